From an optimization exercise on the open Yosys and OpenROAD flow, aimed at small area; shortcuts taken in it are not production practice. Function was checked by simulation only, so behaviour that the tests miss may differ from the original. Order is by start time. A run may have started before the one above it ended, and the first run may already hold edits. Some runs may be left out. An edit can pass the tests and still lose a function that they never use. Power is estimated from default activity; no workload was simulated.

==> run.sh <==
#!/bin/bash
# synth_recipe.tcl (not shown) runs the flow's synth.tcl, then flattens the netlist and writes it again
# the make line also repeats each setting of config.mk as NAME=value (left out here)
make -C /OpenROAD-flow-scripts/flow DESIGN_CONFIG=/design/flow/config.mk WORK_HOME=/design/flow/orfs CLKGATE_MAP_FILE= SYNTH_SCRIPT=/design/flow/synth_recipe.tcl finish
==> config.mk <==
export PLATFORM = sky130hd
export DESIGN_NAME = HART_DISPLAY
export DESIGN_NICKNAME = HART_DISPLAY
export VERILOG_FILES = /design/flow/design.v
export SDC_FILE = /design/flow/constraint.sdc
export NUM_CORES = 4
export LEC_CHECK = 0
export CAP_MARGIN = 20
export CORE_MARGIN = 2
export CORE_UTILIZATION = 40
export SLEW_MARGIN = 20
==> constraint.sdc <==
create_clock -name core_clock -period 10.0 [get_ports {clk}]
set_input_delay 2.0000 -clock core_clock [delete_from_list [all_inputs] [get_ports {clk}]]
set_output_delay 2.0000 -clock core_clock [all_outputs]
set_load 0.01 [all_outputs]
==> design.v <==
module	square_object	(	
					input		logic	clk,
					input		logic	resetN,
					input 	logic signed	[10:0] pixelX, 
					input 	logic signed	[10:0] pixelY,
					input 	logic signed	[10:0] topLeftX,  
					input 	logic	signed [10:0] topLeftY,    
					output 	logic	[10:0] offsetX, 
					output 	logic	[10:0] offsetY,
					output	logic	drawingRequest,  
					output	logic	[7:0]	 RGBout  
);
parameter  int OBJECT_WIDTH_X = 100;
parameter  int OBJECT_HEIGHT_Y = 100;
parameter  logic [7:0] OBJECT_COLOR = 8'h5b ; 
localparam logic [7:0] TRANSPARENT_ENCODING = 8'hFF ; 
int rightX ;  
int bottomY ;
logic insideBracket ; 
assign rightX	= (topLeftX + OBJECT_WIDTH_X);
assign bottomY	= (topLeftY + OBJECT_HEIGHT_Y);
assign	insideBracket  = 	 ( (pixelX  >= topLeftX) &&  (pixelX < rightX)  
						   && (pixelY  >= topLeftY) &&  (pixelY < bottomY) )  ;  
always_ff@(posedge clk or negedge resetN)
begin
	if(!resetN) begin
		RGBout			<=	8'b0;
		drawingRequest	<=	1'b0;
	end
	else begin 
	      RGBout <= TRANSPARENT_ENCODING ;  
			drawingRequest <= 1'b0 ; 
			offsetX	<= 0;  
			offsetY	<= 0;  
		if (insideBracket)  
		begin 
			RGBout  <= OBJECT_COLOR ;	 
			drawingRequest <= 1'b1 ;
			offsetX	<= (pixelX - topLeftX);  
			offsetY	<= (pixelY - topLeftY);
		end 
	end
end 
endmodule 
module random 	
 ( 
	input	logic  clk,
	input	logic  resetN, 
	input	logic	 rise,
	output logic unsigned [SIZE_BITS-1:0] dout	
  ) ;
parameter SIZE_BITS = 8;
parameter unsigned MIN_VAL = 0;   
parameter unsigned MAX_VAL = 255;
	logic unsigned  [SIZE_BITS-1:0] counter ;
	logic rise_d  ;
always_ff @(posedge clk or negedge resetN) begin
		if (!resetN) begin
			dout <= (MAX_VAL+MIN_VAL)/2;
			counter <= MIN_VAL;
			rise_d <= 1'b0;
		end
		else begin
			counter <= counter+1;
			if ( counter >= MAX_VAL )  
				counter <=  MIN_VAL ;  
			rise_d <= rise;
			if (rise && !rise_d)  
				dout <= counter;
		end
	end
endmodule
module	GridMatrixBitMap	(	
					input	logic	clk,
					input	logic	resetN,
					input logic	[10:0] offsetX, 
					input logic	[10:0] offsetY,
					input	logic	InsideRectangle,  
					input logic random,
					input logic coin_collision,
					output	logic	drawingRequest,  
					output	logic	[7:0] RGBout,   
					output   logic coin_collect
 ) ;
localparam logic [7:0] TRANSPARENT_ENCODING = 8'hFF ; 
wire logic [1:0][0:15] [0:15] [2:0]  MazeBiMapMask= {
{{3'b01, 3'b01, 3'b01, 3'b01, 3'b01, 3'b01, 3'b01, 3'b01, 3'b01, 3'b01, 3'b01, 3'b01, 3'b01, 3'b01, 3'b01, 3'b01},
 {3'b01, 3'b10, 3'b10, 3'b10, 3'b10, 3'b10, 3'b10, 3'b01, 3'b01, 3'b01, 3'b01, 3'b01, 3'b01, 3'b01, 3'b01, 3'b01},
 {3'b10, 3'b01, 3'b01, 3'b01, 3'b01, 3'b01, 3'b10, 3'b01, 3'b01, 3'b01, 3'b01, 3'b01, 3'b01, 3'b01, 3'b01, 3'b01},
 {3'b10, 3'b01, 3'b01, 3'b01, 3'b01, 3'b01, 3'b10, 3'b01, 3'b01, 3'b01, 3'b01, 3'b01, 3'b01, 3'b01, 3'b01, 3'b01},
 {3'b10, 3'b01, 3'b01, 3'b01, 3'b01, 3'b01, 3'b10, 3'b01, 3'b01, 3'b01, 3'b01, 3'b01, 3'b01, 3'b01, 3'b01, 3'b01},
 {3'b10, 3'b01, 3'b01, 3'b01, 3'b01, 3'b01, 3'b10, 3'b01, 3'b01, 3'b01, 3'b01, 3'b01, 3'b01, 3'b01, 3'b01, 3'b01},
 {3'b10, 3'b01, 3'b01, 3'b01, 3'b01, 3'b01, 3'b10, 3'b10, 3'b10, 3'b10, 3'b10, 3'b10, 3'b10, 3'b10, 3'b01, 3'b01},
 {3'b10, 3'b01, 3'b01, 3'b01, 3'b01, 3'b01, 3'b10, 3'b10, 3'b01, 3'b01, 3'b01, 3'b10, 3'b10, 3'b10, 3'b01, 3'b01},
 {3'b10, 3'b01, 3'b01, 3'b01, 3'b01, 3'b01, 3'b10, 3'b10, 3'b10, 3'b01, 3'b01, 3'b10, 3'b01, 3'b01, 3'b01, 3'b01},
 {3'b01, 3'b01, 3'b01, 3'b10, 3'b01, 3'b01, 3'b01, 3'b01, 3'b01, 3'b01, 3'b01, 3'b10, 3'b01, 3'b01, 3'b01, 3'b01},
 {3'b01, 3'b01, 3'b01, 3'b10, 3'b01, 3'b01, 3'b01, 3'b01, 3'b10, 3'b10, 3'b10, 3'b10, 3'b01, 3'b01, 3'b01, 3'b01},
 {3'b01, 3'b01, 3'b01, 3'b10, 3'b01, 3'b01, 3'b01, 3'b01, 3'b10, 3'b01, 3'b01, 3'b10, 3'b01, 3'b01, 3'b01, 3'b01},
 {3'b01, 3'b01, 3'b01, 3'b10, 3'b01, 3'b01, 3'b01, 3'b01, 3'b10, 3'b01, 3'b01, 3'b10, 3'b01, 3'b01, 3'b01, 3'b01},
 {3'b01, 3'b01, 3'b01, 3'b10, 3'b01, 3'b01, 3'b01, 3'b01, 3'b01, 3'b01, 3'b01, 3'b01, 3'b01, 3'b01, 3'b01, 3'b01},
 {3'b01, 3'b01, 3'b01, 3'b01, 3'b01, 3'b01, 3'b01, 3'b01, 3'b01, 3'b01, 3'b01, 3'b01, 3'b10, 3'b10, 3'b10, 3'b01},
 {3'b01, 3'b01, 3'b01, 3'b01, 3'b01, 3'b01, 3'b01, 3'b01, 3'b01, 3'b01, 3'b01, 3'b01, 3'b01, 3'b01, 3'b01, 3'b01}},
 {{3'b01, 3'b01, 3'b01, 3'b01, 3'b10, 3'b10, 3'b10, 3'b10, 3'b10, 3'b01, 3'b01, 3'b01, 3'b01, 3'b01, 3'b01, 3'b01},
 {3'b01, 3'b01, 3'b10, 3'b10, 3'b10, 3'b10, 3'b10, 3'b01, 3'b10, 3'b01, 3'b01, 3'b01, 3'b01, 3'b01, 3'b01, 3'b01},
 {3'b10, 3'b01, 3'b01, 3'b01, 3'b01, 3'b01, 3'b10, 3'b01, 3'b10, 3'b01, 3'b01, 3'b01, 3'b01, 3'b01, 3'b01, 3'b01},
 {3'b10, 3'b01, 3'b01, 3'b01, 3'b01, 3'b01, 3'b10, 3'b01, 3'b10, 3'b01, 3'b01, 3'b01, 3'b01, 3'b01, 3'b01, 3'b01},
 {3'b10, 3'b10, 3'b10, 3'b10, 3'b10, 3'b01, 3'b01, 3'b01, 3'b10, 3'b01, 3'b01, 3'b01, 3'b01, 3'b01, 3'b01, 3'b01},
 {3'b10, 3'b01, 3'b01, 3'b01, 3'b01, 3'b01, 3'b10, 3'b01, 3'b01, 3'b01, 3'b01, 3'b01, 3'b01, 3'b01, 3'b01, 3'b01},
 {3'b10, 3'b10, 3'b10, 3'b10, 3'b10, 3'b10, 3'b10, 3'b10, 3'b10, 3'b10, 3'b10, 3'b10, 3'b10, 3'b10, 3'b01, 3'b01},
 {3'b10, 3'b01, 3'b01, 3'b01, 3'b01, 3'b01, 3'b10, 3'b10, 3'b10, 3'b01, 3'b01, 3'b10, 3'b10, 3'b10, 3'b01, 3'b01},
 {3'b10, 3'b01, 3'b01, 3'b01, 3'b01, 3'b01, 3'b10, 3'b10, 3'b10, 3'b01, 3'b01, 3'b10, 3'b01, 3'b01, 3'b01, 3'b01},
 {3'b01, 3'b01, 3'b01, 3'b10, 3'b01, 3'b01, 3'b01, 3'b01, 3'b01, 3'b01, 3'b01, 3'b10, 3'b01, 3'b01, 3'b01, 3'b01},
 {3'b01, 3'b10, 3'b01, 3'b10, 3'b01, 3'b01, 3'b01, 3'b01, 3'b01, 3'b10, 3'b10, 3'b10, 3'b01, 3'b01, 3'b01, 3'b01},
 {3'b01, 3'b10, 3'b01, 3'b10, 3'b01, 3'b01, 3'b01, 3'b01, 3'b10, 3'b01, 3'b01, 3'b10, 3'b01, 3'b01, 3'b01, 3'b01},
 {3'b01, 3'b10, 3'b01, 3'b10, 3'b01, 3'b01, 3'b01, 3'b01, 3'b01, 3'b01, 3'b01, 3'b10, 3'b01, 3'b01, 3'b01, 3'b01},
 {3'b01, 3'b10, 3'b10, 3'b10, 3'b01, 3'b01, 3'b01, 3'b01, 3'b01, 3'b01, 3'b01, 3'b01, 3'b01, 3'b01, 3'b01, 3'b01},
 {3'b01, 3'b01, 3'b01, 3'b01, 3'b01, 3'b01, 3'b01, 3'b01, 3'b01, 3'b01, 3'b01, 3'b01, 3'b10, 3'b10, 3'b10, 3'b01},
 {3'b10, 3'b10, 3'b10, 3'b10, 3'b10, 3'b10, 3'b10, 3'b10, 3'b10, 3'b10, 3'b10, 3'b10, 3'b10, 3'b10, 3'b10, 3'b10}}
 };
 logic [0:15] [0:15] [2:0] histo_cs;
 logic random_cs;
wire logic[0:31][0:31][7:0] object_colors = {
	{8'hff,8'hff,8'hff,8'hff,8'hff,8'hff,8'hff,8'hff,8'hff,8'hff,8'hff,8'hff,8'hff,8'hff,8'hff,8'hff,8'hff,8'hff,8'hff,8'hff,8'hff,8'hff,8'hff,8'hff,8'hff,8'hff,8'hff,8'hff,8'hff,8'hff,8'hff,8'hff},
	{8'hff,8'hff,8'hff,8'hff,8'hff,8'hff,8'hff,8'hff,8'hff,8'hff,8'hff,8'hff,8'hff,8'hff,8'hff,8'hff,8'hff,8'hff,8'hff,8'hff,8'hff,8'hff,8'hff,8'hff,8'hff,8'hff,8'hff,8'hff,8'hff,8'hff,8'hff,8'hff},
	{8'hff,8'hff,8'hff,8'hff,8'hff,8'hff,8'hff,8'hff,8'hff,8'hff,8'hff,8'hff,8'hff,8'hff,8'hff,8'hff,8'hff,8'hff,8'hff,8'hff,8'hff,8'hff,8'hff,8'hff,8'hff,8'hff,8'hff,8'hff,8'hff,8'hff,8'hff,8'hff},
	{8'hff,8'hff,8'hff,8'hff,8'hff,8'hff,8'hff,8'hff,8'hff,8'hff,8'hff,8'hff,8'hff,8'hff,8'hff,8'hff,8'hff,8'hff,8'hff,8'hff,8'hff,8'hff,8'hff,8'hff,8'hff,8'hff,8'hff,8'hff,8'hff,8'hff,8'hff,8'hff},
	{8'hff,8'hff,8'hff,8'hff,8'hff,8'hff,8'hff,8'hff,8'hff,8'hff,8'hff,8'hff,8'hff,8'hff,8'hff,8'hff,8'hff,8'hff,8'hff,8'hff,8'hff,8'hff,8'hff,8'hff,8'hff,8'hff,8'hff,8'hff,8'hff,8'hff,8'hff,8'hff},
	{8'hff,8'hff,8'hff,8'hff,8'hff,8'hff,8'hff,8'hff,8'hff,8'hff,8'hff,8'hff,8'hff,8'hff,8'h20,8'hf5,8'hf5,8'hf1,8'hf5,8'h64,8'hdf,8'hff,8'hff,8'hff,8'hff,8'hff,8'hff,8'hff,8'hff,8'hff,8'hff,8'hff},
	{8'hff,8'hff,8'hff,8'hff,8'hff,8'hff,8'hff,8'hff,8'hff,8'hff,8'hff,8'hff,8'hd1,8'hf0,8'hf0,8'hf0,8'hf0,8'hf0,8'hf0,8'hf0,8'hf0,8'hf5,8'hb6,8'hff,8'hff,8'hff,8'hff,8'hff,8'hff,8'hff,8'hff,8'hff},
	{8'hff,8'hff,8'hff,8'hff,8'hff,8'hff,8'hff,8'hff,8'hff,8'hff,8'h64,8'hf0,8'hf0,8'hf0,8'hf0,8'hf0,8'hf0,8'hf0,8'hf0,8'hf0,8'hf0,8'hf0,8'hf0,8'hd1,8'hff,8'hff,8'hff,8'hff,8'hff,8'hff,8'hff,8'hff},
	{8'hff,8'hff,8'hff,8'hff,8'hff,8'hff,8'hff,8'hff,8'hff,8'h84,8'hf0,8'hf0,8'hf0,8'hf0,8'hf0,8'hf0,8'hf0,8'hf0,8'hf0,8'hf0,8'hf0,8'hf0,8'hf0,8'hf0,8'hb1,8'hff,8'hff,8'hff,8'hff,8'hff,8'hff,8'hff},
	{8'hff,8'hff,8'hff,8'hff,8'hff,8'hff,8'hff,8'hff,8'h6d,8'hf0,8'hf0,8'hf0,8'hf0,8'hf0,8'hf0,8'hf0,8'hf0,8'hf0,8'hf0,8'hf0,8'hf0,8'hf0,8'hf0,8'hf0,8'hf0,8'had,8'hff,8'hff,8'hff,8'hff,8'hff,8'hff},
	{8'hff,8'hff,8'hff,8'hff,8'hff,8'hff,8'hff,8'hff,8'hf0,8'hf0,8'hf0,8'hf0,8'hf0,8'hf0,8'hf0,8'hf0,8'hf0,8'hf0,8'hf0,8'hf0,8'hf0,8'hf0,8'hf0,8'hf0,8'hf0,8'hf0,8'h6d,8'hff,8'hff,8'hff,8'hff,8'hff},
	{8'hff,8'hff,8'hff,8'hff,8'hff,8'hff,8'hff,8'h64,8'hf0,8'hf0,8'hf0,8'hf0,8'hf0,8'hf0,8'hf0,8'hf0,8'hf0,8'hf4,8'hf0,8'hf0,8'hf0,8'hf0,8'hf0,8'hf0,8'hf0,8'hf0,8'hf5,8'hff,8'hff,8'hff,8'hff,8'hff},
	{8'hff,8'hff,8'hff,8'hff,8'hff,8'hff,8'hff,8'hf0,8'hf0,8'hf0,8'hf0,8'hf0,8'hf0,8'hf0,8'hf0,8'hf0,8'hf0,8'h00,8'hf0,8'hf0,8'hf0,8'hf0,8'hf0,8'hf0,8'hf0,8'hf0,8'hf0,8'hda,8'hff,8'hff,8'hff,8'hff},
	{8'hff,8'hff,8'hff,8'hff,8'hff,8'hff,8'h20,8'hf0,8'hf0,8'hf0,8'hf0,8'hf0,8'hf0,8'hf0,8'hf0,8'hf0,8'hac,8'h00,8'hf5,8'hf0,8'hf0,8'hf0,8'hf0,8'hf0,8'hf0,8'hf0,8'hf0,8'h64,8'hff,8'hff,8'hff,8'hff},
	{8'hff,8'hff,8'hff,8'hff,8'hff,8'hff,8'had,8'hf0,8'hf0,8'hf0,8'hf0,8'hf0,8'hf0,8'hf0,8'hf0,8'h00,8'hf1,8'hf5,8'h20,8'hf0,8'hf0,8'hf0,8'hf0,8'hf0,8'hf0,8'hf0,8'hf0,8'hf5,8'hff,8'hff,8'hff,8'hff},
	{8'hff,8'hff,8'hff,8'hff,8'hff,8'hff,8'hf5,8'hf0,8'hf0,8'hf0,8'hf0,8'hf0,8'hf0,8'hf0,8'hf0,8'h00,8'hf5,8'hf0,8'hf0,8'hf0,8'hf0,8'hf0,8'hf0,8'hf0,8'hf0,8'hf0,8'hf0,8'hf0,8'hff,8'hff,8'hff,8'hff},
	{8'hff,8'hff,8'hff,8'hff,8'hff,8'hff,8'hf5,8'hf0,8'hf0,8'hf0,8'hf0,8'hf0,8'hf0,8'hf0,8'hf0,8'hf1,8'h00,8'h20,8'hf0,8'hf4,8'hf0,8'hf0,8'hf0,8'hf0,8'hf0,8'hf0,8'hf0,8'hf0,8'hff,8'hff,8'hff,8'hff},
	{8'hff,8'hff,8'hff,8'hff,8'hff,8'hff,8'hf5,8'hf0,8'hf0,8'hf0,8'hf0,8'hf0,8'hf0,8'hf0,8'hf0,8'hf0,8'hf0,8'hf5,8'h00,8'hf4,8'hf0,8'hf0,8'hf0,8'hf0,8'hf0,8'hf0,8'hf0,8'hf0,8'hff,8'hff,8'hff,8'hff},
	{8'hff,8'hff,8'hff,8'hff,8'hff,8'hff,8'hd1,8'hf0,8'hf0,8'hf0,8'hf0,8'hf0,8'hf0,8'hf0,8'hf0,8'hf0,8'hf0,8'hf4,8'h00,8'hf4,8'hf0,8'hf0,8'hf0,8'hf0,8'hf0,8'hf0,8'hf0,8'hf5,8'hff,8'hff,8'hff,8'hff},
	{8'hff,8'hff,8'hff,8'hff,8'hff,8'hff,8'h24,8'hf0,8'hf0,8'hf0,8'hf0,8'hf0,8'hf0,8'hf0,8'hf0,8'h00,8'h20,8'h00,8'h00,8'hf0,8'hf0,8'hf0,8'hf0,8'hf0,8'hf0,8'hf0,8'hf0,8'h8d,8'hff,8'hff,8'hff,8'hff},
	{8'hff,8'hff,8'hff,8'hff,8'hff,8'hff,8'hff,8'hf0,8'hf0,8'hf0,8'hf0,8'hf0,8'hf0,8'hf0,8'hf0,8'hf0,8'h00,8'hf0,8'hf0,8'hf0,8'hf0,8'hf0,8'hf0,8'hf0,8'hf0,8'hf0,8'hf0,8'hdb,8'hff,8'hff,8'hff,8'hff},
	{8'hff,8'hff,8'hff,8'hff,8'hff,8'hff,8'hff,8'hac,8'hf0,8'hf0,8'hf0,8'hf0,8'hf0,8'hf0,8'hf0,8'hf0,8'hf5,8'hf0,8'hf0,8'hf0,8'hf0,8'hf0,8'hf0,8'hf0,8'hf0,8'hf0,8'hf0,8'hff,8'hff,8'hff,8'hff,8'hff},
	{8'hff,8'hff,8'hff,8'hff,8'hff,8'hff,8'hff,8'hff,8'hf0,8'hf0,8'hf0,8'hf0,8'hf0,8'hf0,8'hf0,8'hf0,8'hf0,8'hf0,8'hf0,8'hf0,8'hf0,8'hf0,8'hf0,8'hf0,8'hf0,8'hf0,8'h6d,8'hff,8'hff,8'hff,8'hff,8'hff},
	{8'hff,8'hff,8'hff,8'hff,8'hff,8'hff,8'hff,8'hff,8'h24,8'hf0,8'hf0,8'hf0,8'hf0,8'hf0,8'hf0,8'hf0,8'hf0,8'hf0,8'hf0,8'hf0,8'hf0,8'hf0,8'hf0,8'hf0,8'hf0,8'hf1,8'hff,8'hff,8'hff,8'hff,8'hff,8'hff},
	{8'hff,8'hff,8'hff,8'hff,8'hff,8'hff,8'hff,8'hff,8'hff,8'hd1,8'hf0,8'hf0,8'hf0,8'hf0,8'hf0,8'hf0,8'hf0,8'hf0,8'hf0,8'hf0,8'hf0,8'hf0,8'hf0,8'hf0,8'hf5,8'hff,8'hff,8'hff,8'hff,8'hff,8'hff,8'hff},
	{8'hff,8'hff,8'hff,8'hff,8'hff,8'hff,8'hff,8'hff,8'hff,8'hff,8'h64,8'hf0,8'hf0,8'hf0,8'hf0,8'hf0,8'hf0,8'hf0,8'hf0,8'hf0,8'hf0,8'hf0,8'hf0,8'hd1,8'hff,8'hff,8'hff,8'hff,8'hff,8'hff,8'hff,8'hff},
	{8'hff,8'hff,8'hff,8'hff,8'hff,8'hff,8'hff,8'hff,8'hff,8'hff,8'hff,8'hda,8'hf5,8'hf0,8'hf0,8'hf0,8'hf0,8'hf0,8'hf0,8'hf4,8'hf0,8'hf0,8'h20,8'hff,8'hff,8'hff,8'hff,8'hff,8'hff,8'hff,8'hff,8'hff},
	{8'hff,8'hff,8'hff,8'hff,8'hff,8'hff,8'hff,8'hff,8'hff,8'hff,8'hff,8'hff,8'hff,8'hff,8'h24,8'hf5,8'hf5,8'hf5,8'hf5,8'h64,8'hff,8'hff,8'hff,8'hff,8'hff,8'hff,8'hff,8'hff,8'hff,8'hff,8'hff,8'hff},
	{8'hff,8'hff,8'hff,8'hff,8'hff,8'hff,8'hff,8'hff,8'hff,8'hff,8'hff,8'hff,8'hff,8'hff,8'hff,8'hff,8'hff,8'hff,8'hff,8'hff,8'hff,8'hff,8'hff,8'hff,8'hff,8'hff,8'hff,8'hff,8'hff,8'hff,8'hff,8'hff},
	{8'hff,8'hff,8'hff,8'hff,8'hff,8'hff,8'hff,8'hff,8'hff,8'hff,8'hff,8'hff,8'hff,8'hff,8'hff,8'hff,8'hff,8'hff,8'hff,8'hff,8'hff,8'hff,8'hff,8'hff,8'hff,8'hff,8'hff,8'hff,8'hff,8'hff,8'hff,8'hff},
	{8'hff,8'hff,8'hff,8'hff,8'hff,8'hff,8'hff,8'hff,8'hff,8'hff,8'hff,8'hff,8'hff,8'hff,8'hff,8'hff,8'hff,8'hff,8'hff,8'hff,8'hff,8'hff,8'hff,8'hff,8'hff,8'hff,8'hff,8'hff,8'hff,8'hff,8'hff,8'hff},
	{8'hff,8'hff,8'hff,8'hff,8'hff,8'hff,8'hff,8'hff,8'hff,8'hff,8'hff,8'hff,8'hff,8'hff,8'hff,8'hff,8'hff,8'hff,8'hff,8'hff,8'hff,8'hff,8'hff,8'hff,8'hff,8'hff,8'hff,8'hff,8'hff,8'hff,8'hff,8'hff}};
always_ff@(posedge clk or negedge resetN)
begin
	if(!resetN) begin
		RGBout <=	8'h00;
		histo_cs <= MazeBiMapMask[0];
		random_cs <= 0;
	end
	else begin
		RGBout <= TRANSPARENT_ENCODING ;
		coin_collect = 0;
		if(random != random_cs) begin
			random_cs <= random;
			histo_cs <= MazeBiMapMask[random];
		end
		if ((InsideRectangle == 1'b1 ) & (histo_cs[offsetY[8:5]][offsetX[8:5]] == 3'b01 ) && coin_collision) begin
				coin_collect = 1;
				histo_cs[offsetY[8:5]][offsetX[8:5]] <= 0;
		end
		if((InsideRectangle == 1'b1 ) & (histo_cs[offsetY[8:5]][offsetX[8:5]] == 3'b00 )) begin
				RGBout <= TRANSPARENT_ENCODING;
		end else if((InsideRectangle == 1'b1 ) & (histo_cs[offsetY[8:5] ][offsetX[8:5]] == 3'b10 ))
				RGBout <= 8'b00000011;
      else if((InsideRectangle == 1'b1 ) & (histo_cs[offsetY[8:5]][offsetX[8:5]] == 3'b01 ))
				RGBout <= object_colors[offsetY[4:0]][offsetX[4:0]];
end
end
assign drawingRequest = (RGBout != TRANSPARENT_ENCODING ) ? 1'b1 : 1'b0 ;  
endmodule
module	HART_DISPLAY	(
					input	logic	clk,
					input	logic	resetN,
					input	logic	[10:0] pixelX,
					input	logic	[10:0] pixelY,
					input	logic	[10:0] topLeftX,
					input	logic	[10:0] topLeftY,
					input	logic	coin_collision,
					input	logic	star,
					output	logic	[7:0] hartRGB,
					output	logic	HartDrawingRequest,
					output	logic	coin_collect
);
logic	[10:0] offsetX;
logic	[10:0] offsetY;
logic	boxHartDrawingRequest;
logic	[7:0] boxRGB;
logic	rand_bit;
square_object #(
	.OBJECT_WIDTH_X(512),
	.OBJECT_HEIGHT_Y(416),
	.OBJECT_COLOR(8'b01011011)
) inst11 (
	.clk(clk),
	.resetN(resetN),
	.pixelX(pixelX),
	.pixelY(pixelY),
	.topLeftX(topLeftX),
	.topLeftY(topLeftY),
	.offsetX(offsetX),
	.offsetY(offsetY),
	.drawingRequest(boxHartDrawingRequest),
	.RGBout(boxRGB)
);
random #(
	.SIZE_BITS(1),
	.MIN_VAL(0),
	.MAX_VAL(1)
) inst1 (
	.clk(clk),
	.resetN(resetN),
	.rise(star),
	.dout(rand_bit)
);
GridMatrixBitMap inst (
	.clk(clk),
	.resetN(resetN),
	.offsetX(offsetX),
	.offsetY(offsetY),
	.InsideRectangle(boxHartDrawingRequest),
	.random(rand_bit),
	.coin_collision(coin_collision),
	.drawingRequest(HartDrawingRequest),
	.RGBout(hartRGB),
	.coin_collect(coin_collect)
);
endmodule
==> results.toml, run 1 <==
[outcome]
outcome = "complete, no violations"

[sta]
hold_viol = 0
setup_ws_ns = 1.860
skew_ns = 0.03914
fin_crit_sh_pct = 81.40
setup_viol = 0
maxSlewViolCount = 0
tightest_slew_ns = 1.424
max-slew-margin-rel_pct = 5.066
layout_min_cycle_time_ns = 8.140
rsz0062_at_grt = "no"
max_freq_ghz = 0.1228
setup_tns_ns = 0

[finish]
nFillCells = 11950
final_core_util_pct = 44.52
drive_gt1_share_pct = 24.35
area_growth_pct = 10.25
finish.net_count = 4913

[route]
drc = 0
vias = 46630
wl_per_cell_um = 37.37
viasPerCell = 7.118
first_pass_iters = 6
ant_nets = 0
wirelength_mm = 244.8
drtIter0Drc = 7275

[synth]
netlist_top_cells_area = "dfrtp_1 (25%), mux4_2 (21%), dfstp_2 (13%)"
ys_seq_area_share_pct = 39.63
synth_xor_area_share_pct = 0.6406
synth-seq-cells = 800
syn_inst = 4978
synth_top_family_by_area = "multiplexers"
yosys.area.top_type = "dfrtp_1"
synth_common_cells = "a21oi_1 (814), nand2_1 (708), dfrtp_1 (525), mux4_2 (482), nor2_1 (408)"
synth_edf_count = 19
synth-main-ff-cell = "dfrtp_1"
synthMuxAreaShare_pct = 24.49
syn_nets = 5085
async_flop_share_pct = 97.63
synth_compound_area_share_pct = 16.63
synth-simple-area-share_pct = 11.86
synth.distinct_cells = 91
synth.top_cell.area_share_pct = 25.48
synthesis.area_um2 = 51560
synthAdderAreaFrac_pct = 1.490
yosysMostFrequentCell = "a21oi_1"
yosys_warnings = 3
syn_avg_cell_area_um2 = 10.36

[setup_path]
worstPathRequired_ns = 10.55
critPathArrivalTime_ns = 8.69
cp_slowest_cell = "fa_4"
path_cells = "inv_1, ha_1, ha_4, inv_1, fa_4, inv_2, nand2_1, o31ai_1, o41ai_1, o21ai_0, a211o_1, a211oi_2, o32ai_4, buf_4, nor4_4, buf_4, a21oi_1"
cp-start-kind = "flip-flop"
cp_max_fo = 41
critPathMaxStageDelay_ns = 1.40
r2r-start = "inst11.offsetX[7]"
crit_type = "flip-flop to flip-flop"
crit_path_end_kind = "flip-flop"
critPathBufInv = 5
worstRegToRegCells = 17
reg2reg_slack_ns = 1.86
worst_path_dominant_cell_family = "compound AO/OA/AOI/OAI gates"
timing.rr.end = "inst.histo_cs[677]"

[clock_network]
clockBufferDepth = 3
holdBufCountCts = 0
clock-sinks = 800
cts_tree = "done"
postCtsResizedCells = 0
cts_root_buffer = "clkbuf_16"
clk_pin_slew_ns = 0.06
numCtsBuffers = 94
post-cts-setup-buffer-count = 0
htree_levels = 3
insertion_delay_ns = 0.74

[run]
max_cap_viol_count = 0

[die]
row_count = 131
core_area_um2 = 127700
start_util_pct = 40.38
die_area_um2 = 131800
io-pin-count = 58
chipHeight_um = 363.0
die_w_um = 363.0

[global_routing]
antenna_found_initial = 20
grt_start_max_net_pins = 202
grtUsageTotal_pct = 36.89
overflow = 0
met2_usage_pct = 51.50
grt_pass1_wl_mm = 346.1
grt-busiest-layer = "met2"
first_global_vias = 44410
globalRouteMet1Util_pct = 48.34
met3_usage_pct = 13.15

[power]
irDropWorstVdd_uv = 221.9
sw_frac_of_total_pct = 42.67
p_sw_mw = 5.162
p_seq_share_pct = 29.0
leakagePower_nw = 22.34
internal_power_mw = 6.937
power_density_nw_per_um2 = 212.8
comb_power_share_pct = 41.3
power_mw = 12.10
pwr-share-clk_pct = 29.7

[placement]
gp_congestion = 1.065
dp_hpwl_mm = 166.6
dp_slack_ns = 2.132
io_buffers = 57

[min_path]
hold_end = "inst1.counter"
hp-class = "flip-flop to flip-flop"
worstHoldStart = "inst1.counter"
holdPathStages = 1
==> through the flow <==
step	area [um2]	cells	hold WS, ns
after floorplan	51560	4978	0.3829
after global placement	53510	6365	0.3930
after detailed placement	53610	6371	0.3940
after CTS	56800	6548	0.4013
after global routing	56840	6549	0.4232
final	56840	6551	0.4054
==> worst max path at each step <==
| stage | cells after the start | slack (ns) | to | from |
|---|---|---|---|---|
| 2_1_floorplan | 25 | 4.41 | inst.histo_cs[200] | inst11.offsetX[5] |
| 3_3_place_gp | 17 | 2.00 | inst.histo_cs[680] | inst11.offsetX[7] |
| 3_5_place_dp | 17 | 2.13 | inst.histo_cs[680] | inst11.offsetX[7] |
| 4_1_cts | 17 | 2.08 | inst.histo_cs[685] | inst11.offsetX[7] |
| 5_1_grt | 17 | 1.71 | inst.histo_cs[677] | inst11.offsetX[7] |
| 6_report | 17 | 1.86 | inst.histo_cs[677] | inst11.offsetX[7] |
==> logic make-up (layout without fill, tap and decap cells) <==
family	count (synthesis)	count (layout)
other	0	2
xor gates and xnor gates	36	36
AOI/OAI and AO/OA	1443	1443
muxes	656	656
adders and majority gates	59	59
DFF	800	800
and+or+nand+nor	1423	1423
buffers and inverters	561	470
==> power groups by stage <==
stage	logic [mW]	registers (mW)	clock network (mW)
3_5_place_dp	4.74	3.56	0
4_1_cts	4.75	3.50	3.62
2_1_floorplan	2.71	3.50	0
3_3_place_gp	4.72	3.55	0
5_1_grt	5.02	3.52	3.75
6_report	5.00	3.51	3.59
==> worst reg2reg max path, cell delays in order, from the launching register on <==
cell	delay [ns]
edfxtp_1	0.59
inv_1	0.24
ha_1	0.37
ha_4	0.14
inv_1	0.06
fa_4	1.40
inv_2	0.53
nand2_1	0.83
o31ai_1	0.17
o41ai_1	0.89
o21ai_0	0.20
a211o_1	0.36
a211oi_2	0.30
o32ai_4	0.27
buf_4	0.26
nor4_4	0.66
buf_4	0.49
a21oi_1	0.18
==> per-layer routing <==
metal	part of all wire, %	wire length [um]
met5	0.054	131
met3	13	32970
met2	42	101800
met1	37	90600
met4	7.9	19270
==> cells in the final DEF, fill, tap and decap left out, drive strengths merged, types with 28 or more instances in the layout <==
master / netlist / final
a21oi: 815 / 815
a22oi: 84 / 84
a31oi: 168 / 168
buf: 232 / 167
clkbuf: 259 / 133
clkdlybuf4s50: 0 / 56
dfrtp: 525 / 525
dfstp: 256 / 256
ha: 55 / 55
inv: 67 / 74
mux2i: 149 / 149
mux4: 482 / 482
nand2: 708 / 708
nand3: 80 / 80
nor2: 409 / 409
nor2b: 28 / 28
nor3: 46 / 46
nor4: 37 / 37
o21ai: 90 / 90
o22ai: 55 / 55
==> registers in the layout (all words and copies together), names as in the netlist <==
| register | count |
|---|---|
| inst.RGBout | 8 |
| inst11.offsetX | 9 |
| inst1.counter | 1 |
| inst.histo_cs | 768 |
| inst.random_cs | 1 |
| inst1.rise_d | 1 |
| inst.coin_collect | 1 |
| inst1.dout | 1 |
| inst11.offsetY | 9 |
| inst11.drawingRequest | 1 |
==> cell type report <==
cell class / instances / area [um2] / share of cell area, %
clock buffers: 133 / 2761 / 4.858
inverters: 70 / 264.0 / 0.4644
clock inverters: 44 / 422.9 / 0.7440
well taps: 1662 / 2079 / 3.658
multi-input cells: 3617 / 28810 / 50.69
diodes: 2 / 5.005 / 0.008804
repair buffers: 223 / 2063 / 3.630
flip-flops and latches: 800 / 20430 / 35.95
==> run 2, diff against run 1 <==
==> design.v (replaced) <==
module	square_object	(
					input		logic	clk,
					input		logic	resetN,
					input 	logic signed	[10:0] pixelX,
					input 	logic signed	[10:0] pixelY,
					input 	logic signed	[10:0] topLeftX,
					input 	logic	signed [10:0] topLeftY,
					output 	logic	[8:0] offsetX,
					output 	logic	[8:0] offsetY,
					output	logic	drawingRequest  
);
parameter  int OBJECT_WIDTH_X = 512;
parameter  int OBJECT_HEIGHT_Y = 416;
wire signed [11:0] dX = pixelX - topLeftX;
wire signed [11:0] dY = pixelY - topLeftY;
wire insideBracket = (dX >= 0) && (dX < OBJECT_WIDTH_X) && (dY >= 0) && (dY < OBJECT_HEIGHT_Y);
always_ff@(posedge clk or negedge resetN)
begin
	if(!resetN)
		drawingRequest	<=	1'b0;
	else
		drawingRequest	<=	insideBracket;
end
always_ff@(posedge clk)
begin
	offsetX	<= dX[8:0];
	offsetY	<= dY[8:0];
end
endmodule
module random 	
 ( 
	input	logic  clk,
	input	logic  resetN, 
	input	logic	 rise,
	output logic unsigned [SIZE_BITS-1:0] dout	
  ) ;
parameter SIZE_BITS = 8;
parameter unsigned MIN_VAL = 0;   
parameter unsigned MAX_VAL = 255;
	logic unsigned  [SIZE_BITS-1:0] counter ;
	logic rise_d  ;
always_ff @(posedge clk or negedge resetN) begin
		if (!resetN) begin
			dout <= (MAX_VAL+MIN_VAL)/2;
			counter <= MIN_VAL;
			rise_d <= 1'b0;
		end
		else begin
			counter <= counter+1;
			if ( counter >= MAX_VAL )  
				counter <=  MIN_VAL ;  
			rise_d <= rise;
			if (rise && !rise_d)  
				dout <= counter;
		end
	end
endmodule
module GridMatrixBitMap (
	input  logic       clk,
	input  logic       resetN,
	input  logic [3:0] row,       
	input  logic [3:0] col,       
	input  logic [4:0] px,        
	input  logic [4:0] py,        
	input  logic       in_box,
	input  logic       random,
	input  logic       coin_collision,
	output logic       drawingRequest,
	output logic [7:0] RGBout,
	output logic       coin_collect
);
localparam logic [7:0] TRANSPARENT_ENCODING = 8'hFF;
localparam logic [255:0] M0COIN = 256'b0000000000000000000000000000000000000000000000001111011111110101111101101111010111110001111101011111011111110111111101100011111011000110001111101100000000000000111111111011111011111110111000001111111010111110111111101011111011111110100000111111111000001111;
localparam logic [255:0] M1COIN = 256'b0000000000000000000000000000000000000000000000001111011011110111111101101111011111110000111101111111011111110111111101100011111011000111001111101100000000111110111111111011111011111111101111101111111110111110111111111011111011111111100000011111111111111111;
localparam logic [255:0] M0WALL = 256'b0000000000000000000000000000000000000000000000000000100000001010000010010000101000001110000010100000100000001000000010011100000100111001110000010011111111111111000000000100000100000001000111110000000101000001000000010100000100000001011111000000000111110000;
localparam logic [255:0] M1WALL = 256'b0000000000000000000000000000000000000000000000000000100100001000000010010000100000001111000010000000100000001000000010011100000100111000110000010011111111000001000000000100000100000000010000010000000001000001000000000100000100000000011111100000000000000000;
logic random_cs;    
logic valid;        
logic [164:0] eaten;
wire  [255:0] eaten_grid;
wire  [7:0] cidx = {row, col};
assign eaten_grid[0] = eaten[0];
assign eaten_grid[1] = eaten[1];
assign eaten_grid[2] = eaten[2];
assign eaten_grid[3] = eaten[3];
assign eaten_grid[4] = eaten[4];
assign eaten_grid[5] = eaten[5];
assign eaten_grid[6] = eaten[6];
assign eaten_grid[7] = eaten[7];
assign eaten_grid[8] = eaten[8];
assign eaten_grid[9] = eaten[9];
assign eaten_grid[10] = eaten[10];
assign eaten_grid[11] = eaten[11];
assign eaten_grid[12] = eaten[12];
assign eaten_grid[13] = eaten[13];
assign eaten_grid[14] = eaten[14];
assign eaten_grid[15] = eaten[15];
assign eaten_grid[16] = eaten[16];
assign eaten_grid[17] = eaten[17];
assign eaten_grid[23] = eaten[18];
assign eaten_grid[24] = eaten[19];
assign eaten_grid[25] = eaten[20];
assign eaten_grid[26] = eaten[21];
assign eaten_grid[27] = eaten[22];
assign eaten_grid[28] = eaten[23];
assign eaten_grid[29] = eaten[24];
assign eaten_grid[30] = eaten[25];
assign eaten_grid[31] = eaten[26];
assign eaten_grid[33] = eaten[27];
assign eaten_grid[34] = eaten[28];
assign eaten_grid[35] = eaten[29];
assign eaten_grid[36] = eaten[30];
assign eaten_grid[37] = eaten[31];
assign eaten_grid[39] = eaten[32];
assign eaten_grid[40] = eaten[33];
assign eaten_grid[41] = eaten[34];
assign eaten_grid[42] = eaten[35];
assign eaten_grid[43] = eaten[36];
assign eaten_grid[44] = eaten[37];
assign eaten_grid[45] = eaten[38];
assign eaten_grid[46] = eaten[39];
assign eaten_grid[47] = eaten[40];
assign eaten_grid[49] = eaten[41];
assign eaten_grid[50] = eaten[42];
assign eaten_grid[51] = eaten[43];
assign eaten_grid[52] = eaten[44];
assign eaten_grid[53] = eaten[45];
assign eaten_grid[55] = eaten[46];
assign eaten_grid[56] = eaten[47];
assign eaten_grid[57] = eaten[48];
assign eaten_grid[58] = eaten[49];
assign eaten_grid[59] = eaten[50];
assign eaten_grid[60] = eaten[51];
assign eaten_grid[61] = eaten[52];
assign eaten_grid[62] = eaten[53];
assign eaten_grid[63] = eaten[54];
assign eaten_grid[65] = eaten[55];
assign eaten_grid[66] = eaten[56];
assign eaten_grid[67] = eaten[57];
assign eaten_grid[68] = eaten[58];
assign eaten_grid[69] = eaten[59];
assign eaten_grid[70] = eaten[60];
assign eaten_grid[71] = eaten[61];
assign eaten_grid[72] = eaten[62];
assign eaten_grid[73] = eaten[63];
assign eaten_grid[74] = eaten[64];
assign eaten_grid[75] = eaten[65];
assign eaten_grid[76] = eaten[66];
assign eaten_grid[77] = eaten[67];
assign eaten_grid[78] = eaten[68];
assign eaten_grid[79] = eaten[69];
assign eaten_grid[81] = eaten[70];
assign eaten_grid[82] = eaten[71];
assign eaten_grid[83] = eaten[72];
assign eaten_grid[84] = eaten[73];
assign eaten_grid[85] = eaten[74];
assign eaten_grid[87] = eaten[75];
assign eaten_grid[88] = eaten[76];
assign eaten_grid[89] = eaten[77];
assign eaten_grid[90] = eaten[78];
assign eaten_grid[91] = eaten[79];
assign eaten_grid[92] = eaten[80];
assign eaten_grid[93] = eaten[81];
assign eaten_grid[94] = eaten[82];
assign eaten_grid[95] = eaten[83];
assign eaten_grid[97] = eaten[84];
assign eaten_grid[98] = eaten[85];
assign eaten_grid[99] = eaten[86];
assign eaten_grid[100] = eaten[87];
assign eaten_grid[101] = eaten[88];
assign eaten_grid[110] = eaten[89];
assign eaten_grid[111] = eaten[90];
assign eaten_grid[113] = eaten[91];
assign eaten_grid[114] = eaten[92];
assign eaten_grid[115] = eaten[93];
assign eaten_grid[116] = eaten[94];
assign eaten_grid[117] = eaten[95];
assign eaten_grid[120] = eaten[96];
assign eaten_grid[121] = eaten[97];
assign eaten_grid[122] = eaten[98];
assign eaten_grid[126] = eaten[99];
assign eaten_grid[127] = eaten[100];
assign eaten_grid[129] = eaten[101];
assign eaten_grid[130] = eaten[102];
assign eaten_grid[131] = eaten[103];
assign eaten_grid[132] = eaten[104];
assign eaten_grid[133] = eaten[105];
assign eaten_grid[137] = eaten[106];
assign eaten_grid[138] = eaten[107];
assign eaten_grid[140] = eaten[108];
assign eaten_grid[141] = eaten[109];
assign eaten_grid[142] = eaten[110];
assign eaten_grid[143] = eaten[111];
assign eaten_grid[144] = eaten[112];
assign eaten_grid[145] = eaten[113];
assign eaten_grid[146] = eaten[114];
assign eaten_grid[148] = eaten[115];
assign eaten_grid[149] = eaten[116];
assign eaten_grid[150] = eaten[117];
assign eaten_grid[151] = eaten[118];
assign eaten_grid[152] = eaten[119];
assign eaten_grid[153] = eaten[120];
assign eaten_grid[154] = eaten[121];
assign eaten_grid[156] = eaten[122];
assign eaten_grid[157] = eaten[123];
assign eaten_grid[158] = eaten[124];
assign eaten_grid[159] = eaten[125];
assign eaten_grid[160] = eaten[126];
assign eaten_grid[161] = eaten[127];
assign eaten_grid[162] = eaten[128];
assign eaten_grid[164] = eaten[129];
assign eaten_grid[165] = eaten[130];
assign eaten_grid[166] = eaten[131];
assign eaten_grid[167] = eaten[132];
assign eaten_grid[168] = eaten[133];
assign eaten_grid[172] = eaten[134];
assign eaten_grid[173] = eaten[135];
assign eaten_grid[174] = eaten[136];
assign eaten_grid[175] = eaten[137];
assign eaten_grid[176] = eaten[138];
assign eaten_grid[177] = eaten[139];
assign eaten_grid[178] = eaten[140];
assign eaten_grid[180] = eaten[141];
assign eaten_grid[181] = eaten[142];
assign eaten_grid[182] = eaten[143];
assign eaten_grid[183] = eaten[144];
assign eaten_grid[185] = eaten[145];
assign eaten_grid[186] = eaten[146];
assign eaten_grid[188] = eaten[147];
assign eaten_grid[189] = eaten[148];
assign eaten_grid[190] = eaten[149];
assign eaten_grid[191] = eaten[150];
assign eaten_grid[192] = eaten[151];
assign eaten_grid[193] = eaten[152];
assign eaten_grid[194] = eaten[153];
assign eaten_grid[196] = eaten[154];
assign eaten_grid[197] = eaten[155];
assign eaten_grid[198] = eaten[156];
assign eaten_grid[199] = eaten[157];
assign eaten_grid[200] = eaten[158];
assign eaten_grid[201] = eaten[159];
assign eaten_grid[202] = eaten[160];
assign eaten_grid[204] = eaten[161];
assign eaten_grid[205] = eaten[162];
assign eaten_grid[206] = eaten[163];
assign eaten_grid[207] = eaten[164];
assign eaten_grid[18] = 1'b0;
assign eaten_grid[19] = 1'b0;
assign eaten_grid[20] = 1'b0;
assign eaten_grid[21] = 1'b0;
assign eaten_grid[22] = 1'b0;
assign eaten_grid[32] = 1'b0;
assign eaten_grid[38] = 1'b0;
assign eaten_grid[48] = 1'b0;
assign eaten_grid[54] = 1'b0;
assign eaten_grid[64] = 1'b0;
assign eaten_grid[80] = 1'b0;
assign eaten_grid[86] = 1'b0;
assign eaten_grid[96] = 1'b0;
assign eaten_grid[102] = 1'b0;
assign eaten_grid[103] = 1'b0;
assign eaten_grid[104] = 1'b0;
assign eaten_grid[105] = 1'b0;
assign eaten_grid[106] = 1'b0;
assign eaten_grid[107] = 1'b0;
assign eaten_grid[108] = 1'b0;
assign eaten_grid[109] = 1'b0;
assign eaten_grid[112] = 1'b0;
assign eaten_grid[118] = 1'b0;
assign eaten_grid[119] = 1'b0;
assign eaten_grid[123] = 1'b0;
assign eaten_grid[124] = 1'b0;
assign eaten_grid[125] = 1'b0;
assign eaten_grid[128] = 1'b0;
assign eaten_grid[134] = 1'b0;
assign eaten_grid[135] = 1'b0;
assign eaten_grid[136] = 1'b0;
assign eaten_grid[139] = 1'b0;
assign eaten_grid[147] = 1'b0;
assign eaten_grid[155] = 1'b0;
assign eaten_grid[163] = 1'b0;
assign eaten_grid[169] = 1'b0;
assign eaten_grid[170] = 1'b0;
assign eaten_grid[171] = 1'b0;
assign eaten_grid[179] = 1'b0;
assign eaten_grid[184] = 1'b0;
assign eaten_grid[187] = 1'b0;
assign eaten_grid[195] = 1'b0;
assign eaten_grid[203] = 1'b0;
assign eaten_grid[208] = 1'b0;
assign eaten_grid[209] = 1'b0;
assign eaten_grid[210] = 1'b0;
assign eaten_grid[211] = 1'b0;
assign eaten_grid[212] = 1'b0;
assign eaten_grid[213] = 1'b0;
assign eaten_grid[214] = 1'b0;
assign eaten_grid[215] = 1'b0;
assign eaten_grid[216] = 1'b0;
assign eaten_grid[217] = 1'b0;
assign eaten_grid[218] = 1'b0;
assign eaten_grid[219] = 1'b0;
assign eaten_grid[220] = 1'b0;
assign eaten_grid[221] = 1'b0;
assign eaten_grid[222] = 1'b0;
assign eaten_grid[223] = 1'b0;
assign eaten_grid[224] = 1'b0;
assign eaten_grid[225] = 1'b0;
assign eaten_grid[226] = 1'b0;
assign eaten_grid[227] = 1'b0;
assign eaten_grid[228] = 1'b0;
assign eaten_grid[229] = 1'b0;
assign eaten_grid[230] = 1'b0;
assign eaten_grid[231] = 1'b0;
assign eaten_grid[232] = 1'b0;
assign eaten_grid[233] = 1'b0;
assign eaten_grid[234] = 1'b0;
assign eaten_grid[235] = 1'b0;
assign eaten_grid[236] = 1'b0;
assign eaten_grid[237] = 1'b0;
assign eaten_grid[238] = 1'b0;
assign eaten_grid[239] = 1'b0;
assign eaten_grid[240] = 1'b0;
assign eaten_grid[241] = 1'b0;
assign eaten_grid[242] = 1'b0;
assign eaten_grid[243] = 1'b0;
assign eaten_grid[244] = 1'b0;
assign eaten_grid[245] = 1'b0;
assign eaten_grid[246] = 1'b0;
assign eaten_grid[247] = 1'b0;
assign eaten_grid[248] = 1'b0;
assign eaten_grid[249] = 1'b0;
assign eaten_grid[250] = 1'b0;
assign eaten_grid[251] = 1'b0;
assign eaten_grid[252] = 1'b0;
assign eaten_grid[253] = 1'b0;
assign eaten_grid[254] = 1'b0;
assign eaten_grid[255] = 1'b0;
wire present = ~(valid & eaten_grid[cidx]);
wire coin_m  = random_cs ? M1COIN[cidx] : M0COIN[cidx];
wire wall_m  = random_cs ? M1WALL[cidx] : M0WALL[cidx];
wire is_coin = in_box & present & coin_m;
wire is_wall = in_box & present & wall_m;
wire eat     = is_coin & coin_collision;
wire clr     = ~valid | (random != random_cs);
logic [7:0] coin_pix;
always_comb begin
	case ({py, px})
		10'd401, 10'd433, 10'd463, 10'd495, 10'd528, 10'd562, 10'd594, 10'd623, 10'd625, 10'd626, 10'd656: coin_pix = 8'h00;
		10'd174, 10'd422, 10'd466, 10'd529, 10'd624, 10'd854: coin_pix = 8'h20;
		10'd614, 10'd744, 10'd878: coin_pix = 8'h24;
		10'd179, 10'd234, 10'd359, 10'd443, 10'd810, 10'd883: coin_pix = 8'h64;
		10'd296, 10'd346, 10'd730: coin_pix = 8'h6d;
		10'd265: coin_pix = 8'h84;
		10'd635: coin_pix = 8'h8d;
		10'd432, 10'd679: coin_pix = 8'hac;
		10'd313, 10'd454: coin_pix = 8'had;
		10'd280: coin_pix = 8'hb1;
		10'd214: coin_pix = 8'hb6;
		10'd204, 10'd247, 10'd582, 10'd777, 10'd823: coin_pix = 8'hd1;
		10'd411, 10'd843: coin_pix = 8'hda;
		10'd667: coin_pix = 8'hdb;
		10'd180: coin_pix = 8'hdf;
		10'd205, 10'd206, 10'd207, 10'd208, 10'd209, 10'd210, 10'd211, 10'd212, 10'd235, 10'd236, 10'd237, 10'd238, 10'd239, 10'd240, 10'd241, 10'd242, 10'd243, 10'd244, 10'd245, 10'd246, 10'd266, 10'd267, 10'd268, 10'd269, 10'd270, 10'd271, 10'd272, 10'd273, 10'd274, 10'd275, 10'd276, 10'd277, 10'd278, 10'd279, 10'd297, 10'd298, 10'd299, 10'd300, 10'd301, 10'd302, 10'd303, 10'd304, 10'd305, 10'd306, 10'd307, 10'd308, 10'd309, 10'd310, 10'd311, 10'd312, 10'd328, 10'd329, 10'd330, 10'd331, 10'd332, 10'd333, 10'd334, 10'd335, 10'd336, 10'd337, 10'd338, 10'd339, 10'd340, 10'd341, 10'd342, 10'd343, 10'd344, 10'd345, 10'd360, 10'd361, 10'd362, 10'd363, 10'd364, 10'd365, 10'd366, 10'd367, 10'd368, 10'd370, 10'd371, 10'd372, 10'd373, 10'd374, 10'd375, 10'd376, 10'd377, 10'd391, 10'd392, 10'd393, 10'd394, 10'd395, 10'd396, 10'd397, 10'd398, 10'd399, 10'd400, 10'd402, 10'd403, 10'd404, 10'd405, 10'd406, 10'd407, 10'd408, 10'd409, 10'd410, 10'd423, 10'd424, 10'd425, 10'd426, 10'd427, 10'd428, 10'd429, 10'd430, 10'd431, 10'd435, 10'd436, 10'd437, 10'd438, 10'd439, 10'd440, 10'd441, 10'd442, 10'd455, 10'd456, 10'd457, 10'd458, 10'd459, 10'd460, 10'd461, 10'd462, 10'd467, 10'd468, 10'd469, 10'd470, 10'd471, 10'd472, 10'd473, 10'd474, 10'd487, 10'd488, 10'd489, 10'd490, 10'd491, 10'd492, 10'd493, 10'd494, 10'd497, 10'd498, 10'd499, 10'd500, 10'd501, 10'd502, 10'd503, 10'd504, 10'd505, 10'd506, 10'd507, 10'd519, 10'd520, 10'd521, 10'd522, 10'd523, 10'd524, 10'd525, 10'd526, 10'd530, 10'd532, 10'd533, 10'd534, 10'd535, 10'd536, 10'd537, 10'd538, 10'd539, 10'd551, 10'd552, 10'd553, 10'd554, 10'd555, 10'd556, 10'd557, 10'd558, 10'd559, 10'd560, 10'd564, 10'd565, 10'd566, 10'd567, 10'd568, 10'd569, 10'd570, 10'd571, 10'd583, 10'd584, 10'd585, 10'd586, 10'd587, 10'd588, 10'd589, 10'd590, 10'd591, 10'd592, 10'd596, 10'd597, 10'd598, 10'd599, 10'd600, 10'd601, 10'd602, 10'd615, 10'd616, 10'd617, 10'd618, 10'd619, 10'd620, 10'd621, 10'd622, 10'd627, 10'd628, 10'd629, 10'd630, 10'd631, 10'd632, 10'd633, 10'd634, 10'd647, 10'd648, 10'd649, 10'd650, 10'd651, 10'd652, 10'd653, 10'd654, 10'd655, 10'd657, 10'd658, 10'd659, 10'd660, 10'd661, 10'd662, 10'd663, 10'd664, 10'd665, 10'd666, 10'd680, 10'd681, 10'd682, 10'd683, 10'd684, 10'd685, 10'd686, 10'd687, 10'd689, 10'd690, 10'd691, 10'd692, 10'd693, 10'd694, 10'd695, 10'd696, 10'd697, 10'd698, 10'd712, 10'd713, 10'd714, 10'd715, 10'd716, 10'd717, 10'd718, 10'd719, 10'd720, 10'd721, 10'd722, 10'd723, 10'd724, 10'd725, 10'd726, 10'd727, 10'd728, 10'd729, 10'd745, 10'd746, 10'd747, 10'd748, 10'd749, 10'd750, 10'd751, 10'd752, 10'd753, 10'd754, 10'd755, 10'd756, 10'd757, 10'd758, 10'd759, 10'd760, 10'd778, 10'd779, 10'd780, 10'd781, 10'd782, 10'd783, 10'd784, 10'd785, 10'd786, 10'd787, 10'd788, 10'd789, 10'd790, 10'd791, 10'd811, 10'd812, 10'd813, 10'd814, 10'd815, 10'd816, 10'd817, 10'd818, 10'd819, 10'd820, 10'd821, 10'd822, 10'd845, 10'd846, 10'd847, 10'd848, 10'd849, 10'd850, 10'd852, 10'd853: coin_pix = 8'hf0;
		10'd177, 10'd464, 10'd527, 10'd761: coin_pix = 8'hf1;
		10'd369, 10'd531, 10'd563, 10'd593, 10'd595, 10'd851: coin_pix = 8'hf4;
		10'd175, 10'd176, 10'd178, 10'd213, 10'd378, 10'd434, 10'd465, 10'd475, 10'd486, 10'd496, 10'd518, 10'd550, 10'd561, 10'd603, 10'd688, 10'd792, 10'd844, 10'd879, 10'd880, 10'd881, 10'd882: coin_pix = 8'hf5;
		default: coin_pix = 8'hff;
	endcase
end
wire [15:0] row_hit = eat ? (16'd1 << row) : 16'd0;
wire [15:0] col_hit = 16'd1 << col;
always_ff @(posedge clk) begin
	coin_collect <= eat;
	eaten[0] <= (eaten[0] & ~clr) | (row_hit[0] & col_hit[0]);
	eaten[1] <= (eaten[1] & ~clr) | (row_hit[0] & col_hit[1]);
	eaten[2] <= (eaten[2] & ~clr) | (row_hit[0] & col_hit[2]);
	eaten[3] <= (eaten[3] & ~clr) | (row_hit[0] & col_hit[3]);
	eaten[4] <= (eaten[4] & ~clr) | (row_hit[0] & col_hit[4]);
	eaten[5] <= (eaten[5] & ~clr) | (row_hit[0] & col_hit[5]);
	eaten[6] <= (eaten[6] & ~clr) | (row_hit[0] & col_hit[6]);
	eaten[7] <= (eaten[7] & ~clr) | (row_hit[0] & col_hit[7]);
	eaten[8] <= (eaten[8] & ~clr) | (row_hit[0] & col_hit[8]);
	eaten[9] <= (eaten[9] & ~clr) | (row_hit[0] & col_hit[9]);
	eaten[10] <= (eaten[10] & ~clr) | (row_hit[0] & col_hit[10]);
	eaten[11] <= (eaten[11] & ~clr) | (row_hit[0] & col_hit[11]);
	eaten[12] <= (eaten[12] & ~clr) | (row_hit[0] & col_hit[12]);
	eaten[13] <= (eaten[13] & ~clr) | (row_hit[0] & col_hit[13]);
	eaten[14] <= (eaten[14] & ~clr) | (row_hit[0] & col_hit[14]);
	eaten[15] <= (eaten[15] & ~clr) | (row_hit[0] & col_hit[15]);
	eaten[16] <= (eaten[16] & ~clr) | (row_hit[1] & col_hit[0]);
	eaten[17] <= (eaten[17] & ~clr) | (row_hit[1] & col_hit[1]);
	eaten[18] <= (eaten[18] & ~clr) | (row_hit[1] & col_hit[7]);
	eaten[19] <= (eaten[19] & ~clr) | (row_hit[1] & col_hit[8]);
	eaten[20] <= (eaten[20] & ~clr) | (row_hit[1] & col_hit[9]);
	eaten[21] <= (eaten[21] & ~clr) | (row_hit[1] & col_hit[10]);
	eaten[22] <= (eaten[22] & ~clr) | (row_hit[1] & col_hit[11]);
	eaten[23] <= (eaten[23] & ~clr) | (row_hit[1] & col_hit[12]);
	eaten[24] <= (eaten[24] & ~clr) | (row_hit[1] & col_hit[13]);
	eaten[25] <= (eaten[25] & ~clr) | (row_hit[1] & col_hit[14]);
	eaten[26] <= (eaten[26] & ~clr) | (row_hit[1] & col_hit[15]);
	eaten[27] <= (eaten[27] & ~clr) | (row_hit[2] & col_hit[1]);
	eaten[28] <= (eaten[28] & ~clr) | (row_hit[2] & col_hit[2]);
	eaten[29] <= (eaten[29] & ~clr) | (row_hit[2] & col_hit[3]);
	eaten[30] <= (eaten[30] & ~clr) | (row_hit[2] & col_hit[4]);
	eaten[31] <= (eaten[31] & ~clr) | (row_hit[2] & col_hit[5]);
	eaten[32] <= (eaten[32] & ~clr) | (row_hit[2] & col_hit[7]);
	eaten[33] <= (eaten[33] & ~clr) | (row_hit[2] & col_hit[8]);
	eaten[34] <= (eaten[34] & ~clr) | (row_hit[2] & col_hit[9]);
	eaten[35] <= (eaten[35] & ~clr) | (row_hit[2] & col_hit[10]);
	eaten[36] <= (eaten[36] & ~clr) | (row_hit[2] & col_hit[11]);
	eaten[37] <= (eaten[37] & ~clr) | (row_hit[2] & col_hit[12]);
	eaten[38] <= (eaten[38] & ~clr) | (row_hit[2] & col_hit[13]);
	eaten[39] <= (eaten[39] & ~clr) | (row_hit[2] & col_hit[14]);
	eaten[40] <= (eaten[40] & ~clr) | (row_hit[2] & col_hit[15]);
	eaten[41] <= (eaten[41] & ~clr) | (row_hit[3] & col_hit[1]);
	eaten[42] <= (eaten[42] & ~clr) | (row_hit[3] & col_hit[2]);
	eaten[43] <= (eaten[43] & ~clr) | (row_hit[3] & col_hit[3]);
	eaten[44] <= (eaten[44] & ~clr) | (row_hit[3] & col_hit[4]);
	eaten[45] <= (eaten[45] & ~clr) | (row_hit[3] & col_hit[5]);
	eaten[46] <= (eaten[46] & ~clr) | (row_hit[3] & col_hit[7]);
	eaten[47] <= (eaten[47] & ~clr) | (row_hit[3] & col_hit[8]);
	eaten[48] <= (eaten[48] & ~clr) | (row_hit[3] & col_hit[9]);
	eaten[49] <= (eaten[49] & ~clr) | (row_hit[3] & col_hit[10]);
	eaten[50] <= (eaten[50] & ~clr) | (row_hit[3] & col_hit[11]);
	eaten[51] <= (eaten[51] & ~clr) | (row_hit[3] & col_hit[12]);
	eaten[52] <= (eaten[52] & ~clr) | (row_hit[3] & col_hit[13]);
	eaten[53] <= (eaten[53] & ~clr) | (row_hit[3] & col_hit[14]);
	eaten[54] <= (eaten[54] & ~clr) | (row_hit[3] & col_hit[15]);
	eaten[55] <= (eaten[55] & ~clr) | (row_hit[4] & col_hit[1]);
	eaten[56] <= (eaten[56] & ~clr) | (row_hit[4] & col_hit[2]);
	eaten[57] <= (eaten[57] & ~clr) | (row_hit[4] & col_hit[3]);
	eaten[58] <= (eaten[58] & ~clr) | (row_hit[4] & col_hit[4]);
	eaten[59] <= (eaten[59] & ~clr) | (row_hit[4] & col_hit[5]);
	eaten[60] <= (eaten[60] & ~clr) | (row_hit[4] & col_hit[6]);
	eaten[61] <= (eaten[61] & ~clr) | (row_hit[4] & col_hit[7]);
	eaten[62] <= (eaten[62] & ~clr) | (row_hit[4] & col_hit[8]);
	eaten[63] <= (eaten[63] & ~clr) | (row_hit[4] & col_hit[9]);
	eaten[64] <= (eaten[64] & ~clr) | (row_hit[4] & col_hit[10]);
	eaten[65] <= (eaten[65] & ~clr) | (row_hit[4] & col_hit[11]);
	eaten[66] <= (eaten[66] & ~clr) | (row_hit[4] & col_hit[12]);
	eaten[67] <= (eaten[67] & ~clr) | (row_hit[4] & col_hit[13]);
	eaten[68] <= (eaten[68] & ~clr) | (row_hit[4] & col_hit[14]);
	eaten[69] <= (eaten[69] & ~clr) | (row_hit[4] & col_hit[15]);
	eaten[70] <= (eaten[70] & ~clr) | (row_hit[5] & col_hit[1]);
	eaten[71] <= (eaten[71] & ~clr) | (row_hit[5] & col_hit[2]);
	eaten[72] <= (eaten[72] & ~clr) | (row_hit[5] & col_hit[3]);
	eaten[73] <= (eaten[73] & ~clr) | (row_hit[5] & col_hit[4]);
	eaten[74] <= (eaten[74] & ~clr) | (row_hit[5] & col_hit[5]);
	eaten[75] <= (eaten[75] & ~clr) | (row_hit[5] & col_hit[7]);
	eaten[76] <= (eaten[76] & ~clr) | (row_hit[5] & col_hit[8]);
	eaten[77] <= (eaten[77] & ~clr) | (row_hit[5] & col_hit[9]);
	eaten[78] <= (eaten[78] & ~clr) | (row_hit[5] & col_hit[10]);
	eaten[79] <= (eaten[79] & ~clr) | (row_hit[5] & col_hit[11]);
	eaten[80] <= (eaten[80] & ~clr) | (row_hit[5] & col_hit[12]);
	eaten[81] <= (eaten[81] & ~clr) | (row_hit[5] & col_hit[13]);
	eaten[82] <= (eaten[82] & ~clr) | (row_hit[5] & col_hit[14]);
	eaten[83] <= (eaten[83] & ~clr) | (row_hit[5] & col_hit[15]);
	eaten[84] <= (eaten[84] & ~clr) | (row_hit[6] & col_hit[1]);
	eaten[85] <= (eaten[85] & ~clr) | (row_hit[6] & col_hit[2]);
	eaten[86] <= (eaten[86] & ~clr) | (row_hit[6] & col_hit[3]);
	eaten[87] <= (eaten[87] & ~clr) | (row_hit[6] & col_hit[4]);
	eaten[88] <= (eaten[88] & ~clr) | (row_hit[6] & col_hit[5]);
	eaten[89] <= (eaten[89] & ~clr) | (row_hit[6] & col_hit[14]);
	eaten[90] <= (eaten[90] & ~clr) | (row_hit[6] & col_hit[15]);
	eaten[91] <= (eaten[91] & ~clr) | (row_hit[7] & col_hit[1]);
	eaten[92] <= (eaten[92] & ~clr) | (row_hit[7] & col_hit[2]);
	eaten[93] <= (eaten[93] & ~clr) | (row_hit[7] & col_hit[3]);
	eaten[94] <= (eaten[94] & ~clr) | (row_hit[7] & col_hit[4]);
	eaten[95] <= (eaten[95] & ~clr) | (row_hit[7] & col_hit[5]);
	eaten[96] <= (eaten[96] & ~clr) | (row_hit[7] & col_hit[8]);
	eaten[97] <= (eaten[97] & ~clr) | (row_hit[7] & col_hit[9]);
	eaten[98] <= (eaten[98] & ~clr) | (row_hit[7] & col_hit[10]);
	eaten[99] <= (eaten[99] & ~clr) | (row_hit[7] & col_hit[14]);
	eaten[100] <= (eaten[100] & ~clr) | (row_hit[7] & col_hit[15]);
	eaten[101] <= (eaten[101] & ~clr) | (row_hit[8] & col_hit[1]);
	eaten[102] <= (eaten[102] & ~clr) | (row_hit[8] & col_hit[2]);
	eaten[103] <= (eaten[103] & ~clr) | (row_hit[8] & col_hit[3]);
	eaten[104] <= (eaten[104] & ~clr) | (row_hit[8] & col_hit[4]);
	eaten[105] <= (eaten[105] & ~clr) | (row_hit[8] & col_hit[5]);
	eaten[106] <= (eaten[106] & ~clr) | (row_hit[8] & col_hit[9]);
	eaten[107] <= (eaten[107] & ~clr) | (row_hit[8] & col_hit[10]);
	eaten[108] <= (eaten[108] & ~clr) | (row_hit[8] & col_hit[12]);
	eaten[109] <= (eaten[109] & ~clr) | (row_hit[8] & col_hit[13]);
	eaten[110] <= (eaten[110] & ~clr) | (row_hit[8] & col_hit[14]);
	eaten[111] <= (eaten[111] & ~clr) | (row_hit[8] & col_hit[15]);
	eaten[112] <= (eaten[112] & ~clr) | (row_hit[9] & col_hit[0]);
	eaten[113] <= (eaten[113] & ~clr) | (row_hit[9] & col_hit[1]);
	eaten[114] <= (eaten[114] & ~clr) | (row_hit[9] & col_hit[2]);
	eaten[115] <= (eaten[115] & ~clr) | (row_hit[9] & col_hit[4]);
	eaten[116] <= (eaten[116] & ~clr) | (row_hit[9] & col_hit[5]);
	eaten[117] <= (eaten[117] & ~clr) | (row_hit[9] & col_hit[6]);
	eaten[118] <= (eaten[118] & ~clr) | (row_hit[9] & col_hit[7]);
	eaten[119] <= (eaten[119] & ~clr) | (row_hit[9] & col_hit[8]);
	eaten[120] <= (eaten[120] & ~clr) | (row_hit[9] & col_hit[9]);
	eaten[121] <= (eaten[121] & ~clr) | (row_hit[9] & col_hit[10]);
	eaten[122] <= (eaten[122] & ~clr) | (row_hit[9] & col_hit[12]);
	eaten[123] <= (eaten[123] & ~clr) | (row_hit[9] & col_hit[13]);
	eaten[124] <= (eaten[124] & ~clr) | (row_hit[9] & col_hit[14]);
	eaten[125] <= (eaten[125] & ~clr) | (row_hit[9] & col_hit[15]);
	eaten[126] <= (eaten[126] & ~clr) | (row_hit[10] & col_hit[0]);
	eaten[127] <= (eaten[127] & ~clr) | (row_hit[10] & col_hit[1]);
	eaten[128] <= (eaten[128] & ~clr) | (row_hit[10] & col_hit[2]);
	eaten[129] <= (eaten[129] & ~clr) | (row_hit[10] & col_hit[4]);
	eaten[130] <= (eaten[130] & ~clr) | (row_hit[10] & col_hit[5]);
	eaten[131] <= (eaten[131] & ~clr) | (row_hit[10] & col_hit[6]);
	eaten[132] <= (eaten[132] & ~clr) | (row_hit[10] & col_hit[7]);
	eaten[133] <= (eaten[133] & ~clr) | (row_hit[10] & col_hit[8]);
	eaten[134] <= (eaten[134] & ~clr) | (row_hit[10] & col_hit[12]);
	eaten[135] <= (eaten[135] & ~clr) | (row_hit[10] & col_hit[13]);
	eaten[136] <= (eaten[136] & ~clr) | (row_hit[10] & col_hit[14]);
	eaten[137] <= (eaten[137] & ~clr) | (row_hit[10] & col_hit[15]);
	eaten[138] <= (eaten[138] & ~clr) | (row_hit[11] & col_hit[0]);
	eaten[139] <= (eaten[139] & ~clr) | (row_hit[11] & col_hit[1]);
	eaten[140] <= (eaten[140] & ~clr) | (row_hit[11] & col_hit[2]);
	eaten[141] <= (eaten[141] & ~clr) | (row_hit[11] & col_hit[4]);
	eaten[142] <= (eaten[142] & ~clr) | (row_hit[11] & col_hit[5]);
	eaten[143] <= (eaten[143] & ~clr) | (row_hit[11] & col_hit[6]);
	eaten[144] <= (eaten[144] & ~clr) | (row_hit[11] & col_hit[7]);
	eaten[145] <= (eaten[145] & ~clr) | (row_hit[11] & col_hit[9]);
	eaten[146] <= (eaten[146] & ~clr) | (row_hit[11] & col_hit[10]);
	eaten[147] <= (eaten[147] & ~clr) | (row_hit[11] & col_hit[12]);
	eaten[148] <= (eaten[148] & ~clr) | (row_hit[11] & col_hit[13]);
	eaten[149] <= (eaten[149] & ~clr) | (row_hit[11] & col_hit[14]);
	eaten[150] <= (eaten[150] & ~clr) | (row_hit[11] & col_hit[15]);
	eaten[151] <= (eaten[151] & ~clr) | (row_hit[12] & col_hit[0]);
	eaten[152] <= (eaten[152] & ~clr) | (row_hit[12] & col_hit[1]);
	eaten[153] <= (eaten[153] & ~clr) | (row_hit[12] & col_hit[2]);
	eaten[154] <= (eaten[154] & ~clr) | (row_hit[12] & col_hit[4]);
	eaten[155] <= (eaten[155] & ~clr) | (row_hit[12] & col_hit[5]);
	eaten[156] <= (eaten[156] & ~clr) | (row_hit[12] & col_hit[6]);
	eaten[157] <= (eaten[157] & ~clr) | (row_hit[12] & col_hit[7]);
	eaten[158] <= (eaten[158] & ~clr) | (row_hit[12] & col_hit[8]);
	eaten[159] <= (eaten[159] & ~clr) | (row_hit[12] & col_hit[9]);
	eaten[160] <= (eaten[160] & ~clr) | (row_hit[12] & col_hit[10]);
	eaten[161] <= (eaten[161] & ~clr) | (row_hit[12] & col_hit[12]);
	eaten[162] <= (eaten[162] & ~clr) | (row_hit[12] & col_hit[13]);
	eaten[163] <= (eaten[163] & ~clr) | (row_hit[12] & col_hit[14]);
	eaten[164] <= (eaten[164] & ~clr) | (row_hit[12] & col_hit[15]);
end
always_ff @(posedge clk or negedge resetN) begin
	if (!resetN) begin
		RGBout    <= 8'h00;
		random_cs <= 1'b0;
		valid     <= 1'b0;
	end else begin
		valid     <= 1'b1;
		random_cs <= random;
		if (is_wall)
			RGBout <= 8'b00000011;
		else if (is_coin)
			RGBout <= coin_pix;
		else
			RGBout <= TRANSPARENT_ENCODING;
	end
end
assign drawingRequest = (RGBout != TRANSPARENT_ENCODING);
endmodule
module	HART_DISPLAY	(
					input	logic	clk,
					input	logic	resetN,
					input	logic	[10:0] pixelX,
					input	logic	[10:0] pixelY,
					input	logic	[10:0] topLeftX,
					input	logic	[10:0] topLeftY,
					input	logic	coin_collision,
					input	logic	star,
					output	logic	[7:0] hartRGB,
					output	logic	HartDrawingRequest,
					output	logic	coin_collect
);
logic	[8:0] offsetX;
logic	[8:0] offsetY;
logic	boxHartDrawingRequest;
logic	rand_bit;
square_object #(
	.OBJECT_WIDTH_X(512),
	.OBJECT_HEIGHT_Y(416)
) inst11 (
	.clk(clk),
	.resetN(resetN),
	.pixelX(pixelX),
	.pixelY(pixelY),
	.topLeftX(topLeftX),
	.topLeftY(topLeftY),
	.offsetX(offsetX),
	.offsetY(offsetY),
	.drawingRequest(boxHartDrawingRequest)
);
random #(
	.SIZE_BITS(1),
	.MIN_VAL(0),
	.MAX_VAL(1)
) inst1 (
	.clk(clk),
	.resetN(resetN),
	.rise(star),
	.dout(rand_bit)
);
GridMatrixBitMap inst (
	.clk(clk),
	.resetN(resetN),
	.row(offsetY[8:5]),
	.col(offsetX[8:5]),
	.px(offsetX[4:0]),
	.py(offsetY[4:0]),
	.in_box(boxHartDrawingRequest),
	.random(rand_bit),
	.coin_collision(coin_collision),
	.drawingRequest(HartDrawingRequest),
	.RGBout(hartRGB),
	.coin_collect(coin_collect)
);
endmodule
==> run 2 against run 1 <==
Effect of this change: the run now fails in synthesis (1_2_yosys).
==> results.toml, run 2 <==
[outcome]
outcome = "aborted with a tool error"
lastStage = "synthesis (1_2_yosys)"
firstError = "ERROR: TCL interpreter returned an error: Source files actually used in the design:"

[synth]
yosys_warnings = 3
==> run 3, diff against run 2 <==
--- a/config.mk
+++ b/config.mk
@@ -9,3 +9,4 @@
 export CORE_MARGIN = 2
 export CORE_UTILIZATION = 40
 export SLEW_MARGIN = 20
+export SYNTH_MEMORY_MAX_BITS = 16384
==> run 3 against run 2 <==
Effect of this change: the run now finishes clean.
==> results.toml, run 3 <==
[sta]
maxSlewViolCount = 0
skew_ns = 0.01073
setup_viol = 0
max_freq_ghz = 0.1832
hold_viol = 0
tightest_slew_ns = 1.000
fin_hold_ws_ns = 0.4030
rsz0062_at_grt = "no"
layout_min_cycle_time_ns = 5.458
fin_crit_sh_pct = 54.58
max-slew-margin-rel_pct = 33.07
setup_tns_ns = 0

[synth]
synthAdderAreaFrac_pct = 4.248
syn_avg_cell_area_um2 = 7.963
netlist_top_cells_area = "dfxtp_1 (32%), o21ai_0 (9.1%), nand2_1 (8.2%)"
ys_seq_area_share_pct = 35.49
synth_top_family_by_area = "compound AO/OA/AOI/OAI gates"
synthMuxAreaShare_pct = 7.673
async_flop_share_pct = 7.143
synth.top_cell.area_share_pct = 32.38
synth_xor_area_share_pct = 1.557
synthesis.area_um2 = 11250
synth-seq-cells = 196
synth-main-ff-cell = "dfxtp_1"
yosys_warnings = 3
synth_compound_area_share_pct = 25.55
synth-simple-area-share_pct = 19.69
yosys.area.top_type = "dfxtp_1"
synth_common_cells = "nand2_1 (247), o21ai_0 (205), dfxtp_1 (182), clkbuf_1 (64), nor2_1 (63)"
synth.distinct_cells = 78
syn_nets = 1498
syn_inst = 1413
yosysMostFrequentCell = "nand2_1"
synth_edf_count = 0

[placement]
io_buffers = 57
dp_hpwl_mm = 24.54
gp_congestion = 0.9819

[setup_path]
worstRegToRegCells = 9
crit_path_end_kind = "flip-flop"
worstPathRequired_ns = 10.31
reg2reg_slack_ns = 5.13
timing.rr.end = "inst.eaten[8]"
cp_max_fo = 35
crit_type = "input port to flip-flop"
cp-start-kind = "input port"
r2r-start = "inst11.offsetX[6]"
critPathArrivalTime_ns = 5.77

[route]
viasPerCell = 6.004
wl_per_cell_um = 20.04
first_pass_iters = 6
vias = 10750
drtIter0Drc = 1379
wirelength_mm = 35.87
drc = 0
ant_nets = 0

[clock_network]
htree_levels = 4
clk_pin_slew_ns = 0.08
postCtsResizedCells = 0
cts_root_buffer = "clkbuf_16"
post-cts-setup-buffer-count = 0
cts_tree = "done"
clock-sinks = 196
numCtsBuffers = 17
insertion_delay_ns = 0.43
holdBufCountCts = 0
clockBufferDepth = 2

[outcome]
outcome = "complete, no violations"

[die]
start_util_pct = 40.61
die_area_um2 = 29490
chipHeight_um = 171.7
row_count = 61
die_w_um = 171.7
core_area_um2 = 27710
io-pin-count = 58

[finish]
drive_gt1_share_pct = 7.578
nFillCells = 2741
final_core_util_pct = 45.40
finish.net_count = 1484
area_growth_pct = 11.79
final_common_cell = "nand2_1"
final_cell_mix = "nand2_1 (247), o21ai_0 (205), dfxtp_1 (179)"
multi_input_area_um2 = 6651
seqCellArea_um2 = 4000
num_antenna_cells = 0
largest_reg_flops = 165
max_flop_register = "inst.eaten"

[power]
leakagePower_nw = 4.468
power_mw = 2.310
irDropWorstVdd_uv = 114.5
power_density_nw_per_um2 = 183.6

[global_routing]
grtUsageTotal_pct = 24.46
antenna_found_initial = 0
first_global_vias = 9930
grt_start_max_net_pins = 96
overflow = 0
grt_pass1_wl_mm = 56.23

[min_path]
worstHoldStart = "inst1.counter"
holdPathStages = 1
hold_end = "inst1.counter"
hp-class = "flip-flop to flip-flop"

[run]
max_cap_viol_count = 0
[run 3: area by class of cell]
cell class                      count  share of cell area, %
Timing Repair Buffer               75                  5.610
Clock buffer                       19                  3.521
Clock inverter                     13                  1.144
Inverter                           43                  1.283
Tap cell                          378                  3.760
Sequential cell                   196                  31.80
Multi-Input combinational cell   1066                  52.88
[run 3: per-stage QoR]
stage / setup slack, ns / instance area, um2 / cells
6_report: 4.542 / 12580 / 1790
5_1_grt: 4.350 / 12580 / 1790
4_1_cts: 4.630 / 12580 / 1790
3_5_place_dp: 4.177 / 11990 / 1758
3_3_place_gp: 4.224 / 11990 / 1758
2_1_floorplan: 5.146 / 11250 / 1413
[run 3: logic make-up (layout without fill, tap and decap cells)]
group,after synthesis,count (layout)
flip-flops,196,196
XOR/XNOR,20,20
multiplexers,68,68
adder cells (fa/ha/maj),37,37
other,1,1
buffers and inverters,151,150
AO/OA/AOI/OAI,456,456
AND/OR/NAND/NOR,484,484
[run 3: power by group]
part	internal [mW]	total, mW	switching (mW)
Combinational	0.254	0.776	0.522
Sequential	0.806	0.854	0.0481
Clock	0.359	0.680	0.321
[run 3: how the worst max path moves through the flow]
| stage | slack [ns] | from | end |
|---|---|---|---|
| finish | 4.54 | pixelX[0] | inst.coin_pix[0] |
| CTS | 4.63 | pixelX[0] | inst.coin_pix[2] |
| global route | 4.35 | pixelX[0] | inst.coin_pix[1] |
| global placement | 4.22 | pixelX[0] | inst.coin_pix[2] |
| detailed placement | 4.18 | pixelX[0] | inst.coin_pix[2] |
| floorplan | 5.15 | pixelX[0] | inst.coin_pix[2] |
[run 3: layer usage]
| layer | vias to the layer above | global-route usage [%] | wire length, um |
|---|---|---|---|
| li1 | 5108 | - | - |
| met1 | 5058 | 31.96 | 15400 |
| met2 | 468 | 40.63 | 16830 |
| met3 | 114 | 3.451 | 2330 |
| met4 | 0 | 9.838 | 1312 |
| met5 | - | 0 | 0 |
[run 3: worst max-delay path, stage by stage]
cell	delay, ns
clkdlybuf4s50_1	0.45
inv_1	0.04
ha_1	0.22
fa_1	0.51
nand2b_1	0.23
a21oi_1	0.40
xnor2_2	0.08
buf_4	0.26
nor3_1	0.66
a21oi_1	0.16
o31ai_1	0.25
a211oi_1	0.12
o32ai_1	0.38
==> run 4, diff against run 3 <==
==> flow/run.sh (new file) <==
#!/bin/bash
# Standard layout, with each tool's output kept in a log here.
bash standard.sh > standard.log 2>&1
==> standard.sh (new file) <==
#!/bin/bash
# synth_recipe.tcl (not shown) runs the flow's synth.tcl, then flattens the netlist and writes it again
# the make line also repeats each setting of config.mk as NAME=value (left out here)
make -C /OpenROAD-flow-scripts/flow DESIGN_CONFIG=/design/flow/config.mk WORK_HOME=/design/flow/orfs CLKGATE_MAP_FILE= SYNTH_SCRIPT=/design/flow/synth_recipe.tcl "${@:-finish}"
removed: run.sh
==> run 4 against run 3 <==
Effect of this change: still clean on timing, DRC and antenna; routed wire length unchanged; final cell count unchanged; via count unchanged; sequential share of layout area unchanged; global-route usage unchanged; die area unchanged; hold slack unchanged.
==> results.toml, run 4 <==
[outcome]
outcome = "complete, no violations"

[setup_path]
reg2reg_slack_ns = 5.13
r2r-start = "inst11.offsetX[6]"
startpoint = "pixelX[0]"
cp-start-kind = "input port"
crit_type = "input port to flip-flop"
crit_path_end_kind = "flip-flop"
crit_end = "inst.coin_pix[0]"
critPathArrivalTime_ns = 5.77
cp_max_fo = 35
timing.rr.end = "inst.eaten[8]"
worstPathRequired_ns = 10.31
worstRegToRegCells = 9

[clock_network]
insertion_delay_ns = 0.43
holdBufCountCts = 0
cts_root_buffer = "clkbuf_16"
clockBufferDepth = 2
postCtsResizedCells = 0
post-cts-setup-buffer-count = 0
numCtsBuffers = 17
cts_tree = "done"
clock-sinks = 196
clk_pin_slew_ns = 0.08
htree_levels = 4

[synth]
async_flop_share_pct = 7.143
syn_avg_cell_area_um2 = 7.963
synth_edf_count = 0
syn_inst = 1413
synth-seq-cells = 196
syn_nets = 1498
ys_seq_area_share_pct = 35.49
synthesis.area_um2 = 11250
synthMuxAreaShare_pct = 7.673
synthAdderAreaFrac_pct = 4.248
yosys_warnings = 3
synth_top_family_by_area = "compound AO/OA/AOI/OAI gates"
synth_xor_area_share_pct = 1.557
synth_compound_area_share_pct = 25.55
synth-main-ff-cell = "dfxtp_1"
synth.distinct_cells = 78
yosys.area.top_type = "dfxtp_1"
synth-simple-area-share_pct = 19.69
synth.top_cell.area_share_pct = 32.38
synth_common_cells = "nand2_1 (247), o21ai_0 (205), dfxtp_1 (182), clkbuf_1 (64), nor2_1 (63)"
netlist_top_cells_area = "dfxtp_1 (32%), o21ai_0 (9.1%), nand2_1 (8.2%)"
yosysMostFrequentCell = "nand2_1"

[route]
wl_per_cell_um = 20.04
vias = 10750
ant_nets = 0
wirelength_mm = 35.87
first_pass_iters = 6
viasPerCell = 6.004
drtIter0Drc = 1379
drc = 0

[die]
io-pin-count = 58
row_count = 61
start_util_pct = 40.61
core_area_um2 = 27710
die_area_um2 = 29490
die_w_um = 171.7
chipHeight_um = 171.7

[sta]
setup_viol = 0
skew_ns = 0.01073
maxSlewViolCount = 0
max-slew-margin-rel_pct = 33.07
layout_min_cycle_time_ns = 5.458
setup_tns_ns = 0
fin_crit_sh_pct = 54.58
max_freq_ghz = 0.1832
tightest_slew_ns = 1.000
setup_ws_ns = 4.542
hold_viol = 0
rsz0062_at_grt = "no"

[finish]
num_antenna_cells = 0
final_area_um2 = 12580
finish.net_count = 1484
max_flop_register = "inst.eaten"
seqCellArea_um2 = 4000
drive_gt1_share_pct = 7.578
final_common_cell = "nand2_1"
area_growth_pct = 11.79
final_cell_mix = "nand2_1 (247), o21ai_0 (205), dfxtp_1 (179)"
multi_input_area_um2 = 6651
largest_reg_flops = 165
nFillCells = 2741
layout.cells.non_filler = 1790

[placement]
io_buffers = 57
dp_slack_ns = 4.177
gp_congestion = 0.9819
dp_hpwl_mm = 24.54
placed_cell_area_um2 = 11990
dp.cells = 1758

[min_path]
hp-class = "flip-flop to flip-flop"
holdPathStages = 1

[power]
internal_power_mw = 1.419
p_seq_share_pct = 37.0
power_density_nw_per_um2 = 183.6
p_sw_uw = 891.0
sw_frac_of_total_pct = 38.57
irDropWorstVdd_uv = 114.5
pwr-share-clk_pct = 29.5
comb_power_share_pct = 33.6
leakagePower_nw = 4.468
power_mw = 2.310

[global_routing]
grt_pass1_wl_mm = 56.23
first_global_vias = 9930
overflow = 0
antenna_found_initial = 0
grt_start_max_net_pins = 96
grtUsageTotal_pct = 24.46

[run]
max_cap_viol_count = 0
## run 4: final cells by class
class	count	area share, %
Sequential cell	196	31.80
Multi-Input combinational cell	1066	52.88
Timing Repair Buffer	75	5.610
Clock buffer	19	3.521
Clock inverter	13	1.144
Inverter	43	1.283
Tap cell	378	3.760
## run 4: worst min-delay path by stage
stage | start | end | slack (ns)
2_1_floorplan | inst1.counter | inst1.counter | 0.38
3_3_place_gp | inst1.counter | inst1.counter | 0.40
3_5_place_dp | inst1.counter | inst1.counter | 0.39
4_1_cts | inst1.counter | inst1.counter | 0.40
5_1_grt | inst1.counter | inst1.counter | 0.45
6_report | inst1.counter | inst1.counter | 0.40
## run 4: routing by layer
metal | GRT usage, % | wire length, um
met1 | 31.96 | 15400
met2 | 40.63 | 16830
met3 | 3.451 | 2330
met4 | 9.838 | 1312
met5 | 0 | 0
## run 4: kinds of logic (layout without fill, tap and decap cells)
group | Yosys count | count (layout)
AO/OA/AOI/OAI | 456 | 456
flip-flops | 196 | 196
XOR/XNOR | 20 | 20
AND/OR/NAND/NOR | 484 | 484
buffers and inverters | 151 | 150
multiplexers | 68 | 68
adder cells (fa/ha/maj) | 37 | 37
other | 1 | 1
## run 4: metrics by stage
stage / hold slack, ns / utilization, %
6_report: 0.4030 / 45.40
5_1_grt: 0.4458 / 45.40
4_1_cts: 0.4048 / 45.40
3_5_place_dp: 0.3940 / 43.28
3_3_place_gp: 0.3953 / 43.28
2_1_floorplan: 0.3829 / -
## run 4: worst max-delay path, cell delays in order
cell,delay (ns)
clkdlybuf4s50_1,0.45
inv_1,0.04
ha_1,0.22
fa_1,0.51
nand2b_1,0.23
a21oi_1,0.40
xnor2_2,0.08
buf_4,0.26
nor3_1,0.66
a21oi_1,0.16
o31ai_1,0.25
a211oi_1,0.12
o32ai_1,0.38
## run 4: power by group through the flow
stage                     logic, mW  clock network (mW)  registers [mW]
after floorplan               0.561                   0           0.833
after global placement        0.762                   0           0.871
after detailed placement      0.752                   0           0.871
after CTS                     0.754               0.691           0.853
after global routing          0.828               0.721           0.858
final                         0.776               0.680           0.854
==> run 5, diff against run 4 <==
==> design.v (replaced) <==
module	square_object	(
	input	logic	clk,
	input	logic	resetN,
	input 	logic signed	[10:0] pixelX,
	input 	logic signed	[10:0] pixelY,
	input 	logic signed	[10:0] topLeftX,
	input 	logic	signed [10:0] topLeftY,
	output 	logic	[3:0] row,         
	output 	logic	[3:0] col,         
	output 	logic	[4:0] pix_code,    
	output	logic	drawingRequest     
);
parameter  int OBJECT_WIDTH_X = 512;
parameter  int OBJECT_HEIGHT_Y = 416;
wire [11:0] pXe = {pixelX[10], pixelX}, tXe = {topLeftX[10], topLeftX};
wire [11:0] pYe = {pixelY[10], pixelY}, tYe = {topLeftY[10], topLeftY};
wire [12:0] cX, cY;
wire signed [11:0] dX, dY;
assign cX[0] = 1'b1;
assign cY[0] = 1'b1;
genvar gi;
for (gi = 0; gi < 12; gi++) begin : g_sub
	assign dX[gi] = pXe[gi] ^ ~tXe[gi] ^ cX[gi];
	assign cX[gi+1] = (pXe[gi] & ~tXe[gi]) | (pXe[gi] & cX[gi]) | (~tXe[gi] & cX[gi]);
	assign dY[gi] = pYe[gi] ^ ~tYe[gi] ^ cY[gi];
	assign cY[gi+1] = (pYe[gi] & ~tYe[gi]) | (pYe[gi] & cY[gi]) | (~tYe[gi] & cY[gi]);
end
wire insideBracket = (dX >= 0) && (dX < OBJECT_WIDTH_X) && (dY >= 0) && (dY < OBJECT_HEIGHT_Y);
wire [4:0] code_now;
coin_lut lut (.a({dY[4:0], dX[4:0]}), .q(code_now));
always_ff@(posedge clk or negedge resetN)
begin
	if(!resetN)
		drawingRequest	<=	1'b0;
	else
		drawingRequest	<=	insideBracket;
end
always_ff@(posedge clk)
begin
	row      <= dY[8:5];
	col      <= dX[8:5];
	pix_code <= code_now;
end
endmodule
module coin_lut(a, q);
  input [9:0] a;
  wire [9:0] a;
  output [4:0] q;
  wire [4:0] q;
  wire _000_;
  wire _001_;
  wire _002_;
  wire _003_;
  wire _004_;
  wire _005_;
  wire _006_;
  wire _007_;
  wire _008_;
  wire _009_;
  wire _010_;
  wire _011_;
  wire _012_;
  wire _013_;
  wire _014_;
  wire _015_;
  wire _016_;
  wire _017_;
  wire _018_;
  wire _019_;
  wire _020_;
  wire _021_;
  wire _022_;
  wire _023_;
  wire _024_;
  wire _025_;
  wire _026_;
  wire _027_;
  wire _028_;
  wire _029_;
  wire _030_;
  wire _031_;
  wire _032_;
  wire _033_;
  wire _034_;
  wire _035_;
  wire _036_;
  wire _037_;
  wire _038_;
  wire _039_;
  wire _040_;
  wire _041_;
  wire _042_;
  wire _043_;
  wire _044_;
  wire _045_;
  wire _046_;
  wire _047_;
  wire _048_;
  wire _049_;
  wire _050_;
  wire _051_;
  wire _052_;
  wire _053_;
  wire _054_;
  wire _055_;
  wire _056_;
  wire _057_;
  wire _058_;
  wire _059_;
  wire _060_;
  wire _061_;
  wire _062_;
  wire _063_;
  wire _064_;
  wire _065_;
  wire _066_;
  wire _067_;
  wire _068_;
  wire _069_;
  wire _070_;
  wire _071_;
  wire _072_;
  wire _073_;
  wire _074_;
  wire _075_;
  wire _076_;
  wire _077_;
  wire _078_;
  wire _079_;
  wire _080_;
  wire _081_;
  wire _082_;
  wire _083_;
  wire _084_;
  wire _085_;
  wire _086_;
  wire _087_;
  wire _088_;
  wire _089_;
  wire _090_;
  wire _091_;
  wire _092_;
  wire _093_;
  wire _094_;
  wire _095_;
  wire _096_;
  wire _097_;
  wire _098_;
  wire _099_;
  wire _100_;
  wire _101_;
  wire _102_;
  wire _103_;
  wire _104_;
  wire _105_;
  wire _106_;
  wire _107_;
  wire _108_;
  wire _109_;
  wire _110_;
  wire _111_;
  wire _112_;
  wire _113_;
  wire _114_;
  wire _115_;
  wire _116_;
  wire _117_;
  wire _118_;
  wire _119_;
  wire _120_;
  wire _121_;
  wire _122_;
  wire _123_;
  wire _124_;
  wire _125_;
  wire _126_;
  wire _127_;
  wire _128_;
  wire _129_;
  wire _130_;
  wire _131_;
  wire _132_;
  wire _133_;
  wire _134_;
  wire _135_;
  wire _136_;
  wire _137_;
  wire _138_;
  wire _139_;
  wire _140_;
  wire _141_;
  wire _142_;
  wire _143_;
  wire _144_;
  wire _145_;
  wire _146_;
  wire _147_;
  wire _148_;
  wire _149_;
  wire _150_;
  wire _151_;
  wire _152_;
  wire _153_;
  wire _154_;
  wire _155_;
  wire _156_;
  wire _157_;
  wire _158_;
  wire _159_;
  wire _160_;
  wire _161_;
  wire _162_;
  wire _163_;
  wire _164_;
  wire _165_;
  wire _166_;
  wire _167_;
  wire _168_;
  wire _169_;
  wire _170_;
  wire _171_;
  wire _172_;
  wire _173_;
  wire _174_;
  wire _175_;
  wire _176_;
  wire _177_;
  wire _178_;
  wire _179_;
  wire _180_;
  wire _181_;
  wire _182_;
  wire _183_;
  wire _184_;
  wire _185_;
  wire _186_;
  wire _187_;
  wire _188_;
  wire _189_;
  wire _190_;
  wire _191_;
  wire _192_;
  wire _193_;
  wire _194_;
  wire _195_;
  wire _196_;
  wire _197_;
  wire _198_;
  wire _199_;
  wire _200_;
  wire _201_;
  wire _202_;
  wire _203_;
  wire _204_;
  wire _205_;
  wire _206_;
  wire _207_;
  wire _208_;
  wire _209_;
  wire _210_;
  wire _211_;
  wire _212_;
  wire _213_;
  wire _214_;
  wire _215_;
  wire _216_;
  wire _217_;
  wire _218_;
  wire _219_;
  wire _220_;
  wire _221_;
  wire _222_;
  wire _223_;
  wire _224_;
  wire _225_;
  wire _226_;
  wire _227_;
  wire _228_;
  wire _229_;
  wire _230_;
  wire _231_;
  wire _232_;
  wire _233_;
  wire _234_;
  wire _235_;
  wire _236_;
  wire _237_;
  wire _238_;
  wire _239_;
  assign _059_ = 4'h8 >> a[6:5];
  assign _070_ = 4'h4 >> a[8:7];
  assign _081_ = 4'h4 >> a[4:3];
  assign _092_ = 4'h8 >> { a[1], a[2] };
  assign _102_ = 4'h8 >> a[1:0];
  assign _113_ = 4'h1 >> { _102_, a[2] };
  assign _124_ = 4'h2 >> { _113_, a[5] };
  assign _134_ = 4'h1 >> { _124_, _092_ };
  assign _145_ = 4'h2 >> { _134_, a[6] };
  assign _156_ = 4'h2 >> { _145_, _081_ };
  assign _166_ = 4'h2 >> { a[1], a[6] };
  assign _167_ = 4'h1 >> { _166_, _113_ };
  assign _168_ = 4'h2 >> { _167_, a[5] };
  assign _169_ = 4'h2 >> a[4:3];
  assign _170_ = 4'h4 >> { a[1], a[6] };
  assign _171_ = 4'h1 >> { _170_, a[2] };
  assign _172_ = 4'h4 >> { a[0], a[6] };
  assign _173_ = 4'h2 >> { _172_, _171_ };
  assign _174_ = 4'h2 >> { _173_, _169_ };
  assign _175_ = 4'h4 >> { _174_, _168_ };
  assign _176_ = 4'h1 >> a[1:0];
  assign _177_ = 4'h8 >> { _176_, a[4] };
  assign _178_ = 4'h1 >> a[6:5];
  assign _179_ = 4'h4 >> { _178_, a[2] };
  assign _180_ = 4'h8 >> { _179_, _177_ };
  assign _181_ = 4'h1 >> { _180_, _175_ };
  assign _182_ = 4'h4 >> { _181_, _156_ };
  assign _183_ = 4'h2 >> { _182_, _070_ };
  assign _184_ = 4'h2 >> { a[1], a[4] };
  assign _185_ = 4'h4 >> { _184_, a[2] };
  assign _186_ = 4'h4 >> { _092_, a[4] };
  assign _187_ = 4'h1 >> { _186_, _185_ };
  assign _188_ = 4'h1 >> { _187_, a[3] };
  assign _189_ = 4'h4 >> { _188_, _102_ };
  assign _190_ = 4'h8 >> { _102_, a[3] };
  assign _191_ = 4'h8 >> { _190_, a[4] };
  assign _192_ = 4'h1 >> { _191_, _189_ };
  assign _193_ = 4'h1 >> { _192_, a[6] };
  assign _194_ = 4'h4 >> a[3:2];
  assign _195_ = 4'h1 >> { a[0], a[4] };
  assign _196_ = 4'h2 >> { a[1], a[5] };
  assign _197_ = 4'h8 >> { _196_, _195_ };
  assign _198_ = 4'h4 >> a[1:0];
  assign _199_ = 4'h8 >> { _196_, a[0] };
  assign _200_ = 4'h1 >> { _199_, _198_ };
  assign _201_ = 4'h2 >> { a[0], a[5] };
  assign _202_ = 4'h2 >> { _201_, a[4] };
  assign _203_ = 4'h4 >> { _202_, _200_ };
  assign _204_ = 4'h1 >> { _203_, _197_ };
  assign _205_ = 4'h2 >> { _204_, _194_ };
  assign _206_ = 4'h8 >> { _205_, a[0] };
  assign _207_ = 4'h1 >> { _206_, _193_ };
  assign _208_ = 4'h1 >> { _207_, _172_ };
  assign _209_ = 4'h8 >> { a[0], a[5] };
  assign _210_ = 4'h1 >> { _209_, a[6] };
  assign _211_ = 4'h1 >> { _169_, _081_ };
  assign _212_ = 4'h4 >> { _211_, _184_ };
  assign _213_ = 4'h4 >> { _212_, _210_ };
  assign _214_ = 4'h2 >> { _213_, a[7] };
  assign _215_ = 4'h4 >> { _214_, _208_ };
  assign _216_ = 4'h1 >> { _178_, _059_ };
  assign _217_ = 4'h8 >> { _190_, a[2] };
  assign _218_ = 4'h4 >> { _217_, _216_ };
  assign _219_ = 4'h1 >> a[3:2];
  assign _220_ = 4'h1 >> { _219_, a[7] };
  assign _221_ = 4'h4 >> { _220_, _218_ };
  assign _222_ = 4'h1 >> { _221_, _215_ };
  assign _223_ = 4'h1 >> { _194_, _186_ };
  assign _224_ = 4'h8 >> { _223_, _211_ };
  assign _225_ = 4'h1 >> { _224_, _222_ };
  assign _226_ = 4'h4 >> { _216_, a[1] };
  assign _227_ = 4'h8 >> { _178_, a[1] };
  assign _228_ = 4'h1 >> { _227_, _102_ };
  assign _229_ = 4'h4 >> { _228_, _226_ };
  assign _230_ = 4'h2 >> { _229_, _081_ };
  assign _231_ = 4'h1 >> { _230_, _225_ };
  assign _232_ = 4'h4 >> a[9:8];
  assign _233_ = 4'h4 >> { _232_, _231_ };
  assign _234_ = 4'h1 >> { _233_, _183_ };
  assign _235_ = 4'h1 >> { _234_, _059_ };
  assign _236_ = 4'h4 >> { a[0], a[5] };
  assign _237_ = 4'h8 >> { _236_, _169_ };
  assign _238_ = 4'h1 >> { _188_, a[8] };
  assign _239_ = 4'h1 >> { _238_, a[0] };
  assign _000_ = 4'h1 >> { _239_, a[7] };
  assign _001_ = 4'h2 >> { _175_, a[8] };
  assign _002_ = 4'h1 >> { _001_, _000_ };
  assign _003_ = 4'h1 >> { _002_, _237_ };
  assign _004_ = 4'h1 >> { _176_, _172_ };
  assign _005_ = 4'h4 >> { _004_, a[4] };
  assign _006_ = 4'h2 >> { _102_, _059_ };
  assign _007_ = 4'h1 >> { _006_, _171_ };
  assign _008_ = 4'h4 >> { _007_, _005_ };
  assign _009_ = 4'h8 >> { _008_, _188_ };
  assign _010_ = 4'h2 >> { _009_, a[7] };
  assign _011_ = 4'h2 >> { _010_, a[1] };
  assign _012_ = 4'h1 >> { _011_, _205_ };
  assign _013_ = 4'h2 >> { _012_, a[9] };
  assign _014_ = 4'h4 >> { _013_, _003_ };
  assign _015_ = 4'h4 >> { _014_, _235_ };
  assign _016_ = 4'h1 >> { _201_, _194_ };
  assign _017_ = 4'h2 >> { _016_, _193_ };
  assign _018_ = 4'h1 >> { a[0], a[5] };
  assign _019_ = 4'h8 >> { _018_, a[6] };
  assign _020_ = 4'h8 >> { _019_, _188_ };
  assign _021_ = 4'h1 >> { _020_, _017_ };
  assign _022_ = 4'h8 >> a[8:7];
  assign _023_ = 4'h4 >> { _022_, a[9] };
  assign _024_ = 4'h4 >> { _023_, _124_ };
  assign _025_ = 4'h4 >> { _024_, _021_ };
  assign _026_ = 4'h8 >> { _205_, _070_ };
  assign _027_ = 4'h1 >> { _237_, _081_ };
  assign _028_ = 4'h1 >> { _019_, _176_ };
  assign _029_ = 4'h2 >> { _028_, a[2] };
  assign _030_ = 4'h2 >> { _166_, a[0] };
  assign _031_ = 4'h8 >> { _030_, _171_ };
  assign _032_ = 4'h1 >> { _031_, _029_ };
  assign _033_ = 4'h1 >> { _032_, _027_ };
  assign _034_ = 4'h2 >> a[8:7];
  assign _035_ = 4'h8 >> { _169_, a[2] };
  assign _036_ = 4'h8 >> { _035_, _176_ };
  assign _037_ = 4'h8 >> { _081_, a[2] };
  assign _038_ = 4'h8 >> { _037_, _198_ };
  assign _039_ = 4'h1 >> { _038_, a[5] };
  assign _040_ = 4'h4 >> { _039_, _036_ };
  assign _041_ = 4'h2 >> { _040_, _034_ };
  assign _042_ = 4'h8 >> { _041_, _033_ };
  assign _043_ = 4'h1 >> { _042_, _026_ };
  assign _044_ = 4'h2 >> { _043_, _216_ };
  assign _045_ = 4'h4 >> { _044_, a[9] };
  assign _046_ = 4'h1 >> { _045_, _025_ };
  assign q[3] = 4'hb >> { _046_, _015_ };
  assign _047_ = 4'h2 >> { _176_, a[2] };
  assign _048_ = 4'h2 >> { _113_, _081_ };
  assign _049_ = 4'h4 >> { _048_, _047_ };
  assign _050_ = 4'h8 >> { _198_, a[2] };
  assign _051_ = 4'h8 >> { _050_, _169_ };
  assign _052_ = 4'h1 >> { _051_, a[6] };
  assign _053_ = 4'h4 >> { _052_, _049_ };
  assign _054_ = 4'h1 >> { _053_, a[9] };
  assign _055_ = 4'h1 >> { _054_, _015_ };
  assign _056_ = 4'h8 >> { _037_, _102_ };
  assign _057_ = 4'h8 >> { _194_, a[1] };
  assign _058_ = 4'h8 >> { _057_, _195_ };
  assign _060_ = 4'h1 >> { _058_, _056_ };
  assign _061_ = 4'h8 >> { _060_, _059_ };
  assign _062_ = 4'h2 >> { _061_, _041_ };
  assign _063_ = 4'h8 >> { _209_, _070_ };
  assign _064_ = 4'h8 >> { _063_, _188_ };
  assign _065_ = 4'h1 >> { _064_, _062_ };
  assign _066_ = 4'h1 >> { _065_, _055_ };
  assign _067_ = 4'h4 >> { _219_, a[0] };
  assign _068_ = 4'h1 >> { _067_, _217_ };
  assign _069_ = 4'h2 >> { _068_, a[6] };
  assign _071_ = 4'h8 >> { _069_, _203_ };
  assign _072_ = 4'h1 >> { _071_, _017_ };
  assign _073_ = 4'h2 >> { _072_, _023_ };
  assign _074_ = 4'h2 >> { _202_, a[6] };
  assign _075_ = 4'h8 >> { _074_, _189_ };
  assign _076_ = 4'h2 >> { _188_, _172_ };
  assign _077_ = 4'h1 >> { _076_, _236_ };
  assign _078_ = 4'h4 >> { _077_, _075_ };
  assign _079_ = 4'h1 >> { _018_, _081_ };
  assign _080_ = 4'h1 >> { _037_, a[8] };
  assign _082_ = 4'h4 >> { _080_, _079_ };
  assign _083_ = 4'h4 >> { _082_, _078_ };
  assign _084_ = 4'h2 >> a[6:5];
  assign _085_ = 4'h4 >> { _084_, _060_ };
  assign _086_ = 4'h1 >> { _085_, _033_ };
  assign _087_ = 4'h2 >> { _184_, a[8] };
  assign _088_ = 4'h4 >> { _087_, _086_ };
  assign _089_ = 4'h1 >> { _088_, _083_ };
  assign _090_ = 4'h4 >> { a[9], a[7] };
  assign _091_ = 4'h4 >> { _090_, _089_ };
  assign _093_ = 4'h1 >> { _091_, _073_ };
  assign q[2] = 4'hb >> { _093_, _066_ };
  assign _094_ = 4'h8 >> { _193_, _181_ };
  assign _095_ = 4'h2 >> { _069_, _022_ };
  assign _096_ = 4'h4 >> { _095_, _094_ };
  assign _097_ = 4'h4 >> { _194_, _124_ };
  assign _098_ = 4'h4 >> { _034_, _178_ };
  assign _099_ = 4'h4 >> { _098_, _097_ };
  assign _100_ = 4'h1 >> { _050_, _195_ };
  assign _101_ = 4'h1 >> { _100_, a[6] };
  assign _103_ = 4'h8 >> { _236_, _092_ };
  assign _104_ = 4'h1 >> { _103_, _172_ };
  assign _105_ = 4'h1 >> { _104_, _186_ };
  assign _106_ = 4'h1 >> { _105_, _101_ };
  assign _107_ = 4'h8 >> { _106_, _099_ };
  assign _108_ = 4'h1 >> { _107_, _070_ };
  assign _109_ = 4'h4 >> { _194_, a[1] };
  assign _110_ = 4'h4 >> { _109_, a[6] };
  assign _111_ = 4'h1 >> { _110_, _212_ };
  assign _112_ = 4'h4 >> { _111_, _108_ };
  assign _114_ = 4'h1 >> { _006_, _196_ };
  assign _115_ = 4'h2 >> { _195_, a[8] };
  assign _116_ = 4'h4 >> { _115_, _114_ };
  assign _117_ = 4'h4 >> { _116_, _193_ };
  assign _118_ = 4'h1 >> { _117_, _112_ };
  assign _119_ = 4'h4 >> { _118_, _096_ };
  assign _120_ = 4'h1 >> { _119_, _224_ };
  assign _121_ = 4'h4 >> { _120_, a[9] };
  assign _122_ = 4'h2 >> { _121_, _234_ };
  assign _123_ = 4'h1 >> { _120_, a[9] };
  assign q[1] = 4'h1 >> { _123_, _122_ };
  assign _125_ = 4'h2 >> { _200_, _193_ };
  assign _126_ = 4'h2 >> { _125_, _232_ };
  assign _127_ = 4'h4 >> { _008_, _177_ };
  assign _128_ = 4'h2 >> { _127_, _099_ };
  assign _129_ = 4'h1 >> { _128_, _126_ };
  assign _130_ = 4'h1 >> { _017_, _213_ };
  assign _131_ = 4'h2 >> { _130_, a[7] };
  assign _132_ = 4'h1 >> { _192_, a[5] };
  assign _133_ = 4'h8 >> { _132_, _213_ };
  assign _135_ = 4'h1 >> { _133_, _131_ };
  assign _136_ = 4'h4 >> { _135_, _129_ };
  assign _137_ = 4'h2 >> { a[0], a[3] };
  assign _138_ = 4'h2 >> { _137_, _059_ };
  assign _139_ = 4'h8 >> { _137_, _166_ };
  assign _140_ = 4'h1 >> { _139_, _109_ };
  assign _141_ = 4'h4 >> { _140_, _138_ };
  assign _142_ = 4'h2 >> { _033_, _178_ };
  assign _143_ = 4'h1 >> { _142_, a[9] };
  assign _144_ = 4'h4 >> { _143_, _044_ };
  assign _146_ = 4'h1 >> { _144_, _141_ };
  assign _147_ = 4'h2 >> { _178_, a[9] };
  assign _148_ = 4'h4 >> { _147_, _060_ };
  assign _149_ = 4'h2 >> { _212_, _070_ };
  assign _150_ = 4'h4 >> { _149_, _148_ };
  assign _151_ = 4'h4 >> { _150_, _146_ };
  assign _152_ = 4'h8 >> { _132_, _004_ };
  assign _153_ = 4'h1 >> { _067_, _191_ };
  assign _154_ = 4'h2 >> { _153_, _084_ };
  assign _155_ = 4'h2 >> { _154_, _023_ };
  assign _157_ = 4'h4 >> { _155_, _075_ };
  assign _158_ = 4'h4 >> { _157_, _152_ };
  assign _159_ = 4'h1 >> { _158_, _151_ };
  assign _160_ = 4'h4 >> { _159_, _136_ };
  assign q[0] = 4'he >> { _160_, _224_ };
  assign _161_ = 4'h1 >> { _059_, a[7] };
  assign _162_ = 4'h2 >> { _178_, a[7] };
  assign _163_ = 4'h1 >> { _162_, _161_ };
  assign _164_ = 4'h8 >> { _163_, _191_ };
  assign _165_ = 4'h1 >> { _164_, _123_ };
  assign q[4] = 4'h1 >> { _165_, _122_ };
endmodule
module random 	
 ( 
	input	logic  clk,
	input	logic  resetN, 
	input	logic	 rise,
	output logic unsigned [SIZE_BITS-1:0] dout	
  ) ;
parameter SIZE_BITS = 8;
parameter unsigned MIN_VAL = 0;   
parameter unsigned MAX_VAL = 255;
	logic unsigned  [SIZE_BITS-1:0] counter ;
	logic rise_d  ;
always_ff @(posedge clk or negedge resetN) begin
		if (!resetN) begin
			dout <= (MAX_VAL+MIN_VAL)/2;
			counter <= MIN_VAL;
			rise_d <= 1'b0;
		end
		else begin
			counter <= counter+1;
			if ( counter >= MAX_VAL )  
				counter <=  MIN_VAL ;  
			rise_d <= rise;
			if (rise && !rise_d)  
				dout <= counter;
		end
	end
endmodule
module GridMatrixBitMap (
	input  logic       clk,
	input  logic       resetN,
	input  logic [3:0] row,
	input  logic [3:0] col,
	input  logic [4:0] pix_code,
	input  logic       in_box,
	input  logic       random,
	input  logic       coin_collision,
	output logic       drawingRequest,
	output logic [7:0] RGBout,
	output logic       coin_collect
);
localparam logic [255:0] M0COIN = 256'b0000000000000000000000000000000000000000000000001111011111110101111101101111010111110001111101011111011111110111111101100011111011000110001111101100000000000000111111111011111011111110111000001111111010111110111111101011111011111110100000111111111000001111;
localparam logic [255:0] M1COIN = 256'b0000000000000000000000000000000000000000000000001111011011110111111101101111011111110000111101111111011111110111111101100011111011000111001111101100000000111110111111111011111011111111101111101111111110111110111111111011111011111111100000011111111111111111;
localparam logic [255:0] M0WALL = 256'b0000000000000000000000000000000000000000000000000000100000001010000010010000101000001110000010100000100000001000000010011100000100111001110000010011111111111111000000000100000100000001000111110000000101000001000000010100000100000001011111000000000111110000;
localparam logic [255:0] M1WALL = 256'b0000000000000000000000000000000000000000000000000000100100001000000010010000100000001111000010000000100000001000000010011100000100111000110000010011111111000001000000000100000100000000010000010000000001000001000000000100000100000000011111100000000000000000;
logic random_cs;    
logic valid;        
logic [164:0] eaten;
logic [4:0] out_code;
wire  [7:0] cidx = {row, col};
wire [12:0] rsel;
wire [15:0] csel;
genvar gi;
for (gi = 0; gi < 13; gi++) begin : g_r assign rsel[gi] = (row == gi); end
for (gi = 0; gi < 16; gi++) begin : g_c assign csel[gi] = (col == gi); end
wire [12:0] row_eaten;
assign row_eaten[0] = (csel[0] & ~eaten[0]) | (csel[1] & ~eaten[1]) | (csel[2] & ~eaten[2]) | (csel[3] & ~eaten[3]) | (csel[4] & ~eaten[4]) | (csel[5] & ~eaten[5]) | (csel[6] & ~eaten[6]) | (csel[7] & ~eaten[7]) | (csel[8] & ~eaten[8]) | (csel[9] & ~eaten[9]) | (csel[10] & ~eaten[10]) | (csel[11] & ~eaten[11]) | (csel[12] & ~eaten[12]) | (csel[13] & ~eaten[13]) | (csel[14] & ~eaten[14]) | (csel[15] & ~eaten[15]);
assign row_eaten[1] = (csel[0] & ~eaten[16]) | (csel[1] & ~eaten[17]) | (csel[7] & ~eaten[18]) | (csel[8] & ~eaten[19]) | (csel[9] & ~eaten[20]) | (csel[10] & ~eaten[21]) | (csel[11] & ~eaten[22]) | (csel[12] & ~eaten[23]) | (csel[13] & ~eaten[24]) | (csel[14] & ~eaten[25]) | (csel[15] & ~eaten[26]);
assign row_eaten[2] = (csel[1] & ~eaten[27]) | (csel[2] & ~eaten[28]) | (csel[3] & ~eaten[29]) | (csel[4] & ~eaten[30]) | (csel[5] & ~eaten[31]) | (csel[7] & ~eaten[32]) | (csel[8] & ~eaten[33]) | (csel[9] & ~eaten[34]) | (csel[10] & ~eaten[35]) | (csel[11] & ~eaten[36]) | (csel[12] & ~eaten[37]) | (csel[13] & ~eaten[38]) | (csel[14] & ~eaten[39]) | (csel[15] & ~eaten[40]);
assign row_eaten[3] = (csel[1] & ~eaten[41]) | (csel[2] & ~eaten[42]) | (csel[3] & ~eaten[43]) | (csel[4] & ~eaten[44]) | (csel[5] & ~eaten[45]) | (csel[7] & ~eaten[46]) | (csel[8] & ~eaten[47]) | (csel[9] & ~eaten[48]) | (csel[10] & ~eaten[49]) | (csel[11] & ~eaten[50]) | (csel[12] & ~eaten[51]) | (csel[13] & ~eaten[52]) | (csel[14] & ~eaten[53]) | (csel[15] & ~eaten[54]);
assign row_eaten[4] = (csel[1] & ~eaten[55]) | (csel[2] & ~eaten[56]) | (csel[3] & ~eaten[57]) | (csel[4] & ~eaten[58]) | (csel[5] & ~eaten[59]) | (csel[6] & ~eaten[60]) | (csel[7] & ~eaten[61]) | (csel[8] & ~eaten[62]) | (csel[9] & ~eaten[63]) | (csel[10] & ~eaten[64]) | (csel[11] & ~eaten[65]) | (csel[12] & ~eaten[66]) | (csel[13] & ~eaten[67]) | (csel[14] & ~eaten[68]) | (csel[15] & ~eaten[69]);
assign row_eaten[5] = (csel[1] & ~eaten[70]) | (csel[2] & ~eaten[71]) | (csel[3] & ~eaten[72]) | (csel[4] & ~eaten[73]) | (csel[5] & ~eaten[74]) | (csel[7] & ~eaten[75]) | (csel[8] & ~eaten[76]) | (csel[9] & ~eaten[77]) | (csel[10] & ~eaten[78]) | (csel[11] & ~eaten[79]) | (csel[12] & ~eaten[80]) | (csel[13] & ~eaten[81]) | (csel[14] & ~eaten[82]) | (csel[15] & ~eaten[83]);
assign row_eaten[6] = (csel[1] & ~eaten[84]) | (csel[2] & ~eaten[85]) | (csel[3] & ~eaten[86]) | (csel[4] & ~eaten[87]) | (csel[5] & ~eaten[88]) | (csel[14] & ~eaten[89]) | (csel[15] & ~eaten[90]);
assign row_eaten[7] = (csel[1] & ~eaten[91]) | (csel[2] & ~eaten[92]) | (csel[3] & ~eaten[93]) | (csel[4] & ~eaten[94]) | (csel[5] & ~eaten[95]) | (csel[8] & ~eaten[96]) | (csel[9] & ~eaten[97]) | (csel[10] & ~eaten[98]) | (csel[14] & ~eaten[99]) | (csel[15] & ~eaten[100]);
assign row_eaten[8] = (csel[1] & ~eaten[101]) | (csel[2] & ~eaten[102]) | (csel[3] & ~eaten[103]) | (csel[4] & ~eaten[104]) | (csel[5] & ~eaten[105]) | (csel[9] & ~eaten[106]) | (csel[10] & ~eaten[107]) | (csel[12] & ~eaten[108]) | (csel[13] & ~eaten[109]) | (csel[14] & ~eaten[110]) | (csel[15] & ~eaten[111]);
assign row_eaten[9] = (csel[0] & ~eaten[112]) | (csel[1] & ~eaten[113]) | (csel[2] & ~eaten[114]) | (csel[4] & ~eaten[115]) | (csel[5] & ~eaten[116]) | (csel[6] & ~eaten[117]) | (csel[7] & ~eaten[118]) | (csel[8] & ~eaten[119]) | (csel[9] & ~eaten[120]) | (csel[10] & ~eaten[121]) | (csel[12] & ~eaten[122]) | (csel[13] & ~eaten[123]) | (csel[14] & ~eaten[124]) | (csel[15] & ~eaten[125]);
assign row_eaten[10] = (csel[0] & ~eaten[126]) | (csel[1] & ~eaten[127]) | (csel[2] & ~eaten[128]) | (csel[4] & ~eaten[129]) | (csel[5] & ~eaten[130]) | (csel[6] & ~eaten[131]) | (csel[7] & ~eaten[132]) | (csel[8] & ~eaten[133]) | (csel[12] & ~eaten[134]) | (csel[13] & ~eaten[135]) | (csel[14] & ~eaten[136]) | (csel[15] & ~eaten[137]);
assign row_eaten[11] = (csel[0] & ~eaten[138]) | (csel[1] & ~eaten[139]) | (csel[2] & ~eaten[140]) | (csel[4] & ~eaten[141]) | (csel[5] & ~eaten[142]) | (csel[6] & ~eaten[143]) | (csel[7] & ~eaten[144]) | (csel[9] & ~eaten[145]) | (csel[10] & ~eaten[146]) | (csel[12] & ~eaten[147]) | (csel[13] & ~eaten[148]) | (csel[14] & ~eaten[149]) | (csel[15] & ~eaten[150]);
assign row_eaten[12] = (csel[0] & ~eaten[151]) | (csel[1] & ~eaten[152]) | (csel[2] & ~eaten[153]) | (csel[4] & ~eaten[154]) | (csel[5] & ~eaten[155]) | (csel[6] & ~eaten[156]) | (csel[7] & ~eaten[157]) | (csel[8] & ~eaten[158]) | (csel[9] & ~eaten[159]) | (csel[10] & ~eaten[160]) | (csel[12] & ~eaten[161]) | (csel[13] & ~eaten[162]) | (csel[14] & ~eaten[163]) | (csel[15] & ~eaten[164]);
wire eaten_sel = |(rsel & row_eaten);
wire coin_m  = random_cs ? M1COIN[cidx] : M0COIN[cidx];
wire wall_m  = random_cs ? M1WALL[cidx] : M0WALL[cidx];
wire is_coin = in_box & ~eaten_sel & coin_m;
wire is_wall = in_box & ~eaten_sel & wall_m;
wire eat     = is_coin & coin_collision;
wire clr     = ~valid | (random != random_cs);
wire [12:0] wrow = rsel & {13{eat}};
always_ff @(posedge clk) begin
	coin_collect <= eat;
	eaten[0] <= (eaten[0] | clr) & ~(wrow[0] & csel[0]);
	eaten[1] <= (eaten[1] | clr) & ~(wrow[0] & csel[1]);
	eaten[2] <= (eaten[2] | clr) & ~(wrow[0] & csel[2]);
	eaten[3] <= (eaten[3] | clr) & ~(wrow[0] & csel[3]);
	eaten[4] <= (eaten[4] | clr) & ~(wrow[0] & csel[4]);
	eaten[5] <= (eaten[5] | clr) & ~(wrow[0] & csel[5]);
	eaten[6] <= (eaten[6] | clr) & ~(wrow[0] & csel[6]);
	eaten[7] <= (eaten[7] | clr) & ~(wrow[0] & csel[7]);
	eaten[8] <= (eaten[8] | clr) & ~(wrow[0] & csel[8]);
	eaten[9] <= (eaten[9] | clr) & ~(wrow[0] & csel[9]);
	eaten[10] <= (eaten[10] | clr) & ~(wrow[0] & csel[10]);
	eaten[11] <= (eaten[11] | clr) & ~(wrow[0] & csel[11]);
	eaten[12] <= (eaten[12] | clr) & ~(wrow[0] & csel[12]);
	eaten[13] <= (eaten[13] | clr) & ~(wrow[0] & csel[13]);
	eaten[14] <= (eaten[14] | clr) & ~(wrow[0] & csel[14]);
	eaten[15] <= (eaten[15] | clr) & ~(wrow[0] & csel[15]);
	eaten[16] <= (eaten[16] | clr) & ~(wrow[1] & csel[0]);
	eaten[17] <= (eaten[17] | clr) & ~(wrow[1] & csel[1]);
	eaten[18] <= (eaten[18] | clr) & ~(wrow[1] & csel[7]);
	eaten[19] <= (eaten[19] | clr) & ~(wrow[1] & csel[8]);
	eaten[20] <= (eaten[20] | clr) & ~(wrow[1] & csel[9]);
	eaten[21] <= (eaten[21] | clr) & ~(wrow[1] & csel[10]);
	eaten[22] <= (eaten[22] | clr) & ~(wrow[1] & csel[11]);
	eaten[23] <= (eaten[23] | clr) & ~(wrow[1] & csel[12]);
	eaten[24] <= (eaten[24] | clr) & ~(wrow[1] & csel[13]);
	eaten[25] <= (eaten[25] | clr) & ~(wrow[1] & csel[14]);
	eaten[26] <= (eaten[26] | clr) & ~(wrow[1] & csel[15]);
	eaten[27] <= (eaten[27] | clr) & ~(wrow[2] & csel[1]);
	eaten[28] <= (eaten[28] | clr) & ~(wrow[2] & csel[2]);
	eaten[29] <= (eaten[29] | clr) & ~(wrow[2] & csel[3]);
	eaten[30] <= (eaten[30] | clr) & ~(wrow[2] & csel[4]);
	eaten[31] <= (eaten[31] | clr) & ~(wrow[2] & csel[5]);
	eaten[32] <= (eaten[32] | clr) & ~(wrow[2] & csel[7]);
	eaten[33] <= (eaten[33] | clr) & ~(wrow[2] & csel[8]);
	eaten[34] <= (eaten[34] | clr) & ~(wrow[2] & csel[9]);
	eaten[35] <= (eaten[35] | clr) & ~(wrow[2] & csel[10]);
	eaten[36] <= (eaten[36] | clr) & ~(wrow[2] & csel[11]);
	eaten[37] <= (eaten[37] | clr) & ~(wrow[2] & csel[12]);
	eaten[38] <= (eaten[38] | clr) & ~(wrow[2] & csel[13]);
	eaten[39] <= (eaten[39] | clr) & ~(wrow[2] & csel[14]);
	eaten[40] <= (eaten[40] | clr) & ~(wrow[2] & csel[15]);
	eaten[41] <= (eaten[41] | clr) & ~(wrow[3] & csel[1]);
	eaten[42] <= (eaten[42] | clr) & ~(wrow[3] & csel[2]);
	eaten[43] <= (eaten[43] | clr) & ~(wrow[3] & csel[3]);
	eaten[44] <= (eaten[44] | clr) & ~(wrow[3] & csel[4]);
	eaten[45] <= (eaten[45] | clr) & ~(wrow[3] & csel[5]);
	eaten[46] <= (eaten[46] | clr) & ~(wrow[3] & csel[7]);
	eaten[47] <= (eaten[47] | clr) & ~(wrow[3] & csel[8]);
	eaten[48] <= (eaten[48] | clr) & ~(wrow[3] & csel[9]);
	eaten[49] <= (eaten[49] | clr) & ~(wrow[3] & csel[10]);
	eaten[50] <= (eaten[50] | clr) & ~(wrow[3] & csel[11]);
	eaten[51] <= (eaten[51] | clr) & ~(wrow[3] & csel[12]);
	eaten[52] <= (eaten[52] | clr) & ~(wrow[3] & csel[13]);
	eaten[53] <= (eaten[53] | clr) & ~(wrow[3] & csel[14]);
	eaten[54] <= (eaten[54] | clr) & ~(wrow[3] & csel[15]);
	eaten[55] <= (eaten[55] | clr) & ~(wrow[4] & csel[1]);
	eaten[56] <= (eaten[56] | clr) & ~(wrow[4] & csel[2]);
	eaten[57] <= (eaten[57] | clr) & ~(wrow[4] & csel[3]);
	eaten[58] <= (eaten[58] | clr) & ~(wrow[4] & csel[4]);
	eaten[59] <= (eaten[59] | clr) & ~(wrow[4] & csel[5]);
	eaten[60] <= (eaten[60] | clr) & ~(wrow[4] & csel[6]);
	eaten[61] <= (eaten[61] | clr) & ~(wrow[4] & csel[7]);
	eaten[62] <= (eaten[62] | clr) & ~(wrow[4] & csel[8]);
	eaten[63] <= (eaten[63] | clr) & ~(wrow[4] & csel[9]);
	eaten[64] <= (eaten[64] | clr) & ~(wrow[4] & csel[10]);
	eaten[65] <= (eaten[65] | clr) & ~(wrow[4] & csel[11]);
	eaten[66] <= (eaten[66] | clr) & ~(wrow[4] & csel[12]);
	eaten[67] <= (eaten[67] | clr) & ~(wrow[4] & csel[13]);
	eaten[68] <= (eaten[68] | clr) & ~(wrow[4] & csel[14]);
	eaten[69] <= (eaten[69] | clr) & ~(wrow[4] & csel[15]);
	eaten[70] <= (eaten[70] | clr) & ~(wrow[5] & csel[1]);
	eaten[71] <= (eaten[71] | clr) & ~(wrow[5] & csel[2]);
	eaten[72] <= (eaten[72] | clr) & ~(wrow[5] & csel[3]);
	eaten[73] <= (eaten[73] | clr) & ~(wrow[5] & csel[4]);
	eaten[74] <= (eaten[74] | clr) & ~(wrow[5] & csel[5]);
	eaten[75] <= (eaten[75] | clr) & ~(wrow[5] & csel[7]);
	eaten[76] <= (eaten[76] | clr) & ~(wrow[5] & csel[8]);
	eaten[77] <= (eaten[77] | clr) & ~(wrow[5] & csel[9]);
	eaten[78] <= (eaten[78] | clr) & ~(wrow[5] & csel[10]);
	eaten[79] <= (eaten[79] | clr) & ~(wrow[5] & csel[11]);
	eaten[80] <= (eaten[80] | clr) & ~(wrow[5] & csel[12]);
	eaten[81] <= (eaten[81] | clr) & ~(wrow[5] & csel[13]);
	eaten[82] <= (eaten[82] | clr) & ~(wrow[5] & csel[14]);
	eaten[83] <= (eaten[83] | clr) & ~(wrow[5] & csel[15]);
	eaten[84] <= (eaten[84] | clr) & ~(wrow[6] & csel[1]);
	eaten[85] <= (eaten[85] | clr) & ~(wrow[6] & csel[2]);
	eaten[86] <= (eaten[86] | clr) & ~(wrow[6] & csel[3]);
	eaten[87] <= (eaten[87] | clr) & ~(wrow[6] & csel[4]);
	eaten[88] <= (eaten[88] | clr) & ~(wrow[6] & csel[5]);
	eaten[89] <= (eaten[89] | clr) & ~(wrow[6] & csel[14]);
	eaten[90] <= (eaten[90] | clr) & ~(wrow[6] & csel[15]);
	eaten[91] <= (eaten[91] | clr) & ~(wrow[7] & csel[1]);
	eaten[92] <= (eaten[92] | clr) & ~(wrow[7] & csel[2]);
	eaten[93] <= (eaten[93] | clr) & ~(wrow[7] & csel[3]);
	eaten[94] <= (eaten[94] | clr) & ~(wrow[7] & csel[4]);
	eaten[95] <= (eaten[95] | clr) & ~(wrow[7] & csel[5]);
	eaten[96] <= (eaten[96] | clr) & ~(wrow[7] & csel[8]);
	eaten[97] <= (eaten[97] | clr) & ~(wrow[7] & csel[9]);
	eaten[98] <= (eaten[98] | clr) & ~(wrow[7] & csel[10]);
	eaten[99] <= (eaten[99] | clr) & ~(wrow[7] & csel[14]);
	eaten[100] <= (eaten[100] | clr) & ~(wrow[7] & csel[15]);
	eaten[101] <= (eaten[101] | clr) & ~(wrow[8] & csel[1]);
	eaten[102] <= (eaten[102] | clr) & ~(wrow[8] & csel[2]);
	eaten[103] <= (eaten[103] | clr) & ~(wrow[8] & csel[3]);
	eaten[104] <= (eaten[104] | clr) & ~(wrow[8] & csel[4]);
	eaten[105] <= (eaten[105] | clr) & ~(wrow[8] & csel[5]);
	eaten[106] <= (eaten[106] | clr) & ~(wrow[8] & csel[9]);
	eaten[107] <= (eaten[107] | clr) & ~(wrow[8] & csel[10]);
	eaten[108] <= (eaten[108] | clr) & ~(wrow[8] & csel[12]);
	eaten[109] <= (eaten[109] | clr) & ~(wrow[8] & csel[13]);
	eaten[110] <= (eaten[110] | clr) & ~(wrow[8] & csel[14]);
	eaten[111] <= (eaten[111] | clr) & ~(wrow[8] & csel[15]);
	eaten[112] <= (eaten[112] | clr) & ~(wrow[9] & csel[0]);
	eaten[113] <= (eaten[113] | clr) & ~(wrow[9] & csel[1]);
	eaten[114] <= (eaten[114] | clr) & ~(wrow[9] & csel[2]);
	eaten[115] <= (eaten[115] | clr) & ~(wrow[9] & csel[4]);
	eaten[116] <= (eaten[116] | clr) & ~(wrow[9] & csel[5]);
	eaten[117] <= (eaten[117] | clr) & ~(wrow[9] & csel[6]);
	eaten[118] <= (eaten[118] | clr) & ~(wrow[9] & csel[7]);
	eaten[119] <= (eaten[119] | clr) & ~(wrow[9] & csel[8]);
	eaten[120] <= (eaten[120] | clr) & ~(wrow[9] & csel[9]);
	eaten[121] <= (eaten[121] | clr) & ~(wrow[9] & csel[10]);
	eaten[122] <= (eaten[122] | clr) & ~(wrow[9] & csel[12]);
	eaten[123] <= (eaten[123] | clr) & ~(wrow[9] & csel[13]);
	eaten[124] <= (eaten[124] | clr) & ~(wrow[9] & csel[14]);
	eaten[125] <= (eaten[125] | clr) & ~(wrow[9] & csel[15]);
	eaten[126] <= (eaten[126] | clr) & ~(wrow[10] & csel[0]);
	eaten[127] <= (eaten[127] | clr) & ~(wrow[10] & csel[1]);
	eaten[128] <= (eaten[128] | clr) & ~(wrow[10] & csel[2]);
	eaten[129] <= (eaten[129] | clr) & ~(wrow[10] & csel[4]);
	eaten[130] <= (eaten[130] | clr) & ~(wrow[10] & csel[5]);
	eaten[131] <= (eaten[131] | clr) & ~(wrow[10] & csel[6]);
	eaten[132] <= (eaten[132] | clr) & ~(wrow[10] & csel[7]);
	eaten[133] <= (eaten[133] | clr) & ~(wrow[10] & csel[8]);
	eaten[134] <= (eaten[134] | clr) & ~(wrow[10] & csel[12]);
	eaten[135] <= (eaten[135] | clr) & ~(wrow[10] & csel[13]);
	eaten[136] <= (eaten[136] | clr) & ~(wrow[10] & csel[14]);
	eaten[137] <= (eaten[137] | clr) & ~(wrow[10] & csel[15]);
	eaten[138] <= (eaten[138] | clr) & ~(wrow[11] & csel[0]);
	eaten[139] <= (eaten[139] | clr) & ~(wrow[11] & csel[1]);
	eaten[140] <= (eaten[140] | clr) & ~(wrow[11] & csel[2]);
	eaten[141] <= (eaten[141] | clr) & ~(wrow[11] & csel[4]);
	eaten[142] <= (eaten[142] | clr) & ~(wrow[11] & csel[5]);
	eaten[143] <= (eaten[143] | clr) & ~(wrow[11] & csel[6]);
	eaten[144] <= (eaten[144] | clr) & ~(wrow[11] & csel[7]);
	eaten[145] <= (eaten[145] | clr) & ~(wrow[11] & csel[9]);
	eaten[146] <= (eaten[146] | clr) & ~(wrow[11] & csel[10]);
	eaten[147] <= (eaten[147] | clr) & ~(wrow[11] & csel[12]);
	eaten[148] <= (eaten[148] | clr) & ~(wrow[11] & csel[13]);
	eaten[149] <= (eaten[149] | clr) & ~(wrow[11] & csel[14]);
	eaten[150] <= (eaten[150] | clr) & ~(wrow[11] & csel[15]);
	eaten[151] <= (eaten[151] | clr) & ~(wrow[12] & csel[0]);
	eaten[152] <= (eaten[152] | clr) & ~(wrow[12] & csel[1]);
	eaten[153] <= (eaten[153] | clr) & ~(wrow[12] & csel[2]);
	eaten[154] <= (eaten[154] | clr) & ~(wrow[12] & csel[4]);
	eaten[155] <= (eaten[155] | clr) & ~(wrow[12] & csel[5]);
	eaten[156] <= (eaten[156] | clr) & ~(wrow[12] & csel[6]);
	eaten[157] <= (eaten[157] | clr) & ~(wrow[12] & csel[7]);
	eaten[158] <= (eaten[158] | clr) & ~(wrow[12] & csel[8]);
	eaten[159] <= (eaten[159] | clr) & ~(wrow[12] & csel[9]);
	eaten[160] <= (eaten[160] | clr) & ~(wrow[12] & csel[10]);
	eaten[161] <= (eaten[161] | clr) & ~(wrow[12] & csel[12]);
	eaten[162] <= (eaten[162] | clr) & ~(wrow[12] & csel[13]);
	eaten[163] <= (eaten[163] | clr) & ~(wrow[12] & csel[14]);
	eaten[164] <= (eaten[164] | clr) & ~(wrow[12] & csel[15]);
end
always_ff @(posedge clk or negedge resetN) begin
	if (!resetN) begin
		out_code  <= 5'd0;    
		random_cs <= 1'b0;
		valid     <= 1'b0;
	end else begin
		valid     <= 1'b1;
		random_cs <= random;
		if (is_wall)
			out_code <= 5'd20;    
		else if (is_coin)
			out_code <= pix_code;
		else
			out_code <= 5'd1;    
	end
end
always_comb begin
	case (out_code)
		5'd0: RGBout = 8'h00;
		5'd1: RGBout = 8'hff;
		5'd2: RGBout = 8'hf0;
		5'd3: RGBout = 8'hf5;
		5'd4: RGBout = 8'h20;
		5'd5: RGBout = 8'h64;
		5'd6: RGBout = 8'hf4;
		5'd7: RGBout = 8'hd1;
		5'd8: RGBout = 8'hf1;
		5'd9: RGBout = 8'h6d;
		5'd10: RGBout = 8'h24;
		5'd11: RGBout = 8'had;
		5'd12: RGBout = 8'hda;
		5'd13: RGBout = 8'hac;
		5'd14: RGBout = 8'hdf;
		5'd15: RGBout = 8'hb6;
		5'd16: RGBout = 8'h84;
		5'd17: RGBout = 8'hb1;
		5'd18: RGBout = 8'h8d;
		5'd19: RGBout = 8'hdb;
		5'd20: RGBout = 8'h03;
		default: RGBout = 8'hff;
	endcase
end
assign drawingRequest = (out_code != 5'd1);
endmodule
module	HART_DISPLAY	(
					input	logic	clk,
					input	logic	resetN,
					input	logic	[10:0] pixelX,
					input	logic	[10:0] pixelY,
					input	logic	[10:0] topLeftX,
					input	logic	[10:0] topLeftY,
					input	logic	coin_collision,
					input	logic	star,
					output	logic	[7:0] hartRGB,
					output	logic	HartDrawingRequest,
					output	logic	coin_collect
);
logic	[3:0] row;
logic	[3:0] col;
logic	[4:0] pix_code;
logic	boxHartDrawingRequest;
logic	rand_bit;
square_object #(
	.OBJECT_WIDTH_X(512),
	.OBJECT_HEIGHT_Y(416)
) inst11 (
	.clk(clk),
	.resetN(resetN),
	.pixelX(pixelX),
	.pixelY(pixelY),
	.topLeftX(topLeftX),
	.topLeftY(topLeftY),
	.row(row),
	.col(col),
	.pix_code(pix_code),
	.drawingRequest(boxHartDrawingRequest)
);
random #(
	.SIZE_BITS(1),
	.MIN_VAL(0),
	.MAX_VAL(1)
) inst1 (
	.clk(clk),
	.resetN(resetN),
	.rise(star),
	.dout(rand_bit)
);
GridMatrixBitMap inst (
	.clk(clk),
	.resetN(resetN),
	.row(row),
	.col(col),
	.pix_code(pix_code),
	.in_box(boxHartDrawingRequest),
	.random(rand_bit),
	.coin_collision(coin_collision),
	.drawingRequest(HartDrawingRequest),
	.RGBout(hartRGB),
	.coin_collect(coin_collect)
);
endmodule
==> flow/run.sh (replaced) <==
#!/bin/bash
# Layout flow: the standard ORFS flow, except that
#  - synthesis maps the logic with an area-oriented abc script (flow/abc_area.script)
#    instead of ORFS's delay-oriented one; everything else in synthesis (the
#    registers, their names and cells) is the standard synthesis;
#  - port buffers are buf_1 cells.
# Each step's output goes to a log file here (and ORFS's own logs under orfs/logs).
set -euo pipefail
W=$(pwd)
ABC_SCRIPT=$W/flow/abc_area.script

# synthesis script: synth_recipe.tcl, sourcing a copy of ORFS's synth.tcl whose
# abc call uses our script (abc_args starts with "-script <ORFS script>")
sed 's|log_cmd abc {\*}$abc_args|log_cmd abc -script '"$ABC_SCRIPT"' {*}[lrange $abc_args 2 end]|' \
  "$FLOW_HOME/scripts/synth.tcl" > "$W/synth_area.tcl"
grep -q "abc -script $ABC_SCRIPT" "$W/synth_area.tcl"
sed 's|\$::env(SCRIPTS_DIR)/synth.tcl|'"$W"'/synth_area.tcl|' synth_recipe.tcl > "$W/flow_synth.tcl"
grep -q "$W/synth_area.tcl" "$W/flow_synth.tcl"

bash standard.sh SYNTH_SCRIPT="$W/flow_synth.tcl" synth > "$W/synth.log" 2>&1
bash standard.sh BUFFER_PORTS_ARGS="-buffer_cell sky130_fd_sc_hd__buf_1" finish > "$W/layout.log" 2>&1
==> flow/abc_area.script (new file) <==
strash
dch
amap
topo
--- a/config.mk
+++ b/config.mk
@@ -9,4 +9,3 @@
 export CORE_MARGIN = 2
 export CORE_UTILIZATION = 40
 export SLEW_MARGIN = 20
-export SYNTH_MEMORY_MAX_BITS = 16384
==> run 5 against run 4 <==
Effect of this change: register-to-register slack worse by 1.5 ns; cell area shrank 20%; sequential cell count is 6 lower; global-route usage decreased by 3.7 points; critical path depth is 12 higher; clock skew up 0.0063 ns; worst setup slack worse by 1.2 ns; core utilization is 1.3 points higher; total power shrank 18%; final cell count shrank 26%; die area down 21%; clock power is 4.0% higher.
==> results.toml, run 5 <==
[power]
power_density_nw_per_um2 = 186.7
comb_power_share_pct = 20.5
sw_frac_of_total_pct = 33.64
leakagePower_nw = 3.191
irDropWorstVdd_uv = 116.4
p_sw_uw = 635.8
p_seq_share_pct = 42.1
internal_power_mw = 1.254
pwr-share-clk_pct = 37.4

[run]
max_cap_viol_count = 0

[finish]
largest_reg_flops = 165
final_common_cell = "dfxtp_1"
num_antenna_cells = 0
nFillCells = 2112
max_flop_register = "inst.eaten"
drive_gt1_share_pct = 4.693
seqCellArea_um2 = 3859
final_area_um2 = 10120
multi_input_area_um2 = 4593
area_growth_pct = 15.29
finish.net_count = 1121
final_cell_mix = "dfxtp_1 (179), o22a_1 (172), nor2_1 (139)"

[synth]
yosys.area.top_type = "dfxtp_1"
synth_compound_area_share_pct = 30.68
synth_xor_area_share_pct = 0
synthMuxAreaShare_pct = 0
syn_nets = 1029
synth_edf_count = 0
ys_seq_area_share_pct = 43.95
synth_common_cells = "dfxtp_1 (179), o22a_1 (172), nor2_1 (139), clkinv_1 (92), o22ai_1 (53)"
synth_top_family_by_area = "compound AO/OA/AOI/OAI gates"
synthAdderAreaFrac_pct = 7.781
synthesis.area_um2 = 8780
yosysMostFrequentCell = "dfxtp_1"
synth.top_cell.area_share_pct = 40.82
synth-seq-cells = 190
syn_avg_cell_area_um2 = 9.350
syn_inst = 939
async_flop_share_pct = 5.789
synth-main-ff-cell = "dfxtp_1"
synth-simple-area-share_pct = 13.61
synth.distinct_cells = 47
yosys_warnings = 3
netlist_top_cells_area = "dfxtp_1 (41%), o22a_1 (17%), nor2_1 (5.9%)"

[min_path]
worstHoldStart = "inst11.pix_code[2]"
hold_end = "inst.out_code[2]"
holdPathStages = 2
hp-class = "flip-flop to flip-flop"

[clock_network]
cts_tree = "done"
postCtsResizedCells = 0
post-cts-setup-buffer-count = 0
insertion_delay_ns = 0.44
clock-sinks = 190
numCtsBuffers = 17
holdBufCountCts = 0
clockBufferDepth = 2
cts_root_buffer = "clkbuf_16"
clk_pin_slew_ns = 0.07
htree_levels = 4

[route]
ant_nets = 0
wirelength_mm = 23.94
first_pass_iters = 5
vias = 7890
viasPerCell = 5.959
drc = 0
wl_per_cell_um = 18.08
drtIter0Drc = 560

[global_routing]
first_global_vias = 7396
grt_start_max_net_pins = 100
overflow = 0
antenna_found_initial = 0
grtUsageTotal_pct = 20.80
grt_pass1_wl_mm = 39.18

[die]
start_util_pct = 40.48
chipHeight_um = 152.2
row_count = 54
die_w_um = 152.2
die_area_um2 = 23150
io-pin-count = 58
core_area_um2 = 21690

[setup_path]
r2r-start = "inst11.col[3]"
worstPathRequired_ns = 10.32
timing.rr.end = "inst.eaten[59]"
critPathArrivalTime_ns = 6.99
crit_path_end_kind = "flip-flop"
worstRegToRegCells = 14
reg2reg_slack_ns = 3.60
crit_type = "input port to flip-flop"
cp-start-kind = "input port"
cp_max_fo = 6

[placement]
io_buffers = 57
gp_congestion = 0.9555
dp_hpwl_mm = 16.32
placed_cell_area_um2 = 9482

[sta]
rsz0062_at_grt = "no"
hold_viol = 0
max-slew-margin-rel_pct = 30.20
setup_viol = 0
max_freq_ghz = 0.1497
fin_crit_sh_pct = 66.78
maxSlewViolCount = 0
layout_min_cycle_time_ns = 6.678
skew_ns = 0.01701
setup_tns_ns = 0
tightest_slew_ns = 1.047

[outcome]
outcome = "complete, no violations"
[run 5: cell type report]
| cell class | instances | share of cell area, % |
|---|---|---|
| multi-input cells | 657 | 45.38 |
| clock inverters | 15 | 2.126 |
| clock buffers | 17 | 4.203 |
| repair buffers | 73 | 3.300 |
| flip-flops and latches | 190 | 38.12 |
| inverters | 92 | 3.412 |
| well taps | 280 | 3.461 |
[run 5: power groups by stage]
stage          clock (mW)  combinational (mW)  sequential [mW]
5_1_grt             0.759               0.427            0.799
6_report            0.707               0.387            0.796
2_1_floorplan           0               0.254            0.805
4_1_cts             0.726               0.381            0.795
3_5_place_dp            0               0.379            0.813
3_3_place_gp            0               0.390            0.813
[run 5: kinds of logic (layout without fill, tap and decap cells)]
group                    after synthesis  count (layout)
adder cells (fa/ha/maj)               42              42
AO/OA/AOI/OAI                        347             347
other                                  1               1
AND/OR/NAND/NOR                      267             267
buffers and inverters                 92             197
flip-flops                           190             190
[run 5: worst max-delay path by stage]
stage	depth (start not counted)	startpoint	endpoint	slack (ns)
2_1_floorplan	2	inst.random_cs	inst.eaten[0]	2.72
3_3_place_gp	25	pixelX[0]	inst11.pix_code[2]	2.97
3_5_place_dp	25	pixelX[0]	inst11.pix_code[2]	2.93
4_1_cts	25	pixelX[0]	inst11.pix_code[2]	3.39
5_1_grt	25	pixelX[0]	inst11.pix_code[2]	2.90
6_report	25	pixelX[0]	inst11.pix_code[2]	3.32
[run 5: per-stage QoR]
stage | worst slack, ns | util, % | power, mW | instances | hold slack, ns
floorplan | 2.720 | - | 1.059 | 939 | 0.3818
global placement | 2.969 | 43.72 | 1.202 | 1292 | 0.4289
finish | 3.322 | 46.67 | 1.890 | 1324 | 0.4460
detailed placement | 2.927 | 43.72 | 1.191 | 1292 | 0.4412
CTS | 3.390 | 46.67 | 1.902 | 1324 | 0.4540
global route | 2.900 | 46.67 | 1.985 | 1324 | 0.4645
[run 5: routing by layer]
layer  share of wire (%)  GRT usage, %  up-vias
li1                    -             -     3771
met1                  48         29.54     3791
met2                  44         32.30      280
met3                 5.6         3.555       48
met4                 2.3         6.765        0
met5                   0             0        -
[run 5: critical path, cell delays in order]
cell and delay [ns]:
buf_1 0.07, clkinv_1 0.04, ha_1 0.13, clkinv_1 0.07, fa_1 0.38, fa_1 0.39
fa_1 0.39, fa_1 0.55, clkinv_1 0.14, nor2_1 0.07, clkinv_1 0.07, nor2_1 0.05
o21ai_0 0.50, clkinv_1 0.25, a21oi_1 0.22, nor2_1 0.12, a31oi_1 0.18, nor2_1 0.06
o21ai_0 0.16, a22oi_1 0.10, o32a_1 0.33, o2111ai_1 0.22, o21ai_0 0.12, a222oi_1 0.28
clkinv_1 0.10
==> run 6, diff against run 5 <==
--- a/config.mk
+++ b/config.mk
@@ -8,4 +8,6 @@
 export CAP_MARGIN = 20
 export CORE_MARGIN = 2
 export CORE_UTILIZATION = 40
+export CTS_BUF_LIST = sky130_fd_sc_hd__clkbuf_16
+export CTS_CLUSTER_SIZE = 30
 export SLEW_MARGIN = 20
==> run 6 against run 5 <==
Effect of this change: routed wire length unchanged; die area unchanged; final cell count unchanged; non-clock buffer count unchanged; first-iteration DRC count unchanged; sequential share of layout area unchanged; clock skew unchanged; sequential power about the same; synthesized area unchanged; sequential cell count unchanged; critical path depth unchanged.
==> results.toml, run 6 <==
[sta]
fin_crit_sh_pct = 66.78
max-slew-margin-rel_pct = 30.20
layout_min_cycle_time_ns = 6.678
setup_viol = 0
setup_tns_ns = 0
skew_ns = 0.01701
rsz0062_at_grt = "no"
hold_viol = 0
tightest_slew_ns = 1.047
max_freq_ghz = 0.1497
maxSlewViolCount = 0

[clock_network]
clockBufferDepth = 2
post-cts-setup-buffer-count = 0
numCtsBuffers = 17
holdBufCountCts = 0
clk_pin_slew_ns = 0.07
clock-sinks = 190
htree_levels = 4
postCtsResizedCells = 0
cts_tree = "done"
cts_root_buffer = "clkbuf_16"
insertion_delay_ns = 0.44

[power]
leakagePower_nw = 3.191
p_seq_share_pct = 42.1
sw_frac_of_total_pct = 33.64
power_density_nw_per_um2 = 186.7
comb_power_share_pct = 20.5
internal_power_mw = 1.254
irDropWorstVdd_uv = 116.4
p_sw_uw = 635.8
pwr-share-clk_pct = 37.4

[synth]
synth_compound_area_share_pct = 30.68
synthAdderAreaFrac_pct = 7.781
syn_inst = 939
syn_avg_cell_area_um2 = 9.350
yosys.area.top_type = "dfxtp_1"
synth_top_family_by_area = "compound AO/OA/AOI/OAI gates"
synth-seq-cells = 190
ys_seq_area_share_pct = 43.95
synth-main-ff-cell = "dfxtp_1"
syn_nets = 1029
synth_xor_area_share_pct = 0
synth_common_cells = "dfxtp_1 (179), o22a_1 (172), nor2_1 (139), clkinv_1 (92), o22ai_1 (53)"
yosys_warnings = 3
synth.top_cell.area_share_pct = 40.82
synth_edf_count = 0
synth.distinct_cells = 47
async_flop_share_pct = 5.789
synth-simple-area-share_pct = 13.61
yosysMostFrequentCell = "dfxtp_1"
synthMuxAreaShare_pct = 0
netlist_top_cells_area = "dfxtp_1 (41%), o22a_1 (17%), nor2_1 (5.9%)"
synthesis.area_um2 = 8780

[global_routing]
first_global_vias = 7396
grtUsageTotal_pct = 20.80
grt_start_max_net_pins = 100
overflow = 0
antenna_found_initial = 0
grt_pass1_wl_mm = 39.18

[setup_path]
cp_max_fo = 6
r2r-start = "inst11.col[3]"
crit_end = "inst11.pix_code[2]"
cp_slowest_cell = "fa_1"
crit_type = "input port to flip-flop"
cp-start-kind = "input port"
worstPathRequired_ns = 10.32
timing.rr.end = "inst.eaten[59]"
critPathMaxStageDelay_ns = 0.55
worstRegToRegCells = 14
critPathMostFrequentCell = "clkinv_1"
crit_path_end_kind = "flip-flop"
reg2reg_slack_ns = 3.60
startpoint = "pixelX[0]"
critPathArrivalTime_ns = 6.99

[finish]
area_growth_pct = 15.29
final_cell_mix = "dfxtp_1 (179), o22a_1 (172), nor2_1 (139)"
num_antenna_cells = 0
max_flop_register = "inst.eaten"
layout.cells.non_filler = 1324
drive_gt1_share_pct = 4.693
finish.net_count = 1121
largest_reg_flops = 165
final_common_cell = "dfxtp_1"

[outcome]
outcome = "complete, no violations"

[die]
die_w_um = 152.2
row_count = 54
die_area_um2 = 23150
io-pin-count = 58
core_area_um2 = 21690
start_util_pct = 40.48
chipHeight_um = 152.2

[route]
drtIter0Drc = 560
first_pass_iters = 5
ant_nets = 0
vias = 7890
wl_per_cell_um = 18.08
drc = 0
wirelength_mm = 23.94
viasPerCell = 5.959

[placement]
dp_hpwl_mm = 16.32
gp_congestion = 0.9555
io_buffers = 57
dp.cells = 1292

[run]
max_cap_viol_count = 0

[min_path]
hp-class = "flip-flop to flip-flop"
-- run 6: layer usage --
layer | GRT usage (%) | share of wire (%)
met1 | 29.54 | 48
met3 | 3.555 | 5.6
met5 | 0 | 0
met4 | 6.765 | 2.3
met2 | 32.30 | 44
-- run 6: kinds of logic after synthesis --
group           Yosys count
buf+inv                  92
compound gates          347
flops                   190
fa+ha+maj                42
simple gates            267
other cells               1
-- run 6: metrics by stage --
step | power (mW) | instance area (um2) | hold slack, ns | setup WS [ns] | util (%)
final | 1.890 | 10120 | 0.4460 | 3.322 | 46.67
after global placement | 1.202 | 9482 | 0.4289 | 2.969 | 43.72
after global routing | 1.985 | 10120 | 0.4645 | 2.900 | 46.67
after detailed placement | 1.191 | 9482 | 0.4412 | 2.927 | 43.72
after CTS | 1.902 | 10120 | 0.4540 | 3.390 | 46.67
after floorplan | 1.059 | 8780 | 0.3818 | 2.720 | -
-- run 6: cell type report --
cell class                      count  area (um2)
Clock buffer                       17       425.4
Multi-Input combinational cell    657        4593
Tap cell                          280       350.3
Inverter                           92       345.3
Sequential cell                   190        3859
Clock inverter                     15       215.2
Fill cell                        2112       11570
Timing Repair Buffer               73       334.1
-- run 6: power groups by stage --
| stage | clock [mW] | sequential [mW] | combinational [mW] |
|---|---|---|---|
| 2_1_floorplan | 0 | 0.805 | 0.254 |
| 3_3_place_gp | 0 | 0.813 | 0.390 |
| 3_5_place_dp | 0 | 0.813 | 0.379 |
| 4_1_cts | 0.726 | 0.795 | 0.381 |
| 5_1_grt | 0.759 | 0.799 | 0.427 |
| 6_report | 0.707 | 0.796 | 0.387 |
-- run 6: worst max-delay path: cells and delay by family --
kind,cells,cell delay (ns)
AO/OA/AOI/OAI,9,2.11
adder cells (fa/ha/maj),5,1.84
buffers and inverters,7,0.74
AND/OR/NAND/NOR,4,0.30
-- run 6: how the worst min path moves through the flow --
stage	from	endpoint	slack, ns	depth (start not counted)
floorplan	inst1.dout	inst.random_cs	0.38	0
global placement	inst11.pix_code[4]	inst.out_code[4]	0.43	2
detailed placement	inst1.counter	inst1.counter	0.44	1
CTS	inst11.pix_code[2]	inst.out_code[2]	0.45	2
global route	inst11.pix_code[2]	inst.out_code[2]	0.46	2
finish	inst11.pix_code[2]	inst.out_code[2]	0.45	2
==> run 7, diff against run 6 <==
--- a/config.mk
+++ b/config.mk
@@ -8,6 +8,5 @@
 export CAP_MARGIN = 20
 export CORE_MARGIN = 2
 export CORE_UTILIZATION = 40
-export CTS_BUF_LIST = sky130_fd_sc_hd__clkbuf_16
-export CTS_CLUSTER_SIZE = 30
+export CTS_BUF_LIST = sky130_fd_sc_hd__clkbuf_8
 export SLEW_MARGIN = 20
==> run 7 against run 6 <==
Effect of this change: cell area fell by 1.9%; critical endpoint unchanged; synthesized cell count unchanged; non-clock buffer count did not move; clock skew increased by 0.011 ns; count of clock-buffer cells in the layout did not move; highest routed layer unchanged; register-to-register slack lost 0.05 ns.
==> results.toml, run 7 <==
[outcome]
outcome = "complete, no violations"

[finish]
final_core_util_pct = 45.79
num_antenna_cells = 0
largest_reg_flops = 165
max_flop_register = "inst.eaten"
drive_gt1_share_pct = 4.693
finish.net_count = 1121
final_cell_mix = "dfxtp_1 (179), o22a_1 (172), nor2_1 (139)"
area_growth_pct = 13.11
final_common_cell = "dfxtp_1"

[synth]
syn_inst = 939
syn_nets = 1029
async_flop_share_pct = 5.789
synth-main-ff-cell = "dfxtp_1"
yosys_warnings = 3
ys_seq_area_share_pct = 43.95
synth.top_cell.area_share_pct = 40.82
synth.distinct_cells = 47
synth_edf_count = 0
yosys.area.top_type = "dfxtp_1"
yosysMostFrequentCell = "dfxtp_1"
synth_common_cells = "dfxtp_1 (179), o22a_1 (172), nor2_1 (139), clkinv_1 (92), o22ai_1 (53)"
syn_avg_cell_area_um2 = 9.350
netlist_top_cells_area = "dfxtp_1 (41%), o22a_1 (17%), nor2_1 (5.9%)"
synth-seq-cells = 190
synthesis.area_um2 = 8780

[clock_network]
htree_levels = 4
postCtsResizedCells = 0
holdBufCountCts = 0
clock-sinks = 190
cts_root_buffer = "clkbuf_8"
clockBufferDepth = 2
post-cts-setup-buffer-count = 0
insertion_delay_ns = 0.48
clk_pin_slew_ns = 0.10
numCtsBuffers = 17
cts_tree = "done"

[route]
wl_per_cell_um = 17.99
vias = 7842
drc = 0
drtIter0Drc = 616
ant_nets = 0
viasPerCell = 5.923
wirelength_mm = 23.83
first_pass_iters = 5

[setup_path]
critPathMaxStageDelay_ns = 0.55
r2r-start = "inst11.col[3]"
crit_type = "input port to flip-flop"
worstRegToRegCells = 14
timing.rr.end = "inst.eaten[59]"
critPathMostFrequentCell = "clkinv_1"
worst_path_dominant_cell_family = "compound AO/OA/AOI/OAI gates"
crit_path_end_kind = "flip-flop"
worstPathRequired_ns = 10.35
cp-start-kind = "input port"
cp_slowest_cell = "fa_1"
cp_max_fo = 6
reg2reg_slack_ns = 3.55
critPathBufInv = 7
critPathArrivalTime_ns = 7.00

[global_routing]
antenna_found_initial = 0
grt_pass1_wl_mm = 38.99
grtUsageTotal_pct = 20.67
grt_start_max_net_pins = 100
first_global_vias = 7356
overflow = 0

[sta]
maxSlewViolCount = 0
rsz0062_at_grt = "no"
max_freq_ghz = 0.1504
max-slew-margin-rel_pct = 29.19
setup_viol = 0
tightest_slew_ns = 1.062
fin_crit_sh_pct = 66.50
hold_viol = 0
layout_min_cycle_time_ns = 6.650
setup_tns_ns = 0
skew_ns = 0.02786

[min_path]
holdPathStages = 2
worstHoldStart = "inst11.pix_code[2]"
hp-class = "flip-flop to flip-flop"
hold_end = "inst.out_code[2]"

[placement]
gp_congestion = 0.9555
io_buffers = 57
dp_hpwl_mm = 16.32

[power]
leakagePower_nw = 3.104
power_density_nw_per_um2 = 173.7
irDropWorstVdd_uv = 77.20

[die]
row_count = 54
die_w_um = 152.2
core_area_um2 = 21690
start_util_pct = 40.48
io-pin-count = 58
chipHeight_um = 152.2
die_area_um2 = 23150

[run]
max_cap_viol_count = 0
[run 7: cell families (layout without fill, tap and decap cells)]
kind of cell / after synthesis / after routing / share of synthesized area, %
AO/OA/AOI/OAI: 347 / 347 / 30.68
AND/OR/NAND/NOR: 267 / 267 / 13.61
flip-flops: 190 / 190 / 43.95
buffers and inverters: 92 / 197 / 3.933
adder cells (fa/ha/maj): 42 / 42 / 7.781
other: 1 / 1 / 0.04271
[run 7: cell type report]
type                       count  area [um2]
timing repair buffer          73       334.1
tap                          280       350.3
fill                        2133       11760
inverter                      92       345.3
multi-input combinational    657        4593
clock inverter                15       215.2
sequential                   190        3859
clock buffer                  17       234.0
[run 7: metrics by stage]
stage	instance area [um2]	hold WS, ns	worst slack [ns]	power [mW]	std cells
after floorplan	8780	0.3818	2.720	1.059	939
final	9931	0.4499	3.350	1.725	1324
after global placement	9482	0.4289	2.969	1.202	1292
after CTS	9931	0.4585	3.437	1.731	1324
after detailed placement	9482	0.4412	2.927	1.191	1292
after global routing	9931	0.4698	2.961	1.816	1324
[run 7: worst max-delay path by stage]
stage                   start                  to  slack, ns  depth (start not counted)
2_1_floorplan  inst.random_cs       inst.eaten[0]       2.72                          2
3_3_place_gp        pixelX[0]  inst11.pix_code[2]       2.97                         25
3_5_place_dp        pixelX[0]  inst11.pix_code[2]       2.93                         25
4_1_cts             pixelX[0]  inst11.pix_code[2]       3.44                         25
5_1_grt             pixelX[0]  inst11.pix_code[2]       2.96                         25
6_report            pixelX[0]  inst11.pix_code[2]       3.35                         25
[run 7: per-layer routing]
layer	vias up	global-route usage (%)	part of all wire (%)
met5	-	0	0
met4	0	5.874	1.7
met3	31	4.010	5.4
met2	267	32.07	45
met1	3778	29.41	48
li1	3766	-	-
[run 7: power by group]
part | leakage, nW | internal (mW) | switching, mW
sequential | 1.59 | 0.772 | 0.0236
clock | 0.222 | 0.220 | 0.322
combinational | 1.29 | 0.115 | 0.272
[run 7: worst register-to-register path: stages, from the launching register on]
cell       delay, ns
dfxtp_1         0.66
clkinv_1        0.58
nand3_1         0.75
buf_4           0.33
o22ai_1         0.10
nor4_1          0.19
nor4b_1         0.63
o32ai_1         0.15
nor4_1          0.26
and4_1          0.31
o2111ai_1       0.37
nor2b_1         0.78
clkinv_1        0.35
or3_1           0.62
o22a_1          0.26
==> run 8, diff against run 7 <==
--- a/design.v
+++ b/design.v
@@ -242,296 +242,206 @@
   wire _192_;
   wire _193_;
   wire _194_;
-  wire _195_;
-  wire _196_;
-  wire _197_;
-  wire _198_;
-  wire _199_;
-  wire _200_;
-  wire _201_;
-  wire _202_;
-  wire _203_;
-  wire _204_;
-  wire _205_;
-  wire _206_;
-  wire _207_;
-  wire _208_;
-  wire _209_;
-  wire _210_;
-  wire _211_;
-  wire _212_;
-  wire _213_;
-  wire _214_;
-  wire _215_;
-  wire _216_;
-  wire _217_;
-  wire _218_;
-  wire _219_;
-  wire _220_;
-  wire _221_;
-  wire _222_;
-  wire _223_;
-  wire _224_;
-  wire _225_;
-  wire _226_;
-  wire _227_;
-  wire _228_;
-  wire _229_;
-  wire _230_;
-  wire _231_;
-  wire _232_;
-  wire _233_;
-  wire _234_;
-  wire _235_;
-  wire _236_;
-  wire _237_;
-  wire _238_;
-  wire _239_;
-  assign _059_ = 4'h8 >> a[6:5];
-  assign _070_ = 4'h4 >> a[8:7];
-  assign _081_ = 4'h4 >> a[4:3];
-  assign _092_ = 4'h8 >> { a[1], a[2] };
-  assign _102_ = 4'h8 >> a[1:0];
-  assign _113_ = 4'h1 >> { _102_, a[2] };
-  assign _124_ = 4'h2 >> { _113_, a[5] };
-  assign _134_ = 4'h1 >> { _124_, _092_ };
-  assign _145_ = 4'h2 >> { _134_, a[6] };
-  assign _156_ = 4'h2 >> { _145_, _081_ };
-  assign _166_ = 4'h2 >> { a[1], a[6] };
-  assign _167_ = 4'h1 >> { _166_, _113_ };
-  assign _168_ = 4'h2 >> { _167_, a[5] };
-  assign _169_ = 4'h2 >> a[4:3];
-  assign _170_ = 4'h4 >> { a[1], a[6] };
-  assign _171_ = 4'h1 >> { _170_, a[2] };
-  assign _172_ = 4'h4 >> { a[0], a[6] };
-  assign _173_ = 4'h2 >> { _172_, _171_ };
-  assign _174_ = 4'h2 >> { _173_, _169_ };
-  assign _175_ = 4'h4 >> { _174_, _168_ };
-  assign _176_ = 4'h1 >> a[1:0];
-  assign _177_ = 4'h8 >> { _176_, a[4] };
-  assign _178_ = 4'h1 >> a[6:5];
-  assign _179_ = 4'h4 >> { _178_, a[2] };
-  assign _180_ = 4'h8 >> { _179_, _177_ };
-  assign _181_ = 4'h1 >> { _180_, _175_ };
-  assign _182_ = 4'h4 >> { _181_, _156_ };
-  assign _183_ = 4'h2 >> { _182_, _070_ };
-  assign _184_ = 4'h2 >> { a[1], a[4] };
-  assign _185_ = 4'h4 >> { _184_, a[2] };
-  assign _186_ = 4'h4 >> { _092_, a[4] };
-  assign _187_ = 4'h1 >> { _186_, _185_ };
-  assign _188_ = 4'h1 >> { _187_, a[3] };
-  assign _189_ = 4'h4 >> { _188_, _102_ };
-  assign _190_ = 4'h8 >> { _102_, a[3] };
-  assign _191_ = 4'h8 >> { _190_, a[4] };
-  assign _192_ = 4'h1 >> { _191_, _189_ };
-  assign _193_ = 4'h1 >> { _192_, a[6] };
-  assign _194_ = 4'h4 >> a[3:2];
-  assign _195_ = 4'h1 >> { a[0], a[4] };
-  assign _196_ = 4'h2 >> { a[1], a[5] };
-  assign _197_ = 4'h8 >> { _196_, _195_ };
-  assign _198_ = 4'h4 >> a[1:0];
-  assign _199_ = 4'h8 >> { _196_, a[0] };
-  assign _200_ = 4'h1 >> { _199_, _198_ };
-  assign _201_ = 4'h2 >> { a[0], a[5] };
-  assign _202_ = 4'h2 >> { _201_, a[4] };
-  assign _203_ = 4'h4 >> { _202_, _200_ };
-  assign _204_ = 4'h1 >> { _203_, _197_ };
-  assign _205_ = 4'h2 >> { _204_, _194_ };
-  assign _206_ = 4'h8 >> { _205_, a[0] };
-  assign _207_ = 4'h1 >> { _206_, _193_ };
-  assign _208_ = 4'h1 >> { _207_, _172_ };
-  assign _209_ = 4'h8 >> { a[0], a[5] };
-  assign _210_ = 4'h1 >> { _209_, a[6] };
-  assign _211_ = 4'h1 >> { _169_, _081_ };
-  assign _212_ = 4'h4 >> { _211_, _184_ };
-  assign _213_ = 4'h4 >> { _212_, _210_ };
-  assign _214_ = 4'h2 >> { _213_, a[7] };
-  assign _215_ = 4'h4 >> { _214_, _208_ };
-  assign _216_ = 4'h1 >> { _178_, _059_ };
-  assign _217_ = 4'h8 >> { _190_, a[2] };
-  assign _218_ = 4'h4 >> { _217_, _216_ };
-  assign _219_ = 4'h1 >> a[3:2];
-  assign _220_ = 4'h1 >> { _219_, a[7] };
-  assign _221_ = 4'h4 >> { _220_, _218_ };
-  assign _222_ = 4'h1 >> { _221_, _215_ };
-  assign _223_ = 4'h1 >> { _194_, _186_ };
-  assign _224_ = 4'h8 >> { _223_, _211_ };
-  assign _225_ = 4'h1 >> { _224_, _222_ };
-  assign _226_ = 4'h4 >> { _216_, a[1] };
-  assign _227_ = 4'h8 >> { _178_, a[1] };
-  assign _228_ = 4'h1 >> { _227_, _102_ };
-  assign _229_ = 4'h4 >> { _228_, _226_ };
-  assign _230_ = 4'h2 >> { _229_, _081_ };
-  assign _231_ = 4'h1 >> { _230_, _225_ };
-  assign _232_ = 4'h4 >> a[9:8];
-  assign _233_ = 4'h4 >> { _232_, _231_ };
-  assign _234_ = 4'h1 >> { _233_, _183_ };
-  assign _235_ = 4'h1 >> { _234_, _059_ };
-  assign _236_ = 4'h4 >> { a[0], a[5] };
-  assign _237_ = 4'h8 >> { _236_, _169_ };
-  assign _238_ = 4'h1 >> { _188_, a[8] };
-  assign _239_ = 4'h1 >> { _238_, a[0] };
-  assign _000_ = 4'h1 >> { _239_, a[7] };
-  assign _001_ = 4'h2 >> { _175_, a[8] };
-  assign _002_ = 4'h1 >> { _001_, _000_ };
-  assign _003_ = 4'h1 >> { _002_, _237_ };
-  assign _004_ = 4'h1 >> { _176_, _172_ };
-  assign _005_ = 4'h4 >> { _004_, a[4] };
-  assign _006_ = 4'h2 >> { _102_, _059_ };
-  assign _007_ = 4'h1 >> { _006_, _171_ };
-  assign _008_ = 4'h4 >> { _007_, _005_ };
-  assign _009_ = 4'h8 >> { _008_, _188_ };
-  assign _010_ = 4'h2 >> { _009_, a[7] };
-  assign _011_ = 4'h2 >> { _010_, a[1] };
-  assign _012_ = 4'h1 >> { _011_, _205_ };
-  assign _013_ = 4'h2 >> { _012_, a[9] };
-  assign _014_ = 4'h4 >> { _013_, _003_ };
-  assign _015_ = 4'h4 >> { _014_, _235_ };
-  assign _016_ = 4'h1 >> { _201_, _194_ };
-  assign _017_ = 4'h2 >> { _016_, _193_ };
-  assign _018_ = 4'h1 >> { a[0], a[5] };
-  assign _019_ = 4'h8 >> { _018_, a[6] };
-  assign _020_ = 4'h8 >> { _019_, _188_ };
-  assign _021_ = 4'h1 >> { _020_, _017_ };
-  assign _022_ = 4'h8 >> a[8:7];
-  assign _023_ = 4'h4 >> { _022_, a[9] };
-  assign _024_ = 4'h4 >> { _023_, _124_ };
-  assign _025_ = 4'h4 >> { _024_, _021_ };
-  assign _026_ = 4'h8 >> { _205_, _070_ };
-  assign _027_ = 4'h1 >> { _237_, _081_ };
-  assign _028_ = 4'h1 >> { _019_, _176_ };
-  assign _029_ = 4'h2 >> { _028_, a[2] };
-  assign _030_ = 4'h2 >> { _166_, a[0] };
-  assign _031_ = 4'h8 >> { _030_, _171_ };
-  assign _032_ = 4'h1 >> { _031_, _029_ };
-  assign _033_ = 4'h1 >> { _032_, _027_ };
-  assign _034_ = 4'h2 >> a[8:7];
-  assign _035_ = 4'h8 >> { _169_, a[2] };
-  assign _036_ = 4'h8 >> { _035_, _176_ };
-  assign _037_ = 4'h8 >> { _081_, a[2] };
-  assign _038_ = 4'h8 >> { _037_, _198_ };
-  assign _039_ = 4'h1 >> { _038_, a[5] };
-  assign _040_ = 4'h4 >> { _039_, _036_ };
-  assign _041_ = 4'h2 >> { _040_, _034_ };
-  assign _042_ = 4'h8 >> { _041_, _033_ };
-  assign _043_ = 4'h1 >> { _042_, _026_ };
-  assign _044_ = 4'h2 >> { _043_, _216_ };
-  assign _045_ = 4'h4 >> { _044_, a[9] };
-  assign _046_ = 4'h1 >> { _045_, _025_ };
-  assign q[3] = 4'hb >> { _046_, _015_ };
-  assign _047_ = 4'h2 >> { _176_, a[2] };
-  assign _048_ = 4'h2 >> { _113_, _081_ };
-  assign _049_ = 4'h4 >> { _048_, _047_ };
-  assign _050_ = 4'h8 >> { _198_, a[2] };
-  assign _051_ = 4'h8 >> { _050_, _169_ };
-  assign _052_ = 4'h1 >> { _051_, a[6] };
-  assign _053_ = 4'h4 >> { _052_, _049_ };
-  assign _054_ = 4'h1 >> { _053_, a[9] };
-  assign _055_ = 4'h1 >> { _054_, _015_ };
-  assign _056_ = 4'h8 >> { _037_, _102_ };
-  assign _057_ = 4'h8 >> { _194_, a[1] };
-  assign _058_ = 4'h8 >> { _057_, _195_ };
-  assign _060_ = 4'h1 >> { _058_, _056_ };
-  assign _061_ = 4'h8 >> { _060_, _059_ };
-  assign _062_ = 4'h2 >> { _061_, _041_ };
-  assign _063_ = 4'h8 >> { _209_, _070_ };
-  assign _064_ = 4'h8 >> { _063_, _188_ };
-  assign _065_ = 4'h1 >> { _064_, _062_ };
-  assign _066_ = 4'h1 >> { _065_, _055_ };
-  assign _067_ = 4'h4 >> { _219_, a[0] };
-  assign _068_ = 4'h1 >> { _067_, _217_ };
-  assign _069_ = 4'h2 >> { _068_, a[6] };
-  assign _071_ = 4'h8 >> { _069_, _203_ };
-  assign _072_ = 4'h1 >> { _071_, _017_ };
-  assign _073_ = 4'h2 >> { _072_, _023_ };
-  assign _074_ = 4'h2 >> { _202_, a[6] };
-  assign _075_ = 4'h8 >> { _074_, _189_ };
-  assign _076_ = 4'h2 >> { _188_, _172_ };
-  assign _077_ = 4'h1 >> { _076_, _236_ };
-  assign _078_ = 4'h4 >> { _077_, _075_ };
-  assign _079_ = 4'h1 >> { _018_, _081_ };
-  assign _080_ = 4'h1 >> { _037_, a[8] };
-  assign _082_ = 4'h4 >> { _080_, _079_ };
-  assign _083_ = 4'h4 >> { _082_, _078_ };
-  assign _084_ = 4'h2 >> a[6:5];
-  assign _085_ = 4'h4 >> { _084_, _060_ };
-  assign _086_ = 4'h1 >> { _085_, _033_ };
-  assign _087_ = 4'h2 >> { _184_, a[8] };
-  assign _088_ = 4'h4 >> { _087_, _086_ };
-  assign _089_ = 4'h1 >> { _088_, _083_ };
-  assign _090_ = 4'h4 >> { a[9], a[7] };
-  assign _091_ = 4'h4 >> { _090_, _089_ };
-  assign _093_ = 4'h1 >> { _091_, _073_ };
-  assign q[2] = 4'hb >> { _093_, _066_ };
-  assign _094_ = 4'h8 >> { _193_, _181_ };
-  assign _095_ = 4'h2 >> { _069_, _022_ };
-  assign _096_ = 4'h4 >> { _095_, _094_ };
-  assign _097_ = 4'h4 >> { _194_, _124_ };
-  assign _098_ = 4'h4 >> { _034_, _178_ };
-  assign _099_ = 4'h4 >> { _098_, _097_ };
-  assign _100_ = 4'h1 >> { _050_, _195_ };
-  assign _101_ = 4'h1 >> { _100_, a[6] };
-  assign _103_ = 4'h8 >> { _236_, _092_ };
-  assign _104_ = 4'h1 >> { _103_, _172_ };
-  assign _105_ = 4'h1 >> { _104_, _186_ };
-  assign _106_ = 4'h1 >> { _105_, _101_ };
-  assign _107_ = 4'h8 >> { _106_, _099_ };
-  assign _108_ = 4'h1 >> { _107_, _070_ };
-  assign _109_ = 4'h4 >> { _194_, a[1] };
-  assign _110_ = 4'h4 >> { _109_, a[6] };
-  assign _111_ = 4'h1 >> { _110_, _212_ };
-  assign _112_ = 4'h4 >> { _111_, _108_ };
-  assign _114_ = 4'h1 >> { _006_, _196_ };
-  assign _115_ = 4'h2 >> { _195_, a[8] };
-  assign _116_ = 4'h4 >> { _115_, _114_ };
-  assign _117_ = 4'h4 >> { _116_, _193_ };
-  assign _118_ = 4'h1 >> { _117_, _112_ };
-  assign _119_ = 4'h4 >> { _118_, _096_ };
-  assign _120_ = 4'h1 >> { _119_, _224_ };
-  assign _121_ = 4'h4 >> { _120_, a[9] };
-  assign _122_ = 4'h2 >> { _121_, _234_ };
-  assign _123_ = 4'h1 >> { _120_, a[9] };
-  assign q[1] = 4'h1 >> { _123_, _122_ };
-  assign _125_ = 4'h2 >> { _200_, _193_ };
-  assign _126_ = 4'h2 >> { _125_, _232_ };
-  assign _127_ = 4'h4 >> { _008_, _177_ };
-  assign _128_ = 4'h2 >> { _127_, _099_ };
-  assign _129_ = 4'h1 >> { _128_, _126_ };
-  assign _130_ = 4'h1 >> { _017_, _213_ };
-  assign _131_ = 4'h2 >> { _130_, a[7] };
-  assign _132_ = 4'h1 >> { _192_, a[5] };
-  assign _133_ = 4'h8 >> { _132_, _213_ };
-  assign _135_ = 4'h1 >> { _133_, _131_ };
-  assign _136_ = 4'h4 >> { _135_, _129_ };
-  assign _137_ = 4'h2 >> { a[0], a[3] };
-  assign _138_ = 4'h2 >> { _137_, _059_ };
-  assign _139_ = 4'h8 >> { _137_, _166_ };
-  assign _140_ = 4'h1 >> { _139_, _109_ };
-  assign _141_ = 4'h4 >> { _140_, _138_ };
-  assign _142_ = 4'h2 >> { _033_, _178_ };
-  assign _143_ = 4'h1 >> { _142_, a[9] };
-  assign _144_ = 4'h4 >> { _143_, _044_ };
-  assign _146_ = 4'h1 >> { _144_, _141_ };
-  assign _147_ = 4'h2 >> { _178_, a[9] };
-  assign _148_ = 4'h4 >> { _147_, _060_ };
-  assign _149_ = 4'h2 >> { _212_, _070_ };
-  assign _150_ = 4'h4 >> { _149_, _148_ };
-  assign _151_ = 4'h4 >> { _150_, _146_ };
-  assign _152_ = 4'h8 >> { _132_, _004_ };
-  assign _153_ = 4'h1 >> { _067_, _191_ };
-  assign _154_ = 4'h2 >> { _153_, _084_ };
-  assign _155_ = 4'h2 >> { _154_, _023_ };
-  assign _157_ = 4'h4 >> { _155_, _075_ };
-  assign _158_ = 4'h4 >> { _157_, _152_ };
-  assign _159_ = 4'h1 >> { _158_, _151_ };
-  assign _160_ = 4'h4 >> { _159_, _136_ };
-  assign q[0] = 4'he >> { _160_, _224_ };
-  assign _161_ = 4'h1 >> { _059_, a[7] };
-  assign _162_ = 4'h2 >> { _178_, a[7] };
-  assign _163_ = 4'h1 >> { _162_, _161_ };
-  assign _164_ = 4'h8 >> { _163_, _191_ };
-  assign _165_ = 4'h1 >> { _164_, _123_ };
-  assign q[4] = 4'h1 >> { _165_, _122_ };
+  assign _059_ = a[6] & a[5];
+  assign _070_ = a[8] & ~(a[7]);
+  assign _080_ = a[4] & ~(a[3]);
+  assign _091_ = ~_080_;
+  assign _101_ = ~a[6];
+  assign _112_ = ~(a[1] & a[2]);
+  assign _117_ = ~a[2];
+  assign _118_ = a[1] & a[0];
+  assign _119_ = _117_ & ~(_118_);
+  assign _120_ = _119_ | ~(a[5]);
+  assign _121_ = ~((_120_ & _112_) | _101_);
+  assign _122_ = ~(_121_ | _091_);
+  assign _123_ = a[6] & ~(a[1]);
+  assign _124_ = ~(_123_ | _119_);
+  assign _125_ = a[5] & ~(_124_);
+  assign _126_ = a[3] & ~(a[4]);
+  assign _127_ = ~_126_;
+  assign _128_ = ~((a[1] & _101_) | a[2]);
+  assign _129_ = a[0] & ~(a[6]);
+  assign _130_ = ~_129_;
+  assign _131_ = ~((_130_ & _128_) | _127_);
+  assign _132_ = _131_ & ~(_125_);
+  assign _133_ = ~a[4];
+  assign _134_ = ~(a[1] | a[0]);
+  assign _135_ = _134_ & ~(_133_);
+  assign _136_ = ~(a[6] | a[5]);
+  assign _137_ = _136_ & ~(a[2]);
+  assign _138_ = ~((_137_ & _135_) | _132_);
+  assign _139_ = _138_ & ~(_122_);
+  assign _140_ = ~_139_;
+  assign _141_ = ~a[3];
+  assign _142_ = a[1] | ~(a[4]);
+  assign _143_ = _117_ & ~(_142_);
+  assign _144_ = _133_ & ~(_112_);
+  assign _145_ = ~((_144_ | _143_) & _141_);
+  assign _146_ = _145_ | _118_;
+  assign _147_ = ~(_118_ & a[3]);
+  assign _148_ = a[4] & ~(_147_);
+  assign _149_ = _146_ & ~(_148_);
+  assign _150_ = _101_ & ~(_149_);
+  assign _151_ = a[3] & ~(a[2]);
+  assign _152_ = ~(a[0] | a[4]);
+  assign _153_ = a[5] & ~(a[1]);
+  assign _154_ = _153_ & _152_;
+  assign _155_ = a[1] & ~(a[0]);
+  assign _156_ = ~((_153_ & a[0]) | _155_);
+  assign _157_ = a[5] & ~(a[0]);
+  assign _158_ = _157_ | _133_;
+  assign _159_ = ~(_158_ | _156_);
+  assign _160_ = ~((_159_ | _154_) & _151_);
+  assign _161_ = ~_160_;
+  assign _162_ = ~((_161_ & a[0]) | _150_);
+  assign _163_ = _130_ & ~(_162_);
+  assign _164_ = ~_163_;
+  assign _165_ = a[0] & a[5];
+  assign _166_ = ~_165_;
+  assign _167_ = _126_ | _080_;
+  assign _168_ = _142_ & ~(_167_);
+  assign _169_ = ~_168_;
+  assign _170_ = ~((_166_ & _101_) | _169_);
+  assign _171_ = a[7] & ~(_170_);
+  assign _172_ = ~(_136_ | _059_);
+  assign _173_ = a[2] & ~(_147_);
+  assign _174_ = _173_ & ~(_172_);
+  assign _175_ = ~_174_;
+  assign _176_ = ~a[7];
+  assign _177_ = ~(a[3] | a[2]);
+  assign _178_ = _176_ & ~(_177_);
+  assign _179_ = ~((_178_ & _175_) | (_171_ & _164_));
+  assign _180_ = ~_179_;
+  assign _181_ = _151_ | _144_;
+  assign _182_ = ~(_181_ | _167_);
+  assign _183_ = ~_182_;
+  assign _184_ = ~_172_;
+  assign _185_ = ~((_136_ | a[0]) & a[1]);
+  assign _186_ = ~((_184_ | a[1]) & _185_);
+  assign _187_ = ~((_186_ & _080_) | (_183_ & _180_));
+  assign _188_ = ~_187_;
+  assign _189_ = a[9] & ~(a[8]);
+  assign _190_ = ~((_189_ & _188_) | (_140_ & _070_));
+  assign _191_ = _190_ | _059_;
+  assign _192_ = a[5] | ~(a[0]);
+  assign _193_ = _126_ & ~(_192_);
+  assign _194_ = ~_132_;
+  assign _000_ = ~a[0];
+  assign _001_ = ~_145_;
+  assign _002_ = ~((_001_ | a[8]) & _000_);
+  assign _003_ = ~((_002_ & _176_) | (_194_ & a[8]));
+  assign _004_ = a[0] ? a[6] : a[1];
+  assign _005_ = _004_ & ~(a[4]);
+  assign _006_ = _059_ & ~(_118_);
+  assign _007_ = _006_ | _128_;
+  assign _008_ = _007_ | _005_;
+  assign _009_ = ~((_008_ | _145_) & a[7]);
+  assign _010_ = ~((_009_ & a[1]) | _161_);
+  assign _011_ = a[9] & ~(_010_);
+  assign _012_ = ~((_003_ | _193_) & _011_);
+  assign _013_ = _191_ & ~(_012_);
+  assign _014_ = ~((_157_ | _151_) & _150_);
+  assign _015_ = ~(a[0] | a[5]);
+  assign _016_ = _015_ & ~(_101_);
+  assign _017_ = _016_ & ~(_145_);
+  assign _018_ = _014_ & ~(_017_);
+  assign _019_ = ~a[9];
+  assign _020_ = ~(a[8] & a[7]);
+  assign _021_ = _019_ & ~(_020_);
+  assign _022_ = ~_021_;
+  assign _023_ = _022_ | ~(_120_);
+  assign _024_ = ~((_016_ | _134_) & a[2]);
+  assign _025_ = ~_024_;
+  assign _026_ = _123_ | _000_;
+  assign _027_ = _128_ & ~(_026_);
+  assign _028_ = ~((_027_ | _025_) & (_193_ | _080_));
+  assign _029_ = ~_028_;
+  assign _030_ = a[8] | ~(a[7]);
+  assign _031_ = ~_134_;
+  assign _032_ = ~(_126_ & a[2]);
+  assign _033_ = _032_ | _031_;
+  assign _034_ = _080_ & ~(_117_);
+  assign _035_ = ~((_034_ & _155_) | a[5]);
+  assign _036_ = ~((_035_ & _033_) | _030_);
+  assign _037_ = ~((_036_ & _029_) | (_161_ & _070_));
+  assign _038_ = _037_ | _184_;
+  assign _039_ = ~((_038_ | a[9]) & (_023_ | _018_));
+  assign q[3] = _039_ | _013_;
+  assign _040_ = _119_ | _091_;
+  assign _041_ = ~((_031_ & a[2]) | _040_);
+  assign _042_ = ~(_155_ & a[2]);
+  assign _043_ = ~((_042_ | _127_) & _101_);
+  assign _044_ = _043_ | _041_;
+  assign _045_ = ~((_044_ & _019_) | _013_);
+  assign _046_ = ~a[1];
+  assign _047_ = _151_ & ~(_046_);
+  assign _048_ = ~((_047_ & _152_) | (_034_ & _118_));
+  assign _049_ = ~(_048_ & _059_);
+  assign _050_ = _165_ & _070_;
+  assign _051_ = ~((_050_ & _001_) | (_049_ & _036_));
+  assign _052_ = _177_ & ~(a[0]);
+  assign _053_ = ~((_052_ | _173_) & a[6]);
+  assign _054_ = _159_ & ~(_053_);
+  assign _055_ = _054_ | ~(_014_);
+  assign _056_ = ~(_158_ & a[6]);
+  assign _057_ = _056_ | _146_;
+  assign _058_ = ~((_001_ | _130_) & _192_);
+  assign _060_ = _057_ & ~(_058_);
+  assign _061_ = ~(_034_ | a[8]);
+  assign _062_ = ~((_015_ | _080_) & _061_);
+  assign _063_ = a[5] & ~(a[6]);
+  assign _064_ = _063_ & ~(_048_);
+  assign _065_ = _028_ & ~(_064_);
+  assign _066_ = ~(_142_ & a[8]);
+  assign _067_ = ~((_066_ | _065_) & (_062_ | _060_));
+  assign _068_ = a[9] & ~(a[7]);
+  assign _069_ = ~((_068_ & _067_) | (_055_ & _021_));
+  assign q[2] = ~((_051_ | _045_) & _069_);
+  assign _071_ = _020_ | ~(_053_);
+  assign _072_ = ~((_150_ & _138_) | _071_);
+  assign _073_ = _030_ | _136_;
+  assign _074_ = ~((_151_ & _120_) | _073_);
+  assign _075_ = ~_144_;
+  assign _076_ = _152_ | ~(_042_);
+  assign _077_ = ~((_192_ | _112_) & _130_);
+  assign _078_ = ~((_077_ & _075_) | (_076_ & _101_));
+  assign _079_ = ~((_078_ & _074_) | _070_);
+  assign _081_ = ~(_151_ & _046_);
+  assign _082_ = ~((_081_ | a[6]) & _169_);
+  assign _083_ = a[8] & ~(_152_);
+  assign _084_ = ~((_006_ | _153_) & _083_);
+  assign _085_ = ~((_084_ | _150_) & (_082_ | _079_));
+  assign _086_ = ~((_085_ | _072_) & _183_);
+  assign _087_ = _086_ | a[9];
+  assign _088_ = _087_ & _190_;
+  assign _089_ = _086_ & ~(a[9]);
+  assign _090_ = ~_089_;
+  assign q[1] = _090_ & ~(_088_);
+  assign _092_ = _156_ | ~(_150_);
+  assign _093_ = ~(_092_ & _189_);
+  assign _094_ = ~((_008_ | _135_) & _074_);
+  assign _095_ = ~_170_;
+  assign _096_ = _014_ & ~(_170_);
+  assign _097_ = _149_ | a[5];
+  assign _098_ = ~((_097_ | _095_) & (_096_ | _176_));
+  assign _099_ = ~((_094_ & _093_) | _098_);
+  assign _100_ = a[3] & ~(a[0]);
+  assign _102_ = _100_ | ~(_059_);
+  assign _103_ = ~((_100_ & _123_) | (_151_ & _046_));
+  assign _104_ = ~((_028_ & _136_) | a[9]);
+  assign _105_ = ~((_104_ & _038_) | (_103_ & _102_));
+  assign _106_ = _136_ | _019_;
+  assign _107_ = _070_ & ~(_168_);
+  assign _108_ = ~((_106_ | _048_) & _107_);
+  assign _109_ = _004_ & ~(_097_);
+  assign _110_ = _052_ | _148_;
+  assign _111_ = ~((_110_ & _063_) | _022_);
+  assign _113_ = ~(_111_ & _057_);
+  assign _114_ = ~((_113_ | _109_) & (_108_ | _105_));
+  assign q[0] = ~((_114_ | _099_) & _183_);
+  assign _115_ = _176_ ? _059_ : _136_;
+  assign _116_ = ~(_115_ & _148_);
+  assign q[4] = ~((_116_ & _090_) | _088_);
 endmodule
 module random 	
  ( 
@@ -588,20 +498,21 @@
 genvar gi;
 for (gi = 0; gi < 13; gi++) begin : g_r assign rsel[gi] = (row == gi); end
 for (gi = 0; gi < 16; gi++) begin : g_c assign csel[gi] = (col == gi); end
+wire [15:0] cseln = ~csel;
 wire [12:0] row_eaten;
-assign row_eaten[0] = (csel[0] & ~eaten[0]) | (csel[1] & ~eaten[1]) | (csel[2] & ~eaten[2]) | (csel[3] & ~eaten[3]) | (csel[4] & ~eaten[4]) | (csel[5] & ~eaten[5]) | (csel[6] & ~eaten[6]) | (csel[7] & ~eaten[7]) | (csel[8] & ~eaten[8]) | (csel[9] & ~eaten[9]) | (csel[10] & ~eaten[10]) | (csel[11] & ~eaten[11]) | (csel[12] & ~eaten[12]) | (csel[13] & ~eaten[13]) | (csel[14] & ~eaten[14]) | (csel[15] & ~eaten[15]);
-assign row_eaten[1] = (csel[0] & ~eaten[16]) | (csel[1] & ~eaten[17]) | (csel[7] & ~eaten[18]) | (csel[8] & ~eaten[19]) | (csel[9] & ~eaten[20]) | (csel[10] & ~eaten[21]) | (csel[11] & ~eaten[22]) | (csel[12] & ~eaten[23]) | (csel[13] & ~eaten[24]) | (csel[14] & ~eaten[25]) | (csel[15] & ~eaten[26]);
-assign row_eaten[2] = (csel[1] & ~eaten[27]) | (csel[2] & ~eaten[28]) | (csel[3] & ~eaten[29]) | (csel[4] & ~eaten[30]) | (csel[5] & ~eaten[31]) | (csel[7] & ~eaten[32]) | (csel[8] & ~eaten[33]) | (csel[9] & ~eaten[34]) | (csel[10] & ~eaten[35]) | (csel[11] & ~eaten[36]) | (csel[12] & ~eaten[37]) | (csel[13] & ~eaten[38]) | (csel[14] & ~eaten[39]) | (csel[15] & ~eaten[40]);
-assign row_eaten[3] = (csel[1] & ~eaten[41]) | (csel[2] & ~eaten[42]) | (csel[3] & ~eaten[43]) | (csel[4] & ~eaten[44]) | (csel[5] & ~eaten[45]) | (csel[7] & ~eaten[46]) | (csel[8] & ~eaten[47]) | (csel[9] & ~eaten[48]) | (csel[10] & ~eaten[49]) | (csel[11] & ~eaten[50]) | (csel[12] & ~eaten[51]) | (csel[13] & ~eaten[52]) | (csel[14] & ~eaten[53]) | (csel[15] & ~eaten[54]);
-assign row_eaten[4] = (csel[1] & ~eaten[55]) | (csel[2] & ~eaten[56]) | (csel[3] & ~eaten[57]) | (csel[4] & ~eaten[58]) | (csel[5] & ~eaten[59]) | (csel[6] & ~eaten[60]) | (csel[7] & ~eaten[61]) | (csel[8] & ~eaten[62]) | (csel[9] & ~eaten[63]) | (csel[10] & ~eaten[64]) | (csel[11] & ~eaten[65]) | (csel[12] & ~eaten[66]) | (csel[13] & ~eaten[67]) | (csel[14] & ~eaten[68]) | (csel[15] & ~eaten[69]);
-assign row_eaten[5] = (csel[1] & ~eaten[70]) | (csel[2] & ~eaten[71]) | (csel[3] & ~eaten[72]) | (csel[4] & ~eaten[73]) | (csel[5] & ~eaten[74]) | (csel[7] & ~eaten[75]) | (csel[8] & ~eaten[76]) | (csel[9] & ~eaten[77]) | (csel[10] & ~eaten[78]) | (csel[11] & ~eaten[79]) | (csel[12] & ~eaten[80]) | (csel[13] & ~eaten[81]) | (csel[14] & ~eaten[82]) | (csel[15] & ~eaten[83]);
-assign row_eaten[6] = (csel[1] & ~eaten[84]) | (csel[2] & ~eaten[85]) | (csel[3] & ~eaten[86]) | (csel[4] & ~eaten[87]) | (csel[5] & ~eaten[88]) | (csel[14] & ~eaten[89]) | (csel[15] & ~eaten[90]);
-assign row_eaten[7] = (csel[1] & ~eaten[91]) | (csel[2] & ~eaten[92]) | (csel[3] & ~eaten[93]) | (csel[4] & ~eaten[94]) | (csel[5] & ~eaten[95]) | (csel[8] & ~eaten[96]) | (csel[9] & ~eaten[97]) | (csel[10] & ~eaten[98]) | (csel[14] & ~eaten[99]) | (csel[15] & ~eaten[100]);
-assign row_eaten[8] = (csel[1] & ~eaten[101]) | (csel[2] & ~eaten[102]) | (csel[3] & ~eaten[103]) | (csel[4] & ~eaten[104]) | (csel[5] & ~eaten[105]) | (csel[9] & ~eaten[106]) | (csel[10] & ~eaten[107]) | (csel[12] & ~eaten[108]) | (csel[13] & ~eaten[109]) | (csel[14] & ~eaten[110]) | (csel[15] & ~eaten[111]);
-assign row_eaten[9] = (csel[0] & ~eaten[112]) | (csel[1] & ~eaten[113]) | (csel[2] & ~eaten[114]) | (csel[4] & ~eaten[115]) | (csel[5] & ~eaten[116]) | (csel[6] & ~eaten[117]) | (csel[7] & ~eaten[118]) | (csel[8] & ~eaten[119]) | (csel[9] & ~eaten[120]) | (csel[10] & ~eaten[121]) | (csel[12] & ~eaten[122]) | (csel[13] & ~eaten[123]) | (csel[14] & ~eaten[124]) | (csel[15] & ~eaten[125]);
-assign row_eaten[10] = (csel[0] & ~eaten[126]) | (csel[1] & ~eaten[127]) | (csel[2] & ~eaten[128]) | (csel[4] & ~eaten[129]) | (csel[5] & ~eaten[130]) | (csel[6] & ~eaten[131]) | (csel[7] & ~eaten[132]) | (csel[8] & ~eaten[133]) | (csel[12] & ~eaten[134]) | (csel[13] & ~eaten[135]) | (csel[14] & ~eaten[136]) | (csel[15] & ~eaten[137]);
-assign row_eaten[11] = (csel[0] & ~eaten[138]) | (csel[1] & ~eaten[139]) | (csel[2] & ~eaten[140]) | (csel[4] & ~eaten[141]) | (csel[5] & ~eaten[142]) | (csel[6] & ~eaten[143]) | (csel[7] & ~eaten[144]) | (csel[9] & ~eaten[145]) | (csel[10] & ~eaten[146]) | (csel[12] & ~eaten[147]) | (csel[13] & ~eaten[148]) | (csel[14] & ~eaten[149]) | (csel[15] & ~eaten[150]);
-assign row_eaten[12] = (csel[0] & ~eaten[151]) | (csel[1] & ~eaten[152]) | (csel[2] & ~eaten[153]) | (csel[4] & ~eaten[154]) | (csel[5] & ~eaten[155]) | (csel[6] & ~eaten[156]) | (csel[7] & ~eaten[157]) | (csel[8] & ~eaten[158]) | (csel[9] & ~eaten[159]) | (csel[10] & ~eaten[160]) | (csel[12] & ~eaten[161]) | (csel[13] & ~eaten[162]) | (csel[14] & ~eaten[163]) | (csel[15] & ~eaten[164]);
+assign row_eaten[0] = ~((cseln[0] | eaten[0]) & (cseln[1] | eaten[1])) | ~((cseln[2] | eaten[2]) & (cseln[3] | eaten[3])) | ~((cseln[4] | eaten[4]) & (cseln[5] | eaten[5])) | ~((cseln[6] | eaten[6]) & (cseln[7] | eaten[7])) | ~((cseln[8] | eaten[8]) & (cseln[9] | eaten[9])) | ~((cseln[10] | eaten[10]) & (cseln[11] | eaten[11])) | ~((cseln[12] | eaten[12]) & (cseln[13] | eaten[13])) | ~((cseln[14] | eaten[14]) & (cseln[15] | eaten[15]));
+assign row_eaten[1] = ~((cseln[0] | eaten[16]) & (cseln[1] | eaten[17])) | ~((cseln[7] | eaten[18]) & (cseln[8] | eaten[19])) | ~((cseln[9] | eaten[20]) & (cseln[10] | eaten[21])) | ~((cseln[11] | eaten[22]) & (cseln[12] | eaten[23])) | ~((cseln[13] | eaten[24]) & (cseln[14] | eaten[25])) | ~(cseln[15] | eaten[26]);
+assign row_eaten[2] = ~((cseln[1] | eaten[27]) & (cseln[2] | eaten[28])) | ~((cseln[3] | eaten[29]) & (cseln[4] | eaten[30])) | ~((cseln[5] | eaten[31]) & (cseln[7] | eaten[32])) | ~((cseln[8] | eaten[33]) & (cseln[9] | eaten[34])) | ~((cseln[10] | eaten[35]) & (cseln[11] | eaten[36])) | ~((cseln[12] | eaten[37]) & (cseln[13] | eaten[38])) | ~((cseln[14] | eaten[39]) & (cseln[15] | eaten[40]));
+assign row_eaten[3] = ~((cseln[1] | eaten[41]) & (cseln[2] | eaten[42])) | ~((cseln[3] | eaten[43]) & (cseln[4] | eaten[44])) | ~((cseln[5] | eaten[45]) & (cseln[7] | eaten[46])) | ~((cseln[8] | eaten[47]) & (cseln[9] | eaten[48])) | ~((cseln[10] | eaten[49]) & (cseln[11] | eaten[50])) | ~((cseln[12] | eaten[51]) & (cseln[13] | eaten[52])) | ~((cseln[14] | eaten[53]) & (cseln[15] | eaten[54]));
+assign row_eaten[4] = ~((cseln[1] | eaten[55]) & (cseln[2] | eaten[56])) | ~((cseln[3] | eaten[57]) & (cseln[4] | eaten[58])) | ~((cseln[5] | eaten[59]) & (cseln[6] | eaten[60])) | ~((cseln[7] | eaten[61]) & (cseln[8] | eaten[62])) | ~((cseln[9] | eaten[63]) & (cseln[10] | eaten[64])) | ~((cseln[11] | eaten[65]) & (cseln[12] | eaten[66])) | ~((cseln[13] | eaten[67]) & (cseln[14] | eaten[68])) | ~(cseln[15] | eaten[69]);
+assign row_eaten[5] = ~((cseln[1] | eaten[70]) & (cseln[2] | eaten[71])) | ~((cseln[3] | eaten[72]) & (cseln[4] | eaten[73])) | ~((cseln[5] | eaten[74]) & (cseln[7] | eaten[75])) | ~((cseln[8] | eaten[76]) & (cseln[9] | eaten[77])) | ~((cseln[10] | eaten[78]) & (cseln[11] | eaten[79])) | ~((cseln[12] | eaten[80]) & (cseln[13] | eaten[81])) | ~((cseln[14] | eaten[82]) & (cseln[15] | eaten[83]));
+assign row_eaten[6] = ~((cseln[1] | eaten[84]) & (cseln[2] | eaten[85])) | ~((cseln[3] | eaten[86]) & (cseln[4] | eaten[87])) | ~((cseln[5] | eaten[88]) & (cseln[14] | eaten[89])) | ~(cseln[15] | eaten[90]);
+assign row_eaten[7] = ~((cseln[1] | eaten[91]) & (cseln[2] | eaten[92])) | ~((cseln[3] | eaten[93]) & (cseln[4] | eaten[94])) | ~((cseln[5] | eaten[95]) & (cseln[8] | eaten[96])) | ~((cseln[9] | eaten[97]) & (cseln[10] | eaten[98])) | ~((cseln[14] | eaten[99]) & (cseln[15] | eaten[100]));
+assign row_eaten[8] = ~((cseln[1] | eaten[101]) & (cseln[2] | eaten[102])) | ~((cseln[3] | eaten[103]) & (cseln[4] | eaten[104])) | ~((cseln[5] | eaten[105]) & (cseln[9] | eaten[106])) | ~((cseln[10] | eaten[107]) & (cseln[12] | eaten[108])) | ~((cseln[13] | eaten[109]) & (cseln[14] | eaten[110])) | ~(cseln[15] | eaten[111]);
+assign row_eaten[9] = ~((cseln[0] | eaten[112]) & (cseln[1] | eaten[113])) | ~((cseln[2] | eaten[114]) & (cseln[4] | eaten[115])) | ~((cseln[5] | eaten[116]) & (cseln[6] | eaten[117])) | ~((cseln[7] | eaten[118]) & (cseln[8] | eaten[119])) | ~((cseln[9] | eaten[120]) & (cseln[10] | eaten[121])) | ~((cseln[12] | eaten[122]) & (cseln[13] | eaten[123])) | ~((cseln[14] | eaten[124]) & (cseln[15] | eaten[125]));
+assign row_eaten[10] = ~((cseln[0] | eaten[126]) & (cseln[1] | eaten[127])) | ~((cseln[2] | eaten[128]) & (cseln[4] | eaten[129])) | ~((cseln[5] | eaten[130]) & (cseln[6] | eaten[131])) | ~((cseln[7] | eaten[132]) & (cseln[8] | eaten[133])) | ~((cseln[12] | eaten[134]) & (cseln[13] | eaten[135])) | ~((cseln[14] | eaten[136]) & (cseln[15] | eaten[137]));
+assign row_eaten[11] = ~((cseln[0] | eaten[138]) & (cseln[1] | eaten[139])) | ~((cseln[2] | eaten[140]) & (cseln[4] | eaten[141])) | ~((cseln[5] | eaten[142]) & (cseln[6] | eaten[143])) | ~((cseln[7] | eaten[144]) & (cseln[9] | eaten[145])) | ~((cseln[10] | eaten[146]) & (cseln[12] | eaten[147])) | ~((cseln[13] | eaten[148]) & (cseln[14] | eaten[149])) | ~(cseln[15] | eaten[150]);
+assign row_eaten[12] = ~((cseln[0] | eaten[151]) & (cseln[1] | eaten[152])) | ~((cseln[2] | eaten[153]) & (cseln[4] | eaten[154])) | ~((cseln[5] | eaten[155]) & (cseln[6] | eaten[156])) | ~((cseln[7] | eaten[157]) & (cseln[8] | eaten[158])) | ~((cseln[9] | eaten[159]) & (cseln[10] | eaten[160])) | ~((cseln[12] | eaten[161]) & (cseln[13] | eaten[162])) | ~((cseln[14] | eaten[163]) & (cseln[15] | eaten[164]));
 wire eaten_sel = |(rsel & row_eaten);
 wire coin_m  = random_cs ? M1COIN[cidx] : M0COIN[cidx];
 wire wall_m  = random_cs ? M1WALL[cidx] : M0WALL[cidx];
--- a/flow/run.sh
+++ b/flow/run.sh
@@ -17,5 +17,5 @@
 sed 's|\$::env(SCRIPTS_DIR)/synth.tcl|'"$W"'/synth_area.tcl|' synth_recipe.tcl > "$W/flow_synth.tcl"
 grep -q "$W/synth_area.tcl" "$W/flow_synth.tcl"
 
-bash standard.sh SYNTH_SCRIPT="$W/flow_synth.tcl" synth > "$W/synth.log" 2>&1
+bash standard.sh SYNTH_SCRIPT="$W/flow_synth.tcl" ADDER_MAP_FILE= synth > "$W/synth.log" 2>&1
 bash standard.sh BUFFER_PORTS_ARGS="-buffer_cell sky130_fd_sc_hd__buf_1" finish > "$W/layout.log" 2>&1
==> run 8 against run 7 <==
Effect of this change: critical path depth is 3 lower; still clean; clock power increased by 1%; non-clock buffer count is 5 higher; highest routed layer unchanged; combinational power down 24%; total power decreased by 5.4%; largest power group unchanged; routed wire length fell by 3.5%; largest cell class unchanged; count of clock-buffer cells in the layout stayed put; register-to-register slack improved by 0.45 ns; global-route usage up 0.34 points; fmax up 11%.
==> results.toml, run 8 <==
[synth]
synth.distinct_cells = 44
syn_inst = 974
yosys_warnings = 3
yosysMostFrequentCell = "dfxtp_1"
synth.top_cell.area_share_pct = 42.39
netlist_top_cells_area = "dfxtp_1 (42%), o22a_1 (17%), nor2_1 (7.0%)"
synthesis.area_um2 = 8453
synth-main-ff-cell = "dfxtp_1"
syn_avg_cell_area_um2 = 8.679
synth-seq-cells = 190
yosys.area.top_type = "dfxtp_1"
synth_edf_count = 0
syn_nets = 1022
synth_common_cells = "dfxtp_1 (179), o22a_1 (167), nor2_1 (157), clkinv_1 (77), nand2_1 (66)"
ys_seq_area_share_pct = 45.65
async_flop_share_pct = 5.789

[setup_path]
cp-start-kind = "input port"
worst_path_dominant_cell_family = "compound AO/OA/AOI/OAI gates"
crit_end = "inst11.pix_code[2]"
r2r-start = "inst11.col[3]"
critPathMostFrequentCell = "nor2_1"
worstRegToRegCells = 17
cp.depth = 22
cp_max_fo = 7
critPathArrivalTime_ns = 6.40
critPathBufInv = 4
timing.rr.end = "inst.eaten[2]"
reg2reg_slack_ns = 4.00
critPathMaxStageDelay_ns = 0.81
worstPathRequired_ns = 10.39
path_cells = "buf_1, clkinv_1, nor2_1, nor2_1, a222oi_1, a21oi_1, o21ai_0, clkinv_1, nor3_1, a21oi_1, nor2_1, clkinv_1, nor2_1, nor2_1, nor2_1, o21ai_0, a31oi_1, o32a_1, o32ai_1, a21oi_1, nor2_1, o21ai_0"
crit_type = "input port to flip-flop"
startpoint = "topLeftX[1]"
cp_slowest_cell = "o21ai_0"
crit_path_end_kind = "flip-flop"

[finish]
largest_reg_flops = 165
area_growth_pct = 13.80
num_antenna_cells = 0
final_core_util_pct = 46.05
final_cell_mix = "dfxtp_1 (179), o22a_1 (167), nor2_1 (157)"
finish.net_count = 1119
nFillCells = 2075
max_flop_register = "inst.eaten"
final_common_cell = "dfxtp_1"
seqCellArea_um2 = 3859
multi_input_area_um2 = 4323
drive_gt1_share_pct = 4.894

[power]
internal_power_mw = 1.110
comb_power_share_pct = 18.0
p_seq_share_pct = 48.3
p_sw_uw = 521.4
sw_frac_of_total_pct = 31.96
leakagePower_nw = 2.982
pwr-share-clk_pct = 33.7
irDropWorstVdd_uv = 91.85
power_mw = 1.631
power_density_nw_per_um2 = 169.6

[placement]
gp_congestion = 0.9586
dp_hpwl_mm = 15.25
io_buffers = 57

[global_routing]
grt_start_max_net_pins = 89
overflow = 0
antenna_found_initial = 0
first_global_vias = 7254
grt_pass1_wl_mm = 37.43
grtUsageTotal_pct = 21.01

[route]
ant_nets = 0
wirelength_mm = 22.99
drc = 0
first_pass_iters = 8
wl_per_cell_um = 16.93
drtIter0Drc = 648
viasPerCell = 5.889
vias = 7997

[die]
chipHeight_um = 149.4
io-pin-count = 58
row_count = 53
start_util_pct = 40.47
die_area_um2 = 22310
core_area_um2 = 20890
die_w_um = 149.4

[sta]
rsz0062_at_grt = "no"
max-slew-margin-rel_pct = 33.94
setup_tns_ns = 0
setup_viol = 0
hold_viol = 0
layout_min_cycle_time_ns = 6.012
max_freq_ghz = 0.1663
maxSlewViolCount = 0
fin_hold_ws_ns = 0.4440
fin_crit_sh_pct = 60.12
tightest_slew_ns = 0.9806
skew_ns = 0.01698

[min_path]
hp-class = "flip-flop to flip-flop"

[clock_network]
htree_levels = 4
clock-sinks = 190
cts_root_buffer = "clkbuf_8"
numCtsBuffers = 17
insertion_delay_ns = 0.48
clockBufferDepth = 2
cts_tree = "done"
clk_pin_slew_ns = 0.10
holdBufCountCts = 0
postCtsResizedCells = 0
post-cts-setup-buffer-count = 0

[run]
max_cap_viol_count = 0

[outcome]
outcome = "complete, no violations"
-- run 8: metal layers --
layer,global-route usage (%),up-vias,share of wire (%)
li1,-,3962,-
met1,29.93,3738,49
met2,31.88,260,44
met3,4.098,37,6.1
met4,6.905,0,1.7
met5,0,-,0
-- run 8: power by group through the flow --
stage	registers, mW	clock network, mW	logic, mW
4_1_cts	0.786	0.563	0.288
5_1_grt	0.790	0.591	0.324
3_5_place_dp	0.804	0	0.287
3_3_place_gp	0.804	0	0.294
2_1_floorplan	0.798	0	0.191
6_report	0.787	0.550	0.294
-- run 8: stage by stage --
step | worst slack [ns] | area, um2 | std cells
after floorplan | 2.733 | 8453 | 974
after global placement | 3.989 | 9186 | 1327
after detailed placement | 3.711 | 9186 | 1327
after CTS | 4.126 | 9619 | 1358
after global routing | 3.388 | 9619 | 1358
final | 3.988 | 9619 | 1358
-- run 8: area by class of cell --
type                       count  area share [%]
inverter                      77           3.005
sequential                   190           40.11
timing repair buffer          78           3.863
clock inverter                14           2.068
tap                          275           3.577
multi-input combinational    707           44.94
clock buffer                  17           2.432
-- run 8: kinds of logic after synthesis --
group / after synthesis / share of synthesized area (%)
flops: 190 / 45.65
simple gates: 303 / 15.42
buf+inv: 77 / 3.419
compound gates: 401 / 35.26
xor+xnor: 2 / 0.2073
other cells: 1 / 0.04436
-- run 8: worst reg2reg max path, cell delays in order, from the launching register on --
cell and delay (ns):
dfxtp_1 0.67, clkinv_1 0.41, nand3_1 0.19, buf_4 0.36, o22ai_1 0.13, nor4_1 0.34, o221ai_1 0.19, nor3_1 0.35
o32ai_1 0.12, or4_1 0.52, nor3_1 0.18, nand2_1 0.11, a31oi_1 0.17, o221ai_1 0.30, nor2b_1 0.55, clkinv_1 0.41
or3_1 0.65, o22a_1 0.27
-- run 8: worst min-delay path by stage --
stage,start,end,slack (ns),cells after the start
floorplan,inst1.dout,inst.random_cs,0.38,0
global placement,inst11.pix_code[4],inst.out_code[4],0.43,2
detailed placement,inst11.pix_code[3],inst.out_code[3],0.43,1
CTS,inst11.pix_code[3],inst.out_code[3],0.45,1
global route,inst11.pix_code[1],inst.out_code[1],0.47,1
finish,inst11.pix_code[3],inst.out_code[3],0.44,1
==> run 9, diff against run 8 <==
--- a/flow/run.sh
+++ b/flow/run.sh
@@ -1,9 +1,11 @@
 #!/bin/bash
 # Layout flow: the standard ORFS flow, except that
 #  - synthesis maps the logic with an area-oriented abc script (flow/abc_area.script)
-#    instead of ORFS's delay-oriented one; everything else in synthesis (the
+#    instead of ORFS's delay-oriented one, and no adder cells (ADDER_MAP_FILE=);
+#    everything else in synthesis (the
 #    registers, their names and cells) is the standard synthesis;
-#  - port buffers are buf_1 cells.
+#  - port buffers are buf_1 cells;
+#  - clock tree synthesis uses clkbuf_8 and adds no dummy loads.
 # Each step's output goes to a log file here (and ORFS's own logs under orfs/logs).
 set -euo pipefail
 W=$(pwd)
@@ -18,4 +20,6 @@
 grep -q "$W/synth_area.tcl" "$W/flow_synth.tcl"
 
 bash standard.sh SYNTH_SCRIPT="$W/flow_synth.tcl" ADDER_MAP_FILE= synth > "$W/synth.log" 2>&1
-bash standard.sh BUFFER_PORTS_ARGS="-buffer_cell sky130_fd_sc_hd__buf_1" finish > "$W/layout.log" 2>&1
+bash standard.sh BUFFER_PORTS_ARGS="-buffer_cell sky130_fd_sc_hd__buf_1" \
+  CTS_ARGS="-sink_clustering_enable -repair_clock_nets -buf_list sky130_fd_sc_hd__clkbuf_8 -dont_use_dummy_load" \
+  finish > "$W/layout.log" 2>&1
==> flow/abc_area.script (replaced) <==
strash
&get -n
&deepsyn -T 120
&put
dch
amap
topo
==> run 9 against run 8 <==
Effect of this change: fmax rose by 2.6%; core utilization down 0.67 points; via count down 4.6%; combinational power down 6%; synthesized cell count down 3.5%; clock skew increased by 0.030 ns; non-clock buffer count is 4 lower; global-route usage grew 0.29 points; cell area is 4.6% lower; die area shrank 2.3%; sequential power hardly changed; sequential share of layout area rose by 1.9 points.
==> results.toml, run 9 <==
[sta]
setup_tns_ns = 0
hold_viol = 0
max-slew-margin-rel_pct = 29.17
layout_min_cycle_time_ns = 5.858
tightest_slew_ns = 1.051
max_freq_ghz = 0.1707
fin_hold_ws_ns = 0.4460
skew_ns = 0.04730
rsz0062_at_grt = "no"
fin_crit_sh_pct = 58.58
maxSlewViolCount = 0
setup_viol = 0

[finish]
drive_gt1_share_pct = 3.395
num_antenna_cells = 0
final_common_cell = "dfxtp_1"
finish.net_count = 1081
nFillCells = 2046
area_growth_pct = 11.28
final_core_util_pct = 45.37
final_cell_mix = "dfxtp_1 (179), o22a_1 (167), nor2_1 (144)"
largest_reg_flops = 165
max_flop_register = "inst.eaten"

[die]
io-pin-count = 58
die_area_um2 = 21790
start_util_pct = 40.77
core_area_um2 = 20230
die_w_um = 147.6
row_count = 52
chipHeight_um = 147.6

[setup_path]
critPathArrivalTime_ns = 6.19
path_cells = "clkinv_1, nand3_1, buf_4, o221ai_1, or4_1, nor3_1, o2111ai_1, a31oi_1, a31oi_1, or3b_1, a31o_1, or2_0, nor2b_1, nand3_1, or3_1, o22a_1"
critPathBufInv = 2
reg2reg_slack_ns = 4.14
cp_max_fo = 16
crit_path_end_kind = "flip-flop"
cp-start-kind = "flip-flop"
worst_path_dominant_cell_family = "simple AND/OR/NAND/NOR gates"
worstRegToRegCells = 16
worstPathRequired_ns = 10.33
timing.rr.end = "inst.eaten[81]"
crit_type = "flip-flop to flip-flop"
critPathMaxStageDelay_ns = 0.66
cp_slowest_cell = "nor2b_1"
r2r-start = "inst11.col[0]"

[clock_network]
post-cts-setup-buffer-count = 0
clockBufferDepth = 2
cts_root_buffer = "clkbuf_8"
postCtsResizedCells = 0
insertion_delay_ns = 0.46
numCtsBuffers = 17
clock-sinks = 190
holdBufCountCts = 0
clk_pin_slew_ns = 0.08
cts_tree = "done"
htree_levels = 4

[placement]
io_buffers = 57
gp_congestion = 0.9826
dp_hpwl_mm = 15.53

[synth]
synth_edf_count = 0
yosys_warnings = 3
synth.top_cell.area_share_pct = 43.43
syn_inst = 940
yosysMostFrequentCell = "dfxtp_1"
netlist_top_cells_area = "dfxtp_1 (43%), o22a_1 (18%), nor2_1 (6.6%)"
synth_common_cells = "dfxtp_1 (179), o22a_1 (167), nor2_1 (144), clkinv_1 (70), o21ai_0 (62)"
synthesis.area_um2 = 8250
synth-main-ff-cell = "dfxtp_1"
synth-seq-cells = 190
syn_avg_cell_area_um2 = 8.777
async_flop_share_pct = 5.789
ys_seq_area_share_pct = 46.77
yosys.area.top_type = "dfxtp_1"
syn_nets = 988
synth.distinct_cells = 43

[global_routing]
grt_start_max_net_pins = 103
antenna_found_initial = 0
first_global_vias = 6919
grt_pass1_wl_mm = 37.10
overflow = 0
grtUsageTotal_pct = 21.30

[power]
irDropWorstVdd_uv = 85.59
leakagePower_nw = 2.747
power_density_nw_per_um2 = 157.2

[route]
drc = 0
wirelength_mm = 22.77
ant_nets = 0
wl_per_cell_um = 17.50
first_pass_iters = 5
vias = 7631
viasPerCell = 5.865
drtIter0Drc = 613

[outcome]
outcome = "complete, no violations"

[min_path]
hold_end = "inst.out_code[4]"
worstHoldStart = "inst11.pix_code[4]"
hp-class = "flip-flop to flip-flop"
holdPathStages = 2

[run]
max_cap_viol_count = 0
==> run 9: cell count changes in the layout (fill, tap and decap cells not counted), sizes merged, moves of 10 or more <==
cell and delta:
a21oi -11, clkinv -10, nand2 -13, nor2 -13, o21ai +19
==> run 9: layout make-up <==
| class | instances | area, um2 | area share (%) |
|---|---|---|---|
| Clock buffer | 17 | 234.0 | 2.548 |
| Inverter | 70 | 262.8 | 2.862 |
| Multi-Input combinational cell | 680 | 4146 | 45.16 |
| Sequential cell | 190 | 3859 | 42.03 |
| Tap cell | 270 | 337.8 | 3.679 |
| Timing Repair Buffer | 74 | 341.6 | 3.720 |
==> run 9: layer usage <==
| metal | wire length, um | GRT usage (%) |
|---|---|---|
| met2 | 9900 | 32.47 |
| met1 | 11100 | 31.12 |
| met5 | 0 | 0 |
| met4 | 372 | 5.240 |
| met3 | 1404 | 4.074 |
==> run 9: per-stage QoR <==
stage / instances / total power, mW / cell area (um2) / setup slack, ns
final: 1301 / 1.443 / 9181 / 4.142
after global routing: 1301 / 1.517 / 9181 / 3.647
after CTS: 1301 / 1.451 / 9181 / 4.177
after detailed placement: 1284 / 1.078 / 8947 / 3.922
after global placement: 1284 / 1.085 / 8947 / 3.756
after floorplan: 940 / 0.9797 / 8250 / 3.058
==> run 9: worst max-delay path by stage <==
stage | start | cells past startpoint | endpoint | slack, ns
after global routing | inst11.col[0] | 16 | inst.eaten[10] | 3.65
after CTS | inst11.col[0] | 16 | inst.eaten[81] | 4.18
after detailed placement | pixelX[0] | 24 | inst11.pix_code[2] | 3.92
after floorplan | inst.random_cs | 2 | inst.eaten[0] | 3.06
final | inst11.col[0] | 16 | inst.eaten[81] | 4.14
after global placement | pixelY[1] | 21 | inst11.pix_code[2] | 3.76
==> run 9: where the power goes <==
group	internal (mW)	switching (mW)	total [mW]
Combinational	0.0813	0.195	0.277
Clock	0.151	0.227	0.378
Sequential	0.769	0.0194	0.789
Total	1.00	0.442	1.44
==> run 9: cell families after synthesis <==
| kind of cell | synth area share, % |
|---|---|
| other cells | 0.04545 |
| compound gates | 34.82 |
| flops | 46.77 |
| buf+inv | 3.185 |
| simple gates | 15.18 |
==> run 9: worst reg2reg max path: cells and delay by family, from the launching register on <==
family | cells | cell delay, ns
AO/OA/AOI/OAI | 6 | 1.17
buffers and inverters | 2 | 0.72
flip-flops | 1 | 0.48
AND/OR/NAND/NOR | 8 | 3.38
==> run 10, diff against run 9 <==
==> config.mk (replaced) <==
export PLATFORM = sky130hd
export DESIGN_NAME = HART_DISPLAY
export DESIGN_NICKNAME = HART_DISPLAY
export VERILOG_FILES = /design/flow/design.v
export SDC_FILE = /design/flow/constraint.sdc
export NUM_CORES = 4
export LEC_CHECK = 0
export CAP_MARGIN = 0
export CORE_MARGIN = 2
export CORE_UTILIZATION = 40
export SLEW_MARGIN = 0
==> run 10 against run 9 <==
Effect of this change: via count hardly changed; hold slack stayed put; register-to-register slack hardly changed; count of clock-buffer cells in the layout stayed put; fmax stayed put; sequential share of layout area stayed put; first-iteration DRC count stayed put; sequential cell count stayed put; non-clock buffer count stayed put; synthesized area stayed put; largest cell class unchanged; still clean on timing, DRC and antenna.
==> results.toml, run 10 <==
[finish]
final_cell_mix = "dfxtp_1 (179), o22a_1 (167), nor2_1 (144)"
area_growth_pct = 11.28
num_antenna_cells = 0
layout.cells.non_filler = 1301
drive_gt1_share_pct = 3.395
max_flop_register = "inst.eaten"
final_area_um2 = 9181
final_common_cell = "dfxtp_1"
finish.net_count = 1081
largest_reg_flops = 165

[route]
wirelength_mm = 22.78
drc = 0
ant_nets = 0
first_pass_iters = 5
wl_per_cell_um = 17.51
vias = 7637
viasPerCell = 5.870
drtIter0Drc = 613

[clock_network]
postCtsResizedCells = 0
cts_root_buffer = "clkbuf_8"
post-cts-setup-buffer-count = 0
holdBufCountCts = 0
clk_pin_slew_ns = 0.08
clockBufferDepth = 2
clock-sinks = 190
htree_levels = 4
cts_tree = "done"
numCtsBuffers = 17
insertion_delay_ns = 0.46

[synth]
syn_inst = 940
ys_seq_area_share_pct = 46.77
yosysMostFrequentCell = "dfxtp_1"
yosys_warnings = 3
synth-seq-cells = 190
netlist_top_cells_area = "dfxtp_1 (43%), o22a_1 (18%), nor2_1 (6.6%)"
synth-main-ff-cell = "dfxtp_1"
syn_avg_cell_area_um2 = 8.777
synth_edf_count = 0
syn_nets = 988
synth_common_cells = "dfxtp_1 (179), o22a_1 (167), nor2_1 (144), clkinv_1 (70), o21ai_0 (62)"
yosys.area.top_type = "dfxtp_1"
synth.top_cell.area_share_pct = 43.43
async_flop_share_pct = 5.789
synth.distinct_cells = 43
synthesis.area_um2 = 8250

[global_routing]
grt_pass1_wl_mm = 37.10
grtUsageTotal_pct = 21.30
antenna_found_initial = 0
first_global_vias = 6919
overflow = 0
grt_start_max_net_pins = 103

[power]
leakagePower_nw = 2.746
irDropWorstVdd_uv = 85.59
power_density_nw_per_um2 = 157.2

[sta]
max_freq_ghz = 0.1707
rsz0062_at_grt = "no"
maxSlewViolCount = 0
tightest_slew_ns = 1.124
hold_viol = 0
max-slew-margin-rel_pct = 24.29
fin_crit_sh_pct = 58.58
skew_ns = 0.04730
layout_min_cycle_time_ns = 5.858
setup_viol = 0
setup_tns_ns = 0

[setup_path]
worstPathRequired_ns = 10.33
path_cells = "clkinv_1, nand3_1, buf_4, o221ai_1, or4_1, nor3_1, o2111ai_1, a31oi_1, a31oi_1, or3b_1, a31o_1, or2_0, nor2b_1, nand3_1, or3_1, o22a_1"
timing.rr.end = "inst.eaten[81]"
worstRegToRegCells = 16
cp_slowest_cell = "nor2b_1"
critPathBufInv = 2
critPathMaxStageDelay_ns = 0.66
cp.depth = 16
crit_type = "flip-flop to flip-flop"
r2r-start = "inst11.col[0]"
crit_path_end_kind = "flip-flop"
reg2reg_slack_ns = 4.14
critPathArrivalTime_ns = 6.19
worst_path_dominant_cell_family = "simple AND/OR/NAND/NOR gates"
cp-start-kind = "flip-flop"
cp_max_fo = 16

[placement]
io_buffers = 57
dp_hpwl_mm = 15.53
gp_congestion = 0.9826
dp.cells = 1284
placed_cell_area_um2 = 8947

[min_path]
worstHoldStart = "inst11.pix_code[4]"
hp-class = "flip-flop to flip-flop"
hold_end = "inst.out_code[4]"
holdPathStages = 2

[outcome]
outcome = "complete, no violations"

[die]
chipHeight_um = 147.6
start_util_pct = 40.77
io-pin-count = 58
row_count = 52
core_area_um2 = 20230
die_area_um2 = 21790
die_w_um = 147.6

[run]
max_cap_viol_count = 0
## run 10: worst register-to-register path: stages, from the launching register on
cell       delay [ns]
dfxtp_1          0.48
clkinv_1         0.37
nand3_1          0.56
buf_4            0.35
o221ai_1         0.17
or4_1            0.45
nor3_1           0.15
o2111ai_1        0.16
a31oi_1          0.21
a31oi_1          0.08
or3b_1           0.44
a31o_1           0.25
or2_0            0.26
nor2b_1          0.66
nand3_1          0.25
or3_1            0.61
o22a_1           0.30
## run 10: power by group
group | total [mW] | internal (mW) | switching (mW)
clock network | 0.378 | 0.151 | 0.227
logic | 0.277 | 0.0813 | 0.195
registers | 0.789 | 0.769 | 0.0194
total | 1.44 | 1.00 | 0.442
## run 10: worst max path at each step
stage,from,to
after global routing,inst11.col[0],inst.eaten[10]
after floorplan,inst.random_cs,inst.eaten[0]
final,inst11.col[0],inst.eaten[81]
after global placement,pixelY[1],inst11.pix_code[2]
after CTS,inst11.col[0],inst.eaten[81]
after detailed placement,pixelX[0],inst11.pix_code[2]
## run 10: through the flow
stage                     total power, mW  hold slack (ns)  setup WS, ns  util, %
final                               1.443           0.4460         4.142    45.37
after global routing                1.517           0.4684         3.647    45.37
after CTS                           1.451           0.4516         4.177    45.37
after detailed placement            1.078           0.4400         3.922    44.22
after global placement              1.085           0.4308         3.756    44.22
after floorplan                    0.9797           0.3818         3.058        -
## run 10: area by class of cell
class,count,area [um2]
inverters,70,262.8
well taps,270,337.8
flip-flops and latches,190,3859
clock buffers,17,234.0
multi-input cells,680,4146
repair buffers,74,341.6
fillers,2046,11050
## run 10: kinds of logic after synthesis
kind of cell,synth area share (%)
DFF,46.77
other,0.04545
AOI/OAI and AO/OA,34.82
and+or+nand+nor,15.18
buffers and inverters,3.185
## run 10: per-layer routing
layer | wire length [um] | vias to the layer above | track usage (%)
met1 | 11120 | 3544 | 31.12
met2 | 9902 | 272 | 32.47
met4 | 373 | 0 | 5.240
met5 | 0 | - | 0
met3 | 1388 | 32 | 4.074
li1 | - | 3789 | -
==> run 11, diff against run 10 <==
==> flow/adders_fa_only.v (new file) <==
// Adder map for synthesis: full adders become sky130 fa_1 cells; half adders
// (an input held at 0) are left as plain gates for abc.
(* techmap_celltype = "$fa" *)
module _tech_fa (A, B, C, X, Y);
  parameter WIDTH = 1;
  (* force_downto *)
    input [WIDTH-1 : 0] A, B, C;
  (* force_downto *)
    output [WIDTH-1 : 0] X, Y;

  parameter _TECHMAP_CONSTVAL_A_ = WIDTH'bx;
  parameter _TECHMAP_CONSTVAL_B_ = WIDTH'bx;
  parameter _TECHMAP_CONSTVAL_C_ = WIDTH'bx;

  genvar i;
  generate for (i = 0; i < WIDTH; i = i + 1) begin
      if (_TECHMAP_CONSTVAL_A_[i] === 1'b0 || _TECHMAP_CONSTVAL_B_[i] === 1'b0 || _TECHMAP_CONSTVAL_C_[i] === 1'b0) begin
        assign Y[i] = A[i] ^ B[i] ^ C[i];
        assign X[i] = (A[i] & B[i]) | (A[i] & C[i]) | (B[i] & C[i]);
      end
      else begin
        sky130_fd_sc_hd__fa_1 fulladder (
            .A(A[i]), .B(B[i]), .CIN(C[i]), .COUT(X[i]), .SUM(Y[i])
          );
      end
    end endgenerate

endmodule
--- a/config.mk
+++ b/config.mk
@@ -5,7 +5,8 @@
 export SDC_FILE = /design/flow/constraint.sdc
 export NUM_CORES = 4
 export LEC_CHECK = 0
-export CAP_MARGIN = 0
+export CAP_MARGIN = 20
 export CORE_MARGIN = 2
 export CORE_UTILIZATION = 40
-export SLEW_MARGIN = 0
+export GPL_TIMING_DRIVEN = 0
+export SLEW_MARGIN = 20
==> run 11 against run 10 <==
Effect of this change: synthesized area is the same; non-clock buffer count is 9 lower; fmax down 4.6%; still clean on timing, DRC and antenna; clock power barely moved; sequential cell count did not move; critical endpoint is now inst11.pix_code[2]; clock skew increased by 0.0020 ns; count of clock-buffer cells in the layout is the same; sequential power about the same; register-to-register slack lost 0.17 ns; final cell count fell by 0.69%; via count increased by 0.33%.
==> results.toml, run 11 <==
[outcome]
outcome = "complete, no violations"

[setup_path]
critPathMaxStageDelay_ns = 0.76
path_cells = "buf_1, clkinv_1, o21ai_0, clkinv_1, nor2_1, clkinv_1, o22ai_1, o21ai_0, o21ai_0, o32a_1, nor2_1, a211oi_1, a21oi_1, or2_0, a31o_1, o211ai_1, a21oi_1, o32ai_1"
reg2reg_slack_ns = 3.97
critPathArrivalTime_ns = 6.49
cp_slowest_cell = "o21ai_0"
crit_type = "input port to flip-flop"
cp-start-kind = "input port"
critPathBufInv = 4
worstPathRequired_ns = 10.35
crit_path_end_kind = "flip-flop"
startpoint = "pixelY[0]"
cp_max_fo = 8
r2r-start = "inst11.col[0]"
worst_path_dominant_cell_family = "compound AO/OA/AOI/OAI gates"

[min_path]
worstHoldStart = "inst11.pix_code[3]"
hp-class = "flip-flop to flip-flop"

[placement]
io_buffers = 57
dp.cells = 1275
gp_congestion = 0.8965
dp_hpwl_mm = 15.21

[clock_network]
cts_root_buffer = "clkbuf_8"
numCtsBuffers = 17
post-cts-setup-buffer-count = 0
htree_levels = 4
insertion_delay_ns = 0.47
clock-sinks = 190
clockBufferDepth = 2
holdBufCountCts = 0
postCtsResizedCells = 0
cts_tree = "done"
clk_pin_slew_ns = 0.08

[global_routing]
grtUsageTotal_pct = 21.24
met2_usage_pct = 30.65
first_global_vias = 7082
overflow = 0
grt_start_max_net_pins = 27
grt-busiest-layer = "met1"
globalRouteMet1Util_pct = 31.89
antenna_found_initial = 0
met3_usage_pct = 3.920
grt_pass1_wl_mm = 37.13

[power]
sw_frac_of_total_pct = 30.60
leakagePower_nw = 2.774
comb_power_share_pct = 20.0
pwr-share-clk_pct = 25.9
power_density_nw_per_um2 = 156.9
power_mw = 1.458
internal_power_mw = 1.012
p_seq_share_pct = 54.1
p_sw_uw = 446.1
irDropWorstVdd_uv = 72.45

[finish]
finish.net_count = 1072
nFillCells = 2017
max_flop_register = "inst.eaten"
final_cell_mix = "dfxtp_1 (179), o22a_1 (167), nor2_1 (144)"
area_growth_pct = 12.62
num_antenna_cells = 0
final_common_cell = "dfxtp_1"
drive_gt1_share_pct = 3.327
layout.cells.non_filler = 1292
largest_reg_flops = 165
final_core_util_pct = 45.92

[route]
first_pass_iters = 5
wl_per_cell_um = 17.39
drtIter0Drc = 639
viasPerCell = 5.930
ant_nets = 0
drc = 0
vias = 7662
wirelength_mm = 22.47

[synth]
synth-seq-cells = 190
yosys.area.top_type = "dfxtp_1"
synth.top_cell.area_share_pct = 43.43
synthesis.area_um2 = 8250
synth_top_family_by_area = "compound AO/OA/AOI/OAI gates"
synthMuxAreaShare_pct = 0
synth.distinct_cells = 43
yosys_warnings = 3
syn_inst = 940
synth_xor_area_share_pct = 0
yosysMostFrequentCell = "dfxtp_1"
syn_nets = 988
synth-simple-area-share_pct = 15.18
synthAdderAreaFrac_pct = 0
async_flop_share_pct = 5.789
synth_edf_count = 0
ys_seq_area_share_pct = 46.77
synth_common_cells = "dfxtp_1 (179), o22a_1 (167), nor2_1 (144), clkinv_1 (70), o21ai_0 (62)"
netlist_top_cells_area = "dfxtp_1 (43%), o22a_1 (18%), nor2_1 (6.6%)"
synth_compound_area_share_pct = 34.82
synth-main-ff-cell = "dfxtp_1"
syn_avg_cell_area_um2 = 8.777

[die]
start_util_pct = 40.77
chipHeight_um = 147.6
io-pin-count = 58
die_w_um = 147.6
die_area_um2 = 21790
row_count = 52
core_area_um2 = 20230

[sta]
fin_crit_sh_pct = 61.43
fin_hold_ws_ns = 0.4464
max-slew-margin-rel_pct = 32.57
hold_viol = 0
max_freq_ghz = 0.1628
setup_tns_ns = 0
layout_min_cycle_time_ns = 6.143
maxSlewViolCount = 0
setup_viol = 0
tightest_slew_ns = 1.009
rsz0062_at_grt = "no"
skew_ns = 0.04933

[run]
max_cap_viol_count = 0
## run 11: layout make-up
cell class / count / area [um2] / share of cell area (%)
Inverter: 70 / 262.8 / 2.828
Clock buffer: 17 / 234.0 / 2.518
Timing Repair Buffer: 65 / 414.1 / 4.457
Multi-Input combinational cell: 680 / 4184 / 45.03
Sequential cell: 190 / 3859 / 41.53
Tap cell: 270 / 337.8 / 3.636
## run 11: per-layer routing
layer,part of all wire [%],vias up
li1,-,3787
met3,6.0,32
met2,42,262
met1,50,3581
met5,0,-
met4,2.0,0
## run 11: power groups by stage
stage                     combinational (mW)  clock [mW]  sequential [mW]
after global placement                 0.272           0            0.805
after global routing                   0.322       0.417            0.791
final                                  0.291       0.377            0.789
after floorplan                        0.182           0            0.797
after CTS                              0.288       0.389            0.788
after detailed placement               0.286           0            0.806
## run 11: path summary, 6_finish.rpt
path	end	depth (start not counted)
max	inst11.pix_code[2]	18
min	inst.out_code[3]	1
max reg2reg	inst.eaten[8]	16
min reg2reg	inst.out_code[3]	1
max in group asynchronous	inst1.dout	1
min in group asynchronous	inst.out_code[3]	1
## run 11: metrics by stage
stage / area (um2) / setup slack, ns
detailed placement: 9045 / 3.454
CTS: 9279 / 3.638
global route: 9291 / 3.427
global placement: 8802 / -0.4852
finish: 9291 / 3.857
floorplan: 8250 / 3.058
## run 11: cell families after synthesis
group	after synthesis
and+or+nand+nor	286
DFF	190
other	1
buffers and inverters	70
AOI/OAI and AO/OA	393
==> run 12, diff against run 11 <==
--- a/config.mk
+++ b/config.mk
@@ -7,6 +7,5 @@
 export LEC_CHECK = 0
 export CAP_MARGIN = 20
 export CORE_MARGIN = 2
-export CORE_UTILIZATION = 40
-export GPL_TIMING_DRIVEN = 0
+export CORE_UTILIZATION = 60
 export SLEW_MARGIN = 20
removed: flow/adders_fa_only.v
==> run 12 against run 11 <==
Effect of this change: still clean on timing, DRC and antenna; die area shrank 33%; sequential share of layout area grew 0.99 points; global-route usage grew 11 points; critical path depth shrank 2; first-iteration DRC count grew 90%; synthesized cell count is the same; combinational power shrank 2%; clock power is essentially flat; register-to-register slack gained 0.15 ns; non-clock buffer count grew 10; clock skew shrank 0.018 ns; sequential power is essentially flat; critical path type is now flip-flop to flip-flop; critical endpoint is now inst.eaten[0]; highest routed layer unchanged.
==> results.toml, run 12 <==
[clock_network]
cts_root_buffer = "clkbuf_8"
clk_pin_slew_ns = 0.08
insertion_delay_ns = 0.46
holdBufCountCts = 0
cts_tree = "done"
clock-sinks = 190
numCtsBuffers = 17
htree_levels = 4
clockBufferDepth = 2
postCtsResizedCells = 0
post-cts-setup-buffer-count = 0

[synth]
synth-main-ff-cell = "dfxtp_1"
yosys_warnings = 3
syn_avg_cell_area_um2 = 8.777
synth_edf_count = 0
netlist_top_cells_area = "dfxtp_1 (43%), o22a_1 (18%), nor2_1 (6.6%)"
yosys.area.top_type = "dfxtp_1"
syn_inst = 940
synth.top_cell.area_share_pct = 43.43
yosysMostFrequentCell = "dfxtp_1"
syn_nets = 988
synth.distinct_cells = 43
synth-seq-cells = 190
synthesis.area_um2 = 8250
ys_seq_area_share_pct = 46.77
synth_common_cells = "dfxtp_1 (179), o22a_1 (167), nor2_1 (144), clkinv_1 (70), o21ai_0 (62)"
async_flop_share_pct = 5.789

[power]
p_sw_uw = 446.8
p_seq_share_pct = 54.5
pwr-share-clk_pct = 25.9
internal_power_mw = 1.002
sw_frac_of_total_pct = 30.83
comb_power_share_pct = 19.6
power_density_nw_per_um2 = 159.7
irDropWorstVdd_uv = 103.0
leakagePower_nw = 2.754

[finish]
drive_gt1_share_pct = 3.488
finish.net_count = 1082
largest_reg_flops = 165
final_area_um2 = 9075
final_common_cell = "dfxtp_1"
area_growth_pct = 9.994
max_flop_register = "inst.eaten"
final_core_util_pct = 67.99
nFillCells = 1067
layout.cells.non_filler = 1208
final_cell_mix = "dfxtp_1 (179), o22a_1 (167), nor2_1 (144)"
num_antenna_cells = 0

[die]
chipHeight_um = 121.3
die_w_um = 121.3
die_area_um2 = 14710
start_util_pct = 61.81
io-pin-count = 58
core_area_um2 = 13350
row_count = 42

[sta]
setup_tns_ns = 0
tightest_slew_ns = 0.9624
maxSlewViolCount = 0
layout_min_cycle_time_ns = 5.877
skew_ns = 0.03162
hold_viol = 0
setup_viol = 0
max_freq_ghz = 0.1702
fin_crit_sh_pct = 58.77
max-slew-margin-rel_pct = 35.84
rsz0062_at_grt = "no"

[min_path]
worstHoldStart = "inst11.pix_code[1]"
holdPathStages = 1
hp-class = "flip-flop to flip-flop"
hold_end = "inst.out_code[1]"

[route]
ant_nets = 0
vias = 8133
drtIter0Drc = 1211
first_pass_iters = 6
drc = 0
wirelength_mm = 23.79
wl_per_cell_um = 19.69
viasPerCell = 6.733

[global_routing]
overflow = 0
first_global_vias = 7759
grtUsageTotal_pct = 32.73
antenna_found_initial = 0
grt_start_max_net_pins = 131
grt_pass1_wl_mm = 37.77

[setup_path]
critPathArrivalTime_ns = 6.22
worstRegToRegCells = 16
reg2reg_slack_ns = 4.12
cp_max_fo = 16
r2r-start = "inst11.col[0]"
crit_path_end_kind = "flip-flop"
cp-start-kind = "flip-flop"
crit_type = "flip-flop to flip-flop"
worstPathRequired_ns = 10.34
timing.rr.end = "inst.eaten[0]"

[placement]
io_buffers = 57
dp.cells = 1191
dp_hpwl_mm = 16.37
gp_congestion = 0.9375
placed_cell_area_um2 = 8837

[run]
max_cap_viol_count = 0

[outcome]
outcome = "complete, no violations"
==> run 12: worst max-delay path, stage by stage (launching register included) <==
cell	delay, ns
dfxtp_1	0.47
clkinv_1	0.38
nand3_1	0.60
buf_4	0.34
o221ai_1	0.14
or4_1	0.42
nor3_1	0.14
o2111ai_1	0.19
a31oi_1	0.22
a31oi_1	0.06
or3b_1	0.41
a31o_1	0.26
or2_0	0.27
nor2b_1	0.68
nand3_1	0.23
or3_1	0.61
o22a_1	0.31
==> run 12: power groups by stage <==
stage / logic, mW / clock network (mW) / registers (mW)
after global routing: 0.308 / 0.407 / 0.791
final: 0.284 / 0.375 / 0.790
after CTS: 0.275 / 0.378 / 0.788
after global placement: 0.271 / 0 / 0.805
after floorplan: 0.182 / 0 / 0.797
after detailed placement: 0.273 / 0 / 0.805
==> run 12: worst max-delay path by stage <==
stage | start | end | slack [ns] | depth (start not counted)
6_report | inst11.col[0] | inst.eaten[0] | 4.12 | 16
5_1_grt | inst11.col[0] | inst.eaten[3] | 3.88 | 16
4_1_cts | inst11.col[0] | inst.eaten[0] | 4.28 | 16
2_1_floorplan | inst.random_cs | inst.eaten[0] | 3.06 | 2
3_3_place_gp | pixelX[0] | inst11.pix_code[2] | 4.14 | 24
3_5_place_dp | pixelX[0] | inst11.pix_code[2] | 3.97 | 24
==> run 12: metrics by stage <==
step / power, mW / hold WS, ns / setup WS (ns)
floorplan: 0.9797 / 0.3818 / 3.058
global placement: 1.076 / 0.4291 / 4.139
detailed placement: 1.078 / 0.4358 / 3.967
CTS: 1.440 / 0.4440 / 4.282
global route: 1.506 / 0.4600 / 3.878
finish: 1.449 / 0.4413 / 4.123
==> run 12: final cells by class <==
cell class	count	area (um2)	area share, %
well taps	176	220.2	2.427
inverters	70	262.8	2.895
flip-flops and latches	190	3859	42.52
repair buffers	75	352.8	3.888
multi-input cells	680	4146	45.69
clock buffers	17	234.0	2.578
==> run 12: logic make-up after synthesis <==
family	share of synthesized area, %
other cells	0.04545
buf+inv	3.185
simple gates	15.18
flops	46.77
compound gates	34.82
==> run 12: metal layers <==
metal  GRT usage [%]  part of all wire (%)  vias to the layer above  routed length (um)
met1           41.20                    40                     3779                9598
li1                -                     -                     3792                   -
met4           15.01                   3.5                        0                 825
met5               0                     0                        -                   0
met3           8.036                   9.1                       91                2173
met2           53.13                    47                      471               11190
==> run 13, diff against run 12 <==
--- a/config.mk
+++ b/config.mk
@@ -7,5 +7,5 @@
 export LEC_CHECK = 0
 export CAP_MARGIN = 20
 export CORE_MARGIN = 2
-export CORE_UTILIZATION = 60
+export CORE_UTILIZATION = 75
 export SLEW_MARGIN = 20
==> run 13 against run 12 <==
Effect of this change: combinational power about the same; still clean; highest routed layer unchanged; routed wire length down 3.0%; global-route usage up 5.3 points; sequential cell count unchanged; synthesized area unchanged.
==> results.toml, run 13 <==
[finish]
max_flop_register = "inst.eaten"
nFillCells = 673
final_cell_mix = "dfxtp_1 (179), o22a_1 (167), nor2_1 (144)"
finish.net_count = 1079
area_growth_pct = 9.372
largest_reg_flops = 165
final_common_cell = "dfxtp_1"
num_antenna_cells = 0
drive_gt1_share_pct = 3.207

[sta]
tightest_slew_ns = 1.184
hold_viol = 0
layout_min_cycle_time_ns = 6.202
setup_tns_ns = 0
max-slew-margin-rel_pct = 20.22
rsz0062_at_grt = "no"
fin_crit_sh_pct = 62.02
maxSlewViolCount = 0
fin_hold_ws_ns = 0.4433
setup_viol = 0
max_freq_ghz = 0.1612
skew_ns = 0.04155

[clock_network]
cts_root_buffer = "clkbuf_8"
clockBufferDepth = 2
post-cts-setup-buffer-count = 0
clock-sinks = 190
holdBufCountCts = 0
numCtsBuffers = 17
htree_levels = 4
cts_tree = "done"
clk_pin_slew_ns = 0.08
postCtsResizedCells = 0
insertion_delay_ns = 0.47

[synth]
synthesis.area_um2 = 8250
synth-main-ff-cell = "dfxtp_1"
synth.top_cell.area_share_pct = 43.43
yosysMostFrequentCell = "dfxtp_1"
netlist_top_cells_area = "dfxtp_1 (43%), o22a_1 (18%), nor2_1 (6.6%)"
synth-seq-cells = 190
yosys.area.top_type = "dfxtp_1"
synth.distinct_cells = 43
syn_nets = 988
synth_common_cells = "dfxtp_1 (179), o22a_1 (167), nor2_1 (144), clkinv_1 (70), o21ai_0 (62)"
ys_seq_area_share_pct = 46.77
async_flop_share_pct = 5.789
yosys_warnings = 3
syn_avg_cell_area_um2 = 8.777
syn_inst = 940
synth_edf_count = 0

[placement]
io_buffers = 57
gp_congestion = 1.159
dp_hpwl_mm = 15.35

[setup_path]
cp-start-kind = "flip-flop"
cp_max_fo = 16
crit_type = "flip-flop to flip-flop"
worstPathRequired_ns = 10.35
path_cells = "clkinv_1, nand3_1, buf_4, nor2_1, or4_1, nor3_1, o2111ai_1, a31oi_1, a31oi_1, or3b_1, a31o_1, or2_0, nor2b_1, nand3_1, or3_1, o22a_1"
cp_slowest_cell = "nor2b_1"
r2r-start = "inst11.col[0]"
critPathArrivalTime_ns = 6.55
startpoint = "inst11.col[0]"
crit_path_end_kind = "flip-flop"
critPathMaxStageDelay_ns = 0.74

[power]
p_seq_share_pct = 54.1
power_mw = 1.453
sw_frac_of_total_pct = 31.01
irDropWorstVdd_uv = 131.6
internal_power_mw = 1.002
leakagePower_nw = 2.746
power_density_nw_per_um2 = 161.0
p_sw_uw = 450.5
pwr-share-clk_pct = 26.1
comb_power_share_pct = 19.8

[outcome]
outcome = "complete, no violations"

[global_routing]
grt_start_max_net_pins = 118
overflow = 0
grtUsageTotal_pct = 38.03
first_global_vias = 7536
antenna_found_initial = 0
grt_pass1_wl_mm = 35.38

[min_path]
hp-class = "flip-flop to flip-flop"
worstHoldStart = "inst11.pix_code[3]"

[run]
max_cap_viol_count = 0

[die]
row_count = 38
core_area_um2 = 10790
io-pin-count = 58
start_util_pct = 76.44
die_w_um = 108.9
chipHeight_um = 108.9
die_area_um2 = 11860

[route]
ant_nets = 0
drtIter0Drc = 1647
viasPerCell = 7.223
drc = 0
vias = 8444
first_pass_iters = 9
wirelength_mm = 23.06
wl_per_cell_um = 19.73
## run 13: final timing paths
kind / depth (start not counted) / end / slack [ns]
hold / removal: 1 / inst.out_code[3] / 0.44
setup / recovery: 16 / inst.eaten[13] / 3.80
max in group asynchronous: 1 / inst1.dout / 8.12
hold reg to reg: 1 / inst.out_code[3] / 0.44
setup reg to reg: 16 / inst.eaten[13] / 3.80
min in group asynchronous: 1 / inst1.rise_d / 1.49
## run 13: power by group through the flow
stage	clock [mW]	combinational (mW)	sequential, mW
CTS	0.379	0.268	0.784
finish	0.379	0.287	0.786
detailed placement	0	0.266	0.802
global placement	0	0.255	0.801
floorplan	0	0.182	0.797
global route	0.408	0.304	0.786
## run 13: through the flow
step / area [um2] / instances / setup WS (ns) / util (%)
2_1_floorplan: 8250 / 940 / 3.058 / -
5_1_grt: 9024 / 1169 / 3.686 / 83.61
6_report: 9024 / 1169 / 3.798 / 83.61
3_5_place_dp: 8762 / 1151 / 3.468 / 81.18
3_3_place_gp: 8762 / 1151 / 3.835 / 81.18
4_1_cts: 8996 / 1168 / 3.923 / 83.35
## run 13: area by class of cell
cell class	count	area, um2	area share (%)
Inverter	70	262.8	2.912
Timing Repair Buffer	72	346.6	3.841
Clock buffer	17	234.0	2.593
Multi-Input combinational cell	680	4146	45.95
Sequential cell	190	3859	42.76
Tap cell	140	175.2	1.941
## run 13: cells by family after synthesis
logic type	Yosys count	share of synthesized area (%)
other cells	1	0.04545
flops	190	46.77
simple gates	286	15.18
compound gates	393	34.82
buf+inv	70	3.185
## run 13: worst max-delay path, delay by kind of cell, from the launching register on
family	cells	cell delay, ns
buf+inv	2	0.75
compound gates	5	1.00
simple gates	9	3.83
flops	1	0.50
## run 13: layer usage
layer	track usage, %	routed length, um	vias up
li1	-	-	3775
met1	48.55	8936	3894
met2	60.87	10490	604
met3	9.205	2593	171
met4	17.67	1044	0
met5	0	0	-
==> run 14, diff against run 13 <==
--- a/design.v
+++ b/design.v
@@ -230,218 +230,194 @@
   wire _180_;
   wire _181_;
   wire _182_;
-  wire _183_;
-  wire _184_;
-  wire _185_;
-  wire _186_;
-  wire _187_;
-  wire _188_;
-  wire _189_;
-  wire _190_;
-  wire _191_;
-  wire _192_;
-  wire _193_;
-  wire _194_;
-  assign _059_ = a[6] & a[5];
-  assign _070_ = a[8] & ~(a[7]);
-  assign _080_ = a[4] & ~(a[3]);
-  assign _091_ = ~_080_;
-  assign _101_ = ~a[6];
-  assign _112_ = ~(a[1] & a[2]);
-  assign _117_ = ~a[2];
-  assign _118_ = a[1] & a[0];
-  assign _119_ = _117_ & ~(_118_);
-  assign _120_ = _119_ | ~(a[5]);
-  assign _121_ = ~((_120_ & _112_) | _101_);
-  assign _122_ = ~(_121_ | _091_);
-  assign _123_ = a[6] & ~(a[1]);
-  assign _124_ = ~(_123_ | _119_);
-  assign _125_ = a[5] & ~(_124_);
-  assign _126_ = a[3] & ~(a[4]);
-  assign _127_ = ~_126_;
-  assign _128_ = ~((a[1] & _101_) | a[2]);
-  assign _129_ = a[0] & ~(a[6]);
-  assign _130_ = ~_129_;
-  assign _131_ = ~((_130_ & _128_) | _127_);
-  assign _132_ = _131_ & ~(_125_);
-  assign _133_ = ~a[4];
-  assign _134_ = ~(a[1] | a[0]);
-  assign _135_ = _134_ & ~(_133_);
-  assign _136_ = ~(a[6] | a[5]);
-  assign _137_ = _136_ & ~(a[2]);
-  assign _138_ = ~((_137_ & _135_) | _132_);
-  assign _139_ = _138_ & ~(_122_);
-  assign _140_ = ~_139_;
-  assign _141_ = ~a[3];
-  assign _142_ = a[1] | ~(a[4]);
-  assign _143_ = _117_ & ~(_142_);
-  assign _144_ = _133_ & ~(_112_);
-  assign _145_ = ~((_144_ | _143_) & _141_);
-  assign _146_ = _145_ | _118_;
-  assign _147_ = ~(_118_ & a[3]);
-  assign _148_ = a[4] & ~(_147_);
-  assign _149_ = _146_ & ~(_148_);
-  assign _150_ = _101_ & ~(_149_);
-  assign _151_ = a[3] & ~(a[2]);
-  assign _152_ = ~(a[0] | a[4]);
-  assign _153_ = a[5] & ~(a[1]);
-  assign _154_ = _153_ & _152_;
-  assign _155_ = a[1] & ~(a[0]);
-  assign _156_ = ~((_153_ & a[0]) | _155_);
-  assign _157_ = a[5] & ~(a[0]);
-  assign _158_ = _157_ | _133_;
-  assign _159_ = ~(_158_ | _156_);
-  assign _160_ = ~((_159_ | _154_) & _151_);
-  assign _161_ = ~_160_;
-  assign _162_ = ~((_161_ & a[0]) | _150_);
-  assign _163_ = _130_ & ~(_162_);
-  assign _164_ = ~_163_;
-  assign _165_ = a[0] & a[5];
-  assign _166_ = ~_165_;
-  assign _167_ = _126_ | _080_;
-  assign _168_ = _142_ & ~(_167_);
-  assign _169_ = ~_168_;
-  assign _170_ = ~((_166_ & _101_) | _169_);
-  assign _171_ = a[7] & ~(_170_);
-  assign _172_ = ~(_136_ | _059_);
-  assign _173_ = a[2] & ~(_147_);
-  assign _174_ = _173_ & ~(_172_);
-  assign _175_ = ~_174_;
-  assign _176_ = ~a[7];
-  assign _177_ = ~(a[3] | a[2]);
-  assign _178_ = _176_ & ~(_177_);
-  assign _179_ = ~((_178_ & _175_) | (_171_ & _164_));
-  assign _180_ = ~_179_;
-  assign _181_ = _151_ | _144_;
-  assign _182_ = ~(_181_ | _167_);
-  assign _183_ = ~_182_;
-  assign _184_ = ~_172_;
-  assign _185_ = ~((_136_ | a[0]) & a[1]);
-  assign _186_ = ~((_184_ | a[1]) & _185_);
-  assign _187_ = ~((_186_ & _080_) | (_183_ & _180_));
-  assign _188_ = ~_187_;
-  assign _189_ = a[9] & ~(a[8]);
-  assign _190_ = ~((_189_ & _188_) | (_140_ & _070_));
-  assign _191_ = _190_ | _059_;
-  assign _192_ = a[5] | ~(a[0]);
-  assign _193_ = _126_ & ~(_192_);
-  assign _194_ = ~_132_;
-  assign _000_ = ~a[0];
-  assign _001_ = ~_145_;
-  assign _002_ = ~((_001_ | a[8]) & _000_);
-  assign _003_ = ~((_002_ & _176_) | (_194_ & a[8]));
-  assign _004_ = a[0] ? a[6] : a[1];
-  assign _005_ = _004_ & ~(a[4]);
-  assign _006_ = _059_ & ~(_118_);
-  assign _007_ = _006_ | _128_;
-  assign _008_ = _007_ | _005_;
-  assign _009_ = ~((_008_ | _145_) & a[7]);
-  assign _010_ = ~((_009_ & a[1]) | _161_);
-  assign _011_ = a[9] & ~(_010_);
-  assign _012_ = ~((_003_ | _193_) & _011_);
-  assign _013_ = _191_ & ~(_012_);
-  assign _014_ = ~((_157_ | _151_) & _150_);
-  assign _015_ = ~(a[0] | a[5]);
-  assign _016_ = _015_ & ~(_101_);
-  assign _017_ = _016_ & ~(_145_);
-  assign _018_ = _014_ & ~(_017_);
-  assign _019_ = ~a[9];
-  assign _020_ = ~(a[8] & a[7]);
-  assign _021_ = _019_ & ~(_020_);
-  assign _022_ = ~_021_;
-  assign _023_ = _022_ | ~(_120_);
-  assign _024_ = ~((_016_ | _134_) & a[2]);
-  assign _025_ = ~_024_;
-  assign _026_ = _123_ | _000_;
-  assign _027_ = _128_ & ~(_026_);
-  assign _028_ = ~((_027_ | _025_) & (_193_ | _080_));
-  assign _029_ = ~_028_;
-  assign _030_ = a[8] | ~(a[7]);
-  assign _031_ = ~_134_;
-  assign _032_ = ~(_126_ & a[2]);
-  assign _033_ = _032_ | _031_;
-  assign _034_ = _080_ & ~(_117_);
-  assign _035_ = ~((_034_ & _155_) | a[5]);
-  assign _036_ = ~((_035_ & _033_) | _030_);
-  assign _037_ = ~((_036_ & _029_) | (_161_ & _070_));
-  assign _038_ = _037_ | _184_;
-  assign _039_ = ~((_038_ | a[9]) & (_023_ | _018_));
-  assign q[3] = _039_ | _013_;
-  assign _040_ = _119_ | _091_;
-  assign _041_ = ~((_031_ & a[2]) | _040_);
-  assign _042_ = ~(_155_ & a[2]);
-  assign _043_ = ~((_042_ | _127_) & _101_);
-  assign _044_ = _043_ | _041_;
-  assign _045_ = ~((_044_ & _019_) | _013_);
-  assign _046_ = ~a[1];
-  assign _047_ = _151_ & ~(_046_);
-  assign _048_ = ~((_047_ & _152_) | (_034_ & _118_));
-  assign _049_ = ~(_048_ & _059_);
-  assign _050_ = _165_ & _070_;
-  assign _051_ = ~((_050_ & _001_) | (_049_ & _036_));
-  assign _052_ = _177_ & ~(a[0]);
-  assign _053_ = ~((_052_ | _173_) & a[6]);
-  assign _054_ = _159_ & ~(_053_);
-  assign _055_ = _054_ | ~(_014_);
-  assign _056_ = ~(_158_ & a[6]);
-  assign _057_ = _056_ | _146_;
-  assign _058_ = ~((_001_ | _130_) & _192_);
-  assign _060_ = _057_ & ~(_058_);
-  assign _061_ = ~(_034_ | a[8]);
-  assign _062_ = ~((_015_ | _080_) & _061_);
-  assign _063_ = a[5] & ~(a[6]);
-  assign _064_ = _063_ & ~(_048_);
-  assign _065_ = _028_ & ~(_064_);
-  assign _066_ = ~(_142_ & a[8]);
-  assign _067_ = ~((_066_ | _065_) & (_062_ | _060_));
-  assign _068_ = a[9] & ~(a[7]);
-  assign _069_ = ~((_068_ & _067_) | (_055_ & _021_));
-  assign q[2] = ~((_051_ | _045_) & _069_);
-  assign _071_ = _020_ | ~(_053_);
-  assign _072_ = ~((_150_ & _138_) | _071_);
-  assign _073_ = _030_ | _136_;
-  assign _074_ = ~((_151_ & _120_) | _073_);
-  assign _075_ = ~_144_;
-  assign _076_ = _152_ | ~(_042_);
-  assign _077_ = ~((_192_ | _112_) & _130_);
-  assign _078_ = ~((_077_ & _075_) | (_076_ & _101_));
-  assign _079_ = ~((_078_ & _074_) | _070_);
-  assign _081_ = ~(_151_ & _046_);
-  assign _082_ = ~((_081_ | a[6]) & _169_);
-  assign _083_ = a[8] & ~(_152_);
-  assign _084_ = ~((_006_ | _153_) & _083_);
-  assign _085_ = ~((_084_ | _150_) & (_082_ | _079_));
-  assign _086_ = ~((_085_ | _072_) & _183_);
-  assign _087_ = _086_ | a[9];
-  assign _088_ = _087_ & _190_;
-  assign _089_ = _086_ & ~(a[9]);
-  assign _090_ = ~_089_;
-  assign q[1] = _090_ & ~(_088_);
-  assign _092_ = _156_ | ~(_150_);
-  assign _093_ = ~(_092_ & _189_);
-  assign _094_ = ~((_008_ | _135_) & _074_);
-  assign _095_ = ~_170_;
-  assign _096_ = _014_ & ~(_170_);
-  assign _097_ = _149_ | a[5];
-  assign _098_ = ~((_097_ | _095_) & (_096_ | _176_));
-  assign _099_ = ~((_094_ & _093_) | _098_);
-  assign _100_ = a[3] & ~(a[0]);
-  assign _102_ = _100_ | ~(_059_);
-  assign _103_ = ~((_100_ & _123_) | (_151_ & _046_));
-  assign _104_ = ~((_028_ & _136_) | a[9]);
-  assign _105_ = ~((_104_ & _038_) | (_103_ & _102_));
-  assign _106_ = _136_ | _019_;
-  assign _107_ = _070_ & ~(_168_);
-  assign _108_ = ~((_106_ | _048_) & _107_);
-  assign _109_ = _004_ & ~(_097_);
-  assign _110_ = _052_ | _148_;
-  assign _111_ = ~((_110_ & _063_) | _022_);
-  assign _113_ = ~(_111_ & _057_);
-  assign _114_ = ~((_113_ | _109_) & (_108_ | _105_));
-  assign q[0] = ~((_114_ | _099_) & _183_);
-  assign _115_ = _176_ ? _059_ : _136_;
-  assign _116_ = ~(_115_ & _148_);
-  assign q[4] = ~((_116_ & _090_) | _088_);
+  assign _059_ = ~a[9];
+  assign _070_ = a[6] & a[5];
+  assign _081_ = a[8] & ~(a[7]);
+  assign _092_ = a[4] & ~(a[3]);
+  assign _100_ = a[3] & ~(a[4]);
+  assign _104_ = ~(_100_ | _092_);
+  assign _105_ = ~_104_;
+  assign _106_ = a[3] & ~(a[2]);
+  assign _107_ = _106_ & ~(a[1]);
+  assign _108_ = ~((_107_ | _105_) & _081_);
+  assign _109_ = ~a[2];
+  assign _110_ = a[4] & ~(a[0]);
+  assign _111_ = a[4] | ~(a[0]);
+  assign _112_ = _111_ & ~(_110_);
+  assign _113_ = _112_ & ~(a[1]);
+  assign _114_ = ~a[1];
+  assign _115_ = a[0] & a[5];
+  assign _116_ = _115_ & ~(_114_);
+  assign _117_ = a[5] & ~(_116_);
+  assign _118_ = ~((_117_ | _113_) & _109_);
+  assign _119_ = ~a[6];
+  assign _120_ = a[1] & a[2];
+  assign _121_ = ~_120_;
+  assign _122_ = a[3] ? a[2] : _121_;
+  assign _123_ = ~(a[3] | a[2]);
+  assign _124_ = ~((_123_ | _114_) & a[5]);
+  assign _125_ = ~((_124_ & _122_) | _119_);
+  assign _126_ = _125_ | ~(_118_);
+  assign _127_ = ~_123_;
+  assign _128_ = ~(a[0] ^ a[2]);
+  assign _129_ = ~(a[6] | a[5]);
+  assign _130_ = _128_ & ~(_129_);
+  assign _131_ = a[1] & ~(_130_);
+  assign _132_ = ~a[0];
+  assign _133_ = _120_ & ~(_132_);
+  assign _134_ = ~((_133_ & a[3]) | a[7]);
+  assign _135_ = ~((_131_ | _127_) & _134_);
+  assign _136_ = _126_ & ~(_135_);
+  assign _137_ = a[1] & a[4];
+  assign _138_ = ~_137_;
+  assign _139_ = ~a[3];
+  assign _140_ = _123_ & a[4];
+  assign _141_ = ~((_120_ & _139_) | _140_);
+  assign _142_ = _138_ & ~(_141_);
+  assign _143_ = a[0] | a[6];
+  assign _144_ = _143_ | ~(_142_);
+  assign _145_ = ~_115_;
+  assign _146_ = a[1] & a[6];
+  assign _147_ = ~_146_;
+  assign _148_ = ~((_147_ & _145_) | _105_);
+  assign _149_ = a[7] & ~(_148_);
+  assign _150_ = a[1] & ~(_100_);
+  assign _151_ = _129_ | _070_;
+  assign _152_ = ~((_151_ | _150_) & _135_);
+  assign _153_ = ~((_149_ & _144_) | _152_);
+  assign _154_ = a[9] & ~(a[8]);
+  assign _155_ = ~_154_;
+  assign _156_ = _122_ & ~(_105_);
+  assign _157_ = _156_ | _155_;
+  assign _158_ = ~((_157_ | _153_) & (_136_ | _108_));
+  assign _159_ = _070_ | ~(_158_);
+  assign _160_ = a[8] | ~(a[7]);
+  assign _161_ = a[0] & ~(a[6]);
+  assign _162_ = a[1] ? a[4] : _112_;
+  assign _163_ = ~_106_;
+  assign _164_ = a[5] ? _114_ : _110_;
+  assign _165_ = _164_ & ~(_163_);
+  assign _166_ = _165_ & _162_;
+  assign _167_ = ~((_161_ & _142_) | _166_);
+  assign _168_ = ~a[5];
+  assign _169_ = a[0] & a[3];
+  assign _170_ = a[8] | ~(a[3]);
+  assign _171_ = a[0] | ~(a[2]);
+  assign _172_ = ~((a[8] & _139_) | _171_);
+  assign _173_ = ~((_172_ & _170_) | (_169_ & _168_));
+  assign _174_ = a[4] | ~(a[1]);
+  assign _175_ = _174_ | a[7];
+  assign _176_ = ~((_175_ | _173_) & (_167_ | _160_));
+  assign _177_ = ~((_176_ & _159_) | _059_);
+  assign _178_ = a[1] ^ a[6];
+  assign _179_ = ~(a[0] | a[3]);
+  assign _180_ = _179_ & ~(_114_);
+  assign _181_ = ~(a[1] | a[0]);
+  assign _182_ = _181_ & ~(_139_);
+  assign _000_ = _168_ & ~(_182_);
+  assign _001_ = ~_000_;
+  assign _002_ = ~((_117_ | _109_) & a[6]);
+  assign _003_ = a[2] & ~(_110_);
+  assign _004_ = _161_ | a[4];
+  assign _005_ = ~((_004_ | _181_) & (_003_ | a[1]));
+  assign _006_ = _002_ & ~(_005_);
+  assign _007_ = ~((_174_ | _163_) & a[6]);
+  assign _008_ = ~((_007_ | _006_) & (_001_ | _180_));
+  assign _009_ = ~(_008_ | _160_);
+  assign _010_ = _092_ & ~(_128_);
+  assign _011_ = ~((_010_ & _009_) | (_166_ & _081_));
+  assign _012_ = ~((_011_ | _178_) & _059_);
+  assign _013_ = ~_142_;
+  assign _014_ = _169_ & _137_;
+  assign _015_ = ~_014_;
+  assign _016_ = ~((_015_ & _013_) | _133_);
+  assign _017_ = ~(a[8] & a[7]);
+  assign _018_ = _123_ & ~(_168_);
+  assign _019_ = _018_ & ~(_143_);
+  assign _020_ = _119_ ? a[3] : _132_;
+  assign _021_ = ~((_020_ & _168_) | _019_);
+  assign _022_ = ~(_021_ | _017_);
+  assign _023_ = ~(_022_ & _016_);
+  assign _024_ = _012_ | ~(_023_);
+  assign q[3] = _024_ & ~(_177_);
+  assign _025_ = ~_070_;
+  assign _026_ = ~_122_;
+  assign _027_ = ~_131_;
+  assign _028_ = a[0] | ~(a[3]);
+  assign _029_ = _028_ | _182_;
+  assign _030_ = a[6] & ~(_000_);
+  assign _031_ = ~((_030_ & _029_) | (_027_ & _026_));
+  assign _032_ = ~(_031_ | _181_);
+  assign _033_ = ~(_160_ | _129_);
+  assign _034_ = ~((_116_ | _163_) & _033_);
+  assign _035_ = ~((_032_ & _025_) | _034_);
+  assign _036_ = ~_035_;
+  assign _037_ = ~((_036_ | _104_) & _108_);
+  assign _038_ = _133_ | a[8];
+  assign _039_ = ~((_179_ & _121_) | _038_);
+  assign _040_ = ~((_039_ | _107_) & _119_);
+  assign _041_ = ~_133_;
+  assign _042_ = a[0] | a[5];
+  assign _043_ = ~((_042_ | _127_) & (_041_ | _139_));
+  assign _044_ = _119_ & ~(_043_);
+  assign _045_ = ~(_044_ & _016_);
+  assign _046_ = a[0] | ~(a[6]);
+  assign _047_ = ~((a[0] | a[4]) & a[5]);
+  assign _048_ = ~((_046_ & a[1]) | _047_);
+  assign _049_ = ~((_048_ | a[7]) & a[8]);
+  assign _050_ = ~((_043_ & a[6]) | _049_);
+  assign _051_ = ~((_050_ & _045_) | (_040_ & _037_));
+  assign _052_ = _017_ | a[9];
+  assign _053_ = ~((_138_ & _168_) | _052_);
+  assign _054_ = ~((_027_ & a[6]) | _104_);
+  assign _055_ = ~((_032_ | a[6]) & _054_);
+  assign _056_ = ~(_055_ & a[8]);
+  assign _057_ = a[9] & ~(a[7]);
+  assign _058_ = ~((_057_ & _056_) | (_053_ & _051_));
+  assign _060_ = ~_032_;
+  assign _061_ = _137_ | ~(_115_);
+  assign _062_ = ~(a[3] & a[2]);
+  assign _063_ = a[8] & ~(_070_);
+  assign _064_ = ~((_063_ & _062_) | (_140_ & a[0]));
+  assign _065_ = _061_ & ~(_064_);
+  assign _066_ = _142_ & _125_;
+  assign _067_ = ~((_066_ | _065_) & (_060_ | a[8]));
+  assign _068_ = ~((_051_ & _111_) | _012_);
+  assign _069_ = ~(_068_ | _031_);
+  assign _071_ = _112_ & ~(a[5]);
+  assign _072_ = ~((_146_ | _139_) & _071_);
+  assign _073_ = ~((_072_ & _026_) | _105_);
+  assign _074_ = ~(_142_ & _112_);
+  assign _075_ = ~(_074_ | _008_);
+  assign _076_ = ~((_075_ | _155_) & (_036_ | _006_));
+  assign _077_ = _016_ | _148_;
+  assign _078_ = ~((_019_ | a[1]) & a[7]);
+  assign _079_ = _077_ & ~(_078_);
+  assign _080_ = ~_079_;
+  assign _082_ = _042_ & ~(_115_);
+  assign _083_ = _119_ ? _148_ : _082_;
+  assign _084_ = _083_ & _016_;
+  assign _085_ = ~_084_;
+  assign _086_ = ~(_052_ | _019_);
+  assign _087_ = ~((_086_ & _085_) | (_080_ & _076_));
+  assign _088_ = ~((_087_ | _073_) & (_069_ | _108_));
+  assign _089_ = ~(a[9] | a[6]);
+  assign _090_ = _065_ | ~(_089_);
+  assign _091_ = ~((_088_ & _132_) | _090_);
+  assign _093_ = ~_141_;
+  assign _094_ = ~_169_;
+  assign _095_ = _081_ & ~(_061_);
+  assign _096_ = ~((_095_ & _093_) | (_009_ & _094_));
+  assign _097_ = _096_ | _177_;
+  assign q[2] = ~((_097_ | _091_) & (_067_ | _058_));
+  assign _098_ = ~(_051_ | _156_);
+  assign q[1] = a[9] ? _158_ : _098_;
+  assign q[0] = ~_088_;
+  assign _099_ = ~((_098_ & _059_) | _158_);
+  assign _101_ = _098_ | a[9];
+  assign _102_ = ~((a[7] & a[6]) | _015_);
+  assign _103_ = ~((_070_ | a[7]) & _102_);
+  assign q[4] = ~((_103_ & _101_) | _099_);
 endmodule
 module random 	
  ( 
--- a/config.mk
+++ b/config.mk
@@ -7,5 +7,6 @@
 export LEC_CHECK = 0
 export CAP_MARGIN = 20
 export CORE_MARGIN = 2
-export CORE_UTILIZATION = 75
+export CORE_UTILIZATION = 40
+export CTS_BUF_LIST = sky130_fd_sc_hd__clkbuf_8
 export SLEW_MARGIN = 20
==> run 14 against run 13 <==
Effect of this change: die area up 81%; critical endpoint is now inst11.pix_code[2]; fmax up 0.17%; hold slack is essentially flat; combinational power decreased by 3%; sequential power barely moved; first-iteration DRC count decreased by 55%; cell area rose by 0.60%; non-clock buffer count is 4 higher.
==> results.toml, run 14 <==
[setup_path]
critPathMaxStageDelay_ns = 0.71
crit_type = "input port to flip-flop"
cp_max_fo = 8
critPathBufInv = 4
crit_path_end_kind = "flip-flop"
worstPathRequired_ns = 10.34
critPathMostFrequentCell = "o21ai_0"
critPathArrivalTime_ns = 6.53
cp_slowest_cell = "o21ai_0"
cp-start-kind = "input port"
path_cells = "buf_1, clkinv_1, o21ai_0, o22ai_1, o21ai_0, clkinv_1, o22ai_1, a21oi_1, o32ai_1, o21ai_0, clkinv_1, nand3_1, a31oi_1, nand3_1, o22a_1, o21ai_0, a21oi_1, nor2_1, nor2_1, a21oi_1, o2111a_1, o32ai_1"
worst_path_dominant_cell_family = "compound AO/OA/AOI/OAI gates"

[power]
power_mw = 1.443
p_sw_uw = 441.7
pwr-share-clk_pct = 26.1
p_seq_share_pct = 54.6
power_density_nw_per_um2 = 159.0
internal_power_mw = 1.001
irDropWorstVdd_uv = 69.16
leakagePower_nw = 2.750
comb_power_share_pct = 19.3
sw_frac_of_total_pct = 30.61

[route]
ant_nets = 0
drc = 0
viasPerCell = 5.909
first_pass_iters = 7
wirelength_mm = 22.79
vias = 7510
drtIter0Drc = 739
wl_per_cell_um = 17.93

[synth]
ys_seq_area_share_pct = 47.45
synth.top_cell.area_share_pct = 44.07
netlist_top_cells_area = "dfxtp_1 (44%), o22a_1 (18%), o22ai_1 (5.5%)"
yosysMostFrequentCell = "dfxtp_1"
syn_avg_cell_area_um2 = 8.955
synth-seq-cells = 190
synth.distinct_cells = 41
async_flop_share_pct = 5.789
syn_nets = 956
synthesis.area_um2 = 8132
syn_inst = 908
synth-main-ff-cell = "dfxtp_1"
yosys_warnings = 3
synth_edf_count = 0
yosys.area.top_type = "dfxtp_1"
synth_common_cells = "dfxtp_1 (179), o22a_1 (170), nor2_1 (110), o22ai_1 (71), clkinv_1 (66)"

[outcome]
outcome = "complete, no violations"

[clock_network]
numCtsBuffers = 17
cts_tree = "done"
clockBufferDepth = 2
htree_levels = 4
cts_root_buffer = "clkbuf_8"
clock-sinks = 190
holdBufCountCts = 0
post-cts-setup-buffer-count = 0
insertion_delay_ns = 0.46
postCtsResizedCells = 0
clk_pin_slew_ns = 0.08

[die]
row_count = 52
die_w_um = 146.6
core_area_um2 = 20100
chipHeight_um = 146.6
io-pin-count = 58
start_util_pct = 40.45
die_area_um2 = 21490

[sta]
hold_viol = 0
setup_viol = 0
rsz0062_at_grt = "no"
maxSlewViolCount = 0
max-slew-margin-rel_pct = 34.95
fin_crit_sh_pct = 61.91
max_freq_ghz = 0.1615
fin_hold_ws_ns = 0.4434
setup_tns_ns = 0
layout_min_cycle_time_ns = 6.191
tightest_slew_ns = 0.9656
skew_ns = 0.02642

[placement]
gp_congestion = 0.8646
io_buffers = 57
dp_hpwl_mm = 15.02

[finish]
final_cell_mix = "dfxtp_1 (179), o22a_1 (170), nor2_1 (110)"
area_growth_pct = 11.63
largest_reg_flops = 165
max_flop_register = "inst.eaten"
drive_gt1_share_pct = 3.696
multi_input_area_um2 = 4043
finish.net_count = 1051
nFillCells = 1988
seqCellArea_um2 = 3859
final_common_cell = "dfxtp_1"
num_antenna_cells = 0

[run]
max_cap_viol_count = 0

[global_routing]
grt_pass1_wl_mm = 36.26
antenna_found_initial = 0
grt_start_max_net_pins = 86
first_global_vias = 6802
overflow = 0
grtUsageTotal_pct = 21.09

[min_path]
hp-class = "flip-flop to flip-flop"
run 14: changes by cell type in the layout (fill, tap and decap cells not counted), moves of 3 or more:
| cell | before | now |
|---|---|---|
| nor2_1 | 144 | 110 |
| o22ai_1 | 56 | 71 |
| nand3_1 | 15 | 23 |
| a211oi_1 | 9 | 4 |
| buf_4 | 14 | 19 |
| clkinv_1 | 70 | 66 |
| a2111oi_0 | 1 | 4 |
| nor3_1 | 26 | 23 |
| o22a_1 | 167 | 170 |
run 14: final cells by class:
cell class                      instances  area share, %
Clock buffer                           17          2.578
Inverter                               66          2.729
Multi-Input combinational cell        652          44.53
Sequential cell                       190          42.51
Tap cell                              270          3.722
Timing Repair Buffer                   76          3.928
run 14: through the flow:
stage               cells  area, um2  utilization (%)  setup WS [ns]
finish               1271       9077            45.15          3.809
global placement     1254       8843            43.99          3.536
CTS                  1271       9077            45.15          3.913
global route         1271       9077            45.15          3.183
floorplan             908       8132                -          3.027
detailed placement   1254       8843            43.99          3.424
run 14: path summary, 6_finish.rpt:
| kind | startpoint | end | slack [ns] | cells after the start |
|---|---|---|---|---|
| worst min-delay path | inst11.pix_code[1] | inst.out_code[1] | 0.44 | 1 |
| worst max register to register | inst11.col[0] | inst.eaten[56] | 4.50 | 14 |
| worst min register to register | inst11.pix_code[1] | inst.out_code[1] | 0.44 | 1 |
| worst max-delay path | topLeftX[1] | inst11.pix_code[2] | 3.81 | 22 |
| min in group asynchronous | resetN | inst.out_code[1] | 1.57 | 1 |
| max in group asynchronous | resetN | inst1.counter | 7.95 | 1 |
run 14: cell families (layout without fill, tap and decap cells):
group | count (synthesis) | in the layout | share of synthesized area [%]
compound gates | 400 | 400 | 35.84
buf+inv | 66 | 159 | 3.047
simple gates | 251 | 251 | 13.62
other cells | 1 | 1 | 0.04612
flops | 190 | 190 | 47.45
run 14: layer usage:
metal  GRT usage, %  wire [um]
met5              0          0
met3          4.156       1321
met4          4.903        227
met2          31.71       9872
met1          31.17      11370
run 14: power by group through the flow:
stage               combinational [mW]  sequential, mW  clock [mW]
finish                           0.278           0.788       0.377
global placement                 0.279           0.805           0
detailed placement               0.273           0.805           0
floorplan                        0.182           0.797           0
CTS                              0.274           0.788       0.388
global route                     0.308           0.791       0.413
==> run 15, diff against run 14 <==
--- a/design.v
+++ b/design.v
@@ -460,10 +460,8 @@
 	output logic [7:0] RGBout,
 	output logic       coin_collect
 );
-localparam logic [255:0] M0COIN = 256'b0000000000000000000000000000000000000000000000001111011111110101111101101111010111110001111101011111011111110111111101100011111011000110001111101100000000000000111111111011111011111110111000001111111010111110111111101011111011111110100000111111111000001111;
-localparam logic [255:0] M1COIN = 256'b0000000000000000000000000000000000000000000000001111011011110111111101101111011111110000111101111111011111110111111101100011111011000111001111101100000000111110111111111011111011111111101111101111111110111110111111111011111011111111100000011111111111111111;
-localparam logic [255:0] M0WALL = 256'b0000000000000000000000000000000000000000000000000000100000001010000010010000101000001110000010100000100000001000000010011100000100111001110000010011111111111111000000000100000100000001000111110000000101000001000000010100000100000001011111000000000111110000;
-localparam logic [255:0] M1WALL = 256'b0000000000000000000000000000000000000000000000000000100100001000000010010000100000001111000010000000100000001000000010011100000100111000110000010011111111000001000000000100000100000000010000010000000001000001000000000100000100000000011111100000000000000000;
+localparam logic [255:0] M0COIN = 256'b1111011111110101111101111111010111110111111101011111011111110101111101101111010111110001111101011111011111110111111101100011111011000110001111101100000000000000111111111011111011111110111000001111111010111110111111101011111011111110100000111111111000001111;
+localparam logic [255:0] M1COIN = 256'b1111011011110111111101101111011111110110111101111111011011110111111101101111011111110000111101111111011111110111111101100011111011000111001111101100000000111110111111111011111011111111101111101111111110111110111111111011111011111111100000011111111111111111;
 logic random_cs;    
 logic valid;        
 logic [164:0] eaten;
@@ -472,7 +470,8 @@
 wire [12:0] rsel;
 wire [15:0] csel;
 genvar gi;
-for (gi = 0; gi < 13; gi++) begin : g_r assign rsel[gi] = (row == gi); end
+for (gi = 0; gi < 12; gi++) begin : g_r0 assign rsel[gi] = (row == gi); end
+assign rsel[12] = (row[3:2] == 2'b11);
 for (gi = 0; gi < 16; gi++) begin : g_c assign csel[gi] = (col == gi); end
 wire [15:0] cseln = ~csel;
 wire [12:0] row_eaten;
@@ -491,7 +490,7 @@
 assign row_eaten[12] = ~((cseln[0] | eaten[151]) & (cseln[1] | eaten[152])) | ~((cseln[2] | eaten[153]) & (cseln[4] | eaten[154])) | ~((cseln[5] | eaten[155]) & (cseln[6] | eaten[156])) | ~((cseln[7] | eaten[157]) & (cseln[8] | eaten[158])) | ~((cseln[9] | eaten[159]) & (cseln[10] | eaten[160])) | ~((cseln[12] | eaten[161]) & (cseln[13] | eaten[162])) | ~((cseln[14] | eaten[163]) & (cseln[15] | eaten[164]));
 wire eaten_sel = |(rsel & row_eaten);
 wire coin_m  = random_cs ? M1COIN[cidx] : M0COIN[cidx];
-wire wall_m  = random_cs ? M1WALL[cidx] : M0WALL[cidx];
+wire wall_m  = ~coin_m;
 wire is_coin = in_box & ~eaten_sel & coin_m;
 wire is_wall = in_box & ~eaten_sel & wall_m;
 wire eat     = is_coin & coin_collision;
==> run 15 against run 14 <==
Effect of this change: critical endpoint unchanged; fmax increased by 4.4%; clock power increased by 2%; first-iteration DRC count decreased by 11%; cell area increased by 0.98%; clock skew is 0.025 ns higher; combinational power increased by about 10%; hold slack about the same; largest cell class unchanged; largest power group unchanged; register-to-register slack improved by 0.26 ns; count of clock-buffer cells in the layout unchanged.
==> results.toml, run 15 <==
[synth]
syn_inst = 918
async_flop_share_pct = 5.789
synth-main-ff-cell = "dfxtp_1"
synth_edf_count = 0
synth.distinct_cells = 41
yosys_warnings = 3
ys_seq_area_share_pct = 46.98
syn_avg_cell_area_um2 = 8.946
synth.top_cell.area_share_pct = 43.63
netlist_top_cells_area = "dfxtp_1 (44%), o22a_1 (18%), nor2_1 (5.3%)"
synth-seq-cells = 190
synth_common_cells = "dfxtp_1 (179), o22a_1 (170), nor2_1 (117), clkinv_1 (74), o22ai_1 (64)"
yosys.area.top_type = "dfxtp_1"
syn_nets = 966
yosysMostFrequentCell = "dfxtp_1"
synthesis.area_um2 = 8213

[clock_network]
insertion_delay_ns = 0.48
clk_pin_slew_ns = 0.07
postCtsResizedCells = 0
htree_levels = 4
cts_tree = "done"
clockBufferDepth = 2
post-cts-setup-buffer-count = 0
holdBufCountCts = 0
clock-sinks = 190
numCtsBuffers = 17
cts_root_buffer = "clkbuf_8"

[finish]
num_antenna_cells = 0
area_growth_pct = 11.61
final_cell_mix = "dfxtp_1 (179), o22a_1 (170), nor2_1 (117)"
layout.cells.non_filler = 1282
max_flop_register = "inst.eaten"
finish.net_count = 1062
drive_gt1_share_pct = 3.755
final_common_cell = "dfxtp_1"
largest_reg_flops = 165

[setup_path]
path_cells = "buf_1, clkinv_1, a21oi_1, a21oi_1, nand2_1, o21ai_0, nand2_1, o21ai_0, o21ai_0, clkinv_1, nor2_1, nor2_1, a21oi_1, clkinv_1, nand2_1, nor2_1, o41ai_1, nor2_1, o22a_1, o32ai_1, o2111ai_1, o21ai_0"
critPathMaxStageDelay_ns = 0.81
r2r-start = "inst11.col[3]"
critPathArrivalTime_ns = 6.30
cp-start-kind = "input port"
timing.rr.end = "inst.eaten[116]"
reg2reg_slack_ns = 4.76
crit_path_end_kind = "flip-flop"
crit_type = "input port to flip-flop"
critPathBufInv = 4
cp_slowest_cell = "o21ai_0"
cp_max_fo = 8
worstPathRequired_ns = 10.37
worst_path_dominant_cell_family = "compound AO/OA/AOI/OAI gates"
worstRegToRegCells = 15

[sta]
maxSlewViolCount = 0
max-slew-margin-rel_pct = 30.95
tightest_slew_ns = 1.036
setup_tns_ns = 0
setup_ws_ns = 4.070
hold_viol = 0
max_freq_ghz = 0.1686
fin_crit_sh_pct = 59.30
setup_viol = 0
layout_min_cycle_time_ns = 5.930
skew_ns = 0.05156
rsz0062_at_grt = "no"

[global_routing]
first_global_vias = 6981
antenna_found_initial = 0
overflow = 0
grtUsageTotal_pct = 21.23
grt_start_max_net_pins = 99
grt_pass1_wl_mm = 36.63

[min_path]
worstHoldStart = "inst11.pix_code[3]"
hp-class = "flip-flop to flip-flop"
hold_end = "inst.out_code[3]"
holdPathStages = 1

[power]
power_density_nw_per_um2 = 161.3
power_mw = 1.478
leakagePower_nw = 2.797
irDropWorstVdd_uv = 68.07

[outcome]
outcome = "complete, no violations"

[placement]
gp_congestion = 0.9472
dp_slack_ns = 3.734
dp.cells = 1265
dp_hpwl_mm = 15.36
io_buffers = 57

[route]
first_pass_iters = 5
viasPerCell = 5.899
drc = 0
drtIter0Drc = 659
vias = 7563
wl_per_cell_um = 17.87
wirelength_mm = 22.91
ant_nets = 0

[die]
start_util_pct = 40.72
core_area_um2 = 20170
die_w_um = 147.3
die_area_um2 = 21690
io-pin-count = 58
chipHeight_um = 147.3
row_count = 52

[run]
max_cap_viol_count = 0
-- run 15: cell type report --
class | instances | area, um2
clock buffers | 17 | 234.0
fillers | 2063 | 11000
inverters | 74 | 277.8
multi-input cells | 654 | 4094
flip-flops and latches | 190 | 3859
well taps | 270 | 337.8
repair buffers | 77 | 364.1
-- run 15: cells by family after synthesis --
group | Yosys count | synth area share (%)
AO/OA/AOI/OAI | 392 | 35.07
flip-flops | 190 | 46.98
other | 1 | 0.04566
buffers and inverters | 74 | 3.382
AND/OR/NAND/NOR | 261 | 14.52
-- run 15: report_power, final --
group | switching, mW | internal [mW] | total [mW]
clock | 0.235 | 0.151 | 0.386
combinational | 0.216 | 0.0911 | 0.307
sequential | 0.0160 | 0.770 | 0.786
total | 0.467 | 1.01 | 1.48
-- run 15: worst max path at each step --
stage	startpoint	cells after the start	endpoint	slack, ns
3_5_place_dp	pixelX[1]	22	inst11.pix_code[2]	3.73
5_1_grt	pixelX[1]	22	inst11.pix_code[2]	3.51
4_1_cts	pixelX[1]	22	inst11.pix_code[2]	4.16
6_report	pixelX[1]	22	inst11.pix_code[2]	4.07
2_1_floorplan	inst.random_cs	2	inst.eaten[0]	2.72
3_3_place_gp	pixelX[1]	22	inst11.pix_code[2]	3.81
-- run 15: layer usage --
metal	vias up	GRT usage, %	wire [um]
li1	3737	-	-
met3	27	3.727	1263
met4	0	5.721	280
met1	3560	30.07	11080
met5	-	0	0
met2	239	33.48	10290
-- run 15: stage by stage --
stage / hold slack [ns] / area, um2 / util (%)
after global routing: 0.4623 / 9166 / 45.45
final: 0.4429 / 9166 / 45.45
after detailed placement: 0.4318 / 8932 / 44.29
after CTS: 0.4471 / 9166 / 45.45
after floorplan: 0.3818 / 8213 / -
after global placement: 0.4279 / 8932 / 44.29
==> run 16, diff against run 15 <==
==> flow/run.sh (replaced) <==
#!/bin/bash
# Layout flow: the standard ORFS flow, except that
#  - synthesis maps the logic with area-oriented abc scripts (flow/abc_*.script,
#    keeping the smallest result; flow/abc_portfolio.tcl) instead of ORFS's
#    delay-oriented one, and with no adder cells (ADDER_MAP_FILE=); everything
#    else in synthesis (the registers, their names and cells) is the standard flow's
#    standard synthesis;
#  - port buffers are buf_1 cells;
#  - clock tree synthesis uses clkbuf_8 and adds no dummy loads.
# Each step's output goes to a log file here (and ORFS's own logs under orfs/logs).
set -euo pipefail
W=$(pwd)

# synthesis script: synth_recipe.tcl, sourcing a copy of ORFS's synth.tcl whose
# abc call is replaced by flow/abc_portfolio.tcl
sed 's|log_cmd abc {\*}$abc_args|source '"$W"'/flow/abc_portfolio.tcl|' \
  "$FLOW_HOME/scripts/synth.tcl" > "$W/synth_area.tcl"
grep -q "source $W/flow/abc_portfolio.tcl" "$W/synth_area.tcl"
sed 's|\$::env(SCRIPTS_DIR)/synth.tcl|'"$W"'/synth_area.tcl|' synth_recipe.tcl > "$W/flow_synth.tcl"
grep -q "$W/synth_area.tcl" "$W/flow_synth.tcl"

bash standard.sh SYNTH_SCRIPT="$W/flow_synth.tcl" ADDER_MAP_FILE= synth > "$W/synth.log" 2>&1
bash standard.sh BUFFER_PORTS_ARGS="-buffer_cell sky130_fd_sc_hd__buf_1" \
  CTS_ARGS="-sink_clustering_enable -repair_clock_nets -buf_list sky130_fd_sc_hd__clkbuf_8 -dont_use_dummy_load" \
  finish > "$W/layout.log" 2>&1
==> flow/abc_1.script (new file) <==
strash
&get -n
&deepsyn -T 120
&put
dch
amap
topo
==> flow/abc_2.script (new file) <==
strash
&get -n
&deepsyn -T 60
&put
dch
amap
strash
&get -n
&deepsyn -T 60
&put
dch
amap
topo
==> flow/abc_3.script (new file) <==
strash
&get -n
&deepsyn -T 120
&put
dch -f
amap
topo
==> flow/abc_4.script (new file) <==
strash
dch -f
amap
strash
dch -f
amap
topo
==> flow/abc_portfolio.tcl (new file) <==
# Sourced by the flow's copy of ORFS synth.tcl in place of its single abc call:
# maps the logic with each abc script flow/abc_*.script and keeps the netlist
# with the smallest cell area. abc_args is synth_preamble's argument list
# (it starts with "-script <ORFS script>", which is dropped here).
set portfolio_dir [file dirname [info script]]
set portfolio_best_area ""
set portfolio_best ""
design -save portfolio_pre_abc
foreach portfolio_script [lsort [glob $portfolio_dir/abc_*.script]] {
  design -load portfolio_pre_abc
  log_cmd abc -script $portfolio_script {*}[lrange $abc_args 2 end]
  set portfolio_stat [tee -q -s result.string stat {*}$lib_args]
  if { ![regexp {Chip area for module '[^']*': ([0-9.]+)} $portfolio_stat -> portfolio_area] } {
    error "abc portfolio: no area for $portfolio_script"
  }
  puts "abc portfolio: [file tail $portfolio_script] area $portfolio_area"
  if { $portfolio_best_area eq "" || $portfolio_area < $portfolio_best_area } {
    set portfolio_best_area $portfolio_area
    set portfolio_best $portfolio_script
    design -save portfolio_best
  }
}
design -load portfolio_best
puts "abc portfolio: kept [file tail $portfolio_best] area $portfolio_best_area"
removed: flow/abc_area.script
==> run 16 against run 15 <==
Effect of this change: synthesized cell count unchanged; fmax unchanged; still clean on timing, DRC and antenna; die area unchanged; sequential share of layout area unchanged; largest cell class unchanged; non-clock buffer count unchanged; routed wire length unchanged; largest power group unchanged; clock power about the same; sequential cell count unchanged; highest routed layer unchanged.
==> results.toml, run 16 <==
[placement]
dp_hpwl_mm = 15.36
placed_cell_area_um2 = 8932
dp_slack_ns = 3.734
dp.cells = 1265
io_buffers = 57
gp_congestion = 0.9472

[setup_path]
worst_path_dominant_cell_family = "compound AO/OA/AOI/OAI gates"
crit_path_end_kind = "flip-flop"
cp_max_fo = 8
critPathArrivalTime_ns = 6.30
critPathBufInv = 4
worstRegToRegCells = 15
reg2reg_slack_ns = 4.76
crit_type = "input port to flip-flop"
worstPathRequired_ns = 10.37
timing.rr.end = "inst.eaten[116]"
cp_slowest_cell = "o21ai_0"
path_cells = "buf_1, clkinv_1, a21oi_1, a21oi_1, nand2_1, o21ai_0, nand2_1, o21ai_0, o21ai_0, clkinv_1, nor2_1, nor2_1, a21oi_1, clkinv_1, nand2_1, nor2_1, o41ai_1, nor2_1, o22a_1, o32ai_1, o2111ai_1, o21ai_0"
critPathMaxStageDelay_ns = 0.81
cp-start-kind = "input port"
r2r-start = "inst11.col[3]"

[sta]
max_freq_ghz = 0.1686
setup_ws_ns = 4.070
fin_crit_sh_pct = 59.30
maxSlewViolCount = 0
max-slew-margin-rel_pct = 30.95
fin_hold_ws_ns = 0.4429
setup_tns_ns = 0
layout_min_cycle_time_ns = 5.930
hold_viol = 0
skew_ns = 0.05156
rsz0062_at_grt = "no"
setup_viol = 0
tightest_slew_ns = 1.036

[die]
die_area_um2 = 21690
row_count = 52
io-pin-count = 58
start_util_pct = 40.72
die_w_um = 147.3
core_area_um2 = 20170
chipHeight_um = 147.3

[clock_network]
postCtsResizedCells = 0
numCtsBuffers = 17
holdBufCountCts = 0
insertion_delay_ns = 0.48
post-cts-setup-buffer-count = 0
clk_pin_slew_ns = 0.07
clock-sinks = 190
clockBufferDepth = 2
cts_root_buffer = "clkbuf_8"
cts_tree = "done"
htree_levels = 4

[min_path]
worstHoldStart = "inst11.pix_code[3]"
holdPathStages = 1
hp-class = "flip-flop to flip-flop"
hold_end = "inst.out_code[3]"

[finish]
final_common_cell = "dfxtp_1"
max_flop_register = "inst.eaten"
final_area_um2 = 9166
drive_gt1_share_pct = 3.755
layout.cells.non_filler = 1282
largest_reg_flops = 165
final_core_util_pct = 45.45
num_antenna_cells = 0
finish.net_count = 1062
area_growth_pct = 11.61
final_cell_mix = "dfxtp_1 (179), o22a_1 (170), nor2_1 (117)"
nFillCells = 2063

[synth]
netlist_top_cells_area = "dfxtp_1 (44%), o22a_1 (18%), nor2_1 (5.3%)"
yosysMostFrequentCell = "dfxtp_1"
syn_nets = 966
synth_edf_count = 0
yosys.area.top_type = "dfxtp_1"
syn_inst = 918
synth.top_cell.area_share_pct = 43.63
synth-main-ff-cell = "dfxtp_1"
synth-seq-cells = 190
yosys_warnings = 3
synth.distinct_cells = 41
synth_common_cells = "dfxtp_1 (179), o22a_1 (170), nor2_1 (117), clkinv_1 (74), o22ai_1 (64)"
async_flop_share_pct = 5.789
synthesis.area_um2 = 8213
syn_avg_cell_area_um2 = 8.946
ys_seq_area_share_pct = 46.98

[route]
vias = 7563
ant_nets = 0
wl_per_cell_um = 17.87
viasPerCell = 5.899
drtIter0Drc = 659
drc = 0
wirelength_mm = 22.91
first_pass_iters = 5

[power]
leakagePower_nw = 2.797
power_density_nw_per_um2 = 161.3
irDropWorstVdd_uv = 68.07
power_mw = 1.478

[run]
max_cap_viol_count = 0

[global_routing]
grt_pass1_wl_mm = 36.63
overflow = 0
grt_start_max_net_pins = 99
grtUsageTotal_pct = 21.23
first_global_vias = 6981
antenna_found_initial = 0

[outcome]
outcome = "complete, no violations"
run 16: cell counts in the layout (fill, tap and decap cells not counted):
No cell type changed its count.
run 16: logic make-up (layout without fill, tap and decap cells):
kind of cell	after synthesis	in the layout	share of synthesized area, %
simple gates	261	261	14.52
flops	190	190	46.98
compound gates	392	392	35.07
other cells	1	1	0.04566
buf+inv	74	168	3.382
run 16: area by class of cell:
| class | instances | area, um2 | share of cell area, % |
|---|---|---|---|
| clock buffer | 17 | 234.0 | 2.553 |
| timing repair buffer | 77 | 364.1 | 3.972 |
| tap | 270 | 337.8 | 3.686 |
| sequential | 190 | 3859 | 42.10 |
| multi-input combinational | 654 | 4094 | 44.66 |
| inverter | 74 | 277.8 | 3.030 |
run 16: per-layer routing:
metal  track usage [%]  part of all wire [%]  vias up
li1                  -                     -     3737
met1             30.07                    48     3560
met2             33.48                    45      239
met3             3.727                   5.5       27
met4             5.721                   1.2        0
met5                 0                     0        -
run 16: where the power goes:
group	switching, mW	internal, mW	total [mW]
combinational	0.216	0.0911	0.307
sequential	0.0160	0.770	0.786
clock	0.235	0.151	0.386
total	0.467	1.01	1.48
run 16: how the worst max path moves through the flow:
stage                   startpoint  slack [ns]  depth (start not counted)            endpoint
floorplan           inst.random_cs        2.72                          2       inst.eaten[0]
global placement         pixelX[1]        3.81                         22  inst11.pix_code[2]
detailed placement       pixelX[1]        3.73                         22  inst11.pix_code[2]
CTS                      pixelX[1]        4.16                         22  inst11.pix_code[2]
global route             pixelX[1]        3.51                         22  inst11.pix_code[2]
finish                   pixelX[1]        4.07                         22  inst11.pix_code[2]
==> run 17, diff against run 16 <==
==> design.v: back to that of run 14 <==
==> run 17 against run 16 <==
Effect of this change: still clean on timing, DRC and antenna; fmax fell by 4.2%; synthesized area fell by 0.99%; die area fell by 0.96%; clock skew fell by 0.025 ns; first-iteration DRC count rose by 12%; global-route usage fell by 0.14 points; routed wire length fell by 0.54%; critical path depth did not move; critical endpoint unchanged; highest routed layer unchanged.
==> results.toml, run 17 <==
[outcome]
outcome = "complete, no violations"

[min_path]
hp-class = "flip-flop to flip-flop"
holdPathStages = 1

[synth]
yosys.area.top_type = "dfxtp_1"
syn_inst = 908
yosys_warnings = 3
synth_common_cells = "dfxtp_1 (179), o22a_1 (170), nor2_1 (110), o22ai_1 (71), clkinv_1 (66)"
syn_avg_cell_area_um2 = 8.955
syn_nets = 956
synth.top_cell.area_share_pct = 44.07
synth.distinct_cells = 41
yosysMostFrequentCell = "dfxtp_1"
synth-main-ff-cell = "dfxtp_1"
netlist_top_cells_area = "dfxtp_1 (44%), o22a_1 (18%), o22ai_1 (5.5%)"
async_flop_share_pct = 5.789
synthesis.area_um2 = 8132
synth-seq-cells = 190
ys_seq_area_share_pct = 47.45
synth_edf_count = 0

[finish]
final_common_cell = "dfxtp_1"
final_core_util_pct = 45.15
num_antenna_cells = 0
drive_gt1_share_pct = 3.696
layout.cells.non_filler = 1271
multi_input_area_um2 = 4043
area_growth_pct = 11.63
finish.net_count = 1051
seqCellArea_um2 = 3859
max_flop_register = "inst.eaten"
final_area_um2 = 9077
largest_reg_flops = 165
final_cell_mix = "dfxtp_1 (179), o22a_1 (170), nor2_1 (110)"
nFillCells = 1988

[route]
ant_nets = 0
viasPerCell = 5.909
first_pass_iters = 7
vias = 7510
wl_per_cell_um = 17.93
drc = 0
drtIter0Drc = 739
wirelength_mm = 22.79

[sta]
layout_min_cycle_time_ns = 6.191
setup_tns_ns = 0
hold_viol = 0
fin_crit_sh_pct = 61.91
max_freq_ghz = 0.1615
tightest_slew_ns = 0.9656
skew_ns = 0.02642
rsz0062_at_grt = "no"
max-slew-margin-rel_pct = 34.95
maxSlewViolCount = 0
setup_ws_ns = 3.809
fin_hold_ws_ns = 0.4434
setup_viol = 0

[setup_path]
critPathArrivalTime_ns = 6.53
cp_max_fo = 8
worstRegToRegCells = 14
crit_path_end_kind = "flip-flop"
worstPathRequired_ns = 10.34
cp-start-kind = "input port"
crit_type = "input port to flip-flop"

[global_routing]
antenna_found_initial = 0
grt_pass1_wl_mm = 36.26
grt_start_max_net_pins = 86
grtUsageTotal_pct = 21.09
first_global_vias = 6802
overflow = 0

[clock_network]
clock-sinks = 190
numCtsBuffers = 17
cts_root_buffer = "clkbuf_8"
htree_levels = 4
postCtsResizedCells = 0
clk_pin_slew_ns = 0.08
holdBufCountCts = 0
insertion_delay_ns = 0.46
clockBufferDepth = 2
post-cts-setup-buffer-count = 0
cts_tree = "done"

[die]
chipHeight_um = 146.6
start_util_pct = 40.45
row_count = 52
die_w_um = 146.6
io-pin-count = 58
core_area_um2 = 20100
die_area_um2 = 21490

[placement]
gp_congestion = 0.8646
dp_slack_ns = 3.424
dp.cells = 1254
placed_cell_area_um2 = 8843
io_buffers = 57
dp_hpwl_mm = 15.02

[power]
power_mw = 1.443
leakagePower_nw = 2.750
power_density_nw_per_um2 = 159.0
irDropWorstVdd_uv = 69.16

[run]
max_cap_viol_count = 0
## run 17: path summary, 6_finish.rpt
check | startpoint | endpoint | slack [ns]
max reg2reg | inst11.col[0] | inst.eaten[56] | 4.50
min reg2reg | inst11.pix_code[1] | inst.out_code[1] | 0.44
max in group asynchronous | resetN | inst1.counter | 7.95
max | topLeftX[1] | inst11.pix_code[2] | 3.81
min | inst11.pix_code[1] | inst.out_code[1] | 0.44
min in group asynchronous | resetN | inst.out_code[1] | 1.57
## run 17: metal layers
metal	track usage (%)	up-vias	share of wire (%)
met5	0	-	0
met4	4.903	0	1.0
met3	4.156	15	5.8
met2	31.71	222	43
met1	31.17	3556	50
li1	-	3717	-
## run 17: critical path, stage by stage
cell      delay [ns]
buf_1           0.07
clkinv_1        0.08
o21ai_0         0.36
o22ai_1         0.14
o21ai_0         0.71
clkinv_1        0.46
o22ai_1         0.32
a21oi_1         0.18
o32ai_1         0.35
o21ai_0         0.24
clkinv_1        0.11
nand3_1         0.07
a31oi_1         0.24
nand3_1         0.12
o22a_1          0.19
o21ai_0         0.20
a21oi_1         0.07
nor2_1          0.09
nor2_1          0.04
a21oi_1         0.18
o2111a_1        0.21
o32ai_1         0.08
## run 17: cell families after synthesis
logic type / share of synthesized area (%)
buf+inv: 3.047
compound gates: 35.84
simple gates: 13.62
flops: 47.45
other cells: 0.04612
## run 17: area by class of cell
cell class	count	share of cell area, %
clock buffers	17	2.578
well taps	270	3.722
multi-input cells	652	44.53
inverters	66	2.729
repair buffers	76	3.928
flip-flops and latches	190	42.51
## run 17: where the power goes
part           switching [mW]  total (mW)  internal [mW]
sequential             0.0196       0.788          0.769
clock                   0.226       0.377          0.151
combinational           0.196       0.278         0.0819
total                   0.442        1.44           1.00
==> run 18, diff against run 17 <==
--- a/flow/run.sh
+++ b/flow/run.sh
@@ -6,6 +6,8 @@
 #    else in synthesis (the registers, their names and cells) is the standard flow's
 #    standard synthesis;
 #  - port buffers are buf_1 cells;
+#  - the buffers that timing-driven global placement adds are resized to buf_2
+#    (flow/post_gpl.tcl); the resize step's repair_design fixes what that leaves;
 #  - clock tree synthesis uses clkbuf_8 and adds no dummy loads.
 # Each step's output goes to a log file here (and ORFS's own logs under orfs/logs).
 set -euo pipefail
@@ -22,4 +24,5 @@
 bash standard.sh SYNTH_SCRIPT="$W/flow_synth.tcl" ADDER_MAP_FILE= synth > "$W/synth.log" 2>&1
 bash standard.sh BUFFER_PORTS_ARGS="-buffer_cell sky130_fd_sc_hd__buf_1" \
   CTS_ARGS="-sink_clustering_enable -repair_clock_nets -buf_list sky130_fd_sc_hd__clkbuf_8 -dont_use_dummy_load" \
+  POST_GLOBAL_PLACE_TCL="$W/flow/post_gpl.tcl" \
   finish > "$W/layout.log" 2>&1
==> flow/post_gpl.tcl (new file) <==
# After global placement: the buffers that timing-driven placement added
# (named place*) are resized down to buf_2; the resize step's repair_design
# then fixes any slew or capacitance violation this leaves.
set n 0
foreach inst [get_cells place*] {
  set master [get_property [get_lib_cells -of_objects $inst] name]
  if { [string match "sky130_fd_sc_hd__buf_*" $master] } {
    replace_cell $inst sky130_fd_sc_hd__buf_2
    incr n
  }
}
puts "post_gpl: resized $n placement buffers to buf_2"
==> run 18 against run 17 <==
Effect of this change: sequential cell count stayed put; fmax decreased by 2.0%; sequential power barely moved.
==> results.toml, run 18 <==
[setup_path]
r2r-start = "inst11.col[0]"
startpoint = "topLeftX[1]"
worstPathRequired_ns = 10.33
worst_path_dominant_cell_family = "compound AO/OA/AOI/OAI gates"
cp.depth = 22
reg2reg_slack_ns = 4.45
critPathMostFrequentCell = "o21ai_0"
cp_slowest_cell = "o21ai_0"
crit_type = "input port to flip-flop"
cp-start-kind = "input port"
crit_end = "inst11.pix_code[2]"
critPathMaxStageDelay_ns = 0.74
timing.rr.end = "inst.eaten[5]"
critPathBufInv = 4
worstRegToRegCells = 14
critPathArrivalTime_ns = 6.65
path_cells = "buf_1, clkinv_1, o21ai_0, o22ai_1, o21ai_0, clkinv_1, o22ai_1, a21oi_1, o32ai_1, o21ai_0, clkinv_1, nand3_1, a31oi_1, nand3_1, o22a_1, o21ai_0, a21oi_1, nor2_1, nor2_1, a21oi_1, o2111a_1, o32ai_1"
crit_path_end_kind = "flip-flop"
cp_max_fo = 8

[sta]
max-slew-margin-rel_pct = 32.77
setup_ws_ns = 3.685
maxSlewViolCount = 0
setup_viol = 0
rsz0062_at_grt = "no"
setup_tns_ns = 0
fin_crit_sh_pct = 63.15
max_freq_ghz = 0.1583
tightest_slew_ns = 0.9979
hold_viol = 0
skew_ns = 0.04483
layout_min_cycle_time_ns = 6.315

[clock_network]
postCtsResizedCells = 0
clockBufferDepth = 2
cts_root_buffer = "clkbuf_8"
htree_levels = 4
post-cts-setup-buffer-count = 0
numCtsBuffers = 17
insertion_delay_ns = 0.46
holdBufCountCts = 0
cts_tree = "done"
clock-sinks = 190
clk_pin_slew_ns = 0.08

[synth]
synth-simple-area-share_pct = 13.62
synth_top_family_by_area = "compound AO/OA/AOI/OAI gates"
synth_xor_area_share_pct = 0
synthAdderAreaFrac_pct = 0
syn_nets = 956
yosysMostFrequentCell = "dfxtp_1"
syn_inst = 908
synthMuxAreaShare_pct = 0
synth-seq-cells = 190
synth.top_cell.area_share_pct = 44.07
synth.distinct_cells = 41
yosys.area.top_type = "dfxtp_1"
netlist_top_cells_area = "dfxtp_1 (44%), o22a_1 (18%), o22ai_1 (5.5%)"
synth-main-ff-cell = "dfxtp_1"
synth_edf_count = 0
ys_seq_area_share_pct = 47.45
synthesis.area_um2 = 8132
synth_compound_area_share_pct = 35.84
syn_avg_cell_area_um2 = 8.955
async_flop_share_pct = 5.789
synth_common_cells = "dfxtp_1 (179), o22a_1 (170), nor2_1 (110), o22ai_1 (71), clkinv_1 (66)"
yosys_warnings = 3

[global_routing]
first_global_vias = 6836
grt_start_max_net_pins = 81
grt_pass1_wl_mm = 36.41
grtUsageTotal_pct = 21.10
antenna_found_initial = 0
overflow = 0

[finish]
multi_input_area_um2 = 4043
final_cell_mix = "dfxtp_1 (179), o22a_1 (170), nor2_1 (110)"
nFillCells = 2013
finish.net_count = 1052
largest_reg_flops = 165
max_flop_register = "inst.eaten"
seqCellArea_um2 = 3859
area_growth_pct = 11.45
num_antenna_cells = 0
final_common_cell = "dfxtp_1"
layout.cells.non_filler = 1272
drive_gt1_share_pct = 3.792

[route]
ant_nets = 0
drtIter0Drc = 638
drc = 0
first_pass_iters = 7
viasPerCell = 5.918
wl_per_cell_um = 17.85
vias = 7528
wirelength_mm = 22.70

[placement]
io_buffers = 57
dp_slack_ns = 3.332
dp.cells = 1255
dp_hpwl_mm = 15.17

[die]
row_count = 52
die_w_um = 146.6
chipHeight_um = 146.6
start_util_pct = 40.45
die_area_um2 = 21490
io-pin-count = 58
core_area_um2 = 20100

[run]
max_cap_viol_count = 0

[power]
leakagePower_nw = 2.738
power_density_nw_per_um2 = 159.4
irDropWorstVdd_uv = 70.66

[min_path]
hp-class = "flip-flop to flip-flop"

[outcome]
outcome = "complete, no violations"
-- run 18: power by group --
| group | switching, mW | total [mW] | internal [mW] |
|---|---|---|---|
| Sequential | 0.0195 | 0.788 | 0.769 |
| Combinational | 0.196 | 0.277 | 0.0810 |
| Clock | 0.229 | 0.379 | 0.151 |
-- run 18: worst min-delay path by stage --
| stage | cells after the start | from | slack [ns] | end |
|---|---|---|---|---|
| 2_1_floorplan | 0 | inst1.dout | 0.38 | inst.random_cs |
| 3_3_place_gp | 1 | inst11.pix_code[1] | 0.43 | inst.out_code[1] |
| 3_5_place_dp | 1 | inst11.pix_code[1] | 0.43 | inst.out_code[1] |
| 4_1_cts | 1 | inst11.pix_code[1] | 0.45 | inst.out_code[1] |
| 5_1_grt | 1 | inst1.counter | 0.47 | inst1.counter |
| 6_report | 1 | inst11.pix_code[1] | 0.44 | inst.out_code[1] |
-- run 18: through the flow --
| step | power, mW | util, % | instance area (um2) | hold slack (ns) |
|---|---|---|---|---|
| 6_report | 1.444 | 45.08 | 9062 | 0.4431 |
| 5_1_grt | 1.515 | 45.08 | 9062 | 0.4658 |
| 4_1_cts | 1.451 | 45.08 | 9062 | 0.4457 |
| 3_5_place_dp | 1.077 | 43.91 | 8828 | 0.4334 |
| 3_3_place_gp | 1.084 | 43.99 | 8843 | 0.4284 |
| 2_1_floorplan | 0.9794 | - | 8132 | 0.3818 |
-- run 18: per-layer routing --
layer,GRT usage [%],routed length (um),up-vias
li1,-,-,3718
met1,30.82,11270,3522
met2,31.69,9702,261
met3,4.063,1397,27
met4,6.019,336,0
met5,0,0,-
-- run 18: logic make-up after synthesis --
logic type / after synthesis
AOI/OAI and AO/OA: 400
and+or+nand+nor: 251
DFF: 190
buffers and inverters: 66
other: 1
-- run 18: final cells by class --
cell class	instances	area share, %
sequential	190	42.58
inverter	66	2.734
clock buffer	17	2.582
tap	270	3.728
multi-input combinational	652	44.61
timing repair buffer	77	3.769
-- run 18: worst reg2reg max path, cell delays in order, from the launching register on --
cell and delay (ns):
dfxtp_1 0.51, clkinv_1 0.26, nand4_1 0.43, buf_2 0.42, o22ai_1 0.11, or4_1 0.44, o41ai_1 0.51, a31oi_1 0.15
nor3b_1 0.31, nand3_1 0.21, or2_0 0.35, nor2b_1 0.59, nand3_1 0.24, or3_1 0.62, o22a_1 0.30

==> static timing again, ports no longer ideal <==
No port has a modelled driver above. Below, the same layouts with a new extraction and two added sets of constraints.
Step 1 (the two cells are an assumption about what drives the block):
set clk [get_ports {clk}]
set_driving_cell -lib_cell sky130_fd_sc_hd__clkbuf_16 $clk
set_driving_cell -lib_cell sky130_fd_sc_hd__buf_2 [delete_from_list [all_inputs] $clk]
Step 2 adds t to the input delays and takes it off the output delays; t is the mean of the earliest and latest rising clock arrival at the registers after step 1. Input paths then give back, and output paths get back, about the clock's delay inside the block.
a / b / c = no drivers / after step 1 / after step 2; a / b = the first two.
run	shift t [ns]	slack for setup (ns)	worst hold slack (ns)	clock arrival spread, ns	worst data-port slew with drivers (ns)
run 1	0.798	1.860 / 1.860 / 1.860	0.405 / 0.405 / 0.405	0.039 / 0.039	0.06
run 3	0.476	4.542 / 4.566 / 4.090	0.403 / 0.403 / 0.403	0.011 / 0.011	0.05
run 4	0.476	4.542 / 4.566 / 4.090	0.403 / 0.403 / 0.403	0.011 / 0.011	0.05
run 5	0.476	3.322 / 3.347 / 2.871	0.446 / 0.446 / 0.446	0.017 / 0.017	0.04
run 6	0.476	3.322 / 3.347 / 2.871	0.446 / 0.446 / 0.446	0.017 / 0.017	0.04
run 7	0.506	3.350 / 3.371 / 2.865	0.450 / 0.450 / 0.450	0.028 / 0.028	0.04
run 8	0.506	3.988 / 3.997 / 3.499	0.444 / 0.444 / 0.444	0.017 / 0.017	0.04
run 9	0.472	4.142 / 4.142 / 3.790	0.446 / 0.446 / 0.446	0.047 / 0.047	0.05
run 10	0.472	4.142 / 4.142 / 3.772	0.446 / 0.446 / 0.446	0.047 / 0.047	0.05
run 11	0.483	3.857 / 3.873 / 3.390	0.446 / 0.446 / 0.446	0.049 / 0.049	0.04
run 12	0.486	4.123 / 4.123 / 3.816	0.441 / 0.441 / 0.441	0.032 / 0.031	0.03
run 13	0.493	3.798 / 3.798 / 3.603	0.443 / 0.443 / 0.443	0.042 / 0.042	0.04
run 14	0.479	3.809 / 3.823 / 3.344	0.443 / 0.443 / 0.443	0.026 / 0.027	0.04
run 15	0.498	4.070 / 4.087 / 3.589	0.443 / 0.443 / 0.443	0.052 / 0.052	0.04
run 16	0.498	4.070 / 4.087 / 3.589	0.443 / 0.443 / 0.443	0.052 / 0.052	0.04
run 17	0.479	3.809 / 3.823 / 3.344	0.443 / 0.443 / 0.443	0.026 / 0.027	0.04
run 18	0.475	3.685 / 3.698 / 3.223	0.443 / 0.443 / 0.443	0.045 / 0.045	0.04
After both steps setup and hold are still met in every run listed. For run 8, which loses most, drivers alone change the setup slack by +0.009 ns; drivers and shift together by -0.489 ns.
